This is an optimization exercise on Yosys and OpenROAD, whose aim is small area, a short achievable clock period and few clock cycles, not a production implementation. RTL that was checked went through simulation tests only; none was proved equivalent to the original. Order is by start time. A run may have started before the one above it ended, and the first run may already hold edits. Not every run is shown, and edits may drop behaviour that the tests do not exercise. For runs 14 and 21 to 25, only the layout was checked, not whether the RTL still works. In runs 10 to 39 the design's own scripts or RTL, not TritonCTS, make the clock network. No driver is modelled on the clock port, so clock power and skew are understated where the tree is cut down; a real chip needs a root buffer or a tree. Power figures rest on the tool's default switching activity, not on a simulated workload.

**flow/design.v**
```verilog
module fact_machine_wrapper(
    input logic rst, go, clk,
    input logic [31:0] n,
    output logic [31:0] result,
    output logic done
    );
    logic       busy;    
    logic [5:0] code;    
    function automatic logic [31:0] fact_rom(input logic [5:0] c);
        case (c)
            6'd0: fact_rom = 32'h00000001;
            6'd1: fact_rom = 32'h00000001;
            6'd2: fact_rom = 32'h00000002;
            6'd3: fact_rom = 32'h00000006;
            6'd4: fact_rom = 32'h00000018;
            6'd5: fact_rom = 32'h00000078;
            6'd6: fact_rom = 32'h000002d0;
            6'd7: fact_rom = 32'h000013b0;
            6'd8: fact_rom = 32'h00009d80;
            6'd9: fact_rom = 32'h00058980;
            6'd10: fact_rom = 32'h00375f00;
            6'd11: fact_rom = 32'h02611500;
            6'd12: fact_rom = 32'h1c8cfc00;
            6'd13: fact_rom = 32'h7328cc00;
            6'd14: fact_rom = 32'h4c3b2800;
            6'd15: fact_rom = 32'h77775800;
            6'd16: fact_rom = 32'h77758000;
            6'd17: fact_rom = 32'heecd8000;
            6'd18: fact_rom = 32'hca730000;
            6'd19: fact_rom = 32'h06890000;
            6'd20: fact_rom = 32'h82b40000;
            6'd21: fact_rom = 32'hb8c40000;
            6'd22: fact_rom = 32'he0d80000;
            6'd23: fact_rom = 32'h33680000;
            6'd24: fact_rom = 32'hd1c00000;
            6'd25: fact_rom = 32'h7bc00000;
            6'd26: fact_rom = 32'h91800000;
            6'd27: fact_rom = 32'h58800000;
            6'd28: fact_rom = 32'hae000000;
            6'd29: fact_rom = 32'hb6000000;
            6'd30: fact_rom = 32'h54000000;
            6'd31: fact_rom = 32'h2c000000;
            6'd32: fact_rom = 32'h80000000;
            6'd33: fact_rom = 32'h80000000;
            default: fact_rom = 32'h00000000;
        endcase
    endfunction
    always_ff @(posedge clk) begin
        if (rst) begin
            busy <= 1'b0;
            done <= 1'b0;
        end else begin
            busy <= go;
            done <= ~go & (done | busy);
        end
    end
    always_ff @(posedge clk) begin
        if (go)
            code <= n[5:0] | {6{|n[31:6]}};
    end
    assign result = fact_rom(code);
endmodule
```
**flow/run.sh**
```bash
#!/bin/bash
# synth_recipe.tcl (not shown) runs the flow's synth.tcl, then flattens the netlist and writes it again
# the make line also repeats each setting of config.mk as NAME=value (left out here)
make -C /OpenROAD-flow-scripts/flow DESIGN_CONFIG=/design/flow/config.mk WORK_HOME=/design/flow/orfs CLKGATE_MAP_FILE= SYNTH_SCRIPT=/design/flow/synth_recipe.tcl finish
```
**flow/config.mk**
```make
export PLATFORM = sky130hd
export DESIGN_NAME = fact_machine_wrapper
export DESIGN_NICKNAME = fact_machine_wrapper
export VERILOG_FILES = /design/flow/design.v
export SDC_FILE = /design/flow/constraint.sdc
export NUM_CORES = 4
export LEC_CHECK = 0
export CAP_MARGIN = 20
export CORE_MARGIN = 2
export CORE_UTILIZATION = 40
export SLEW_MARGIN = 20
```
**flow/constraint.sdc**
```tcl
create_clock -name core_clock -period 5.0 [get_ports {clk}]
set_input_delay 1.0000 -clock core_clock [delete_from_list [all_inputs] [get_ports {clk}]]
set_output_delay 1.0000 -clock core_clock [all_outputs]
set_load 0.01 [all_outputs]
```
==> impl_metrics.tcl, run 1 <==
set metrics [dict create \
    outcome "finished clean" \
    async_reset_ff_share_pct 0 \
    fin_area_sq_um 2810 \
    syn_to_final_growth_pct 43.3 \
    hp-start "done" \
    wirelength_um 4960 \
    syn_inst 208 \
    setup_tns_ns 0 \
    cts.clk_slew.worst_paths_ns 0.08 \
    synth_largest_area_cell "dfxtp_1" \
    syn_nets 251 \
    antenna_found_initial 0 \
    cts_buffers 5 \
    crit_path_start "n[6]" \
    layout_min_cycle_time_ns 3.90 \
    dieArea_sq_um 5480 \
    cp-start-kind "primary input" \
    cts_tree "yes" \
    grt_max_degree 27 \
    setup_viol_count_final 0 \
    die_y_um 74.1 \
    initialDrtViolationCount 141 \
    die_x_um 74.1 \
    dr.pass1.iters 5 \
    rsz0062_at_grt "false" \
    drt-vias-per-instance 5.22 \
    ys_seq_elements 40 \
    cts_hold_buffers 0 \
    clk_latency_ns 0.29 \
    synth_area_leaders "dfxtp_1, edfxtp_1, ha_1" \
    final_common_cell "clkdlybuf4s50_1" \
    worstSetupEndpointType "flop" \
    hold_path.class "flop to flop" \
    worst_pin_slew_ns 0.697 \
    hold_path_end "done" \
    ir_worst_vdd_mv 0.161 \
    drc 0 \
    max_freq_mhz 256 \
    placed_cell_area_sq_um 2700 \
    pin_count 68 \
    crit_type "primary input to flop" \
    power.leakage_nw 1.01 \
    cts-resized-gates 0 \
    crit_required_ns 5.19 \
    post_cts_buffers 0 \
    grt_usage_pct 19.1 \
    ant_nets 0 \
    fin_crit_sh_pct 78.1 \
    antenna_cells 0 \
    slew_viol_final 0 \
    skew_ns 0.0111 \
    slew_headroom_pct 53.5 \
    n_fill_cell 445 \
    rows 25 \
    ys.flop_type "dfxtp_1" \
    synth_top_area_share_pct 34.7 \
    wire_per_inst_um 14.4 \
    synth_edf_count 6 \
    finalHoldViolCount 0 \
    postSynthAreaPerCell_sq_um 9.44 \
    gp_congestion 0.902 \
    ff2ff_setup_slack_ns 3.05 \
    power_density_nw_per_um2 259 \
    grt_pass1_vias 1623 \
    r2r-end "result[30]" \
    vias 1797 \
    clk_path_buf_depth 2 \
    cts.sinks 40 \
    hold_depth 2 \
    dpl.hpwl_um 3690 \
    synth.yosys.seq_area_share_pct 43.8 \
    crit_arrival_ns 4.09 \
    final_cell_mix "clkdlybuf4s50_1, dfxtp_1, nor2_1, nand2_1, a21oi_1" \
    io_buffer_count 67 \
    r2r_cells 6 \
    cp_max_fo 10 \
    grt_pass1_wl_um 7970 \
    start_util_pct 41.6 \
    synthDistinctLibCells 52 \
    core_sq_um 4720 \
    drive_above_1_share_pct 9.39 \
    yosys_warnings 1 \
    synth_area_sq_um 1960 \
    htreeDepth 2 \
    grt_remaining_overflow 0 \
    cap_viol_max_count 0 \
    nets 319 \
    cts_root_buf "clkbuf_8" \
    reg2reg_from "code[1]" \
]
## Yosys cell counts, drive strengths merged (2+ instances only)
cell     instances
o32ai            7
o21ai            7
a32oi            2
nand3b           5
nand3            5
o22ai            4
edfxtp           6
inv              4
ha               8
nor4             6
buf              8
a211oi           6
nor3             7
a32o             2
dfxtp           34
clkbuf           5
or3              3
a2bb2oi          2
or4              3
nor2            25
o32a             3
nand2           17
o31ai            2
a21oi           11
nand2b           9
## per-layer routing
layer / global-route usage [%] / vias up / wire [um]
met5: 0 / - / 0
met4: 5.86 / 0 / 27
met3: 4.20 / 2 / 223
met2: 27.4 / 50 / 2270
met1: 28.5 / 831 / 2440
li1: - / 914 / -
## report_power, final
part / internal [mW] / switching [mW] / total, mW
Clock: 0.151 / 0.114 / 0.265
Sequential: 0.337 / 0.00389 / 0.341
Combinational: 0.0642 / 0.0591 / 0.123
Total: 0.552 / 0.177 / 0.729
## sequential cells by signal, summed over array words and instances (netlist names)
| register | flops |
|---|---|
| busy | 1 |
| code | 6 |
| done | 1 |
| result | 32 |
## critical path, stage by stage
cell,delay (ns)
clkdlybuf4s50_1,0.41
or4_4,0.55
or2_1,0.38
o32ai_1,0.60
inv_1,0.34
ha_1,0.33
nor2_1,0.10
o21ai_0,0.09
a32o_1,0.29
## metrics by stage
| stage | utilization [%] | std cells | power (mW) | hold WS, ns | setup WS (ns) |
|---|---|---|---|---|---|
| finish | 59.6 | 344 | 0.729 | 0.486 | 1.10 |
| global route | 59.6 | 344 | 0.761 | 0.529 | 0.856 |
| CTS | 59.6 | 344 | 0.739 | 0.489 | 1.14 |
| detailed placement | 57.2 | 336 | 0.471 | 0.475 | 0.832 |
| global placement | 57.2 | 336 | 0.471 | 0.476 | 0.870 |
| floorplan | - | 208 | 0.411 | 0.453 | 1.40 |
## area by class of cell
cell class	count	area, sq um	share of cell area [%]
flip-flops and latches	40	861	30.6
multi-input cells	151	1020	36.1
clock buffers	5	68.8	2.45
repair buffers	74	723	25.7
well taps	67	83.8	2.98
inverters	4	15.0	0.534
clock inverters	3	45.0	1.60
## how the worst max path moves through the flow
stage | end | slack (ns)
after floorplan | result[27] | 1.40
after global placement | result[30] | 0.87
after detailed placement | result[25] | 0.83
after CTS | result[25] | 1.14
after global routing | result[25] | 0.86
final | result[25] | 1.10
## logic make-up after synthesis
group | Yosys count | synth area share, %
and+or+nand+nor | 86 | 23.2
DFF | 40 | 43.8
xor gates and xnor gates | 1 | 0.446
buffers and inverters | 17 | 4.33
AOI/OAI and AO/OA | 54 | 22.0
muxes | 2 | 1.08
adders and majority gates | 8 | 5.10
Testbench counts, summed over its fixed seeds: cycles 960.
==> run 2: changes to the inputs <==
==> flow/design.v (replaced) <==
module fact_machine_wrapper(
    input logic rst, go, clk,
    input logic [31:0] n,
    output logic [31:0] result,
    output logic done
    );
    logic        busy;        
    logic [5:0]  code;        
    logic [31:0] table_out;   
    assign table_out[0] = (code == 6'd0) | (code == 6'd1);
    assign table_out[1] = (code == 6'd2) | (code == 6'd3);
    assign table_out[2] = (code == 6'd3);
    assign table_out[3] = (code == 6'd4) | (code == 6'd5);
    assign table_out[4] = (code == 6'd4) | (code == 6'd5) | (code == 6'd6) | (code == 6'd7);
    assign table_out[5] = (code == 6'd5) | (code == 6'd7);
    assign table_out[6] = (code == 6'd5) | (code == 6'd6);
    assign table_out[7] = (code == 6'd6) | (code == 6'd7) | (code == 6'd8) | (code == 6'd9);
    assign table_out[8] = (code == 6'd7) | (code == 6'd8) | (code == 6'd9) | (code == 6'd10) | (code == 6'd11);
    assign table_out[9] = (code == 6'd6) | (code == 6'd7) | (code == 6'd10);
    assign table_out[10] = (code == 6'd8) | (code == 6'd10) | (code == 6'd11) | (code == 6'd12) | (code == 6'd13);
    assign table_out[11] = (code == 6'd8) | (code == 6'd9) | (code == 6'd10) | (code == 6'd12) | (code == 6'd13) | (code == 6'd14) | (code == 6'd15);
    assign table_out[12] = (code == 6'd7) | (code == 6'd8) | (code == 6'd10) | (code == 6'd11) | (code == 6'd12) | (code == 6'd15);
    assign table_out[13] = (code == 6'd12) | (code == 6'd14);
    assign table_out[14] = (code == 6'd10) | (code == 6'd12) | (code == 6'd13) | (code == 6'd15);
    assign table_out[15] = (code == 6'd8) | (code == 6'd9) | (code == 6'd12) | (code == 6'd13) | (code == 6'd16) | (code == 6'd17);
    assign table_out[16] = (code == 6'd9) | (code == 6'd10) | (code == 6'd11) | (code == 6'd14) | (code == 6'd15) | (code == 6'd16) | (code == 6'd17) | (code == 6'd18) | (code == 6'd19);
    assign table_out[17] = (code == 6'd10) | (code == 6'd14) | (code == 6'd15) | (code == 6'd18);
    assign table_out[18] = (code == 6'd9) | (code == 6'd10) | (code == 6'd12) | (code == 6'd15) | (code == 6'd16) | (code == 6'd17) | (code == 6'd20) | (code == 6'd21);
    assign table_out[19] = (code == 6'd12) | (code == 6'd13) | (code == 6'd14) | (code == 6'd17) | (code == 6'd19) | (code == 6'd22) | (code == 6'd23);
    assign table_out[20] = (code == 6'd10) | (code == 6'd14) | (code == 6'd15) | (code == 6'd16) | (code == 6'd18) | (code == 6'd20) | (code == 6'd22);
    assign table_out[21] = (code == 6'd10) | (code == 6'd11) | (code == 6'd13) | (code == 6'd14) | (code == 6'd15) | (code == 6'd16) | (code == 6'd18) | (code == 6'd20) | (code == 6'd23);
    assign table_out[22] = (code == 6'd11) | (code == 6'd15) | (code == 6'd16) | (code == 6'd17) | (code == 6'd18) | (code == 6'd21) | (code == 6'd22) | (code == 6'd23) | (code == 6'd24) | (code == 6'd25);
    assign table_out[23] = (code == 6'd12) | (code == 6'd17) | (code == 6'd19) | (code == 6'd20) | (code == 6'd21) | (code == 6'd22) | (code == 6'd24) | (code == 6'd25) | (code == 6'd26) | (code == 6'd27);
    assign table_out[24] = (code == 6'd13) | (code == 6'd15) | (code == 6'd16) | (code == 6'd23) | (code == 6'd24) | (code == 6'd25) | (code == 6'd26);
    assign table_out[25] = (code == 6'd11) | (code == 6'd13) | (code == 6'd15) | (code == 6'd16) | (code == 6'd17) | (code == 6'd18) | (code == 6'd19) | (code == 6'd20) | (code == 6'd23) | (code == 6'd25) | (code == 6'd28) | (code == 6'd29);
    assign table_out[26] = (code == 6'd12) | (code == 6'd14) | (code == 6'd15) | (code == 6'd16) | (code == 6'd17) | (code == 6'd19) | (code == 6'd28) | (code == 6'd29) | (code == 6'd30) | (code == 6'd31);
    assign table_out[27] = (code == 6'd12) | (code == 6'd14) | (code == 6'd17) | (code == 6'd18) | (code == 6'd21) | (code == 6'd25) | (code == 6'd27) | (code == 6'd28) | (code == 6'd31);
    assign table_out[28] = (code == 6'd12) | (code == 6'd13) | (code == 6'd15) | (code == 6'd16) | (code == 6'd21) | (code == 6'd23) | (code == 6'd24) | (code == 6'd25) | (code == 6'd26) | (code == 6'd27) | (code == 6'd29) | (code == 6'd30);
    assign table_out[29] = (code == 6'd13) | (code == 6'd15) | (code == 6'd16) | (code == 6'd17) | (code == 6'd21) | (code == 6'd22) | (code == 6'd23) | (code == 6'd25) | (code == 6'd28) | (code == 6'd29) | (code == 6'd31);
    assign table_out[30] = (code == 6'd13) | (code == 6'd14) | (code == 6'd15) | (code == 6'd16) | (code == 6'd17) | (code == 6'd18) | (code == 6'd22) | (code == 6'd24) | (code == 6'd25) | (code == 6'd27) | (code == 6'd30);
    assign table_out[31] = (code == 6'd17) | (code == 6'd18) | (code == 6'd20) | (code == 6'd21) | (code == 6'd22) | (code == 6'd24) | (code == 6'd26) | (code == 6'd28) | (code == 6'd29) | (code == 6'd32) | (code == 6'd33);
    always_ff @(posedge clk) begin
        if (rst) begin
            busy <= 1'b0;
            done <= 1'b0;
        end else begin
            busy <= go;
            done <= ~go & (done | busy);
        end
    end
    always_ff @(posedge clk) begin
        if (go)
            code <= n[5:0] | {6{|n[31:6]}};
        result <= table_out;
    end
endmodule
==> flow/flow/run.sh (new file) <==
#!/bin/bash
# The standard layout, with a plain buf_1 as each port's buffer.
set -euo pipefail
export BUFFER_PORTS_ARGS="-buffer_cell sky130_fd_sc_hd__buf_1"
bash standard.sh > standard.log 2>&1
==> flow/standard.sh (new file) <==
#!/bin/bash
# synth_recipe.tcl (not shown) runs the flow's synth.tcl, then flattens the netlist and writes it again
# the make line also repeats each setting of config.mk as NAME=value (left out here)
make -C /OpenROAD-flow-scripts/flow DESIGN_CONFIG=/design/flow/config.mk WORK_HOME=/design/flow/orfs CLKGATE_MAP_FILE= SYNTH_SCRIPT=/design/flow/synth_recipe.tcl "${@:-finish}"
--- a/flow/config.mk
+++ b/flow/config.mk
@@ -7,5 +7,5 @@
 export LEC_CHECK = 0
 export CAP_MARGIN = 20
 export CORE_MARGIN = 2
-export CORE_UTILIZATION = 40
+export CORE_UTILIZATION = 25
 export SLEW_MARGIN = 20
removed: flow/run.sh
==> impl_metrics.tcl, run 2 <==
set metrics [dict create \
    outcome "finished clean" \
    netlist_top_cells_count "dfxtp_1, nand2_1, nor2_1" \
    synth.most_common_cell "dfxtp_1" \
    swShare_pct 24.5 \
    crit_arrival_ns 2.07 \
    drive_above_1_share_pct 3.89 \
    setup_tns_ns 0 \
    setup_viol_count_final 0 \
    power_frac_comb_pct 11.8 \
    grt_remaining_overflow 0 \
    ir_worst_vdd_mv 0.0963 \
    grt_usage_pct 11.2 \
    ys.flop_type "dfxtp_1" \
    ant_nets 0 \
    worst_pin_slew_ns 0.859 \
    die_y_um 89.5 \
    clk_path_buf_depth 2 \
    core_sq_um 7180 \
    wirelength_um 4210 \
    dieArea_sq_um 8010 \
    hold_path.class "flop to flop" \
    synthDistinctLibCells 51 \
    die_x_um 89.5 \
    final_cell_mix "buf_1, dfxtp_1, nand2_1, nor2_1, nor4_1" \
    async_reset_ff_share_pct 0 \
    synth_top_area_share_pct 37.3 \
    cp_max_fo 6 \
    max_stage_delay_ns 0.61 \
    ys_seq_elements 40 \
    drc 0 \
    start_util_pct 25.5 \
    wire_per_inst_um 11.8 \
    clk_latency_ns 0.28 \
    holdWs_ns 0.485 \
    cts_hold_buffers 0 \
    slew_viol_final 0 \
    antenna_cells 0 \
    power.leakage_nw 0.750 \
    synth.yosys.seq_area_share_pct 47.1 \
    syn_nets 237 \
    slew_headroom_pct 42.7 \
    grt_pass1_wl_um 6950 \
    cp_slowest_cell "or4_1" \
    sequentialPowerShare_pct 53.8 \
    gp_congestion 0.808 \
    final_common_cell "buf_1" \
    crit_required_ns 5.04 \
    synth_area_leaders "dfxtp_1, edfxtp_1, nor4_1" \
    p_sw_mw 0.162 \
    io_buffer_count 67 \
    worstSetupEndpointType "flop" \
    p_clk_share_pct 34.4 \
    antenna_found_initial 0 \
    nets 291 \
    cts-resized-gates 0 \
    finalHoldViolCount 0 \
    grt_max_degree 40 \
    skew_ns 0.00549 \
    synth_area_sq_um 1830 \
    syn_inst 202 \
    fin_crit_sh_pct 40.7 \
    cts.sinks 40 \
    vias 1687 \
    drt-vias-per-instance 4.74 \
    post_cts_buffers 0 \
    cts_root_buf "clkbuf_8" \
    pin_count 68 \
    dpl.hpwl_um 2880 \
    dr.pass1.iters 4 \
    layout_min_cycle_time_ns 2.03 \
    max_freq_mhz 492 \
    cap_viol_max_count 0 \
    finalPower_mw 0.662 \
    path_cells "buf_1 -> or4_1 -> nor4_1 -> nand2_1" \
    cts.clk_slew.worst_paths_ns 0.07 \
    postSynthAreaPerCell_sq_um 9.04 \
    largest_reg_flops 32 \
    cts_tree "yes" \
    cts_buffers 5 \
    rsz0062_at_grt "false" \
    cp-start-kind "primary input" \
    initialDrtViolationCount 122 \
    synth_largest_area_cell "dfxtp_1" \
    synth_edf_count 6 \
    yosys_warnings 1 \
    syn_to_final_growth_pct 22.0 \
    power_density_nw_per_um2 297 \
    rows 31 \
    htreeDepth 2 \
    internal_power_mw 0.500 \
    grt_pass1_vias 1468 \
    crit_type "primary input to flop" \
]
## run 2: cell count changes in the layout (fill, tap and decap cells not counted), moves of 5 or more
cell	before	now
clkdlybuf4s50_1	67	0
a31oi_1	1	9
buf_4	7	1
ha_1	8	0
nor2b_1	1	7
buf_1	0	67
nand3b_1	5	0
nor2_1	25	12
## run 2: layer usage
layer  wire length [um]  share of wire, %  vias to the layer above  GRT usage [%]
met4                 50               1.2                        0           3.26
met1               1850                44                      759           14.3
met3                347               8.2                        4           3.42
met5                  0                 0                        -              0
li1                   -                 -                      852              -
met2               1960                47                       72           18.2
## run 2: area by class of cell
cell class	instances	area [sq um]
fillers	765	4950
multi-input cells	136	842
well taps	99	124
inverters	4	15.0
clock buffers	8	100
repair buffers	69	287
flip-flops and latches	40	861
## run 2: power groups by stage
stage | Combinational, mW | Clock, mW | Sequential [mW]
final | 0.0780 | 0.228 | 0.356
after detailed placement | 0.0729 | 0 | 0.367
after global routing | 0.0874 | 0.253 | 0.359
after floorplan | 0.0535 | 0 | 0.359
after global placement | 0.0721 | 0 | 0.367
after CTS | 0.0732 | 0.237 | 0.359
## run 2: path summary, 6_finish.rpt
path | startpoint | to | slack [ns] | depth (start not counted)
worst min-delay path | busy | done | 0.48 | 2
worst min register to register | busy | done | 0.48 | 2
worst max register to register | code[2] | result[24] | 3.05 | 3
worst max-delay path | n[28] | code[3] | 2.97 | 4
## run 2: cell families after synthesis
kind of cell / Yosys count / share of synthesized area [%]
AO/OA/AOI/OAI: 45 / 17.1
multiplexers: 1 / 0.548
buffers and inverters: 26 / 6.78
flip-flops: 40 / 47.1
AND/OR/NAND/NOR: 86 / 26.6
XOR/XNOR: 4 / 1.92
## run 2: worst max-delay path, delay by kind of cell
| family | cells | cell delay [ns] |
|---|---|---|
| simple gates | 3 | 1.00 |
| buf+inv | 1 | 0.06 |
## run 2: stage by stage
stage | area [sq um] | cells | worst slack, ns | utilization [%]
floorplan | 1830 | 202 | 2.79 | -
global placement | 2100 | 347 | 2.69 | 29.3
detailed placement | 2100 | 347 | 2.66 | 29.3
CTS | 2200 | 355 | 2.92 | 30.7
global route | 2230 | 356 | 2.79 | 31.1
finish | 2230 | 356 | 2.97 | 31.1
Testbench counts for the RTL of run 2, summed over its fixed seeds: cycles 960.
==> run 3: changes to the inputs <==
--- a/flow/config.mk
+++ b/flow/config.mk
@@ -5,6 +5,7 @@
 export SDC_FILE = /design/flow/constraint.sdc
 export NUM_CORES = 4
 export LEC_CHECK = 0
+export ABC_AREA = 1
 export CAP_MARGIN = 20
 export CORE_MARGIN = 2
 export CORE_UTILIZATION = 25
==> impl_metrics.tcl, run 3 <==
set metrics [dict create \
    outcome "finished clean" \
    ant_nets 0 \
    final_cell_mix "buf_1, nand2_1, nor2_1, dfxtp_1, nand3_1" \
    grt_pass1_vias 1668 \
    r2r-end "result[24]" \
    fin_crit_sh_pct 35.6 \
    largest_reg_flops 32 \
    dpl.hpwl_um 3390 \
    dr.pass1.iters 4 \
    power_density_nw_per_um2 299 \
    ir_worst_vdd_mv 0.0852 \
    power.leakage_nw 1.05 \
    antenna_cells 0 \
    cts_hold_buffers 0 \
    drt-vias-per-instance 4.46 \
    cp_num_buf_inv 1 \
    rows 29 \
    holdWs_ns 0.476 \
    synth_top_area_share_pct 40.3 \
    placedCellCount 378 \
    reg2reg_from "code[4]" \
    cts-resized-gates 0 \
    io_buffer_count 67 \
    crit_arrival_ns 0.78 \
    skew_ns 0.00305 \
    drc 0 \
    vias 1720 \
    gp_congestion 0.939 \
    placed_cell_area_sq_um 2030 \
    drive_above_1_share_pct 3.56 \
    synth_edf_count 6 \
    crit_required_ns 4.00 \
    setup_viol_count_final 0 \
    r2r_cells 5 \
    finalHoldViolCount 0 \
    ys.flop_type "dfxtp_1" \
    cp-start-kind "flop" \
    cts_tree "yes" \
    synth_area_leaders "dfxtp_1, nand2_1, edfxtp_1" \
    cap_viol_max_count 0 \
    rsz0062_at_grt "false" \
    yosys_warnings 1 \
    synth_area_sq_um 1690 \
    cts.clk_slew.worst_paths_ns 0.07 \
    synth.most_common_cell "nand2_1" \
    layout_min_cycle_time_ns 1.78 \
    cp_max_fo 2 \
    cp_slowest_cell "dfxtp_1" \
    worst_pin_slew_ns 0.734 \
    nets 343 \
    postSynthAreaPerCell_sq_um 7.16 \
    synth.yosys.seq_area_share_pct 51.0 \
    antenna_found_initial 0 \
    cp_num_cells 1 \
    wirelength_um 4340 \
    crit_type "flop to primary output" \
    max_freq_mhz 562 \
    cp-endpoint "done" \
    netlist_top_cells_count "nand2_1, nor2_1, dfxtp_1" \
    hp-start "busy" \
    pin_count 68 \
    grt_pass1_wl_um 7250 \
    cts_root_buf "clkbuf_8" \
    max_stage_delay_ns 0.34 \
    initialDrtViolationCount 71 \
    grt_max_degree 13 \
    n_fill_cell 723 \
    dieArea_sq_um 7430 \
    core_sq_um 6460 \
    die_x_um 86.2 \
    wire_per_inst_um 11.2 \
    syn_nets 271 \
    register_area_sq_um 861 \
    syn_to_final_growth_pct 25.5 \
    grt_usage_pct 12.5 \
    start_util_pct 26.2 \
    async_reset_ff_share_pct 0 \
    clk_path_buf_depth 2 \
    synth_largest_area_cell "dfxtp_1" \
    cts_buffers 5 \
    synthDistinctLibCells 16 \
    crit_family "flip-flops" \
    die_y_um 86.2 \
    hold_path.class "flop to flop" \
    finalPower_mw 0.633 \
    cts.sinks 40 \
    worstSetupEndpointType "primary output" \
    path_cells "buf_1" \
    layout.cells.non_filler 386 \
    post_cts_buffers 0 \
    setup_tns_ns 0 \
    slew_headroom_pct 50.9 \
    multi_input_area_sq_um 713 \
    grt_remaining_overflow 0 \
    ff2ff_setup_slack_ns 3.23 \
    htreeDepth 2 \
    slew_viol_final 0 \
    crit_path_start "done" \
    syn_inst 236 \
    final_common_cell "buf_1" \
    fin_area_sq_um 2120 \
    clk_latency_ns 0.29 \
    ys_seq_elements 40 \
]
-- run 3: cell count changes after synthesis, moves of 9 or more --
cell | previous run | this run
nor4_1 | 10 | 0
nor2_1 | 12 | 48
nand3_1 | 6 | 30
buf_2 | 11 | 2
nand2_1 | 14 | 62
a31oi_1 | 9 | 0
inv_1 | 3 | 27
-- run 3: how the worst min path moves through the flow --
stage                     endpoint  slack, ns  cells past startpoint
after global routing          done       0.50                      2
after global placement        done       0.47                      2
after CTS                     done       0.48                      2
final                         done       0.48                      2
after floorplan               done       0.45                      2
after detailed placement      done       0.47                      2
-- run 3: area by class of cell --
class	count	area share (%)
clock buffer	6	3.90
sequential	40	40.6
clock inverter	2	0.472
inverter	28	4.96
multi-input combinational	166	33.6
timing repair buffer	67	11.9
tap	77	4.55
-- run 3: report_power, final --
part	internal, mW	leakage [nW]	switching (mW)
Clock	0.110	0.0510	0.105
Sequential	0.342	0.339	0.00730
Combinational	0.0227	0.665	0.0460
Total	0.475	1.05	0.158
-- run 3: per-stage QoR --
step                      worst slack [ns]  util [%]
after global routing                  3.11      32.8
after global placement                3.08      31.4
after CTS                             3.21      32.8
after detailed placement              3.04      31.4
after floorplan                       3.24         -
final                                 3.22      32.8
-- run 3: cells by family after synthesis --
| group | Yosys count | share of synthesized area (%) |
|---|---|---|
| and+or+nand+nor | 159 | 39.9 |
| DFF | 40 | 51.0 |
| buffers and inverters | 30 | 6.81 |
| AOI/OAI and AO/OA | 7 | 2.37 |
-- run 3: per-layer routing --
layer,GRT usage (%),share of wire [%],routed length [um],vias up
li1,-,-,-,896
met1,14.5,42,1810,726
met2,21.1,46,1980,90
met3,4.00,11,470,8
met4,5.82,1.7,74,0
met5,0,0,0,-
==> run 4: changes to the inputs <==
--- a/flow/config.mk
+++ b/flow/config.mk
@@ -9,4 +9,5 @@
 export CAP_MARGIN = 20
 export CORE_MARGIN = 2
 export CORE_UTILIZATION = 25
+export SETUP_SLACK_MARGIN = 3.3
 export SLEW_MARGIN = 20
==> impl_metrics.tcl, run 4 <==
set metrics [dict create \
    cts.sinks 40 \
    cp_slowest_cell "dfxtp_1" \
    crit_arrival_ns 0.74 \
    grt_usage_pct 12.5 \
    antenna_found_initial 0 \
    cts_root_buf "clkbuf_8" \
    largest_reg_flops 32 \
    fin_area_sq_um 2290 \
    crit_type "flop to primary output" \
    synth_top_area_share_pct 40.3 \
    crit_family "flip-flops" \
    cts_hold_buffers 0 \
    cts_buffers 5 \
    hold_path_end "done" \
    synth_largest_area_cell "dfxtp_1" \
    skew_ns 0.00259 \
    start_util_pct 26.2 \
    gp_congestion 0.928 \
    vias 1726 \
    n_fill_cell 708 \
    htreeDepth 2 \
    worstSetupEndpointType "primary output" \
    grt_remaining_overflow 0 \
    grt_max_degree 12 \
    setup_ws_ns 3.26 \
    async_reset_ff_share_pct 0 \
    syn_to_final_growth_pct 35.7 \
    drive_above_1_share_pct 20.3 \
    power_density_nw_per_um2 287 \
    ys_seq_elements 40 \
    grt_pass1_wl_um 7250 \
    cts_tree "yes" \
    grt_pass1_vias 1676 \
    crit_required_ns 4.00 \
    hold_depth 2 \
    die_y_um 86.2 \
    ant_nets 0 \
    wirelength_um 4440 \
    dp_slack_ns 3.14 \
    setup_tns_ns 0 \
    holdWs_ns 0.471 \
    synth_edf_count 6 \
    hold_path.class "flop to flop" \
    drt-vias-per-instance 4.45 \
    layout_min_cycle_time_ns 1.74 \
    clk_path_buf_depth 2 \
    synth.most_common_cell "nand2_1" \
    slew_headroom_pct 64.8 \
    netlist_top_cells_count "nand2_1, nor2_1, dfxtp_1" \
    synth.yosys.seq_area_share_pct 51.0 \
    dieArea_sq_um 7430 \
    power.leakage_nw 1.22 \
    fin_crit_sh_pct 34.7 \
    final_common_cell "nand2_1" \
    ys.flop_type "dfxtp_1" \
    cp_max_fo 1 \
    cp-start-kind "flop" \
    rows 29 \
    finalHoldViolCount 0 \
    clk_latency_ns 0.30 \
    pin_count 68 \
    yosys_warnings 1 \
    syn_inst 236 \
    dpl.hpwl_um 3450 \
    synthDistinctLibCells 16 \
    outcome "finished clean" \
    setup_viol_count_final 0 \
    postSynthAreaPerCell_sq_um 7.16 \
    max_freq_mhz 576 \
    antenna_cells 0 \
    r2r-end "result[20]" \
    synth_area_leaders "dfxtp_1, nand2_1, edfxtp_1" \
    io_buffer_count 67 \
    dr.pass1.iters 4 \
    hp-start "busy" \
    final_cell_mix "nand2_1, nor2_1, buf_1, nand3_1, inv_1" \
    r2r_cells 6 \
    slew_viol_final 0 \
    die_x_um 86.2 \
    reg2reg_from "code[3]" \
    max_stage_delay_ns 0.30 \
    wire_per_inst_um 11.4 \
    drc 0 \
    initialDrtViolationCount 84 \
    cp_num_buf_inv 1 \
    syn_nets 271 \
    path_cells "buf_4" \
    synth_area_sq_um 1690 \
    worst_pin_slew_ns 0.527 \
    cap_viol_max_count 0 \
    cts.clk_slew.worst_paths_ns 0.07 \
    core_sq_um 6460 \
    ir_worst_vdd_mv 0.108 \
    placed_cell_area_sq_um 2030 \
    nets 346 \
    rsz0062_at_grt "true" \
    ff2ff_setup_slack_ns 3.37 \
]
[run 4: cell counts after synthesis]
No cell type changed its count.
[run 4: worst max-delay path by stage]
stage               startpoint         end  slack [ns]  cells past startpoint
floorplan                n[13]     code[0]        3.31                      4
global placement          n[9]     code[0]        3.17                      5
detailed placement       n[20]     code[1]        3.14                      5
CTS                 result[27]  result[27]        3.25                      1
global route        result[19]  result[19]        3.24                      1
finish              result[19]  result[19]        3.26                      1
[run 4: layout make-up]
cell class	instances	area [sq um]	share of cell area [%]
repair buffers	70	393	17.1
inverters	28	105	4.59
clock buffers	7	96.3	4.20
multi-input cells	166	726	31.7
well taps	77	96.3	4.20
flip-flops and latches	40	876	38.2
[run 4: kinds of logic (layout without fill, tap and decap cells)]
group | count (synthesis) | in the layout | share of synthesized area, %
flops | 40 | 40 | 51.0
buf+inv | 30 | 105 | 6.81
simple gates | 159 | 159 | 39.9
compound gates | 7 | 7 | 2.37
[run 4: metal layers]
| layer | up-vias | part of all wire [%] | GRT usage, % |
|---|---|---|---|
| li1 | 901 | - | - |
| met1 | 742 | 44 | 14.9 |
| met2 | 78 | 45 | 20.9 |
| met3 | 5 | 9.6 | 4.10 |
| met4 | 0 | 1.3 | 4.97 |
| met5 | - | 0 | 0 |
[run 4: timing repair]
action,4_1_cts,5_1_grt
gates cloned,0,0
endpoints found under the setup margin,36,37
resized for setup,40,20
setup buffers,0,3
pin swaps,0,0
[run 4: metrics by stage]
stage | utilization, % | power, mW | instances
floorplan | - | 0.396 | 236
global placement | 31.5 | 0.427 | 378
detailed placement | 31.5 | 0.427 | 378
CTS | 34.0 | 0.656 | 385
global route | 35.5 | 0.688 | 388
finish | 35.5 | 0.658 | 388
[run 4: report_power, final]
part / internal [mW] / switching [mW]
logic: 0.0337 / 0.0472
clock network: 0.123 / 0.103
registers: 0.344 / 0.00802
==> run 5: changes to the inputs <==
==> flow/flow/run.sh (replaced) <==
#!/bin/bash
# The standard layout, with two changes:
#  - the combinational logic of the standard synthesis is re-synthesised for
#    area (flow/resyn.tcl, ABC script flow/resyn.scr); flip-flops are kept as
#    the standard synthesis made them;
#  - each port's buffer is a plain buf_1.
# Each tool's output goes to a log of its own in this folder.
set -euo pipefail
W=$(pwd)
R=$W/orfs/results/sky130hd/fact_machine_wrapper/base
export BUFFER_PORTS_ARGS="-buffer_cell sky130_fd_sc_hd__buf_1"
bash standard.sh $R/1_2_yosys.v > standard_synth.log 2>&1
cp $R/1_2_yosys.v $W/standard_1_2_yosys.v
YOSYS=${YOSYS_EXE:-$(dirname "$FLOW_HOME")/tools/install/yosys/bin/yosys}
LIB=$FLOW_HOME/platforms/sky130hd/lib/sky130_fd_sc_hd__tt_025C_1v80.lib \
IN=$W/standard_1_2_yosys.v OUT=$W/resyn.v TOP=$FLOW_TOP ABCSCRIPT=$W/flow/resyn.scr \
  $YOSYS -c $W/flow/resyn.tcl > resyn.log 2>&1
cp $W/resyn.v $R/1_2_yosys.v
bash standard.sh > standard.log 2>&1
==> flow/flow/resyn.scr (new file) <==
strash
collapse
sop
fx
strash
balance -l
 resub -K 6 -l
 rewrite -l
 resub -K 6 -N 2 -l
 refactor -l
 resub -K 8 -l
 balance -l
 resub -K 8 -N 2 -l
 rewrite -l
 resub -K 10 -l
 rewrite -z -l
 resub -K 10 -N 2 -l
 balance -l
 resub -K 12 -l
 refactor -z -l
 resub -K 12 -N 2 -l
 rewrite -z -l
 balance -l
dch -f
map -a
==> flow/flow/resyn.tcl (new file) <==
# Re-synthesise the combinational logic of the standard synthesis netlist for
# area, keeping every flip-flop instance (name, cell type, connections).
yosys -import
set lib $::env(LIB)
read_liberty -ignore_miss_func -ignore_miss_dir $lib
read_verilog $::env(IN)
hierarchy -top $::env(TOP)
set ffs {}
foreach c [split [string trim [exec grep -oE {sky130_fd_sc_hd__[a-z0-9_]+} $::env(IN)]] "\n"] {
  if {[regexp {__(e?dfxtp|dfrtp|dfstp|dfbbp|sdf|dlx|dlrtp|edfxbp|dfxbp)} $c] && [lsearch $ffs $c] < 0} { lappend ffs $c }
}
puts "flip-flop cells kept: $ffs"
setattr -mod -set keep_hierarchy 1 {*}$ffs
flatten
foreach m $ffs { blackbox $m }
opt_clean -purge
abc -liberty $lib -script $::env(ABCSCRIPT)
read_liberty -lib -nooverwrite $lib
splitnets
opt_clean -purge
hilomap -singleton -hicell sky130_fd_sc_hd__conb_1 HI -locell sky130_fd_sc_hd__conb_1 LO
insbuf -buf sky130_fd_sc_hd__buf_4 A X
yosys rename -hide w:*.*
opt_clean -purge
tee -o $::env(OUT).stat stat -liberty $lib
check -assert -mapped
write_verilog -noattr -nohex -nodec $::env(OUT)
--- a/flow/config.mk
+++ b/flow/config.mk
@@ -5,9 +5,7 @@
 export SDC_FILE = /design/flow/constraint.sdc
 export NUM_CORES = 4
 export LEC_CHECK = 0
-export ABC_AREA = 1
 export CAP_MARGIN = 20
 export CORE_MARGIN = 2
 export CORE_UTILIZATION = 25
-export SETUP_SLACK_MARGIN = 3.3
 export SLEW_MARGIN = 20
==> impl_metrics.tcl, run 5 <==
set metrics [dict create \
    initialDrtViolationCount 76 \
    grt_remaining_overflow 0 \
    dieArea_sq_um 6470 \
    skew_ns 0.00182 \
    slew_viol_final 0 \
    crit_required_ns 5.15 \
    pin_count 68 \
    drc 0 \
    fin_crit_sh_pct 48.2 \
    largest_reg_flops 32 \
    cts_hold_buffers 0 \
    drive_above_1_share_pct 3.63 \
    grt_pass1_wl_um 5930 \
    dr.pass1.iters 4 \
    antenna_cells 0 \
    cts_tree "yes" \
    yosys_warnings 1 \
    finalHoldViolCount 0 \
    cp_max_fo 7 \
    grt_usage_pct 12.0 \
    dpl.hpwl_um 2770 \
    grt_pass1_vias 1378 \
    drt-vias-per-instance 4.38 \
    fin_util_pct 34.2 \
    io_buffer_count 67 \
    cap_viol_max_count 0 \
    ant_nets 0 \
    cts.clk_slew.worst_paths_ns 0.07 \
    gp_congestion 0.867 \
    clk_path_buf_depth 2 \
    crit_arrival_ns 2.56 \
    synth_area_sq_um 1460 \
    nets 282 \
    die_y_um 80.4 \
    syn_inst 173 \
    setup_viol_count_final 0 \
    syn_to_final_growth_pct 30.4 \
    worst_pin_slew_ns 0.533 \
    cp-start-kind "flop" \
    cts-resized-gates 0 \
    post_cts_buffers 0 \
    final_common_cell "buf_1" \
    ir_worst_vdd_mv 0.118 \
    power_density_nw_per_um2 336 \
    cts.sinks 40 \
    outcome "finished clean" \
    htreeDepth 2 \
    wirelength_um 3530 \
    grt_max_degree 13 \
    cp_num_buf_inv 4 \
    max_stage_delay_ns 0.40 \
    cp_slowest_cell "edfxtp_1" \
    path_cells "clkinv_1 -> nor2_1 -> clkinv_1 -> nor2_1 -> clkinv_1 -> nor2_1 -> clkinv_1 -> nor2_1 -> nor3_1 -> nand2_1 -> or2_2 -> o311ai_0" \
    die_x_um 80.4 \
    antenna_found_initial 0 \
    rows 27 \
    rsz0062_at_grt "false" \
    power.leakage_nw 0.688 \
    wire_per_inst_um 11.0 \
    clk_latency_ns 0.29 \
    crit_family "simple AND/OR/NAND/NOR gates" \
    vias 1401 \
    cts_buffers 5 \
    worstSetupEndpointType "flop" \
    start_util_pct 26.2 \
    syn_nets 208 \
    layout_min_cycle_time_ns 2.41 \
    setup_tns_ns 0 \
    core_sq_um 5570 \
    cts_root_buf "clkbuf_8" \
    max_freq_mhz 415 \
    postSynthAreaPerCell_sq_um 8.44 \
    crit_type "flop to flop" \
    slew_headroom_pct 64.2 \
    final_cell_mix "buf_1, dfxtp_1, nor2_1, clkinv_1, nand2_1" \
    hold_path.class "flop to flop" \
]
[run 5: final cells by class]
type / count / area (sq um)
Inverter: 29 / 109
Timing Repair Buffer: 67 / 251
Fill cell: 626 / 3670
Multi-Input combinational cell: 104 / 490
Clock buffer: 7 / 97.6
Clock inverter: 1 / 5.00
Sequential cell: 40 / 861
Tap cell: 72 / 90.1
[run 5: routing by layer]
metal  global-route usage, %  part of all wire, %
met5                       0                    0
met4                    5.42                  1.9
met3                    4.83                   10
met2                    19.8                   46
met1                    13.7                   42
[run 5: worst min-delay path, stage by stage (launching register included)]
cell	delay, ns
dfxtp_1	0.30
nor2_1	0.09
nor3_1	0.04
[run 5: report_power, final]
part | switching [mW] | internal (mW) | total [mW] | leakage [nW]
registers | 0.00799 | 0.342 | 0.350 | 0.339
clock network | 0.104 | 0.128 | 0.231 | 0.0534
logic | 0.0381 | 0.0207 | 0.0589 | 0.296
total | 0.150 | 0.490 | 0.640 | 0.688
[run 5: final timing paths]
check	start	endpoint	slack [ns]	cells past startpoint
hold / removal	busy	done	0.48	2
hold reg to reg	busy	done	0.48	2
setup reg to reg	code[4]	result[21]	2.59	12
setup / recovery	code[4]	result[21]	2.59	12
[run 5: stage by stage]
stage,hold slack (ns),total power [mW],cell area (sq um),std cells,worst slack (ns)
global route,0.544,0.678,1900,320,2.18
detailed placement,0.467,0.416,1800,312,2.40
floorplan,0.453,0.388,1460,173,2.60
global placement,0.469,0.416,1800,312,2.43
CTS,0.481,0.650,1900,320,2.62
finish,0.477,0.640,1900,320,2.59
==> run 6: changes to the inputs <==
--- a/flow/flow/resyn.scr
+++ b/flow/flow/resyn.scr
@@ -21,5 +21,14 @@
  resub -K 12 -N 2 -l
  rewrite -z -l
  balance -l
+&get -n
+&st
+&if -g -K 6
+&synch2
+&if -g -K 6
+&synch2
+&put
 dch -f
-map -a
+map -D 700
+topo
+stime -p
==> impl_metrics.tcl, run 6 <==
set metrics [dict create \
    start_util_pct 26.1 \
    dr.pass1.iters 5 \
    cts-resized-gates 0 \
    clk_path_buf_depth 2 \
    finalHoldViolCount 0 \
    syn_nets 223 \
    holdWs_ns 0.483 \
    gp_congestion 0.925 \
    pin_count 68 \
    crit_required_ns 5.17 \
    cap_viol_max_count 0 \
    cpMostUsedCell "clkinv_1" \
    outcome "finished clean" \
    dp_slack_ns 2.79 \
    core_sq_um 5960 \
    cp_slowest_cell "edfxtp_1" \
    cts_buffers 5 \
    path_cells "clkinv_1 -> nor2_1 -> clkinv_1 -> nand2_1 -> clkinv_1 -> nor2_1 -> o32ai_1" \
    final_cell_mix "buf_1, dfxtp_1, nand2_1, nor2_1, clkinv_1" \
    post_cts_buffers 0 \
    layout.cells.non_filler 338 \
    cts.clk_slew.worst_paths_ns 0.08 \
    cp-start-kind "flop" \
    grt_pass1_vias 1529 \
    ir_worst_vdd_mv 0.159 \
    setup_tns_ns 0 \
    final_common_cell "buf_1" \
    dpl.hpwl_um 3110 \
    grt_remaining_overflow 0 \
    drt-vias-per-instance 4.69 \
    grt_pass1_wl_um 7020 \
    cts_tree "yes" \
    syn_to_final_growth_pct 29.4 \
    layout_min_cycle_time_ns 2.08 \
    power_density_nw_per_um2 340 \
    htreeDepth 2 \
    setup_ws_ns 2.92 \
    cts_hold_buffers 0 \
    yosys_warnings 1 \
    setup_viol_count_final 0 \
    slew_viol_final 0 \
    grt_usage_pct 12.4 \
    io_buffer_count 67 \
    ant_nets 0 \
    drc 0 \
    rows 28 \
    max_stage_delay_ns 0.68 \
    die_y_um 82.9 \
    placedCellCount 330 \
    worst_pin_slew_ns 0.525 \
    n_fill_cell 660 \
    vias 1584 \
    largest_reg_flops 32 \
    synth_area_sq_um 1560 \
    nets 297 \
    crit_type "flop to flop" \
    wirelength_um 4170 \
    antenna_cells 0 \
    drive_above_1_share_pct 3.42 \
    cts.sinks 40 \
    antenna_found_initial 0 \
    grt_max_degree 15 \
    power.leakage_nw 0.683 \
    initialDrtViolationCount 177 \
    cts_root_buf "clkbuf_8" \
    crit_family "flip-flops" \
    postSynthAreaPerCell_sq_um 8.27 \
    skew_ns 0.00512 \
    max_freq_mhz 480 \
    syn_inst 188 \
    clk_latency_ns 0.29 \
    slew_headroom_pct 65.0 \
    die_x_um 82.9 \
    hold_path.class "flop to flop" \
    rsz0062_at_grt "false" \
    worstSetupEndpointType "flop" \
    cp_num_buf_inv 3 \
    cp_max_fo 13 \
    dieArea_sq_um 6870 \
    fin_crit_sh_pct 41.6 \
    wire_per_inst_um 12.3 \
    crit_arrival_ns 2.25 \
]
## run 6: final cells by class
class                   instances  area [sq um]  share of cell area, %
repair buffers                 67           251                   12.5
well taps                      75          93.8                   4.66
clock buffers                   5          68.8                   3.42
flip-flops and latches         40           861                   42.8
inverters                      24          90.1                   4.48
clock inverters                 3          42.5                   2.11
multi-input cells             124           604                   30.0
## run 6: layer usage
layer  routed length (um)  track usage (%)  share of wire [%]  up-vias
met3                  412             3.98                9.9        7
met4                   53             4.32                1.3        0
met2                 1790             18.9                 43       91
li1                     -                -                  -      804
met1                 1910             16.4                 46      682
met5                    0                0                  0        -
## run 6: worst reg2reg max path, delay by kind of cell (launching register included)
family / cells / cell delay (ns)
buf+inv: 3 / 0.67
flops: 1 / 0.68
simple gates: 3 / 0.52
compound gates: 1 / 0.09
## run 6: final timing paths
| check | from | endpoint | slack, ns | cells past startpoint |
|---|---|---|---|---|
| hold reg to reg | done | done | 0.48 | 2 |
| hold / removal | done | done | 0.48 | 2 |
| setup reg to reg | code[0] | result[18] | 2.92 | 7 |
| setup / recovery | code[0] | result[18] | 2.92 | 7 |
## run 6: stage by stage
stage | power, mW | util, % | cell area [sq um]
5_1_grt | 0.715 | 33.8 | 2010
2_1_floorplan | 0.399 | - | 1560
3_5_place_dp | 0.432 | 31.9 | 1900
4_1_cts | 0.690 | 33.8 | 2010
3_3_place_gp | 0.432 | 31.9 | 1900
6_report | 0.684 | 33.8 | 2010
## run 6: where the power goes
group          switching, mW  internal [mW]
Clock                  0.112          0.148
Sequential            0.0124          0.340
Combinational         0.0466         0.0250
==> run 7: changes to the inputs <==
==> flow/flow/run.sh (replaced) <==
#!/bin/bash
# The standard layout, with a plain buf_1 as each port's buffer.
set -euo pipefail
export BUFFER_PORTS_ARGS="-buffer_cell sky130_fd_sc_hd__buf_1"
bash standard.sh > standard.log 2>&1
--- a/flow/config.mk
+++ b/flow/config.mk
@@ -5,7 +5,10 @@
 export SDC_FILE = /design/flow/constraint.sdc
 export NUM_CORES = 4
 export LEC_CHECK = 0
+export ABC_AREA = 1
 export CAP_MARGIN = 20
 export CORE_MARGIN = 2
 export CORE_UTILIZATION = 25
+export CTS_CLUSTER_DIAMETER = 200
+export CTS_CLUSTER_SIZE = 50
 export SLEW_MARGIN = 20
removed: flow/flow/resyn.scr
removed: flow/flow/resyn.tcl
==> impl_metrics.tcl, run 7 <==
set metrics [dict create \
    syn_inst 236 \
    dpl.hpwl_um 3390 \
    crit_type "flop to primary output" \
    die_x_um 86.2 \
    start_util_pct 26.2 \
    setup_tns_ns 0 \
    worstSetupEndpointType "primary output" \
    cts_root_buf "clkbuf_8" \
    gp_congestion 0.939 \
    ir_worst_vdd_mv 0.0852 \
    ys_seq_elements 40 \
    dr.pass1.iters 4 \
    slew_headroom_pct 50.9 \
    rows 29 \
    grt_pass1_vias 1668 \
    slew_viol_final 0 \
    drive_above_1_share_pct 3.56 \
    cts_tree "yes" \
    fin_crit_sh_pct 35.6 \
    skew_ns 0.00305 \
    synth_area_sq_um 1690 \
    cts_hold_buffers 0 \
    hold_path.class "flop to flop" \
    synth_top_area_share_pct 40.3 \
    p_sw_mw 0.158 \
    ant_nets 0 \
    async_reset_ff_share_pct 0 \
    power.leakage_nw 1.05 \
    wirelength_um 4340 \
    io_buffer_count 67 \
    netlist_top_cells_count "nand2_1, nor2_1, dfxtp_1" \
    power_density_nw_per_um2 299 \
    synth_edf_count 6 \
    synthDistinctLibCells 16 \
    synth.yosys.seq_area_share_pct 51.0 \
    cap_viol_max_count 0 \
    cts.clk_slew.worst_paths_ns 0.07 \
    r2r-end "result[24]" \
    sequentialPowerShare_pct 55.2 \
    worst_pin_slew_ns 0.734 \
    initialDrtViolationCount 71 \
    crit_required_ns 4.00 \
    htreeDepth 2 \
    grt_remaining_overflow 0 \
    grt_max_degree 13 \
    nets 343 \
    clk_latency_ns 0.29 \
    swShare_pct 25.0 \
    antenna_cells 0 \
    cp_slowest_cell "dfxtp_1" \
    post_cts_buffers 0 \
    drt-vias-per-instance 4.46 \
    synth_largest_area_cell "dfxtp_1" \
    crit_arrival_ns 0.78 \
    cp-start-kind "flop" \
    yosys_warnings 1 \
    cts-resized-gates 0 \
    final_common_cell "buf_1" \
    final_cell_mix "buf_1, nand2_1, nor2_1, dfxtp_1, nand3_1" \
    layout_min_cycle_time_ns 1.78 \
    ys.flop_type "dfxtp_1" \
    syn_nets 271 \
    reg2reg_from "code[4]" \
    vias 1720 \
    rsz0062_at_grt "false" \
    hold_path_end "done" \
    wl_met2_um 1980 \
    synth.most_common_cell "nand2_1" \
    cts.sinks 40 \
    grt_pass1_wl_um 7250 \
    max_stage_delay_ns 0.34 \
    drc 0 \
    wl_met1_um 1810 \
    pin_count 68 \
    path_cells "buf_1" \
    wl_met3_um 470 \
    cp_num_buf_inv 1 \
    setup_viol_count_final 0 \
    crit_family "flip-flops" \
    max_freq_mhz 562 \
    fin_area_sq_um 2120 \
    cp_max_fo 2 \
    p_clk_share_pct 33.9 \
    internal_power_mw 0.475 \
    r2r_cells 5 \
    core_sq_um 6460 \
    finalHoldViolCount 0 \
    dieArea_sq_um 7430 \
    antenna_found_initial 0 \
    placed_cell_area_sq_um 2030 \
    outcome "finished clean" \
    hold_depth 2 \
    highest_layer "met4" \
    clk_path_buf_depth 2 \
    hp-start "busy" \
    n_fill_cell 723 \
    die_y_um 86.2 \
    synth_area_leaders "dfxtp_1, nand2_1, edfxtp_1" \
    grt_usage_pct 12.5 \
    postSynthAreaPerCell_sq_um 7.16 \
    largest_reg_flops 32 \
    ff2ff_setup_slack_ns 3.23 \
    power_frac_comb_pct 10.8 \
    syn_to_final_growth_pct 25.5 \
    wire_per_inst_um 11.2 \
    cts_buffers 5 \
]
==> run 7: per-stage QoR <==
| stage | hold WS (ns) | util, % | total power, mW | setup WS, ns | instances |
|---|---|---|---|---|---|
| 6_report | 0.476 | 32.8 | 0.633 | 3.22 | 386 |
| 5_1_grt | 0.499 | 32.8 | 0.668 | 3.11 | 386 |
| 4_1_cts | 0.478 | 32.8 | 0.642 | 3.21 | 386 |
| 3_5_place_dp | 0.467 | 31.4 | 0.426 | 3.04 | 378 |
| 3_3_place_gp | 0.467 | 31.4 | 0.426 | 3.08 | 378 |
| 2_1_floorplan | 0.453 | - | 0.396 | 3.24 | 236 |
==> run 7: kinds of logic (layout without fill, tap and decap cells) <==
logic type             after synthesis  in the layout  synth area share, %
buffers and inverters               30            103                 6.81
AND/OR/NAND/NOR                    159            159                 39.9
AO/OA/AOI/OAI                        7              7                 2.37
flip-flops                          40             40                 51.0
==> run 7: worst register-to-register path, delay by kind of cell (launching register included) <==
kind	cells	cell delay, ns
flip-flops	1	0.42
AND/OR/NAND/NOR	5	1.29
==> run 7: worst max-delay path by stage <==
stage	from	endpoint	slack, ns	depth (start not counted)
6_report	done	done	3.22	1
5_1_grt	code[4]	result[24]	3.11	5
4_1_cts	done	done	3.21	1
3_5_place_dp	n[9]	code[5]	3.04	5
3_3_place_gp	n[9]	code[1]	3.08	5
2_1_floorplan	n[9]	code[0]	3.24	4
==> run 7: routing by layer <==
layer / vias up / GRT usage [%]
li1: 896 / -
met1: 726 / 14.5
met2: 90 / 21.1
met3: 8 / 4.00
met4: 0 / 5.82
met5: - / 0
==> run 7: cell type report <==
cell class,instances,area [sq um],share of cell area (%)
clock buffers,6,82.6,3.90
clock inverters,2,10.0,0.472
inverters,28,105,4.96
multi-input cells,166,713,33.6
flip-flops and latches,40,861,40.6
well taps,77,96.3,4.55
repair buffers,67,251,11.9
==> run 7: power groups by stage <==
stage / combinational (mW) / clock [mW] / sequential, mW
final: 0.0687 / 0.215 / 0.350
after global routing: 0.0782 / 0.238 / 0.351
after CTS: 0.0693 / 0.223 / 0.350
after detailed placement: 0.0691 / 0 / 0.357
after global placement: 0.0692 / 0 / 0.357
after floorplan: 0.0331 / 0 / 0.363
==> run 8: changes to the inputs <==
==> flow/flow/run.sh (replaced) <==
#!/bin/bash
# The standard layout, with two changes:
#  - the combinational logic of the standard synthesis is re-synthesised for
#    area (flow/resyn.tcl, ABC script flow/resyn.scr); flip-flops are kept as
#    the standard synthesis made them;
#  - each port's buffer is a plain buf_1.
# Each tool's output goes to a log of its own in this folder.
set -euo pipefail
W=$(pwd)
R=$W/orfs/results/sky130hd/fact_machine_wrapper/base
export BUFFER_PORTS_ARGS="-buffer_cell sky130_fd_sc_hd__buf_1"
bash standard.sh $R/1_2_yosys.v > standard_synth.log 2>&1
cp $R/1_2_yosys.v $W/standard_1_2_yosys.v
YOSYS=${YOSYS_EXE:-$(dirname "$FLOW_HOME")/tools/install/yosys/bin/yosys}
LIB=$FLOW_HOME/platforms/sky130hd/lib/sky130_fd_sc_hd__tt_025C_1v80.lib \
IN=$W/standard_1_2_yosys.v OUT=$W/resyn.v TOP=$FLOW_TOP ABCSCRIPT=$W/flow/resyn.scr \
  $YOSYS -c $W/flow/resyn.tcl > resyn.log 2>&1
cp $W/resyn.v $R/1_2_yosys.v
bash standard.sh > standard.log 2>&1
==> flow/flow/resyn.scr (new file) <==
strash
collapse
sop
fx
strash
balance -l
 resub -K 6 -l
 rewrite -l
 resub -K 6 -N 2 -l
 refactor -l
 resub -K 8 -l
 balance -l
 resub -K 8 -N 2 -l
 rewrite -l
 resub -K 10 -l
 rewrite -z -l
 resub -K 10 -N 2 -l
 balance -l
 resub -K 12 -l
 refactor -z -l
 resub -K 12 -N 2 -l
 rewrite -z -l
 balance -l
&get -n
&st
&if -g -K 6
&synch2
&if -g -K 6
&synch2
&put
dch -f
map -D 700
topo
stime -p
==> flow/flow/resyn.tcl (new file) <==
# Re-synthesise the combinational logic of the standard synthesis netlist for
# area, keeping every flip-flop instance (name, cell type, connections).
yosys -import
set lib $::env(LIB)
read_liberty -ignore_miss_func -ignore_miss_dir $lib
read_verilog $::env(IN)
hierarchy -top $::env(TOP)
set ffs {}
foreach c [split [string trim [exec grep -oE {sky130_fd_sc_hd__[a-z0-9_]+} $::env(IN)]] "\n"] {
  if {[regexp {__(e?dfxtp|dfrtp|dfstp|dfbbp|sdf|dlx|dlrtp|edfxbp|dfxbp)} $c] && [lsearch $ffs $c] < 0} { lappend ffs $c }
}
puts "flip-flop cells kept: $ffs"
setattr -mod -set keep_hierarchy 1 {*}$ffs
flatten
foreach m $ffs { blackbox $m }
opt_clean -purge
abc -liberty $lib -script $::env(ABCSCRIPT)
read_liberty -lib -nooverwrite $lib
splitnets
opt_clean -purge
hilomap -singleton -hicell sky130_fd_sc_hd__conb_1 HI -locell sky130_fd_sc_hd__conb_1 LO
insbuf -buf sky130_fd_sc_hd__buf_4 A X
yosys rename -hide w:*.*
opt_clean -purge
tee -o $::env(OUT).stat stat -liberty $lib
check -assert -mapped
write_verilog -noattr -nohex -nodec $::env(OUT)
--- a/flow/config.mk
+++ b/flow/config.mk
@@ -9,6 +9,5 @@
 export CAP_MARGIN = 20
 export CORE_MARGIN = 2
 export CORE_UTILIZATION = 25
-export CTS_CLUSTER_DIAMETER = 200
-export CTS_CLUSTER_SIZE = 50
+export SETUP_SLACK_MARGIN = 3.2
 export SLEW_MARGIN = 20
==> impl_metrics.tcl, run 8 <==
set metrics [dict create \
    dpl.hpwl_um 3190 \
    drive_above_1_share_pct 15.1 \
    layout.cells.non_filler 359 \
    dieArea_sq_um 6900 \
    die_y_um 83.1 \
    outcome "finished clean" \
    largest_reg_flops 32 \
    crit_required_ns 4.00 \
    ant_nets 0 \
    grt_remaining_overflow 0 \
    setup_ws_ns 3.24 \
    initialDrtViolationCount 317 \
    worst_pin_slew_ns 0.432 \
    core_sq_um 5990 \
    start_util_pct 26.1 \
    grtUsageMet3_pct 4.08 \
    grt_util_met2_pct 19.5 \
    syn_to_final_growth_pct 41.6 \
    power_frac_comb_pct 13.2 \
    cts_tree "yes" \
    yosys_warnings 1 \
    nets 318 \
    cp_slowest_cell "dfxtp_1" \
    htreeDepth 2 \
    grt_pass1_vias 1519 \
    worstSetupEndpointType "primary output" \
    gp_congestion 0.942 \
    top_usage_layer "met2" \
    cp-start-kind "flop" \
    grt_usage_pct 12.1 \
    wirelength_um 4250 \
    die_x_um 83.1 \
    max_stage_delay_ns 0.32 \
    drt-vias-per-instance 4.84 \
    skew_ns 0.00494 \
    setup_viol_count_final 0 \
    rows 28 \
    syn_inst 191 \
    hold_path.class "flop to flop" \
    p_clk_share_pct 36.4 \
    internal_power_mw 0.518 \
    ir_worst_vdd_mv 0.118 \
    grt_max_degree 17 \
    cts_buffers 5 \
    cts_hold_buffers 0 \
    io_buffer_count 67 \
    power_density_nw_per_um2 311 \
    placedCellCount 333 \
    vias 1739 \
    crit_arrival_ns 0.76 \
    postSynthAreaPerCell_sq_um 8.18 \
    grt_pass1_wl_um 6860 \
    pin_count 68 \
    fin_crit_sh_pct 35.3 \
    cp_max_fo 1 \
    n_fill_cell 629 \
    path_cells "buf_1" \
    cts.clk_slew.worst_paths_ns 0.07 \
    cts_root_buf "clkbuf_8" \
    synth_area_sq_um 1560 \
    syn_nets 226 \
    slew_headroom_pct 71.1 \
    layout_min_cycle_time_ns 1.76 \
    met1_usage_pct 15.0 \
    dp_slack_ns 2.92 \
    cp_num_buf_inv 1 \
    swShare_pct 24.8 \
    cts.sinks 40 \
    power.leakage_nw 0.810 \
    antenna_found_initial 0 \
    cap_viol_max_count 0 \
    finalHoldViolCount 0 \
    p_sw_mw 0.171 \
    max_freq_mhz 567 \
    drc 0 \
    crit_type "flop to primary output" \
    crit_family "flip-flops" \
    wire_per_inst_um 11.8 \
    final_common_cell "buf_1" \
    slew_viol_final 0 \
    clk_path_buf_depth 2 \
    antenna_cells 0 \
    fin_util_pct 36.9 \
    rsz0062_at_grt "true" \
    clk_latency_ns 0.29 \
    setup_tns_ns 0 \
    dr.pass1.iters 5 \
    sequentialPowerShare_pct 50.4 \
    final_cell_mix "buf_1, dfxtp_1, nand2_1, nor2_1, clkinv_1" \
]
[run 8: final cells by class]
class | instances | area (sq um) | area share [%]
Clock buffer | 7 | 108 | 4.86
Sequential cell | 40 | 861 | 38.9
Clock inverter | 1 | 8.76 | 0.396
Inverter | 28 | 108 | 4.86
Tap cell | 75 | 93.8 | 4.24
Multi-Input combinational cell | 123 | 638 | 28.8
Timing Repair Buffer | 85 | 397 | 17.9
[run 8: power by group through the flow]
stage / clock [mW] / combinational [mW] / sequential [mW]
after floorplan: 0 / 0.0356 / 0.363
after global placement: 0 / 0.0735 / 0.361
after detailed placement: 0 / 0.0725 / 0.360
after CTS: 0.259 / 0.0774 / 0.350
after global routing: 0.272 / 0.101 / 0.349
final: 0.251 / 0.0909 / 0.347
[run 8: what timing repair did]
item / CTS / global route
pin swaps: 0 / 3
gates resized for setup: 2 / 10
endpoints found under the setup margin: 12 / 21
setup buffers: 3 / 15
hold endpoints to repair: 0 / 0
[run 8: metrics by stage]
step | power, mW | cell area, sq um | hold slack, ns
CTS | 0.687 | 2080 | 0.475
global route | 0.722 | 2210 | 0.548
floorplan | 0.399 | 1600 | 0.438
global placement | 0.434 | 1940 | 0.455
finish | 0.689 | 2210 | 0.472
detailed placement | 0.433 | 1940 | 0.461
[run 8: final timing paths]
| kind | slack [ns] | cells after the start | to | startpoint |
|---|---|---|---|---|
| min | 0.47 | 2 | done | busy |
| max | 3.24 | 1 | result[30] | result[30] |
| min reg2reg | 0.47 | 2 | done | busy |
| max reg2reg | 3.33 | 4 | result[31] | code[2] |
[run 8: metal layers]
layer	vias up	routed length (um)
met4	0	108
met3	17	484
met1	754	1770
met5	-	0
li1	848	-
met2	120	1880
==> run 9: changes to the inputs <==
--- a/flow/flow/resyn.scr
+++ b/flow/flow/resyn.scr
@@ -21,14 +21,5 @@
  resub -K 12 -N 2 -l
  rewrite -z -l
  balance -l
-&get -n
-&st
-&if -g -K 6
-&synch2
-&if -g -K 6
-&synch2
-&put
 dch -f
-map -D 700
-topo
-stime -p
+map -a
==> impl_metrics.tcl, run 9 <==
set metrics [dict create \
    max_stage_delay_ns 0.54 \
    cp-endpoint "code[2]" \
    grt_max_degree 14 \
    cap_viol_max_count 0 \
    hold_depth 2 \
    crit_type "primary input to flop" \
    power_density_nw_per_um2 319 \
    setup_tns_ns 0 \
    grt_pass1_wl_um 5990 \
    antenna_found_initial 0 \
    clk_latency_ns 0.29 \
    fin_crit_sh_pct 38.4 \
    wire_per_inst_um 11.4 \
    rsz0062_at_grt "true" \
    vias 1488 \
    drive_above_1_share_pct 9.88 \
    power.leakage_nw 0.717 \
    reg2reg_from "code[0]" \
    finalHoldViolCount 0 \
    dpl.hpwl_um 2850 \
    slew_viol_final 0 \
    cts_root_buf "clkbuf_8" \
    cp-start-kind "primary input" \
    worstSetupEndpointType "flop" \
    grt_remaining_overflow 0 \
    placed_cell_area_sq_um 1830 \
    crit_required_ns 5.03 \
    cts_tree "yes" \
    cp_slowest_cell "or4_4" \
    crit_arrival_ns 1.95 \
    setup_viol_count_final 0 \
    crit_family "simple AND/OR/NAND/NOR gates" \
    fin_util_pct 35.1 \
    final_cell_mix "buf_1, dfxtp_1, nor2_1, clkinv_1, nand2_1" \
    path_cells "buf_1 -> or4_4 -> nor3_4 -> nand2_1" \
    power_frac_comb_pct 10.5 \
    p_sw_mw 0.148 \
    skew_ns 0.00459 \
    fin_area_sq_um 1970 \
    worst_pin_slew_ns 0.414 \
    r2r_cells 7 \
    cp_num_buf_inv 1 \
    syn_inst 175 \
    hold_path.class "flop to flop" \
    clk_path_buf_depth 2 \
    drc 0 \
    sequentialPowerShare_pct 55.7 \
    outcome "finished clean" \
    largest_reg_flops 32 \
    die_y_um 80.8 \
    pin_count 68 \
    r2r-end "result[24]" \
    final_common_cell "buf_1" \
    swShare_pct 23.7 \
    core_sq_um 5610 \
    gp_congestion 0.919 \
    ir_worst_vdd_mv 0.0991 \
    syn_nets 210 \
    cts_buffers 5 \
    dr.pass1.iters 4 \
    dieArea_sq_um 6530 \
    crit_path_start "n[20]" \
    nets 287 \
    synth_area_sq_um 1470 \
    io_buffer_count 67 \
    syn_to_final_growth_pct 33.4 \
    htreeDepth 2 \
    max_freq_mhz 521 \
    cts.clk_slew.worst_paths_ns 0.07 \
    slew_headroom_pct 72.2 \
    ff2ff_setup_slack_ns 3.37 \
    initialDrtViolationCount 158 \
    grt_usage_pct 12.1 \
    antenna_cells 0 \
    rows 27 \
    layout_min_cycle_time_ns 1.92 \
    hp-start "busy" \
    wirelength_um 3710 \
    cp_max_fo 6 \
    cp_num_cells 4 \
    postSynthAreaPerCell_sq_um 8.42 \
    internal_power_mw 0.478 \
    p_clk_share_pct 33.8 \
    start_util_pct 26.3 \
    grt_pass1_vias 1344 \
    ant_nets 0 \
    drt-vias-per-instance 4.58 \
    cts.sinks 40 \
    die_x_um 80.8 \
    yosys_warnings 1 \
]
==> run 9: metal layers <==
layer,track usage (%),vias up,wire length [um]
met5,0,-,0
met4,4.58,0,33
met3,4.44,4,427
met2,20.1,88,1740
met1,14.2,655,1500
li1,-,741,-
==> run 9: timing repair <==
item	in CTS	in global routing
resized for setup	2	12
setup endpoints to repair	22	21
pin swaps	4	3
hold buffers	0	0
setup buffers	3	0
==> run 9: worst min path at each step <==
stage	endpoint	slack, ns
after floorplan	done	0.44
after global placement	done	0.45
after detailed placement	done	0.46
after CTS	done	0.48
after global routing	done	0.49
final	done	0.46
==> run 9: power groups by stage <==
stage | Sequential [mW] | Clock (mW) | Combinational (mW)
6_report | 0.349 | 0.212 | 0.0655
5_1_grt | 0.350 | 0.237 | 0.0737
4_1_cts | 0.349 | 0.220 | 0.0646
3_5_place_dp | 0.359 | 0 | 0.0593
3_3_place_gp | 0.359 | 0 | 0.0591
2_1_floorplan | 0.363 | 0 | 0.0246
==> run 9: tightest hold or removal path: cells and delay by family, from the launching register on <==
kind	cells	cell delay, ns
flops	1	0.30
simple gates	2	0.13
==> run 9: cell type report <==
cell class	instances	area (sq um)
timing repair buffer	70	279
fill	617	3640
tap	72	90.1
inverter	30	113
sequential	40	862
multi-input combinational	105	532
clock buffer	8	90.1
==> run 9: per-stage QoR <==
stage | std cells | hold WS (ns) | worst slack [ns] | power, mW
2_1_floorplan | 175 | 0.438 | 2.96 | 0.388
3_3_place_gp | 314 | 0.450 | 2.81 | 0.418
3_5_place_dp | 314 | 0.463 | 2.79 | 0.418
4_1_cts | 325 | 0.477 | 3.11 | 0.634
5_1_grt | 325 | 0.488 | 3.01 | 0.661
6_report | 325 | 0.458 | 3.08 | 0.626
==> run 10: changes to the inputs <==
==> flow/flow/run.sh (replaced) <==
#!/bin/bash
# The standard layout (standard.sh), with these changes:
#  - each port's buffer is a plain buf_1;
#  - if flow/resyn.scr exists, the combinational logic of the standard
#    synthesis is re-synthesised with that ABC script (flow/resyn.tcl);
#    flip-flops are kept exactly as the standard synthesis made them;
#  - after CTS, the clock tree is replaced by three clock buffers on the
#    clock port, each driving a third of the registers (flow/onebuf.tcl), so
#    every register's clock passes through one buffer of the same kind.
# Each tool's output goes to a log of its own in this folder.
set -euo pipefail
W=$(pwd)
R=$W/orfs/results/sky130hd/fact_machine_wrapper/base
export BUFFER_PORTS_ARGS="-buffer_cell sky130_fd_sc_hd__buf_1"
if [[ -f $W/flow/resyn.scr ]]; then
  bash standard.sh $R/1_2_yosys.v > standard_synth.log 2>&1
  cp $R/1_2_yosys.v $W/standard_1_2_yosys.v
  YOSYS=${YOSYS_EXE:-$(dirname "$FLOW_HOME")/tools/install/yosys/bin/yosys}
  LIB=$FLOW_HOME/platforms/sky130hd/lib/sky130_fd_sc_hd__tt_025C_1v80.lib \
  IN=$W/standard_1_2_yosys.v OUT=$W/resyn.v TOP=$FLOW_TOP ABCSCRIPT=$W/flow/resyn.scr \
    $YOSYS -c $W/flow/resyn.tcl > resyn.log 2>&1
  cp $W/resyn.v $R/1_2_yosys.v
fi
bash standard.sh $R/4_cts.odb > standard_to_cts.log 2>&1
IN_ODB=$R/4_cts.odb OUT_ODB=$R/4_cts.odb CLK_NBUF=3 CLK_BUF=sky130_fd_sc_hd__clkbuf_8 CLK_PORT=clk \
PLATFORM_DIR=$FLOW_HOME/platforms/sky130hd \
  openroad -no_init -exit $W/flow/onebuf.tcl > onebuf.log 2>&1
bash standard.sh > standard.log 2>&1
==> flow/flow/onebuf.tcl (new file) <==
# Replace the clock tree that CTS built by CLK_NBUF clock buffers (cell
# CLK_BUF) that the clock port drives, each driving an equal share of the
# registers, grouped by position. Every register's clock then passes through
# exactly one buffer of the same kind. CTS's dummy loads are removed.
read_db $::env(IN_ODB)
set block [ord::get_db_block]
set buf_master [[ord::get_db] findMaster $::env(CLK_BUF)]
set clk_net [$block findNet $::env(CLK_PORT)]
set root ""
foreach it [$clk_net getITerms] {
  if {[$it isInputSignal]} { set root [$it getInst] }
}
if {$root eq ""} { error "no buffer on the clock port" }
set root_out ""
foreach it [$root getITerms] { if {[$it isOutputSignal]} { set root_out [$it getNet] } }
# collect every clock buffer below the root, level by level
set todo [list $root_out]
set sinks {}
set dead_insts {}
set dead_nets {}
while {[llength $todo]} {
  set net [lindex $todo 0]; set todo [lrange $todo 1 end]
  foreach it [$net getITerms] {
    if {![$it isInputSignal]} continue
    set inst [$it getInst]
    set m [[$inst getMaster] getName]
    if {[string match "sky130_fd_sc_hd__clkbuf_*" $m] || [string match "sky130_fd_sc_hd__buf_*" $m]} {
      lappend dead_insts $inst
      foreach o [$inst getITerms] {
        if {![$o isOutputSignal]} continue
        set onet [$o getNet]
        if {$onet eq "NULL" || $onet eq ""} continue
        lappend todo $onet
        lappend dead_nets $onet
      }
    } elseif {[$it getMTerm] ne "" && [[$it getMTerm] getName] eq "CLK"} {
      lappend sinks $it
    } else {
      # a dummy load CTS added for balancing: its output drives nothing
      foreach o [$inst getITerms] {
        if {![$o isOutputSignal]} continue
        set onet [$o getNet]
        if {$onet eq "NULL" || $onet eq ""} continue
        if {[llength [$onet getITerms]] > 1 || [llength [$onet getBTerms]] > 0} { error "clock sink [$inst getName] drives logic" }
        lappend dead_nets $onet
      }
      lappend dead_insts $inst
    }
  }
}
puts "clock sinks: [llength $sinks], buffers removed: [llength $dead_insts]"
foreach it $sinks { $it disconnect }
foreach inst $dead_insts { odb::dbInst_destroy $inst }
foreach net $dead_nets { odb::dbNet_destroy $net }
odb::dbInst_destroy $root
odb::dbNet_destroy $root_out
# split the sinks into K groups of equal size by position (slices across the
# wider side of their bounding box), each driven by one buffer on the port
set K $::env(CLK_NBUF)
set pts {}
set x0 1e18; set x1 -1e18; set y0 1e18; set y1 -1e18
foreach it $sinks {
  set b [[$it getInst] getBBox]
  set x [expr {([$b xMin] + [$b xMax]) / 2}]; set y [expr {([$b yMin] + [$b yMax]) / 2}]
  lappend pts [list $it $x $y]
  set x0 [expr {min($x0, $x)}]; set x1 [expr {max($x1, $x)}]; set y0 [expr {min($y0, $y)}]; set y1 [expr {max($y1, $y)}]
}
set key [expr {($x1 - $x0) >= ($y1 - $y0) ? 1 : 2}]
set pts [lsort -integer -index $key $pts]
set n [llength $pts]
for {set g 0} {$g < $K} {incr g} {
  set lo [expr {$g * $n / $K}]; set hi [expr {($g + 1) * $n / $K - 1}]
  set grp [lrange $pts $lo $hi]
  set net [odb::dbNet_create $block "clknet_$g"]
  $net setSigType CLOCK
  set inst [odb::dbInst_create $block $buf_master "clkbuf_$g"]
  [$inst findITerm A] connect $clk_net
  [$inst findITerm X] connect $net
  [$inst findITerm VPWR] connect [$block findNet VDD]
  [$inst findITerm VGND] connect [$block findNet VSS]
  [$inst findITerm VPB] connect [$block findNet VDD]
  [$inst findITerm VNB] connect [$block findNet VSS]
  set xs 0; set ys 0
  foreach p $grp { [lindex $p 0] connect $net; set xs [expr {$xs + [lindex $p 1]}]; set ys [expr {$ys + [lindex $p 2]}] }
  set m [llength $grp]
  $inst setLocation [expr {$xs / $m}] [expr {$ys / $m}]
  $inst setPlacementStatus PLACED
  puts "clock buffer clkbuf_$g drives $m sinks"
}
source $::env(PLATFORM_DIR)/setRC.tcl
detailed_placement
check_placement -verbose
write_db $::env(OUT_ODB)
--- a/flow/config.mk
+++ b/flow/config.mk
@@ -7,7 +7,7 @@
 export LEC_CHECK = 0
 export ABC_AREA = 1
 export CAP_MARGIN = 20
-export CORE_MARGIN = 2
-export CORE_UTILIZATION = 25
-export SETUP_SLACK_MARGIN = 3.2
+export CORE_AREA = 2 2 72 72
+export DIE_AREA = 0 0 74 74
+export SETUP_SLACK_MARGIN = 3.25
 export SLEW_MARGIN = 20
removed: flow/flow/resyn.scr
==> impl_metrics.tcl, run 10 <==
set metrics [dict create \
    die_x_um 74 \
    rsz0062_at_grt "false" \
    antenna_cells 0 \
    syn_nets 271 \
    finalHoldViolCount 0 \
    netlist_top_cells_count "nand2_1, nor2_1, dfxtp_1" \
    nets 341 \
    sequentialPowerShare_pct 63.1 \
    finalPower_mw 0.553 \
    post_cts_buffers 0 \
    met1_usage_pct 19.1 \
    crit_arrival_ns 1.56 \
    worstSetupEndpointType "flop" \
    clk_latency_ns 0.15 \
    ys_seq_elements 40 \
    crit_family "simple AND/OR/NAND/NOR gates" \
    wire_per_inst_um 10.6 \
    p_sw_mw 0.131 \
    setup_ws_ns 3.33 \
    ys.flop_type "dfxtp_1" \
    syn_inst 236 \
    async_reset_ff_share_pct 0 \
    drc 0 \
    rows 25 \
    slew_viol_final 0 \
    synth_largest_area_cell "dfxtp_1" \
    setup_tns_ns 0 \
    cap_viol_max_count 0 \
    power_frac_comb_pct 12.6 \
    cts_hold_buffers 0 \
    grt_util_met2_pct 26.6 \
    slew_headroom_pct 66.9 \
    grtUsageMet3_pct 2.30 \
    worst_pin_slew_ns 0.494 \
    drt-vias-per-instance 4.64 \
    dpl.hpwl_um 3120 \
    synth_edf_count 6 \
    synth_area_sq_um 1690 \
    antenna_found_initial 0 \
    largest_reg_flops 32 \
    final_cell_mix "nand2_1, buf_1, nor2_1, dfxtp_1, nand3_1" \
    pin_count 68 \
    die_y_um 74 \
    final_common_cell "nand2_1" \
    cp_num_buf_inv 1 \
    grt_remaining_overflow 0 \
    core_sq_um 4720 \
    grt_pass1_vias 1533 \
    synth.yosys.seq_area_share_pct 51.0 \
    synthDistinctLibCells 16 \
    p_clk_share_pct 24.3 \
    hold_path.class "flop to flop" \
    syn_to_final_growth_pct 24.1 \
    outcome "finished clean" \
    gp_congestion 0.878 \
    cts.sinks 40 \
    ant_nets 0 \
    vias 1723 \
    swShare_pct 23.7 \
    internal_power_mw 0.422 \
    cts.clk_slew.worst_paths_ns 0.09 \
    max_freq_mhz 600 \
    cp-start-kind "primary input" \
    path_cells "buf_1 -> nor2_1 -> nand2_1 -> nor2_2 -> nand4_1" \
    ir_worst_vdd_mv 0.0907 \
    dr.pass1.iters 4 \
    synth_top_area_share_pct 40.3 \
    initialDrtViolationCount 172 \
    postSynthAreaPerCell_sq_um 7.16 \
    max_stage_delay_ns 0.21 \
    n_fill_cell 531 \
    grt_max_degree 15 \
    setup_viol_count_final 0 \
    grt_usage_pct 15.2 \
    synth_area_leaders "dfxtp_1, nand2_1, edfxtp_1" \
    wirelength_um 3950 \
    crit_required_ns 4.89 \
    dieArea_sq_um 5480 \
    drive_above_1_share_pct 8.22 \
    top_usage_layer "met2" \
    synth.most_common_cell "nand2_1" \
    power.leakage_nw 1.08 \
    skew_ns 0.00952 \
    crit_type "primary input to flop" \
    dp_slack_ns 3.13 \
    io_buffer_count 67 \
    grt_pass1_wl_um 6510 \
    cp_slowest_cell "nor2_2" \
    power_density_nw_per_um2 264 \
    layout_min_cycle_time_ns 1.67 \
    fin_crit_sh_pct 33.3 \
    start_util_pct 35.8 \
    cp_max_fo 6 \
    yosys_warnings 1 \
    holdWs_ns 0.483 \
]
run 10: metrics by stage:
stage / utilization (%) / instances / cell area (sq um)
6_report: 44.4 / 371 / 2100
5_1_grt: 44.4 / 371 / 2100
4_1_cts: 45.2 / 375 / 2140
3_5_place_dp: 42.8 / 368 / 2020
3_3_place_gp: 42.8 / 368 / 2020
2_1_floorplan: - / 236 / 1700
run 10: cells by family (layout without fill, tap and decap cells):
family / Yosys count / after routing / share of synthesized area [%]
flip-flops: 40 / 40 / 51.0
AO/OA/AOI/OAI: 7 / 7 / 2.37
AND/OR/NAND/NOR: 159 / 159 / 39.9
buffers and inverters: 30 / 98 / 6.81
run 10: power groups by stage:
stage          combinational, mW  clock, mW  sequential, mW
6_report                  0.0698      0.134           0.349
5_1_grt                   0.0795      0.152           0.352
3_3_place_gp              0.0680          0           0.357
3_5_place_dp              0.0680          0           0.357
4_1_cts                   0.0699      0.228           0.349
2_1_floorplan             0.0333          0           0.363
run 10: cell type report:
cell class	instances	area, sq um	area share [%]
tap	67	83.8	4.00
timing repair buffer	67	269	12.8
sequential	40	861	41.1
buffer	3	41.3	1.97
inverter	28	105	5.01
multi-input combinational	166	736	35.1
run 10: timing repair:
| item | CTS | global route |
|---|---|---|
| resized for setup | 14 | 4 |
| endpoints found under the setup margin | 14 | 20 |
| pin swaps | 0 | 0 |
run 10: worst reg2reg max path, stage by stage (launching register included):
cell	delay, ns
edfxtp_1	0.42
inv_1	0.09
nor2_1	0.38
nand3_1	0.30
nand2_1	0.14
inv_1	0.08
nand4_1	0.08
run 10: path summary, 6_finish.rpt:
| path | cells past startpoint | to | startpoint | slack [ns] |
|---|---|---|---|---|
| worst max-delay path | 5 | code[1] | n[11] | 3.33 |
| worst min-delay path | 2 | done | busy | 0.48 |
| worst max register to register | 6 | result[20] | code[3] | 3.45 |
| worst min register to register | 2 | done | busy | 0.48 |
run 10: metal layers:
metal | vias to the layer above | share of wire, %
met2 | 90 | 47
met1 | 736 | 42
met3 | 7 | 9.5
li1 | 890 | -
met4 | 0 | 1.4
met5 | - | 0
==> run 11: changes to the inputs <==
--- a/flow/config.mk
+++ b/flow/config.mk
@@ -7,7 +7,7 @@
 export LEC_CHECK = 0
 export ABC_AREA = 1
 export CAP_MARGIN = 20
-export CORE_AREA = 2 2 72 72
-export DIE_AREA = 0 0 74 74
+export CORE_MARGIN = 2
+export CORE_UTILIZATION = 25
 export SETUP_SLACK_MARGIN = 3.25
 export SLEW_MARGIN = 20
==> impl_metrics.tcl, run 11 <==
set metrics [dict create \
    wire_per_inst_um 11.4 \
    dieArea_sq_um 7430 \
    slew_headroom_pct 67.2 \
    synth.most_common_cell "nand2_1" \
    cts.sinks 40 \
    hold_path.class "flop to flop" \
    synth_top_area_share_pct 40.3 \
    drive_above_1_share_pct 12.8 \
    grt_pass1_vias 1657 \
    synth_largest_area_cell "dfxtp_1" \
    rows 29 \
    outcome "finished clean" \
    power.leakage_nw 1.14 \
    finalHoldViolCount 0 \
    hold_depth 2 \
    die_x_um 86.2 \
    r2r_cells 6 \
    io_buffer_count 67 \
    n_fill_cell 737 \
    synthDistinctLibCells 16 \
    fin_util_pct 33.0 \
    grt_max_degree 15 \
    synth_area_leaders "dfxtp_1, nand2_1, edfxtp_1" \
    layout.cells.non_filler 381 \
    initialDrtViolationCount 60 \
    cap_viol_max_count 0 \
    cp_max_fo 6 \
    drc 0 \
    crit_type "primary input to flop" \
    max_freq_mhz 609 \
    worst_pin_slew_ns 0.490 \
    clk_latency_ns 0.14 \
    async_reset_ff_share_pct 0 \
    worstSetupEndpointType "flop" \
    start_util_pct 26.2 \
    synth.yosys.seq_area_share_pct 51.0 \
    vias 1676 \
    placedCellCount 378 \
    cts.clk_slew.worst_paths_ns 0.08 \
    pin_count 68 \
    antenna_found_initial 0 \
    ant_nets 0 \
    grt_remaining_overflow 0 \
    synth_area_sq_um 1690 \
    setup_viol_count_final 0 \
    power_density_nw_per_um2 259 \
    setup_tns_ns 0 \
    nets 341 \
    dpl.hpwl_um 3450 \
    dr.pass1.iters 4 \
    cp-start-kind "primary input" \
    syn_inst 236 \
    skew_ns 0.00361 \
    rsz0062_at_grt "true" \
    largest_reg_flops 32 \
    yosys_warnings 1 \
    syn_nets 271 \
    drt-vias-per-instance 4.40 \
    cts_hold_buffers 0 \
    die_y_um 86.2 \
    fin_crit_sh_pct 32.9 \
    ys_seq_elements 40 \
    final_common_cell "nand2_1" \
    core_sq_um 6460 \
    slew_viol_final 0 \
    grt_usage_pct 12.1 \
    ys.flop_type "dfxtp_1" \
    grt_pass1_wl_um 7200 \
    synth_edf_count 6 \
    ir_worst_vdd_mv 0.0967 \
    finalPower_mw 0.552 \
    syn_to_final_growth_pct 26.1 \
    final_cell_mix "nand2_1, nor2_1, buf_1, dfxtp_1, nand3_1" \
    netlist_top_cells_count "nand2_1, nor2_1, dfxtp_1" \
    gp_congestion 0.928 \
    wirelength_um 4330 \
    layout_min_cycle_time_ns 1.64 \
    antenna_cells 0 \
    postSynthAreaPerCell_sq_um 7.16 \
    crit_required_ns 4.89 \
    crit_arrival_ns 1.53 \
]
[run 11: repair_timing]
item / CTS / global route
hold endpoints to repair: 0 / 0
resized for setup: 28 / 5
setup endpoints to repair: 28 / 24
setup buffers: 0 / 0
[run 11: area by class of cell]
class / instances / area [sq um] / area share, %
Sequential cell: 40 / 861 / 40.4
Multi-Input combinational cell: 166 / 741 / 34.8
Timing Repair Buffer: 67 / 287 / 13.4
Inverter: 28 / 105 / 4.93
Tap cell: 77 / 96.3 / 4.52
Buffer: 3 / 41.3 / 1.94
[run 11: cell families (layout without fill, tap and decap cells)]
logic type | after synthesis | in the layout | synth area share (%)
compound gates | 7 | 7 | 2.37
buf+inv | 30 | 98 | 6.81
flops | 40 | 40 | 51.0
simple gates | 159 | 159 | 39.9
[run 11: metrics by stage]
step                hold slack (ns)  area (sq um)  setup slack, ns
global route                  0.545          2130             3.24
global placement              0.466          2030             3.17
CTS                           0.481          2170             3.23
finish                        0.480          2130             3.36
floorplan                     0.453          1700             3.31
detailed placement            0.471          2030             3.14
[run 11: worst paths after layout]
| check | end | slack (ns) | from |
|---|---|---|---|
| worst min register to register | done | 0.48 | busy |
| worst max register to register | result[20] | 3.40 | code[3] |
| worst max-delay path | code[0] | 3.36 | n[20] |
| worst min-delay path | done | 0.48 | busy |
[run 11: power breakdown]
part,switching [mW],internal [mW]
combinational,0.0466,0.0260
clock,0.0754,0.0551
sequential,0.00723,0.342
[run 11: routing by layer]
layer | global-route usage [%] | part of all wire, %
met1 | 14.7 | 44
met4 | 2.70 | 0.49
met2 | 21.2 | 47
met5 | 0 | 0
met3 | 3.71 | 7.9
[run 11: worst max-delay path: stages]
cell and delay [ns]:
buf_1 0.07, nor2_1 0.10, nand3_1 0.12, nor2_4 0.15, nand4_1 0.09
==> run 12: changes to the inputs <==
--- a/flow/config.mk
+++ b/flow/config.mk
@@ -9,5 +9,5 @@
 export CAP_MARGIN = 20
 export CORE_MARGIN = 2
 export CORE_UTILIZATION = 25
-export SETUP_SLACK_MARGIN = 3.25
+export SETUP_SLACK_MARGIN = 3.4
 export SLEW_MARGIN = 20
==> impl_metrics.tcl, run 12 <==
set metrics [dict create \
    power.leakage_nw 1.20 \
    synth.most_common_cell "nand2_1" \
    drc 0 \
    antenna_cells 0 \
    syn_nets 271 \
    setup_viol_count_final 0 \
    cp-start-kind "primary input" \
    cts_hold_buffers 0 \
    start_util_pct 26.2 \
    cap_viol_max_count 0 \
    worst_pin_slew_ns 0.484 \
    crit_arrival_ns 1.54 \
    synth_area_sq_um 1690 \
    ir_worst_vdd_mv 0.105 \
    fin_crit_sh_pct 33.1 \
    layout_min_cycle_time_ns 1.65 \
    cts.clk_slew.worst_paths_ns 0.08 \
    skew_ns 0.00795 \
    initialDrtViolationCount 155 \
    ys_seq_elements 40 \
    fin_util_pct 35.6 \
    grt_usage_pct 11.9 \
    crit_required_ns 4.89 \
    vias 1698 \
    die_y_um 86.2 \
    placed_cell_area_sq_um 2080 \
    slew_headroom_pct 67.6 \
    nets 345 \
    largest_reg_flops 32 \
    grt_remaining_overflow 0 \
    clk_latency_ns 0.15 \
    synth_largest_area_cell "dfxtp_1" \
    postSynthAreaPerCell_sq_um 7.16 \
    grt_pass1_vias 1621 \
    dpl.hpwl_um 3430 \
    power_density_nw_per_um2 248 \
    netlist_top_cells_count "nand2_1, nor2_1, dfxtp_1" \
    cts.sinks 40 \
    cp_max_fo 6 \
    final_cell_mix "nand2_1, nor2_1, buf_1, nand3_1, inv_1" \
    slew_viol_final 0 \
    pin_count 68 \
    syn_inst 236 \
    drt-vias-per-instance 4.41 \
    yosys_warnings 1 \
    finalPower_mw 0.571 \
    rsz0062_at_grt "true" \
    finalHoldViolCount 0 \
    outcome "finished clean" \
    io_buffer_count 67 \
    drive_above_1_share_pct 22.7 \
    dr.pass1.iters 4 \
    max_freq_mhz 605 \
    wire_per_inst_um 11.6 \
    crit_type "primary input to flop" \
    ys.flop_type "dfxtp_1" \
    syn_to_final_growth_pct 36.1 \
    layout.cells.non_filler 385 \
    synthDistinctLibCells 16 \
    async_reset_ff_share_pct 0 \
    dieArea_sq_um 7430 \
    antenna_found_initial 0 \
    synth.yosys.seq_area_share_pct 51.0 \
    synth_top_area_share_pct 40.3 \
    final_common_cell "nand2_1" \
    core_sq_um 6460 \
    synth_area_leaders "dfxtp_1, nand2_1, edfxtp_1" \
    setup_tns_ns 0 \
    ant_nets 0 \
    grt_pass1_wl_um 7140 \
    wirelength_um 4460 \
    placedCellCount 378 \
    rows 29 \
    worstSetupEndpointType "flop" \
    synth_edf_count 6 \
    gp_congestion 0.898 \
    die_x_um 86.2 \
    grt_max_degree 15 \
    fin_area_sq_um 2300 \
    hold_path.class "flop to flop" \
]
==> run 12: cell counts after synthesis <==
Identical to the previous run, type by type.
==> run 12: path summary, 6_finish.rpt <==
kind / startpoint / endpoint / slack (ns) / cells after the start
setup reg to reg: code[0] / result[31] / 3.50 / 6
hold / removal: busy / done / 0.47 / 2
hold reg to reg: busy / done / 0.47 / 2
setup / recovery: n[24] / code[4] / 3.35 / 5
==> run 12: timing repair <==
item | 4_1_cts | 5_1_grt
buffers inserted | 2 | 2
gates resized for setup | 41 | 21
pin swaps | 0 | 6
endpoints found under the setup margin | 48 | 36
==> run 12: cell families after synthesis <==
logic type	count (synthesis)	synth area share [%]
and+or+nand+nor	159	39.9
buffers and inverters	30	6.81
AOI/OAI and AO/OA	7	2.37
DFF	40	51.0
==> run 12: per-layer routing <==
metal  up-vias  GRT usage (%)  wire [um]
met5         -              0          0
met2        69           20.1       2070
li1        904              -          -
met3         5           3.43        394
met4         0           2.98         42
met1       720           15.1       1950
==> run 12: per-stage QoR <==
step,hold slack [ns],setup WS [ns]
global route,0.506,3.26
finish,0.468,3.35
detailed placement,0.473,3.17
global placement,0.469,3.18
CTS,0.472,3.26
floorplan,0.453,3.33
==> run 12: worst max-delay path, stage by stage <==
cell and delay (ns):
buf_1 0.07, nor2_1 0.10, nand2_1 0.10, nor2_4 0.17, nand4_1 0.10
==> run 12: cell type report <==
class / instances / area (sq um)
Fill cell: 709 / 4160
Sequential cell: 40 / 872
Multi-Input combinational cell: 166 / 806
Timing Repair Buffer: 71 / 379
Inverter: 28 / 105
Tap cell: 77 / 96.3
Buffer: 3 / 41.3
==> run 12: where the power goes <==
group          internal (mW)  total [mW]  switching, mW  leakage, nW
logic                 0.0351      0.0867         0.0516        0.831
registers              0.343       0.351        0.00777        0.342
clock network         0.0551       0.133         0.0780       0.0216
total                  0.433       0.571          0.137         1.20
==> run 13: changes to the inputs <==
==> flow/flow/resyn.scr (new file) <==
strash
collapse
sop
fx
strash
balance -l
 resub -K 6 -l
 rewrite -l
 resub -K 6 -N 2 -l
 refactor -l
 resub -K 8 -l
 balance -l
 resub -K 8 -N 2 -l
 rewrite -l
 resub -K 10 -l
 rewrite -z -l
 resub -K 10 -N 2 -l
 balance -l
 resub -K 12 -l
 refactor -z -l
 resub -K 12 -N 2 -l
 rewrite -z -l
 balance -l
&get -n
&st
&if -g -K 6
&synch2
&if -g -K 6
&synch2
&put
dch -f
map -D 700
topo
stime -p
--- a/flow/config.mk
+++ b/flow/config.mk
@@ -9,5 +9,5 @@
 export CAP_MARGIN = 20
 export CORE_MARGIN = 2
 export CORE_UTILIZATION = 25
-export SETUP_SLACK_MARGIN = 3.4
+export SETUP_SLACK_MARGIN = 3.3
 export SLEW_MARGIN = 20
==> impl_metrics.tcl, run 13 <==
set metrics [dict create \
    outcome "finished clean" \
    crit_required_ns 4.90 \
    finalHoldViolCount 0 \
    start_util_pct 26.1 \
    cts.sinks 40 \
    pin_count 68 \
    yosys_warnings 1 \
    ant_nets 0 \
    cap_viol_max_count 0 \
    reg2reg_from "code[2]" \
    gp_congestion 0.942 \
    setup_viol_count_final 0 \
    dpl.hpwl_um 3190 \
    fin_crit_sh_pct 37.4 \
    n_fill_cell 635 \
    r2r_cells 4 \
    antenna_cells 0 \
    r2r-end "result[31]" \
    worstSetupEndpointType "flop" \
    antenna_found_initial 0 \
    power.leakage_nw 0.875 \
    finalPower_mw 0.574 \
    drive_above_1_share_pct 23.5 \
    core_sq_um 5990 \
    rsz0062_at_grt "true" \
    placed_cell_area_sq_um 1940 \
    crit_arrival_ns 1.77 \
    grt_max_degree 17 \
    cts.clk_slew.worst_paths_ns 0.08 \
    slew_headroom_pct 72.0 \
    cts_hold_buffers 0 \
    hold_path_end "done" \
    layout_min_cycle_time_ns 1.87 \
    hold_depth 2 \
    grt_remaining_overflow 0 \
    die_x_um 83.1 \
    cp_max_fo 6 \
    final_cell_mix "buf_1, nand2_1, dfxtp_1, buf_2" \
    postSynthAreaPerCell_sq_um 8.18 \
    nets 314 \
    power_density_nw_per_um2 263 \
    io_buffer_count 67 \
    largest_reg_flops 32 \
    fin_area_sq_um 2180 \
    dr.pass1.iters 6 \
    hp-start "busy" \
    grt_pass1_wl_um 6950 \
    worst_pin_slew_ns 0.419 \
    syn_to_final_growth_pct 39.8 \
    ir_worst_vdd_mv 0.193 \
    ff2ff_setup_slack_ns 3.34 \
    wire_per_inst_um 12.4 \
    grt_usage_pct 12.0 \
    die_y_um 83.1 \
    max_freq_mhz 535 \
    drt-vias-per-instance 4.89 \
    slew_viol_final 0 \
    dieArea_sq_um 6900 \
    skew_ns 0.00716 \
    hold_path.class "flop to flop" \
    vias 1721 \
    clk_latency_ns 0.15 \
    crit_type "primary input to flop" \
    syn_nets 226 \
    met1_usage_pct 15.0 \
    synth_area_sq_um 1560 \
    drc 0 \
    grt_util_met2_pct 20.6 \
    setup_tns_ns 0 \
    initialDrtViolationCount 269 \
    top_usage_layer "met2" \
    final_common_cell "buf_1" \
    holdWs_ns 0.479 \
    grtUsageMet3_pct 3.68 \
    wirelength_um 4370 \
    grt_pass1_vias 1519 \
    cp-start-kind "primary input" \
    fin_util_pct 36.5 \
    syn_inst 191 \
    rows 28 \
]
run 13: changes by cell type in the layout (fill, tap and decap cells not counted), sizes merged, moves of 3 or more:
cell    change
nand4       -6
a21oi      +13
nand2      -32
nor2       -22
clkinv     +28
o21ai       +3
buf        +12
a22oi       +3
o22ai       +3
a31oi       +6
inv        -28
nor4        +9
nand3      -22
run 13: layer usage:
metal  vias to the layer above  share of wire (%)
met2                       115                 47
met5                         -                  0
met3                         4                 11
met1                       769                 41
li1                        833                  -
met4                         0               0.82
run 13: worst max-delay path by stage:
stage	from	end	slack [ns]
finish	n[19]	code[4]	3.13
global route	n[6]	code[5]	3.01
CTS	result[9]	result[9]	3.25
detailed placement	n[19]	code[4]	2.92
global placement	n[19]	code[3]	2.94
floorplan	n[6]	code[0]	3.14
run 13: worst max-delay path: stages:
cell     delay, ns
buf_1         0.08
nor4_2        0.26
nand4_1       0.18
nor2_4        0.17
nand2_1       0.08
run 13: repair_timing:
item | CTS | global route
buffers inserted | 4 | 12
endpoints found under the setup margin | 55 | 17
pin swaps | 0 | 2
gates resized for setup | 44 | 1
run 13: final cells by class:
cell class / count / area [sq um] / area share, %
timing repair buffer: 83 / 438 / 20.0
inverter: 28 / 108 / 4.93
sequential: 40 / 866 / 39.6
tap: 75 / 93.8 / 4.30
buffer: 3 / 41.3 / 1.89
multi-input combinational: 123 / 638 / 29.2
run 13: stage by stage:
step           cells  worst slack, ns
2_1_floorplan    191             3.14
4_1_cts          345             3.25
5_1_grt          352             3.01
3_5_place_dp     333             2.92
3_3_place_gp     333             2.94
6_report         352             3.13
run 13: report_power, final:
group          switching, mW  internal (mW)  total, mW
Clock                 0.0766         0.0551      0.132
Sequential           0.00633          0.341      0.347
Combinational         0.0577         0.0379     0.0957
Total                  0.141          0.434      0.574
==> run 14: changes to the inputs <==
==> flow/design.v (replaced) <==
module fact_machine_wrapper(
    input logic rst, go, clk,
    input logic [31:0] n,
    output logic [31:0] result,
    output logic done
    );
    logic        busy;        
    logic [5:0]  code;        
    logic [31:0] table_out;   
    logic t000, t001, t002, t003, t004, t005, t006, t007, t008, t009, t010, t011;
    logic t012, t013, t014, t015, t016, t017, t018, t019, t020, t021, t022, t023;
    logic t024, t025, t026, t027, t028, t029, t030, t031, t032, t033, t034, t035;
    logic t036, t037, t038, t039, t040, t041, t042, t043, t044, t045, t046, t047;
    logic t048, t049, t050, t051, t052, t053, t054, t055, t056, t057, t058, t059;
    logic t060, t061, t062, t063, t064, t065, t066, t067, t068, t069, t070, t071;
    logic t072, t073, t074, t075, t076, t077, t078, t079, t080, t081, t082, t083;
    logic t084, t085, t086, t087, t088, t089, t090, t091, t092, t093, t094, t095;
    logic t096, t097, t098, t099, t100, t101, t102, t103, t104, t105, t106, t107;
    logic t108, t109, t110, t111, t112, t113, t114, t115, t116, t117, t118, t119;
    logic t120, t121, t122, t123, t124, t125, t126, t127, t128, t129, t130, t131;
    logic t132, t133, t134, t135, t136, t137, t138, t139, t140, t141, t142, t143;
    logic t144, t145, t146, t147, t148, t149, t150, t151, t152, t153, t154, t155;
    logic t156, t157, t158, t159, t160, t161, t162, t163, t164, t165, t166, t167;
    logic t168, t169, t170, t171, t172, t173, t174, t175, t176, t177, t178, t179;
    logic t180;
    assign t122 = ~code[4];
    assign t123 = ~code[5];
    assign t124 = t123 & code[3];
    assign t125 = t124 & t122;
    assign t126 = t125 & code[1];
    assign t127 = ~t126;
    assign t128 = ~code[3];
    assign t129 = code[4] & t123;
    assign t130 = t129 & t128;
    assign t131 = code[1] & code[0];
    assign t132 = ~t131;
    assign t133 = ~code[0];
    assign t134 = ~code[2];
    assign t135 = t134 & t133;
    assign t136 = ~t135;
    assign t137 = code[2] & code[1];
    assign t138 = ~t137;
    assign t139 = ~code[1];
    assign t140 = t134 & t139;
    assign t141 = ~t140;
    assign t142 = t141 & t138;
    assign t143 = ~t142;
    assign t144 = t143 & t136;
    assign t145 = ~t144;
    assign t146 = t145 & t132;
    assign t147 = ~t146;
    assign t148 = t147 & t130;
    assign t149 = ~t148;
    assign t150 = t125 & code[2];
    assign t151 = t150 & t132;
    assign t152 = ~t151;
    assign t153 = t152 & t149;
    assign t154 = t153 & t127;
    assign t155 = ~t154;
    assign t156 = ~t130;
    assign t157 = code[2] & code[0];
    assign t158 = ~t157;
    assign t159 = t158 & t138;
    assign t160 = t139 & t133;
    assign t161 = ~t160;
    assign t162 = t161 & t132;
    assign t163 = t129 & code[3];
    assign t164 = t163 & t162;
    assign t165 = ~t164;
    assign t166 = t158 & t136;
    assign t167 = ~t166;
    assign t168 = t135 & t130;
    assign t169 = ~t168;
    assign t170 = t134 & code[1];
    assign t171 = t170 & code[0];
    assign t172 = ~t171;
    assign table_out[11] = t172 & t125;
    assign t173 = ~table_out[11];
    assign t174 = t173 & t169;
    assign t175 = ~t174;
    assign table_out[17] = t175 & code[1];
    assign t176 = ~table_out[17];
    assign t177 = t176 & t167;
    assign t178 = t130 & t133;
    assign t179 = ~t178;
    assign t180 = t129 & t139;
    assign t000 = ~t180;
    assign t001 = t000 & t179;
    assign t002 = ~t001;
    assign t003 = t002 & t134;
    assign t004 = ~t003;
    assign t005 = t131 & t125;
    assign t006 = ~t005;
    assign t007 = ~t159;
    assign t008 = t007 & t130;
    assign t009 = ~t008;
    assign t010 = t009 & t006;
    assign t011 = t010 & t004;
    assign table_out[22] = ~t011;
    assign t012 = table_out[22] & t177;
    assign t013 = ~t012;
    assign t014 = t013 & t165;
    assign t015 = t163 & t134;
    assign t016 = ~t015;
    assign t017 = t158 & t143;
    assign t018 = ~t017;
    assign table_out[14] = t018 & table_out[11];
    assign t019 = table_out[14] & code[2];
    assign t020 = ~t019;
    assign t021 = t020 & t016;
    assign t022 = t021 & t014;
    assign table_out[28] = ~t022;
    assign t023 = table_out[28] & t159;
    assign t024 = ~t023;
    assign t025 = t024 & t156;
    assign t026 = ~t025;
    assign t027 = t157 & code[1];
    assign t028 = ~t027;
    assign t029 = t028 & t169;
    assign table_out[23] = t029 & t026;
    assign t030 = ~table_out[23];
    assign t031 = t030 & t155;
    assign t032 = ~t031;
    assign t033 = t178 & t138;
    assign t034 = ~t033;
    assign t035 = t034 & t032;
    assign table_out[21] = ~t035;
    assign t036 = t155 & code[0];
    assign t037 = ~t036;
    assign t038 = t124 & code[2];
    assign t039 = ~t038;
    assign t040 = t130 & t134;
    assign t041 = ~t040;
    assign t042 = t041 & t039;
    assign t043 = t042 & t145;
    assign t044 = ~t043;
    assign t045 = t044 & t180;
    assign t046 = ~t045;
    assign t047 = t046 & t034;
    assign t048 = t047 & t037;
    assign t049 = t048 & t129;
    assign t050 = t049 & t166;
    assign t051 = ~t050;
    assign t052 = t161 & t150;
    assign t053 = ~t052;
    assign t054 = t053 & t004;
    assign t055 = t054 & t051;
    assign table_out[30] = ~t055;
    assign table_out[13] = t150 & t133;
    assign t056 = ~t049;
    assign t057 = t056 & t004;
    assign t058 = ~t057;
    assign t059 = t058 & code[0];
    assign t060 = ~t059;
    assign t061 = ~t042;
    assign t062 = t061 & t133;
    assign t063 = t062 & t014;
    assign t064 = ~t063;
    assign t065 = t064 & t060;
    assign table_out[27] = ~t065;
    assign t066 = t179 & t176;
    assign table_out[20] = ~t066;
    assign table_out[19] = ~t153;
    assign t067 = t132 & t134;
    assign t068 = ~t067;
    assign t069 = t068 & t035;
    assign t070 = ~t069;
    assign table_out[24] = t070 & table_out[28];
    assign t071 = ~table_out[24];
    assign t072 = t071 & t002;
    assign t073 = ~t072;
    assign t074 = table_out[24] & t048;
    assign t075 = ~t074;
    assign t076 = t122 & t128;
    assign t077 = t140 & code[5];
    assign t078 = t077 & t076;
    assign t079 = ~t078;
    assign t080 = t079 & t075;
    assign t081 = t080 & t073;
    assign table_out[31] = ~t081;
    assign t082 = ~t177;
    assign t083 = ~table_out[14];
    assign t084 = t125 & t134;
    assign t085 = t084 & t139;
    assign t086 = ~t085;
    assign t087 = t086 & t083;
    assign t088 = ~t087;
    assign t089 = t088 & t082;
    assign t090 = ~t089;
    assign t091 = t130 & t139;
    assign t092 = ~t091;
    assign t093 = t092 & t090;
    assign table_out[18] = ~t093;
    assign t094 = t070 & t142;
    assign t095 = ~t094;
    assign table_out[26] = t095 & t061;
    assign t096 = ~t125;
    assign t097 = t041 & t096;
    assign t098 = ~t097;
    assign t099 = t066 & t146;
    assign t100 = ~t099;
    assign table_out[16] = t100 & t098;
    assign table_out[15] = t098 & t139;
    assign table_out[25] = ~t048;
    assign t101 = t157 & t124;
    assign t102 = ~t101;
    assign t103 = t102 & t009;
    assign t104 = t103 & t046;
    assign table_out[29] = ~t104;
    assign t105 = t076 & t123;
    assign t106 = t105 & t027;
    assign t107 = ~t106;
    assign t108 = ~t170;
    assign t109 = t108 & t162;
    assign t110 = ~t109;
    assign t111 = t110 & t125;
    assign t112 = ~t111;
    assign t113 = t112 & t107;
    assign table_out[12] = ~t113;
    assign table_out[10] = t145 & t125;
    assign t114 = t135 & t126;
    assign t115 = ~t114;
    assign table_out[4] = t105 & code[2];
    assign t116 = table_out[4] & code[1];
    assign t117 = ~t116;
    assign t118 = t117 & t115;
    assign table_out[9] = ~t118;
    assign t119 = ~t084;
    assign t120 = t107 & t119;
    assign table_out[8] = ~t120;
    assign t121 = t117 & t086;
    assign table_out[7] = ~t121;
    assign table_out[6] = table_out[4] & t162;
    assign table_out[5] = table_out[4] & code[0];
    assign table_out[3] = table_out[4] & t139;
    assign table_out[1] = t105 & t170;
    assign table_out[2] = table_out[1] & code[0];
    assign table_out[0] = t105 & t140;
    always_ff @(posedge clk) begin
        if (rst) begin
            busy <= 1'b0;
            done <= 1'b0;
        end else begin
            busy <= go;
            done <= ~go & (done | busy);
        end
    end
    always_ff @(posedge clk) begin
        if (go)
            code <= n[5:0] | {6{|n[31:6]}};
        result <= table_out;
    end
endmodule
--- a/flow/config.mk
+++ b/flow/config.mk
@@ -9,5 +9,5 @@
 export CAP_MARGIN = 20
 export CORE_MARGIN = 2
 export CORE_UTILIZATION = 25
-export SETUP_SLACK_MARGIN = 3.3
+export SETUP_SLACK_MARGIN = 3.25
 export SLEW_MARGIN = 20
removed: flow/flow/resyn.scr
==> impl_metrics.tcl, run 14 <==
set metrics [dict create \
    outcome "finished clean" \
    netlist_top_cells_count "nand2_1, dfxtp_1, inv_1" \
    cts.clk_slew.worst_paths_ns 0.08 \
    slew_viol_final 0 \
    clk_latency_ns 0.15 \
    initialDrtViolationCount 68 \
    synth.most_common_cell "nand2_1" \
    setup_tns_ns 0 \
    fin_area_sq_um 2760 \
    skew_ns 0.00689 \
    drive_above_1_share_pct 49.2 \
    slew_headroom_pct 75.1 \
    start_util_pct 25.9 \
    yosys_warnings 1 \
    power.leakage_nw 1.33 \
    setup_viol_count_final 0 \
    cts.sinks 40 \
    gp_congestion 0.948 \
    grt_max_degree 15 \
    cp-start-kind "primary input" \
    holdWs_ns 0.474 \
    max_freq_mhz 491 \
    cp_num_buf_inv 1 \
    antenna_found_initial 0 \
    p_clk_share_pct 20.9 \
    sequentialPowerShare_pct 55.0 \
    async_reset_ff_share_pct 0 \
    dr.pass1.iters 4 \
    crit_type "primary input to flop" \
    swShare_pct 26.3 \
    largest_reg_flops 32 \
    synth_area_leaders "dfxtp_1, edfxtp_1, nand2_1" \
    p_sw_mw 0.167 \
    ir_worst_vdd_mv 0.171 \
    crit_arrival_ns 1.92 \
    nets 349 \
    synth_area_sq_um 1640 \
    synthDistinctLibCells 30 \
    max_stage_delay_ns 0.29 \
    drt-vias-per-instance 4.40 \
    synth.yosys.seq_area_share_pct 52.4 \
    wirelength_um 4850 \
    worst_pin_slew_ns 0.373 \
    cap_viol_max_count 0 \
    rows 29 \
    syn_inst 189 \
    die_y_um 85.1 \
    postSynthAreaPerCell_sq_um 8.70 \
    final_cell_mix "buf_1, buf_4, dfxtp_1, buf_2, nand2_1" \
    synth_top_area_share_pct 41.4 \
    internal_power_mw 0.470 \
    core_sq_um 6350 \
    grt_usage_pct 12.3 \
    grt_pass1_vias 1611 \
    rsz0062_at_grt "true" \
    grt_remaining_overflow 0 \
    pin_count 68 \
    vias 1680 \
    path_cells "buf_1 -> nor4_2 -> nand4_1 -> nor4_4 -> nand2_1" \
    placed_cell_area_sq_um 2080 \
    crit_family "simple AND/OR/NAND/NOR gates" \
    layout_min_cycle_time_ns 2.04 \
    die_x_um 85.1 \
    drc 0 \
    crit_required_ns 4.89 \
    synth_edf_count 6 \
    n_fill_cell 579 \
    worstSetupEndpointType "flop" \
    power_density_nw_per_um2 231 \
    ant_nets 0 \
    syn_nets 231 \
    dpl.hpwl_um 3110 \
    cts_hold_buffers 0 \
    cp_slowest_cell "nor4_4" \
    power_frac_comb_pct 24.1 \
    grt_pass1_wl_um 7060 \
    finalHoldViolCount 0 \
    synth_largest_area_cell "dfxtp_1" \
    io_buffer_count 67 \
    ys.flop_type "dfxtp_1" \
    wire_per_inst_um 12.7 \
    ys_seq_elements 40 \
    fin_crit_sh_pct 40.8 \
    syn_to_final_growth_pct 68.0 \
    dieArea_sq_um 7240 \
    hold_path.class "flop to flop" \
    final_common_cell "buf_1" \
    cp_max_fo 6 \
    antenna_cells 0 \
]
-- run 14: worst paths after layout --
kind | startpoint | endpoint | slack, ns | cells after the start
worst min-delay path | busy | done | 0.47 | 2
worst min register to register | busy | done | 0.47 | 2
worst max register to register | code[2] | result[31] | 2.98 | 17
worst max-delay path | n[19] | code[0] | 2.96 | 5
-- run 14: timing repair --
item	CTS	global route
gates resized for setup	40	56
buffers inserted	30	18
pin swaps	13	24
setup endpoints to repair	40	19
-- run 14: worst min-delay path, cell delays in order (launching register included) --
cell     delay, ns
dfxtp_1       0.31
nor2_1        0.09
nor3_1        0.05
-- run 14: metrics by stage --
stage	worst slack [ns]	cells	power [mW]	util [%]
CTS	3.08	368	0.674	38.6
global route	2.84	382	0.668	43.5
detailed placement	2.78	331	0.451	32.7
global placement	2.81	331	0.451	32.7
finish	2.96	382	0.637	43.5
floorplan	3.01	189	0.416	-
-- run 14: routing by layer --
| metal | track usage [%] | vias to the layer above | wire, um |
|---|---|---|---|
| met3 | 4.38 | 15 | 379 |
| met1 | 13.2 | 752 | 1820 |
| met5 | 0 | - | 0 |
| li1 | - | 836 | - |
| met2 | 21.7 | 77 | 2490 |
| met4 | 5.19 | 0 | 161 |
-- run 14: cell type report --
class                      instances  area [sq um]  share of cell area [%]
buffer                             3          41.3                    1.49
inverter                          35           154                    5.57
multi-input combinational        112           911                    33.0
sequential                        40           862                    31.2
tap                               77          96.3                    3.49
timing repair buffer             115           698                    25.3
-- run 14: logic make-up after synthesis --
kind of cell | share of synthesized area (%)
buffers and inverters | 8.60
and+or+nand+nor | 26.3
AOI/OAI and AO/OA | 7.46
adders and majority gates | 5.33
DFF | 52.4
-- run 14: power by group through the flow --
stage / clock (mW) / combinational [mW] / sequential, mW
global placement: 0 / 0.0890 / 0.362
detailed placement: 0 / 0.0879 / 0.363
finish: 0.133 / 0.153 / 0.351
CTS: 0.206 / 0.117 / 0.351
global route: 0.149 / 0.165 / 0.353
floorplan: 0 / 0.0502 / 0.366
==> run 15: changes to the inputs <==
==> flow/design.v: back to that of run 2 <==
--- a/flow/config.mk
+++ b/flow/config.mk
@@ -8,6 +8,6 @@
 export ABC_AREA = 1
 export CAP_MARGIN = 20
 export CORE_MARGIN = 2
-export CORE_UTILIZATION = 25
+export CORE_UTILIZATION = 40
 export SETUP_SLACK_MARGIN = 3.25
 export SLEW_MARGIN = 20
==> impl_metrics.tcl, run 15 <==
set metrics [dict create \
    power_frac_comb_pct 12.8 \
    netlist_top_cells_count "nand2_1, nor2_1, dfxtp_1" \
    synth_adder_area_share_pct 0 \
    crit_required_ns 4.88 \
    antenna_cells 0 \
    antenna_found_initial 0 \
    max_freq_mhz 606 \
    layout_min_cycle_time_ns 1.65 \
    slew_viol_final 0 \
    post_cts_buffers 0 \
    syn_inst 236 \
    cp_max_fo 6 \
    synth_top_area_share_pct 40.3 \
    cts.clk_slew.worst_paths_ns 0.08 \
    synth_simple_gate_area_share_pct 39.9 \
    multi_input_area_sq_um 741 \
    final_common_cell "nand2_1" \
    synth.most_common_cell "nand2_1" \
    holdWs_ns 0.483 \
    placedCellCount 351 \
    worst_pin_slew_ns 0.480 \
    grt_pass1_vias 1505 \
    cap_viol_max_count 0 \
    dieArea_sq_um 4760 \
    post_synth_xor_area_fraction_pct 0 \
    grt_max_degree 15 \
    core_sq_um 4030 \
    grt_remaining_overflow 0 \
    internal_power_mw 0.422 \
    async_reset_ff_share_pct 0 \
    p_sw_mw 0.127 \
    wirelength_um 3900 \
    largest_reg_flops 32 \
    synth_top_family_by_area "simple AND/OR/NAND/NOR gates" \
    ys_seq_elements 40 \
    power_density_nw_per_um2 264 \
    grt_usage_pct 18.8 \
    fin_crit_sh_pct 33.0 \
    start_util_pct 41.9 \
    io_buffer_count 67 \
    clk_latency_ns 0.14 \
    synth_edf_count 6 \
    yosys_warnings 1 \
    initialDrtViolationCount 122 \
    dp_slack_ns 3.15 \
    finalPower_mw 0.549 \
    postSynthAreaPerCell_sq_um 7.16 \
    sequentialPowerShare_pct 63.5 \
    worstSetupEndpointType "flop" \
    muxShareOfSynthArea_pct 0 \
    power.leakage_nw 1.10 \
    wire_per_inst_um 11.0 \
    dr.pass1.iters 4 \
    crit_type "primary input to flop" \
    drt-vias-per-instance 4.79 \
    drive_above_1_share_pct 9.54 \
    setup_tns_ns 0 \
    ir_worst_vdd_mv 0.160 \
    finalHoldViolCount 0 \
    ys.flop_type "dfxtp_1" \
    pin_count 68 \
    placed_cell_area_sq_um 2000 \
    dpl.hpwl_um 3070 \
    n_fill_cell 438 \
    slew_headroom_pct 67.9 \
    synth_area_sq_um 1690 \
    swShare_pct 23.2 \
    synth.yosys.seq_area_share_pct 51.0 \
    cts.sinks 40 \
    syn_nets 271 \
    final_cell_mix "nand2_1, buf_1, nor2_1, dfxtp_1, nand3_1" \
    crit_arrival_ns 1.54 \
    outcome "finished clean" \
    hold_path.class "flop to flop" \
    gp_congestion 0.875 \
    cp-start-kind "primary input" \
    fin_area_sq_um 2080 \
    setup_ws_ns 3.35 \
    rsz0062_at_grt "true" \
    layout.cells.non_filler 354 \
    fin_util_pct 51.7 \
    synth_largest_area_cell "dfxtp_1" \
    rows 23 \
    synthDistinctLibCells 16 \
    drc 0 \
    p_clk_share_pct 23.7 \
    synth_compound_area_share_pct 2.37 \
    die_x_um 69.0 \
    grt_pass1_wl_um 6660 \
    register_area_sq_um 861 \
    ant_nets 0 \
    nets 341 \
    die_y_um 69.0 \
    synth_area_leaders "dfxtp_1, nand2_1, edfxtp_1" \
    cts_hold_buffers 0 \
    vias 1696 \
    syn_to_final_growth_pct 23.4 \
    setup_viol_count_final 0 \
    skew_ns 0.00680 \
    ff2ff_setup_slack_ns 3.45 \
]
run 15: path summary, 6_finish.rpt:
path | start | to | cells past startpoint
worst max-delay path | n[20] | code[5] | 5
worst min-delay path | busy | done | 2
worst max register to register | code[1] | result[24] | 6
worst min register to register | busy | done | 2
run 15: layout make-up:
class                           instances  share of cell area, %
Timing Repair Buffer                   67                   13.1
Multi-Input combinational cell        166                   35.5
Buffer                                  3                   1.98
Inverter                               28                   5.04
Tap cell                               50                   3.00
Sequential cell                        40                   41.3
run 15: power by group through the flow:
stage / registers (mW) / clock network (mW) / logic [mW]
after floorplan: 0.363 / 0 / 0.0333
final: 0.349 / 0.130 / 0.0703
after global routing: 0.352 / 0.148 / 0.0813
after global placement: 0.356 / 0 / 0.0677
after detailed placement: 0.357 / 0 / 0.0676
after CTS: 0.349 / 0.219 / 0.0699
run 15: kinds of logic after synthesis:
logic type             Yosys count
AND/OR/NAND/NOR                159
AO/OA/AOI/OAI                    7
flip-flops                      40
buffers and inverters           30
run 15: metal layers:
metal	up-vias	track usage [%]	part of all wire (%)
met5	-	0	0
met4	0	6.13	1.3
met3	7	5.03	7.8
met2	67	31.4	47
met1	732	23.5	44
li1	890	-	-
run 15: worst max-delay path, stage by stage:
cell and delay (ns):
buf_1 0.07, nor2_1 0.10, nand3_1 0.12, nor2_4 0.15
nand4_1 0.09
run 15: what timing repair did:
action,4_1_cts,5_1_grt
pin swaps,0,1
resized for setup,18,5
hold endpoints to repair,0,0
endpoints found under the setup margin,18,25
Testbench counts for the RTL of run 15, summed over its fixed seeds: cycles 960.
==> run 16: changes to the inputs <==
--- a/flow/config.mk
+++ b/flow/config.mk
@@ -8,6 +8,6 @@
 export ABC_AREA = 1
 export CAP_MARGIN = 20
 export CORE_MARGIN = 2
-export CORE_UTILIZATION = 40
-export SETUP_SLACK_MARGIN = 3.25
+export CORE_UTILIZATION = 25
+export SETUP_SLACK_MARGIN = 3.1
 export SLEW_MARGIN = 20
==> impl_metrics.tcl, run 16 <==
set metrics [dict create \
    fin_crit_sh_pct 35.4 \
    cts.clk_slew.worst_paths_ns 0.08 \
    power.leakage_nw 1.02 \
    netlist_top_cells_count "nand2_1, nor2_1, dfxtp_1" \
    cts_hold_buffers 0 \
    crit_arrival_ns 1.85 \
    cp_max_fo 11 \
    power_frac_comb_pct 12.5 \
    io_buffer_count 67 \
    dieArea_sq_um 7430 \
    grt_usage_pct 12.0 \
    layout_min_cycle_time_ns 1.77 \
    sequentialPowerShare_pct 63.6 \
    ys.flop_type "dfxtp_1" \
    antenna_cells 0 \
    drive_above_1_share_pct 2.96 \
    slew_headroom_pct 50.4 \
    yosys_warnings 1 \
    crit_required_ns 5.08 \
    setup_tns_ns 0 \
    worstSetupEndpointType "flop" \
    fin_util_pct 32.1 \
    final_cell_mix "buf_1, nand2_1, nor2_1, dfxtp_1, nand3_1" \
    grt_max_degree 15 \
    internal_power_mw 0.420 \
    ir_worst_vdd_mv 0.132 \
    dr.pass1.iters 4 \
    wire_per_inst_um 11.2 \
    dp_slack_ns 3.04 \
    clk_latency_ns 0.15 \
    crit_family "simple AND/OR/NAND/NOR gates" \
    setup_ws_ns 3.23 \
    max_stage_delay_ns 0.60 \
    antenna_found_initial 0 \
    cp_slowest_cell "nor2_1" \
    setup_viol_count_final 0 \
    cap_viol_max_count 0 \
    hold_depth 2 \
    cp_num_buf_inv 0 \
    vias 1704 \
    cts.sinks 40 \
    syn_inst 236 \
    p_sw_mw 0.129 \
    synth.most_common_cell "nand2_1" \
    initialDrtViolationCount 83 \
    final_common_cell "buf_1" \
    drt-vias-per-instance 4.47 \
    grt_pass1_wl_um 7090 \
    post_cts_buffers 0 \
    largest_reg_flops 32 \
    swShare_pct 23.6 \
    gp_congestion 0.939 \
    wirelength_um 4280 \
    hold_path.class "flop to flop" \
    die_x_um 86.2 \
    cts-resized-gates 0 \
    cp-start-kind "flop" \
    grt_pass1_vias 1640 \
    async_reset_ff_share_pct 0 \
    holdWs_ns 0.475 \
    ant_nets 0 \
    rsz0062_at_grt "false" \
    syn_to_final_growth_pct 22.9 \
    finalPower_mw 0.549 \
    synth.yosys.seq_area_share_pct 51.0 \
    pin_count 68 \
    die_y_um 86.2 \
    p_clk_share_pct 23.9 \
    drc 0 \
    synth_edf_count 6 \
    synth_area_sq_um 1690 \
    synthDistinctLibCells 16 \
    syn_nets 271 \
    skew_ns 0.00743 \
    r2r_cells 5 \
    synth_area_leaders "dfxtp_1, nand2_1, edfxtp_1" \
    grt_remaining_overflow 0 \
    power_density_nw_per_um2 265 \
    outcome "finished clean" \
    start_util_pct 26.2 \
    core_sq_um 6460 \
    ff2ff_setup_slack_ns 3.23 \
    path_cells "nor2_1 -> nand3_1 -> nand2_1 -> nor2_1 -> nand3_1" \
    worst_pin_slew_ns 0.741 \
    finalHoldViolCount 0 \
    crit_type "flop to flop" \
    cp_num_cells 5 \
    max_freq_mhz 565 \
    ys_seq_elements 40 \
    synth_top_area_share_pct 40.3 \
    slew_viol_final 0 \
    nets 341 \
    postSynthAreaPerCell_sq_um 7.16 \
    rows 29 \
    synth_largest_area_cell "dfxtp_1" \
    dpl.hpwl_um 3390 \
]
==> run 16: cell count changes in the layout (fill, tap and decap cells not counted) <==
cell and change:
buf_1 +18, buf_2 -18, nor2_4 -3, nor2_1 +2, nor2_2 +1
==> run 16: power by group through the flow <==
stage / Combinational (mW) / Clock, mW / Sequential, mW
final: 0.0689 / 0.131 / 0.350
after global routing: 0.0784 / 0.148 / 0.351
after CTS: 0.0693 / 0.223 / 0.350
after detailed placement: 0.0691 / 0 / 0.357
after global placement: 0.0692 / 0 / 0.357
after floorplan: 0.0331 / 0 / 0.363
==> run 16: worst register-to-register path, cell delays in order, from the launching register on <==
cell	delay, ns
edfxtp_1	0.43
nor2_1	0.60
nand3_1	0.29
nand2_1	0.22
nor2_1	0.09
nand3_1	0.09
==> run 16: cell type report <==
class / count / area [sq um]
fillers: 725 / 4380
repair buffers: 67 / 251
plain buffers: 3 / 41.3
multi-input cells: 166 / 721
well taps: 77 / 96.3
flip-flops and latches: 40 / 861
inverters: 28 / 105
==> run 16: worst paths after layout <==
check,to,startpoint
worst max register to register,result[24],code[4]
worst min-delay path,done,busy
worst min register to register,done,busy
worst max-delay path,result[24],code[4]
==> run 16: routing by layer <==
metal / track usage, % / wire length [um] / up-vias
met5: 0 / 0 / -
met4: 2.70 / 43 / 0
met3: 3.71 / 434 / 7
met2: 21.4 / 1980 / 93
met1: 14.1 / 1820 / 714
li1: - / - / 890
==> run 16: logic make-up after synthesis <==
family,after synthesis,share of synthesized area (%)
DFF,40,51.0
and+or+nand+nor,159,39.9
buffers and inverters,30,6.81
AOI/OAI and AO/OA,7,2.37
==> run 16: per-stage QoR <==
step,std cells,area (sq um)
6_report,381,2080
5_1_grt,381,2080
4_1_cts,386,2120
3_5_place_dp,378,2030
3_3_place_gp,378,2030
2_1_floorplan,236,1690
==> run 17: changes to the inputs <==
--- a/flow/config.mk
+++ b/flow/config.mk
@@ -9,5 +9,5 @@
 export CAP_MARGIN = 20
 export CORE_MARGIN = 2
 export CORE_UTILIZATION = 25
-export SETUP_SLACK_MARGIN = 3.1
+export SETUP_SLACK_MARGIN = 3.3
 export SLEW_MARGIN = 20
==> impl_metrics.tcl, run 17 <==
set metrics [dict create \
    dr.pass1.iters 4 \
    hold_path_end "done" \
    largest_reg_flops 32 \
    io_buffer_count 67 \
    layout_min_cycle_time_ns 1.64 \
    dpl.hpwl_um 3450 \
    r2r_cells 6 \
    layout.cells.non_filler 384 \
    netlist_top_cells_count "nand2_1, nor2_1, dfxtp_1" \
    synthDistinctLibCells 16 \
    reg2reg_from "code[3]" \
    async_reset_ff_share_pct 0 \
    final_cell_mix "nand2_1, nor2_1, buf_1, dfxtp_1" \
    syn_to_final_growth_pct 29.2 \
    core_sq_um 6460 \
    cap_viol_max_count 0 \
    crit_required_ns 4.89 \
    hp-start "busy" \
    clk_latency_ns 0.14 \
    post_synth_xor_area_fraction_pct 0 \
    muxShareOfSynthArea_pct 0 \
    synth_top_family_by_area "simple AND/OR/NAND/NOR gates" \
    outcome "finished clean" \
    synth_top_area_share_pct 40.3 \
    drive_above_1_share_pct 16.3 \
    fin_util_pct 33.8 \
    power.leakage_nw 1.18 \
    drc 0 \
    power_density_nw_per_um2 255 \
    synth_largest_area_cell "dfxtp_1" \
    die_x_um 86.2 \
    r2r-end "result[20]" \
    cp-start-kind "primary input" \
    synth_edf_count 6 \
    postSynthAreaPerCell_sq_um 7.16 \
    slew_viol_final 0 \
    drt-vias-per-instance 4.39 \
    grt_remaining_overflow 0 \
    max_freq_mhz 609 \
    wire_per_inst_um 11.3 \
    cts.sinks 40 \
    rows 29 \
    grt_pass1_wl_um 7220 \
    wirelength_um 4350 \
    setup_tns_ns 0 \
    ir_worst_vdd_mv 0.0973 \
    cts.clk_slew.worst_paths_ns 0.08 \
    crit_arrival_ns 1.53 \
    nets 344 \
    yosys_warnings 1 \
    hold_depth 2 \
    pin_count 68 \
    synth.yosys.seq_area_share_pct 51.0 \
    rsz0062_at_grt "true" \
    fin_crit_sh_pct 32.8 \
    crit_type "primary input to flop" \
    placed_cell_area_sq_um 2030 \
    gp_congestion 0.928 \
    grt_usage_pct 12.2 \
    ys.flop_type "dfxtp_1" \
    hold_path.class "flop to flop" \
    ff2ff_setup_slack_ns 3.39 \
    syn_nets 271 \
    final_common_cell "nand2_1" \
    synth_area_leaders "dfxtp_1, nand2_1, edfxtp_1" \
    fin_area_sq_um 2180 \
    ys_seq_elements 40 \
    syn_inst 236 \
    vias 1687 \
    finalHoldViolCount 0 \
    antenna_found_initial 0 \
    placedCellCount 378 \
    synth.most_common_cell "nand2_1" \
    synth_area_sq_um 1690 \
    skew_ns 0.00496 \
    worst_pin_slew_ns 0.506 \
    dieArea_sq_um 7430 \
    antenna_cells 0 \
    synth_simple_gate_area_share_pct 39.9 \
    setup_viol_count_final 0 \
    initialDrtViolationCount 56 \
    slew_headroom_pct 66.1 \
    worstSetupEndpointType "flop" \
    grt_pass1_vias 1660 \
    cp_max_fo 6 \
    ant_nets 0 \
    start_util_pct 26.2 \
    grt_max_degree 15 \
    synth_compound_area_share_pct 2.37 \
    synth_adder_area_share_pct 0 \
    die_y_um 86.2 \
]
run 17: changes by cell type in the layout (fill, tap and decap cells not counted):
cell	change
buf_1	-33
buf_2	+30
buf_4	+3
buf_6	+3
dfxtp_1	-3
dfxtp_2	+3
nor2_4	+3
nor2_1	-2
nor2_2	-1
run 17: where the power goes:
part | internal, mW | switching (mW)
Clock | 0.0551 | 0.0764
Combinational | 0.0286 | 0.0475
Sequential | 0.342 | 0.00689
run 17: cell families (layout without fill, tap and decap cells):
logic type	Yosys count	count (layout)
buffers and inverters	30	101
AOI/OAI and AO/OA	7	7
DFF	40	40
and+or+nand+nor	159	159
run 17: what timing repair did:
item / in CTS / in global routing
pin swaps: 0 / 6
setup buffers: 0 / 3
resized for setup: 40 / 4
endpoints found under the hold margin: 0 / 0
gates cloned: 0 / 0
setup endpoints to repair: 36 / 10
hold buffers: 0 / 0
run 17: worst max path at each step:
stage	start	endpoint	slack (ns)
after floorplan	n[13]	code[0]	3.31
after global placement	n[9]	code[0]	3.17
after detailed placement	n[20]	code[1]	3.14
after CTS	result[27]	result[27]	3.25
after global routing	n[8]	code[4]	3.25
final	n[20]	code[4]	3.36
run 17: final cells by class:
type                            count  area, sq um
Sequential cell                    40          865
Tap cell                           77         96.3
Multi-Input combinational cell    166          741
Buffer                              3         41.3
Inverter                           28          105
Fill cell                         735         4280
Timing Repair Buffer               70          334
run 17: per-layer routing:
layer  up-vias  routed length (um)  GRT usage (%)
li1        898                   -              -
met1       732                1990           14.7
met2        55                2050           21.3
met3         2                 285           3.71
met4         0                  21           2.70
met5         -                   0              0
run 17: worst max-delay path, stage by stage:
cell	delay [ns]
buf_1	0.07
nor2_1	0.10
nand3_1	0.12
nor2_4	0.15
nand4_1	0.09
run 17: metrics by stage:
stage	setup slack (ns)	power (mW)	hold WS [ns]
5_1_grt	3.25	0.584	0.538
4_1_cts	3.25	0.656	0.474
3_3_place_gp	3.17	0.427	0.466
3_5_place_dp	3.14	0.427	0.471
2_1_floorplan	3.31	0.396	0.453
6_report	3.36	0.557	0.473
==> run 18: changes to the inputs <==
--- a/flow/config.mk
+++ b/flow/config.mk
@@ -5,9 +5,9 @@
 export SDC_FILE = /design/flow/constraint.sdc
 export NUM_CORES = 4
 export LEC_CHECK = 0
-export ABC_AREA = 1
+export ABC_AREA = 0
 export CAP_MARGIN = 20
 export CORE_MARGIN = 2
 export CORE_UTILIZATION = 25
-export SETUP_SLACK_MARGIN = 3.3
+export SETUP_SLACK_MARGIN = 3.25
 export SLEW_MARGIN = 20
==> impl_metrics.tcl, run 18 <==
set metrics [dict create \
    crit_type "primary input to flop" \
    start_util_pct 25.5 \
    register_area_sq_um 863 \
    synth_area_leaders "dfxtp_1, edfxtp_1, nor4_1" \
    dieArea_sq_um 8010 \
    synth_largest_area_cell "dfxtp_1" \
    cts_hold_buffers 0 \
    post_synth_xor_area_fraction_pct 1.92 \
    power_density_nw_per_um2 249 \
    cap_viol_max_count 0 \
    fin_util_pct 32.4 \
    drt-vias-per-instance 4.78 \
    synth_top_family_by_area "simple AND/OR/NAND/NOR gates" \
    ys.flop_type "dfxtp_1" \
    cts.sinks 40 \
    syn_to_final_growth_pct 27.4 \
    max_freq_mhz 472 \
    syn_inst 202 \
    synthDistinctLibCells 51 \
    finalHoldViolCount 0 \
    synth_simple_gate_area_share_pct 26.6 \
    die_x_um 89.5 \
    drive_above_1_share_pct 21.3 \
    layout_min_cycle_time_ns 2.12 \
    outcome "finished clean" \
    synth_area_sq_um 1830 \
    grt_max_degree 34 \
    wirelength_um 4660 \
    ys_seq_elements 40 \
    setup_tns_ns 0 \
    final_common_cell "buf_1" \
    vias 1732 \
    yosys_warnings 1 \
    nets 300 \
    antenna_cells 0 \
    skew_ns 0.00568 \
    n_fill_cell 767 \
    core_sq_um 7180 \
    dr.pass1.iters 4 \
    power.leakage_nw 0.891 \
    synth_adder_area_share_pct 0 \
    crit_path_start "n[28]" \
    largest_reg_flops 32 \
    gp_congestion 0.804 \
    grt_pass1_wl_um 7220 \
    ant_nets 0 \
    io_buffer_count 67 \
    crit_required_ns 4.90 \
    worst_pin_slew_ns 0.451 \
    rsz0062_at_grt "true" \
    fin_crit_sh_pct 42.4 \
    syn_nets 237 \
    postSynthAreaPerCell_sq_um 9.04 \
    async_reset_ff_share_pct 0 \
    synth_edf_count 6 \
    initialDrtViolationCount 152 \
    synth_compound_area_share_pct 17.1 \
    dpl.hpwl_um 2860 \
    cts.clk_slew.worst_paths_ns 0.08 \
    cp-start-kind "primary input" \
    grt_remaining_overflow 0 \
    slew_headroom_pct 69.9 \
    drc 0 \
    multi_input_area_sq_um 897 \
    wire_per_inst_um 12.9 \
    synth.yosys.seq_area_share_pct 47.1 \
    pin_count 68 \
    worstSetupEndpointType "flop" \
    holdWs_ns 0.476 \
    reg2reg_from "code[4]" \
    synth.most_common_cell "dfxtp_1" \
    grt_pass1_vias 1503 \
    muxShareOfSynthArea_pct 0.548 \
    rows 31 \
    crit_arrival_ns 2.02 \
    antenna_found_initial 0 \
    grt_usage_pct 11.5 \
    final_cell_mix "buf_1, dfxtp_1, buf_2, nand2_1" \
    cp_max_fo 6 \
    setup_viol_count_final 0 \
    hold_path.class "flop to flop" \
    die_y_um 89.5 \
    netlist_top_cells_count "dfxtp_1, nand2_1, nor2_1" \
    hp-start "busy" \
    ir_worst_vdd_mv 0.129 \
    synth_top_area_share_pct 37.3 \
    slew_viol_final 0 \
    clk_latency_ns 0.15 \
]
run 18: kinds of logic after synthesis:
family | after synthesis
AOI/OAI and AO/OA | 45
muxes | 1
DFF | 40
and+or+nand+nor | 86
xor gates and xnor gates | 4
buffers and inverters | 26
run 18: power by group:
| part | internal (mW) | switching [mW] | leakage [nW] |
|---|---|---|---|
| Sequential | 0.340 | 0.00819 | 0.340 |
| Clock | 0.0551 | 0.0780 | 0.0216 |
| Combinational | 0.0408 | 0.0570 | 0.530 |
run 18: per-layer routing:
layer	global-route usage, %	wire length, um	up-vias
met5	0	0	-
met4	2.04	38	0
met3	3.14	381	4
met2	19.5	2190	75
met1	14.9	2040	796
li1	-	-	857
run 18: area by class of cell:
type	count	share of cell area, %
multi-input combinational	136	38.5
timing repair buffer	80	16.6
tap	99	5.32
sequential	40	37.1
inverter	4	0.645
buffer	3	1.77
run 18: repair_timing:
action                                  CTS  global route
endpoints found under the setup margin   50            15
gates resized for setup                  36             4
setup buffers                             4             8
pin swaps                                 5             3
run 18: worst paths after layout:
kind                endpoint  slack [ns]  depth (start not counted)
setup / recovery     code[2]        2.88                          4
hold / removal          done        0.48                          2
setup reg to reg  result[24]        3.41                          3
hold reg to reg         done        0.48                          2
run 18: per-stage QoR:
step | setup WS [ns] | power [mW] | instances | instance area (sq um)
3_5_place_dp | 2.65 | 0.439 | 347 | 2100
5_1_grt | 2.85 | 0.613 | 362 | 2330
3_3_place_gp | 2.69 | 0.439 | 347 | 2100
4_1_cts | 3.04 | 0.650 | 358 | 2290
6_report | 2.88 | 0.580 | 362 | 2330
2_1_floorplan | 2.79 | 0.413 | 202 | 1830
run 18: critical path, cell delays in order:
cell and delay, ns:
buf_1 0.07, or4_4 0.59, nor4_1 0.28, nand2_1 0.08
==> run 19: changes to the inputs <==
--- a/flow/flow/run.sh
+++ b/flow/flow/run.sh
@@ -22,7 +22,7 @@
   cp $W/resyn.v $R/1_2_yosys.v
 fi
 bash standard.sh $R/4_cts.odb > standard_to_cts.log 2>&1
-IN_ODB=$R/4_cts.odb OUT_ODB=$R/4_cts.odb CLK_NBUF=3 CLK_BUF=sky130_fd_sc_hd__clkbuf_8 CLK_PORT=clk \
+IN_ODB=$R/4_cts.odb OUT_ODB=$R/4_cts.odb CLK_NBUF=4 CLK_BUF=sky130_fd_sc_hd__clkbuf_8 CLK_PORT=clk \
 PLATFORM_DIR=$FLOW_HOME/platforms/sky130hd \
   openroad -no_init -exit $W/flow/onebuf.tcl > onebuf.log 2>&1
 bash standard.sh > standard.log 2>&1
--- a/flow/config.mk
+++ b/flow/config.mk
@@ -5,7 +5,7 @@
 export SDC_FILE = /design/flow/constraint.sdc
 export NUM_CORES = 4
 export LEC_CHECK = 0
-export ABC_AREA = 0
+export ABC_AREA = 1
 export CAP_MARGIN = 20
 export CORE_MARGIN = 2
 export CORE_UTILIZATION = 25
==> impl_metrics.tcl, run 19 <==
set metrics [dict create \
    synth_simple_gate_area_share_pct 39.9 \
    cp_max_fo 6 \
    synth_top_area_share_pct 40.3 \
    synth_largest_area_cell "dfxtp_1" \
    synth.most_common_cell "nand2_1" \
    ant_nets 0 \
    antenna_found_initial 0 \
    wire_per_inst_um 11.5 \
    async_reset_ff_share_pct 0 \
    dpl.hpwl_um 3450 \
    finalPower_mw 0.576 \
    cap_viol_max_count 0 \
    layout_min_cycle_time_ns 1.66 \
    drt-vias-per-instance 4.44 \
    synth_area_sq_um 1690 \
    synth_top_family_by_area "simple AND/OR/NAND/NOR gates" \
    antenna_cells 0 \
    io_buffer_count 67 \
    syn_nets 271 \
    final_cell_mix "nand2_1, nor2_1, buf_1, dfxtp_1, nand3_1" \
    grt_usage_pct 12.3 \
    rsz0062_at_grt "true" \
    die_y_um 86.2 \
    initialDrtViolationCount 81 \
    synth_area_leaders "dfxtp_1, nand2_1, edfxtp_1" \
    die_x_um 86.2 \
    netlist_top_cells_count "nand2_1, nor2_1, dfxtp_1" \
    rows 29 \
    cts.clk_slew.worst_paths_ns 0.06 \
    clk_latency_ns 0.14 \
    crit_type "primary input to flop" \
    largest_reg_flops 32 \
    synth_edf_count 6 \
    synthDistinctLibCells 16 \
    wirelength_um 4380 \
    grt_pass1_wl_um 7240 \
    start_util_pct 26.2 \
    post_cts_buffers 0 \
    setup_tns_ns 0 \
    pin_count 68 \
    yosys_warnings 1 \
    synth_compound_area_share_pct 2.37 \
    crit_required_ns 4.87 \
    muxShareOfSynthArea_pct 0 \
    grt_max_degree 12 \
    cts.sinks 40 \
    slew_headroom_pct 65.8 \
    syn_inst 236 \
    cp-start-kind "primary input" \
    power_density_nw_per_um2 269 \
    grt_pass1_vias 1662 \
    vias 1697 \
    synth_adder_area_share_pct 0 \
    slew_viol_final 0 \
    hold_depth 2 \
    drc 0 \
    nets 342 \
    synth.yosys.seq_area_share_pct 51.0 \
    postSynthAreaPerCell_sq_um 7.16 \
    ys_seq_elements 40 \
    ir_worst_vdd_mv 0.101 \
    holdWs_ns 0.478 \
    outcome "finished clean" \
    ys.flop_type "dfxtp_1" \
    drive_above_1_share_pct 13.1 \
    crit_arrival_ns 1.53 \
    dieArea_sq_um 7430 \
    fin_crit_sh_pct 33.2 \
    finalHoldViolCount 0 \
    gp_congestion 0.928 \
    grt_remaining_overflow 0 \
    skew_ns 0.0122 \
    fin_util_pct 33.2 \
    r2r_cells 6 \
    n_fill_cell 732 \
    worstSetupEndpointType "flop" \
    core_sq_um 6460 \
    setup_viol_count_final 0 \
    hold_path.class "flop to flop" \
    max_freq_mhz 603 \
    post_synth_xor_area_fraction_pct 0 \
    power.leakage_nw 1.15 \
    worst_pin_slew_ns 0.511 \
    syn_to_final_growth_pct 27.0 \
    final_common_cell "nand2_1" \
    dr.pass1.iters 4 \
]
==> run 19: changes by cell type in the layout (fill, tap and decap cells not counted), sizes merged, moves of 7 or more <==
cell   before  now
inv         3   28
nand4       0    8
nand3       6   30
nor4       10    0
nand2      14   62
a21oi       9    2
nor2       12   50
a31oi       9    0
nor2b       7    0
buf        80   67
==> run 19: through the flow <==
stage	cell area [sq um]	worst slack, ns	std cells
2_1_floorplan	1700	3.31	236
3_3_place_gp	2030	3.17	378
3_5_place_dp	2030	3.14	378
4_1_cts	2170	3.23	385
5_1_grt	2140	3.23	382
6_report	2140	3.34	382
==> run 19: what timing repair did <==
action                                  in CTS  in global routing
gates resized for setup                     28                  5
endpoints found under the setup margin      28                 23
hold buffers                                 0                  0
pin swaps                                    0                  5
==> run 19: layout make-up <==
| type | count | area [sq um] | share of cell area [%] |
|---|---|---|---|
| flip-flops and latches | 40 | 861 | 40.1 |
| multi-input cells | 166 | 741 | 34.5 |
| repair buffers | 67 | 287 | 13.4 |
| inverters | 28 | 105 | 4.90 |
| well taps | 77 | 96.3 | 4.49 |
| plain buffers | 4 | 55.1 | 2.57 |
==> run 19: worst max-delay path, cell delays in order <==
cell and delay (ns):
buf_1 0.07, nor2_1 0.10, nand3_1 0.12, nor2_4 0.15, nand4_1 0.09
==> run 19: cells by family after synthesis <==
group | Yosys count
compound gates | 7
buf+inv | 30
flops | 40
simple gates | 159
==> run 19: report_power, final <==
group	leakage, nW	total [mW]	internal (mW)	switching, mW
Combinational	0.780	0.0726	0.0261	0.0466
Sequential	0.339	0.350	0.342	0.00736
Clock	0.0288	0.154	0.0728	0.0808
Total	1.15	0.576	0.441	0.135
==> run 19: per-layer routing <==
| metal | vias to the layer above | wire length [um] | track usage, % |
|---|---|---|---|
| li1 | 892 | - | - |
| met1 | 730 | 1920 | 14.7 |
| met2 | 66 | 2080 | 21.3 |
| met3 | 9 | 333 | 3.62 |
| met4 | 0 | 57 | 3.69 |
| met5 | - | 0 | 0 |
==> run 19: final timing paths <==
kind / startpoint / end / slack (ns)
max reg2reg: code[1] / result[31] / 3.39
min: busy / done / 0.48
max: n[20] / code[0] / 3.34
min reg2reg: busy / done / 0.48
==> run 20: changes to the inputs <==
--- a/flow/flow/run.sh
+++ b/flow/flow/run.sh
@@ -22,7 +22,7 @@
   cp $W/resyn.v $R/1_2_yosys.v
 fi
 bash standard.sh $R/4_cts.odb > standard_to_cts.log 2>&1
-IN_ODB=$R/4_cts.odb OUT_ODB=$R/4_cts.odb CLK_NBUF=4 CLK_BUF=sky130_fd_sc_hd__clkbuf_8 CLK_PORT=clk \
+IN_ODB=$R/4_cts.odb OUT_ODB=$R/4_cts.odb CLK_NBUF=2 CLK_BUF=sky130_fd_sc_hd__clkbuf_16 CLK_PORT=clk \
 PLATFORM_DIR=$FLOW_HOME/platforms/sky130hd \
   openroad -no_init -exit $W/flow/onebuf.tcl > onebuf.log 2>&1
 bash standard.sh > standard.log 2>&1
==> impl_metrics.tcl, run 20 <==
set metrics [dict create \
    r2r-end "result[20]" \
    finalPower_mw 0.569 \
    drc 0 \
    synth_area_sq_um 1690 \
    ys_seq_elements 40 \
    wire_per_inst_um 11.5 \
    cp_slowest_cell "nor2_4" \
    cp_num_buf_inv 1 \
    cp_max_fo 6 \
    synthDistinctLibCells 16 \
    cts.clk_slew.worst_paths_ns 0.08 \
    grt_max_degree 21 \
    crit_type "primary input to flop" \
    async_reset_ff_share_pct 0 \
    layout_min_cycle_time_ns 1.64 \
    netlist_top_cells_count "nand2_1, nor2_1, dfxtp_1" \
    path_cells "buf_1 -> nor2_1 -> nand3_1 -> nor2_4 -> nand4_1" \
    crit_family "simple AND/OR/NAND/NOR gates" \
    p_sw_mw 0.128 \
    synth_largest_area_cell "dfxtp_1" \
    cts.sinks 40 \
    largest_reg_flops 32 \
    dieArea_sq_um 7430 \
    rows 29 \
    p_clk_share_pct 25.8 \
    setup_viol_count_final 0 \
    multi_input_area_sq_um 741 \
    final_cell_mix "nand2_1, nor2_1, buf_1, dfxtp_1, nand3_1" \
    n_fill_cell 736 \
    nets 340 \
    cp-start-kind "primary input" \
    gp_congestion 0.928 \
    initialDrtViolationCount 64 \
    synth.yosys.seq_area_share_pct 51.0 \
    cts_hold_buffers 0 \
    grt_pass1_vias 1641 \
    drt-vias-per-instance 4.48 \
    power_density_nw_per_um2 266 \
    fin_crit_sh_pct 32.8 \
    sequentialPowerShare_pct 61.4 \
    antenna_found_initial 0 \
    ant_nets 0 \
    max_stage_delay_ns 0.15 \
    register_area_sq_um 861 \
    internal_power_mw 0.441 \
    hold_path.class "flop to flop" \
    ir_worst_vdd_mv 0.126 \
    power.leakage_nw 1.14 \
    yosys_warnings 1 \
    power_frac_comb_pct 12.8 \
    synth.most_common_cell "nand2_1" \
    rsz0062_at_grt "true" \
    reg2reg_from "code[3]" \
    fin_area_sq_um 2140 \
    drive_above_1_share_pct 12.5 \
    die_x_um 86.2 \
    dpl.hpwl_um 3450 \
    hp-start "busy" \
    grt_pass1_wl_um 7150 \
    grt_usage_pct 12.0 \
    clk_latency_ns 0.14 \
    synth_top_area_share_pct 40.3 \
    grt_remaining_overflow 0 \
    skew_ns 0.00704 \
    start_util_pct 26.2 \
    synth_area_leaders "dfxtp_1, nand2_1, edfxtp_1" \
    syn_nets 271 \
    crit_required_ns 4.89 \
    wirelength_um 4350 \
    hold_path_end "done" \
    pin_count 68 \
    r2r_cells 6 \
    vias 1701 \
    ys.flop_type "dfxtp_1" \
    crit_arrival_ns 1.53 \
    worst_pin_slew_ns 0.513 \
    placed_cell_area_sq_um 2030 \
    hold_depth 2 \
    syn_to_final_growth_pct 26.7 \
    finalHoldViolCount 0 \
    post_cts_buffers 0 \
    postSynthAreaPerCell_sq_um 7.16 \
    dr.pass1.iters 4 \
    outcome "finished clean" \
    syn_inst 236 \
    ff2ff_setup_slack_ns 3.37 \
    slew_viol_final 0 \
    core_sq_um 6460 \
    antenna_cells 0 \
    worstSetupEndpointType "flop" \
    die_y_um 86.2 \
    cap_viol_max_count 0 \
    setup_tns_ns 0 \
    synth_edf_count 6 \
    io_buffer_count 67 \
    max_freq_mhz 611 \
    slew_headroom_pct 65.7 \
    final_common_cell "nand2_1" \
    swShare_pct 22.6 \
]
==> run 20: changes by cell type in the layout (fill, tap and decap cells not counted), sizes merged <==
cell and delta:
clkbuf -2
==> run 20: logic make-up (layout without fill, tap and decap cells) <==
family          count (synthesis)  in the layout  share of synthesized area, %
buf+inv                        30             97                          6.81
flops                          40             40                          51.0
simple gates                  159            159                          39.9
compound gates                  7              7                          2.37
==> run 20: area by class of cell <==
type | instances | share of cell area, %
buffer | 2 | 2.34
inverter | 28 | 4.91
multi-input combinational | 166 | 34.6
sequential | 40 | 40.2
tap | 77 | 4.50
timing repair buffer | 67 | 13.4
==> run 20: routing by layer <==
metal  GRT usage, %  vias up  share of wire (%)
met5              0        -                  0
met3           3.43        4                7.3
li1               -      888                  -
met1           14.8      746                 45
met4           3.27        0                1.1
met2           20.7       63                 46
==> run 20: repair_timing <==
action | 4_1_cts | 5_1_grt
pin swaps | 0 | 0
gates resized for setup | 28 | 5
endpoints found under the hold margin | 0 | 0
endpoints found under the setup margin | 28 | 25
==> run 20: power by group through the flow <==
stage | registers (mW) | clock network (mW) | logic [mW]
after floorplan | 0.363 | 0 | 0.0333
after global placement | 0.357 | 0 | 0.0697
after detailed placement | 0.357 | 0 | 0.0693
after CTS | 0.350 | 0.232 | 0.0728
after global routing | 0.352 | 0.165 | 0.0817
final | 0.350 | 0.147 | 0.0727
==> run 20: worst max-delay path by stage <==
stage | from | to | slack (ns) | depth (start not counted)
final | n[20] | code[0] | 3.36 | 5
after global routing | n[7] | code[4] | 3.25 | 5
after CTS | done | done | 3.23 | 1
after detailed placement | n[20] | code[1] | 3.14 | 5
after global placement | n[9] | code[0] | 3.17 | 5
after floorplan | n[13] | code[0] | 3.31 | 4
==> run 20: metrics by stage <==
step	hold slack, ns	std cells	setup WS [ns]	utilization, %
6_report	0.481	380	3.36	33.1
5_1_grt	0.545	380	3.25	33.1
4_1_cts	0.481	385	3.23	33.5
3_5_place_dp	0.471	378	3.14	31.5
3_3_place_gp	0.466	378	3.17	31.5
2_1_floorplan	0.453	236	3.31	-
==> run 20: worst register-to-register path, delay by kind of cell (launching register included) <==
family | cells | cell delay [ns]
flip-flops | 1 | 0.44
buffers and inverters | 2 | 0.17
AND/OR/NAND/NOR | 4 | 0.95
==> run 21: changes to the inputs <==
==> flow/design.v (replaced) <==
module fact_machine_wrapper(
    input logic rst, go, clk,
    input logic [31:0] n,
    output logic [31:0] result,
    output logic done
    );
    logic        busy;        
    logic [5:0]  code;        
    logic [31:0] table_out;   
    logic t000, t001, t002, t003, t004, t005, t006, t007, t008, t009, t010, t011;
    logic t012, t013, t014, t015, t016, t017, t018, t019, t020, t021, t022, t023;
    logic t024, t025, t026, t027, t028, t029, t030, t031, t032, t033, t034, t035;
    logic t036, t037, t038, t039, t040, t041, t042, t043, t044, t045, t046, t047;
    logic t048, t049, t050, t051, t052, t053, t054, t055, t056, t057, t058, t059;
    logic t060, t061, t062, t063, t064, t065, t066, t067, t068, t069, t070, t071;
    logic t072, t073, t074, t075, t076, t077, t078, t079, t080, t081, t082, t083;
    logic t084, t085, t086, t087, t088, t089, t090, t091, t092, t093, t094, t095;
    logic t096, t097, t098, t099, t100, t101, t102, t103, t104, t105, t106, t107;
    logic t108, t109, t110, t111, t112, t113, t114, t115, t116, t117, t118, t119;
    logic t120, t121, t122, t123, t124, t125, t126, t127, t128, t129, t130, t131;
    logic t132, t133, t134, t135, t136, t137, t138, t139, t140, t141, t142, t143;
    logic t144, t145, t146, t147, t148, t149, t150, t151, t152, t153, t154, t155;
    logic t156, t157, t158, t159, t160, t161, t162, t163, t164, t165, t166, t167;
    logic t168, t169, t170, t171, t172, t173, t174, t175, t176, t177;
    assign t119 = code[1] & code[0];
    assign t120 = ~t119;
    assign t121 = ~code[0];
    assign t122 = ~code[1];
    assign t123 = t122 & t121;
    assign t124 = ~t123;
    assign t125 = t124 & t120;
    assign t126 = ~code[2];
    assign t127 = ~code[4];
    assign t128 = ~code[5];
    assign t129 = t128 & code[3];
    assign t130 = t129 & t127;
    assign t131 = t130 & t126;
    assign t132 = t131 & t125;
    assign t133 = ~t132;
    assign t134 = t130 & code[1];
    assign t135 = ~t134;
    assign t136 = ~code[3];
    assign t137 = code[4] & t128;
    assign t138 = t137 & t126;
    assign t139 = t138 & t136;
    assign t140 = ~t139;
    assign t141 = t140 & t135;
    assign t142 = t141 & t133;
    assign t143 = t137 & t136;
    assign t144 = t143 & t125;
    assign t145 = code[2] & code[1];
    assign t146 = ~t145;
    assign t147 = t146 & t144;
    assign t148 = ~t147;
    assign t149 = t129 & code[2];
    assign t150 = t149 & t127;
    assign table_out[13] = t150 & t121;
    assign t151 = ~table_out[13];
    assign t152 = t151 & t148;
    assign t153 = t126 & code[0];
    assign t154 = ~t153;
    assign t155 = t143 & t121;
    assign t156 = ~t155;
    assign t157 = t156 & t135;
    assign t158 = ~t157;
    assign table_out[20] = t158 & t154;
    assign t159 = ~table_out[20];
    assign t160 = t159 & t152;
    assign t161 = ~t160;
    assign t162 = t161 & t142;
    assign t163 = ~t162;
    assign t164 = t156 & t138;
    assign t165 = ~t164;
    assign t166 = t165 & t163;
    assign t167 = t153 & code[1];
    assign t168 = ~t167;
    assign t169 = t168 & t137;
    assign t170 = t154 & t146;
    assign t171 = ~t170;
    assign t172 = t171 & t143;
    assign t173 = ~t172;
    assign t174 = t173 & t121;
    assign t175 = ~t174;
    assign t176 = t175 & t169;
    assign t177 = ~t176;
    assign t000 = code[1] & t121;
    assign t001 = ~t000;
    assign t002 = t001 & t149;
    assign t003 = t002 & t151;
    assign t004 = ~t003;
    assign t005 = t004 & t177;
    assign t006 = ~t005;
    assign t007 = t137 & code[3];
    assign t008 = ~t007;
    assign t009 = t008 & t006;
    assign t010 = t009 & t166;
    assign t011 = ~t010;
    assign t012 = t173 & t158;
    assign t013 = ~t012;
    assign t014 = t013 & t011;
    assign table_out[21] = ~t014;
    assign t015 = ~t125;
    assign t016 = t015 & code[2];
    assign t017 = ~t016;
    assign t018 = t017 & t007;
    assign t019 = ~t018;
    assign t020 = t019 & t156;
    assign t021 = ~t020;
    assign t022 = t021 & t171;
    assign t023 = ~t022;
    assign t024 = t150 & t124;
    assign t025 = ~t024;
    assign t026 = t126 & t122;
    assign t027 = ~t026;
    assign t028 = t124 & t136;
    assign t029 = ~t028;
    assign t030 = t029 & t027;
    assign t031 = ~t030;
    assign t032 = t031 & t169;
    assign t033 = t032 & t126;
    assign t034 = ~t033;
    assign t035 = t034 & t025;
    assign t036 = t035 & t023;
    assign table_out[30] = ~t036;
    assign t037 = t017 & t154;
    assign t038 = ~t037;
    assign t039 = t038 & t007;
    assign t040 = ~t039;
    assign t041 = t040 & t152;
    assign table_out[27] = ~t041;
    assign t042 = t150 & t120;
    assign t043 = ~t042;
    assign t044 = t043 & t173;
    assign table_out[19] = ~t044;
    assign t045 = t170 & t137;
    assign t046 = t045 & t140;
    assign t047 = ~t046;
    assign t048 = ~t144;
    assign t049 = t127 & t136;
    assign t050 = t026 & code[5];
    assign t051 = t050 & t049;
    assign t052 = ~t051;
    assign t053 = t052 & t048;
    assign t054 = t053 & t047;
    assign table_out[31] = ~t054;
    assign t055 = t001 & t161;
    assign t056 = ~t055;
    assign t057 = t056 & t133;
    assign table_out[18] = ~t057;
    assign t058 = ~t149;
    assign t059 = t001 & t139;
    assign t060 = ~t059;
    assign t061 = t060 & t058;
    assign t062 = ~t061;
    assign t063 = t122 & code[0];
    assign t064 = t063 & t127;
    assign t065 = ~t064;
    assign table_out[26] = t065 & t062;
    assign t066 = t126 & code[1];
    assign t067 = ~t066;
    assign t068 = t067 & t135;
    assign t069 = ~t068;
    assign table_out[17] = t069 & table_out[20];
    assign table_out[16] = ~t142;
    assign t070 = ~t130;
    assign t071 = t140 & t070;
    assign t072 = ~t071;
    assign table_out[15] = t072 & t122;
    assign t073 = table_out[21] & t001;
    assign t074 = ~t073;
    assign t075 = t001 & t154;
    assign t076 = t075 & t032;
    assign t077 = ~t076;
    assign t078 = t007 & t122;
    assign t079 = t078 & t077;
    assign t080 = ~t079;
    assign t081 = t080 & t140;
    assign t082 = t081 & t074;
    assign table_out[25] = ~t082;
    assign t083 = t139 & t122;
    assign t084 = ~t083;
    assign t085 = t084 & t005;
    assign table_out[29] = ~t085;
    assign t086 = t000 & t131;
    assign t087 = ~t086;
    assign t088 = t001 & t150;
    assign t089 = ~t088;
    assign t090 = t089 & t087;
    assign table_out[14] = ~t090;
    assign t091 = ~t063;
    assign t092 = ~t131;
    assign t093 = t049 & t128;
    assign table_out[4] = t093 & code[2];
    assign t094 = table_out[4] & code[1];
    assign t095 = t094 & code[0];
    assign t096 = ~t095;
    assign t097 = t096 & t092;
    assign t098 = t097 & t089;
    assign t099 = ~t098;
    assign table_out[12] = t099 & t091;
    assign table_out[11] = t168 & t130;
    assign t100 = ~t150;
    assign t101 = ~table_out[12];
    assign t102 = t101 & t100;
    assign t103 = ~t102;
    assign table_out[10] = t103 & t146;
    assign t104 = t089 & t019;
    assign t105 = t104 & t077;
    assign table_out[28] = ~t105;
    assign t106 = t120 & t126;
    assign t107 = t106 & table_out[28];
    assign t108 = ~t107;
    assign t109 = t108 & t011;
    assign table_out[24] = ~t109;
    assign t110 = ~t094;
    assign t111 = t110 & t087;
    assign table_out[9] = ~t111;
    assign table_out[8] = ~t097;
    assign t112 = t131 & t122;
    assign t113 = ~t112;
    assign t114 = t113 & t110;
    assign table_out[7] = ~t114;
    assign table_out[23] = ~t166;
    assign t115 = ~t032;
    assign t116 = t130 & t119;
    assign t117 = ~t116;
    assign t118 = t117 & t115;
    assign table_out[22] = ~t118;
    assign table_out[6] = table_out[4] & t125;
    assign table_out[5] = table_out[4] & code[0];
    assign table_out[3] = table_out[4] & t122;
    assign table_out[1] = t093 & t066;
    assign table_out[2] = table_out[1] & code[0];
    assign table_out[0] = t093 & t026;
    always_ff @(posedge clk) begin
        if (rst) begin
            busy <= 1'b0;
            done <= 1'b0;
        end else begin
            busy <= go;
            done <= ~go & (done | busy);
        end
    end
    always_ff @(posedge clk) begin
        if (go)
            code <= n[5:0] | {6{|n[31:6]}};
        result <= table_out;
    end
endmodule
--- a/flow/flow/run.sh
+++ b/flow/flow/run.sh
@@ -22,7 +22,7 @@
   cp $W/resyn.v $R/1_2_yosys.v
 fi
 bash standard.sh $R/4_cts.odb > standard_to_cts.log 2>&1
-IN_ODB=$R/4_cts.odb OUT_ODB=$R/4_cts.odb CLK_NBUF=2 CLK_BUF=sky130_fd_sc_hd__clkbuf_16 CLK_PORT=clk \
+IN_ODB=$R/4_cts.odb OUT_ODB=$R/4_cts.odb CLK_NBUF=3 CLK_BUF=sky130_fd_sc_hd__clkbuf_8 CLK_PORT=clk \
 PLATFORM_DIR=$FLOW_HOME/platforms/sky130hd \
   openroad -no_init -exit $W/flow/onebuf.tcl > onebuf.log 2>&1
 bash standard.sh > standard.log 2>&1
==> impl_metrics.tcl, run 21 <==
set metrics [dict create \
    dp_slack_ns 2.90 \
    skew_ns 0.00521 \
    wirelength_um 3840 \
    async_reset_ff_share_pct 0 \
    final_common_cell "buf_1" \
    finalHoldViolCount 0 \
    slew_headroom_pct 67.9 \
    fin_crit_sh_pct 38.1 \
    postSynthAreaPerCell_sq_um 8.50 \
    synth.yosys.seq_area_share_pct 55.9 \
    max_stage_delay_ns 0.27 \
    antenna_cells 0 \
    ff2ff_setup_slack_ns 3.35 \
    antenna_found_initial 0 \
    dpl.hpwl_um 3000 \
    reg2reg_from "code[0]" \
    gp_congestion 0.947 \
    grt_max_degree 15 \
    syn_nets 220 \
    wire_per_inst_um 11.5 \
    worstSetupEndpointType "flop" \
    power_density_nw_per_um2 271 \
    grt_usage_pct 11.2 \
    cp-endpoint "code[4]" \
    r2r_cells 10 \
    core_sq_um 5920 \
    initialDrtViolationCount 93 \
    crit_path_start "n[13]" \
    ys.flop_type "dfxtp_1" \
    yosys_warnings 1 \
    slew_viol_final 0 \
    rsz0062_at_grt "true" \
    crit_required_ns 4.89 \
    die_y_um 82.5 \
    setup_viol_count_final 0 \
    synthDistinctLibCells 24 \
    drc 0 \
    dieArea_sq_um 6800 \
    cp_num_buf_inv 1 \
    io_buffer_count 67 \
    cp-start-kind "primary input" \
    dr.pass1.iters 4 \
    vias 1469 \
    cp_num_cells 5 \
    syn_inst 181 \
    cp_slowest_cell "nor4_2" \
    start_util_pct 26.0 \
    die_x_um 82.5 \
    worst_pin_slew_ns 0.476 \
    fin_util_pct 35.1 \
    cp_max_fo 6 \
    r2r-end "result[25]" \
    cts.sinks 40 \
    synth_top_area_share_pct 44.2 \
    setup_tns_ns 0 \
    synth_area_leaders "dfxtp_1, edfxtp_1, nand2_1" \
    grt_remaining_overflow 0 \
    layout_min_cycle_time_ns 1.91 \
    crit_arrival_ns 1.80 \
    synth_largest_area_cell "dfxtp_1" \
    drt-vias-per-instance 4.39 \
    syn_to_final_growth_pct 35.2 \
    ir_worst_vdd_mv 0.170 \
    ys_seq_elements 40 \
    crit_type "primary input to flop" \
    synth_area_sq_um 1540 \
    cap_viol_max_count 0 \
    power.leakage_nw 0.980 \
    cts_hold_buffers 0 \
    synth_edf_count 6 \
    grt_pass1_wl_um 5670 \
    path_cells "buf_1 -> nor4_2 -> nand4_1 -> nor2_4 -> nand2_1" \
    largest_reg_flops 32 \
    max_freq_mhz 525 \
    clk_latency_ns 0.14 \
    nets 301 \
    grt_pass1_vias 1290 \
    final_cell_mix "buf_1, nand2_1, dfxtp_1, buf_2, nor2_1" \
    pin_count 68 \
    netlist_top_cells_count "dfxtp_1, nand2_1, nor2_1" \
    outcome "finished clean" \
    n_fill_cell 650 \
    setup_ws_ns 3.09 \
    cts.clk_slew.worst_paths_ns 0.08 \
    rows 28 \
    crit_family "simple AND/OR/NAND/NOR gates" \
    drive_above_1_share_pct 23.5 \
    hold_path.class "flop to flop" \
    ant_nets 0 \
]
run 21: cell types whose count changed after synthesis, moves of 3 or more:
cell and delta:
nand2_1 -28, nand3_1 -23, nor2_1 -23, o21ai_0 +6
nand2_2 +5, nor3_1 -5, nor4_1 +5, ha_1 +4
nand4_1 -4, inv_1 -3, inv_2 +3
run 21: kinds of logic (layout without fill, tap and decap cells):
kind of cell	Yosys count	after routing	synth area share (%)
and+or+nand+nor	87	87	25.4
DFF	40	40	55.9
buffers and inverters	29	108	7.15
AOI/OAI and AO/OA	21	21	8.29
adders and majority gates	4	4	3.25
run 21: timing repair:
action | 4_1_cts | 5_1_grt
setup buffers | 6 | 4
pin swaps | 1 | 8
endpoints found under the setup margin | 36 | 9
resized for setup | 29 | 8
run 21: report_power, final:
| part | leakage [nW] | internal [mW] | total [mW] | switching, mW |
|---|---|---|---|---|
| Combinational | 0.619 | 0.0325 | 0.0824 | 0.0499 |
| Sequential | 0.340 | 0.342 | 0.349 | 0.00636 |
| Clock | 0.0216 | 0.0551 | 0.132 | 0.0770 |
| Total | 0.980 | 0.430 | 0.563 | 0.133 |
run 21: worst min-delay path: cells and delay by family, from the launching register on:
| kind | cells | cell delay, ns |
|---|---|---|
| flops | 1 | 0.30 |
| simple gates | 2 | 0.13 |
run 21: stage by stage:
stage | std cells | hold WS [ns] | total power, mW | area [sq um]
2_1_floorplan | 181 | 0.453 | 0.397 | 1550
3_3_place_gp | 322 | 0.467 | 0.428 | 1890
3_5_place_dp | 322 | 0.467 | 0.428 | 1890
4_1_cts | 336 | 0.475 | 0.697 | 2100
5_1_grt | 335 | 0.488 | 0.593 | 2080
6_report | 335 | 0.472 | 0.563 | 2080
run 21: routing by layer:
metal  wire length, um  GRT usage [%]  up-vias
met5                 0              0        -
met4                32           3.00        0
met3               343           3.15        4
met2              1870           19.7       71
met1              1590           13.4      646
li1                  -              -      748
run 21: cell type report:
class	instances	area [sq um]	share of cell area, %
plain buffers	3	41.3	1.98
repair buffers	77	359	17.3
multi-input cells	112	614	29.5
flip-flops and latches	40	862	41.4
inverters	28	110	5.29
well taps	75	93.8	4.51
run 21: worst min-delay path by stage:
stage	startpoint	end	slack, ns	cells past startpoint
2_1_floorplan	busy	done	0.45	2
3_3_place_gp	busy	done	0.47	2
3_5_place_dp	busy	done	0.47	2
6_report	busy	done	0.47	2
4_1_cts	busy	done	0.47	2
5_1_grt	busy	done	0.49	2
==> run 22: changes to the inputs <==
==> flow/design.v (replaced) <==
module fact_machine_wrapper(
    input logic rst, go, clk,
    input logic [31:0] n,
    output logic [31:0] result,
    output logic done
    );
    logic        busy;        
    logic [5:0]  code;        
    logic        big;         
    logic [31:0] table_out;   
    assign table_out[0] = (code == 6'd0) | (code == 6'd1);
    assign table_out[1] = (code == 6'd2) | (code == 6'd3);
    assign table_out[2] = (code == 6'd3);
    assign table_out[3] = (code == 6'd4) | (code == 6'd5);
    assign table_out[4] = (code == 6'd4) | (code == 6'd5) | (code == 6'd6) | (code == 6'd7);
    assign table_out[5] = (code == 6'd5) | (code == 6'd7);
    assign table_out[6] = (code == 6'd5) | (code == 6'd6);
    assign table_out[7] = (code == 6'd6) | (code == 6'd7) | (code == 6'd8) | (code == 6'd9);
    assign table_out[8] = (code == 6'd7) | (code == 6'd8) | (code == 6'd9) | (code == 6'd10) | (code == 6'd11);
    assign table_out[9] = (code == 6'd6) | (code == 6'd7) | (code == 6'd10);
    assign table_out[10] = (code == 6'd8) | (code == 6'd10) | (code == 6'd11) | (code == 6'd12) | (code == 6'd13);
    assign table_out[11] = (code == 6'd8) | (code == 6'd9) | (code == 6'd10) | (code == 6'd12) | (code == 6'd13) | (code == 6'd14) | (code == 6'd15);
    assign table_out[12] = (code == 6'd7) | (code == 6'd8) | (code == 6'd10) | (code == 6'd11) | (code == 6'd12) | (code == 6'd15);
    assign table_out[13] = (code == 6'd12) | (code == 6'd14);
    assign table_out[14] = (code == 6'd10) | (code == 6'd12) | (code == 6'd13) | (code == 6'd15);
    assign table_out[15] = (code == 6'd8) | (code == 6'd9) | (code == 6'd12) | (code == 6'd13) | (code == 6'd16) | (code == 6'd17);
    assign table_out[16] = (code == 6'd9) | (code == 6'd10) | (code == 6'd11) | (code == 6'd14) | (code == 6'd15) | (code == 6'd16) | (code == 6'd17) | (code == 6'd18) | (code == 6'd19);
    assign table_out[17] = (code == 6'd10) | (code == 6'd14) | (code == 6'd15) | (code == 6'd18);
    assign table_out[18] = (code == 6'd9) | (code == 6'd10) | (code == 6'd12) | (code == 6'd15) | (code == 6'd16) | (code == 6'd17) | (code == 6'd20) | (code == 6'd21);
    assign table_out[19] = (code == 6'd12) | (code == 6'd13) | (code == 6'd14) | (code == 6'd17) | (code == 6'd19) | (code == 6'd22) | (code == 6'd23);
    assign table_out[20] = (code == 6'd10) | (code == 6'd14) | (code == 6'd15) | (code == 6'd16) | (code == 6'd18) | (code == 6'd20) | (code == 6'd22);
    assign table_out[21] = (code == 6'd10) | (code == 6'd11) | (code == 6'd13) | (code == 6'd14) | (code == 6'd15) | (code == 6'd16) | (code == 6'd18) | (code == 6'd20) | (code == 6'd23);
    assign table_out[22] = (code == 6'd11) | (code == 6'd15) | (code == 6'd16) | (code == 6'd17) | (code == 6'd18) | (code == 6'd21) | (code == 6'd22) | (code == 6'd23) | (code == 6'd24) | (code == 6'd25);
    assign table_out[23] = (code == 6'd12) | (code == 6'd17) | (code == 6'd19) | (code == 6'd20) | (code == 6'd21) | (code == 6'd22) | (code == 6'd24) | (code == 6'd25) | (code == 6'd26) | (code == 6'd27);
    assign table_out[24] = (code == 6'd13) | (code == 6'd15) | (code == 6'd16) | (code == 6'd23) | (code == 6'd24) | (code == 6'd25) | (code == 6'd26);
    assign table_out[25] = (code == 6'd11) | (code == 6'd13) | (code == 6'd15) | (code == 6'd16) | (code == 6'd17) | (code == 6'd18) | (code == 6'd19) | (code == 6'd20) | (code == 6'd23) | (code == 6'd25) | (code == 6'd28) | (code == 6'd29);
    assign table_out[26] = (code == 6'd12) | (code == 6'd14) | (code == 6'd15) | (code == 6'd16) | (code == 6'd17) | (code == 6'd19) | (code == 6'd28) | (code == 6'd29) | (code == 6'd30) | (code == 6'd31);
    assign table_out[27] = (code == 6'd12) | (code == 6'd14) | (code == 6'd17) | (code == 6'd18) | (code == 6'd21) | (code == 6'd25) | (code == 6'd27) | (code == 6'd28) | (code == 6'd31);
    assign table_out[28] = (code == 6'd12) | (code == 6'd13) | (code == 6'd15) | (code == 6'd16) | (code == 6'd21) | (code == 6'd23) | (code == 6'd24) | (code == 6'd25) | (code == 6'd26) | (code == 6'd27) | (code == 6'd29) | (code == 6'd30);
    assign table_out[29] = (code == 6'd13) | (code == 6'd15) | (code == 6'd16) | (code == 6'd17) | (code == 6'd21) | (code == 6'd22) | (code == 6'd23) | (code == 6'd25) | (code == 6'd28) | (code == 6'd29) | (code == 6'd31);
    assign table_out[30] = (code == 6'd13) | (code == 6'd14) | (code == 6'd15) | (code == 6'd16) | (code == 6'd17) | (code == 6'd18) | (code == 6'd22) | (code == 6'd24) | (code == 6'd25) | (code == 6'd27) | (code == 6'd30);
    assign table_out[31] = (code == 6'd17) | (code == 6'd18) | (code == 6'd20) | (code == 6'd21) | (code == 6'd22) | (code == 6'd24) | (code == 6'd26) | (code == 6'd28) | (code == 6'd29) | (code == 6'd32) | (code == 6'd33);
    always_ff @(posedge clk) begin
        if (rst) begin
            busy <= 1'b0;
            done <= 1'b0;
        end else begin
            busy <= go;
            done <= ~go & (done | busy);
        end
    end
    always_ff @(posedge clk) begin
        if (go) begin
            code <= n[5:0];
            big  <= |n[31:6];
        end
        result <= big ? 32'd0 : table_out;
    end
endmodule
==> impl_metrics.tcl, run 22 <==
set metrics [dict create \
    dpl.hpwl_um 3680 \
    synth_compound_area_share_pct 7.03 \
    die_x_um 88.4 \
    post_synth_xor_area_fraction_pct 0 \
    max_stage_delay_ns 0.21 \
    antenna_cells 0 \
    syn_to_final_growth_pct 27.6 \
    ir_worst_vdd_mv 0.148 \
    synth_area_leaders "dfxtp_1, edfxtp_1, nand2_1" \
    gp_congestion 0.901 \
    netlist_top_cells_count "nand2_1, nor2_1, dfxtp_1" \
    nets 353 \
    crit_required_ns 4.88 \
    cap_viol_max_count 0 \
    clk_latency_ns 0.15 \
    final_cell_mix "nand2_1, nor2_1, buf_1, inv_1" \
    synth_largest_area_cell "dfxtp_1" \
    fin_crit_sh_pct 34.5 \
    layout_min_cycle_time_ns 1.72 \
    cp_max_fo 1 \
    cts.clk_slew.worst_paths_ns 0.08 \
    rsz0062_at_grt "true" \
    ant_nets 0 \
    max_freq_mhz 580 \
    placedCellCount 407 \
    die_y_um 88.4 \
    synth_area_sq_um 1780 \
    wire_per_inst_um 11.6 \
    skew_ns 0.0114 \
    worstSetupEndpointType "flop" \
    worst_pin_slew_ns 0.546 \
    core_sq_um 6830 \
    pin_count 68 \
    io_buffer_count 67 \
    grt_remaining_overflow 0 \
    cp_slowest_cell "nor4_4" \
    slew_viol_final 0 \
    antenna_found_initial 0 \
    yosys_warnings 1 \
    rows 30 \
    hold_path.class "flop to flop" \
    initialDrtViolationCount 146 \
    dr.pass1.iters 4 \
    drc 0 \
    cp-start-kind "primary input" \
    vias 1792 \
    drt-vias-per-instance 4.35 \
    dieArea_sq_um 7810 \
    crit_arrival_ns 1.61 \
    ys_seq_elements 41 \
    final_common_cell "nand2_1" \
    outcome "finished clean" \
    setup_tns_ns 0 \
    synth_edf_count 7 \
    drive_above_1_share_pct 15.5 \
    grt_usage_pct 12.8 \
    async_reset_ff_share_pct 0 \
    synth_top_area_share_pct 38.3 \
    start_util_pct 26.0 \
    finalHoldViolCount 0 \
    grt_max_degree 17 \
    syn_nets 284 \
    crit_type "primary input to flop" \
    syn_inst 249 \
    grt_pass1_vias 1684 \
    cts.sinks 41 \
    cp_num_buf_inv 1 \
    synth_top_family_by_area "simple AND/OR/NAND/NOR gates" \
    power_density_nw_per_um2 260 \
    ys.flop_type "dfxtp_1" \
    layout.cells.non_filler 412 \
    synth_simple_gate_area_share_pct 34.5 \
    grt_pass1_wl_um 7820 \
    crit_family "simple AND/OR/NAND/NOR gates" \
    wirelength_um 4760 \
    synth_adder_area_share_pct 0 \
    synth.yosys.seq_area_share_pct 50.1 \
    largest_reg_flops 32 \
    synth.most_common_cell "nand2_1" \
    muxShareOfSynthArea_pct 0 \
    setup_viol_count_final 0 \
    slew_headroom_pct 63.6 \
    postSynthAreaPerCell_sq_um 7.15 \
    power.leakage_nw 1.21 \
    path_cells "buf_1 -> nor2_1 -> nand2_1 -> nor4_4 -> nand4_1" \
    synthDistinctLibCells 19 \
]
[run 22: cell count changes in the layout (fill, tap and decap cells not counted), sizes merged, moves of 4 or more]
cell | previous run | this run
ha | 4 | 0
a21oi | 4 | 10
nor2 | 28 | 46
inv | 28 | 34
nand2 | 39 | 56
nand3 | 7 | 31
buf | 77 | 69
[run 22: logic make-up (layout without fill, tap and decap cells)]
kind of cell / Yosys count / count (layout)
AND/OR/NAND/NOR: 146 / 146
flip-flops: 41 / 41
AO/OA/AOI/OAI: 23 / 23
buffers and inverters: 39 / 106
[run 22: power breakdown]
group | switching, mW | internal, mW
sequential | 0.0105 | 0.352
clock | 0.0797 | 0.0552
combinational | 0.0601 | 0.0327
total | 0.150 | 0.440
[run 22: metrics by stage]
step	hold WS (ns)	setup WS (ns)	total power [mW]	cell area [sq um]	util [%]
5_1_grt	0.555	3.22	0.623	2270	33.2
4_1_cts	0.474	3.25	0.711	2280	33.4
6_report	0.490	3.28	0.591	2270	33.2
3_5_place_dp	0.466	3.04	0.454	2130	31.2
3_3_place_gp	0.465	3.07	0.455	2130	31.2
2_1_floorplan	0.453	3.16	0.421	1780	-
[run 22: routing by layer]
metal  wire [um]  global-route usage [%]
met1        2150                    16.4
met2        2230                    21.9
met3         306                    2.89
met4          76                    3.44
met5           0                       0
[run 22: worst register-to-register path: cells and delay by family (launching register included)]
kind,cells,cell delay (ns)
AND/OR/NAND/NOR,3,0.57
flip-flops,1,0.48
buffers and inverters,2,0.26
AO/OA/AOI/OAI,2,0.19
[run 22: cell type report]
cell class                      instances  area [sq um]
Tap cell                               96           120
Sequential cell                        41           893
Inverter                               34           128
Buffer                                  3          41.3
Timing Repair Buffer                   69           307
Multi-Input combinational cell        169           781
Fill cell                             785          4560
[run 22: final timing paths]
path / depth (start not counted) / to / start / slack [ns]
max: 5 / big / n[12] / 3.28
max reg2reg: 7 / result[31] / code[1] / 3.37
min: 2 / done / busy / 0.49
min reg2reg: 2 / done / busy / 0.49
[run 22: timing repair]
item,CTS,global route
gates resized for setup,35,10
pin swaps,0,3
buffers inserted,0,2
endpoints found under the setup margin,42,19
hold buffers,0,0
==> run 23: changes to the inputs <==
==> flow/design.v (replaced) <==
module fact_machine_wrapper(
    input logic rst, go, clk,
    input logic [31:0] n,
    output logic [31:0] result,
    output logic done
    );
    logic        busy;        
    logic [5:0]  code;        
    logic        big;         
    logic [31:0] table_out;   
    logic t000, t001, t002, t003, t004, t005, t006, t007, t008, t009, t010, t011;
    logic t012, t013, t014, t015, t016, t017, t018, t019, t020, t021, t022, t023;
    logic t024, t025, t026, t027, t028, t029, t030, t031, t032, t033, t034, t035;
    logic t036, t037, t038, t039, t040, t041, t042, t043, t044, t045, t046, t047;
    logic t048, t049, t050, t051, t052, t053, t054, t055, t056, t057, t058, t059;
    logic t060, t061, t062, t063, t064, t065, t066, t067, t068, t069, t070, t071;
    logic t072, t073, t074, t075, t076, t077, t078, t079, t080, t081, t082, t083;
    logic t084, t085, t086, t087, t088, t089, t090, t091, t092, t093, t094, t095;
    logic t096, t097, t098, t099, t100, t101, t102, t103, t104, t105, t106, t107;
    logic t108, t109, t110, t111, t112, t113, t114, t115, t116, t117, t118, t119;
    logic t120, t121, t122, t123, t124, t125, t126, t127, t128, t129, t130, t131;
    logic t132, t133, t134, t135, t136, t137, t138, t139, t140, t141, t142, t143;
    logic t144, t145, t146, t147, t148, t149, t150, t151, t152, t153, t154, t155;
    logic t156, t157, t158, t159, t160, t161, t162, t163, t164, t165, t166, t167;
    logic t168, t169, t170, t171, t172, t173, t174, t175, t176, t177;
    assign t119 = code[1] & code[0];
    assign t120 = ~t119;
    assign t121 = ~code[0];
    assign t122 = ~code[1];
    assign t123 = t122 & t121;
    assign t124 = ~t123;
    assign t125 = t124 & t120;
    assign t126 = ~code[2];
    assign t127 = ~code[4];
    assign t128 = ~code[5];
    assign t129 = t128 & code[3];
    assign t130 = t129 & t127;
    assign t131 = t130 & t126;
    assign t132 = t131 & t125;
    assign t133 = ~t132;
    assign t134 = t130 & code[1];
    assign t135 = ~t134;
    assign t136 = ~code[3];
    assign t137 = code[4] & t128;
    assign t138 = t137 & t126;
    assign t139 = t138 & t136;
    assign t140 = ~t139;
    assign t141 = t140 & t135;
    assign t142 = t141 & t133;
    assign t143 = t137 & t136;
    assign t144 = t143 & t125;
    assign t145 = code[2] & code[1];
    assign t146 = ~t145;
    assign t147 = t146 & t144;
    assign t148 = ~t147;
    assign t149 = t129 & code[2];
    assign t150 = t149 & t127;
    assign table_out[13] = t150 & t121;
    assign t151 = ~table_out[13];
    assign t152 = t151 & t148;
    assign t153 = t126 & code[0];
    assign t154 = ~t153;
    assign t155 = t143 & t121;
    assign t156 = ~t155;
    assign t157 = t156 & t135;
    assign t158 = ~t157;
    assign table_out[20] = t158 & t154;
    assign t159 = ~table_out[20];
    assign t160 = t159 & t152;
    assign t161 = ~t160;
    assign t162 = t161 & t142;
    assign t163 = ~t162;
    assign t164 = t156 & t138;
    assign t165 = ~t164;
    assign t166 = t165 & t163;
    assign t167 = t153 & code[1];
    assign t168 = ~t167;
    assign t169 = t168 & t137;
    assign t170 = t154 & t146;
    assign t171 = ~t170;
    assign t172 = t171 & t143;
    assign t173 = ~t172;
    assign t174 = t173 & t121;
    assign t175 = ~t174;
    assign t176 = t175 & t169;
    assign t177 = ~t176;
    assign t000 = code[1] & t121;
    assign t001 = ~t000;
    assign t002 = t001 & t149;
    assign t003 = t002 & t151;
    assign t004 = ~t003;
    assign t005 = t004 & t177;
    assign t006 = ~t005;
    assign t007 = t137 & code[3];
    assign t008 = ~t007;
    assign t009 = t008 & t006;
    assign t010 = t009 & t166;
    assign t011 = ~t010;
    assign t012 = t173 & t158;
    assign t013 = ~t012;
    assign t014 = t013 & t011;
    assign table_out[21] = ~t014;
    assign t015 = ~t125;
    assign t016 = t015 & code[2];
    assign t017 = ~t016;
    assign t018 = t017 & t007;
    assign t019 = ~t018;
    assign t020 = t019 & t156;
    assign t021 = ~t020;
    assign t022 = t021 & t171;
    assign t023 = ~t022;
    assign t024 = t150 & t124;
    assign t025 = ~t024;
    assign t026 = t126 & t122;
    assign t027 = ~t026;
    assign t028 = t124 & t136;
    assign t029 = ~t028;
    assign t030 = t029 & t027;
    assign t031 = ~t030;
    assign t032 = t031 & t169;
    assign t033 = t032 & t126;
    assign t034 = ~t033;
    assign t035 = t034 & t025;
    assign t036 = t035 & t023;
    assign table_out[30] = ~t036;
    assign t037 = t017 & t154;
    assign t038 = ~t037;
    assign t039 = t038 & t007;
    assign t040 = ~t039;
    assign t041 = t040 & t152;
    assign table_out[27] = ~t041;
    assign t042 = t150 & t120;
    assign t043 = ~t042;
    assign t044 = t043 & t173;
    assign table_out[19] = ~t044;
    assign t045 = t170 & t137;
    assign t046 = t045 & t140;
    assign t047 = ~t046;
    assign t048 = ~t144;
    assign t049 = t127 & t136;
    assign t050 = t026 & code[5];
    assign t051 = t050 & t049;
    assign t052 = ~t051;
    assign t053 = t052 & t048;
    assign t054 = t053 & t047;
    assign table_out[31] = ~t054;
    assign t055 = t001 & t161;
    assign t056 = ~t055;
    assign t057 = t056 & t133;
    assign table_out[18] = ~t057;
    assign t058 = ~t149;
    assign t059 = t001 & t139;
    assign t060 = ~t059;
    assign t061 = t060 & t058;
    assign t062 = ~t061;
    assign t063 = t122 & code[0];
    assign t064 = t063 & t127;
    assign t065 = ~t064;
    assign table_out[26] = t065 & t062;
    assign t066 = t126 & code[1];
    assign t067 = ~t066;
    assign t068 = t067 & t135;
    assign t069 = ~t068;
    assign table_out[17] = t069 & table_out[20];
    assign table_out[16] = ~t142;
    assign t070 = ~t130;
    assign t071 = t140 & t070;
    assign t072 = ~t071;
    assign table_out[15] = t072 & t122;
    assign t073 = table_out[21] & t001;
    assign t074 = ~t073;
    assign t075 = t001 & t154;
    assign t076 = t075 & t032;
    assign t077 = ~t076;
    assign t078 = t007 & t122;
    assign t079 = t078 & t077;
    assign t080 = ~t079;
    assign t081 = t080 & t140;
    assign t082 = t081 & t074;
    assign table_out[25] = ~t082;
    assign t083 = t139 & t122;
    assign t084 = ~t083;
    assign t085 = t084 & t005;
    assign table_out[29] = ~t085;
    assign t086 = t000 & t131;
    assign t087 = ~t086;
    assign t088 = t001 & t150;
    assign t089 = ~t088;
    assign t090 = t089 & t087;
    assign table_out[14] = ~t090;
    assign t091 = ~t063;
    assign t092 = ~t131;
    assign t093 = t049 & t128;
    assign table_out[4] = t093 & code[2];
    assign t094 = table_out[4] & code[1];
    assign t095 = t094 & code[0];
    assign t096 = ~t095;
    assign t097 = t096 & t092;
    assign t098 = t097 & t089;
    assign t099 = ~t098;
    assign table_out[12] = t099 & t091;
    assign table_out[11] = t168 & t130;
    assign t100 = ~t150;
    assign t101 = ~table_out[12];
    assign t102 = t101 & t100;
    assign t103 = ~t102;
    assign table_out[10] = t103 & t146;
    assign t104 = t089 & t019;
    assign t105 = t104 & t077;
    assign table_out[28] = ~t105;
    assign t106 = t120 & t126;
    assign t107 = t106 & table_out[28];
    assign t108 = ~t107;
    assign t109 = t108 & t011;
    assign table_out[24] = ~t109;
    assign t110 = ~t094;
    assign t111 = t110 & t087;
    assign table_out[9] = ~t111;
    assign table_out[8] = ~t097;
    assign t112 = t131 & t122;
    assign t113 = ~t112;
    assign t114 = t113 & t110;
    assign table_out[7] = ~t114;
    assign table_out[23] = ~t166;
    assign t115 = ~t032;
    assign t116 = t130 & t119;
    assign t117 = ~t116;
    assign t118 = t117 & t115;
    assign table_out[22] = ~t118;
    assign table_out[6] = table_out[4] & t125;
    assign table_out[5] = table_out[4] & code[0];
    assign table_out[3] = table_out[4] & t122;
    assign table_out[1] = t093 & t066;
    assign table_out[2] = table_out[1] & code[0];
    assign table_out[0] = t093 & t026;
    always_ff @(posedge clk) begin
        if (rst) begin
            busy <= 1'b0;
            done <= 1'b0;
        end else begin
            busy <= go;
            done <= ~go & (done | busy);
        end
    end
    always_ff @(posedge clk) begin
        if (go) begin
            code <= n[5:0];
            big  <= |n[31:6];
        end
        result <= big ? 32'd0 : table_out;
    end
endmodule
==> impl_metrics.tcl, run 23 <==
set metrics [dict create \
    ys_seq_elements 41 \
    nets 318 \
    grt_usage_pct 11.5 \
    postSynthAreaPerCell_sq_um 8.69 \
    synth.most_common_cell "dfxtp_1" \
    drt-vias-per-instance 4.51 \
    initialDrtViolationCount 63 \
    path_cells "buf_1 -> nor4_1 -> nand2_1 -> nor2_2 -> nand4_1" \
    final_common_cell "buf_1" \
    dr.pass1.iters 4 \
    synth.yosys.seq_area_share_pct 53.7 \
    synth_simple_gate_area_share_pct 28.6 \
    dp_slack_ns 3.06 \
    yosys_warnings 1 \
    wirelength_um 4450 \
    rows 29 \
    crit_type "primary input to flop" \
    skew_ns 0.00964 \
    setup_viol_count_final 0 \
    wire_per_inst_um 12.6 \
    final_cell_mix "buf_1, nand2_1, dfxtp_1, buf_2, nor2_1" \
    crit_arrival_ns 1.67 \
    holdWs_ns 0.472 \
    muxShareOfSynthArea_pct 0 \
    worst_pin_slew_ns 0.453 \
    ant_nets 0 \
    cp_slowest_cell "nor4_1" \
    antenna_cells 0 \
    synth_top_family_by_area "simple AND/OR/NAND/NOR gates" \
    cp-start-kind "primary input" \
    cp_max_fo 1 \
    finalHoldViolCount 0 \
    synth_area_sq_um 1660 \
    grt_max_degree 20 \
    post_synth_xor_area_fraction_pct 0 \
    syn_nets 230 \
    die_y_um 85.5 \
    syn_to_final_growth_pct 36.3 \
    drive_above_1_share_pct 31.0 \
    synth_top_area_share_pct 41.0 \
    worstSetupEndpointType "flop" \
    fin_area_sq_um 2260 \
    max_stage_delay_ns 0.30 \
    max_freq_mhz 562 \
    grt_remaining_overflow 0 \
    ys.flop_type "dfxtp_1" \
    core_sq_um 6390 \
    rsz0062_at_grt "true" \
    vias 1595 \
    synthDistinctLibCells 28 \
    power_density_nw_per_um2 273 \
    ir_worst_vdd_mv 0.221 \
    start_util_pct 26.0 \
    power.leakage_nw 1.02 \
    largest_reg_flops 32 \
    io_buffer_count 67 \
    netlist_top_cells_count "dfxtp_1, nand2_1, nor2_1" \
    setup_ws_ns 3.22 \
    cts.clk_slew.worst_paths_ns 0.08 \
    synth_largest_area_cell "dfxtp_1" \
    dpl.hpwl_um 3290 \
    gp_congestion 0.902 \
    slew_headroom_pct 69.8 \
    fin_crit_sh_pct 35.6 \
    cts.sinks 41 \
    grt_pass1_wl_um 6730 \
    clk_latency_ns 0.15 \
    drc 0 \
    hold_path.class "flop to flop" \
    synth_compound_area_share_pct 8.60 \
    outcome "finished clean" \
    grt_pass1_vias 1453 \
    pin_count 68 \
    synth_area_leaders "dfxtp_1, edfxtp_1, nand2_1" \
    slew_viol_final 0 \
    dieArea_sq_um 7300 \
    antenna_found_initial 0 \
    synth_adder_area_share_pct 3.02 \
    die_x_um 85.5 \
    setup_tns_ns 0 \
    crit_required_ns 4.89 \
    fin_util_pct 35.4 \
    syn_inst 191 \
    async_reset_ff_share_pct 0 \
    placed_cell_area_sq_um 1990 \
    layout_min_cycle_time_ns 1.78 \
    cts_hold_buffers 0 \
    cap_viol_max_count 0 \
    synth_edf_count 7 \
]
-- run 23: changes by cell type after synthesis, moves of 3 or more --
cell | previous run | this run
nor4_1 | 3 | 6
nor2_2 | 0 | 3
ha_1 | 0 | 4
inv_2 | 1 | 4
nand2_2 | 0 | 9
nand3_1 | 31 | 7
nor3_1 | 5 | 2
inv_1 | 33 | 18
buf_2 | 3 | 0
nand2_1 | 56 | 32
nand4_1 | 2 | 5
nor2_1 | 46 | 25
-- run 23: layout make-up --
cell class / instances / area, sq um
flip-flops and latches: 41 / 896
inverters: 23 / 86.3
fillers: 711 / 4130
plain buffers: 3 / 41.3
repair buffers: 86 / 450
multi-input cells: 124 / 691
well taps: 77 / 96.3
-- run 23: path summary, 6_finish.rpt --
kind / start / endpoint / slack (ns) / depth (start not counted)
max: n[15] / big / 3.22 / 5
min: busy / done / 0.47 / 2
max reg2reg: code[5] / result[25] / 3.35 / 11
min reg2reg: busy / done / 0.47 / 2
-- run 23: power breakdown --
part / switching (mW) / internal, mW / total, mW
registers: 0.00904 / 0.353 / 0.362
logic: 0.0708 / 0.0478 / 0.119
clock network: 0.0824 / 0.0553 / 0.138
-- run 23: cell families after synthesis --
family	count (synthesis)
AND/OR/NAND/NOR	96
buffers and inverters	26
flip-flops	41
AO/OA/AOI/OAI	24
adder cells (fa/ha/maj)	4
-- run 23: layer usage --
layer	share of wire (%)	GRT usage, %
met2	51	19.7
met1	41	14.5
met3	7.1	3.11
met4	1.2	2.74
met5	0	0
-- run 23: critical path, delay by kind of cell --
family / cells / cell delay [ns]
AND/OR/NAND/NOR: 4 / 0.58
buffers and inverters: 1 / 0.08
-- run 23: stage by stage --
step	cells	total power [mW]
2_1_floorplan	191	0.430
3_3_place_gp	332	0.466
3_5_place_dp	332	0.465
4_1_cts	345	0.733
5_1_grt	354	0.654
6_report	354	0.618
-- run 23: repair_timing --
action                     4_1_cts  5_1_grt
gates cloned                     0        0
setup endpoints to repair       35        8
buffers inserted                 5       14
resized for setup               39        6
pin swaps                        0        5
==> run 24: changes to the inputs <==
==> flow/design.v (replaced) <==
module fact_machine_wrapper(
    input logic rst, go, clk,
    input logic [31:0] n,
    output logic [31:0] result,
    output logic done
    );
    logic        busy;        
    logic [5:0]  code;        
    logic [31:0] table_out;   
    logic t000, t001, t002, t003, t004, t005, t006, t007, t008, t009, t010, t011;
    logic t012, t013, t014, t015, t016, t017, t018, t019, t020, t021, t022, t023;
    logic t024, t025, t026, t027, t028, t029, t030, t031, t032, t033, t034, t035;
    logic t036, t037, t038, t039, t040, t041, t042, t043, t044, t045, t046, t047;
    logic t048, t049, t050, t051, t052, t053, t054, t055, t056, t057, t058, t059;
    logic t060, t061, t062, t063, t064, t065, t066, t067, t068, t069, t070, t071;
    logic t072, t073, t074, t075, t076, t077, t078, t079, t080, t081, t082, t083;
    logic t084, t085, t086, t087, t088, t089, t090, t091, t092, t093, t094, t095;
    logic t096, t097, t098, t099, t100, t101, t102, t103, t104, t105, t106, t107;
    logic t108, t109, t110, t111, t112, t113, t114, t115, t116, t117, t118, t119;
    logic t120, t121, t122, t123, t124, t125, t126, t127, t128, t129, t130, t131;
    logic t132, t133, t134, t135, t136, t137, t138, t139, t140, t141, t142, t143;
    logic t144, t145, t146, t147, t148, t149, t150, t151, t152, t153, t154, t155;
    logic t156, t157, t158, t159, t160, t161, t162, t163, t164, t165, t166, t167;
    logic t168, t169;
    assign t110 = code[2] & code[1];
    assign t111 = ~t110;
    assign t112 = ~code[0];
    assign t113 = ~code[3];
    assign t114 = ~code[5];
    assign t115 = code[4] & t114;
    assign t116 = t115 & t113;
    assign t117 = t116 & t112;
    assign t118 = t117 & t111;
    assign t119 = ~t118;
    assign t120 = code[2] & code[0];
    assign t121 = t120 & t116;
    assign t122 = ~t121;
    assign t123 = code[1] & t112;
    assign t124 = ~t123;
    assign t125 = ~code[4];
    assign t126 = t114 & code[3];
    assign t127 = t126 & code[2];
    assign t128 = t127 & t125;
    assign t129 = t128 & t124;
    assign t130 = ~t129;
    assign t131 = t130 & t122;
    assign t132 = ~t131;
    assign t133 = t116 & t110;
    assign t134 = ~t133;
    assign t135 = t126 & t120;
    assign t136 = ~t135;
    assign t137 = t136 & t134;
    assign t138 = ~t137;
    assign t139 = t138 & t132;
    assign t140 = ~t139;
    assign t141 = t140 & t119;
    assign t142 = t126 & t125;
    assign t143 = t142 & code[1];
    assign t144 = ~t143;
    assign t145 = t144 & t141;
    assign table_out[21] = ~t145;
    assign t146 = code[3] & code[2];
    assign t147 = t146 & table_out[21];
    assign t148 = ~t147;
    assign t149 = t115 & code[3];
    assign t150 = ~code[1];
    assign t151 = t150 & code[0];
    assign t152 = ~t151;
    assign t153 = t152 & t124;
    assign t154 = ~t153;
    assign t155 = t154 & t149;
    assign t156 = ~t155;
    assign t157 = t115 & t150;
    assign t158 = t157 & code[2];
    assign t159 = ~t158;
    assign t160 = t159 & t149;
    assign t161 = ~t160;
    assign t162 = t116 & t150;
    assign t163 = ~t162;
    assign t164 = t163 & t161;
    assign t165 = ~t164;
    assign t166 = ~code[2];
    assign t167 = t116 & t166;
    assign t168 = t167 & code[0];
    assign t169 = ~t168;
    assign t000 = t169 & t166;
    assign t001 = t000 & t165;
    assign t002 = ~t001;
    assign t003 = t002 & t156;
    assign t004 = ~t003;
    assign t005 = ~t127;
    assign t006 = ~t167;
    assign t007 = t006 & t005;
    assign t008 = t007 & t112;
    assign t009 = t008 & t149;
    assign t010 = ~t009;
    assign t011 = t154 & t116;
    assign t012 = ~t011;
    assign t013 = t166 & t150;
    assign t014 = t125 & t113;
    assign t015 = t014 & code[5];
    assign t016 = t015 & t013;
    assign t017 = ~t016;
    assign t018 = t017 & t159;
    assign t019 = t018 & t012;
    assign t020 = t019 & t010;
    assign t021 = t020 & t004;
    assign t022 = ~t021;
    assign t023 = ~t117;
    assign t024 = ~t157;
    assign t025 = t024 & t023;
    assign t026 = ~t025;
    assign t027 = t026 & t159;
    assign t028 = ~t027;
    assign t029 = t028 & t022;
    assign t030 = t029 & t148;
    assign table_out[30] = ~t030;
    assign table_out[13] = t128 & t112;
    assign t031 = ~t008;
    assign t032 = t165 & code[0];
    assign t033 = ~t032;
    assign t034 = t164 & t112;
    assign t035 = ~t034;
    assign t036 = t035 & t033;
    assign t037 = ~t036;
    assign table_out[27] = t037 & t031;
    assign t038 = ~t142;
    assign t039 = t006 & t038;
    assign t040 = ~t039;
    assign t041 = t124 & t111;
    assign t042 = ~t041;
    assign table_out[17] = t042 & t040;
    assign t043 = ~table_out[17];
    assign t044 = t043 & t023;
    assign table_out[20] = ~t044;
    assign t045 = code[1] & code[0];
    assign t046 = ~t045;
    assign t047 = t046 & t128;
    assign t048 = ~t047;
    assign t049 = t169 & t134;
    assign t050 = t049 & t048;
    assign table_out[19] = ~t050;
    assign table_out[31] = ~t020;
    assign t051 = t142 & t166;
    assign t052 = t051 & t154;
    assign t053 = ~t052;
    assign t054 = t153 & t128;
    assign t055 = ~t054;
    assign t056 = t055 & t163;
    assign t057 = t056 & t053;
    assign table_out[18] = ~t057;
    assign t058 = ~t007;
    assign t059 = ~t141;
    assign t060 = t154 & t059;
    assign t061 = ~t060;
    assign table_out[26] = t061 & t058;
    assign t062 = t006 & t144;
    assign t063 = t062 & t053;
    assign table_out[16] = ~t063;
    assign table_out[15] = t040 & t150;
    assign t064 = t031 & t157;
    assign t065 = t064 & code[3];
    assign t066 = ~t065;
    assign t067 = t143 & code[0];
    assign t068 = ~t067;
    assign t069 = t068 & t006;
    assign t070 = t069 & t141;
    assign t071 = t070 & t066;
    assign table_out[25] = ~t071;
    assign t072 = ~t064;
    assign t073 = t072 & t137;
    assign table_out[29] = ~t073;
    assign t074 = t051 & t123;
    assign t075 = ~t074;
    assign t076 = t075 & t130;
    assign table_out[14] = ~t076;
    assign t077 = ~t051;
    assign t078 = t014 & t114;
    assign table_out[4] = t078 & code[2];
    assign table_out[5] = table_out[4] & code[0];
    assign t079 = table_out[5] & code[1];
    assign t080 = ~t079;
    assign t081 = t080 & t077;
    assign t082 = t081 & t130;
    assign t083 = ~t082;
    assign table_out[12] = t083 & t152;
    assign t084 = t166 & code[1];
    assign t085 = t084 & code[0];
    assign t086 = ~t085;
    assign table_out[11] = t086 & t142;
    assign t087 = ~t128;
    assign t088 = ~table_out[12];
    assign t089 = t088 & t087;
    assign t090 = ~t089;
    assign table_out[10] = t090 & t111;
    assign t091 = t046 & t001;
    assign t092 = ~t091;
    assign t093 = t092 & t140;
    assign table_out[24] = ~t093;
    assign t094 = t078 & t110;
    assign t095 = ~t094;
    assign t096 = t095 & t075;
    assign table_out[9] = ~t096;
    assign table_out[8] = ~t081;
    assign t097 = t051 & t150;
    assign t098 = ~t097;
    assign t099 = t098 & t095;
    assign table_out[7] = ~t099;
    assign t100 = t018 & table_out[21];
    assign t101 = ~t100;
    assign t102 = ~t146;
    assign t103 = t102 & t115;
    assign t104 = ~t103;
    assign t105 = t104 & t087;
    assign t106 = ~t105;
    assign table_out[23] = t106 & t101;
    assign t107 = t068 & t122;
    assign t108 = t107 & t028;
    assign table_out[22] = ~t108;
    assign table_out[6] = table_out[4] & t154;
    assign table_out[3] = table_out[4] & t150;
    assign t109 = t003 & t131;
    assign table_out[28] = ~t109;
    assign table_out[2] = t085 & t078;
    assign table_out[1] = t084 & t078;
    assign table_out[0] = t078 & t013;
    always_ff @(posedge clk) begin
        if (rst) begin
            busy <= 1'b0;
            done <= 1'b0;
        end else begin
            busy <= go;
            done <= ~go & (done | busy);
        end
    end
    always_ff @(posedge clk) begin
        if (go)
            code <= n[5:0] | {6{|n[31:6]}};
        result <= table_out;
    end
endmodule
==> impl_metrics.tcl, run 24 <==
set metrics [dict create \
    outcome "finished clean" \
    cts.clk_slew.worst_paths_ns 0.08 \
    synth_compound_area_share_pct 6.10 \
    antenna_cells 0 \
    cp_max_fo 6 \
    holdWs_ns 0.480 \
    rows 28 \
    reg2reg_from "code[0]" \
    nets 300 \
    grt_pass1_wl_um 6020 \
    crit_type "primary input to flop" \
    async_reset_ff_share_pct 0 \
    final_cell_mix "nand2_1, buf_1, dfxtp_1, buf_2, inv_1" \
    cp-start-kind "primary input" \
    post_synth_xor_area_fraction_pct 0 \
    drive_above_1_share_pct 19.6 \
    ys_seq_elements 40 \
    synth_edf_count 6 \
    worst_pin_slew_ns 0.378 \
    synth_top_area_share_pct 43.7 \
    ant_nets 0 \
    synth.most_common_cell "nand2_1" \
    dr.pass1.iters 4 \
    crit_path_start "n[24]" \
    syn_to_final_growth_pct 29.9 \
    power_density_nw_per_um2 273 \
    synthDistinctLibCells 25 \
    grt_remaining_overflow 0 \
    hp-start "busy" \
    synth_area_sq_um 1560 \
    power.leakage_nw 1.01 \
    rsz0062_at_grt "true" \
    muxShareOfSynthArea_pct 0 \
    max_freq_mhz 539 \
    ys.flop_type "dfxtp_1" \
    yosys_warnings 1 \
    synth_top_family_by_area "simple AND/OR/NAND/NOR gates" \
    grt_max_degree 15 \
    syn_nets 228 \
    pin_count 68 \
    cts_hold_buffers 0 \
    die_x_um 82.9 \
    drc 0 \
    clk_latency_ns 0.14 \
    core_sq_um 5960 \
    gp_congestion 0.855 \
    dpl.hpwl_um 2880 \
    io_buffer_count 67 \
    vias 1459 \
    layout_min_cycle_time_ns 1.86 \
    drt-vias-per-instance 4.36 \
    wire_per_inst_um 10.9 \
    hold_path.class "flop to flop" \
    slew_viol_final 0 \
    antenna_found_initial 0 \
    slew_headroom_pct 74.8 \
    register_area_sq_um 862 \
    netlist_top_cells_count "nand2_1, dfxtp_1, inv_1" \
    skew_ns 0.00496 \
    postSynthAreaPerCell_sq_um 8.20 \
    finalHoldViolCount 0 \
    setup_viol_count_final 0 \
    grt_pass1_vias 1360 \
    crit_arrival_ns 1.75 \
    largest_reg_flops 32 \
    crit_required_ns 4.90 \
    final_common_cell "nand2_1" \
    worstSetupEndpointType "flop" \
    wirelength_um 3660 \
    synth_adder_area_share_pct 2.41 \
    synth.yosys.seq_area_share_pct 55.3 \
    die_y_um 82.9 \
    synth_largest_area_cell "dfxtp_1" \
    dieArea_sq_um 6880 \
    cts.sinks 40 \
    multi_input_area_sq_um 597 \
    cap_viol_max_count 0 \
    n_fill_cell 645 \
    synth_simple_gate_area_share_pct 27.7 \
    synth_area_leaders "dfxtp_1, edfxtp_1, nand2_1" \
    syn_inst 190 \
    setup_tns_ns 0 \
    start_util_pct 26.2 \
    fin_crit_sh_pct 37.1 \
    grt_usage_pct 10.5 \
    initialDrtViolationCount 120 \
    ir_worst_vdd_mv 0.109 \
]
-- run 24: cell types whose count changed in the layout (fill, tap and decap cells not counted), moves of 3 or more --
cell and change:
a21oi_1 -5, dfxtp_2 -3, buf_2 +4, nand2_2 -8
buf_4 -16, nand2_1 +8, inv_1 +12, dfxtp_1 +3
inv_2 -5, nand3_1 +7
-- run 24: layer usage --
layer  up-vias  GRT usage [%]  part of all wire, %
li1        750              -                    -
met1       631           12.8                   42
met2        74           17.5                   47
met3         4           2.58                  9.0
met4         0           4.77                  1.7
met5         -              0                    0
-- run 24: stage by stage --
step	worst slack [ns]	util [%]	std cells	instance area (sq um)	power, mW
finish	3.14	34.0	335	2020	0.552
global route	3.04	34.0	335	2020	0.586
CTS	3.25	34.8	337	2070	0.692
detailed placement	2.92	31.8	329	1890	0.424
global placement	2.98	31.8	329	1890	0.423
floorplan	3.15	-	190	1570	0.395
-- run 24: cells by family after synthesis --
group | Yosys count
compound gates | 17
buf+inv | 32
flops | 40
simple gates | 98
fa+ha+maj | 3
-- run 24: path summary, 6_finish.rpt --
check / end / slack [ns] / cells past startpoint
hold reg to reg: done / 0.48 / 2
hold / removal: done / 0.48 / 2
setup / recovery: code[2] / 3.14 / 5
setup reg to reg: result[25] / 3.40 / 9
-- run 24: area by class of cell --
type | count | area share (%)
flip-flops and latches | 40 | 42.6
multi-input cells | 118 | 29.5
repair buffers | 70 | 15.8
inverters | 29 | 5.38
well taps | 75 | 4.64
plain buffers | 3 | 2.04
-- run 24: repair_timing --
action	4_1_cts	5_1_grt
cloned	0	0
buffers inserted	1	2
pin swaps	0	8
resized for setup	35	2
endpoints found under the setup margin	42	8
-- run 24: critical path, cell delays in order --
cell	delay, ns
buf_1	0.08
nor4_2	0.27
nand3_1	0.15
nor2_4	0.18
nand2_1	0.07
-- run 24: power by group --
part	total, mW	switching, mW	internal, mW
registers	0.349	0.00735	0.342
clock network	0.131	0.0755	0.0551
logic	0.0725	0.0441	0.0284
total	0.552	0.127	0.425
==> run 25: changes to the inputs <==
--- a/flow/config.mk
+++ b/flow/config.mk
@@ -9,5 +9,5 @@
 export CAP_MARGIN = 20
 export CORE_MARGIN = 2
 export CORE_UTILIZATION = 25
-export SETUP_SLACK_MARGIN = 3.25
+export SETUP_SLACK_MARGIN = 3.35
 export SLEW_MARGIN = 20
==> impl_metrics.tcl, run 25 <==
set metrics [dict create \
    max_stage_delay_ns 0.28 \
    power_frac_comb_pct 13.8 \
    dpl.hpwl_um 2880 \
    wire_per_inst_um 10.8 \
    fin_crit_sh_pct 37.1 \
    synth_area_sq_um 1560 \
    setup_viol_count_final 0 \
    synthDistinctLibCells 25 \
    cts.clk_slew.worst_paths_ns 0.08 \
    sequentialPowerShare_pct 62.5 \
    antenna_cells 0 \
    ir_worst_vdd_mv 0.109 \
    final_cell_mix "nand2_1, buf_1, dfxtp_1, buf_2, inv_1" \
    fin_area_sq_um 2070 \
    r2r_cells 9 \
    die_x_um 82.9 \
    p_clk_share_pct 23.7 \
    cp_max_fo 6 \
    initialDrtViolationCount 106 \
    slew_viol_final 0 \
    async_reset_ff_share_pct 0 \
    layout.cells.non_filler 340 \
    path_cells "buf_1 -> nor4_2 -> nand3_1 -> nor2_4 -> nand2_1" \
    reg2reg_from "code[0]" \
    skew_ns 0.00168 \
    cap_viol_max_count 0 \
    worstSetupEndpointType "flop" \
    worst_pin_slew_ns 0.378 \
    clk_latency_ns 0.14 \
    hold_path_end "done" \
    cp_slowest_cell "nor4_2" \
    synth_top_area_share_pct 43.7 \
    wirelength_um 3680 \
    antenna_found_initial 0 \
    crit_type "primary input to flop" \
    p_sw_mw 0.129 \
    dieArea_sq_um 6880 \
    crit_arrival_ns 1.76 \
    largest_reg_flops 32 \
    ff2ff_setup_slack_ns 3.47 \
    power.leakage_nw 1.04 \
    grt_remaining_overflow 0 \
    start_util_pct 26.2 \
    hold_path.class "flop to flop" \
    placedCellCount 329 \
    syn_inst 190 \
    placed_cell_area_sq_um 1890 \
    ys.flop_type "dfxtp_1" \
    drive_above_1_share_pct 22.3 \
    setup_tns_ns 0 \
    power_density_nw_per_um2 269 \
    hp-start "busy" \
    drc 0 \
    core_sq_um 5960 \
    final_common_cell "nand2_1" \
    grt_max_degree 15 \
    fin_util_pct 34.7 \
    synth.yosys.seq_area_share_pct 55.3 \
    grt_pass1_wl_um 6110 \
    max_freq_mhz 539 \
    finalHoldViolCount 0 \
    pin_count 68 \
    internal_power_mw 0.428 \
    grt_usage_pct 10.7 \
    rows 28 \
    ys_seq_elements 40 \
    synth.most_common_cell "nand2_1" \
    postSynthAreaPerCell_sq_um 8.20 \
    cts.sinks 40 \
    layout_min_cycle_time_ns 1.86 \
    nets 305 \
    syn_nets 228 \
    r2r-end "result[25]" \
    cts_hold_buffers 0 \
    crit_required_ns 4.90 \
    drt-vias-per-instance 4.30 \
    synth_edf_count 6 \
    io_buffer_count 67 \
    ant_nets 0 \
    holdWs_ns 0.480 \
    vias 1463 \
    grt_pass1_vias 1377 \
    cp-start-kind "primary input" \
    die_y_um 82.9 \
    syn_to_final_growth_pct 32.9 \
    outcome "finished clean" \
    netlist_top_cells_count "nand2_1, dfxtp_1, inv_1" \
    gp_congestion 0.855 \
    slew_headroom_pct 74.8 \
    dr.pass1.iters 4 \
    synth_area_leaders "dfxtp_1, edfxtp_1, nand2_1" \
    swShare_pct 23.2 \
    hold_depth 2 \
    yosys_warnings 1 \
    synth_largest_area_cell "dfxtp_1" \
    rsz0062_at_grt "true" \
]
run 25: routing by layer:
layer | wire, um | global-route usage [%] | vias to the layer above
met5 | 0 | 0 | -
met4 | 61 | 4.77 | 0
met3 | 314 | 2.58 | 4
met2 | 1720 | 17.6 | 66
met1 | 1580 | 13.2 | 636
li1 | - | - | 757
run 25: cell type report:
class / instances / area, sq um
Buffer: 3 / 41.3
Sequential cell: 40 / 863
Inverter: 29 / 109
Timing Repair Buffer: 75 / 365
Fill cell: 642 / 3890
Tap cell: 75 / 93.8
Multi-Input combinational cell: 118 / 597
run 25: power groups by stage:
| stage | clock, mW | combinational (mW) | sequential, mW |
|---|---|---|---|
| after global routing | 0.152 | 0.0864 | 0.351 |
| after global placement | 0 | 0.0640 | 0.359 |
| after floorplan | 0 | 0.0327 | 0.362 |
| final | 0.132 | 0.0768 | 0.349 |
| after CTS | 0.271 | 0.0748 | 0.349 |
| after detailed placement | 0 | 0.0644 | 0.360 |
run 25: kinds of logic after synthesis:
family	after synthesis	share of synthesized area [%]
buf+inv	32	8.51
fa+ha+maj	3	2.41
simple gates	98	27.7
compound gates	17	6.10
flops	40	55.3
run 25: worst max-delay path by stage:
stage / end / start / cells after the start / slack, ns
final: code[2] / n[24] / 5 / 3.14
after global routing: code[5] / n[27] / 5 / 3.04
after CTS: result[29] / result[29] / 1 / 3.25
after detailed placement: code[2] / n[23] / 5 / 2.92
after global placement: code[5] / n[19] / 5 / 2.98
after floorplan: code[0] / n[19] / 4 / 3.15
run 25: per-stage QoR:
step           total power [mW]  setup slack (ns)
3_5_place_dp              0.424              2.92
6_report                  0.557              3.14
4_1_cts                   0.695              3.25
3_3_place_gp              0.423              2.98
2_1_floorplan             0.395              3.15
5_1_grt                   0.590              3.04
run 25: repair_timing:
action	in CTS	in global routing
buffers inserted	5	3
endpoints found under the setup margin	52	9
gates resized for setup	39	2
pin swaps	2	7
run 25: critical path: cells and delay by family:
kind          cells  cell delay, ns
buf+inv           1            0.08
simple gates      4            0.68
==> run 26: changes to the inputs <==
--- a/flow/design.v
+++ b/flow/design.v
@@ -235,7 +235,7 @@
     end
     always_ff @(posedge clk) begin
         if (go)
-            code <= n[5:0] | {6{|n[31:6]}};
+            code <= {n[5:4] | {2{|n[31:6]}}, n[3:0]};
         result <= table_out;
     end
 endmodule
--- a/flow/config.mk
+++ b/flow/config.mk
@@ -9,5 +9,5 @@
 export CAP_MARGIN = 20
 export CORE_MARGIN = 2
 export CORE_UTILIZATION = 25
-export SETUP_SLACK_MARGIN = 3.35
+export SETUP_SLACK_MARGIN = 3.25
 export SLEW_MARGIN = 20
==> impl_metrics.tcl, run 26 <==
set metrics [dict create \
    largest_reg_flops 32 \
    post_synth_xor_area_fraction_pct 0 \
    fin_util_pct 33.5 \
    synth_top_area_share_pct 44.6 \
    syn_nets 220 \
    crit_type "primary input to flop" \
    layout_min_cycle_time_ns 1.76 \
    finalPower_mw 0.581 \
    grt_util_met2_pct 19.9 \
    ys.flop_type "dfxtp_1" \
    muxShareOfSynthArea_pct 0 \
    cp_max_fo 2 \
    setup_ws_ns 3.24 \
    grt_pass1_vias 1367 \
    yosys_warnings 1 \
    syn_to_final_growth_pct 29.7 \
    hold_path.class "flop to flop" \
    final_common_cell "buf_1" \
    drive_above_1_share_pct 15.9 \
    power_density_nw_per_um2 293 \
    postSynthAreaPerCell_sq_um 8.39 \
    grt_usage_pct 11.4 \
    synth_adder_area_share_pct 2.46 \
    layout.cells.non_filler 327 \
    dp_slack_ns 3.06 \
    setup_tns_ns 0 \
    r2r_cells 8 \
    dieArea_sq_um 6750 \
    setup_viol_count_final 0 \
    r2r-end "result[25]" \
    start_util_pct 25.8 \
    synth_area_leaders "dfxtp_1, edfxtp_1, nand2_1" \
    slew_headroom_pct 73.3 \
    gp_congestion 0.855 \
    die_y_um 82.2 \
    reg2reg_from "code[1]" \
    power.leakage_nw 0.945 \
    antenna_cells 0 \
    vias 1399 \
    cts.sinks 40 \
    wirelength_um 3690 \
    synth.yosys.seq_area_share_pct 56.3 \
    crit_arrival_ns 1.67 \
    crit_required_ns 4.91 \
    drc 0 \
    max_freq_mhz 567 \
    placed_cell_area_sq_um 1880 \
    synth_largest_area_cell "dfxtp_1" \
    cts.clk_slew.worst_paths_ns 0.09 \
    slew_viol_final 0 \
    worstSetupEndpointType "flop" \
    netlist_top_cells_count "nand2_1, dfxtp_1, nor2_1" \
    synth.most_common_cell "nand2_1" \
    met1_usage_pct 14.3 \
    fin_crit_sh_pct 35.3 \
    synth_simple_gate_area_share_pct 27.3 \
    grt_max_degree 15 \
    core_sq_um 5920 \
    outcome "finished clean" \
    wire_per_inst_um 11.3 \
    synth_top_family_by_area "simple AND/OR/NAND/NOR gates" \
    placedCellCount 321 \
    ant_nets 0 \
    hold_depth 2 \
    cap_viol_max_count 0 \
    synthDistinctLibCells 25 \
    io_buffer_count 67 \
    synth_compound_area_share_pct 6.22 \
    ff2ff_setup_slack_ns 3.41 \
    grt_pass1_wl_um 6040 \
    rows 28 \
    syn_inst 182 \
    finalHoldViolCount 0 \
    dr.pass1.iters 4 \
    die_x_um 82.2 \
    grtUsageMet3_pct 1.41 \
    ir_worst_vdd_mv 0.113 \
    clk_latency_ns 0.15 \
    async_reset_ff_share_pct 0 \
    initialDrtViolationCount 93 \
    rsz0062_at_grt "true" \
    nets 292 \
    drt-vias-per-instance 4.28 \
    top_usage_layer "met2" \
    dpl.hpwl_um 2860 \
    ys_seq_elements 40 \
    grt_remaining_overflow 0 \
    worst_pin_slew_ns 0.400 \
    antenna_found_initial 0 \
    synth_edf_count 6 \
    holdWs_ns 0.488 \
    fin_area_sq_um 1980 \
    cp-start-kind "primary input" \
    hold_path_end "done" \
    final_cell_mix "buf_1, nand2_1, dfxtp_1, nor2_1, inv_1" \
    hp-start "busy" \
    synth_area_sq_um 1530 \
    pin_count 68 \
    skew_ns 0.00806 \
]
run 26: changes by cell type in the layout (fill, tap and decap cells not counted), sizes merged:
cell    delta
buf        -6
clkbuf     +1
nand2      -4
inv        -4
run 26: area by class of cell:
cell class                 instances  area, sq um
buffer                             3         41.3
fill                             645         3940
inverter                          25         93.8
multi-input combinational        114          583
sequential                        40          862
tap                               75         93.8
timing repair buffer              70          308
run 26: cell families (layout without fill, tap and decap cells):
family	Yosys count	count (layout)
AOI/OAI and AO/OA	17	17
DFF	40	40
and+or+nand+nor	94	94
adders and majority gates	3	3
buffers and inverters	28	98
run 26: repair_timing:
item,in CTS,in global routing
hold endpoints to repair,0,0
gates resized for setup,21,5
endpoints found under the setup margin,26,5
buffers inserted,1,2
pin swaps,0,4
hold buffers,0,0
run 26: power breakdown:
group          internal [mW]  switching, mW
Sequential             0.347        0.00972
Clock                 0.0552         0.0801
Combinational         0.0335         0.0560
run 26: worst max path at each step:
stage	startpoint	end	slack [ns]	depth (start not counted)
6_report	n[20]	code[4]	3.24	5
5_1_grt	n[23]	code[4]	3.19	5
4_1_cts	result[6]	result[6]	3.25	1
3_5_place_dp	n[23]	code[4]	3.06	5
3_3_place_gp	n[19]	code[5]	3.11	5
2_1_floorplan	n[19]	code[4]	3.24	4
run 26: routing by layer:
metal	part of all wire, %	routed length, um
met4	1.7	63
met2	46	1700
met5	0	0
met3	7.1	261
met1	45	1660
run 26: worst max-delay path, stage by stage:
cell	delay (ns)
buf_6	0.10
nor4_4	0.26
nand3b_1	0.10
nor2_1	0.14
nand2_1	0.08
Testbench counts for the RTL of run 26, summed over its fixed seeds: cycles 960.
==> run 27: changes to the inputs <==
--- a/flow/config.mk
+++ b/flow/config.mk
@@ -9,5 +9,5 @@
 export CAP_MARGIN = 20
 export CORE_MARGIN = 2
 export CORE_UTILIZATION = 25
-export SETUP_SLACK_MARGIN = 3.25
+export SETUP_SLACK_MARGIN = 3.6
 export SLEW_MARGIN = 20
==> impl_metrics.tcl, run 27 <==
set metrics [dict create \
    outcome "finished clean" \
    cts.sinks 40 \
    setup_ws_ns 3.27 \
    layout.cells.non_filler 348 \
    power_density_nw_per_um2 251 \
    grt_max_degree 15 \
    cts.clk_slew.worst_paths_ns 0.08 \
    yosys_warnings 1 \
    ys.flop_type "dfxtp_1" \
    final_common_cell "buf_1" \
    synth_area_leaders "dfxtp_1, edfxtp_1, nand2_1" \
    dieArea_sq_um 6750 \
    worstSetupEndpointType "flop" \
    synth_largest_area_cell "dfxtp_1" \
    holdWs_ns 0.480 \
    antenna_cells 0 \
    finalHoldViolCount 0 \
    fin_crit_sh_pct 34.7 \
    cp_max_fo 2 \
    n_fill_cell 585 \
    start_util_pct 25.8 \
    synth_top_area_share_pct 44.6 \
    io_buffer_count 67 \
    skew_ns 0.00400 \
    power.leakage_nw 1.15 \
    slew_headroom_pct 75.5 \
    worst_pin_slew_ns 0.368 \
    syn_inst 182 \
    die_x_um 82.2 \
    drt-vias-per-instance 4.47 \
    final_cell_mix "buf_1, dfxtp_1, buf_2, nand2_2, buf_6" \
    synth.most_common_cell "nand2_1" \
    setup_tns_ns 0 \
    hp-start "busy" \
    rows 28 \
    synth.yosys.seq_area_share_pct 56.3 \
    cp-start-kind "primary input" \
    finalPower_mw 0.632 \
    synth_edf_count 6 \
    vias 1555 \
    crit_arrival_ns 1.64 \
    path_cells "buf_1 -> nor4_2 -> nand3_1 -> nor2_1 -> nand2_1" \
    cap_viol_max_count 0 \
    ant_nets 0 \
    syn_nets 220 \
    cts_hold_buffers 0 \
    netlist_top_cells_count "nand2_1, dfxtp_1, nor2_1" \
    async_reset_ff_share_pct 0 \
    gp_congestion 0.875 \
    max_freq_mhz 577 \
    nets 313 \
    drc 0 \
    grt_remaining_overflow 0 \
    grt_pass1_wl_um 6040 \
    ys_seq_elements 40 \
    dpl.hpwl_um 2900 \
    placedCellCount 321 \
    core_sq_um 5920 \
    synthDistinctLibCells 25 \
    drive_above_1_share_pct 50.9 \
    pin_count 68 \
    crit_type "primary input to flop" \
    cp_slowest_cell "nor4_2" \
    synth_area_sq_um 1530 \
    layout_min_cycle_time_ns 1.73 \
    antenna_found_initial 0 \
    hold_path.class "flop to flop" \
    crit_required_ns 4.90 \
    grt_pass1_vias 1434 \
    die_y_um 82.2 \
    wirelength_um 4240 \
    placed_cell_area_sq_um 1890 \
    initialDrtViolationCount 77 \
    fin_area_sq_um 2510 \
    fin_util_pct 42.5 \
    dr.pass1.iters 4 \
    postSynthAreaPerCell_sq_um 8.39 \
    wire_per_inst_um 12.2 \
    setup_viol_count_final 0 \
    clk_latency_ns 0.14 \
    crit_path_start "n[28]" \
    dp_slack_ns 3.07 \
    reg2reg_from "code[5]" \
    rsz0062_at_grt "true" \
    largest_reg_flops 32 \
    grt_usage_pct 11.7 \
    ir_worst_vdd_mv 0.165 \
    slew_viol_final 0 \
    max_stage_delay_ns 0.25 \
    syn_to_final_growth_pct 64.6 \
]
run 27: cell counts after synthesis:
No cell type changed its count.
run 27: layer usage:
metal  track usage [%]  share of wire, %  vias to the layer above
li1                  -                 -                      771
met1              13.8                38                      700
met2              20.2                51                       73
met3              3.15               9.1                       11
met4              4.50               2.1                        0
met5                 0                 0                        -
run 27: path summary, 6_finish.rpt:
kind	to	slack (ns)	cells after the start
setup / recovery	code[4]	3.27	5
hold / removal	done	0.48	2
setup reg to reg	result[10]	3.48	8
hold reg to reg	done	0.48	2
run 27: timing repair:
item	4_1_cts	5_1_grt
pin swaps	1	25
gates resized for setup	43	100
endpoints found under the setup margin	51	60
buffers inserted	9	15
cloned	0	0
run 27: power breakdown:
group	internal [mW]	switching (mW)
combinational	0.0645	0.0765
sequential	0.348	0.0129
clock	0.0551	0.0754
run 27: worst max-delay path, delay by kind of cell:
| family | cells | cell delay (ns) |
|---|---|---|
| buffers and inverters | 1 | 0.08 |
| AND/OR/NAND/NOR | 4 | 0.55 |
run 27: cell type report:
type	instances	area [sq um]	share of cell area (%)
multi-input cells	114	801	31.8
flip-flops and latches	40	877	34.9
inverters	25	111	4.43
repair buffers	91	591	23.5
plain buffers	3	41.3	1.64
well taps	75	93.8	3.73
run 27: cell families (layout without fill, tap and decap cells):
group	count (synthesis)	count (layout)	synth area share, %
flops	40	40	56.3
simple gates	94	94	27.3
buf+inv	28	119	7.70
compound gates	17	17	6.22
fa+ha+maj	3	3	2.46
==> run 28: changes to the inputs <==
--- a/flow/config.mk
+++ b/flow/config.mk
@@ -9,5 +9,5 @@
 export CAP_MARGIN = 20
 export CORE_MARGIN = 2
 export CORE_UTILIZATION = 25
-export SETUP_SLACK_MARGIN = 3.6
+export SETUP_SLACK_MARGIN = 3.4
 export SLEW_MARGIN = 20
==> impl_metrics.tcl, run 28 <==
set metrics [dict create \
    drive_above_1_share_pct 32.2 \
    worst_pin_slew_ns 0.389 \
    synth.most_common_cell "nand2_1" \
    die_x_um 82.2 \
    crit_required_ns 4.91 \
    drc 0 \
    initialDrtViolationCount 82 \
    skew_ns 0.00576 \
    internal_power_mw 0.453 \
    synth_simple_gate_area_share_pct 27.3 \
    hold_depth 2 \
    setup_tns_ns 0 \
    cts_hold_buffers 0 \
    hold_path.class "flop to flop" \
    drt-vias-per-instance 4.35 \
    hp-start "busy" \
    outcome "finished clean" \
    finalHoldViolCount 0 \
    synthDistinctLibCells 25 \
    final_cell_mix "buf_1, nand2_1, nor2_1, inv_1, dfxtp_1" \
    core_sq_um 5920 \
    grt_remaining_overflow 0 \
    layout.cells.non_filler 336 \
    power_density_nw_per_um2 276 \
    rsz0062_at_grt "true" \
    async_reset_ff_share_pct 0 \
    yosys_warnings 1 \
    final_common_cell "buf_1" \
    synth_area_leaders "dfxtp_1, edfxtp_1, nand2_1" \
    r2r_cells 7 \
    ir_worst_vdd_mv 0.0921 \
    gp_congestion 0.855 \
    fin_crit_sh_pct 35.2 \
    clk_latency_ns 0.15 \
    cts.clk_slew.worst_paths_ns 0.09 \
    p_clk_share_pct 22.7 \
    power.leakage_nw 1.05 \
    cts.sinks 40 \
    dieArea_sq_um 6750 \
    wirelength_um 3760 \
    muxShareOfSynthArea_pct 0 \
    slew_headroom_pct 74.1 \
    synth_top_area_share_pct 44.6 \
    setup_viol_count_final 0 \
    placedCellCount 321 \
    synth_compound_area_share_pct 6.22 \
    slew_viol_final 0 \
    cp_max_fo 2 \
    crit_path_start "n[19]" \
    start_util_pct 25.8 \
    io_buffer_count 67 \
    vias 1463 \
    post_synth_xor_area_fraction_pct 0 \
    crit_type "primary input to flop" \
    p_sw_mw 0.155 \
    crit_arrival_ns 1.67 \
    antenna_found_initial 0 \
    syn_nets 220 \
    grt_pass1_vias 1393 \
    postSynthAreaPerCell_sq_um 8.39 \
    hold_path_end "done" \
    layout_min_cycle_time_ns 1.76 \
    sequentialPowerShare_pct 58.8 \
    die_y_um 82.2 \
    ff2ff_setup_slack_ns 3.49 \
    synth_edf_count 6 \
    grt_usage_pct 11.7 \
    synth_largest_area_cell "dfxtp_1" \
    synth_top_family_by_area "simple AND/OR/NAND/NOR gates" \
    r2r-end "result[10]" \
    antenna_cells 0 \
    largest_reg_flops 32 \
    synth_adder_area_share_pct 2.46 \
    grt_pass1_wl_um 6170 \
    syn_inst 182 \
    nets 301 \
    netlist_top_cells_count "nand2_1, dfxtp_1, nor2_1" \
    power_frac_comb_pct 18.5 \
    reg2reg_from "code[5]" \
    wire_per_inst_um 11.2 \
    synth.yosys.seq_area_share_pct 56.3 \
    ys.flop_type "dfxtp_1" \
    ant_nets 0 \
    pin_count 68 \
    cp-start-kind "primary input" \
    rows 28 \
    cap_viol_max_count 0 \
    synth_area_sq_um 1530 \
    worstSetupEndpointType "flop" \
    grt_max_degree 15 \
    max_freq_mhz 568 \
    dr.pass1.iters 4 \
    syn_to_final_growth_pct 44.1 \
    dpl.hpwl_um 2860 \
    ys_seq_elements 40 \
    n_fill_cell 627 \
    swShare_pct 25.4 \
]
## run 28: layout make-up
class / count / area [sq um] / area share, %
repair buffers: 79 / 470 / 21.4
multi-input cells: 114 / 623 / 28.3
inverters: 25 / 93.8 / 4.26
plain buffers: 3 / 41.3 / 1.88
flip-flops and latches: 40 / 878 / 39.9
well taps: 75 / 93.8 / 4.26
## run 28: repair_timing
action,CTS,global route
resized for setup,41,35
setup buffers,6,6
setup endpoints to repair,48,37
pin swaps,0,5
## run 28: worst max path at each step
stage / cells past startpoint / to
finish: 5 / code[4]
global route: 5 / code[4]
CTS: 1 / result[25]
detailed placement: 5 / code[4]
global placement: 5 / code[5]
floorplan: 4 / code[4]
## run 28: cell families after synthesis
logic type / count (synthesis)
adder cells (fa/ha/maj): 3
flip-flops: 40
buffers and inverters: 28
AO/OA/AOI/OAI: 17
AND/OR/NAND/NOR: 94
## run 28: per-layer routing
layer	global-route usage, %	part of all wire (%)
met1	14.7	43
met4	4.83	2.2
met2	20.2	47
met5	0	0
met3	1.41	7.4
## run 28: metrics by stage
stage          cell area (sq um)  power (mW)  setup slack (ns)  hold slack (ns)  util [%]
2_1_floorplan               1560       0.413              3.24            0.453         -
3_3_place_gp                1880       0.448              3.11            0.468      31.7
3_5_place_dp                1880       0.448              3.06            0.483      31.7
4_1_cts                     2070       0.660              3.25            0.491      35.0
5_1_grt                     2200       0.642              3.19            0.561      37.2
6_report                    2200       0.608              3.24            0.481      37.2
## run 28: power groups by stage
stage               Clock [mW]  Combinational, mW  Sequential, mW
floorplan                    0             0.0422           0.371
global placement             0             0.0799           0.368
detailed placement           0             0.0801           0.368
CTS                      0.208             0.0955           0.357
global route             0.156              0.126           0.360
finish                   0.138              0.112           0.358
## run 28: worst max-delay path, cell delays in order
cell and delay, ns:
buf_1 0.09, nor4_4 0.27, nand3b_1 0.10, nor2_1 0.13
nand2_1 0.07
==> run 29: changes to the inputs <==
==> flow/design.v: back to that of run 2 <==
==> flow/flow/run.sh (replaced) <==
#!/bin/bash
# The standard layout (standard.sh), with these changes:
#  - each port's buffer is a plain buf_1;
#  - after the standard synthesis, flow/fastor.py rebuilds the wide OR of the
#    operand bits that feeds the code registers as a fast NOR2/NAND tree
#    (it checks the function by simulation and touches no register);
#  - after CTS, the clock tree is replaced by three clock buffers on the
#    clock port, each driving a third of the registers (flow/onebuf.tcl), so
#    every register's clock passes through one buffer of the same kind.
# Each tool's output goes to a log of its own in this folder.
set -euo pipefail
W=$(pwd)
R=$W/orfs/results/sky130hd/fact_machine_wrapper/base
LIB=$FLOW_HOME/platforms/sky130hd/lib/sky130_fd_sc_hd__tt_025C_1v80.lib
export BUFFER_PORTS_ARGS="-buffer_cell sky130_fd_sc_hd__buf_1"
bash standard.sh $R/1_2_yosys.v > standard_synth.log 2>&1
cp $R/1_2_yosys.v $W/standard_1_2_yosys.v
python3 $W/flow/fastor.py $LIB $W/standard_1_2_yosys.v $W/fastor.v > fastor.log 2>&1
cp $W/fastor.v $R/1_2_yosys.v
bash standard.sh $R/4_cts.odb > standard_to_cts.log 2>&1
IN_ODB=$R/4_cts.odb OUT_ODB=$R/4_cts.odb CLK_NBUF=3 CLK_BUF=sky130_fd_sc_hd__clkbuf_8 CLK_PORT=clk \
PLATFORM_DIR=$FLOW_HOME/platforms/sky130hd \
  openroad -no_init -exit $W/flow/onebuf.tcl > onebuf.log 2>&1
bash standard.sh > standard.log 2>&1
==> flow/flow/fastor.py (new file) <==
#!/usr/bin/env python3
"""Rebuild the wide OR in front of the operand-code registers as a fast tree.

The standard synthesis maps code[k] <= n[k] | (|n[31:6]) (k = 4, 5) for least
area, with 4-input NOR gates whose stacked PMOS make it the slowest path of the
design. This script finds the logic cone that feeds the D pins of the code
registers, checks by simulation that each D pin computes n[k] | OR(P) for the
same set P of operand bits, and replaces the cone with a tree of NOR2 / NAND3 /
NAND4 / NOR2 / NAND3 gates. Registers, and every other cell, are untouched.
If the cone is not of that form, the netlist is written back unchanged.
usage: fastor.py LIBERTY IN.v OUT.v
"""
import random, re, sys

lib_path, in_path, out_path = sys.argv[1:4]
text = open(in_path).read()

# --- cell functions from the liberty file
lib = open(lib_path).read()
funcs = {}
starts = [m for m in re.finditer(r'\bcell\s*\(\s*"?(\w+)"?\s*\)\s*\{', lib)]
for j, m in enumerate(starts):
    name = m.group(1)
    body = lib[m.end(): starts[j + 1].start() if j + 1 < len(starts) else len(lib)]
    outs = {}
    pms = list(re.finditer(r'\bpin\s*\(\s*"?(\w+)"?\s*\)\s*\{', body))
    for q, pm in enumerate(pms):
        seg = body[pm.end(): pms[q + 1].start() if q + 1 < len(pms) else len(body)]
        d = re.search(r'\bdirection\s*:\s*"?(\w+)"?', seg)
        f = re.search(r'\bfunction\s*:\s*"([^"]*)"', seg)
        if d and d.group(1) == 'output' and f:
            outs[pm.group(1)] = f.group(1)
    funcs[name] = outs

def is_out(cell, pin):
    return pin in funcs.get(cell, {}) or pin in ('Q', 'Q_N', 'X', 'Y', 'HI', 'LO', 'COUT', 'SUM')

# --- parse instances
inst_re = re.compile(r'^\s*(sky130_fd_sc_hd__\w+)\s+(\\\S+|\S+)\s*\((.*?)\);\s*$', re.S | re.M)
pin_re = re.compile(r'\.(\w+)\(\s*(.*?)\s*\)\s*(?:,|$)', re.S)
def norm(net):
    return net.strip()
insts = []
for m in inst_re.finditer(text):
    pins = {p: norm(n) for p, n in pin_re.findall(m.group(3))}
    insts.append(dict(cell=m.group(1), name=m.group(2), pins=pins, span=m.span()))
driver = {}
loads = {}
for i, c in enumerate(insts):
    for p, n in c['pins'].items():
        if is_out(c['cell'], p):
            driver[n] = i
        else:
            loads.setdefault(n, []).append((i, p))

def write_unchanged(why):
    print("fastor: netlist left unchanged:", why)
    open(out_path, 'w').write(text)
    sys.exit(0)

code = {}
for i, c in enumerate(insts):
    m = re.match(r'\\?code\[(\d+)\]', c['name'])
    if m and 'D' in c['pins']:
        code[int(m.group(1))] = i
if not code:
    write_unchanged("no code registers")

# --- the cone of combinational cells behind the D pins
cone = set()
pis = set()
stack = [insts[i]['pins']['D'] for i in code.values()]
while stack:
    n = stack.pop()
    if n in driver:
        i = driver[n]
        if 'CLK' in insts[i]['pins']:
            write_unchanged("cone reaches a register")
        if i in cone:
            continue
        cone.add(i)
        for p, m in insts[i]['pins'].items():
            if not is_out(insts[i]['cell'], p):
                stack.append(m)
    else:
        pis.add(n)
if not cone:
    write_unchanged("empty cone")
for i in cone:
    for p, n in insts[i]['pins'].items():
        if is_out(insts[i]['cell'], p):
            for j, q in loads.get(n, []):
                if j not in cone and not (j in code.values() and q == 'D'):
                    write_unchanged(f"cone net {n} also feeds {insts[j]['name']}")
if not all(re.fullmatch(r'n\[\d+\]', p) for p in pis):
    write_unchanged(f"cone inputs are not all operand bits: {sorted(pis)}")

# --- simulate the cone (64 random patterns per word, several words, plus one-hot patterns)
W = 64
M = (1 << W) - 1
def lib_eval(expr, env):
    global DBG
    e = expr.replace('!', ' ~').replace('*', '&').replace('+', '|')
    e = re.sub(r'\b([A-Za-z_]\w*)\b', lambda m: f'env["{m.group(1)}"]', e)
    return eval(e) & M
order = []
seen = set()
def visit(i):
    if i in seen:
        return
    seen.add(i)
    for p, n in insts[i]['pins'].items():
        if not is_out(insts[i]['cell'], p) and n in driver and driver[n] in cone:
            visit(driver[n])
    order.append(i)
for i in cone:
    visit(i)
pis = sorted(pis, key=lambda s: int(s[2:-1]))
def simulate(pat):
    val = dict(pat)
    for i in order:
        c = insts[i]
        env = {p: val[n] for p, n in c['pins'].items() if not is_out(c['cell'], p)}
        for p, n in c['pins'].items():
            if is_out(c['cell'], p):
                val[n] = lib_eval(funcs[c['cell']][p], env)
    return val
pats = []
rnd = random.Random(1)
for _ in range(8):
    pats.append({p: rnd.getrandbits(W) & rnd.getrandbits(W) & rnd.getrandbits(W) for p in pis})
for k in range(len(pis)):
    pats.append({p: (M if j == k else 0) for j, p in enumerate(pis)})
pats.append({p: 0 for p in pis})
# each D pin must be n[k] | OR(P) with one common P
targets = {}
for k, i in code.items():
    d = insts[i]['pins']['D']
    targets[k] = d
forms = {k: d for k, d in targets.items() if d not in pis}
for k in forms:
    if f'n[{k}]' not in pis:
        write_unchanged(f"D of code[{k}] does not use n[{k}]")
direct = {d for d in targets.values() if d in pis and d not in [n for i in cone for n in insts[i]['pins'].values()]}
P = [p for p in pis if p not in {f'n[{k}]' for k in forms} and p not in direct]
if not forms or P is None or len(P) < 8:
    write_unchanged("no wide OR found")
for pat in pats:
    val = simulate(pat)
    orp = 0
    for p in P:
        orp |= pat[p]
    for k, d in forms.items():
        if val[d] != (pat[f'n[{k}]'] | orp):
            write_unchanged(f"D of code[{k}] is not n[{k}] | OR of the other operand bits")

# --- the fast tree
new_cells = []
new_wires = []
cnt = [0]
def net():
    cnt[0] += 1
    w = f'fastor_n{cnt[0]}'
    new_wires.append(w)
    return w
def cell(kind, ins, out):
    names = {'nor2': 'AB', 'nand2': 'AB', 'nand3': 'ABC', 'nand4': 'ABCD', 'nor3': 'ABC', 'inv': 'A'}[kind]
    pins = ', '.join(f'.{p}({n})' for p, n in zip(names, ins))
    new_cells.append(f'  sky130_fd_sc_hd__{kind}_1 fastor_c{len(new_cells) + 1} ({pins}, .Y({out}));')
# level 1: NOR2 of pairs (an odd one out gets an inverter)
l1 = []
for j in range(0, len(P) - 1, 2):
    o = net(); cell('nor2', [P[j], P[j + 1]], o); l1.append(o)
if len(P) % 2:
    o = net(); cell('inv', [P[-1]], o); l1.append(o)
def groups(xs, k):
    n = (len(xs) + k - 1) // k
    size = [len(xs) // n + (1 if j < len(xs) % n else 0) for j in range(n)]
    out, s = [], 0
    for z in size:
        out.append(xs[s:s + z]); s += z
    return out
l2 = []
for g in groups(l1, 4):
    if len(g) == 1:
        o = net(); cell('inv', g, o)
    else:
        o = net(); cell({2: 'nand2', 3: 'nand3', 4: 'nand4'}[len(g)], g, o)
    l2.append(o)
# level 3: NOR2 / NOR3 of the group ORs (active-low)
l3 = []
for g in groups(l2, 3):
    o = net()
    if len(g) == 1:
        cell('inv', g, o)
    else:
        cell({2: 'nor2', 3: 'nor3'}[len(g)], g, o)
    l3.append(o)
if len(l3) > 3:
    write_unchanged("OR too wide for the tree")
# level 4: D = NAND(!n[k], l3...)
for k, d in sorted(forms.items()):
    nk = net(); cell('inv', [f'n[{k}]'], nk)
    ins = [nk] + l3
    cell({2: 'nand2', 3: 'nand3', 4: 'nand4'}[len(ins)], ins, d)

# --- write: drop the cone's cells, add the tree
spans = sorted(insts[i]['span'] for i in cone)
out = []
pos = 0
for a, b in spans:
    out.append(text[pos:a]); pos = b
out.append(text[pos:])
res = ''.join(out)
decl = ''.join(f'  wire {w};\n' for w in new_wires)
first = re.search(r'^\s*sky130_fd_sc_hd__', res, re.M).start()
res = res[:first] + decl + res[first:]
res = res.replace('\nendmodule', '\n' + '\n'.join(new_cells) + '\nendmodule', 1)
open(out_path, 'w').write(res)
old_area = len(cone)
print(f"fastor: replaced {len(cone)} cells of the cone ({', '.join(sorted(insts[i]['cell'][16:] for i in cone))}) by {len(new_cells)} cells; OR of {len(P)} operand bits into code{sorted(forms)}")
--- a/flow/config.mk
+++ b/flow/config.mk
@@ -9,5 +9,5 @@
 export CAP_MARGIN = 20
 export CORE_MARGIN = 2
 export CORE_UTILIZATION = 25
-export SETUP_SLACK_MARGIN = 3.4
+export SETUP_SLACK_MARGIN = 3.25
 export SLEW_MARGIN = 20
removed: flow/flow/resyn.tcl
==> impl_metrics.tcl, run 29 <==
set metrics [dict create \
    io_buffer_count 67 \
    n_fill_cell 725 \
    gp_congestion 0.942 \
    die_x_um 85.9 \
    die_y_um 85.9 \
    syn_nets 268 \
    vias 1684 \
    wire_per_inst_um 11.4 \
    ant_nets 0 \
    reg2reg_from "code[1]" \
    skew_ns 0.00173 \
    setup_viol_count_final 0 \
    hold_path.class "flop to flop" \
    hold_path_end "done" \
    rows 29 \
    cts.sinks 40 \
    grt_pass1_vias 1572 \
    yosys_warnings 1 \
    slew_headroom_pct 68.3 \
    dieArea_sq_um 7370 \
    grt_remaining_overflow 0 \
    dpl.hpwl_um 3420 \
    grt_max_degree 15 \
    holdWs_ns 0.483 \
    wirelength_um 4310 \
    postSynthAreaPerCell_sq_um 7.19 \
    setup_ws_ns 3.32 \
    largest_reg_flops 32 \
    cts.clk_slew.worst_paths_ns 0.08 \
    max_freq_mhz 594 \
    worstSetupEndpointType "flop" \
    fin_area_sq_um 2120 \
    post_cts_buffers 0 \
    ir_worst_vdd_mv 0.135 \
    worst_pin_slew_ns 0.475 \
    slew_viol_final 0 \
    dp_slack_ns 3.08 \
    fin_crit_sh_pct 33.7 \
    final_cell_mix "nand2_1, nor2_1, nand3_1, dfxtp_1, buf_1" \
    crit_type "primary input to flop" \
    core_sq_um 6420 \
    crit_required_ns 4.90 \
    clk_latency_ns 0.14 \
    hp-start "busy" \
    outcome "finished clean" \
    power.leakage_nw 1.16 \
    r2r-end "result[27]" \
    layout_min_cycle_time_ns 1.68 \
    start_util_pct 26.1 \
    placed_cell_area_sq_um 2020 \
    register_area_sq_um 861 \
    hold_depth 2 \
    initialDrtViolationCount 74 \
    synth_area_sq_um 1680 \
    drive_above_1_share_pct 15.0 \
    crit_arrival_ns 1.58 \
    drc 0 \
    finalHoldViolCount 0 \
    syn_inst 233 \
    cts_hold_buffers 0 \
    drt-vias-per-instance 4.46 \
    antenna_found_initial 0 \
    final_common_cell "nand2_1" \
    grt_pass1_wl_um 7000 \
    dr.pass1.iters 7 \
    cp-start-kind "primary input" \
    pin_count 68 \
    multi_input_area_sq_um 727 \
    power_density_nw_per_um2 262 \
    cp_max_fo 6 \
    cap_viol_max_count 0 \
    r2r_cells 7 \
    setup_tns_ns 0 \
    antenna_cells 0 \
    grt_usage_pct 12.0 \
    rsz0062_at_grt "true" \
    nets 338 \
    syn_to_final_growth_pct 26.7 \
    ff2ff_setup_slack_ns 3.35 \
]
==> run 29: cell count changes in the layout (fill, tap and decap cells not counted), sizes merged, moves of 3 or more <==
cell,delta
nand3,+23
nand2,+20
nor2,+19
buf,-12
nor3,+5
nor4,-5
a21oi,-4
o21ai,-4
ha,-3
inv,+3
==> run 29: per-stage QoR <==
stage | utilization (%) | power, mW | instances
2_1_floorplan | - | 0.395 | 233
3_3_place_gp | 31.4 | 0.426 | 375
3_5_place_dp | 31.4 | 0.426 | 375
4_1_cts | 33.5 | 0.642 | 383
5_1_grt | 33.1 | 0.585 | 378
6_report | 33.1 | 0.556 | 378
==> run 29: layout make-up <==
class | instances | area share (%)
buffer | 3 | 1.94
inverter | 28 | 4.95
multi-input combinational | 163 | 34.2
sequential | 40 | 40.5
tap | 77 | 4.54
timing repair buffer | 67 | 13.8
==> run 29: repair_timing <==
action / in CTS / in global routing
endpoints found under the setup margin: 33 / 22
pin swaps: 0 / 4
resized for setup: 33 / 6
==> run 29: worst max-delay path, cell delays in order <==
cell and delay, ns:
buf_1 0.07, nor2_1 0.11, nand4_1 0.13, nor2_4 0.17, nand3_1 0.10
==> run 29: how the worst max path moves through the flow <==
stage          cells past startpoint  slack [ns]  endpoint   from
2_1_floorplan                      4        3.27   code[0]  n[12]
3_3_place_gp                       5        3.12   code[4]  n[10]
3_5_place_dp                       5        3.08   code[2]  n[10]
4_1_cts                            1        3.23      done   done
5_1_grt                            5        3.23   code[4]  n[13]
6_report                           5        3.32   code[0]  n[10]
==> run 29: power breakdown <==
| group | total (mW) | leakage [nW] | internal (mW) | switching (mW) |
|---|---|---|---|---|
| Clock | 0.133 | 0.0216 | 0.0552 | 0.0783 |
| Sequential | 0.350 | 0.339 | 0.342 | 0.00753 |
| Combinational | 0.0724 | 0.797 | 0.0264 | 0.0460 |
==> run 29: layer usage <==
| metal | part of all wire, % | global-route usage [%] |
|---|---|---|
| met2 | 46 | 20.4 |
| met3 | 8.5 | 3.66 |
| met5 | 0 | 0 |
| met4 | 0.49 | 2.16 |
| met1 | 45 | 15.1 |
Testbench counts for the RTL of run 29, summed over its fixed seeds: cycles 960.
==> run 30: changes to the inputs <==
==> flow/design.v: back to that of run 26 <==
==> impl_metrics.tcl, run 30 <==
set metrics [dict create \
    hold_path.class "flop to flop" \
    grt_remaining_overflow 0 \
    wirelength_um 3810 \
    crit_family "flip-flops" \
    outcome "finished clean" \
    slew_headroom_pct 72.8 \
    drc 0 \
    power.leakage_nw 1.00 \
    wl_met1_um 1640 \
    yosys_warnings 1 \
    register_area_sq_um 863 \
    crit_type "flop to primary output" \
    path_cells "buf_2" \
    wl_met2_um 1760 \
    reg2reg_from "code[0]" \
    die_y_um 82.5 \
    ir_worst_vdd_mv 0.0978 \
    n_fill_cell 688 \
    p_sw_mw 0.146 \
    r2r-end "result[30]" \
    antenna_found_initial 0 \
    dpl.hpwl_um 2960 \
    swShare_pct 25.0 \
    ff2ff_setup_slack_ns 3.44 \
    syn_inst 188 \
    cts.clk_slew.worst_paths_ns 0.09 \
    grt_pass1_wl_um 6080 \
    finalHoldViolCount 0 \
    dr.pass1.iters 4 \
    crit_arrival_ns 0.62 \
    rows 28 \
    crit_required_ns 4.00 \
    max_stage_delay_ns 0.34 \
    worstSetupEndpointType "primary output" \
    vias 1454 \
    die_x_um 82.5 \
    wl_met3_um 343 \
    core_sq_um 5960 \
    slew_viol_final 0 \
    fin_util_pct 33.3 \
    worst_pin_slew_ns 0.408 \
    syn_nets 226 \
    final_common_cell "nor2_1" \
    wire_per_inst_um 11.4 \
    nets 299 \
    layout_min_cycle_time_ns 1.62 \
    drive_above_1_share_pct 18.5 \
    cp_slowest_cell "dfxtp_1" \
    synth_area_sq_um 1540 \
    io_buffer_count 67 \
    multi_input_area_sq_um 563 \
    grt_max_degree 15 \
    hold_depth 2 \
    dieArea_sq_um 6810 \
    grt_pass1_vias 1345 \
    sequentialPowerShare_pct 61.2 \
    p_clk_share_pct 23.2 \
    antenna_cells 0 \
    power_density_nw_per_um2 295 \
    gp_congestion 0.849 \
    hp-start "busy" \
    cts_hold_buffers 0 \
    r2r_cells 9 \
    dp_slack_ns 3.21 \
    cp_max_fo 2 \
    initialDrtViolationCount 87 \
    ant_nets 0 \
    start_util_pct 25.9 \
    postSynthAreaPerCell_sq_um 8.20 \
    cts.sinks 40 \
    largest_reg_flops 32 \
    cp_num_buf_inv 1 \
    hold_path_end "done" \
    pin_count 68 \
    rsz0062_at_grt "false" \
    highest_layer "met4" \
    drt-vias-per-instance 4.35 \
    cap_viol_max_count 0 \
    holdWs_ns 0.481 \
    clk_latency_ns 0.15 \
    setup_ws_ns 3.38 \
    syn_to_final_growth_pct 28.7 \
    fin_crit_sh_pct 32.4 \
    setup_tns_ns 0 \
    internal_power_mw 0.438 \
    skew_ns 0.00911 \
    power_frac_comb_pct 15.6 \
    cp-start-kind "flop" \
    final_cell_mix "nor2_1, buf_1, nand2_1, dfxtp_1, buf_2" \
    grt_usage_pct 11.9 \
    setup_viol_count_final 0 \
    max_freq_mhz 617 \
]
==> run 30: cell count changes in the layout (fill, tap and decap cells not counted), sizes merged, moves of 3 or more <==
cell	before	now
inv	28	25
a21oi	2	6
nor2	49	39
nor3	8	3
nand2	57	35
buf	67	71
nand3	38	19
o21ai	3	7
ha	0	3
==> run 30: repair_timing <==
action,CTS,global route
setup buffers,1,3
gates cloned,0,0
resized for setup,35,0
setup endpoints to repair,36,2
==> run 30: metrics by stage <==
| stage | instance area, sq um | std cells | power, mW |
|---|---|---|---|
| after detailed placement | 1860 | 327 | 0.447 |
| after global routing | 1980 | 334 | 0.622 |
| after floorplan | 1540 | 188 | 0.413 |
| after CTS | 2020 | 336 | 0.689 |
| final | 1980 | 334 | 0.585 |
| after global placement | 1860 | 327 | 0.448 |
==> run 30: power by group through the flow <==
stage          registers (mW)  clock network, mW  logic, mW
3_3_place_gp            0.368                  0     0.0796
3_5_place_dp            0.368                  0     0.0791
4_1_cts                 0.359              0.242     0.0879
6_report                0.358              0.136     0.0914
2_1_floorplan           0.371                  0     0.0427
5_1_grt                 0.361              0.158      0.103
==> run 30: cell type report <==
cell class,instances,area share (%)
flip-flops and latches,40,43.5
repair buffers,71,16.5
multi-input cells,120,28.4
well taps,75,4.73
inverters,25,4.73
plain buffers,3,2.08
==> run 30: worst max path at each step <==
| stage | slack [ns] | endpoint | from | depth (start not counted) |
|---|---|---|---|---|
| global route | 3.28 | code[4] | n[6] | 5 |
| detailed placement | 3.21 | code[4] | n[8] | 5 |
| floorplan | 3.37 | code[4] | n[12] | 4 |
| finish | 3.38 | done | done | 1 |
| CTS | 3.23 | done | done | 1 |
| global placement | 3.23 | code[5] | n[10] | 5 |
==> run 30: layer usage <==
metal / global-route usage, % / vias up
met1: 14.4 / 636
met2: 20.7 / 72
met3: 2.72 / 8
li1: - / 738
met5: 0 / -
met4: 3.77 / 0
Testbench counts for the RTL of run 30, summed over its fixed seeds: cycles 960.
==> run 31: changes to the inputs <==
--- a/flow/config.mk
+++ b/flow/config.mk
@@ -9,5 +9,5 @@
 export CAP_MARGIN = 20
 export CORE_MARGIN = 2
 export CORE_UTILIZATION = 25
-export SETUP_SLACK_MARGIN = 3.25
+export SETUP_SLACK_MARGIN = 3.1
 export SLEW_MARGIN = 20
==> impl_metrics.tcl, run 31 <==
set metrics [dict create \
    clk_latency_ns 0.15 \
    finalPower_mw 0.578 \
    drt-vias-per-instance 4.31 \
    grt_util_met2_pct 20.2 \
    wire_per_inst_um 11.3 \
    syn_nets 226 \
    worst_pin_slew_ns 0.459 \
    sequentialPowerShare_pct 62.1 \
    grt_pass1_wl_um 6020 \
    power_frac_comb_pct 14.4 \
    fin_crit_sh_pct 33.0 \
    ir_worst_vdd_mv 0.102 \
    drive_above_1_share_pct 5.04 \
    syn_inst 188 \
    grt_max_degree 15 \
    grt_pass1_vias 1321 \
    crit_required_ns 4.00 \
    final_common_cell "buf_1" \
    cap_viol_max_count 0 \
    path_cells "buf_1" \
    rsz0062_at_grt "false" \
    largest_reg_flops 32 \
    dr.pass1.iters 4 \
    core_sq_um 5960 \
    dpl.hpwl_um 2960 \
    die_x_um 82.5 \
    max_freq_mhz 606 \
    nets 298 \
    crit_family "flip-flops" \
    grtUsageMet3_pct 2.72 \
    setup_viol_count_final 0 \
    layout_min_cycle_time_ns 1.65 \
    finalHoldViolCount 0 \
    p_clk_share_pct 23.5 \
    synth_area_sq_um 1540 \
    grt_usage_pct 11.7 \
    yosys_warnings 1 \
    register_area_sq_um 861 \
    vias 1434 \
    setup_tns_ns 0 \
    final_cell_mix "buf_1, nor2_1, dfxtp_1, nand2_1, inv_1" \
    cts.clk_slew.worst_paths_ns 0.09 \
    cp_slowest_cell "dfxtp_1" \
    slew_viol_final 0 \
    hold_path.class "flop to flop" \
    crit_type "flop to primary output" \
    multi_input_area_sq_um 563 \
    crit_arrival_ns 0.65 \
    max_stage_delay_ns 0.35 \
    met1_usage_pct 14.5 \
    n_fill_cell 683 \
    slew_headroom_pct 69.4 \
    postSynthAreaPerCell_sq_um 8.20 \
    holdWs_ns 0.480 \
    skew_ns 0.00703 \
    dieArea_sq_um 6810 \
    drc 0 \
    swShare_pct 25.3 \
    internal_power_mw 0.432 \
    cts_hold_buffers 0 \
    cts.sinks 40 \
    wirelength_um 3760 \
    cp-start-kind "flop" \
    rows 28 \
    initialDrtViolationCount 97 \
    worstSetupEndpointType "primary output" \
    start_util_pct 25.9 \
    power.leakage_nw 0.867 \
    cp_num_buf_inv 1 \
    pin_count 68 \
    antenna_cells 0 \
    ant_nets 0 \
    syn_to_final_growth_pct 25.0 \
    antenna_found_initial 0 \
    grt_remaining_overflow 0 \
    gp_congestion 0.849 \
    io_buffer_count 67 \
    cp_max_fo 2 \
    outcome "finished clean" \
    p_sw_mw 0.146 \
    top_usage_layer "met2" \
    power_density_nw_per_um2 300 \
    die_y_um 82.5 \
]
run 31: metal layers:
metal	vias to the layer above	share of wire, %
met1	620	42
met2	74	47
met3	4	9.4
met4	0	1.1
li1	736	-
met5	-	0
run 31: power groups by stage:
stage,Sequential [mW],Combinational [mW],Clock [mW]
6_report,0.359,0.0832,0.136
5_1_grt,0.362,0.0952,0.158
4_1_cts,0.361,0.0796,0.242
3_5_place_dp,0.368,0.0791,0
3_3_place_gp,0.368,0.0796,0
2_1_floorplan,0.371,0.0427,0
run 31: stage by stage:
stage | util [%] | std cells | area (sq um) | setup WS [ns]
after floorplan | - | 188 | 1540 | 3.37
after global placement | 31.3 | 327 | 1860 | 3.23
after detailed placement | 31.3 | 327 | 1860 | 3.21
after CTS | 33.0 | 335 | 1970 | 3.20
after global routing | 32.4 | 333 | 1930 | 3.20
final | 32.4 | 333 | 1930 | 3.35
run 31: path summary, 6_finish.rpt:
path | slack (ns) | from | end | cells past startpoint
min reg2reg | 0.48 | busy | done | 2
max | 3.35 | done | done | 1
min | 0.48 | busy | done | 2
max reg2reg | 3.36 | code[1] | result[25] | 8
run 31: area by class of cell:
cell class / instances / area share (%)
buffer: 3 / 2.14
inverter: 25 / 4.87
multi-input combinational: 120 / 29.2
sequential: 40 / 44.7
tap: 75 / 4.87
timing repair buffer: 70 / 14.2
run 31: worst reg2reg max path, cell delays in order (launching register included):
cell,delay (ns)
edfxtp_1,0.64
ha_1,0.27
inv_1,0.05
nand3_1,0.15
nand2_1,0.09
nand2_2,0.10
nand2_1,0.07
nor2_1,0.08
o21ai_0,0.08
run 31: what timing repair did:
action                     CTS  global route
buffers inserted             0             3
resized for setup            0             0
setup endpoints to repair    0             5
==> run 32: changes to the inputs <==
--- a/flow/config.mk
+++ b/flow/config.mk
@@ -9,5 +9,4 @@
 export CAP_MARGIN = 20
 export CORE_MARGIN = 2
 export CORE_UTILIZATION = 25
-export SETUP_SLACK_MARGIN = 3.1
 export SLEW_MARGIN = 20
==> impl_metrics.tcl, run 32 <==
set metrics [dict create \
    outcome "finished clean" \
    nets 295 \
    synth_area_sq_um 1540 \
    worst_pin_slew_ns 0.453 \
    dpl.hpwl_um 2960 \
    setup_tns_ns 0 \
    ir_worst_vdd_mv 0.103 \
    crit_arrival_ns 1.92 \
    cts.sinks 40 \
    crit_type "flop to flop" \
    antenna_found_initial 0 \
    slew_viol_final 0 \
    core_sq_um 5960 \
    placedCellCount 327 \
    pin_count 68 \
    hold_path.class "flop to flop" \
    layout_min_cycle_time_ns 1.83 \
    wirelength_um 3770 \
    finalPower_mw 0.575 \
    yosys_warnings 1 \
    grt_pass1_vias 1321 \
    post_cts_buffers 0 \
    rows 28 \
    drt-vias-per-instance 4.32 \
    dieArea_sq_um 6810 \
    path_cells "inv_1 -> ha_1 -> inv_1 -> nand3_1 -> nand2_1 -> nand2_2 -> nand3_2 -> nand2_1 -> nand3_1" \
    dr.pass1.iters 4 \
    cap_viol_max_count 0 \
    syn_to_final_growth_pct 23.5 \
    drive_above_1_share_pct 3.92 \
    finalHoldViolCount 0 \
    layout.cells.non_filler 330 \
    largest_reg_flops 32 \
    start_util_pct 25.9 \
    syn_inst 188 \
    syn_nets 226 \
    power_density_nw_per_um2 302 \
    die_x_um 82.5 \
    setup_viol_count_final 0 \
    wire_per_inst_um 11.4 \
    hp-start "busy" \
    grt_remaining_overflow 0 \
    vias 1426 \
    antenna_cells 0 \
    postSynthAreaPerCell_sq_um 8.20 \
    final_cell_mix "buf_1, nor2_1, dfxtp_1, nand2_1, inv_1" \
    grt_max_degree 15 \
    cts.clk_slew.worst_paths_ns 0.09 \
    skew_ns 0.00926 \
    cts-resized-gates 0 \
    io_buffer_count 67 \
    grt_pass1_wl_um 6020 \
    crit_path_start "code[0]" \
    ant_nets 0 \
    initialDrtViolationCount 123 \
    max_stage_delay_ns 0.63 \
    rsz0062_at_grt "false" \
    cts_hold_buffers 0 \
    die_y_um 82.5 \
    power.leakage_nw 0.852 \
    drc 0 \
    cp_max_fo 13 \
    slew_headroom_pct 69.8 \
    fin_area_sq_um 1900 \
    cp_slowest_cell "edfxtp_1" \
    grt_usage_pct 11.7 \
    clk_latency_ns 0.15 \
    worstSetupEndpointType "flop" \
    placed_cell_area_sq_um 1860 \
    crit_required_ns 5.10 \
    cp-start-kind "flop" \
    holdWs_ns 0.481 \
    fin_crit_sh_pct 36.5 \
    reg2reg_from "code[0]" \
    final_common_cell "buf_1" \
    max_freq_mhz 548 \
    gp_congestion 0.849 \
]
[run 32: worst paths after layout]
check               end  cells past startpoint  slack (ns)
max          result[30]                      9        3.17
min                done                      2        0.48
max reg2reg  result[30]                      9        3.17
min reg2reg        done                      2        0.48
[run 32: report_power, final]
| group | internal [mW] | switching, mW | total [mW] |
|---|---|---|---|
| clock network | 0.0552 | 0.0799 | 0.135 |
| registers | 0.347 | 0.0132 | 0.360 |
| logic | 0.0274 | 0.0519 | 0.0793 |
[run 32: area by class of cell]
type	instances	area (sq um)
Tap cell	75	93.8
Fill cell	691	4050
Multi-Input combinational cell	120	563
Buffer	3	41.3
Sequential cell	40	861
Timing Repair Buffer	67	251
Inverter	25	93.8
[run 32: layer usage]
| layer | global-route usage, % | share of wire [%] | vias to the layer above |
|---|---|---|---|
| met5 | 0 | 0 | - |
| li1 | - | - | 729 |
| met4 | 3.77 | 1.7 | 0 |
| met1 | 14.5 | 43 | 621 |
| met2 | 20.2 | 46 | 68 |
| met3 | 2.72 | 8.9 | 8 |
[run 32: critical path: cells and delay by family (launching register included)]
family,cells,cell delay (ns)
flip-flops,1,0.63
AND/OR/NAND/NOR,6,0.59
buffers and inverters,2,0.29
adder cells (fa/ha/maj),1,0.27
[run 32: stage by stage]
stage	setup WS, ns	utilization (%)
finish	3.17	32.0
global route	3.01	32.0
CTS	3.20	33.0
detailed placement	3.21	31.3
global placement	3.23	31.3
floorplan	3.37	-
==> run 33: changes to the inputs <==
--- a/flow/flow/run.sh
+++ b/flow/flow/run.sh
@@ -18,7 +18,7 @@
 python3 $W/flow/fastor.py $LIB $W/standard_1_2_yosys.v $W/fastor.v > fastor.log 2>&1
 cp $W/fastor.v $R/1_2_yosys.v
 bash standard.sh $R/4_cts.odb > standard_to_cts.log 2>&1
-IN_ODB=$R/4_cts.odb OUT_ODB=$R/4_cts.odb CLK_NBUF=3 CLK_BUF=sky130_fd_sc_hd__clkbuf_8 CLK_PORT=clk \
+IN_ODB=$R/4_cts.odb OUT_ODB=$R/4_cts.odb CLK_NBUF=4 CLK_BUF=sky130_fd_sc_hd__clkbuf_8 CLK_PORT=clk \
 PLATFORM_DIR=$FLOW_HOME/platforms/sky130hd \
   openroad -no_init -exit $W/flow/onebuf.tcl > onebuf.log 2>&1
 bash standard.sh > standard.log 2>&1
--- a/flow/config.mk
+++ b/flow/config.mk
@@ -9,4 +9,5 @@
 export CAP_MARGIN = 20
 export CORE_MARGIN = 2
 export CORE_UTILIZATION = 25
+export SETUP_SLACK_MARGIN = 3.25
 export SLEW_MARGIN = 20
==> impl_metrics.tcl, run 33 <==
set metrics [dict create \
    outcome "finished clean" \
    gp_congestion 0.849 \
    cp_slowest_cell "nor2_1" \
    syn_nets 226 \
    drc 0 \
    max_freq_mhz 616 \
    grt_usage_pct 11.8 \
    crit_type "primary input to flop" \
    crit_arrival_ns 1.51 \
    power.leakage_nw 1.01 \
    dpl.hpwl_um 2960 \
    cpMostUsedCell "nor2_1" \
    worst_pin_slew_ns 0.417 \
    fin_area_sq_um 2000 \
    finalHoldViolCount 0 \
    postSynthAreaPerCell_sq_um 8.20 \
    antenna_cells 0 \
    drt-vias-per-instance 4.37 \
    reg2reg_from "code[1]" \
    grt_pass1_vias 1349 \
    max_stage_delay_ns 0.15 \
    nets 301 \
    grt_pass1_wl_um 6030 \
    ant_nets 0 \
    fin_crit_sh_pct 32.4 \
    wirelength_um 3840 \
    drive_above_1_share_pct 19.2 \
    start_util_pct 25.9 \
    cts.clk_slew.worst_paths_ns 0.07 \
    placed_cell_area_sq_um 1860 \
    rows 28 \
    hold_depth 2 \
    dr.pass1.iters 4 \
    n_fill_cell 683 \
    yosys_warnings 1 \
    fin_util_pct 33.7 \
    syn_inst 188 \
    slew_headroom_pct 72.2 \
    layout.cells.non_filler 336 \
    r2r-end "result[30]" \
    ir_worst_vdd_mv 0.0905 \
    ff2ff_setup_slack_ns 3.41 \
    power_density_nw_per_um2 301 \
    hold_path.class "flop to flop" \
    pin_count 68 \
    final_common_cell "nor2_1" \
    setup_viol_count_final 0 \
    grt_max_degree 14 \
    setup_tns_ns 0 \
    hp-start "busy" \
    cp_max_fo 2 \
    core_sq_um 5960 \
    vias 1467 \
    clk_latency_ns 0.13 \
    cap_viol_max_count 0 \
    cts.sinks 40 \
    die_y_um 82.5 \
    skew_ns 0.00318 \
    r2r_cells 9 \
    placedCellCount 327 \
    dieArea_sq_um 6810 \
    antenna_found_initial 0 \
    cp-start-kind "primary input" \
    syn_to_final_growth_pct 30.0 \
    grt_remaining_overflow 0 \
    initialDrtViolationCount 99 \
    synth_area_sq_um 1540 \
    final_cell_mix "nor2_1, buf_1, nand2_1, dfxtp_1, buf_2" \
    layout_min_cycle_time_ns 1.62 \
    slew_viol_final 0 \
    wire_per_inst_um 11.4 \
    crit_required_ns 4.88 \
    largest_reg_flops 32 \
    worstSetupEndpointType "flop" \
    path_cells "buf_1 -> nor2_1 -> nand4_1 -> nor2_1 -> nand3_1" \
    io_buffer_count 67 \
    rsz0062_at_grt "false" \
    die_x_um 82.5 \
    hold_path_end "done" \
]
## run 33: metrics by stage
stage	hold slack (ns)	total power [mW]	setup slack, ns
after global routing	0.501	0.640	3.27
after CTS	0.483	0.689	3.23
final	0.478	0.602	3.38
after floorplan	0.453	0.413	3.37
after global placement	0.468	0.448	3.23
after detailed placement	0.469	0.447	3.21
## run 33: worst max-delay path by stage
stage / startpoint / to / slack [ns] / cells after the start
4_1_cts: done / done / 3.23 / 1
5_1_grt: n[6] / code[4] / 3.27 / 5
3_5_place_dp: n[8] / code[4] / 3.21 / 5
6_report: n[8] / code[4] / 3.38 / 5
2_1_floorplan: n[12] / code[4] / 3.37 / 4
3_3_place_gp: n[10] / code[5] / 3.23 / 5
## run 33: cell type report
class / instances / area [sq um] / area share (%)
multi-input combinational: 120 / 563 / 28.1
timing repair buffer: 72 / 335 / 16.7
tap: 75 / 93.8 / 4.68
buffer: 4 / 55.1 / 2.75
inverter: 25 / 93.8 / 4.68
sequential: 40 / 863 / 43.1
## run 33: critical path: cells and delay by family
family / cells / cell delay [ns]
AND/OR/NAND/NOR: 4 / 0.44
buffers and inverters: 1 / 0.07
## run 33: metal layers
metal	share of wire, %	vias to the layer above	GRT usage, %
met2	46	76	20.6
met4	1.6	0	3.44
met5	0	-	0
met3	9.7	6	2.83
met1	43	639	14.5
li1	-	746	-
## run 33: what timing repair did
item                       CTS  global route
resized for setup           35             0
hold buffers                 0             0
buffers inserted             1             4
setup endpoints to repair   36             2
## run 33: power by group
part / internal [mW] / total, mW / switching [mW]
Sequential: 0.348 / 0.358 / 0.0102
Combinational: 0.0364 / 0.0924 / 0.0560
Clock: 0.0728 / 0.152 / 0.0794
Total: 0.457 / 0.602 / 0.145
==> run 34: changes to the inputs <==
--- a/flow/flow/run.sh
+++ b/flow/flow/run.sh
@@ -18,7 +18,7 @@
 python3 $W/flow/fastor.py $LIB $W/standard_1_2_yosys.v $W/fastor.v > fastor.log 2>&1
 cp $W/fastor.v $R/1_2_yosys.v
 bash standard.sh $R/4_cts.odb > standard_to_cts.log 2>&1
-IN_ODB=$R/4_cts.odb OUT_ODB=$R/4_cts.odb CLK_NBUF=4 CLK_BUF=sky130_fd_sc_hd__clkbuf_8 CLK_PORT=clk \
+IN_ODB=$R/4_cts.odb OUT_ODB=$R/4_cts.odb CLK_NBUF=3 CLK_BUF=sky130_fd_sc_hd__clkbuf_8 CLK_PORT=clk \
 PLATFORM_DIR=$FLOW_HOME/platforms/sky130hd \
   openroad -no_init -exit $W/flow/onebuf.tcl > onebuf.log 2>&1
 bash standard.sh > standard.log 2>&1
--- a/flow/config.mk
+++ b/flow/config.mk
@@ -9,5 +9,5 @@
 export CAP_MARGIN = 20
 export CORE_MARGIN = 2
 export CORE_UTILIZATION = 25
-export SETUP_SLACK_MARGIN = 3.25
+export SETUP_SLACK_MARGIN = 3.35
 export SLEW_MARGIN = 20
==> impl_metrics.tcl, run 34 <==
set metrics [dict create \
    outcome "finished clean" \
    r2r-end "result[25]" \
    met1_usage_pct 14.5 \
    cp_max_fo 2 \
    fin_area_sq_um 2040 \
    antenna_cells 0 \
    dp_slack_ns 3.21 \
    die_x_um 82.5 \
    crit_type "flop to primary output" \
    grtUsageMet3_pct 2.72 \
    crit_arrival_ns 0.61 \
    sequentialPowerShare_pct 60.5 \
    antenna_found_initial 0 \
    wire_per_inst_um 11.5 \
    syn_to_final_growth_pct 32.5 \
    crit_required_ns 4.00 \
    hold_depth 2 \
    crit_path_start "done" \
    finalPower_mw 0.593 \
    hold_path.class "flop to flop" \
    syn_inst 188 \
    start_util_pct 25.9 \
    gp_congestion 0.849 \
    power_frac_comb_pct 16.7 \
    cts.clk_slew.worst_paths_ns 0.09 \
    dr.pass1.iters 4 \
    grt_max_degree 15 \
    r2r_cells 9 \
    vias 1461 \
    placed_cell_area_sq_um 1860 \
    multi_input_area_sq_um 568 \
    wirelength_um 3860 \
    drive_above_1_share_pct 22.6 \
    hp-start "busy" \
    nets 301 \
    n_fill_cell 681 \
    setup_ws_ns 3.39 \
    p_clk_share_pct 22.8 \
    setup_viol_count_final 0 \
    syn_nets 226 \
    cp-start-kind "flop" \
    hold_path_end "done" \
    grt_usage_pct 11.9 \
    cts_hold_buffers 0 \
    finalHoldViolCount 0 \
    max_stage_delay_ns 0.33 \
    cp_num_buf_inv 1 \
    dieArea_sq_um 6810 \
    p_sw_mw 0.148 \
    power.leakage_nw 1.02 \
    io_buffer_count 67 \
    register_area_sq_um 870 \
    skew_ns 0.0102 \
    power_density_nw_per_um2 290 \
    rsz0062_at_grt "true" \
    ir_worst_vdd_mv 0.0987 \
    grt_pass1_wl_um 6090 \
    path_cells "buf_2" \
    clk_latency_ns 0.15 \
    worstSetupEndpointType "primary output" \
    fin_crit_sh_pct 32.1 \
    max_freq_mhz 622 \
    postSynthAreaPerCell_sq_um 8.20 \
    cap_viol_max_count 0 \
    cts.sinks 40 \
    top_usage_layer "met2" \
    ant_nets 0 \
    yosys_warnings 1 \
    final_cell_mix "nor2_1, buf_1, nand2_1, dfxtp_1, buf_2" \
    dpl.hpwl_um 2960 \
    grt_util_met2_pct 20.7 \
    setup_tns_ns 0 \
    core_sq_um 5960 \
    reg2reg_from "code[0]" \
    layout_min_cycle_time_ns 1.61 \
    pin_count 68 \
    swShare_pct 24.9 \
    synth_area_sq_um 1540 \
    ff2ff_setup_slack_ns 3.50 \
    grt_pass1_vias 1349 \
    crit_family "flip-flops" \
    largest_reg_flops 32 \
    grt_remaining_overflow 0 \
    slew_headroom_pct 72.7 \
    initialDrtViolationCount 120 \
    rows 28 \
    drc 0 \
    drt-vias-per-instance 4.35 \
    worst_pin_slew_ns 0.409 \
    cp_slowest_cell "dfxtp_2" \
    internal_power_mw 0.445 \
    die_y_um 82.5 \
    slew_viol_final 0 \
]
-- run 34: repair_timing --
| item | 4_1_cts | 5_1_grt |
|---|---|---|
| pin swaps | 0 | 4 |
| setup buffers | 1 | 5 |
| hold endpoints to repair | 0 | 0 |
| gates resized for setup | 45 | 4 |
| endpoints found under the setup margin | 40 | 7 |
-- run 34: metrics by stage --
stage	instances	utilization, %	hold slack, ns
finish	336	34.3	0.474
global route	336	34.3	0.498
CTS	336	34.6	0.483
detailed placement	327	31.3	0.469
global placement	327	31.3	0.468
floorplan	188	-	0.453
-- run 34: cell type report --
type,count,area share (%)
flip-flops and latches,40,42.6
repair buffers,73,18.4
plain buffers,3,2.02
well taps,75,4.60
inverters,25,4.60
multi-input cells,120,27.8
-- run 34: worst max path at each step --
| stage | end | slack [ns] | depth (start not counted) |
|---|---|---|---|
| 2_1_floorplan | code[4] | 3.37 | 4 |
| 3_3_place_gp | code[5] | 3.23 | 5 |
| 3_5_place_dp | code[4] | 3.21 | 5 |
| 4_1_cts | done | 3.23 | 1 |
| 5_1_grt | code[4] | 3.35 | 5 |
| 6_report | done | 3.39 | 1 |
-- run 34: layer usage --
layer	routed length, um	share of wire (%)
met3	389	10
met2	1780	46
met4	62	1.6
met5	0	0
met1	1630	42
-- run 34: power groups by stage --
stage	logic, mW	registers (mW)	clock network (mW)
floorplan	0.0427	0.371	0
global placement	0.0796	0.368	0
detailed placement	0.0791	0.368	0
CTS	0.0928	0.361	0.242
global route	0.111	0.362	0.158
finish	0.0988	0.359	0.135
==> run 35: changes to the inputs <==
--- a/flow/config.mk
+++ b/flow/config.mk
@@ -9,5 +9,6 @@
 export CAP_MARGIN = 20
 export CORE_MARGIN = 2
 export CORE_UTILIZATION = 25
-export SETUP_SLACK_MARGIN = 3.35
+export GPL_TIMING_DRIVEN = 1
+export SETUP_SLACK_MARGIN = 3.25
 export SLEW_MARGIN = 20
==> impl_metrics.tcl, run 35 <==
set metrics [dict create \
    outcome "finished clean" \
    start_util_pct 25.9 \
    postSynthAreaPerCell_sq_um 8.20 \
    max_freq_mhz 617 \
    cap_viol_max_count 0 \
    power_density_nw_per_um2 295 \
    clk_latency_ns 0.15 \
    setup_tns_ns 0 \
    synth_area_sq_um 1540 \
    cts_hold_buffers 0 \
    worst_pin_slew_ns 0.408 \
    crit_arrival_ns 0.62 \
    cp_num_buf_inv 1 \
    antenna_cells 0 \
    grt_remaining_overflow 0 \
    cp_slowest_cell "dfxtp_1" \
    crit_family "flip-flops" \
    dr.pass1.iters 4 \
    die_x_um 82.5 \
    finalHoldViolCount 0 \
    syn_inst 188 \
    rows 28 \
    setup_viol_count_final 0 \
    layout.cells.non_filler 334 \
    wire_per_inst_um 11.4 \
    dp_slack_ns 3.21 \
    slew_viol_final 0 \
    placedCellCount 327 \
    crit_required_ns 4.00 \
    hold_path.class "flop to flop" \
    placed_cell_area_sq_um 1860 \
    power.leakage_nw 1.00 \
    grt_max_degree 15 \
    holdWs_ns 0.481 \
    io_buffer_count 67 \
    drive_above_1_share_pct 18.5 \
    drt-vias-per-instance 4.35 \
    largest_reg_flops 32 \
    cp_max_fo 2 \
    core_sq_um 5960 \
    drc 0 \
    slew_headroom_pct 72.8 \
    path_cells "buf_2" \
    syn_nets 226 \
    max_stage_delay_ns 0.34 \
    ff2ff_setup_slack_ns 3.44 \
    setup_ws_ns 3.38 \
    fin_crit_sh_pct 32.4 \
    rsz0062_at_grt "false" \
    grt_usage_pct 11.9 \
    cts.clk_slew.worst_paths_ns 0.09 \
    ant_nets 0 \
    syn_to_final_growth_pct 28.7 \
    worstSetupEndpointType "primary output" \
    die_y_um 82.5 \
    antenna_found_initial 0 \
    initialDrtViolationCount 87 \
    final_common_cell "nor2_1" \
    nets 299 \
    gp_congestion 0.849 \
    ir_worst_vdd_mv 0.0978 \
    layout_min_cycle_time_ns 1.62 \
    grt_pass1_wl_um 6080 \
    vias 1454 \
    grt_pass1_vias 1345 \
    pin_count 68 \
    skew_ns 0.00911 \
    cts.sinks 40 \
    wirelength_um 3810 \
    cp-start-kind "flop" \
    dpl.hpwl_um 2960 \
    dieArea_sq_um 6810 \
    fin_util_pct 33.3 \
    crit_type "flop to primary output" \
    fin_area_sq_um 1980 \
    finalPower_mw 0.585 \
    final_cell_mix "nor2_1, buf_1, nand2_1, dfxtp_1, buf_2" \
    yosys_warnings 1 \
]
-- run 35: metal layers --
layer | vias up | GRT usage (%) | routed length [um]
li1 | 738 | - | -
met1 | 636 | 14.4 | 1640
met2 | 72 | 20.7 | 1760
met3 | 8 | 2.72 | 343
met4 | 0 | 3.77 | 66
met5 | - | 0 | 0
-- run 35: worst paths after layout --
path | start | end | cells past startpoint
max | done | done | 1
min | busy | done | 2
max reg2reg | code[0] | result[30] | 9
min reg2reg | busy | done | 2
-- run 35: report_power, final --
part | switching, mW | internal, mW
clock network | 0.0804 | 0.0552
registers | 0.0103 | 0.347
logic | 0.0556 | 0.0357
-- run 35: area by class of cell --
type                    instances  area [sq um]
well taps                      75          93.8
flip-flops and latches         40           863
multi-input cells             120           563
plain buffers                   3          41.3
inverters                      25          93.8
fillers                       688          3970
repair buffers                 71           328
-- run 35: timing repair --
action                                  4_1_cts  5_1_grt
endpoints found under the setup margin       36        2
setup buffers                                 1        3
resized for setup                            35        0
endpoints found under the hold margin         0        0
==> run 36: changes to the inputs <==
--- a/flow/config.mk
+++ b/flow/config.mk
@@ -8,7 +8,6 @@
 export ABC_AREA = 1
 export CAP_MARGIN = 20
 export CORE_MARGIN = 2
-export CORE_UTILIZATION = 25
-export GPL_TIMING_DRIVEN = 1
+export CORE_UTILIZATION = 40
 export SETUP_SLACK_MARGIN = 3.25
 export SLEW_MARGIN = 20
==> impl_metrics.tcl, run 36 <==
set metrics [dict create \
    drc 0 \
    ff2ff_setup_slack_ns 3.46 \
    skew_ns 0.00635 \
    fin_crit_sh_pct 32.2 \
    cp_num_buf_inv 1 \
    setup_viol_count_final 0 \
    rows 22 \
    core_sq_um 3690 \
    yosys_warnings 1 \
    finalHoldViolCount 0 \
    drive_above_1_share_pct 10.0 \
    grt_pass1_vias 1290 \
    die_y_um 66.1 \
    ir_worst_vdd_mv 0.103 \
    pin_count 68 \
    outcome "finished clean" \
    ant_nets 0 \
    crit_type "flop to primary output" \
    start_util_pct 41.8 \
    max_freq_mhz 622 \
    grt_max_degree 15 \
    wirelength_um 3380 \
    dp_slack_ns 3.23 \
    holdWs_ns 0.492 \
    cp-start-kind "flop" \
    largest_reg_flops 32 \
    worstSetupEndpointType "primary output" \
    syn_inst 188 \
    cp_slowest_cell "dfxtp_1" \
    placedCellCount 300 \
    setup_tns_ns 0 \
    synth_area_sq_um 1540 \
    grt_pass1_wl_um 5510 \
    cts.sinks 40 \
    dpl.hpwl_um 2620 \
    grt_remaining_overflow 0 \
    io_buffer_count 67 \
    die_x_um 66.1 \
    layout.cells.non_filler 307 \
    crit_required_ns 4.00 \
    dr.pass1.iters 4 \
    antenna_cells 0 \
    antenna_found_initial 0 \
    crit_family "flip-flops" \
    nets 299 \
    initialDrtViolationCount 34 \
    gp_congestion 0.906 \
    cp_max_fo 2 \
    drt-vias-per-instance 4.63 \
    syn_to_final_growth_pct 24.3 \
    rsz0062_at_grt "false" \
    n_fill_cell 388 \
    power.leakage_nw 0.919 \
    final_common_cell "buf_1" \
    slew_viol_final 0 \
    path_cells "buf_2" \
    dieArea_sq_um 4370 \
    syn_nets 226 \
    cts_hold_buffers 0 \
    vias 1422 \
    slew_headroom_pct 75.3 \
    layout_min_cycle_time_ns 1.61 \
    grt_usage_pct 16.4 \
    cts.clk_slew.worst_paths_ns 0.08 \
    worst_pin_slew_ns 0.371 \
    hold_path.class "flop to flop" \
    clk_latency_ns 0.15 \
    postSynthAreaPerCell_sq_um 8.20 \
    max_stage_delay_ns 0.34 \
    final_cell_mix "buf_1, nor2_1, dfxtp_1, nand2_1, inv_1" \
    cap_viol_max_count 0 \
    power_density_nw_per_um2 300 \
    setup_ws_ns 3.39 \
    crit_arrival_ns 0.61 \
    wire_per_inst_um 11.0 \
]
## run 36: cell types whose count changed in the layout (fill, tap and decap cells not counted)
cell,delta
buf_1,+20
buf_2,-19
dfxtp_1,+2
dfxtp_2,-2
buf_6,-1
## run 36: layout make-up
class	count	area, sq um	share of cell area (%)
Sequential cell	40	861	44.9
Multi-Input combinational cell	120	563	29.4
Timing Repair Buffer	71	297	15.5
Inverter	25	93.8	4.90
Tap cell	48	60.1	3.14
Buffer	3	41.3	2.16
## run 36: path summary, 6_finish.rpt
check / startpoint / to / cells past startpoint
setup / recovery: done / done / 1
hold reg to reg: done / done / 2
setup reg to reg: code[0] / result[30] / 9
hold / removal: done / done / 2
## run 36: metal layers
metal / track usage, % / part of all wire [%]
met1: 19.7 / 44
met2: 28.4 / 48
met3: 3.58 / 6.8
met4: 6.12 / 1.0
met5: 0 / 0
## run 36: power breakdown
group	switching (mW)	leakage (nW)	internal, mW
registers	0.00892	0.338	0.347
logic	0.0547	0.560	0.0321
clock network	0.0779	0.0216	0.0551
total	0.141	0.919	0.434
## run 36: through the flow
| stage | area, sq um | power, mW | utilization (%) |
|---|---|---|---|
| after floorplan | 1540 | 0.413 | - |
| after global placement | 1830 | 0.445 | 49.6 |
| after detailed placement | 1830 | 0.445 | 49.6 |
| after CTS | 1950 | 0.675 | 53.0 |
| after global routing | 1920 | 0.607 | 51.9 |
| final | 1920 | 0.576 | 51.9 |
## run 36: what timing repair did
| item | CTS | global route |
|---|---|---|
| pin swaps | 0 | 0 |
| gates resized for setup | 12 | 0 |
| endpoints found under the setup margin | 16 | 2 |
| setup buffers | 1 | 3 |
==> run 37: changes to the inputs <==
--- a/flow/config.mk
+++ b/flow/config.mk
@@ -8,6 +8,6 @@
 export ABC_AREA = 1
 export CAP_MARGIN = 20
 export CORE_MARGIN = 2
-export CORE_UTILIZATION = 40
+export CORE_UTILIZATION = 55
 export SETUP_SLACK_MARGIN = 3.25
 export SLEW_MARGIN = 20
==> impl_metrics.tcl, run 37 <==
set metrics [dict create \
    io_buffer_count 67 \
    hold_path.class "flop to flop" \
    ff2ff_setup_slack_ns 3.44 \
    n_fill_cell 234 \
    p_sw_mw 0.139 \
    crit_required_ns 4.90 \
    dp_slack_ns 3.19 \
    path_cells "buf_1 -> nor2_1 -> nand4_1 -> nor2_1 -> nand3_1" \
    grt_pass1_wl_um 5590 \
    pin_count 68 \
    vias 1462 \
    ir_worst_vdd_mv 0.299 \
    max_freq_mhz 610 \
    setup_viol_count_final 0 \
    swShare_pct 24.1 \
    power.leakage_nw 1.00 \
    r2r-end "result[25]" \
    reg2reg_from "code[0]" \
    dpl.hpwl_um 2500 \
    syn_inst 188 \
    worst_pin_slew_ns 0.350 \
    hold_depth 2 \
    slew_viol_final 0 \
    cpMostUsedCell "nor2_1" \
    yosys_warnings 1 \
    cp_slowest_cell "nor2_1" \
    cts.sinks 40 \
    cts_hold_buffers 0 \
    hold_path_end "done" \
    grt_remaining_overflow 0 \
    cts.clk_slew.worst_paths_ns 0.08 \
    syn_to_final_growth_pct 25.1 \
    cp-start-kind "primary input" \
    sequentialPowerShare_pct 61.9 \
    ant_nets 0 \
    drc 0 \
    largest_reg_flops 32 \
    internal_power_mw 0.437 \
    start_util_pct 56.9 \
    crit_arrival_ns 1.54 \
    crit_type "primary input to flop" \
    dieArea_sq_um 3240 \
    power_density_nw_per_um2 298 \
    syn_nets 226 \
    final_common_cell "nor2_1" \
    die_x_um 56.9 \
    rsz0062_at_grt "false" \
    final_cell_mix "nor2_1, buf_1, nand2_1, dfxtp_1, buf_2" \
    initialDrtViolationCount 42 \
    antenna_cells 0 \
    grt_usage_pct 21.9 \
    layout_min_cycle_time_ns 1.64 \
    synth_area_sq_um 1540 \
    max_stage_delay_ns 0.16 \
    outcome "finished clean" \
    cap_viol_max_count 0 \
    core_sq_um 2710 \
    crit_path_start "n[12]" \
    wire_per_inst_um 11.0 \
    nets 298 \
    r2r_cells 9 \
    p_clk_share_pct 22.9 \
    worstSetupEndpointType "flop" \
    register_area_sq_um 863 \
    drt-vias-per-instance 5.06 \
    setup_tns_ns 0 \
    setup_ws_ns 3.36 \
    dr.pass1.iters 4 \
    rows 19 \
    drive_above_1_share_pct 18.6 \
    slew_headroom_pct 76.7 \
    cp_max_fo 2 \
    die_y_um 56.9 \
    fin_crit_sh_pct 32.8 \
    wirelength_um 3180 \
    skew_ns 0.00489 \
    postSynthAreaPerCell_sq_um 8.20 \
    hp-start "busy" \
    grt_pass1_vias 1321 \
    finalHoldViolCount 0 \
    multi_input_area_sq_um 563 \
    antenna_found_initial 0 \
    power_frac_comb_pct 15.2 \
    grt_max_degree 15 \
    gp_congestion 0.888 \
    clk_latency_ns 0.14 \
]
## run 37: layer usage
layer / track usage, % / up-vias / share of wire [%] / wire length [um]
met5: 0 / - / 0 / 0
met4: 8.64 / 0 / 1.6 / 51
met3: 4.31 / 5 / 7.1 / 227
met2: 37.8 / 65 / 49 / 1560
met1: 27.1 / 653 / 42 / 1340
li1: - / 739 / - / -
## run 37: what timing repair did
action | CTS | global route
setup endpoints to repair | 35 | 2
buffers inserted | 1 | 2
resized for setup | 37 | 0
## run 37: layout make-up
type	instances	share of cell area (%)
timing repair buffer	70	17.0
tap	31	2.01
multi-input combinational	120	29.2
inverter	25	4.87
sequential	40	44.8
buffer	3	2.14
## run 37: worst max path at each step
stage	slack (ns)	endpoint	depth (start not counted)
final	3.36	code[5]	5
after floorplan	3.37	code[4]	4
after global routing	3.28	code[4]	5
after CTS	3.18	result[25]	1
after global placement	3.21	code[5]	5
after detailed placement	3.19	code[5]	5
## run 37: stage by stage
| stage | hold WS [ns] | utilization [%] | instance area (sq um) | power (mW) | instances |
|---|---|---|---|---|---|
| 2_1_floorplan | 0.453 | - | 1540 | 0.413 | 188 |
| 3_3_place_gp | 0.471 | 66.7 | 1810 | 0.444 | 283 |
| 3_5_place_dp | 0.479 | 66.7 | 1810 | 0.444 | 283 |
| 4_1_cts | 0.489 | 72.6 | 1970 | 0.676 | 292 |
| 5_1_grt | 0.553 | 71.1 | 1930 | 0.601 | 289 |
| 6_report | 0.478 | 71.1 | 1930 | 0.575 | 289 |
## run 37: critical path, delay by kind of cell
kind | cells | cell delay (ns)
simple gates | 4 | 0.47
buf+inv | 1 | 0.07
## run 37: power by group through the flow
stage / combinational [mW] / clock [mW] / sequential [mW]
final: 0.0875 / 0.132 / 0.356
after global routing: 0.0993 / 0.143 / 0.359
after detailed placement: 0.0767 / 0 / 0.367
after CTS: 0.0847 / 0.234 / 0.357
after floorplan: 0.0427 / 0 / 0.371
after global placement: 0.0770 / 0 / 0.367
==> run 38: changes to the inputs <==
--- a/flow/config.mk
+++ b/flow/config.mk
@@ -8,6 +8,6 @@
 export ABC_AREA = 1
 export CAP_MARGIN = 20
 export CORE_MARGIN = 2
-export CORE_UTILIZATION = 55
-export SETUP_SLACK_MARGIN = 3.25
+export CORE_UTILIZATION = 40
+export SETUP_SLACK_MARGIN = 3.3
 export SLEW_MARGIN = 20
==> impl_metrics.tcl, run 38 <==
set metrics [dict create \
    initialDrtViolationCount 29 \
    pin_count 68 \
    setup_tns_ns 0 \
    cts.sinks 40 \
    layout_min_cycle_time_ns 1.61 \
    dpl.hpwl_um 2620 \
    grt_pass1_wl_um 5470 \
    outcome "finished clean" \
    dieArea_sq_um 4370 \
    crit_arrival_ns 0.61 \
    worst_pin_slew_ns 0.371 \
    power.leakage_nw 1.00 \
    crit_type "flop to primary output" \
    fin_crit_sh_pct 32.2 \
    synth_area_sq_um 1540 \
    cap_viol_max_count 0 \
    gp_congestion 0.906 \
    syn_inst 188 \
    dp_slack_ns 3.23 \
    wire_per_inst_um 11.1 \
    core_sq_um 3690 \
    vias 1417 \
    multi_input_area_sq_um 563 \
    hold_path.class "flop to flop" \
    grt_max_degree 15 \
    nets 298 \
    final_cell_mix "nor2_1, buf_1, nand2_1, dfxtp_1, buf_2" \
    ant_nets 0 \
    rsz0062_at_grt "false" \
    cp_slowest_cell "dfxtp_1" \
    start_util_pct 41.8 \
    die_y_um 66.1 \
    slew_viol_final 0 \
    crit_family "flip-flops" \
    setup_viol_count_final 0 \
    grt_usage_pct 16.3 \
    yosys_warnings 1 \
    grt_pass1_vias 1271 \
    ir_worst_vdd_mv 0.103 \
    crit_required_ns 4.00 \
    setup_ws_ns 3.39 \
    finalHoldViolCount 0 \
    fin_util_pct 52.6 \
    dr.pass1.iters 4 \
    antenna_cells 0 \
    syn_to_final_growth_pct 26.0 \
    cts.clk_slew.worst_paths_ns 0.08 \
    grt_remaining_overflow 0 \
    power_density_nw_per_um2 298 \
    largest_reg_flops 32 \
    antenna_found_initial 0 \
    register_area_sq_um 862 \
    drive_above_1_share_pct 18.2 \
    final_common_cell "nor2_1" \
    drc 0 \
    max_freq_mhz 622 \
    wirelength_um 3410 \
    drt-vias-per-instance 4.63 \
    io_buffer_count 67 \
    max_stage_delay_ns 0.34 \
    skew_ns 0.00610 \
    layout.cells.non_filler 306 \
    syn_nets 226 \
    cp-start-kind "flop" \
    placedCellCount 300 \
    path_cells "buf_2" \
    rows 22 \
    cp_max_fo 2 \
    die_x_um 66.1 \
    slew_headroom_pct 75.3 \
    clk_latency_ns 0.14 \
    postSynthAreaPerCell_sq_um 8.20 \
    cp_num_buf_inv 1 \
    worstSetupEndpointType "primary output" \
    n_fill_cell 384 \
]
[run 38: path summary, 6_finish.rpt]
kind                            slack (ns)    start  cells after the start         end
worst min register to register        0.49     done                      2        done
worst max-delay path                  3.39     done                      1        done
worst max register to register        3.45  code[1]                      8  result[30]
worst min-delay path                  0.49     done                      2        done
[run 38: area by class of cell]
cell class                      instances  share of cell area [%]
Timing Repair Buffer                   70                    16.6
Multi-Input combinational cell        120                    29.0
Inverter                               25                    4.83
Tap cell                               48                    3.09
Sequential cell                        40                    44.4
Buffer                                  3                    2.13
[run 38: what timing repair did]
action,in CTS,in global routing
gates cloned,0,0
gates resized for setup,35,0
buffers inserted,1,2
endpoints found under the setup margin,37,4
hold buffers,0,0
[run 38: through the flow]
| step | instance area, sq um | hold WS [ns] | total power [mW] |
|---|---|---|---|
| global route | 1940 | 0.531 | 0.610 |
| global placement | 1830 | 0.471 | 0.445 |
| finish | 1940 | 0.492 | 0.578 |
| floorplan | 1540 | 0.453 | 0.413 |
| CTS | 1990 | 0.495 | 0.679 |
| detailed placement | 1830 | 0.479 | 0.445 |
[run 38: report_power, final]
part	switching (mW)	total [mW]	internal [mW]
clock	0.0778	0.133	0.0551
combinational	0.0541	0.0891	0.0350
sequential	0.00938	0.356	0.347
total	0.141	0.578	0.437
[run 38: metal layers]
| metal | vias up | part of all wire (%) | global-route usage [%] |
|---|---|---|---|
| met5 | - | 0 | 0 |
| met4 | 0 | 1.0 | 6.12 |
| met3 | 2 | 7.5 | 3.58 |
| met2 | 62 | 48 | 28.0 |
| met1 | 612 | 44 | 19.7 |
| li1 | 741 | - | - |
==> run 39: changes to the inputs <==
--- a/flow/config.mk
+++ b/flow/config.mk
@@ -9,5 +9,5 @@
 export CAP_MARGIN = 20
 export CORE_MARGIN = 2
 export CORE_UTILIZATION = 40
-export SETUP_SLACK_MARGIN = 3.3
+export SETUP_SLACK_MARGIN = 3.15
 export SLEW_MARGIN = 20
==> impl_metrics.tcl, run 39 <==
set metrics [dict create \
    cts-resized-gates 0 \
    worst_pin_slew_ns 0.473 \
    nets 300 \
    fin_crit_sh_pct 34.0 \
    worstSetupEndpointType "flop" \
    layout_min_cycle_time_ns 1.70 \
    p_clk_share_pct 23.0 \
    hold_path_end "done" \
    syn_inst 188 \
    power.leakage_nw 0.876 \
    drive_above_1_share_pct 5.77 \
    drc 0 \
    syn_nets 226 \
    internal_power_mw 0.433 \
    initialDrtViolationCount 46 \
    final_common_cell "buf_1" \
    start_util_pct 41.8 \
    cts.sinks 40 \
    path_cells "inv_1 -> ha_1 -> inv_1 -> nand3_1 -> nand2_1 -> nand2_2 -> nand3_2 -> nand2_1 -> nand3_1" \
    cp_num_buf_inv 2 \
    die_x_um 66.1 \
    cap_viol_max_count 0 \
    crit_required_ns 5.02 \
    crit_family "simple AND/OR/NAND/NOR gates" \
    slew_viol_final 0 \
    syn_to_final_growth_pct 23.8 \
    setup_tns_ns 0 \
    hold_depth 2 \
    cts_hold_buffers 0 \
    yosys_warnings 1 \
    pin_count 68 \
    swShare_pct 24.5 \
    hp-start "done" \
    ff2ff_setup_slack_ns 3.30 \
    fin_util_pct 51.7 \
    ir_worst_vdd_mv 0.0997 \
    cp_slowest_cell "edfxtp_1" \
    skew_ns 0.00508 \
    r2r_cells 9 \
    gp_congestion 0.906 \
    antenna_cells 0 \
    grt_max_degree 15 \
    p_sw_mw 0.141 \
    rows 22 \
    antenna_found_initial 0 \
    max_freq_mhz 589 \
    ant_nets 0 \
    die_y_um 66.1 \
    grt_util_met2_pct 28.0 \
    crit_type "flop to flop" \
    crit_arrival_ns 1.72 \
    outcome "finished clean" \
    largest_reg_flops 32 \
    grtUsageMet3_pct 3.07 \
    finalHoldViolCount 0 \
    rsz0062_at_grt "false" \
    hold_path.class "flop to flop" \
    max_stage_delay_ns 0.52 \
    grt_remaining_overflow 0 \
    grt_usage_pct 16.2 \
    final_cell_mix "buf_1, nor2_1, dfxtp_1, nand2_1, inv_1" \
    sequentialPowerShare_pct 62.5 \
    dr.pass1.iters 4 \
    cp_max_fo 9 \
    cts.clk_slew.worst_paths_ns 0.08 \
    dpl.hpwl_um 2620 \
    wirelength_um 3370 \
    power_density_nw_per_um2 301 \
    vias 1437 \
    slew_headroom_pct 68.5 \
    cp-start-kind "flop" \
    met1_usage_pct 19.9 \
    grt_pass1_wl_um 5490 \
    dieArea_sq_um 4370 \
    grt_pass1_vias 1290 \
    power_frac_comb_pct 14.6 \
    wire_per_inst_um 11.0 \
    top_usage_layer "met2" \
    core_sq_um 3690 \
    clk_latency_ns 0.14 \
    post_cts_buffers 0 \
    reg2reg_from "code[0]" \
    drt-vias-per-instance 4.67 \
    synth_area_sq_um 1540 \
    postSynthAreaPerCell_sq_um 8.20 \
    setup_viol_count_final 0 \
    r2r-end "result[30]" \
    io_buffer_count 67 \
]
## run 39: worst max-delay path by stage
stage                 start         end  slack, ns  depth (start not counted)
detailed placement    n[12]     code[5]       3.23                          5
CTS                    done        done       3.22                          1
finish              code[0]  result[30]       3.30                          9
global route        code[0]  result[30]       3.16                          9
global placement      n[12]     code[5]       3.23                          5
floorplan             n[12]     code[4]       3.37                          4
## run 39: power by group through the flow
stage,clock [mW],combinational [mW],sequential [mW]
after global routing,0.150,0.0952,0.361
after detailed placement,0,0.0783,0.367
after CTS,0.235,0.0787,0.360
after floorplan,0,0.0427,0.371
final,0.132,0.0836,0.358
after global placement,0,0.0787,0.367
## run 39: per-layer routing
layer	vias to the layer above	part of all wire (%)
met5	-	0
met4	0	1.4
met3	5	7.6
met2	64	46
met1	621	45
li1	747	-
## run 39: final cells by class
class                      instances  area (sq um)
fill                             394          1780
sequential                        40           861
tap                               48          60.1
timing repair buffer              72           289
buffer                             3          41.3
inverter                          25          93.8
multi-input combinational        120           563
## run 39: worst reg2reg max path, cell delays in order (launching register included)
cell and delay, ns:
edfxtp_1 0.52, inv_1 0.23, ha_1 0.22, inv_1 0.05
nand3_1 0.15, nand2_1 0.09, nand2_2 0.09, nand3_2 0.08
nand2_1 0.07, nand3_1 0.07
## run 39: through the flow
step | cell area [sq um] | power, mW | worst slack, ns | hold WS (ns) | instances
after floorplan | 1540 | 0.413 | 3.37 | 0.453 | 188
after global placement | 1830 | 0.445 | 3.23 | 0.471 | 300
after detailed placement | 1830 | 0.445 | 3.23 | 0.479 | 300
after CTS | 1930 | 0.673 | 3.22 | 0.497 | 308
after global routing | 1910 | 0.607 | 3.16 | 0.531 | 308
final | 1910 | 0.574 | 3.30 | 0.494 | 308

[re-timing with driven ports]
Ports are ideal in the flow. The routed layouts listed here were re-timed in OpenROAD.
Step 1 assumes that a clkbuf_16 drives the clock port and a buf_2 every other input.
Step 2 also shifts input and output timing later by t, the mid clock arrival at the registers, as if the neighbouring blocks saw the same clock.
Slacks: ideal / step 1 / step 2; pairs: ideal / step 1.
| run | shift t [ns] | slack for setup (ns) | pins driven straight from the clock port |
|---|---|---|---|
| run 1 | 0.314 | 1.097 / 1.092 / 0.778 | 1 |
| run 2 | 0.309 | 2.966 / 2.973 / 2.664 | 1 |
| run 3 | 0.317 | 3.219 / 3.191 / 3.046 | 1 |
| run 4 | 0.324 | 3.263 / 3.236 / 3.156 | 1 |
| run 5 | 0.315 | 2.592 / 2.592 / 2.428 | 1 |
| run 6 | 0.317 | 2.918 / 2.918 / 2.821 | 1 |
| run 7 | 0.317 | 3.219 / 3.191 / 3.046 | 1 |
| run 8 | 0.316 | 3.236 / 3.209 / 2.955 | 1 |
| run 9 | 0.308 | 3.081 / 3.085 / 2.777 | 1 |
| run 10 | 0.183 | 3.335 / 3.340 / 3.171 | 3 |
| run 11 | 0.186 | 3.357 / 3.334 / 3.196 | 3 |
| run 12 | 0.188 | 3.347 / 3.367 / 3.184 | 3 |
| run 13 | 0.185 | 3.129 / 3.152 / 2.966 | 3 |
| run 14 | 0.193 | 2.962 / 2.983 / 2.800 | 3 |
| run 15 | 0.188 | 3.349 / 3.342 / 3.187 | 3 |
| run 16 | 0.187 | 3.229 / 3.229 / 3.141 | 3 |
| run 17 | 0.188 | 3.358 / 3.357 / 3.195 | 3 |
| run 18 | 0.186 | 2.881 / 2.905 / 2.719 | 3 |
| run 19 | 0.184 | 3.341 / 3.346 / 3.189 | 4 |
| run 20 | 0.191 | 3.362 / 3.325 / 3.200 | 2 |
| run 21 | 0.190 | 3.095 / 3.122 / 2.932 | 3 |
| run 22 | 0.191 | 3.275 / 3.301 / 3.110 | 3 |
| run 23 | 0.189 | 3.220 / 3.236 / 3.047 | 3 |
| run 24 | 0.187 | 3.144 / 3.170 / 2.983 | 3 |
| run 25 | 0.189 | 3.145 / 3.171 / 2.983 | 3 |
| run 26 | 0.185 | 3.236 / 3.244 / 3.059 | 3 |
| run 27 | 0.191 | 3.267 / 3.297 / 3.106 | 3 |
| run 28 | 0.190 | 3.240 / 3.265 / 3.075 | 3 |
| run 29 | 0.189 | 3.317 / 3.326 / 3.154 | 3 |
| run 30 | 0.189 | 3.379 / 3.335 / 3.228 | 3 |
| run 31 | 0.190 | 3.351 / 3.304 / 3.232 | 3 |
| run 32 | 0.189 | 3.174 / 3.174 / 3.174 | 3 |
| run 33 | 0.181 | 3.378 / 3.358 / 3.227 | 4 |
| run 34 | 0.192 | 3.393 / 3.346 / 3.256 | 3 |
| run 35 | 0.189 | 3.379 / 3.335 / 3.228 | 3 |
| run 36 | 0.186 | 3.392 / 3.349 / 3.255 | 3 |
| run 37 | 0.185 | 3.360 / 3.367 / 3.198 | 3 |
| run 38 | 0.185 | 3.392 / 3.349 / 3.254 | 3 |
| run 39 | 0.183 | 3.301 / 3.301 / 3.253 | 3 |
After both steps setup and hold are still met in every run listed. For run 1, which loses most, drivers alone change the setup slack by -0.005 ns; drivers and shift together by -0.319 ns.
